From an optimization exercise on the open Yosys and OpenROAD flow, aimed at small area, a short achievable clock period and few clock cycles per item; shortcuts taken in it are not production practice. At most, simulation tests tie the RTL to the original design; equivalence was not proved. Runs are listed by start time; runs that overlapped did not see each other's results, and the first one shown may already differ from the original design. Some runs may be left out. An edit can pass the tests and still lose a function that they never use. For runs 2 to 10, 17, 23, 24, 33 and 34, only the layout was checked, not whether the RTL still works. Power is estimated from default activity; no workload was simulated.

--- design/flow/run.sh ---
#!/bin/bash
# synth_recipe.tcl (not shown) runs the flow's synth.tcl, then flattens the netlist and writes it again
# the make line also repeats each setting of config.mk as NAME=value (left out here)
make -C /OpenROAD-flow-scripts/flow DESIGN_CONFIG=/design/flow/config.mk WORK_HOME=/design/flow/orfs CLKGATE_MAP_FILE= SYNTH_SCRIPT=/design/flow/synth_recipe.tcl finish
--- design/flow/config.mk ---
export PLATFORM = sky130hd
export DESIGN_NAME = fp
export DESIGN_NICKNAME = fp
export VERILOG_FILES = /design/flow/design.v
export SDC_FILE = /design/flow/constraint.sdc
export NUM_CORES = 4
export LEC_CHECK = 0
export CAP_MARGIN = 20
export CORE_MARGIN = 2
export CORE_UTILIZATION = 40
export SLEW_MARGIN = 20
--- design/flow/constraint.sdc ---
create_clock -name core_clock -period 8.0 [get_ports {clk}]
set_input_delay 1.6000 -clock core_clock [delete_from_list [all_inputs] [get_ports {clk}]]
set_output_delay 1.6000 -clock core_clock [all_outputs]
set_load 0.01 [all_outputs]
--- design/flow/design.v ---
module fp(out,done,a,b,start,clk,rst);
input wire [9:0]a,b;
input wire start;
input wire clk,rst;
output reg [9:0]out;
output reg done;
wire [3:0] ea = a[8:5];
wire [3:0] eb = b[8:5];
wire [5:0] ma0 = {1'b1,a[4:0]};
wire [5:0] mb0 = {1'b1,b[4:0]};
wire agb = ea > eb;
wire [3:0] dab = ea - eb;
wire [3:0] dba = eb - ea;
wire [5:0] ma = agb ? ma0 : (ma0 >> dba);
wire [5:0] mb = agb ? (mb0 >> dab) : mb0;
wire [3:0] e  = agb ? ea : eb;
wire [6:0] sum = ma + mb;
wire [5:0] diff_ab = ma - mb;
wire [5:0] diff_ba = mb - ma;
wire a_gt = ma > mb;
wire eq = ma == mb;
reg [5:0] m;
reg [3:0] en;
reg sg;
reg [9:0] res;
integer k;
always @* begin
  if (a[9] == b[9]) begin
    sg = a[9];
    if (sum[6]) begin m = sum[6:1]; en = e + 4'd1; end
    else begin m = sum[5:0]; en = e; end
    res = {sg, en, m[4:0]};
  end else if (eq) begin
    m = 6'd0; en = e; sg = 1'b0;
    res = 10'd0;
  end else begin
    sg = a_gt ? a[9] : b[9];
    m = a_gt ? diff_ab : diff_ba;
    en = e;
    for (k = 0; k < 5; k = k + 1)
      if (!m[5]) begin m = m << 1; en = en - 4'd1; end
    res = {sg, en, m[4:0]};
  end
end
always @(posedge clk) begin
  out <= res;
  if (rst) done <= 1'b0;
  else done <= start;
end
endmodule
==> run_results.csv, run 1 <==
group,metric,value,unit
sta,drv_slew,0,
clock_network,postCtsSetupBuffers,0,
global_routing,grt_pass1_wl,11600,um
min_path,min_path_cells,2,
route,drt_pass1_iterations,5,
global_routing,overflow,0,
synth,synthesis.nets,407,
power_and_ir_drop,ir_worst_vdd,0.000173,V
route,vias,2654,
synth,synth_cell_type_count,74,
floorplanning,start_util,41.3,%
setup_path,crit_type,"in2reg",
power_and_ir_drop,p_sw,0.498,mW
floorplanning,rows,29,
power_and_ir_drop,p_leak,1.30,nW
layout,fillers,641,
placement,pre_cts_slack,143,ps
sta,worst_pin_slew,1000,ps
clock_network,clkSlewWorstSetupHoldPaths,50,ps
job,cap_viol_max_count,0,
floorplanning,core-area,6350,sq um
placement,portBuffers,33,
setup_path,start_kind,"input port",
placement,place_area,3050,sq um
sta,setup_slack,466,ps
sta,fin_setup_tns,0,ps
layout,layout.nets,441,
route,wl_per_cell,14.7,um
setup_path,crit_fanout,13,
synth,synth_area,2620,sq um
synth,synth-edff-count,0,
clock_network,clkSinkCount,11,
sta,rsz0062_at_grt,"no",
placement,post-dp-hpwl,5610,um
min_path,min_path_type,"in2reg",
sta,min_period,7530,ps
route,detail_route.vias_per_cell,5.76,
clock_network,clockRootBuffer,"clkbuf_8",
sta,hold_violations,0,
clock_network,tritoncts,"yes",
layout,final_layout_size_suffix_gt1_share,11.5,%
route,drtAntennaViolNets,0,
min_path,hold_start,"rst",
route,dr.first_iter.drc_count,160,
floorplanning,dieArea,7220,sq um
layout,num_antenna_cells,0,
placement,dp_cells,457,
placement,globalplace.congestion,0.877,
global_routing,grt_max_degree,14,
setup_path,critPathMaxStageDelay,590,ps
global_routing,track_usage,19.2,%
clock_network,h-tree-depth,1,
layout,stdcell_count,461,
setup_path,critical-path-slowest-cell,"or4_4",
floorplanning,io_pins,34,
sta,max_freq,133,MHz
layout,final_area,3100,sq um
power_and_ir_drop,p_sw_share,49.5,%
clock_network,cts_buffer_depth,2,
setup_path,crit_path_end_kind,"flip-flop",
route,drt_wl_total,6770,um
synth,synthArstFlopShare,0,%
synth,seq_area_frac_synth,8.39,%
clock_network,numCtsBuffers,3,
setup_path,critical-path-top-delay-family,"simple AND/OR/NAND/NOR gates",
layout,areaGrowthSynthToFinish,18.2,%
synth,ys_dominant_reg_cell,"dfxtp_1",
setup_path,required,8090,ps
floorplanning,dieWidth,85.0,um
sta,slew-limit-headroom,33.0,%
setup_path,crit_buf_inv,2,
synth,syn_inst,351,
sta,fin_crit_sh,94.2,%
route,drc,0,
power_and_ir_drop,pwr-share-clk,5.7,%
setup_path,cp-startpoint,"a[7]",
synth,syn_area_per_cell,7.48,sq um
setup_path,arrival,7630,ps
power_and_ir_drop,p_int,0.508,mW
power_and_ir_drop,seq_power_share,8.7,%
global_routing,grt_antenna_before_repair,0,
setup_path,path_depth,25,
synth,yosys_warnings,1,
power_and_ir_drop,pwr_density_cell,325,nW/um^2
global_routing,first_global_vias,2495,
outcome,status,"timing/DRC/antenna clean",
power_and_ir_drop,power_frac_comb,85.5,%
floorplanning,die_h,85.0,um
sta,setup_viol,0,
synth,yosys_register_bits,11,
## timing repair
action	CTS	global route
hold buffers	0	0
setup endpoints to repair	0	1
resized for setup	0	2
## per-stage QoR
| step | util [%] | power, mW | hold WS [ps] |
|---|---|---|---|
| floorplan | - | 0.718 | 1670 |
| global placement | 48.1 | 0.934 | 2150 |
| detailed placement | 48.1 | 0.937 | 2160 |
| CTS | 48.8 | 1.00 | 1900 |
| global route | 48.8 | 1.11 | 1920 |
| finish | 48.8 | 1.01 | 1900 |
## path summary, 6_finish.rpt
path / endpoint / slack, ps
worst max-delay path: out[7]$_DFF_P_ / 470
worst min-delay path: done$_SDFF_PP0_ / 1900
## registers in the layout (all words and copies together), names as in the netlist
signal,count
out,10
done,1
## power groups by stage
stage / combinational, mW / sequential (mW) / clock (mW)
2_1_floorplan: 0.615 / 0.103 / 0
4_1_cts: 0.855 / 0.0885 / 0.0588
3_5_place_dp: 0.847 / 0.0898 / 0
6_report: 0.861 / 0.0880 / 0.0578
3_3_place_gp: 0.846 / 0.0881 / 0
5_1_grt: 0.954 / 0.0906 / 0.0625
## cell families (layout without fill, tap and decap cells)
group                    Yosys count  count (layout)  share of synthesized area [%]
flip-flops                        11              11                           8.39
AND/OR/NAND/NOR                  113             113                           23.6
XOR/XNOR                          19              19                           6.34
multiplexers                      13              13                           6.53
AO/OA/AOI/OAI                    109             109                           29.3
adder cells (fa/ha/maj)           33              33                           17.2
buffers and inverters             53              86                           8.68
## synth_stat cells (2+ instances only)
cell | count | share of area, %
and3_1 | 3 | 0.72
o21bai_1 | 3 | 0.86
nand4_1 | 3 | 0.72
nor3b_1 | 5 | 1.4
o22a_1 | 3 | 1.0
and2_1 | 2 | 0.48
clkbuf_1 | 9 | 1.3
nor4_2 | 2 | 0.95
a22o_1 | 2 | 0.67
a211o_1 | 2 | 0.67
o21ai_0 | 17 | 3.2
o21a_1 | 2 | 0.57
buf_6 | 3 | 1.3
a21oi_2 | 2 | 0.67
a211oi_1 | 3 | 0.86
nor3_1 | 7 | 1.3
ha_1 | 28 | 13
o22ai_1 | 4 | 0.95
dfxtp_1 | 11 | 8.4
or2_2 | 3 | 0.72
a21o_1 | 6 | 1.7
a21boi_0 | 3 | 0.86
o32ai_1 | 6 | 2.0
nand3_1 | 4 | 0.76
nor2_1 | 25 | 3.6
xnor2_1 | 14 | 4.7
o2111a_1 | 2 | 0.86
fa_1 | 5 | 3.8
mux2i_1 | 7 | 2.7
xor2_1 | 5 | 1.7
a21oi_1 | 20 | 3.8
o221ai_1 | 2 | 0.67
mux2_2 | 3 | 1.3
nand2_1 | 31 | 4.4
buf_2 | 2 | 0.38
nand2b_1 | 4 | 0.95
nor2b_1 | 9 | 2.1
o211ai_1 | 5 | 1.4
o31ai_1 | 5 | 1.4
inv_1 | 37 | 5.3
mux2i_4 | 2 | 1.7
or3_1 | 3 | 0.72
a31oi_1 | 6 | 1.4
## per-layer routing
layer  GRT usage, %  up-vias  part of all wire, %
li1               -     1332                    -
met1           25.6     1245                   47
met2           33.2       67                   48
met3           2.43       10                  4.2
met4           3.75        0                  1.2
met5              0        -                    0
## final cells by class
| type | count | area, sq um | area share [%] |
|---|---|---|---|
| inverters | 37 | 139 | 4.48 |
| repair buffers | 45 | 420 | 13.6 |
| multi-input cells | 287 | 2180 | 70.3 |
| well taps | 77 | 96.3 | 3.11 |
| flip-flops and latches | 11 | 220 | 7.10 |
| clock buffers | 4 | 45.0 | 1.45 |
## cells in the final DEF, fill, tap and decap left out, types with 4 or more instances in the layout
master | Yosys | layout
a21o_1 | 6 | 6
a21oi_1 | 20 | 20
a31oi_1 | 6 | 6
buf_4 | 1 | 12
clkdlybuf4s50_1 | 0 | 33
dfxtp_1 | 11 | 11
fa_1 | 5 | 5
ha_1 | 28 | 28
inv_1 | 37 | 37
mux2i_1 | 7 | 7
nand2_1 | 31 | 31
nand2b_1 | 4 | 4
nand3_1 | 4 | 4
nor2_1 | 25 | 25
nor2b_1 | 9 | 9
nor3_1 | 7 | 7
nor3b_1 | 5 | 5
o211ai_1 | 5 | 5
o21ai_0 | 17 | 16
o22ai_1 | 4 | 4
o31ai_1 | 5 | 4
o32ai_1 | 6 | 6
xnor2_1 | 14 | 14
xor2_1 | 5 | 5
Testbench counts, summed over its fixed seeds: cycles 24,000, items 24,000.
==> inputs of run 2 (changes only) <==
==> design/flow/design.v (replaced) <==
module fp(out,done,a,b,start,clk,rst);
input wire [9:0]a,b;
input wire start;
input wire clk,rst;
output wire [9:0]out;
output reg done;
wire a_lt_b = a[8:0] < b[8:0];
wire [9:0] x = a_lt_b ? b : a;
wire [9:0] y = a_lt_b ? a : b;
wire [3:0] dab = a[8:5] - b[8:5];
wire [3:0] dba = b[8:5] - a[8:5];
wire [3:0] d = a_lt_b ? dba : dab;
wire sub = a[9] ^ b[9];
wire [5:0] mx = {1'b1, x[4:0]};
wire [5:0] my = ({1'b1, y[4:0]} >> d) ^ {6{sub}};
reg [5:0] r_p, r_g;
reg [3:0] r_e;
reg r_s, r_sub, r_zero;
always @(posedge clk) begin
  r_p <= mx ^ my;
  r_g <= mx & my;
  r_e <= x[8:5];
  r_s <= x[9];
  r_sub <= sub;
  r_zero <= sub & (a[8:0] == b[8:0]);
  if (rst) done <= 1'b0;
  else done <= start;
end
wire [5:0] g = r_g, p = r_p;
wire cin = r_sub;
wire g10 = g[1] | (p[1] & g[0]);           wire p10 = p[1] & p[0];
wire g32 = g[3] | (p[3] & g[2]);           wire p32 = p[3] & p[2];
wire g54 = g[5] | (p[5] & g[4]);           wire p54 = p[5] & p[4];
wire g0c = g[0] | (p[0] & cin);
wire c0 = cin;
wire c1 = g0c;
wire c2 = g10 | (p10 & cin);
wire c3 = g[2] | (p[2] & c2);
wire g30 = g32 | (p32 & g10);              wire p30 = p32 & p10;
wire c4 = g30 | (p30 & cin);
wire c5 = g[4] | (p[4] & c4);
wire c6 = g54 | (p54 & c4);
wire [6:0] mag = {c6 & ~r_sub, p ^ {c5, c4, c3, c2, c1, c0}};
wire h6 = mag[6];
wire h5 = ~mag[6] & mag[5];
wire h4 = ~mag[6] & ~mag[5] & mag[4];
wire h3 = ~|mag[6:4] & mag[3];
wire h2 = ~|mag[6:3] & mag[2];
wire h1 = ~|mag[6:2] & mag[1];
wire h0 = ~|mag[6:1];
wire [3:0] ep1 = r_e + 4'd1;
wire [3:0] em1 = r_e - 4'd1;
wire [3:0] em2 = r_e - 4'd2;
wire [3:0] em3 = r_e - 4'd3;
wire [3:0] em4 = r_e - 4'd4;
wire [3:0] em5 = r_e - 4'd5;
wire [4:0] m = ({5{h6}} & mag[5:1])
             | ({5{h5}} & mag[4:0])
             | ({5{h4}} & {mag[3:0], 1'b0})
             | ({5{h3}} & {mag[2:0], 2'b0})
             | ({5{h2}} & {mag[1:0], 3'b0})
             | ({5{h1}} & {mag[0], 4'b0});
wire [3:0] e = ({4{h6}} & ep1) | ({4{h5}} & r_e) | ({4{h4}} & em1)
             | ({4{h3}} & em2) | ({4{h2}} & em3) | ({4{h1}} & em4)
             | ({4{h0}} & em5);
assign out = r_zero ? 10'd0 : {r_s, e, m};
endmodule
==> run_results.csv, run 2 <==
group,metric,value,unit
synth,synth_area,2030,sq um
power_and_ir_drop,ir_worst_vdd,0.000144,V
floorplanning,rows,25,
placement,globalplace.congestion,0.873,
synth,synth_cell_type_count,52,
floorplanning,die_h,75.2,um
placement,post-dp-hpwl,3820,um
route,drc,0,
min_path,min_path_type,"in2reg",
layout,layout_common_cells,"33 x clkdlybuf4s50_1, 27 x ha_1, 26 x nand2_1",
layout,fillers,501,
synth,yosysTopAreaCellShare,19.7,%
power_and_ir_drop,pwr-share-clk,12.9,%
synth,synthArstFlopShare,0,%
floorplanning,core-area,4820,sq um
sta,fin_setup_tns,0,ps
sta,hold_violations,0,
power_and_ir_drop,p_int,0.432,mW
sta,drv_slew,0,
route,wl_per_cell,13.4,um
synth,seq_area_frac_synth,19.7,%
global_routing,track_usage,18.2,%
clock_network,clkSinkCount,20,
clock_network,post_cts_resized,0,
synth,synth.most_common_cell,"ha_1",
power_and_ir_drop,power_frac_comb,68.3,%
power_and_ir_drop,pwr_density_cell,300,nW/um^2
clock_network,clockRootBuffer,"clkbuf_8",
sta,worst_pin_slew,951,ps
clock_network,tritoncts,"yes",
synth,yosys_warnings,1,
setup_path,crit_type,"in2reg",
layout,final_common_cell,"clkdlybuf4s50_1",
route,vias,1884,
synth,syn_inst,249,
setup_path,crit_path_end_kind,"flip-flop",
floorplanning,dieWidth,75.2,um
layout,final_layout_size_suffix_gt1_share,6.03,%
synth,synth-edff-count,0,
layout,stdcell_count,349,
synth,yosys_register_bits,20,
route,detail_route.vias_per_cell,5.40,
layout,layout.nets,335,
sta,rsz0062_at_grt,"no",
min_path,min_path_cells,2,
sta,setup_viol,0,
clock_network,h-tree-depth,1,
route,drt_pass1_iterations,4,
global_routing,overflow,0,
route,top_layer,"met4",
synth,ys_dominant_reg_cell,"dfxtp_1",
setup_path,crit_fanout,14,
placement,dp_cells,345,
sta,max_freq,199,MHz
layout,top_regs,"r_g: 6 flops, r_p: 6 flops, r_e: 4 flops",
global_routing,grt_max_degree,15,
min_path,hold_start,"rst",
route,dr.first_iter.drc_count,64,
clock_network,cts_buffer_depth,2,
route,drt_wl_total,4690,um
layout,areaGrowthSynthToFinish,23.3,%
floorplanning,start_util,42.1,%
layout,final_util,51.9,%
setup_path,arrival,5160,ps
layout,num_antenna_cells,0,
job,cap_viol_max_count,0,
global_routing,grt_antenna_before_repair,0,
sta,slew-limit-headroom,36.4,%
global_routing,grt_pass1_wl,8170,um
route,dr_wl_met2,2310,um
sta,min_period,5030,ps
route,wl_met3,109,um
setup_path,required,8140,ps
route,drtAntennaViolNets,0,
sta,fin_crit_sh,62.8,%
global_routing,first_global_vias,1788,
synth,synthTopCellsByArea,"dfxtp_1 20%, ha_1 17%, nand2_1 4.8%, mux4_2 4.4%, xnor2_1 4.3%",
power_and_ir_drop,p_sw,0.319,mW
route,m1WireLength,2240,um
outcome,status,"timing/DRC/antenna clean",
power_and_ir_drop,p_leak,1.05,nW
clock_network,holdBufCountCts,0,
placement,portBuffers,33,
synth,synthesis.nets,301,
clock_network,numCtsBuffers,3,
power_and_ir_drop,seq_power_share,18.8,%
floorplanning,io_pins,34,
setup_path,start_kind,"input port",
clock_network,postCtsSetupBuffers,0,
synth,synth_top_cell_by_area,"dfxtp_1",
synth,syn_area_per_cell,8.15,sq um
synth,synth_common_cells,"27 x ha_1, 26 x nand2_1, 20 x dfxtp_1",
floorplanning,dieArea,5660,sq um
min_path,worstHoldEndpoint,"done$_SDFF_PP0_",
power_and_ir_drop,p_sw_share,42.5,%
clock_network,clkSlewWorstSetupHoldPaths,70,ps
-- run 2: changes by cell type in the layout (fill, tap and decap cells not counted), sizes merged, moves of 7 or more --
cell	before	now
mux2i	9	2
inv	37	18
buf	12	1
dfxtp	11	20
a21oi	22	15
-- run 2: worst max path at each step --
stage,from,to,cells past startpoint
global placement,b[5],r_p[0]$_DFF_P_,12
detailed placement,b[5],r_p[0]$_DFF_P_,12
finish,b[5],r_p[0]$_DFF_P_,12
floorplan,b[5],r_p[0]$_DFF_P_,12
CTS,b[5],r_p[0]$_DFF_P_,12
global route,b[5],r_p[0]$_DFF_P_,12
-- run 2: power by group through the flow --
stage	clock network (mW)	logic, mW	registers, mW
after floorplan	0	0.336	0.139
after global placement	0	0.512	0.143
after detailed placement	0	0.512	0.144
after CTS	0.0999	0.515	0.141
after global routing	0.102	0.580	0.144
final	0.0970	0.513	0.141
-- run 2: layer usage --
metal	up-vias	track usage, %
met5	-	0
met4	0	5.26
met3	2	0.134
met2	41	33.2
met1	857	23.5
li1	984	-
-- run 2: final cells by class --
| class | count | area, sq um | area share (%) |
|---|---|---|---|
| Clock buffer | 3 | 41.3 | 1.65 |
| Clock inverter | 1 | 30.0 | 1.20 |
| Inverter | 19 | 71.3 | 2.85 |
| Multi-Input combinational cell | 205 | 1540 | 61.4 |
| Sequential cell | 20 | 400 | 16.0 |
| Tap cell | 67 | 83.8 | 3.35 |
| Timing Repair Buffer | 34 | 338 | 13.5 |
-- run 2: per-stage QoR --
step / instance area, sq um / hold slack, ps / setup slack, ps / total power, mW
6_report: 2500 / 1870 / 2970 / 0.752
5_1_grt: 2500 / 1890 / 2660 / 0.826
4_1_cts: 2500 / 1860 / 3000 / 0.756
3_5_place_dp: 2430 / 2130 / 2750 / 0.655
3_3_place_gp: 2430 / 2130 / 2850 / 0.655
2_1_floorplan: 2030 / 1670 / 3950 / 0.475
-- run 2: kinds of logic (layout without fill, tap and decap cells) --
kind of cell               after synthesis  in the layout  synth area share, %
AOI/OAI and AO/OA                       76             76                 25.8
adders and majority gates               29             29                 18.6
and+or+nand+nor                         81             81                 20.2
DFF                                     20             20                 19.7
muxes                                    7              7                 5.98
buffers and inverters                   24             57                 4.50
xor gates and xnor gates                12             12                 5.18
-- run 2: critical path, cell delays in order --
cell and delay, ps:
clkdlybuf4s50_1 500, inv_1 50, ha_1 210, fa_1 410, nand3_1 110, o211ai_1 170, nor2_1 760, mux4_2 590
mux2i_1 190, nor2_1 60, a211oi_1 230, ha_1 270
==> inputs of run 3 (changes only) <==
--- a/design/flow/config.mk
+++ b/design/flow/config.mk
@@ -8,4 +8,5 @@
 export CAP_MARGIN = 20
 export CORE_MARGIN = 2
 export CORE_UTILIZATION = 40
+export SETUP_SLACK_MARGIN = 4.4
 export SLEW_MARGIN = 20
==> run_results.csv, run 3 <==
group,metric,value,unit
sta,slew-limit-headroom,63.2,%
route,vias,2225,
synth,synth_common_cells,"27 x ha_1, 26 x nand2_1, 20 x dfxtp_1",
floorplanning,io_pins,34,
route,drt_wl_total,6380,um
clock_network,holdBufCountCts,0,
route,drc,0,
placement,globalplace.congestion,0.875,
setup_path,required,6400,ps
clock_network,tritoncts,"yes",
sta,hold_violations,0,
floorplanning,start_util,42.1,%
sta,max_freq,241,MHz
setup_path,path_depth,12,
route,drtAntennaViolNets,0,
placement,portBuffers,33,
setup_path,crit_path_end_kind,"output pin",
global_routing,first_global_vias,2151,
floorplanning,core-area,4820,sq um
setup_path,start_kind,"flip-flop",
floorplanning,die_h,75.2,um
job,cap_viol_max_count,0,
min_path,min_path_type,"in2reg",
setup_path,crit_fanout,4,
route,dr.first_iter.drc_count,89,
placement,post-dp-hpwl,4100,um
layout,areaGrowthSynthToFinish,70.8,%
setup_path,crit_buf_inv,3,
synth,yosys_warnings,1,
synth,synth.most_common_cell,"ha_1",
clock_network,clockRootBuffer,"clkbuf_8",
layout,register_area,404,sq um
outcome,status,"timing/DRC/antenna clean",
global_routing,grt_antenna_before_repair,0,
layout,final_layout_size_suffix_gt1_share,52.8,%
power_and_ir_drop,pwr_density_cell,303,nW/um^2
setup_path,arrival,2550,ps
setup_path,critPathMaxStageDelay,320,ps
setup_path,critical-path-slowest-cell,"dfxtp_2",
synth,synth-edff-count,0,
clock_network,h-tree-depth,1,
synth,yosys_register_bits,20,
floorplanning,dieArea,5660,sq um
clock_network,numCtsBuffers,3,
layout,final_common_cell,"buf_4",
route,wl_per_cell,15.9,um
power_and_ir_drop,ir_worst_vdd,0.000173,V
synth,synth_top_cell_by_area,"dfxtp_1",
sta,min_period,4150,ps
layout,multi_input_area,2090,sq um
route,detail_route.vias_per_cell,5.53,
floorplanning,rows,25,
setup_path,crit_path_frequent_cell,"a21o_1",
global_routing,grt_pass1_wl,10000,um
synth,synth_area,2030,sq um
setup_path,crit_end,"out[1]",
layout,fillers,381,
layout,layout.nets,388,
setup_path,critical-path-top-delay-family,"compound AO/OA/AOI/OAI gates",
synth,yosysTopAreaCellShare,19.7,%
sta,fin_setup_tns,0,ps
layout,num_antenna_cells,0,
synth,synthArstFlopShare,0,%
clock_network,clkSinkCount,20,
min_path,min_path_cells,3,
setup_path,cp_cell_sequence,"a21o_1 -> a21o_1 -> a31o_4 -> ha_4 -> nor2_4 -> xor2_4 -> buf_4 -> buf_6 -> nor2_1 -> a311oi_1 -> a211oi_1 -> buf_2",
global_routing,overflow,0,
sta,rsz0062_at_grt,"yes",
power_and_ir_drop,p_leak,1.42,nW
synth,synth_cell_type_count,52,
synth,seq_area_frac_synth,19.7,%
layout,top_regs,"r_g: 6 flops, r_p: 6 flops, r_e: 4 flops",
floorplanning,dieWidth,75.2,um
synth,ys_dominant_reg_cell,"dfxtp_1",
synth,synthTopCellsByArea,"dfxtp_1 20%, ha_1 17%, nand2_1 4.8%, mux4_2 4.4%, xnor2_1 4.3%",
setup_path,crit_type,"reg2out",
clock_network,clkSlewWorstSetupHoldPaths,70,ps
sta,setup_viol,0,
layout,layout_common_cells,"39 x buf_4, 22 x nand2_1, 20 x buf_6",
sta,fin_crit_sh,51.9,%
sta,hold_ws,1620,ps
clock_network,cts_buffer_depth,2,
route,drt_pass1_iterations,4,
synth,synthesis.nets,301,
synth,syn_area_per_cell,8.15,sq um
synth,syn_inst,249,
sta,worst_pin_slew,549,ps
sta,drv_slew,0,
global_routing,grt_max_degree,14,
global_routing,track_usage,22.9,%
setup_path,cp-startpoint,"r_p[0]$_DFF_P_",
==> run 3: changes by cell type in the layout (fill, tap and decap cells not counted), moves of 9 or more <==
cell / before / now
inv_2: 0 / 9
ha_4: 0 / 11
buf_6: 0 / 20
ha_1: 27 / 12
inv_1: 18 / 7
clkdlybuf4s50_1: 33 / 6
buf_4: 1 / 39
buf_2: 0 / 18
==> run 3: routing by layer <==
metal / wire length, um / share of wire (%) / track usage [%]
met1: 2730 / 43 / 28.6
met4: 172 / 2.7 / 9.55
met2: 3300 / 52 / 41.1
met3: 175 / 2.7 / 0.937
met5: 0 / 0 / 0
==> run 3: worst min path at each step <==
stage	from	to	slack, ps
final	b[7]	r_e[2]$_DFF_P_	1620
after global routing	b[7]	r_e[2]$_DFF_P_	1630
after CTS	b[7]	r_e[2]$_DFF_P_	1610
after detailed placement	rst	done$_SDFF_PP0_	2140
after global placement	rst	done$_SDFF_PP0_	2130
after floorplan	rst	done$_SDFF_PP0_	1670
==> run 3: power breakdown <==
group	internal, mW	total (mW)	switching [mW]
registers	0.124	0.152	0.0278
clock network	0.0667	0.0985	0.0318
logic	0.406	0.799	0.393
==> run 3: per-stage QoR <==
step                      total power [mW]  utilization [%]  worst slack (ps)  instance area (sq um)  cells
after floorplan                      0.534                -              4160                   2250    249
after global placement               0.715             54.9              3060                   2650    345
after detailed placement             0.716             54.9              2990                   2650    345
after CTS                            0.985             69.1              3840                   3330    392
after global routing                  1.12             72.0              3740                   3470    402
final                                 1.05             72.0              3850                   3470    402
==> run 3: repair_timing <==
action,4_1_cts,5_1_grt
buffers inserted,43,10
pin swaps,53,20
resized for setup,193,20
endpoints found under the setup margin,26,21
==> run 3: layout make-up <==
cell class / instances / share of cell area [%]
clock inverter: 1 / 0.866
sequential: 20 / 11.7
inverter: 19 / 2.35
timing repair buffer: 87 / 21.2
multi-input combinational: 205 / 60.3
clock buffer: 3 / 1.19
tap: 67 / 2.42
==> run 3: cells by family (layout without fill, tap and decap cells) <==
logic type | Yosys count | count (layout) | share of synthesized area, %
compound gates | 76 | 76 | 25.8
xor+xnor | 12 | 12 | 5.18
fa+ha+maj | 29 | 29 | 18.6
buf+inv | 24 | 110 | 4.50
flops | 20 | 20 | 19.7
mux | 7 | 7 | 5.98
simple gates | 81 | 81 | 20.2
==> run 3: tightest hold or removal path, cell delays in order <==
cell and delay [ps]:
buf_2 120, nand2_1 50, o21ai_0 60
==> inputs of run 4 (changes only) <==
--- a/design/flow/config.mk
+++ b/design/flow/config.mk
@@ -8,5 +8,5 @@
 export CAP_MARGIN = 20
 export CORE_MARGIN = 2
 export CORE_UTILIZATION = 40
-export SETUP_SLACK_MARGIN = 4.4
+export SETUP_SLACK_MARGIN = 3.2
 export SLEW_MARGIN = 20
==> run_results.csv, run 4 <==
group,metric,value,unit
setup_path,crit_type,"reg2out",
route,detail_route.vias_per_cell,5.52,
floorplanning,die_h,75.2,um
setup_path,critPathMaxStageDelay,580,ps
setup_path,arrival,3030,ps
global_routing,overflow,0,
setup_path,crit_path_end_kind,"output pin",
power_and_ir_drop,p_leak,1.11,nW
synth,synthesis.nets,301,
clock_network,h-tree-depth,1,
synth,syn_inst,249,
global_routing,met2_usage,33.1,%
global_routing,grt_use_met3,0.134,%
setup_path,crit_buf_inv,1,
synth,synth_area,2030,sq um
sta,fin_crit_sh,57.8,%
sta,min_period,4630,ps
route,drc,0,
floorplanning,dieWidth,75.2,um
floorplanning,core-area,4820,sq um
sta,max_freq,216,MHz
sta,rsz0062_at_grt,"no",
clock_network,clkSinkCount,20,
placement,globalplace.congestion,0.873,
route,vias,1949,
synth,syn_area_per_cell,8.15,sq um
clock_network,tritoncts,"yes",
synth,synthTopCellsByArea,"dfxtp_1 20%, ha_1 17%, nand2_1 4.8%, mux4_2 4.4%, xnor2_1 4.3%",
clock_network,cts_buffer_depth,2,
global_routing,grt.busiest_layer,"met2",
setup_path,start_kind,"flip-flop",
sta,fin_setup_tns,0,ps
synth,seq_area_frac_synth,19.7,%
synth,synth_top_cell_by_area,"dfxtp_1",
sta,drv_slew,0,
global_routing,use_met1,23.5,%
placement,dp_cells,345,
placement,portBuffers,33,
setup_path,critical-path-slowest-cell,"clkdlybuf4s50_1",
outcome,status,"timing/DRC/antenna clean",
sta,hold_violations,0,
synth,synth-edff-count,0,
global_routing,grt_antenna_before_repair,0,
setup_path,required,6400,ps
floorplanning,rows,25,
placement,pre_cts_slack,2750,ps
clock_network,numCtsBuffers,3,
route,dr.first_iter.drc_count,73,
power_and_ir_drop,ir_worst_vdd,0.000139,V
job,cap_viol_max_count,0,
layout,layout.nets,339,
route,drt_wl_total,4810,um
route,drt_pass1_iterations,5,
route,drtAntennaViolNets,0,
synth,synth.most_common_cell,"ha_1",
clock_network,clkSlewWorstSetupHoldPaths,70,ps
sta,setup_viol,0,
sta,hold_ws,1870,ps
layout,final_layout_size_suffix_gt1_share,10.5,%
global_routing,track_usage,18.2,%
layout,top_regs,"r_g: 6 flops, r_p: 6 flops, r_e: 4 flops",
power_and_ir_drop,pwr_density_cell,299,nW/um^2
clock_network,clockRootBuffer,"clkbuf_8",
synth,synth_common_cells,"27 x ha_1, 26 x nand2_1, 20 x dfxtp_1",
layout,layout_common_cells,"31 x clkdlybuf4s50_1, 27 x ha_1, 25 x nand2_1",
global_routing,first_global_vias,1797,
setup_path,critical-path-top-delay-family,"compound AO/OA/AOI/OAI gates",
synth,yosys_warnings,1,
setup_path,crit_fanout,10,
floorplanning,io_pins,34,
synth,synth_cell_type_count,52,
sta,slew-limit-headroom,39.9,%
setup_path,crit_path_frequent_cell,"a21o_1",
layout,final_util,53.7,%
synth,yosys_register_bits,20,
sta,setup_slack,3370,ps
global_routing,grt_max_degree,15,
route,wl_per_cell,13.6,um
floorplanning,start_util,42.1,%
min_path,min_path_type,"in2reg",
setup_path,cp_cell_sequence,"a21o_1 -> a21o_1 -> a31o_2 -> ha_1 -> nor2_2 -> xnor2_2 -> nor2_2 -> nand2_1 -> a21o_1 -> a221oi_1 -> clkdlybuf4s50_1",
layout,final_common_cell,"clkdlybuf4s50_1",
placement,post-dp-hpwl,3820,um
layout,stdcell_count,353,
synth,ys_dominant_reg_cell,"dfxtp_1",
synth,synthArstFlopShare,0,%
clock_network,holdBufCountCts,0,
floorplanning,dieArea,5660,sq um
synth,yosysTopAreaCellShare,19.7,%
global_routing,grt_pass1_wl,8160,um
sta,worst_pin_slew,895,ps
layout,num_antenna_cells,0,
layout,areaGrowthSynthToFinish,27.6,%
## run 4: cell counts after synthesis
No cell type changed its count.
## run 4: path summary, 6_finish.rpt
path,cells past startpoint,from,to
worst max-delay path,11,r_sub$_DFF_P_,out[4]
worst min-delay path,2,rst,done$_SDFF_PP0_
## run 4: where the power goes
part	switching [mW]	internal, mW	leakage [nW]
Sequential	0.0195	0.123	0.168
Combinational	0.279	0.254	0.902
Clock	0.0304	0.0667	0.0357
## run 4: metal layers
layer / part of all wire [%] / wire length (um) / vias up
li1: - / - / 992
met4: 1.1 / 53 / 0
met2: 49 / 2370 / 62
met1: 46 / 2200 / 889
met3: 3.7 / 176 / 6
met5: 0 / 0 / -
## run 4: cell type report
class,instances,area [sq um]
fill,493,2230
multi-input combinational,205,1590
sequential,20,400
timing repair buffer,38,373
tap,67,83.8
inverter,19,71.3
clock buffer,3,41.3
clock inverter,1,30.0
## run 4: through the flow
stage          total power, mW  area [sq um]
4_1_cts                  0.759          2520
3_3_place_gp             0.655          2430
3_5_place_dp             0.655          2430
2_1_floorplan            0.475          2030
5_1_grt                  0.845          2590
6_report                 0.774          2590
## run 4: cells by family (layout without fill, tap and decap cells)
logic type | Yosys count | in the layout | synth area share (%)
AOI/OAI and AO/OA | 76 | 76 | 25.8
xor gates and xnor gates | 12 | 12 | 5.18
adders and majority gates | 29 | 29 | 18.6
buffers and inverters | 24 | 61 | 4.50
DFF | 20 | 20 | 19.7
muxes | 7 | 7 | 5.98
and+or+nand+nor | 81 | 81 | 20.2
## run 4: timing repair
item,in CTS,in global routing
endpoints found under the setup margin,5,9
cloned,0,0
buffers inserted,0,4
pin swaps,0,2
resized for setup,3,10
==> inputs of run 5 (changes only) <==
--- a/design/flow/config.mk
+++ b/design/flow/config.mk
@@ -8,5 +8,5 @@
 export CAP_MARGIN = 20
 export CORE_MARGIN = 2
 export CORE_UTILIZATION = 40
-export SETUP_SLACK_MARGIN = 3.2
+export SETUP_SLACK_MARGIN = 2.5
 export SLEW_MARGIN = 20
==> run_results.csv, run 5 <==
group,metric,value,unit
layout,num_antenna_cells,0,
synth,yosysTopAreaCellShare,19.7,%
global_routing,grt_antenna_before_repair,0,
global_routing,grt_pass1_wl,8170,um
floorplanning,die_h,75.2,um
route,drt_wl_total,4690,um
clock_network,clkSlewWorstSetupHoldPaths,70,ps
placement,dp_cells,345,
sta,min_period,5030,ps
synth,synth.most_common_cell,"ha_1",
floorplanning,io_pins,34,
synth,synth_area,2030,sq um
layout,top_regs,"r_g: 6 flops, r_p: 6 flops, r_e: 4 flops",
global_routing,overflow,0,
layout,final_util,51.9,%
clock_network,cts_buffer_depth,2,
synth,synth-edff-count,0,
global_routing,track_usage,18.2,%
route,drc,0,
sta,fin_setup_tns,0,ps
synth,synth_cell_type_count,52,
layout,fillers,501,
layout,final_common_cell,"clkdlybuf4s50_1",
route,drt_pass1_iterations,4,
route,vias,1884,
layout,final_layout_size_suffix_gt1_share,6.03,%
synth,synth_top_cell_by_area,"dfxtp_1",
placement,globalplace.congestion,0.873,
sta,drv_slew,0,
floorplanning,rows,25,
synth,synth_common_cells,"27 x ha_1, 26 x nand2_1, 20 x dfxtp_1",
global_routing,first_global_vias,1788,
synth,synthArstFlopShare,0,%
route,detail_route.vias_per_cell,5.40,
synth,synth-xor-area-share,5.18,%
clock_network,tritoncts,"yes",
sta,fin_crit_sh,62.8,%
clock_network,clkSinkCount,20,
clock_network,h-tree-depth,1,
route,wl_per_cell,13.4,um
clock_network,numCtsBuffers,3,
floorplanning,start_util,42.1,%
clock_network,postCtsSetupBuffers,0,
floorplanning,core-area,4820,sq um
synth,syn_area_per_cell,8.15,sq um
power_and_ir_drop,pwr_density_cell,300,nW/um^2
synth,syn_inst,249,
sta,worst_pin_slew,951,ps
layout,layout.nets,335,
min_path,worstHoldEndpoint,"done$_SDFF_PP0_",
sta,hold_violations,0,
synth,synth-simple-area-share,20.2,%
placement,portBuffers,33,
min_path,min_path_type,"in2reg",
synth,synthTopCellsByArea,"dfxtp_1 20%, ha_1 17%, nand2_1 4.8%, mux4_2 4.4%, xnor2_1 4.3%",
synth,seq_area_frac_synth,19.7,%
clock_network,post_cts_resized,0,
synth,synth_top_family_by_area,"compound AO/OA/AOI/OAI gates",
min_path,hold_start,"rst",
synth,muxShareOfSynthArea,5.98,%
layout,areaGrowthSynthToFinish,23.3,%
setup_path,start_kind,"input port",
layout,layout_common_cells,"33 x clkdlybuf4s50_1, 27 x ha_1, 26 x nand2_1",
synth,synthAdderAreaFrac,18.6,%
sta,slew-limit-headroom,36.4,%
floorplanning,dieWidth,75.2,um
sta,max_freq,199,MHz
setup_path,crit_path_end_kind,"flip-flop",
layout,stdcell_count,349,
synth,yosys_register_bits,20,
setup_path,crit_type,"in2reg",
synth,synthesis.nets,301,
global_routing,grt_max_degree,15,
job,cap_viol_max_count,0,
placement,post-dp-hpwl,3820,um
setup_path,crit_fanout,14,
route,drtAntennaViolNets,0,
clock_network,holdBufCountCts,0,
setup_path,arrival,5160,ps
power_and_ir_drop,ir_worst_vdd,0.000144,V
min_path,min_path_cells,2,
floorplanning,dieArea,5660,sq um
outcome,status,"timing/DRC/antenna clean",
route,dr.first_iter.drc_count,64,
synth,yosys_warnings,1,
synth,ys_dominant_reg_cell,"dfxtp_1",
sta,rsz0062_at_grt,"no",
sta,setup_viol,0,
synth,synth_compound_area_share,25.8,%
power_and_ir_drop,p_leak,1.05,nW
clock_network,clockRootBuffer,"clkbuf_8",
setup_path,required,8140,ps
## run 5: cell counts after synthesis
Identical to the previous run, type by type.
## run 5: cell type report
type	count	area (sq um)	share of cell area (%)
clock buffer	3	41.3	1.65
tap	67	83.8	3.35
clock inverter	1	30.0	1.20
timing repair buffer	34	338	13.5
multi-input combinational	205	1540	61.4
inverter	19	71.3	2.85
sequential	20	400	16.0
## run 5: layer usage
| layer | vias up | global-route usage [%] | share of wire, % |
|---|---|---|---|
| met2 | 41 | 33.2 | 49 |
| li1 | 984 | - | - |
| met1 | 857 | 23.5 | 48 |
| met4 | 0 | 5.26 | 0.70 |
| met3 | 2 | 0.134 | 2.3 |
| met5 | - | 0 | 0 |
## run 5: worst max-delay path by stage
stage               startpoint              to  slack (ps)  depth (start not counted)
floorplan                 b[5]  r_p[0]$_DFF_P_        3950                         12
global placement          b[5]  r_p[0]$_DFF_P_        2850                         12
detailed placement        b[5]  r_p[0]$_DFF_P_        2750                         12
CTS                       b[5]  r_p[0]$_DFF_P_        3000                         12
global route              b[5]  r_p[0]$_DFF_P_        2660                         12
finish                    b[5]  r_p[0]$_DFF_P_        2970                         12
## run 5: critical path, stage by stage
cell and delay [ps]:
clkdlybuf4s50_1 500, inv_1 50, ha_1 210, fa_1 410, nand3_1 110, o211ai_1 170, nor2_1 760, mux4_2 590
mux2i_1 190, nor2_1 60, a211oi_1 230, ha_1 270
## run 5: logic make-up (layout without fill, tap and decap cells)
family,after synthesis,after routing
fa+ha+maj,29,29
mux,7,7
buf+inv,24,57
flops,20,20
compound gates,76,76
xor+xnor,12,12
simple gates,81,81
## run 5: report_power, final
group | switching [mW] | internal (mW)
logic | 0.271 | 0.242
clock network | 0.0304 | 0.0667
registers | 0.0177 | 0.123
## run 5: through the flow
stage / power [mW] / setup WS, ps / instance area, sq um / hold WS (ps)
finish: 0.752 / 2970 / 2500 / 1870
global route: 0.826 / 2660 / 2500 / 1890
detailed placement: 0.655 / 2750 / 2430 / 2130
floorplan: 0.475 / 3950 / 2030 / 1670
global placement: 0.655 / 2850 / 2430 / 2130
CTS: 0.756 / 3000 / 2500 / 1860
==> inputs of run 6 (changes only) <==
--- a/design/flow/config.mk
+++ b/design/flow/config.mk
@@ -8,5 +8,5 @@
 export CAP_MARGIN = 20
 export CORE_MARGIN = 2
 export CORE_UTILIZATION = 40
-export SETUP_SLACK_MARGIN = 2.5
+export SETUP_SLACK_MARGIN = 3.6
 export SLEW_MARGIN = 20
==> run_results.csv, run 6 <==
group,metric,value,unit
synth,synth_cell_type_count,52,
route,detail_route.vias_per_cell,5.44,
layout,layout.nets,348,
setup_path,start_kind,"input port",
clock_network,numCtsBuffers,3,
synth,synth-xor-area-share,5.18,%
setup_path,crit_type,"in2reg",
route,drc,0,
setup_path,critical-path-slowest-cell,"clkdlybuf4s50_1",
floorplanning,rows,25,
synth,yosysTopAreaCellShare,19.7,%
setup_path,critPathMaxStageDelay,450,ps
power_and_ir_drop,p_leak,1.17,nW
route,drt_pass1_iterations,4,
sta,hold_ws,1690,ps
layout,num_antenna_cells,0,
placement,post-dp-hpwl,3820,um
clock_network,h-tree-depth,1,
setup_path,required,8150,ps
setup_path,arrival,4480,ps
min_path,min_path_type,"in2reg",
setup_path,crit_path_end_kind,"flip-flop",
synth,ys_dominant_reg_cell,"dfxtp_1",
route,dr.first_iter.drc_count,69,
setup_path,cp_cell_sequence,"clkdlybuf4s50_1 -> inv_1 -> ha_2 -> nand4_4 -> o211ai_1 -> nor2_4 -> buf_4 -> mux4_2 -> mux2i_1 -> o221ai_1 -> a211oi_1 -> ha_1",
sta,hold_violations,0,
synth,synthArstFlopShare,0,%
route,wl_per_cell,14.1,um
sta,setup_viol,0,
global_routing,first_global_vias,1844,
sta,max_freq,231,MHz
clock_network,clockRootBuffer,"clkbuf_8",
global_routing,overflow,0,
synth,syn_area_per_cell,8.15,sq um
synth,synthAdderAreaFrac,18.6,%
layout,fillers,474,
power_and_ir_drop,power,0.809,mW
synth,synth_area,2030,sq um
placement,dp_cells,345,
route,drtAntennaViolNets,0,
synth,synth_compound_area_share,25.8,%
floorplanning,dieArea,5660,sq um
placement,globalplace.congestion,0.873,
layout,final_util,56.8,%
floorplanning,core-area,4820,sq um
route,drt_wl_total,5100,um
global_routing,grt_antenna_before_repair,0,
floorplanning,io_pins,34,
layout,final_layout_size_suffix_gt1_share,17.6,%
synth,seq_area_frac_synth,19.7,%
synth,synth.most_common_cell,"ha_1",
clock_network,cts_buffer_depth,2,
outcome,status,"timing/DRC/antenna clean",
sta,fin_setup_tns,0,ps
floorplanning,dieWidth,75.2,um
global_routing,grt_max_degree,14,
synth,synth_common_cells,"27 x ha_1, 26 x nand2_1, 20 x dfxtp_1",
sta,min_period,4340,ps
power_and_ir_drop,ir_worst_vdd,0.000123,V
layout,final_common_cell,"nand2_1",
sta,setup_slack,3660,ps
synth,synthTopCellsByArea,"dfxtp_1 20%, ha_1 17%, nand2_1 4.8%, mux4_2 4.4%, xnor2_1 4.3%",
synth,synth_top_family_by_area,"compound AO/OA/AOI/OAI gates",
sta,rsz0062_at_grt,"yes",
synth,synth-edff-count,0,
layout,stdcell_count,362,
synth,muxShareOfSynthArea,5.98,%
clock_network,clkSinkCount,20,
job,cap_viol_max_count,0,
synth,syn_inst,249,
clock_network,tritoncts,"yes",
layout,areaGrowthSynthToFinish,34.9,%
global_routing,track_usage,18.8,%
sta,fin_crit_sh,54.2,%
route,vias,1971,
clock_network,clkSlewWorstSetupHoldPaths,70,ps
placement,pre_cts_slack,2750,ps
setup_path,critical-path-top-delay-family,"compound AO/OA/AOI/OAI gates",
setup_path,crit_fanout,7,
sta,drv_slew,0,
power_and_ir_drop,pwr_density_cell,295,nW/um^2
layout,final_area,2740,sq um
synth,synth-simple-area-share,20.2,%
synth,yosys_register_bits,20,
sta,slew-limit-headroom,40.0,%
setup_path,crit_buf_inv,3,
placement,place_area,2430,sq um
synth,yosys_warnings,1,
floorplanning,die_h,75.2,um
layout,layout_common_cells,"25 x nand2_1, 23 x clkdlybuf4s50_1, 22 x ha_1",
global_routing,grt_pass1_wl,8390,um
synth,synthesis.nets,301,
placement,portBuffers,33,
floorplanning,start_util,42.1,%
sta,worst_pin_slew,893,ps
layout,top_regs,"r_g: 6 flops, r_p: 6 flops, r_e: 4 flops",
synth,synth_top_cell_by_area,"dfxtp_1",
## run 6: logic make-up (layout without fill, tap and decap cells)
kind of cell,Yosys count,in the layout
mux,7,7
simple gates,81,81
buf+inv,24,70
fa+ha+maj,29,29
compound gates,76,76
xor+xnor,12,12
flops,20,20
## run 6: layout make-up
cell class                 instances  area [sq um]  area share [%]
clock inverter                     1          30.0            1.10
tap                               67          83.8            3.06
clock buffer                       3          41.3            1.51
multi-input combinational        205          1680            61.5
inverter                          19          71.3            2.61
timing repair buffer              47           427            15.6
sequential                        20           402            14.7
## run 6: what timing repair did
action | in CTS | in global routing
pin swaps | 4 | 9
buffers inserted | 7 | 6
hold buffers | 0 | 0
endpoints found under the setup margin | 20 | 19
resized for setup | 21 | 26
## run 6: worst min-delay path: stages
cell and delay, ps:
dlymetal6s2s_1 170, nand2_1 60, o21ai_0 70
## run 6: path summary, 6_finish.rpt
kind	from	end	slack (ps)	cells after the start
setup / recovery	b[8]	r_p[1]$_DFF_P_	3660	12
hold / removal	b[5]	r_e[0]$_DFF_P_	1690	3
## run 6: routing by layer
layer	GRT usage [%]	wire, um	up-vias
met2	35.1	2570	51
li1	-	-	1008
met5	0	0	-
met3	0.268	136	8
met1	23.5	2330	904
met4	5.65	68	0
## run 6: power by group
| group | switching, mW | internal [mW] | total (mW) |
|---|---|---|---|
| logic | 0.301 | 0.267 | 0.568 |
| registers | 0.0207 | 0.124 | 0.144 |
| clock network | 0.0300 | 0.0667 | 0.0967 |
| total | 0.351 | 0.457 | 0.809 |
==> inputs of run 7 (changes only) <==
--- a/design/flow/design.v
+++ b/design/flow/design.v
@@ -4,15 +4,36 @@
 input wire clk,rst;
 output wire [9:0]out;
 output reg done;
-wire a_lt_b = a[8:0] < b[8:0];
+wire [8:0] lt_b = ~a[8:0] & b[8:0];
+wire [8:0] eq_b = ~(a[8:0] ^ b[8:0]);
+wire lt87 = lt_b[8] | (eq_b[8] & lt_b[7]);  wire eq87 = eq_b[8] & eq_b[7];
+wire lt65 = lt_b[6] | (eq_b[6] & lt_b[5]);  wire eq65 = eq_b[6] & eq_b[5];
+wire lt43 = lt_b[4] | (eq_b[4] & lt_b[3]);  wire eq43 = eq_b[4] & eq_b[3];
+wire lt21 = lt_b[2] | (eq_b[2] & lt_b[1]);  wire eq21 = eq_b[2] & eq_b[1];
+wire lt85 = lt87 | (eq87 & lt65);           wire eq85 = eq87 & eq65;
+wire lt41 = lt43 | (eq43 & lt21);           wire eq41 = eq43 & eq21;
+wire lt40 = lt41 | (eq41 & lt_b[0]);        wire eq40 = eq41 & eq_b[0];
+wire a_lt_b = lt85 | (eq85 & lt40);
+wire a_eq_b = eq85 & eq40;
+wire [3:0] ea = a[8:5], eb = b[8:5];
+wire [3:0] bo_ab, bo_ba;    
+assign bo_ab[0] = 1'b0;
+assign bo_ab[1] = ~ea[0] & eb[0];
+assign bo_ab[2] = (~ea[1] & eb[1]) | (eq_b[6] & bo_ab[1]);
+assign bo_ab[3] = (~ea[2] & eb[2]) | (eq_b[7] & (~ea[1] & eb[1])) | (eq_b[7] & eq_b[6] & bo_ab[1]);
+assign bo_ba[0] = 1'b0;
+assign bo_ba[1] = ~eb[0] & ea[0];
+assign bo_ba[2] = (~eb[1] & ea[1]) | (eq_b[6] & bo_ba[1]);
+assign bo_ba[3] = (~eb[2] & ea[2]) | (eq_b[7] & (~eb[1] & ea[1])) | (eq_b[7] & eq_b[6] & bo_ba[1]);
+wire [3:0] dab = ~eq_b[8:5] ^ bo_ab;
+wire [3:0] dba = ~eq_b[8:5] ^ bo_ba;
+wire [5:0] ma = {1'b1, a[4:0]};
+wire [5:0] mb = {1'b1, b[4:0]};
+wire sub = a[9] ^ b[9];
+wire [5:0] mx = a_lt_b ? mb : ma;
+wire [3:0] d = lt85 ? dba : dab;
+wire [5:0] my = ((a_lt_b ? ma : mb) >> d) ^ {6{sub}};
 wire [9:0] x = a_lt_b ? b : a;
-wire [9:0] y = a_lt_b ? a : b;
-wire [3:0] dab = a[8:5] - b[8:5];
-wire [3:0] dba = b[8:5] - a[8:5];
-wire [3:0] d = a_lt_b ? dba : dab;
-wire sub = a[9] ^ b[9];
-wire [5:0] mx = {1'b1, x[4:0]};
-wire [5:0] my = ({1'b1, y[4:0]} >> d) ^ {6{sub}};
 reg [5:0] r_p, r_g;
 reg [3:0] r_e;
 reg r_s, r_sub, r_zero;
@@ -22,7 +43,7 @@
   r_e <= x[8:5];
   r_s <= x[9];
   r_sub <= sub;
-  r_zero <= sub & (a[8:0] == b[8:0]);
+  r_zero <= sub & a_eq_b;
   if (rst) done <= 1'b0;
   else done <= start;
 end
==> design/flow/flow/run.sh (new file) <==
#!/bin/bash
# The standard layout (standard.sh: ORFS synthesis to finish,
# unchanged), with extra ORFS settings from flow/extra.mk appended to
# config.mk: the port buffers are made as a sized buffer cell instead of
# the cell buffer_ports picks by default, and repair may aim at a setup
# margin.  The tool output goes to standard.log.
cat flow/extra.mk >> config.mk
bash standard.sh > standard.log 2>&1
==> design/flow/flow/extra.mk (new file) <==
export BUFFER_PORTS_ARGS = -buffer_cell sky130_fd_sc_hd__buf_2
==> design/flow/standard.sh (new file) <==
#!/bin/bash
# synth_recipe.tcl (not shown) runs the flow's synth.tcl, then flattens the netlist and writes it again
# the make line also repeats each setting of config.mk as NAME=value (left out here)
make -C /OpenROAD-flow-scripts/flow DESIGN_CONFIG=/design/flow/config.mk WORK_HOME=/design/flow/orfs CLKGATE_MAP_FILE= SYNTH_SCRIPT=/design/flow/synth_recipe.tcl "${@:-finish}"
--- a/design/flow/config.mk
+++ b/design/flow/config.mk
@@ -8,5 +8,5 @@
 export CAP_MARGIN = 20
 export CORE_MARGIN = 2
 export CORE_UTILIZATION = 40
-export SETUP_SLACK_MARGIN = 3.6
 export SLEW_MARGIN = 20
+export BUFFER_PORTS_ARGS = -buffer_cell sky130_fd_sc_hd__buf_2
removed: design/flow/run.sh
==> run_results.csv, run 7 <==
group,metric,value,unit
clock_network,cts_buffer_depth,2,
clock_network,numCtsBuffers,3,
floorplanning,core-area,5110,sq um
setup_path,crit_path_end_kind,"output pin",
placement,pre_cts_slack,3240,ps
layout,top_regs,"r_g: 6 flops, r_p: 6 flops, r_e: 4 flops",
layout,layout.nets,329,
sta,hold_violations,0,
setup_path,crit_type,"reg2out",
layout,final_area,2360,sq um
setup_path,arrival,3090,ps
clock_network,clkSinkCount,20,
sta,fin_crit_sh,58.6,%
route,drt_wl_total,4480,um
sta,rsz0062_at_grt,"no",
synth,synth.most_common_cell,"nand2_1",
outcome,status,"timing/DRC/antenna clean",
power_and_ir_drop,ir_worst_vdd,0.000160,V
power_and_ir_drop,power,0.762,mW
global_routing,grt_pass1_wl,7750,um
layout,layout_common_cells,"33 x buf_2, 28 x nand2_1, 27 x ha_1",
power_and_ir_drop,p_int,0.416,mW
global_routing,met2_usage,27.6,%
synth,yosys_register_bits,20,
synth,syn_inst,253,
synth,seq_area_frac_synth,19.0,%
floorplanning,start_util,41.2,%
synth,synth-edff-count,0,
sta,setup_viol,0,
global_routing,use_met1,21.1,%
route,detail_route.vias_per_cell,5.30,
sta,setup_slack,3310,ps
floorplanning,die_h,76.5,um
floorplanning,io_pins,34,
route,wl_per_cell,12.9,um
route,vias,1845,
clock_network,post_cts_resized,0,
floorplanning,dieArea,5860,sq um
clock_network,holdBufCountCts,0,
global_routing,grt_antenna_before_repair,0,
layout,final_layout_size_suffix_gt1_share,20.9,%
clock_network,h-tree-depth,1,
synth,synthTopCellsByArea,"dfxtp_1 19%, ha_1 16%, a21oi_1 5.2%, nand2_1 5.0%, xnor2_1 5.0%",
global_routing,grt_max_degree,25,
layout,areaGrowthSynthToFinish,12.1,%
global_routing,track_usage,15.7,%
layout,num_antenna_cells,0,
min_path,min_path_type,"in2reg",
route,dr.first_iter.drc_count,74,
global_routing,grt.busiest_layer,"met2",
clock_network,tritoncts,"yes",
route,drt_pass1_iterations,4,
route,drc,0,
layout,fillers,526,
sta,max_freq,213,MHz
synth,synth_cell_type_count,62,
synth,yosysTopAreaCellShare,19.0,%
route,drtAntennaViolNets,0,
clock_network,clockRootBuffer,"clkbuf_8",
synth,yosys_warnings,1,
global_routing,grt_use_met3,0.711,%
power_and_ir_drop,pwr_density_cell,323,nW/um^2
setup_path,start_kind,"flip-flop",
floorplanning,dieWidth,76.5,um
layout,final_common_cell,"buf_2",
power_and_ir_drop,p_sw_share,45.5,%
job,cap_viol_max_count,0,
global_routing,overflow,0,
power_and_ir_drop,pwr-share-clk,12.7,%
synth,syn_area_per_cell,8.32,sq um
sta,fin_setup_tns,0,ps
power_and_ir_drop,p_leak,1.09,nW
synth,synth_common_cells,"28 x nand2_1, 27 x ha_1, 22 x a21oi_1",
power_and_ir_drop,p_sw,0.346,mW
floorplanning,rows,26,
synth,ys_dominant_reg_cell,"dfxtp_1",
power_and_ir_drop,power_frac_comb,67.6,%
sta,min_period,4690,ps
synth,synthesis.nets,303,
setup_path,required,6400,ps
clock_network,postCtsSetupBuffers,0,
placement,globalplace.congestion,0.863,
synth,synth_top_cell_by_area,"dfxtp_1",
global_routing,first_global_vias,1728,
clock_network,clkSlewWorstSetupHoldPaths,70,ps
sta,slew-limit-headroom,34.7,%
placement,portBuffers,33,
power_and_ir_drop,seq_power_share,19.7,%
synth,synth_area,2100,sq um
placement,post-dp-hpwl,3650,um
setup_path,crit_fanout,11,
synth,synthArstFlopShare,0,%
placement,place_area,2290,sq um
sta,drv_slew,0,
sta,worst_pin_slew,979,ps
-- run 7: changes by cell type after synthesis, sizes merged, moves of 4 or more --
cell   previous run  this run
buf               1         6
nor3              6         2
o21ai            17        11
a21oi            15        22
a21o              5         9
-- run 7: layer usage --
metal | routed length, um | vias up
li1 | - | 971
met1 | 2230 | 823
met2 | 2080 | 49
met3 | 132 | 2
met4 | 34 | 0
met5 | 0 | -
-- run 7: metrics by stage --
step | instances | hold slack (ps) | utilization (%)
final | 348 | 1490 | 46.2
after global routing | 348 | 1480 | 46.2
after CTS | 348 | 1490 | 46.2
after detailed placement | 344 | 1760 | 44.8
after global placement | 344 | 1750 | 44.8
after floorplan | 253 | 1670 | -
-- run 7: cell families after synthesis --
| group | Yosys count | share of synthesized area, % |
|---|---|---|
| simple gates | 77 | 19.8 |
| buf+inv | 31 | 6.72 |
| mux | 10 | 7.73 |
| flops | 20 | 19.0 |
| compound gates | 72 | 24.0 |
| fa+ha+maj | 27 | 16.1 |
| xor+xnor | 16 | 6.66 |
-- run 7: worst paths after layout --
path	cells after the start	to	from	slack (ps)
min	2	done$_SDFF_PP0_	rst	1490
max	10	out[6]	r_sub$_DFF_P_	3310
-- run 7: critical path: stages, from the launching register on --
cell and delay [ps]:
dfxtp_1 360, a21o_1 210, a21o_1 180, ha_1 170, nor2_1 110, xor2_1 620
nor4b_4 480, a21boi_1 150, mux2_2 280, a21oi_1 140, buf_2 150
-- run 7: power groups by stage --
| stage | registers [mW] | clock network [mW] | logic (mW) |
|---|---|---|---|
| detailed placement | 0.152 | 0 | 0.514 |
| floorplan | 0.143 | 0 | 0.397 |
| global placement | 0.152 | 0 | 0.514 |
| global route | 0.155 | 0.103 | 0.575 |
| CTS | 0.150 | 0.0989 | 0.517 |
| finish | 0.150 | 0.0971 | 0.515 |
-- run 7: cell type report --
class / count / area, sq um / area share (%)
multi-input combinational: 202 / 1560 / 66.3
sequential: 20 / 400 / 17.0
timing repair buffer: 33 / 165 / 7.00
tap: 70 / 87.6 / 3.71
inverter: 19 / 71.3 / 3.02
clock buffer: 3 / 41.3 / 1.75
clock inverter: 1 / 30.0 / 1.27
==> inputs of run 8 (changes only) <==
==> design/flow/design.v (replaced) <==
module fp(out,done,a,b,start,clk,rst);
input wire [9:0]a,b;
input wire start;
input wire clk,rst;
output wire [9:0]out;
output reg done;
wire a_lt_b = a[8:0] < b[8:0];
wire [9:0] x = a_lt_b ? b : a;
wire [9:0] y = a_lt_b ? a : b;
wire [3:0] dab = a[8:5] - b[8:5];
wire [3:0] dba = b[8:5] - a[8:5];
wire [3:0] d = a_lt_b ? dba : dab;
wire sub = a[9] ^ b[9];
wire [5:0] mx = {1'b1, x[4:0]};
wire [5:0] my = ({1'b1, y[4:0]} >> d) ^ {6{sub}};
reg [5:0] r_p, r_g;
reg [3:0] r_e;
reg r_s, r_sub, r_zero;
always @(posedge clk) begin
  r_p <= mx ^ my;
  r_g <= mx & my;
  r_e <= x[8:5];
  r_s <= x[9];
  r_sub <= sub;
  r_zero <= sub & (a[8:0] == b[8:0]);
  if (rst) done <= 1'b0;
  else done <= start;
end
wire [5:0] g = r_g, p = r_p;
wire cin = r_sub;
wire g10 = g[1] | (p[1] & g[0]);           wire p10 = p[1] & p[0];
wire g32 = g[3] | (p[3] & g[2]);           wire p32 = p[3] & p[2];
wire g54 = g[5] | (p[5] & g[4]);           wire p54 = p[5] & p[4];
wire g0c = g[0] | (p[0] & cin);
wire c0 = cin;
wire c1 = g0c;
wire c2 = g10 | (p10 & cin);
wire c3 = g[2] | (p[2] & c2);
wire g30 = g32 | (p32 & g10);              wire p30 = p32 & p10;
wire c4 = g30 | (p30 & cin);
wire c5 = g[4] | (p[4] & c4);
wire c6 = g54 | (p54 & c4);
wire [6:0] mag = {c6 & ~r_sub, p ^ {c5, c4, c3, c2, c1, c0}};
wire h6 = mag[6];
wire h5 = ~mag[6] & mag[5];
wire h4 = ~mag[6] & ~mag[5] & mag[4];
wire h3 = ~|mag[6:4] & mag[3];
wire h2 = ~|mag[6:3] & mag[2];
wire h1 = ~|mag[6:2] & mag[1];
wire h0 = ~|mag[6:1];
wire [3:0] ep1 = r_e + 4'd1;
wire [3:0] em1 = r_e - 4'd1;
wire [3:0] em2 = r_e - 4'd2;
wire [3:0] em3 = r_e - 4'd3;
wire [3:0] em4 = r_e - 4'd4;
wire [3:0] em5 = r_e - 4'd5;
wire [4:0] m = ({5{h6}} & mag[5:1])
             | ({5{h5}} & mag[4:0])
             | ({5{h4}} & {mag[3:0], 1'b0})
             | ({5{h3}} & {mag[2:0], 2'b0})
             | ({5{h2}} & {mag[1:0], 3'b0})
             | ({5{h1}} & {mag[0], 4'b0});
wire [3:0] e = ({4{h6}} & ep1) | ({4{h5}} & r_e) | ({4{h4}} & em1)
             | ({4{h3}} & em2) | ({4{h2}} & em3) | ({4{h1}} & em4)
             | ({4{h0}} & em5);
assign out = r_zero ? 10'd0 : {r_s, e, m};
endmodule
==> design/flow/flow/extra.mk (replaced) <==
export BUFFER_PORTS_ARGS = -buffer_cell sky130_fd_sc_hd__buf_2
export SETUP_SLACK_MARGIN = 3.7
--- a/design/flow/config.mk
+++ b/design/flow/config.mk
@@ -10,3 +10,4 @@
 export CORE_UTILIZATION = 40
 export SLEW_MARGIN = 20
 export BUFFER_PORTS_ARGS = -buffer_cell sky130_fd_sc_hd__buf_2
+export SETUP_SLACK_MARGIN = 3.7
==> run_results.csv, run 8 <==
group,metric,value,unit
outcome,status,"timing/DRC/antenna clean",
layout,final_layout_size_suffix_gt1_share,22.2,%
layout,fillers,485,
sta,fin_crit_sh,52.1,%
route,detail_route.vias_per_cell,5.46,
clock_network,tritoncts,"yes",
power_and_ir_drop,p_sw_share,46.4,%
floorplanning,die_h,75.2,um
global_routing,use_met1,23.2,%
layout,layout_common_cells,"33 x buf_2, 26 x ha_1, 25 x nand2_1",
synth,synth.most_common_cell,"ha_1",
synth,synth-edff-count,0,
clock_network,h-tree-depth,1,
route,vias,1918,
clock_network,clockRootBuffer,"clkbuf_8",
route,drc,0,
synth,synthesis.nets,301,
sta,setup_slack,3830,ps
layout,num_antenna_cells,0,
job,cap_viol_max_count,0,
sta,drv_slew,0,
floorplanning,dieArea,5660,sq um
clock_network,clkSlewWorstSetupHoldPaths,60,ps
placement,pre_cts_slack,3150,ps
global_routing,first_global_vias,1761,
setup_path,arrival,2570,ps
sta,rsz0062_at_grt,"yes",
layout,final_util,50.9,%
global_routing,grt_use_met3,0.134,%
clock_network,cts_buffer_depth,2,
sta,min_period,4170,ps
power_and_ir_drop,power,0.725,mW
global_routing,overflow,0,
min_path,hold_start,"rst",
route,wl_per_cell,13.4,um
power_and_ir_drop,p_leak,1.09,nW
power_and_ir_drop,power_frac_comb,69.8,%
synth,ys_dominant_reg_cell,"dfxtp_1",
setup_path,crit_fanout,8,
layout,layout.nets,337,
power_and_ir_drop,p_int,0.388,mW
synth,syn_area_per_cell,8.15,sq um
power_and_ir_drop,pwr-share-clk,9.7,%
floorplanning,start_util,42.1,%
floorplanning,core-area,4820,sq um
min_path,min_path_type,"in2reg",
layout,final_common_cell,"buf_2",
placement,post-dp-hpwl,3800,um
global_routing,grt_max_degree,15,
global_routing,met2_usage,31.9,%
power_and_ir_drop,pwr_density_cell,296,nW/um^2
layout,areaGrowthSynthToFinish,20.8,%
power_and_ir_drop,p_sw,0.336,mW
layout,multi_input_area,1650,sq um
route,dr.first_iter.drc_count,47,
global_routing,track_usage,17.5,%
sta,worst_pin_slew,867,ps
synth,yosys_register_bits,20,
clock_network,clkSinkCount,20,
sta,setup_viol,0,
setup_path,crit_type,"reg2out",
min_path,worstHoldEndpoint,"done$_SDFF_PP0_",
global_routing,grt.busiest_layer,"met2",
sta,fin_setup_tns,0,ps
synth,yosys_warnings,1,
synth,synthArstFlopShare,0,%
min_path,min_path_cells,2,
route,drt_wl_total,4710,um
sta,max_freq,240,MHz
layout,top_regs,"r_g: 6 flops, r_p: 6 flops, r_e: 4 flops",
route,drtAntennaViolNets,0,
synth,synth_common_cells,"27 x ha_1, 26 x nand2_1, 20 x dfxtp_1",
setup_path,crit_path_end_kind,"output pin",
synth,syn_inst,249,
floorplanning,dieWidth,75.2,um
floorplanning,io_pins,34,
clock_network,numCtsBuffers,3,
synth,seq_area_frac_synth,19.7,%
setup_path,start_kind,"flip-flop",
synth,synthTopCellsByArea,"dfxtp_1 20%, ha_1 17%, nand2_1 4.8%, mux4_2 4.4%, xnor2_1 4.3%",
synth,synth_cell_type_count,52,
power_and_ir_drop,seq_power_share,20.4,%
setup_path,required,6400,ps
floorplanning,rows,25,
synth,synth_area,2030,sq um
global_routing,grt_pass1_wl,7900,um
global_routing,grt_antenna_before_repair,0,
layout,register_area,400,sq um
sta,slew-limit-headroom,41.8,%
synth,yosysTopAreaCellShare,19.7,%
placement,portBuffers,33,
sta,hold_violations,0,
clock_network,holdBufCountCts,0,
placement,globalplace.congestion,0.845,
route,drt_pass1_iterations,4,
setup_path,cp-startpoint,"r_sub$_DFF_P_",
power_and_ir_drop,ir_worst_vdd,0.000132,V
synth,synth_top_cell_by_area,"dfxtp_1",
run 8: cell types whose count changed after synthesis, moves of 3 or more:
cell | before | now
o221ai_1 | 0 | 3
and4_1 | 3 | 0
nor2_1 | 16 | 19
buf_6 | 3 | 0
a21oi_1 | 22 | 15
o211ai_1 | 2 | 5
nor3_1 | 1 | 6
o21ai_0 | 11 | 17
run 8: power by group through the flow:
stage / logic, mW / registers (mW) / clock network (mW)
detailed placement: 0.451 / 0.143 / 0
floorplan: 0.336 / 0.139 / 0
global placement: 0.451 / 0.143 / 0
finish: 0.506 / 0.148 / 0.0705
global route: 0.563 / 0.152 / 0.0752
CTS: 0.459 / 0.142 / 0.0725
run 8: timing repair:
item / 4_1_cts / 5_1_grt
buffers inserted: 0 / 3
pin swaps: 0 / 1
resized for setup: 5 / 14
setup endpoints to repair: 11 / 13
run 8: metal layers:
layer,routed length (um),part of all wire (%),vias to the layer above
li1,-,-,989
met1,2220,47,887
met2,2310,49,36
met3,112,2.4,6
met4,60,1.3,0
met5,0,0,-
run 8: logic make-up after synthesis:
family | synth area share, %
compound gates | 25.8
xor+xnor | 5.18
fa+ha+maj | 18.6
buf+inv | 4.50
flops | 19.7
mux | 5.98
simple gates | 20.2
run 8: cell type report:
cell class	count	area share (%)
sequential	20	16.3
tap	67	3.42
multi-input combinational	205	67.4
clock buffer	4	2.24
inverter	19	2.91
timing repair buffer	36	7.65
run 8: worst max path at each step:
stage / endpoint / slack (ps) / depth (start not counted)
finish: out[7] / 3830 / 11
floorplan: r_p[0]$_DFF_P_ / 3950 / 12
global route: out[5] / 3670 / 10
CTS: r_p[0]$_DFF_P_ / 3670 / 12
global placement: r_p[0]$_DFF_P_ / 3290 / 12
detailed placement: r_p[0]$_DFF_P_ / 3150 / 12
run 8: stage by stage:
stage / cells / hold WS [ps] / cell area, sq um
2_1_floorplan: 249 / 1670 / 2030
3_3_place_gp: 344 / 1750 / 2260
3_5_place_dp: 344 / 1760 / 2260
4_1_cts: 348 / 1500 / 2340
5_1_grt: 351 / 1520 / 2450
6_report: 351 / 1500 / 2450
run 8: worst max-delay path, stage by stage (launching register included):
cell	delay, ps
dfxtp_1	320
a21o_1	170
a21o_1	190
a31o_2	260
ha_2	180
nor2_4	220
xor2_4	270
nand3_1	110
o21ai_0	80
a221oi_1	100
a221oi_1	250
buf_2	170
==> inputs of run 9 (changes only) <==
==> design/flow/flow/extra.mk (replaced) <==
export BUFFER_PORTS_ARGS = -buffer_cell sky130_fd_sc_hd__buf_2
--- a/design/flow/config.mk
+++ b/design/flow/config.mk
@@ -5,9 +5,9 @@
 export SDC_FILE = /design/flow/constraint.sdc
 export NUM_CORES = 4
 export LEC_CHECK = 0
+export ABC_AREA = 1
 export CAP_MARGIN = 20
 export CORE_MARGIN = 2
 export CORE_UTILIZATION = 40
 export SLEW_MARGIN = 20
 export BUFFER_PORTS_ARGS = -buffer_cell sky130_fd_sc_hd__buf_2
-export SETUP_SLACK_MARGIN = 3.7
==> run_results.csv, run 9 <==
group,metric,value,unit
floorplanning,dieWidth,79.3,um
synth,seq_area_frac_synth,17.6,%
route,drc,0,
sta,worst_pin_slew,478,ps
placement,dp_cells,448,
synth,synth_top_cell_by_area,"dfxtp_1",
layout,register_area,400,sq um
power_and_ir_drop,power_frac_comb,64.8,%
sta,fin_crit_sh,51.9,%
job,cap_viol_max_count,0,
route,drt_pass1_iterations,4,
synth,yosys_warnings,1,
layout,final_util,46.2,%
outcome,status,"timing/DRC/antenna clean",
sta,hold_violations,0,
min_path,min_path_type,"in2reg",
floorplanning,start_util,41.2,%
setup_path,crit_type,"reg2out",
synth,synth_cell_type_count,37,
layout,layout.nets,433,
route,vias,2183,
sta,setup_viol,0,
global_routing,use_met1,23.5,%
setup_path,arrival,2550,ps
synth,synthTopCellsByArea,"dfxtp_1 18%, nand2_1 15%, ha_1 15%, inv_1 7.9%, nand3_1 7.3%",
floorplanning,dieArea,6290,sq um
setup_path,crit_path_frequent_cell,"nand2_1",
clock_network,post_cts_resized,0,
layout,multi_input_area,1620,sq um
layout,areaGrowthSynthToFinish,12.1,%
synth,synth.most_common_cell,"nand2_1",
clock_network,tritoncts,"yes",
sta,min_period,4150,ps
clock_network,clkSinkCount,20,
layout,num_antenna_cells,0,
setup_path,critical-path-slowest-cell,"dfxtp_1",
route,wl_per_cell,11.1,um
clock_network,holdBufCountCts,0,
setup_path,critPathMaxStageDelay,350,ps
clock_network,clkSlewWorstSetupHoldPaths,70,ps
sta,rsz0062_at_grt,"no",
synth,syn_area_per_cell,6.47,sq um
power_and_ir_drop,p_sw_share,48.1,%
floorplanning,io_pins,34,
layout,layout_common_cells,"92 x nand2_1, 48 x inv_1, 33 x nand3_1, 33 x buf_2, 28 x nor2_1",
setup_path,crit_buf_inv,2,
setup_path,required,6400,ps
global_routing,grt_pass1_wl,8840,um
route,detail_route.vias_per_cell,4.83,
setup_path,crit_fanout,9,
power_and_ir_drop,p_leak,1.39,nW
global_routing,first_global_vias,1996,
floorplanning,rows,27,
setup_path,cp_cell_sequence,"nand2_1 -> nand2_1 -> o21bai_1 -> ha_1 -> nor2_1 -> xor2_1 -> inv_2 -> nor3_1 -> nand3_1 -> nand2_1 -> a21oi_1 -> a21oi_1 -> buf_2",
power_and_ir_drop,p_sw,0.324,mW
route,drt_wl_total,5030,um
layout,stdcell_count,452,
clock_network,postCtsSetupBuffers,0,
global_routing,grt_use_met3,1.02,%
power_and_ir_drop,p_int,0.349,mW
synth,yosys_register_bits,20,
sta,slew-limit-headroom,68.1,%
setup_path,start_kind,"flip-flop",
power_and_ir_drop,ir_worst_vdd,0.000113,V
layout,final_layout_size_suffix_gt1_share,15.5,%
synth,ys_dominant_reg_cell,"dfxtp_1",
synth,yosysTopAreaCellShare,17.6,%
layout,top_regs,"r_g: 6 flops, r_p: 6 flops, r_e: 4 flops",
sta,max_freq,241,MHz
synth,synth_area,2270,sq um
placement,post-dp-hpwl,4290,um
placement,portBuffers,33,
global_routing,grt_max_degree,29,
global_routing,grt_antenna_before_repair,0,
route,dr.first_iter.drc_count,89,
global_routing,overflow,0,
global_routing,met2_usage,29.1,%
sta,drv_slew,0,
floorplanning,core-area,5510,sq um
synth,synth-edff-count,0,
clock_network,cts_buffer_depth,2,
placement,globalplace.congestion,0.871,
power_and_ir_drop,pwr_density_cell,264,nW/um^2
clock_network,h-tree-depth,1,
synth,synthesis.nets,403,
power_and_ir_drop,seq_power_share,20.7,%
clock_network,numCtsBuffers,3,
clock_network,clockRootBuffer,"clkbuf_8",
sta,fin_setup_tns,0,ps
global_routing,track_usage,17.1,%
layout,final_common_cell,"nand2_1",
layout,fillers,588,
synth,synthArstFlopShare,0,%
route,drtAntennaViolNets,0,
synth,synth_common_cells,"92 x nand2_1, 48 x inv_1, 33 x nand3_1",
power_and_ir_drop,pwr-share-clk,14.4,%
setup_path,crit_path_end_kind,"output pin",
synth,syn_inst,351,
setup_path,critical-path-top-delay-family,"simple AND/OR/NAND/NOR gates",
floorplanning,die_h,79.3,um
global_routing,grt.busiest_layer,"met2",
## run 9: path summary, 6_finish.rpt
kind                          end  slack [ps]  cells after the start      startpoint
hold / removal    done$_SDFF_PP0_        1510                      2             rst
setup / recovery           out[6]        3850                     13  r_p[1]$_DFF_P_
## run 9: layout make-up
type                       instances  area share, %
multi-input combinational        271           63.7
sequential                        20           15.7
inverter                          52           7.67
timing repair buffer              33           6.49
tap                               72           3.54
clock buffer                       3           1.62
clock inverter                     1           1.18
## run 9: logic make-up (layout without fill, tap and decap cells)
kind of cell | Yosys count | count (layout) | synth area share (%)
simple gates | 188 | 188 | 38.5
buf+inv | 60 | 89 | 10.9
compound gates | 38 | 38 | 9.76
fa+ha+maj | 29 | 29 | 16.6
flops | 20 | 20 | 17.6
xor+xnor | 16 | 16 | 6.51
## run 9: through the flow
step / setup slack (ps) / power, mW / instance area, sq um / hold WS, ps
after CTS: 3800 / 0.676 / 2540 / 1510
after floorplan: 4410 / 0.463 / 2270 / 1670
final: 3850 / 0.673 / 2540 / 1510
after global routing: 3600 / 0.747 / 2540 / 1520
after global placement: 3910 / 0.576 / 2470 / 1760
after detailed placement: 3890 / 0.578 / 2470 / 1770
## run 9: power groups by stage
| stage | sequential (mW) | combinational, mW | clock [mW] |
|---|---|---|---|
| 2_1_floorplan | 0.135 | 0.328 | 0 |
| 3_3_place_gp | 0.142 | 0.434 | 0 |
| 3_5_place_dp | 0.142 | 0.436 | 0 |
| 4_1_cts | 0.140 | 0.438 | 0.0986 |
| 5_1_grt | 0.143 | 0.500 | 0.104 |
| 6_report | 0.139 | 0.436 | 0.0971 |
## run 9: per-layer routing
metal  routed length [um]  vias to the layer above  part of all wire, %
li1                     -                     1185                    -
met1                 2430                      944                   48
met2                 2360                       50                   47
met3                  186                        4                  3.7
met4                   44                        0                 0.88
met5                    0                        -                    0
==> inputs of run 10 (changes only) <==
--- a/design/flow/design.v
+++ b/design/flow/design.v
@@ -4,15 +4,36 @@
 input wire clk,rst;
 output wire [9:0]out;
 output reg done;
-wire a_lt_b = a[8:0] < b[8:0];
+wire [8:0] lt_b = ~a[8:0] & b[8:0];
+wire [8:0] eq_b = ~(a[8:0] ^ b[8:0]);
+wire lt87 = lt_b[8] | (eq_b[8] & lt_b[7]);  wire eq87 = eq_b[8] & eq_b[7];
+wire lt65 = lt_b[6] | (eq_b[6] & lt_b[5]);  wire eq65 = eq_b[6] & eq_b[5];
+wire lt43 = lt_b[4] | (eq_b[4] & lt_b[3]);  wire eq43 = eq_b[4] & eq_b[3];
+wire lt21 = lt_b[2] | (eq_b[2] & lt_b[1]);  wire eq21 = eq_b[2] & eq_b[1];
+wire lt85 = lt87 | (eq87 & lt65);           wire eq85 = eq87 & eq65;
+wire lt41 = lt43 | (eq43 & lt21);           wire eq41 = eq43 & eq21;
+wire lt40 = lt41 | (eq41 & lt_b[0]);        wire eq40 = eq41 & eq_b[0];
+wire a_lt_b = lt85 | (eq85 & lt40);
+wire a_eq_b = eq85 & eq40;
+wire [3:0] ea = a[8:5], eb = b[8:5];
+wire [3:0] bo_ab, bo_ba;    
+assign bo_ab[0] = 1'b0;
+assign bo_ab[1] = ~ea[0] & eb[0];
+assign bo_ab[2] = (~ea[1] & eb[1]) | (eq_b[6] & bo_ab[1]);
+assign bo_ab[3] = (~ea[2] & eb[2]) | (eq_b[7] & (~ea[1] & eb[1])) | (eq_b[7] & eq_b[6] & bo_ab[1]);
+assign bo_ba[0] = 1'b0;
+assign bo_ba[1] = ~eb[0] & ea[0];
+assign bo_ba[2] = (~eb[1] & ea[1]) | (eq_b[6] & bo_ba[1]);
+assign bo_ba[3] = (~eb[2] & ea[2]) | (eq_b[7] & (~eb[1] & ea[1])) | (eq_b[7] & eq_b[6] & bo_ba[1]);
+wire [3:0] dab = ~eq_b[8:5] ^ bo_ab;
+wire [3:0] dba = ~eq_b[8:5] ^ bo_ba;
+wire [5:0] ma = {1'b1, a[4:0]};
+wire [5:0] mb = {1'b1, b[4:0]};
+wire sub = a[9] ^ b[9];
+wire [5:0] mx = a_lt_b ? mb : ma;
+wire [3:0] d = lt85 ? dba : dab;
+wire [5:0] my = ((a_lt_b ? ma : mb) >> d) ^ {6{sub}};
 wire [9:0] x = a_lt_b ? b : a;
-wire [9:0] y = a_lt_b ? a : b;
-wire [3:0] dab = a[8:5] - b[8:5];
-wire [3:0] dba = b[8:5] - a[8:5];
-wire [3:0] d = a_lt_b ? dba : dab;
-wire sub = a[9] ^ b[9];
-wire [5:0] mx = {1'b1, x[4:0]};
-wire [5:0] my = ({1'b1, y[4:0]} >> d) ^ {6{sub}};
 reg [5:0] r_p, r_g;
 reg [3:0] r_e;
 reg r_s, r_sub, r_zero;
@@ -22,7 +43,7 @@
   r_e <= x[8:5];
   r_s <= x[9];
   r_sub <= sub;
-  r_zero <= sub & (a[8:0] == b[8:0]);
+  r_zero <= sub & a_eq_b;
   if (rst) done <= 1'b0;
   else done <= start;
 end
==> run_results.csv, run 10 <==
group,metric,value,unit
floorplanning,io_pins,34,
synth,ys_dominant_reg_cell,"dfxtp_1",
min_path,hold_start,"rst",
layout,final_layout_size_suffix_gt1_share,16.9,%
synth,yosys_register_bits,20,
sta,hold_ws,1500,ps
sta,slew-limit-headroom,60.0,%
route,drtAntennaViolNets,0,
synth,synth_common_cells,"90 x nand2_1, 50 x inv_1, 39 x nand3_1",
layout,num_antenna_cells,0,
power_and_ir_drop,pwr_density_cell,258,nW/um^2
route,vias,2137,
route,drt_wl_total,4790,um
synth,yosys_warnings,1,
global_routing,first_global_vias,1949,
global_routing,grt_max_degree,25,
layout,final_common_cell,"nand2_1",
layout,layout_common_cells,"90 x nand2_1, 50 x inv_1, 39 x nand3_1",
clock_network,cts_buffer_depth,2,
setup_path,cp-startpoint,"r_p[1]$_DFF_P_",
sta,rsz0062_at_grt,"no",
setup_path,crit_type,"reg2out",
floorplanning,rows,26,
synth,syn_inst,341,
setup_path,crit_path_end_kind,"output pin",
layout,layout.nets,423,
synth,syn_area_per_cell,6.40,sq um
synth,synth.most_common_cell,"nand2_1",
synth,synthTopCellsByArea,"dfxtp_1 18%, ha_1 15%, nand2_1 15%, nand3_1 8.9%, inv_1 8.6%",
setup_path,arrival,2410,ps
global_routing,overflow,0,
layout,areaGrowthSynthToFinish,13.1,%
setup_path,critical-path-slowest-cell,"dfxtp_1",
sta,min_period,4010,ps
placement,globalplace.congestion,0.868,
route,dr.first_iter.drc_count,89,
synth,synth_cell_type_count,36,
power_and_ir_drop,ir_worst_vdd,0.000101,V
floorplanning,start_util,42.2,%
synth,synth_top_cell_by_area,"dfxtp_1",
placement,portBuffers,33,
synth,synthArstFlopShare,0,%
setup_path,crit_fanout,7,
sta,max_freq,250,MHz
route,drc,0,
floorplanning,core-area,5170,sq um
clock_network,clkSinkCount,20,
global_routing,track_usage,16.8,%
sta,fin_crit_sh,50.1,%
floorplanning,dieWidth,77.9,um
route,wl_per_cell,10.8,um
sta,fin_setup_tns,0,ps
synth,synth_area,2180,sq um
floorplanning,die_h,77.9,um
global_routing,grt_antenna_before_repair,0,
route,detail_route.vias_per_cell,4.83,
sta,hold_violations,0,
placement,post-dp-hpwl,4060,um
clock_network,h-tree-depth,1,
synth,seq_area_frac_synth,18.3,%
min_path,min_path_type,"in2reg",
sta,setup_viol,0,
clock_network,post_cts_resized,0,
clock_network,tritoncts,"yes",
setup_path,cp_cell_sequence,"nand2_1 -> nand2_1 -> o21bai_1 -> ha_1 -> nor2_1 -> xor2_1 -> inv_1 -> nor2_1 -> nand3_1 -> a21oi_1 -> nor2_1 -> nand3_1 -> nand2_1 -> inv_1 -> buf_2",
setup_path,start_kind,"flip-flop",
setup_path,critPathMaxStageDelay,350,ps
route,drt_pass1_iterations,4,
clock_network,numCtsBuffers,3,
clock_network,holdBufCountCts,0,
job,cap_viol_max_count,0,
synth,yosysTopAreaCellShare,18.3,%
synth,synthesis.nets,391,
clock_network,clkSlewWorstSetupHoldPaths,70,ps
outcome,status,"timing/DRC/antenna clean",
global_routing,grt_pass1_wl,8380,um
sta,drv_slew,0,
clock_network,postCtsSetupBuffers,0,
synth,synth-edff-count,0,
layout,top_regs,"r_g: 6 flops, r_p: 6 flops, r_e: 4 flops",
sta,worst_pin_slew,596,ps
floorplanning,dieArea,6060,sq um
clock_network,clockRootBuffer,"clkbuf_8",
setup_path,required,6400,ps
power_and_ir_drop,p_leak,1.37,nW
-- run 10: changes by cell type in the layout (fill, tap and decap cells not counted), moves of 2 or more --
cell      before  now
nand3_2        0    4
o21ai_1        4    2
nand4_1       13    6
fa_1           2    0
nand3b_1       3    0
nand2_1       92   90
nand3_1       33   39
inv_1         48   50
-- run 10: logic make-up (layout without fill, tap and decap cells) --
family,count (synthesis),after routing,synth area share [%]
compound gates,35,35,9.17
flops,20,20,18.3
xor+xnor,13,13,5.22
mux,1,1,0.516
fa+ha+maj,27,27,15.5
simple gates,184,184,40.0
buf+inv,61,92,11.3
-- run 10: cell type report --
type,instances,area [sq um]
clock buffer,3,41.3
clock inverter,1,30.0
fill,566,2700
inverter,55,209
multi-input combinational,260,1540
sequential,20,400
tap,70,87.6
timing repair buffer,33,165
-- run 10: critical path: cells and delay by family, from the launching register on --
kind / cells / cell delay (ps)
buffers and inverters: 3 / 310
AO/OA/AOI/OAI: 2 / 330
adder cells (fa/ha/maj): 1 / 180
flip-flops: 1 / 350
AND/OR/NAND/NOR: 8 / 760
XOR/XNOR: 1 / 230
-- run 10: per-stage QoR --
stage	power (mW)	cell area [sq um]	setup WS (ps)	util (%)	std cells
5_1_grt	0.706	2470	3670	47.7	442
4_1_cts	0.644	2470	3980	47.7	442
3_5_place_dp	0.544	2400	4260	46.3	438
6_report	0.638	2470	3990	47.7	442
3_3_place_gp	0.544	2400	4260	46.3	438
2_1_floorplan	0.439	2180	4550	-	341
-- run 10: where the power goes --
group          switching (mW)  internal (mW)
combinational           0.253          0.149
sequential             0.0173          0.121
clock                  0.0303         0.0667
total                   0.301          0.337
-- run 10: path summary, 6_finish.rpt --
kind,slack (ps),endpoint,depth (start not counted)
max,3990,out[8],15
min,1500,done$_SDFF_PP0_,2
-- run 10: per-layer routing --
metal  track usage [%]  vias to the layer above  part of all wire, %
li1                  -                     1152                    -
met1              21.0                      922                   46
met2              29.7                       57                   49
met3             0.581                        6                  3.0
met4              7.14                        0                  1.6
met5                 0                        -                    0
==> inputs of run 11 (changes only) <==
--- a/design/flow/design.v
+++ b/design/flow/design.v
@@ -34,20 +34,21 @@
 wire [3:0] d = lt85 ? dba : dab;
 wire [5:0] my = ((a_lt_b ? ma : mb) >> d) ^ {6{sub}};
 wire [9:0] x = a_lt_b ? b : a;
-reg [5:0] r_p, r_g;
+reg [5:0] r_p;
+reg [4:0] r_g;    
 reg [3:0] r_e;
-reg r_s, r_sub, r_zero;
+reg r_s, r_sub;
 always @(posedge clk) begin
   r_p <= mx ^ my;
-  r_g <= mx & my;
+  r_g <= mx[4:0] & my[4:0];
   r_e <= x[8:5];
   r_s <= x[9];
   r_sub <= sub;
-  r_zero <= sub & a_eq_b;
   if (rst) done <= 1'b0;
   else done <= start;
 end
-wire [5:0] g = r_g, p = r_p;
+wire [5:0] p = r_p;
+wire [5:0] g = {~r_p[5], r_g};
 wire cin = r_sub;
 wire g10 = g[1] | (p[1] & g[0]);           wire p10 = p[1] & p[0];
 wire g32 = g[3] | (p[3] & g[2]);           wire p32 = p[3] & p[2];
@@ -84,5 +85,6 @@
 wire [3:0] e = ({4{h6}} & ep1) | ({4{h5}} & r_e) | ({4{h4}} & em1)
              | ({4{h3}} & em2) | ({4{h2}} & em3) | ({4{h1}} & em4)
              | ({4{h0}} & em5);
-assign out = r_zero ? 10'd0 : {r_s, e, m};
+wire zero = r_sub & (&r_p);
+assign out = zero ? 10'd0 : {r_s, e, m};
 endmodule
==> design/flow/flow/extra.mk (replaced) <==
export BUFFER_PORTS_ARGS = -buffer_cell sky130_fd_sc_hd__buf_2
export SETUP_SLACK_MARGIN = 4.0
--- a/design/flow/config.mk
+++ b/design/flow/config.mk
@@ -11,3 +11,4 @@
 export CORE_UTILIZATION = 40
 export SLEW_MARGIN = 20
 export BUFFER_PORTS_ARGS = -buffer_cell sky130_fd_sc_hd__buf_2
+export SETUP_SLACK_MARGIN = 4.0
==> run_results.csv, run 11 <==
group,metric,value,unit
synth,synthesis.nets,369,
global_routing,grt.busiest_layer,"met2",
sta,fin_crit_sh,49.0,%
clock_network,clockRootBuffer,"clkbuf_8",
floorplanning,die_h,76.1,um
sta,min_period,3920,ps
floorplanning,start_util,41.0,%
placement,pre_cts_slack,4120,ps
layout,stdcell_count,431,
route,dr.first_iter.drc_count,51,
power_and_ir_drop,pwr_density_cell,284,nW/um^2
sta,drv_slew,0,
placement,portBuffers,33,
sta,fin_setup_tns,0,ps
setup_path,cp_cell_sequence,"inv_2 -> nor2_4 -> or2_4 -> ha_4 -> nor2_4 -> xor2_4 -> inv_2 -> nor2_4 -> nand3_4 -> or2_1 -> nand3_1 -> nor2_1 -> nor2_1 -> buf_2",
floorplanning,dieWidth,76.1,um
global_routing,overflow,0,
floorplanning,io_pins,34,
global_routing,track_usage,16.1,%
layout,final_common_cell,"nand2_1",
setup_path,crit_buf_inv,3,
power_and_ir_drop,ir_worst_vdd,0.000152,V
layout,top_regs,"r_p: 6 flops, r_g: 5 flops, r_e: 4 flops",
synth,seq_area_frac_synth,17.3,%
floorplanning,dieArea,5800,sq um
setup_path,start_kind,"flip-flop",
setup_path,crit_path_end_kind,"output pin",
global_routing,first_global_vias,1814,
floorplanning,rows,26,
setup_path,crit_path_frequent_cell,"nor2_4",
sta,slew-limit-headroom,59.6,%
clock_network,tritoncts,"yes",
synth,syn_area_per_cell,6.50,sq um
clock_network,clkSinkCount,18,
placement,dp_cells,417,
clock_network,cts_buffer_depth,2,
clock_network,h-tree-depth,1,
sta,max_freq,255,MHz
synth,synth_top_cell_by_area,"dfxtp_1",
setup_path,crit_fanout,3,
synth,synth.most_common_cell,"nand2_1",
power_and_ir_drop,power,0.737,mW
layout,final_util,51.1,%
layout,areaGrowthSynthToFinish,24.7,%
layout,max_flop_register,"r_p",
route,drtAntennaViolNets,0,
layout,largest_reg_flops,6,
job,cap_viol_max_count,0,
outcome,status,"timing/DRC/antenna clean",
synth,syn_inst,320,
route,vias,2060,
clock_network,clkSlewWorstSetupHoldPaths,60,ps
setup_path,arrival,2320,ps
synth,synth_area,2080,sq um
placement,post-dp-hpwl,3740,um
route,detail_route.vias_per_cell,4.78,
synth,yosysTopAreaCellShare,17.3,%
synth,synthArstFlopShare,0,%
min_path,min_path_cells,2,
sta,setup_slack,4080,ps
sta,hold_violations,0,
global_routing,use_met1,20.6,%
synth,ys_dominant_reg_cell,"dfxtp_1",
synth,synth_common_cells,"74 x nand2_1, 41 x inv_1, 41 x nand3_1",
setup_path,required,6400,ps
layout,num_antenna_cells,0,
route,wl_per_cell,10.9,um
synth,synthTopCellsByArea,"dfxtp_1 17%, ha_1 16%, nand2_1 13%, nand3_1 9.9%, inv_1 7.4%",
global_routing,grt_use_met3,0.592,%
setup_path,critical-path-slowest-cell,"dfxtp_2",
route,drt_pass1_iterations,4,
synth,synth-edff-count,0,
placement,globalplace.congestion,0.868,
route,drt_wl_total,4680,um
min_path,min_path_type,"in2reg",
layout,final_layout_size_suffix_gt1_share,28.5,%
route,drc,0,
sta,worst_pin_slew,601,ps
global_routing,met2_usage,28.4,%
sta,setup_viol,0,
clock_network,numCtsBuffers,3,
global_routing,grt_antenna_before_repair,0,
setup_path,critical-path-top-delay-family,"simple AND/OR/NAND/NOR gates",
synth,synth_cell_type_count,35,
layout,layout.nets,411,
layout,layout_common_cells,"66 x nand2_1, 40 x inv_1, 39 x nand3_1",
synth,yosys_register_bits,18,
synth,yosys_warnings,1,
power_and_ir_drop,p_leak,1.34,nW
floorplanning,core-area,5070,sq um
sta,rsz0062_at_grt,"yes",
global_routing,grt_max_degree,25,
global_routing,grt_pass1_wl,7850,um
setup_path,critPathMaxStageDelay,320,ps
setup_path,path_depth,14,
clock_network,holdBufCountCts,0,
setup_path,crit_type,"reg2out",
## run 11: cell count changes after synthesis, moves of 3 or more
cell | before | now
inv_1 | 50 | 41
nand2_2 | 6 | 9
nand2_1 | 90 | 74
nand4_1 | 6 | 10
o21ai_0 | 12 | 9
o22ai_1 | 1 | 5
## run 11: cells by family after synthesis
logic type | Yosys count | synth area share (%)
adders and majority gates | 26 | 15.6
xor gates and xnor gates | 15 | 7.04
buffers and inverters | 52 | 10.1
muxes | 1 | 0.541
and+or+nand+nor | 180 | 41.1
AOI/OAI and AO/OA | 28 | 8.30
DFF | 18 | 17.3
## run 11: layer usage
layer  share of wire [%]  routed length [um]
met5                   0                   0
met4                 1.5                  71
met3                 2.8                 130
met2                  49                2310
met1                  46                2170
## run 11: layout make-up
cell class / instances / area (sq um)
multi-input cells: 250 / 1650
flip-flops and latches: 18 / 370
clock buffers: 4 / 55.1
inverters: 46 / 175
repair buffers: 43 / 253
well taps: 70 / 87.6
fillers: 548 / 2480
## run 11: power breakdown
group / total, mW / internal, mW / switching, mW
clock network: 0.0715 / 0.0437 / 0.0279
registers: 0.138 / 0.114 / 0.0246
logic: 0.527 / 0.223 / 0.304
## run 11: repair_timing
action | CTS | global route
setup buffers | 6 | 4
hold endpoints to repair | 0 | 0
pin swaps | 3 | 17
endpoints found under the setup margin | 5 | 7
gates resized for setup | 12 | 26
## run 11: through the flow
step / hold slack, ps / cell area, sq um
after floorplan: 1670 / 2080
after global placement: 1750 / 2300
after detailed placement: 1760 / 2300
after CTS: 1490 / 2450
after global routing: 1490 / 2590
final: 1500 / 2590
## run 11: path summary, 6_finish.rpt
check                startpoint         endpoint  slack [ps]
hold / removal              rst  done$_SDFF_PP0_        1500
setup / recovery  r_sub$_DFF_P_           out[7]        4080
Testbench counts for the RTL of run 11, summed over its fixed seeds: cycles 24,000, items 24,000.
==> inputs of run 12 (changes only) <==
==> design/flow/flow/extra.mk (replaced) <==
export BUFFER_PORTS_ARGS = -buffer_cell sky130_fd_sc_hd__buf_2
--- a/design/flow/config.mk
+++ b/design/flow/config.mk
@@ -11,4 +11,3 @@
 export CORE_UTILIZATION = 40
 export SLEW_MARGIN = 20
 export BUFFER_PORTS_ARGS = -buffer_cell sky130_fd_sc_hd__buf_2
-export SETUP_SLACK_MARGIN = 4.0
==> run_results.csv, run 12 <==
group,metric,value,unit
outcome,status,"timing/DRC/antenna clean",
sta,worst_pin_slew,600,ps
layout,max_flop_register,"r_p",
floorplanning,core-area,5070,sq um
setup_path,crit_fanout,4,
power_and_ir_drop,pwr_density_cell,260,nW/um^2
clock_network,clkSlewWorstSetupHoldPaths,60,ps
floorplanning,rows,26,
layout,multi_input_area,1510,sq um
placement,post-dp-hpwl,3740,um
floorplanning,io_pins,34,
synth,synthesis.nets,369,
setup_path,crit_path_end_kind,"output pin",
synth,synth_area,2080,sq um
layout,final_common_cell,"nand2_1",
route,detail_route.vias_per_cell,4.71,
synth,synth.most_common_cell,"nand2_1",
sta,rsz0062_at_grt,"no",
layout,final_layout_size_suffix_gt1_share,19.4,%
layout,register_area,360,sq um
floorplanning,start_util,41.0,%
floorplanning,dieWidth,76.1,um
sta,setup_viol,0,
setup_path,required,6400,ps
floorplanning,dieArea,5800,sq um
layout,fillers,576,
clock_network,h-tree-depth,1,
layout,areaGrowthSynthToFinish,13.1,%
power_and_ir_drop,ir_worst_vdd,0.000115,V
sta,max_freq,243,MHz
synth,yosys_warnings,1,
power_and_ir_drop,p_leak,1.27,nW
synth,syn_area_per_cell,6.50,sq um
layout,top_regs,"r_p: 6 flops, r_g: 5 flops, r_e: 4 flops",
clock_network,clockRootBuffer,"clkbuf_8",
setup_path,start_kind,"flip-flop",
clock_network,numCtsBuffers,3,
synth,synthArstFlopShare,0,%
setup_path,arrival,2520,ps
layout,stdcell_count,421,
sta,fin_crit_sh,51.5,%
layout,layout.nets,401,
synth,synth_cell_type_count,35,
global_routing,grt_antenna_before_repair,0,
placement,dp_cells,417,
setup_path,cp-startpoint,"r_p[1]$_DFF_P_",
sta,min_period,4120,ps
layout,layout_common_cells,"74 x nand2_1, 41 x inv_1, 41 x nand3_1",
clock_network,cts_buffer_depth,2,
synth,synthTopCellsByArea,"dfxtp_1 17%, ha_1 16%, nand2_1 13%, nand3_1 9.9%, inv_1 7.4%",
global_routing,grt_pass1_wl,7650,um
synth,ys_dominant_reg_cell,"dfxtp_1",
setup_path,crit_type,"reg2out",
clock_network,tritoncts,"yes",
min_path,min_path_type,"in2reg",
setup_path,crit_end,"out[7]",
clock_network,postCtsSetupBuffers,0,
synth,yosysTopAreaCellShare,17.3,%
synth,synth-edff-count,0,
global_routing,grt_max_degree,25,
setup_path,critical-path-slowest-cell,"dfxtp_1",
route,drc,0,
route,dr.first_iter.drc_count,47,
setup_path,crit_path_frequent_cell,"nor2_1",
global_routing,first_global_vias,1780,
layout,final_area,2350,sq um
synth,seq_area_frac_synth,17.3,%
placement,place_area,2300,sq um
layout,largest_reg_flops,6,
global_routing,overflow,0,
setup_path,critPathMaxStageDelay,330,ps
synth,syn_inst,320,
clock_network,post_cts_resized,0,
power_and_ir_drop,power,0.612,mW
sta,slew-limit-headroom,59.7,%
synth,yosys_register_bits,18,
synth,synth_top_cell_by_area,"dfxtp_1",
placement,portBuffers,33,
global_routing,track_usage,15.6,%
route,wl_per_cell,10.5,um
layout,num_antenna_cells,0,
sta,drv_slew,0,
job,cap_viol_max_count,0,
route,drt_pass1_iterations,6,
route,drt_wl_total,4430,um
placement,globalplace.congestion,0.868,
setup_path,cp_cell_sequence,"nand2_1 -> nand2_1 -> or2_2 -> ha_1 -> nor2_1 -> xor2_2 -> inv_2 -> nor2_4 -> nand3_1 -> or2_1 -> nand3_1 -> nor2_1 -> nor2_1 -> buf_2",
route,drtAntennaViolNets,0,
sta,fin_setup_tns,0,ps
clock_network,holdBufCountCts,0,
floorplanning,die_h,76.1,um
synth,synth_common_cells,"74 x nand2_1, 41 x inv_1, 41 x nand3_1",
sta,hold_violations,0,
clock_network,clkSinkCount,18,
route,vias,1985,
==> run 12: where the power goes <==
| group | internal (mW) | total [mW] | switching, mW |
|---|---|---|---|
| registers | 0.111 | 0.129 | 0.0185 |
| clock network | 0.0437 | 0.0713 | 0.0276 |
| logic | 0.153 | 0.412 | 0.258 |
==> run 12: area by class of cell <==
| type | count | area share, % |
|---|---|---|
| inverters | 46 | 7.44 |
| multi-input cells | 250 | 64.2 |
| flip-flops and latches | 18 | 15.3 |
| repair buffers | 33 | 7.02 |
| well taps | 70 | 3.72 |
| clock buffers | 4 | 2.34 |
==> run 12: kinds of logic after synthesis <==
kind of cell,count (synthesis),share of synthesized area (%)
xor gates and xnor gates,15,7.04
AOI/OAI and AO/OA,28,8.30
muxes,1,0.541
DFF,18,17.3
adders and majority gates,26,15.6
buffers and inverters,52,10.1
and+or+nand+nor,180,41.1
==> run 12: metrics by stage <==
step | util (%) | hold slack, ps | worst slack [ps]
6_report | 46.4 | 1500 | 3880
5_1_grt | 46.4 | 1490 | 3620
4_1_cts | 46.4 | 1490 | 3840
3_5_place_dp | 45.3 | 1760 | 4120
3_3_place_gp | 45.3 | 1750 | 4140
2_1_floorplan | - | 1670 | 4410
==> run 12: worst min path at each step <==
stage	start	endpoint	slack [ps]	cells after the start
5_1_grt	rst	done$_SDFF_PP0_	1490	2
2_1_floorplan	rst	done$_SDFF_PP0_	1670	1
3_3_place_gp	rst	done$_SDFF_PP0_	1750	2
4_1_cts	rst	done$_SDFF_PP0_	1490	2
3_5_place_dp	rst	done$_SDFF_PP0_	1760	2
6_report	rst	done$_SDFF_PP0_	1500	2
==> run 12: layer usage <==
metal  track usage, %  wire length, um
met4             6.55               83
met5                0                0
met2             27.5             2110
met3            0.592               98
met1             20.1             2140
==> run 12: worst max-delay path: cells and delay by family, from the launching register on <==
family / cells / cell delay (ps)
DFF: 1 / 330
xor gates and xnor gates: 1 / 240
adders and majority gates: 1 / 180
and+or+nand+nor: 10 / 1290
buffers and inverters: 2 / 230
==> inputs of run 13 (changes only) <==
--- a/design/flow/config.mk
+++ b/design/flow/config.mk
@@ -9,5 +9,7 @@
 export CAP_MARGIN = 20
 export CORE_MARGIN = 2
 export CORE_UTILIZATION = 40
+export CTS_BUF_LIST = sky130_fd_sc_hd__clkbuf_8
+export CTS_CLUSTER_SIZE = 30
 export SLEW_MARGIN = 20
 export BUFFER_PORTS_ARGS = -buffer_cell sky130_fd_sc_hd__buf_2
==> run_results.csv, run 13 <==
group,metric,value,unit
power_and_ir_drop,pwr_density_cell,260,nW/um^2
route,drt_wl_total,4430,um
global_routing,first_global_vias,1780,
clock_network,h-tree-depth,1,
sta,fin_setup_tns,0,ps
power_and_ir_drop,seq_power_share,21.1,%
layout,layout.nets,401,
sta,hold_violations,0,
synth,synth_top_cell_by_area,"dfxtp_1",
power_and_ir_drop,p_int,0.307,mW
sta,min_period,4120,ps
synth,synth_cell_type_count,35,
placement,place_area,2300,sq um
power_and_ir_drop,ir_worst_vdd,0.000115,V
min_path,min_path_type,"in2reg",
route,wl_per_cell,10.5,um
placement,post-dp-hpwl,3740,um
sta,fin_crit_sh,51.5,%
route,drt_pass1_iterations,6,
route,m1WireLength,2140,um
clock_network,cts_buffer_depth,2,
floorplanning,rows,26,
global_routing,track_usage,15.6,%
floorplanning,dieWidth,76.1,um
power_and_ir_drop,power,0.612,mW
sta,setup_viol,0,
route,detail_route.vias_per_cell,4.71,
synth,synthesis.nets,369,
sta,worst_pin_slew,600,ps
synth,synth-edff-count,0,
placement,pre_cts_slack,4120,ps
sta,drv_slew,0,
power_and_ir_drop,p_leak,1.27,nW
placement,portBuffers,33,
setup_path,start_kind,"flip-flop",
synth,seq_area_frac_synth,17.3,%
clock_network,clkSlewWorstSetupHoldPaths,60,ps
route,drtAntennaViolNets,0,
synth,ys_dominant_reg_cell,"dfxtp_1",
setup_path,crit_type,"reg2out",
min_path,hold_start,"rst",
min_path,min_path_cells,2,
clock_network,postCtsSetupBuffers,0,
min_path,worstHoldEndpoint,"done$_SDFF_PP0_",
power_and_ir_drop,pwr-share-clk,11.7,%
clock_network,clockRootBuffer,"clkbuf_8",
placement,globalplace.congestion,0.868,
floorplanning,start_util,41.0,%
synth,synth_common_cells,"74 x nand2_1, 41 x inv_1, 41 x nand3_1",
layout,final_area,2350,sq um
layout,areaGrowthSynthToFinish,13.1,%
synth,synth.most_common_cell,"nand2_1",
floorplanning,dieArea,5800,sq um
synth,synthArstFlopShare,0,%
route,dr.first_iter.drc_count,47,
job,cap_viol_max_count,0,
power_and_ir_drop,p_sw,0.304,mW
synth,yosys_register_bits,18,
setup_path,crit_path_end_kind,"output pin",
clock_network,holdBufCountCts,0,
route,dr_wl_met2,2110,um
setup_path,arrival,2520,ps
power_and_ir_drop,power_frac_comb,67.3,%
layout,layout_common_cells,"74 x nand2_1, 41 x inv_1, 41 x nand3_1",
route,wl_met3,98,um
global_routing,grt_pass1_wl,7650,um
setup_path,required,6400,ps
sta,rsz0062_at_grt,"no",
synth,yosys_warnings,1,
power_and_ir_drop,p_sw_share,49.7,%
layout,max_flop_register,"r_p",
floorplanning,die_h,76.1,um
layout,final_common_cell,"nand2_1",
sta,setup_slack,3880,ps
global_routing,grt_max_degree,25,
synth,syn_area_per_cell,6.50,sq um
route,vias,1985,
sta,max_freq,243,MHz
global_routing,overflow,0,
layout,final_layout_size_suffix_gt1_share,19.4,%
layout,largest_reg_flops,6,
clock_network,clkSinkCount,18,
layout,top_regs,"r_p: 6 flops, r_g: 5 flops, r_e: 4 flops",
floorplanning,io_pins,34,
route,drc,0,
global_routing,grt_antenna_before_repair,0,
synth,syn_inst,320,
synth,synthTopCellsByArea,"dfxtp_1 17%, ha_1 16%, nand2_1 13%, nand3_1 9.9%, inv_1 7.4%",
outcome,status,"timing/DRC/antenna clean",
setup_path,crit_fanout,4,
clock_network,numCtsBuffers,3,
sta,slew-limit-headroom,59.7,%
route,top_layer,"met4",
clock_network,post_cts_resized,0,
clock_network,tritoncts,"yes",
floorplanning,core-area,5070,sq um
layout,num_antenna_cells,0,
synth,yosysTopAreaCellShare,17.3,%
synth,synth_area,2080,sq um
[run 13: kinds of logic (layout without fill, tap and decap cells)]
group                    count (synthesis)  count (layout)  synth area share, %
AO/OA/AOI/OAI                           28              28                 8.30
XOR/XNOR                                15              15                 7.04
adder cells (fa/ha/maj)                 26              26                 15.6
buffers and inverters                   52              83                 10.1
flip-flops                              18              18                 17.3
multiplexers                             1               1                0.541
AND/OR/NAND/NOR                        180             180                 41.1
[run 13: critical path: stages, from the launching register on]
cell and delay (ps):
dfxtp_1 330, nand2_1 70, nand2_1 60, or2_2 290, ha_1 180, nor2_1 150
xor2_2 240, inv_2 100, nor2_4 110, nand3_1 170, or2_1 260, nand3_1 70
nor2_1 40, nor2_1 70, buf_2 130
[run 13: layer usage]
metal	global-route usage, %	vias up
li1	-	1100
met1	20.1	845
met2	27.5	33
met3	0.592	7
met4	6.55	0
met5	0	-
[run 13: stage by stage]
step / hold slack (ps) / utilization [%] / instances
3_3_place_gp: 1750 / 45.3 / 417
2_1_floorplan: 1670 / - / 320
4_1_cts: 1490 / 46.4 / 421
3_5_place_dp: 1760 / 45.3 / 417
5_1_grt: 1490 / 46.4 / 421
6_report: 1500 / 46.4 / 421
[run 13: power by group through the flow]
stage	sequential, mW	combinational, mW	clock (mW)
finish	0.129	0.412	0.0713
global route	0.132	0.470	0.0764
CTS	0.129	0.415	0.0738
detailed placement	0.131	0.413	0
global placement	0.131	0.411	0
floorplan	0.123	0.317	0
[run 13: how the worst max path moves through the flow]
stage	start	endpoint	slack (ps)	cells after the start
finish	r_p[1]$_DFF_P_	out[7]	3880	14
floorplan	r_p[1]$_DFF_P_	out[7]	4410	13
global route	r_p[1]$_DFF_P_	out[7]	3620	14
global placement	r_p[1]$_DFF_P_	out[7]	4140	14
CTS	r_p[1]$_DFF_P_	out[7]	3840	14
detailed placement	r_p[1]$_DFF_P_	out[7]	4120	14
[run 13: area by class of cell]
class	count	area (sq um)
flip-flops and latches	18	360
inverters	46	175
well taps	70	87.6
multi-input cells	250	1510
clock buffers	4	55.1
fillers	576	2720
repair buffers	33	165
==> inputs of run 14 (changes only) <==
==> design/flow/flow/run.sh (replaced) <==
#!/bin/bash
# The standard layout with two changes, each tool's output in its own log:
#  - synthesis is the standard flow's own script (synth_recipe.tcl) run without ORFS's
#    adder extraction (ADDER_MAP_FILE empty), so ABC maps the whole logic,
#    and, if flow/abc.script exists, with that ABC script in place of
#    ORFS's; registers, flattening and renaming are as in the standard run
#  - flow/extra.mk adds ORFS settings to config.mk (port buffer cell, ...)
# The rest is standard.sh, unchanged.
set -e
cat flow/extra.mk >> config.mk
{ head -1 synth_recipe.tcl; cat flow/abc_swap.tcl; tail -n +2 synth_recipe.tcl; } > my_synth.tcl
if [ -f flow/abc.script ]; then export FLOW_ABC_SCRIPT=$PWD/flow/abc.script; fi
bash standard.sh ADDER_MAP_FILE= SYNTH_SCRIPT=$PWD/my_synth.tcl synth > synth.log 2>&1
bash standard.sh > standard.log 2>&1
==> design/flow/flow/abc_swap.tcl (new file) <==
# Map the combinational logic with the ABC script named by FLOW_ABC_SCRIPT
# instead of ORFS's; every other step of the synthesis is unchanged.
if {[info exists ::env(FLOW_ABC_SCRIPT)] && $::env(FLOW_ABC_SCRIPT) ne ""} {
  proc abc {args} {
    set i [lsearch -exact $args -script]
    if {$i >= 0} { set args [lreplace $args [expr {$i + 1}] [expr {$i + 1}] $::env(FLOW_ABC_SCRIPT)] }
    yosys abc {*}$args
  }
}
--- a/design/flow/config.mk
+++ b/design/flow/config.mk
@@ -9,7 +9,5 @@
 export CAP_MARGIN = 20
 export CORE_MARGIN = 2
 export CORE_UTILIZATION = 40
-export CTS_BUF_LIST = sky130_fd_sc_hd__clkbuf_8
-export CTS_CLUSTER_SIZE = 30
 export SLEW_MARGIN = 20
 export BUFFER_PORTS_ARGS = -buffer_cell sky130_fd_sc_hd__buf_2
==> run_results.csv, run 14 <==
group,metric,value,unit
synth,syn_inst,342,
placement,place_area,2090,sq um
synth,muxShareOfSynthArea,0.598,%
synth,synth_top_cell_by_area,"nand2_1",
route,dr.first_iter.drc_count,125,
layout,final_area,2150,sq um
power_and_ir_drop,ir_worst_vdd,0.0000654,V
sta,fin_setup_tns,0,ps
floorplanning,dieWidth,72.6,um
setup_path,crit_path_frequent_cell,"nand2_1",
synth,synth-edff-count,0,
placement,globalplace.congestion,0.898,
sta,fin_crit_sh,50.4,%
route,drc,0,
setup_path,crit_fanout,7,
synth,ys_dominant_reg_cell,"dfxtp_1",
clock_network,h-tree-depth,1,
synth,yosys_warnings,1,
global_routing,grt_max_degree,23,
outcome,status,"timing/DRC/antenna clean",
clock_network,tritoncts,"yes",
synth,seq_area_frac_synth,19.1,%
setup_path,start_kind,"flip-flop",
layout,final_layout_size_suffix_gt1_share,15.2,%
global_routing,first_global_vias,1910,
synth,synth_cell_type_count,35,
layout,layout.nets,399,
sta,rsz0062_at_grt,"no",
setup_path,required,6400,ps
synth,synthesis.nets,365,
setup_path,crit_type,"reg2out",
floorplanning,die_h,72.6,um
sta,hold_violations,0,
synth,synthArstFlopShare,0,%
setup_path,path_depth,13,
clock_network,clockRootBuffer,"clkbuf_8",
sta,setup_slack,3970,ps
synth,synth_top_family_by_area,"simple AND/OR/NAND/NOR gates",
layout,max_flop_register,"r_p",
global_routing,track_usage,17.9,%
synth,synthAdderAreaFrac,0,%
power_and_ir_drop,p_leak,1.23,nW
setup_path,critical-path-slowest-cell,"nor3_2",
clock_network,post_cts_resized,0,
sta,max_freq,248,MHz
sta,slew-limit-headroom,45.9,%
synth,synthTopCellsByArea,"nand2_1 22%, dfxtp_1 19%, nand3_1 14%, inv_1 9.4%, nor2_1 7.0%",
sta,hold_ws,1500,ps
synth,yosysTopAreaCellShare,22.3,%
synth,syn_area_per_cell,5.50,sq um
layout,largest_reg_flops,6,
clock_network,clkSinkCount,18,
setup_path,crit_path_end_kind,"output pin",
synth,synth-xor-area-share,6.72,%
synth,synth_compound_area_share,13.2,%
synth,synth_common_cells,"112 x nand2_1, 51 x nand3_1, 47 x inv_1",
route,wl_per_cell,10.5,um
synth,synth.most_common_cell,"nand2_1",
setup_path,crit_buf_inv,1,
route,drt_pass1_iterations,4,
route,detail_route.vias_per_cell,4.98,
sta,min_period,4030,ps
floorplanning,io_pins,34,
synth,synth_area,1880,sq um
route,vias,2127,
layout,areaGrowthSynthToFinish,14.0,%
clock_network,numCtsBuffers,3,
clock_network,postCtsSetupBuffers,0,
setup_path,cp_cell_sequence,"nand2_1 -> nand2_1 -> a21oi_2 -> o21ai_0 -> nand2_1 -> nand3_1 -> nand3_1 -> nor3_2 -> o21ai_0 -> nand2_1 -> nor2_1 -> nor2_1 -> buf_2",
setup_path,cp-startpoint,"r_sub$_DFF_P_",
floorplanning,rows,24,
setup_path,critical-path-top-delay-family,"simple AND/OR/NAND/NOR gates",
floorplanning,start_util,42.3,%
route,drt_wl_total,4460,um
global_routing,grt_pass1_wl,7730,um
placement,post-dp-hpwl,3800,um
floorplanning,core-area,4440,sq um
placement,portBuffers,33,
synth,yosys_register_bits,18,
global_routing,grt_antenna_before_repair,0,
sta,setup_viol,0,
layout,final_util,48.3,%
global_routing,overflow,0,
layout,fillers,481,
clock_network,cts_buffer_depth,2,
setup_path,arrival,2430,ps
layout,num_antenna_cells,0,
floorplanning,dieArea,5270,sq um
job,cap_viol_max_count,0,
layout,layout_common_cells,"112 x nand2_1, 51 x nand3_1, 47 x inv_1",
layout,top_regs,"r_p: 6 flops, r_g: 5 flops, r_e: 4 flops",
clock_network,clkSlewWorstSetupHoldPaths,60,ps
min_path,min_path_type,"in2reg",
power_and_ir_drop,pwr_density_cell,217,nW/um^2
clock_network,holdBufCountCts,0,
route,drtAntennaViolNets,0,
setup_path,critPathMaxStageDelay,390,ps
sta,worst_pin_slew,805,ps
layout,final_common_cell,"nand2_1",
synth,synth-simple-area-share,48.9,%
placement,pre_cts_slack,4240,ps
setup_path,crit_end,"out[8]",
sta,drv_slew,0,
run 14: cell types whose count changed after synthesis, sizes merged, moves of 2 or more:
cell | before | now
o21ai | 9 | 18
nor2 | 32 | 38
xor2 | 11 | 9
nand2 | 86 | 116
nand4 | 10 | 3
ha | 26 | 0
inv | 46 | 51
clkbuf | 3 | 1
o21bai | 2 | 0
xnor2 | 4 | 2
o2111ai | 0 | 2
nand3 | 44 | 51
run 14: per-stage QoR:
stage	power, mW	instances
floorplan	0.325	342
global placement	0.399	423
detailed placement	0.397	423
CTS	0.470	427
global route	0.513	427
finish	0.465	427
run 14: kinds of logic (layout without fill, tap and decap cells):
| kind of cell | Yosys count | count (layout) |
|---|---|---|
| AOI/OAI and AO/OA | 40 | 40 |
| DFF | 18 | 18 |
| and+or+nand+nor | 215 | 215 |
| xor gates and xnor gates | 12 | 12 |
| muxes | 1 | 1 |
| buffers and inverters | 56 | 89 |
run 14: layout make-up:
type                            instances  area, sq um  share of cell area, %
Tap cell                               52         65.1                   3.03
Timing Repair Buffer                   33          165                   7.70
Clock buffer                            4         55.1                   2.57
Multi-Input combinational cell        268         1310                   60.8
Inverter                               52          195                   9.10
Sequential cell                        18          360                   16.8
run 14: worst min path at each step:
stage	slack, ps	end	from	cells past startpoint
after floorplan	1670	done$_SDFF_PP0_	rst	1
after global placement	1760	done$_SDFF_PP0_	rst	2
after detailed placement	1760	done$_SDFF_PP0_	rst	2
after CTS	1490	done$_SDFF_PP0_	rst	2
after global routing	1490	done$_SDFF_PP0_	rst	2
final	1500	done$_SDFF_PP0_	rst	2
run 14: power breakdown:
group	switching [mW]	internal (mW)
Sequential	0.0119	0.107
Combinational	0.178	0.0991
Clock	0.0260	0.0436
run 14: per-layer routing:
| metal | GRT usage, % | vias to the layer above | wire [um] |
|---|---|---|---|
| met1 | 22.2 | 909 | 2030 |
| li1 | - | 1157 | - |
| met3 | 1.10 | 8 | 148 |
| met5 | 0 | - | 0 |
| met2 | 31.3 | 53 | 2190 |
| met4 | 9.05 | 0 | 96 |
==> inputs of run 15 (changes only) <==
==> design/flow/flow/abc.script (new file) <==
strash
dch
map -B 0.9
topo
stime -c
buffer -c
upsize -c
dnsize -c
strash
dch
map -B 0.9
topo
stime -c
buffer -c
upsize -c
dnsize -c
==> run_results.csv, run 15 <==
group,metric,value,unit
sta,hold_violations,0,
min_path,min_path_type,"in2reg",
synth,synthArstFlopShare,0,%
clock_network,tritoncts,"yes",
floorplanning,dieWidth,73.4,um
route,vias,1997,
power_and_ir_drop,pwr_density_cell,234,nW/um^2
min_path,worstHoldEndpoint,"done$_SDFF_PP0_",
route,drt_wl_total,4300,um
synth,synthTopCellsByArea,"dfxtp_1 19%, nand2_1 17%, nand3_1 13%, inv_1 9.9%, nor2_1 8.2%",
route,drtAntennaViolNets,0,
global_routing,track_usage,17.1,%
sta,setup_viol,0,
sta,fin_crit_sh,48.4,%
route,wl_per_cell,10.1,um
synth,synth_cell_type_count,33,
clock_network,post_cts_resized,0,
clock_network,cts_buffer_depth,2,
job,cap_viol_max_count,0,
setup_path,critical-path-top-delay-family,"simple AND/OR/NAND/NOR gates",
synth,synth.most_common_cell,"nand2_1",
floorplanning,dieArea,5390,sq um
synth,syn_inst,337,
sta,worst_pin_slew,775,ps
route,dr.first_iter.drc_count,84,
clock_network,numCtsBuffers,3,
setup_path,crit_buf_inv,1,
layout,multi_input_area,1320,sq um
layout,layout_common_cells,"85 x nand2_1, 51 x inv_1, 49 x nand3_1",
placement,portBuffers,33,
synth,synth-edff-count,0,
clock_network,clockRootBuffer,"clkbuf_8",
synth,synth-xor-area-share,6.10,%
layout,areaGrowthSynthToFinish,13.9,%
outcome,status,"timing/DRC/antenna clean",
setup_path,start_kind,"flip-flop",
global_routing,first_global_vias,1806,
setup_path,crit_type,"reg2out",
clock_network,clkSlewWorstSetupHoldPaths,60,ps
clock_network,holdBufCountCts,0,
synth,yosysTopAreaCellShare,18.7,%
synth,synth_area,1930,sq um
layout,layout.nets,395,
setup_path,crit_path_end_kind,"output pin",
synth,synthesis.nets,360,
sta,fin_setup_tns,0,ps
global_routing,grt_max_degree,23,
synth,synth_common_cells,"85 x nand2_1, 51 x inv_1, 49 x nand3_1",
setup_path,crit_path_frequent_cell,"nand2_1",
clock_network,postCtsSetupBuffers,0,
clock_network,clkSinkCount,18,
synth,synth_top_family_by_area,"simple AND/OR/NAND/NOR gates",
setup_path,critPathMaxStageDelay,340,ps
global_routing,grt_pass1_wl,7530,um
setup_path,critical-path-slowest-cell,"dfxtp_1",
sta,setup_slack,4130,ps
route,detail_route.vias_per_cell,4.70,
min_path,hold_start,"rst",
synth,synth_compound_area_share,12.0,%
clock_network,h-tree-depth,1,
layout,fillers,527,
power_and_ir_drop,p_leak,1.24,nW
placement,post-dp-hpwl,3680,um
route,drc,0,
floorplanning,rows,25,
placement,place_area,2140,sq um
layout,final_layout_size_suffix_gt1_share,21.3,%
synth,syn_area_per_cell,5.72,sq um
layout,top_regs,"r_p: 6 flops, r_g: 5 flops, r_e: 4 flops",
synth,synth-simple-area-share,49.9,%
setup_path,crit_fanout,10,
min_path,min_path_cells,2,
layout,num_antenna_cells,0,
placement,pre_cts_slack,4410,ps
route,drt_pass1_iterations,4,
synth,synthAdderAreaFrac,0,%
setup_path,required,6400,ps
synth,muxShareOfSynthArea,0.584,%
layout,largest_reg_flops,6,
sta,rsz0062_at_grt,"no",
global_routing,grt_antenna_before_repair,0,
layout,final_util,46.8,%
power_and_ir_drop,ir_worst_vdd,0.0000719,V
synth,synth_top_cell_by_area,"dfxtp_1",
sta,max_freq,258,MHz
floorplanning,start_util,41.1,%
synth,ys_dominant_reg_cell,"dfxtp_1",
layout,max_flop_register,"r_p",
floorplanning,die_h,73.4,um
setup_path,cp_cell_sequence,"nand2_1 -> nand2_1 -> nand2_1 -> nand2_1 -> nand2_1 -> nand2_1 -> o21ai_2 -> nand3_1 -> nand2_2 -> nand2_1 -> o21ai_0 -> a21oi_1 -> o21ai_0 -> buf_2",
synth,seq_area_frac_synth,18.7,%
synth,yosys_warnings,1,
placement,globalplace.congestion,0.869,
floorplanning,core-area,4690,sq um
synth,yosys_register_bits,18,
layout,final_area,2190,sq um
sta,slew-limit-headroom,48.0,%
layout,final_common_cell,"nand2_1",
sta,drv_slew,0,
sta,min_period,3870,ps
setup_path,arrival,2270,ps
global_routing,overflow,0,
layout,register_area,360,sq um
floorplanning,io_pins,34,
run 15: cell types whose count changed after synthesis, moves of 4 or more:
cell / change
nor2_1: +7
inv_2: +4
nand3_2: +6
inv_1: +4
nand2_1: -27
nor2_2: +4
run 15: worst max-delay path by stage:
stage / startpoint / to / slack [ps] / cells after the start
3_5_place_dp: r_sub$_DFF_P_ / out[2] / 4410 / 14
6_report: r_sub$_DFF_P_ / out[2] / 4130 / 14
5_1_grt: r_sub$_DFF_P_ / out[8] / 3860 / 17
2_1_floorplan: r_sub$_DFF_P_ / out[8] / 4710 / 17
4_1_cts: r_sub$_DFF_P_ / out[2] / 4140 / 14
3_3_place_gp: r_sub$_DFF_P_ / out[2] / 4480 / 14
run 15: kinds of logic (layout without fill, tap and decap cells):
logic type             Yosys count  in the layout
AO/OA/AOI/OAI                   38             38
XOR/XNOR                        11             11
buffers and inverters           63             97
flip-flops                      18             18
multiplexers                     1              1
AND/OR/NAND/NOR                206            206
run 15: metrics by stage:
step                cells  hold WS, ps  total power, mW
floorplan             337         1670            0.363
global placement      421         1760            0.445
detailed placement    421         1760            0.445
CTS                   425         1490            0.517
global route          425         1500            0.568
finish                425         1490            0.514
run 15: area by class of cell:
| cell class | count | share of cell area [%] |
|---|---|---|
| Timing Repair Buffer | 33 | 7.53 |
| Sequential cell | 18 | 16.4 |
| Multi-Input combinational cell | 256 | 60.2 |
| Clock buffer | 4 | 2.51 |
| Tap cell | 54 | 3.08 |
| Inverter | 60 | 10.3 |
run 15: power breakdown:
| group | internal [mW] | total, mW | switching, mW |
|---|---|---|---|
| Clock | 0.0436 | 0.0709 | 0.0272 |
| Combinational | 0.114 | 0.320 | 0.206 |
| Sequential | 0.109 | 0.123 | 0.0134 |
run 15: layer usage:
layer,track usage (%),vias to the layer above,share of wire (%)
li1,-,1132,-
met1,21.3,836,48
met2,31.9,25,49
met3,0.823,4,1.7
met4,4.24,0,0.95
met5,0,-,0
==> inputs of run 16 (changes only) <==
--- a/design/flow/design.v
+++ b/design/flow/design.v
@@ -70,21 +70,15 @@
 wire h2 = ~|mag[6:3] & mag[2];
 wire h1 = ~|mag[6:2] & mag[1];
 wire h0 = ~|mag[6:1];
-wire [3:0] ep1 = r_e + 4'd1;
-wire [3:0] em1 = r_e - 4'd1;
-wire [3:0] em2 = r_e - 4'd2;
-wire [3:0] em3 = r_e - 4'd3;
-wire [3:0] em4 = r_e - 4'd4;
-wire [3:0] em5 = r_e - 4'd5;
 wire [4:0] m = ({5{h6}} & mag[5:1])
              | ({5{h5}} & mag[4:0])
              | ({5{h4}} & {mag[3:0], 1'b0})
              | ({5{h3}} & {mag[2:0], 2'b0})
              | ({5{h2}} & {mag[1:0], 3'b0})
              | ({5{h1}} & {mag[0], 4'b0});
-wire [3:0] e = ({4{h6}} & ep1) | ({4{h5}} & r_e) | ({4{h4}} & em1)
-             | ({4{h3}} & em2) | ({4{h2}} & em3) | ({4{h1}} & em4)
-             | ({4{h0}} & em5);
+wire [3:0] adj = ({4{h6}} & 4'd1) | ({4{h4}} & 4'hf) | ({4{h3}} & 4'he)
+               | ({4{h2}} & 4'hd) | ({4{h1}} & 4'hc) | ({4{h0}} & 4'hb);
+wire [3:0] e = r_e + adj;
 wire zero = r_sub & (&r_p);
 assign out = zero ? 10'd0 : {r_s, e, m};
 endmodule
==> run_results.csv, run 16 <==
group,metric,value,unit
layout,final_common_cell,"nand2_1",
layout,top_regs,"r_p: 6 flops, r_g: 5 flops, r_e: 4 flops",
synth,synth-edff-count,0,
placement,post-dp-hpwl,3350,um
route,vias,1937,
synth,yosysTopAreaCellShare,19.5,%
sta,min_period,3890,ps
placement,dp_cells,411,
setup_path,crit_fanout,5,
setup_path,arrival,2290,ps
setup_path,start_kind,"flip-flop",
synth,syn_inst,328,
min_path,min_path_cells,2,
layout,layout.nets,387,
global_routing,grt_max_degree,23,
route,wl_per_cell,9.35,um
clock_network,h-tree-depth,1,
global_routing,grt_antenna_before_repair,0,
global_routing,grt_pass1_wl,6790,um
power_and_ir_drop,ir_worst_vdd,0.0000786,V
sta,max_freq,257,MHz
synth,seq_area_frac_synth,19.1,%
layout,stdcell_count,414,
synth,ys_dominant_reg_cell,"dfxtp_1",
clock_network,post_cts_resized,0,
floorplanning,dieWidth,72.7,um
clock_network,cts_buffer_depth,2,
clock_network,numCtsBuffers,3,
floorplanning,core-area,4440,sq um
global_routing,track_usage,15.6,%
sta,slew-limit-headroom,55.8,%
synth,synth_area,1890,sq um
synth,yosys_register_bits,18,
layout,largest_reg_flops,6,
synth,synth.most_common_cell,"nand2_1",
synth,yosys_warnings,1,
outcome,status,"timing/DRC/antenna clean",
sta,drv_slew,0,
route,drt_wl_total,3870,um
power_and_ir_drop,pwr_density_cell,229,nW/um^2
global_routing,overflow,0,
layout,areaGrowthSynthToFinish,13.5,%
clock_network,clkSlewWorstSetupHoldPaths,60,ps
route,detail_route.vias_per_cell,4.68,
job,cap_viol_max_count,0,
placement,portBuffers,33,
layout,final_area,2140,sq um
clock_network,clockRootBuffer,"clkbuf_8",
layout,layout_common_cells,"98 x nand2_1, 51 x inv_1, 36 x nand3_1",
synth,synth_cell_type_count,34,
route,drtAntennaViolNets,0,
synth,synth_top_cell_by_area,"nand2_1",
sta,worst_pin_slew,658,ps
layout,max_flop_register,"r_p",
sta,hold_violations,0,
clock_network,postCtsSetupBuffers,0,
sta,fin_crit_sh,48.7,%
floorplanning,rows,24,
global_routing,first_global_vias,1740,
clock_network,tritoncts,"yes",
floorplanning,io_pins,34,
clock_network,clkSinkCount,18,
route,drt_pass1_iterations,4,
layout,fillers,480,
sta,fin_setup_tns,0,ps
synth,synthArstFlopShare,0,%
setup_path,crit_type,"reg2out",
synth,synthTopCellsByArea,"nand2_1 19%, dfxtp_1 19%, inv_1 10%, nand3_1 9.5%, nor2_1 6.0%",
synth,synthesis.nets,351,
placement,globalplace.congestion,0.829,
layout,num_antenna_cells,0,
route,drc,0,
floorplanning,die_h,72.7,um
clock_network,holdBufCountCts,0,
route,dr.first_iter.drc_count,57,
placement,place_area,2100,sq um
power_and_ir_drop,p_leak,1.23,nW
min_path,min_path_type,"in2reg",
layout,final_layout_size_suffix_gt1_share,22.1,%
setup_path,required,6400,ps
synth,synth_common_cells,"98 x nand2_1, 51 x inv_1, 36 x nand3_1",
sta,rsz0062_at_grt,"no",
sta,setup_viol,0,
setup_path,crit_path_end_kind,"output pin",
synth,syn_area_per_cell,5.75,sq um
floorplanning,dieArea,5280,sq um
floorplanning,start_util,42.5,%
## run 16: kinds of logic (layout without fill, tap and decap cells)
logic type	after synthesis	after routing	synth area share [%]
AOI/OAI and AO/OA	40	40	12.3
xor gates and xnor gates	7	7	4.64
buffers and inverters	59	93	12.2
DFF	18	18	19.1
muxes	1	1	0.597
and+or+nand+nor	203	203	51.2
## run 16: layout make-up
| cell class | instances | area, sq um | share of cell area [%] |
|---|---|---|---|
| flip-flops and latches | 18 | 360 | 16.8 |
| well taps | 52 | 65.1 | 3.04 |
| repair buffers | 33 | 165 | 7.71 |
| inverters | 57 | 214 | 9.99 |
| multi-input cells | 251 | 1300 | 60.5 |
| clock buffers | 3 | 41.3 | 1.93 |
## run 16: worst max-delay path, stage by stage (launching register included)
cell	delay, ps
dfxtp_1	320
nand2_1	80
inv_1	60
nor2_2	140
nand3_2	130
nand2_2	90
nand2_1	60
nand2_1	120
nand4_1	200
nand2_1	110
inv_1	60
a21oi_2	210
nand3_1	120
nand3_1	90
nand2_1	50
nor2_1	70
buf_2	130
## run 16: through the flow
stage	worst slack [ps]	utilization [%]	hold WS [ps]	power, mW
3_5_place_dp	4350	47.3	1760	0.435
4_1_cts	4080	48.2	1500	0.494
6_report	4110	48.2	1500	0.490
5_1_grt	3810	48.2	1510	0.544
2_1_floorplan	4690	-	1670	0.361
3_3_place_gp	4330	47.3	1750	0.436
## run 16: worst paths after layout
kind	to	start
worst min-delay path	done$_SDFF_PP0_	rst
worst max-delay path	out[8]	r_p[3]$_DFF_P_
## run 16: per-layer routing
layer	part of all wire, %	track usage, %	wire (um)
met1	47	20.0	1830
met2	49	27.7	1900
met3	2.6	0.552	101
met4	1.1	6.17	44
met5	0	0	0
## run 16: report_power, final
part           switching [mW]  leakage [nW]  internal (mW)  total (mW)
Sequential             0.0135         0.151          0.108       0.122
Combinational           0.198          1.06          0.114       0.311
Clock                  0.0242        0.0216         0.0333      0.0575
Total                   0.235          1.23          0.255       0.490
Testbench counts for the RTL of run 16, summed over its fixed seeds: cycles 24,000, items 24,000.
==> inputs of run 17 (changes only) <==
==> design/flow/design.v (replaced) <==
module fp(out,done,a,b,start,clk,rst);
input wire [9:0]a,b;
input wire start;
input wire clk,rst;
output wire [9:0]out;
output reg done;
wire a_lt_b = a[8:0] < b[8:0];
wire [9:0] x = a_lt_b ? b : a;
wire [9:0] y = a_lt_b ? a : b;
wire [3:0] dab = a[8:5] - b[8:5];
wire [3:0] dba = b[8:5] - a[8:5];
wire [3:0] d = a_lt_b ? dba : dab;
wire sub = a[9] ^ b[9];
wire [5:0] mx = {1'b1, x[4:0]};
wire [5:0] my = ({1'b1, y[4:0]} >> d) ^ {6{sub}};
reg [5:0] r_p;
reg [4:0] r_g;    
reg [3:0] r_e;
reg r_s, r_sub;
always @(posedge clk) begin
  r_p <= mx ^ my;
  r_g <= mx[4:0] & my[4:0];
  r_e <= x[8:5];
  r_s <= x[9];
  r_sub <= sub;
  if (rst) done <= 1'b0;
  else done <= start;
end
wire [5:0] p = r_p;
wire [5:0] g = {~r_p[5], r_g};
wire cin = r_sub;
wire g10 = g[1] | (p[1] & g[0]);           wire p10 = p[1] & p[0];
wire g32 = g[3] | (p[3] & g[2]);           wire p32 = p[3] & p[2];
wire g54 = g[5] | (p[5] & g[4]);           wire p54 = p[5] & p[4];
wire g0c = g[0] | (p[0] & cin);
wire c0 = cin;
wire c1 = g0c;
wire c2 = g10 | (p10 & cin);
wire c3 = g[2] | (p[2] & c2);
wire g30 = g32 | (p32 & g10);              wire p30 = p32 & p10;
wire c4 = g30 | (p30 & cin);
wire c5 = g[4] | (p[4] & c4);
wire c6 = g54 | (p54 & c4);
wire [6:0] mag = {c6 & ~r_sub, p ^ {c5, c4, c3, c2, c1, c0}};
wire h6 = mag[6];
wire h5 = ~mag[6] & mag[5];
wire h4 = ~mag[6] & ~mag[5] & mag[4];
wire h3 = ~|mag[6:4] & mag[3];
wire h2 = ~|mag[6:3] & mag[2];
wire h1 = ~|mag[6:2] & mag[1];
wire h0 = ~|mag[6:1];
wire [3:0] ep1 = r_e + 4'd1;
wire [3:0] em1 = r_e - 4'd1;
wire [3:0] em2 = r_e - 4'd2;
wire [3:0] em3 = r_e - 4'd3;
wire [3:0] em4 = r_e - 4'd4;
wire [3:0] em5 = r_e - 4'd5;
wire [4:0] m = ({5{h6}} & mag[5:1])
             | ({5{h5}} & mag[4:0])
             | ({5{h4}} & {mag[3:0], 1'b0})
             | ({5{h3}} & {mag[2:0], 2'b0})
             | ({5{h2}} & {mag[1:0], 3'b0})
             | ({5{h1}} & {mag[0], 4'b0});
wire [3:0] e = ({4{h6}} & ep1) | ({4{h5}} & r_e) | ({4{h4}} & em1)
             | ({4{h3}} & em2) | ({4{h2}} & em3) | ({4{h1}} & em4)
             | ({4{h0}} & em5);
wire zero = r_sub & (&r_p);
assign out = zero ? 10'd0 : {r_s, e, m};
endmodule
==> run_results.csv, run 17 <==
group,metric,value,unit
outcome,status,"timing/DRC/antenna clean",
placement,portBuffers,33,
global_routing,overflow,0,
route,drc,0,
layout,layout_common_cells,"101 x nand2_1, 46 x nand3_1, 44 x inv_1",
route,drtAntennaViolNets,0,
route,vias,2078,
power_and_ir_drop,p_leak,1.24,nW
setup_path,critical-path-top-delay-family,"simple AND/OR/NAND/NOR gates",
min_path,hold_start,"rst",
synth,synthTopCellsByArea,"nand2_1 19%, dfxtp_1 18%, nand3_1 12%, inv_1 8.4%, nor2_1 6.1%",
floorplanning,rows,25,
route,detail_route.vias_per_cell,4.78,
min_path,worstHoldEndpoint,"done$_SDFF_PP0_",
synth,synth-xor-area-share,9.03,%
floorplanning,start_util,41.6,%
clock_network,clkSlewWorstSetupHoldPaths,60,ps
power_and_ir_drop,pwr-share-clk,14.0,%
route,drt_pass1_iterations,4,
route,drt_wl_total,4320,um
setup_path,critPathMaxStageDelay,330,ps
synth,synth-edff-count,0,
global_routing,grt_pass1_wl,7620,um
sta,worst_pin_slew,736,ps
placement,globalplace.congestion,0.947,
power_and_ir_drop,power,0.502,mW
clock_network,numCtsBuffers,3,
placement,post-dp-hpwl,3710,um
layout,fillers,508,
synth,synth_top_family_by_area,"simple AND/OR/NAND/NOR gates",
layout,max_flop_register,"r_p",
sta,fin_setup_tns,0,ps
clock_network,clockRootBuffer,"clkbuf_8",
synth,ys_dominant_reg_cell,"dfxtp_1",
clock_network,tritoncts,"yes",
power_and_ir_drop,p_sw_share,47.2,%
sta,fin_crit_sh,49.4,%
synth,synth_compound_area_share,13.1,%
global_routing,grt_max_degree,28,
floorplanning,dieWidth,74.1,um
clock_network,h-tree-depth,1,
power_and_ir_drop,pwr_density_cell,222,nW/um^2
layout,stdcell_count,435,
setup_path,required,6400,ps
power_and_ir_drop,power_frac_comb,62.0,%
power_and_ir_drop,p_sw,0.237,mW
setup_path,crit_path_end_kind,"output pin",
layout,final_common_cell,"nand2_1",
synth,yosys_register_bits,18,
route,wl_per_cell,9.92,um
layout,layout.nets,392,
clock_network,clkSinkCount,18,
setup_path,crit_fanout,8,
min_path,min_path_cells,2,
setup_path,critical-path-slowest-cell,"dfxtp_1",
sta,drv_slew,0,
synth,yosysTopAreaCellShare,19.3,%
sta,min_period,3950,ps
synth,synthArstFlopShare,0,%
sta,setup_viol,0,
synth,syn_area_per_cell,5.92,sq um
global_routing,grt_antenna_before_repair,0,
synth,synthesis.nets,355,
synth,synthAdderAreaFrac,0,%
clock_network,post_cts_resized,0,
floorplanning,dieArea,5490,sq um
sta,rsz0062_at_grt,"no",
floorplanning,die_h,74.1,um
power_and_ir_drop,seq_power_share,23.9,%
setup_path,crit_path_frequent_cell,"nand2_1",
synth,synth.most_common_cell,"nand2_1",
synth,synth_common_cells,"101 x nand2_1, 46 x nand3_1, 44 x inv_1",
global_routing,track_usage,17.2,%
global_routing,first_global_vias,1855,
setup_path,start_kind,"flip-flop",
sta,hold_violations,0,
power_and_ir_drop,p_int,0.265,mW
clock_network,postCtsSetupBuffers,0,
setup_path,crit_type,"reg2out",
setup_path,crit_buf_inv,1,
synth,syn_inst,332,
layout,num_antenna_cells,0,
clock_network,holdBufCountCts,0,
synth,muxShareOfSynthArea,0.573,%
setup_path,arrival,2350,ps
setup_path,cp_cell_sequence,"nand2_1 -> nor2_1 -> or2_1 -> nand2_1 -> nand2_1 -> nand3_1 -> nand2_1 -> nor2_2 -> nand2_1 -> nand2_1 -> nor3_1 -> nor3_1 -> buf_2",
layout,areaGrowthSynthToFinish,14.7,%
floorplanning,io_pins,34,
min_path,min_path_type,"in2reg",
synth,synth_top_cell_by_area,"nand2_1",
layout,largest_reg_flops,6,
sta,max_freq,253,MHz
layout,top_regs,"r_p: 6 flops, r_g: 5 flops, r_e: 4 flops",
sta,slew-limit-headroom,50.6,%
synth,yosys_warnings,1,
clock_network,cts_buffer_depth,2,
synth,synth_area,1970,sq um
route,dr.first_iter.drc_count,56,
job,cap_viol_max_count,0,
placement,dp_cells,431,
layout,final_layout_size_suffix_gt1_share,19.8,%
floorplanning,core-area,4720,sq um
synth,synth_cell_type_count,36,
setup_path,path_depth,13,
power_and_ir_drop,ir_worst_vdd,0.0000835,V
synth,synth-simple-area-share,48.1,%
synth,seq_area_frac_synth,18.3,%
## run 17: changes by cell type after synthesis, sizes merged, moves of 2 or more
cell and change:
o21ai +3, nand2 -2, nand3 +10, nor3 +2, inv -8, o2111ai +2
xor2 +5, clkinv +2, nand3b -2, nor2 -2, a21oi -9, nand4 -3
xnor2 +4
## run 17: power by group through the flow
stage | Sequential [mW] | Clock, mW | Combinational [mW]
3_5_place_dp | 0.122 | 0 | 0.310
3_3_place_gp | 0.122 | 0 | 0.311
2_1_floorplan | 0.119 | 0 | 0.234
5_1_grt | 0.122 | 0.0779 | 0.351
6_report | 0.120 | 0.0704 | 0.311
4_1_cts | 0.120 | 0.0732 | 0.311
## run 17: logic make-up (layout without fill, tap and decap cells)
kind of cell    Yosys count  in the layout
xor+xnor                 17             17
flops                    18             18
buf+inv                  53             89
mux                       1              1
simple gates            205            205
compound gates           38             38
## run 17: final cells by class
class | count | area, sq um | share of cell area (%)
inverter | 51 | 191 | 8.49
timing repair buffer | 34 | 173 | 7.65
sequential | 18 | 360 | 16.0
multi-input combinational | 261 | 1390 | 61.7
clock buffer | 4 | 55.1 | 2.44
tap | 67 | 83.8 | 3.72
## run 17: worst max path at each step
stage                        end  slack (ps)          start
after floorplan           out[5]        4630  r_sub$_DFF_P_
after global placement    out[5]        4270  r_sub$_DFF_P_
after detailed placement  out[5]        4330  r_sub$_DFF_P_
after CTS                 out[5]        4050  r_sub$_DFF_P_
after global routing      out[5]        3850  r_sub$_DFF_P_
final                     out[5]        4050  r_sub$_DFF_P_
## run 17: per-layer routing
metal  wire [um]  track usage [%]  vias to the layer above
li1            -                -                     1129
met1        1990             21.8                      887
met2        2100             30.4                       52
met3         133            0.813                       10
met4          83             7.07                        0
met5           0                0                        -
## run 17: per-stage QoR
step | util, % | setup slack, ps | hold WS (ps) | area (sq um)
after CTS | 47.8 | 4050 | 1500 | 2260
final | 47.8 | 4050 | 1500 | 2260
after global placement | 46.6 | 4270 | 1750 | 2200
after global routing | 47.8 | 3850 | 1500 | 2260
after detailed placement | 46.6 | 4330 | 1760 | 2200
after floorplan | - | 4630 | 1670 | 1970
==> inputs of run 18 (changes only) <==
==> design/flow/design.v: back to that of run 16 <==
==> design/flow/flow/abc.script (replaced) <==
strash
&get -n
&dch -f
&nf -R 1000
&put
topo
stime -c
buffer -c
upsize -c
dnsize -c
==> run_results.csv, run 18 <==
group,metric,value,unit
outcome,status,"timing/DRC/antenna clean",
sta,slew-limit-headroom,59.4,%
route,detail_route.vias_per_cell,4.98,
layout,layout_common_cells,"33 x buf_2, 19 x nor2_1, 18 x dfxtp_1",
clock_network,clkSlewWorstSetupHoldPaths,60,ps
route,drc,0,
synth,syn_area_per_cell,8.40,sq um
synth,seq_area_frac_synth,23.8,%
sta,min_period,4730,ps
synth,synth_cell_type_count,38,
layout,num_antenna_cells,0,
sta,fin_crit_sh,59.1,%
route,wl_per_cell,10.7,um
placement,portBuffers,33,
route,drtAntennaViolNets,0,
global_routing,grt_max_degree,15,
power_and_ir_drop,pwr_density_cell,317,nW/um^2
min_path,min_path_cells,2,
setup_path,cp_cell_sequence,"a21oi_1 -> nand2_1 -> nand3_1 -> nand2_1 -> a21oi_2 -> xor2_2 -> and2_1 -> nand3_1 -> o211a_1 -> nor2_4 -> nand2_1 -> a21o_1 -> o21ai_1 -> xnor2_1 -> nor2_1 -> buf_2",
floorplanning,core-area,3660,sq um
min_path,hold_start,"rst",
min_path,worstHoldEndpoint,"done$_SDFF_PP0_",
placement,pre_cts_slack,3500,ps
synth,synth_top_cell_by_area,"dfxtp_1",
layout,final_area,1770,sq um
setup_path,critPathMaxStageDelay,330,ps
layout,top_regs,"r_p: 6 flops, r_g: 5 flops, r_e: 4 flops",
synth,synth_area,1510,sq um
setup_path,start_kind,"flip-flop",
sta,setup_slack,3270,ps
synth,ys_dominant_reg_cell,"dfxtp_1",
layout,largest_reg_flops,6,
synth,synth_common_cells,"19 x nor2_1, 18 x dfxtp_1, 16 x mux2i_1",
clock_network,cts_buffer_depth,2,
global_routing,first_global_vias,1237,
sta,hold_violations,0,
placement,globalplace.congestion,0.800,
sta,rsz0062_at_grt,"no",
synth,yosys_warnings,1,
synth,synth-edff-count,0,
floorplanning,dieArea,4290,sq um
synth,syn_inst,180,
power_and_ir_drop,ir_worst_vdd,0.0000844,V
placement,place_area,1720,sq um
layout,max_flop_register,"r_p",
sta,drv_slew,0,
power_and_ir_drop,p_leak,0.800,nW
clock_network,numCtsBuffers,3,
floorplanning,die_h,65.5,um
setup_path,arrival,3130,ps
global_routing,overflow,0,
placement,post-dp-hpwl,2380,um
synth,synthArstFlopShare,0,%
floorplanning,start_util,41.3,%
setup_path,crit_type,"reg2out",
floorplanning,io_pins,34,
sta,max_freq,212,MHz
route,drt_pass1_iterations,5,
clock_network,clockRootBuffer,"clkbuf_8",
layout,final_layout_size_suffix_gt1_share,25.1,%
clock_network,tritoncts,"yes",
global_routing,grt_antenna_before_repair,0,
clock_network,post_cts_resized,0,
setup_path,crit_path_end_kind,"output pin",
sta,setup_viol,0,
synth,synth.most_common_cell,"nor2_1",
synth,yosys_register_bits,18,
layout,final_common_cell,"buf_2",
setup_path,crit_fanout,8,
clock_network,clkSinkCount,18,
sta,worst_pin_slew,608,ps
layout,layout.nets,239,
route,drt_wl_total,2800,um
floorplanning,rows,22,
clock_network,h-tree-depth,1,
job,cap_viol_max_count,0,
synth,synthTopCellsByArea,"dfxtp_1 24%, mux2i_1 11%, xnor2_1 7.5%, xor2_1 5.2%, nor2_1 4.7%",
min_path,min_path_type,"in2reg",
route,dr.first_iter.drc_count,25,
setup_path,required,6400,ps
setup_path,critical-path-slowest-cell,"dfxtp_1",
route,vias,1311,
power_and_ir_drop,power,0.561,mW
clock_network,holdBufCountCts,0,
synth,yosysTopAreaCellShare,23.8,%
clock_network,postCtsSetupBuffers,0,
global_routing,track_usage,14.8,%
setup_path,crit_path_frequent_cell,"nand2_1",
global_routing,grt_pass1_wl,5210,um
floorplanning,dieWidth,65.5,um
layout,areaGrowthSynthToFinish,17.0,%
synth,synthesis.nets,203,
sta,fin_setup_tns,0,ps
-- run 18: changes by cell type in the layout (fill, tap and decap cells not counted), moves of 13 or more --
cell	before	now
mux2i_1	0	16
nor2_1	32	19
nand2_1	101	11
inv_1	44	9
nand3_1	46	5
-- run 18: metal layers --
| metal | part of all wire [%] | up-vias | track usage (%) |
|---|---|---|---|
| met2 | 47 | 37 | 25.9 |
| li1 | - | 706 | - |
| met1 | 49 | 566 | 19.6 |
| met3 | 3.7 | 2 | 0.514 |
| met5 | 0 | - | 0 |
| met4 | 0.50 | 0 | 4.69 |
-- run 18: logic make-up (layout without fill, tap and decap cells) --
family	count (synthesis)	after routing	synth area share, %
AOI/OAI and AO/OA	44	44	19.9
xor gates and xnor gates	26	26	17.0
adders and majority gates	2	2	1.49
buffers and inverters	11	46	3.72
DFF	18	18	23.8
muxes	21	21	15.1
and+or+nand+nor	58	58	18.9
-- run 18: final cells by class --
class,instances,area [sq um]
Fill cell,357,1890
Sequential cell,18,360
Timing Repair Buffer,33,165
Tap cell,48,60.1
Inverter,9,33.8
Clock buffer,4,55.1
Multi-Input combinational cell,151,1100
-- run 18: worst max-delay path by stage --
stage,start,to,slack (ps)
final,r_p[1]$_DFF_P_,out[8],3270
after detailed placement,r_sub$_DFF_P_,out[8],3500
after CTS,r_sub$_DFF_P_,out[8],3230
after floorplan,r_p[1]$_DFF_P_,out[8],3920
after global placement,r_sub$_DFF_P_,out[8],3500
after global routing,r_p[1]$_DFF_P_,out[8],2890
-- run 18: critical path, delay by kind of cell (launching register included) --
kind / cells / cell delay, ps
compound gates: 5 / 990
flops: 1 / 330
xor+xnor: 2 / 360
simple gates: 8 / 1050
buf+inv: 1 / 140
-- run 18: where the power goes --
group | total (mW) | switching (mW) | internal (mW) | leakage, nW
clock network | 0.0699 | 0.0263 | 0.0436 | 0.0288
registers | 0.132 | 0.0192 | 0.113 | 0.151
logic | 0.359 | 0.205 | 0.154 | 0.620
-- run 18: through the flow --
step	hold slack, ps	instances	util, %
5_1_grt	1510	263	48.4
2_1_floorplan	1670	180	-
3_5_place_dp	1760	259	46.9
4_1_cts	1500	263	48.4
3_3_place_gp	1750	259	46.9
6_report	1500	263	48.4
Testbench counts for the RTL of run 18, summed over its fixed seeds: cycles 24,000, items 24,000.
==> inputs of run 19 (changes only) <==
==> design/flow/flow/abc.script (replaced) <==
strash
balance
rewrite
refactor
balance
rewrite
rewrite -z
balance
refactor -z
rewrite -z
balance
dch -f
map -B 0.9
topo
stime -c
buffer -c
upsize -c
dnsize -c
==> design/flow/flow/extra.mk (replaced) <==
export BUFFER_PORTS_ARGS = -buffer_cell sky130_fd_sc_hd__buf_2
export SETUP_SLACK_MARGIN = 4.2
--- a/design/flow/config.mk
+++ b/design/flow/config.mk
@@ -11,3 +11,4 @@
 export CORE_UTILIZATION = 40
 export SLEW_MARGIN = 20
 export BUFFER_PORTS_ARGS = -buffer_cell sky130_fd_sc_hd__buf_2
+export SETUP_SLACK_MARGIN = 4.2
==> run_results.csv, run 19 <==
group,metric,value,unit
power_and_ir_drop,ir_worst_vdd,0.0000719,V
synth,seq_area_frac_synth,20.4,%
synth,ys_dominant_reg_cell,"dfxtp_1",
placement,post-dp-hpwl,3130,um
layout,top_regs,"r_p: 6 flops, r_g: 5 flops, r_e: 4 flops",
sta,max_freq,264,MHz
placement,globalplace.congestion,0.924,
sta,hold_violations,0,
layout,fillers,468,
min_path,min_path_type,"in2reg",
sta,min_period,3780,ps
setup_path,crit_path_frequent_cell,"nand2_4",
global_routing,grt_antenna_before_repair,0,
sta,drv_slew,0,
synth,synthesis.nets,312,
synth,synth_cell_type_count,37,
floorplanning,core-area,4290,sq um
setup_path,required,6400,ps
setup_path,crit_path_end_kind,"output pin",
clock_network,cts_buffer_depth,2,
floorplanning,die_h,70.4,um
synth,synth_common_cells,"84 x nand2_1, 45 x inv_1, 30 x nand3_1",
power_and_ir_drop,p_leak,1.23,nW
route,wl_per_cell,10.2,um
synth,synth.most_common_cell,"nand2_1",
sta,worst_pin_slew,633,ps
layout,layout.nets,357,
setup_path,crit_fanout,4,
synth,yosys_register_bits,18,
clock_network,numCtsBuffers,3,
sta,setup_viol,0,
synth,synth-edff-count,0,
floorplanning,rows,24,
route,vias,1841,
layout,areaGrowthSynthToFinish,26.4,%
clock_network,h-tree-depth,1,
synth,synthTopCellsByArea,"dfxtp_1 20%, nand2_1 18%, inv_1 9.6%, nand3_1 8.5%, nor2_1 4.5%",
synth,yosys_warnings,1,
outcome,status,"timing/DRC/antenna clean",
setup_path,crit_type,"reg2out",
layout,num_antenna_cells,0,
floorplanning,io_pins,34,
setup_path,critPathMaxStageDelay,360,ps
floorplanning,dieArea,4960,sq um
route,detail_route.vias_per_cell,4.78,
layout,final_common_cell,"nand2_1",
layout,largest_reg_flops,6,
floorplanning,dieWidth,70.4,um
sta,fin_crit_sh,47.3,%
clock_network,tritoncts,"yes",
clock_network,clockRootBuffer,"clkbuf_8",
global_routing,overflow,0,
setup_path,cp-startpoint,"r_sub$_DFF_P_",
synth,syn_inst,289,
route,dr.first_iter.drc_count,60,
floorplanning,start_util,41.1,%
synth,synth_top_cell_by_area,"dfxtp_1",
global_routing,first_global_vias,1595,
job,cap_viol_max_count,0,
setup_path,cp_cell_sequence,"nand3_4 -> nand3_4 -> nand2_4 -> nand2_4 -> nand2_4 -> nand2_2 -> nand2_2 -> nand2_4 -> nor2_4 -> nand2_2 -> nand2_2 -> nand2_4 -> and2_1 -> o21ai_2 -> nand3_1 -> nand2_1 -> nor2_1 -> buf_2",
synth,yosysTopAreaCellShare,20.4,%
synth,synthArstFlopShare,0,%
clock_network,clkSlewWorstSetupHoldPaths,60,ps
setup_path,crit_end,"out[8]",
layout,final_layout_size_suffix_gt1_share,33.6,%
setup_path,start_kind,"flip-flop",
route,drt_wl_total,3930,um
layout,max_flop_register,"r_p",
synth,syn_area_per_cell,6.11,sq um
route,drtAntennaViolNets,0,
global_routing,grt_max_degree,23,
power_and_ir_drop,power,0.570,mW
sta,slew-limit-headroom,57.6,%
setup_path,crit_buf_inv,1,
clock_network,holdBufCountCts,0,
placement,portBuffers,33,
clock_network,clkSinkCount,18,
route,drc,0,
setup_path,critical-path-top-delay-family,"simple AND/OR/NAND/NOR gates",
route,drt_pass1_iterations,4,
global_routing,grt_pass1_wl,6690,um
sta,fin_setup_tns,0,ps
setup_path,path_depth,18,
setup_path,critical-path-slowest-cell,"dfxtp_4",
synth,synth_area,1770,sq um
setup_path,arrival,2180,ps
global_routing,track_usage,16.0,%
layout,layout_common_cells,"71 x nand2_1, 44 x inv_1, 33 x buf_2",
power_and_ir_drop,pwr_density_cell,255,nW/um^2
sta,rsz0062_at_grt,"yes",
[run 19: per-stage QoR]
| step | setup WS, ps | cell area (sq um) | utilization (%) | hold WS (ps) | std cells |
|---|---|---|---|---|---|
| floorplan | 4660 | 1770 | - | 1670 | 289 |
| global placement | 4360 | 1980 | 46.0 | 1750 | 372 |
| detailed placement | 4360 | 1980 | 46.0 | 1760 | 372 |
| CTS | 4200 | 2140 | 49.9 | 1490 | 382 |
| global route | 4020 | 2230 | 52.0 | 1510 | 385 |
| finish | 4220 | 2230 | 52.0 | 1500 | 385 |
[run 19: worst min-delay path by stage]
stage | start | to | depth (start not counted)
finish | rst | done$_SDFF_PP0_ | 2
CTS | rst | done$_SDFF_PP0_ | 2
global route | rst | done$_SDFF_PP0_ | 2
floorplan | rst | done$_SDFF_PP0_ | 1
detailed placement | rst | done$_SDFF_PP0_ | 2
global placement | rst | done$_SDFF_PP0_ | 2
[run 19: logic make-up after synthesis]
logic type / synth area share [%]
XOR/XNOR: 6.09
flip-flops: 20.4
AO/OA/AOI/OAI: 14.3
multiplexers: 0.638
buffers and inverters: 11.8
AND/OR/NAND/NOR: 46.8
[run 19: layout make-up]
| class | instances | area (sq um) | share of cell area, % |
|---|---|---|---|
| Clock buffer | 4 | 55.1 | 2.47 |
| Inverter | 50 | 188 | 8.41 |
| Multi-Input combinational cell | 219 | 1320 | 59.1 |
| Sequential cell | 18 | 373 | 16.7 |
| Tap cell | 52 | 65.1 | 2.92 |
| Timing Repair Buffer | 42 | 233 | 10.4 |
[run 19: power by group]
group / internal, mW / leakage, nW / switching, mW / total [mW]
combinational: 0.153 / 1.05 / 0.220 / 0.373
clock: 0.0436 / 0.0288 / 0.0260 / 0.0695
sequential: 0.110 / 0.152 / 0.0172 / 0.127
total: 0.306 / 1.23 / 0.263 / 0.570
[run 19: metal layers]
layer	wire length, um	GRT usage, %	part of all wire, %	up-vias
met4	45	4.91	1.1	0
met3	93	1.01	2.4	4
li1	-	-	-	1011
met2	2030	28.7	52	35
met5	0	0	0	-
met1	1760	20.3	45	791
[run 19: timing repair]
item,in CTS,in global routing
gates resized for setup,18,21
buffers inserted,6,3
pin swaps,3,11
endpoints found under the hold margin,0,0
endpoints found under the setup margin,3,6
==> inputs of run 20 (changes only) <==
==> design/flow/flow/abc.script (replaced) <==
strash
&get -n
&dch -f
&nf -R 1000
&put
topo
stime -c
buffer -c
upsize -c
dnsize -c
==> design/flow/flow/extra.mk (replaced) <==
export BUFFER_PORTS_ARGS = -buffer_cell sky130_fd_sc_hd__buf_2
export SETUP_SLACK_MARGIN = 3.9
--- a/design/flow/config.mk
+++ b/design/flow/config.mk
@@ -11,4 +11,4 @@
 export CORE_UTILIZATION = 40
 export SLEW_MARGIN = 20
 export BUFFER_PORTS_ARGS = -buffer_cell sky130_fd_sc_hd__buf_2
-export SETUP_SLACK_MARGIN = 4.2
+export SETUP_SLACK_MARGIN = 3.9
==> run_results.csv, run 20 <==
group,metric,value,unit
power_and_ir_drop,power_frac_comb,69.1,%
clock_network,h-tree-depth,1,
setup_path,critPathMaxStageDelay,330,ps
min_path,hold_start,"rst",
floorplanning,io_pins,34,
synth,synth_common_cells,"19 x nor2_1, 18 x dfxtp_1, 16 x mux2i_1",
setup_path,required,6400,ps
clock_network,clkSinkCount,18,
sta,setup_viol,0,
synth,synthTopCellsByArea,"dfxtp_1 24%, mux2i_1 11%, xnor2_1 7.5%, xor2_1 5.2%, nor2_1 4.7%",
setup_path,cp_cell_sequence,"a21oi_2 -> nand2_2 -> nand3_2 -> nand2_4 -> a21oi_4 -> xor2_2 -> and2_4 -> buf_4 -> o21ai_1 -> xnor2_1 -> nand2_2 -> a21o_1 -> o21ai_1 -> xnor2_1 -> nor2_1 -> buf_2",
layout,layout_common_cells,"33 x buf_2, 20 x buf_4, 19 x nor2_1",
floorplanning,dieWidth,65.5,um
route,drt_pass1_iterations,5,
global_routing,first_global_vias,1353,
min_path,worstHoldEndpoint,"done$_SDFF_PP0_",
placement,place_area,1720,sq um
synth,yosys_register_bits,18,
placement,portBuffers,33,
setup_path,crit_fanout,6,
sta,rsz0062_at_grt,"yes",
outcome,status,"timing/DRC/antenna clean",
power_and_ir_drop,pwr_density_cell,340,nW/um^2
layout,max_flop_register,"r_p",
job,cap_viol_max_count,0,
synth,synth-edff-count,0,
route,drc,0,
setup_path,critical-path-top-delay-family,"compound AO/OA/AOI/OAI gates",
route,dr.first_iter.drc_count,29,
power_and_ir_drop,pwr-share-clk,10.2,%
placement,pre_cts_slack,3500,ps
sta,drv_slew,0,
synth,syn_inst,180,
layout,stdcell_count,284,
sta,min_period,4230,ps
placement,post-dp-hpwl,2380,um
synth,synth_top_cell_by_area,"dfxtp_1",
sta,fin_crit_sh,52.9,%
sta,fin_setup_tns,0,ps
min_path,min_path_cells,2,
layout,final_common_cell,"buf_2",
clock_network,clkSlewWorstSetupHoldPaths,60,ps
floorplanning,start_util,41.3,%
layout,largest_reg_flops,6,
synth,synth_cell_type_count,38,
route,detail_route.vias_per_cell,4.94,
power_and_ir_drop,seq_power_share,20.7,%
layout,top_regs,"r_p: 6 flops, r_g: 5 flops, r_e: 4 flops",
power_and_ir_drop,p_sw,0.296,mW
synth,syn_area_per_cell,8.40,sq um
setup_path,crit_type,"reg2out",
synth,ys_dominant_reg_cell,"dfxtp_1",
route,wl_per_cell,11.3,um
floorplanning,dieArea,4290,sq um
synth,yosysTopAreaCellShare,23.8,%
sta,slew-limit-headroom,63.2,%
layout,areaGrowthSynthToFinish,33.1,%
global_routing,grt_max_degree,15,
sta,max_freq,236,MHz
floorplanning,core-area,3660,sq um
placement,dp_cells,259,
layout,num_antenna_cells,0,
synth,synthesis.nets,203,
floorplanning,rows,22,
clock_network,tritoncts,"yes",
synth,seq_area_frac_synth,23.8,%
min_path,min_path_type,"in2reg",
placement,globalplace.congestion,0.800,
global_routing,overflow,0,
setup_path,start_kind,"flip-flop",
power_and_ir_drop,p_int,0.387,mW
layout,final_layout_size_suffix_gt1_share,39.0,%
global_routing,track_usage,15.9,%
global_routing,grt_pass1_wl,5590,um
power_and_ir_drop,p_sw_share,43.4,%
floorplanning,die_h,65.5,um
route,drt_wl_total,3220,um
power_and_ir_drop,ir_worst_vdd,0.000101,V
sta,hold_violations,0,
clock_network,clockRootBuffer,"clkbuf_8",
setup_path,critical-path-slowest-cell,"dfxtp_1",
setup_path,crit_path_end_kind,"output pin",
sta,setup_slack,3770,ps
layout,final_area,2010,sq um
sta,worst_pin_slew,550,ps
clock_network,cts_buffer_depth,2,
route,vias,1402,
clock_network,numCtsBuffers,3,
setup_path,arrival,2630,ps
layout,layout.nets,260,
route,drtAntennaViolNets,0,
setup_path,crit_buf_inv,2,
synth,synthArstFlopShare,0,%
synth,synth.most_common_cell,"nor2_1",
power_and_ir_drop,p_leak,0.919,nW
synth,yosys_warnings,1,
global_routing,grt_antenna_before_repair,0,
synth,synth_area,1510,sq um
run 20: changes by cell type in the layout (fill, tap and decap cells not counted), moves of 6 or more:
| cell | delta |
|---|---|
| nand2_2 | -16 |
| nor2_2 | -6 |
| inv_2 | -6 |
| mux2i_1 | +16 |
| nand2b_1 | +9 |
| nand2_1 | -64 |
| nand3_1 | -28 |
| nand2_4 | -8 |
| xnor2_1 | +11 |
| buf_4 | +11 |
| a21oi_1 | +7 |
| inv_1 | -35 |
run 20: power groups by stage:
stage               clock [mW]  combinational [mW]  sequential, mW
finish                  0.0699               0.472           0.141
CTS                     0.0719               0.421           0.139
detailed placement           0               0.360           0.134
global route            0.0765               0.517           0.146
floorplan                    0               0.279           0.130
global placement             0               0.360           0.134
run 20: metal layers:
metal,share of wire (%),track usage [%]
met5,0,0
met4,0.50,5.47
met1,46,19.8
met2,51,29.2
met3,2.6,0.514
run 20: worst max-delay path by stage:
stage,start,endpoint,slack (ps),depth (start not counted)
3_3_place_gp,r_sub$_DFF_P_,out[8],3500,16
4_1_cts,r_p[1]$_DFF_P_,out[8],3810,16
2_1_floorplan,r_p[1]$_DFF_P_,out[8],3920,16
6_report,r_g[0]$_DFF_P_,out[8],3770,16
5_1_grt,r_g[0]$_DFF_P_,out[8],3610,16
3_5_place_dp,r_sub$_DFF_P_,out[8],3500,16
run 20: final cells by class:
| cell class | count | area (sq um) |
|---|---|---|
| timing repair buffer | 54 | 327 |
| clock buffer | 4 | 55.1 |
| multi-input combinational | 151 | 1170 |
| tap | 48 | 60.1 |
| sequential | 18 | 367 |
| inverter | 9 | 33.8 |
| fill | 342 | 1650 |
run 20: metrics by stage:
step           total power [mW]  utilization [%]  hold WS [ps]
3_5_place_dp              0.494             46.9          1760
5_1_grt                   0.739             55.0          1510
4_1_cts                   0.632             52.3          1500
3_3_place_gp              0.495             46.9          1750
6_report                  0.684             55.0          1500
2_1_floorplan             0.409                -          1670
run 20: what timing repair did:
action	in CTS	in global routing
pin swaps	10	2
hold buffers	0	0
buffers inserted	10	11
gates resized for setup	18	4
endpoints found under the setup margin	5	11
run 20: kinds of logic after synthesis:
group	count (synthesis)	share of synthesized area, %
mux	21	15.1
compound gates	44	19.9
xor+xnor	26	17.0
buf+inv	11	3.72
simple gates	58	18.9
fa+ha+maj	2	1.49
flops	18	23.8
==> inputs of run 21 (changes only) <==
==> design/flow/flow/abc.script (replaced) <==
strash
balance
rewrite
refactor
balance
rewrite
rewrite -z
balance
refactor -z
rewrite -z
balance
dch -f
map -B 0.9
topo
stime -c
buffer -c
upsize -c
dnsize -c
==> design/flow/flow/extra.mk (replaced) <==
export BUFFER_PORTS_ARGS = -buffer_cell sky130_fd_sc_hd__buf_2
--- a/design/flow/config.mk
+++ b/design/flow/config.mk
@@ -11,4 +11,3 @@
 export CORE_UTILIZATION = 40
 export SLEW_MARGIN = 20
 export BUFFER_PORTS_ARGS = -buffer_cell sky130_fd_sc_hd__buf_2
-export SETUP_SLACK_MARGIN = 3.9
==> run_results.csv, run 21 <==
group,metric,value,unit
synth,synthArstFlopShare,0,%
route,drt_pass1_iterations,4,
clock_network,numCtsBuffers,3,
layout,multi_input_area,1200,sq um
clock_network,clkSinkCount,18,
placement,portBuffers,33,
global_routing,grt_antenna_before_repair,0,
synth,syn_area_per_cell,6.11,sq um
placement,dp_cells,372,
synth,synth.most_common_cell,"nand2_1",
power_and_ir_drop,pwr_density_cell,242,nW/um^2
setup_path,start_kind,"flip-flop",
global_routing,track_usage,15.2,%
clock_network,cts_buffer_depth,2,
sta,hold_violations,0,
layout,fillers,481,
placement,post-dp-hpwl,3130,um
route,drc,0,
power_and_ir_drop,p_leak,1.15,nW
synth,yosys_register_bits,18,
sta,fin_setup_tns,0,ps
power_and_ir_drop,ir_worst_vdd,0.0000606,V
route,dr.first_iter.drc_count,27,
layout,areaGrowthSynthToFinish,15.0,%
layout,top_regs,"r_p: 6 flops, r_g: 5 flops, r_e: 4 flops",
layout,final_util,47.3,%
clock_network,clkSlewWorstSetupHoldPaths,60,ps
clock_network,postCtsSetupBuffers,0,
floorplanning,dieArea,4960,sq um
layout,final_common_cell,"nand2_1",
layout,final_area,2030,sq um
layout,final_layout_size_suffix_gt1_share,24.1,%
setup_path,required,6400,ps
min_path,min_path_type,"in2reg",
job,cap_viol_max_count,0,
synth,seq_area_frac_synth,20.4,%
floorplanning,die_h,70.4,um
route,detail_route.vias_per_cell,4.74,
synth,synthesis.nets,312,
sta,fin_crit_sh,48.6,%
placement,place_area,1980,sq um
sta,rsz0062_at_grt,"no",
synth,synth_top_cell_by_area,"dfxtp_1",
setup_path,crit_fanout,5,
power_and_ir_drop,power,0.491,mW
global_routing,grt_pass1_wl,6370,um
layout,register_area,360,sq um
setup_path,crit_path_end_kind,"output pin",
synth,synth_area,1770,sq um
sta,drv_slew,0,
global_routing,grt_max_degree,23,
floorplanning,core-area,4290,sq um
layout,stdcell_count,376,
layout,num_antenna_cells,0,
setup_path,arrival,2290,ps
layout,layout_common_cells,"84 x nand2_1, 45 x inv_1, 33 x buf_2",
clock_network,holdBufCountCts,0,
floorplanning,io_pins,34,
floorplanning,rows,24,
synth,synthTopCellsByArea,"dfxtp_1 20%, nand2_1 18%, inv_1 9.6%, nand3_1 8.5%, nor2_1 4.5%",
floorplanning,start_util,41.1,%
synth,ys_dominant_reg_cell,"dfxtp_1",
synth,synth-edff-count,0,
clock_network,clockRootBuffer,"clkbuf_8",
synth,yosysTopAreaCellShare,20.4,%
global_routing,first_global_vias,1525,
route,wl_per_cell,9.57,um
outcome,status,"timing/DRC/antenna clean",
layout,max_flop_register,"r_p",
route,drt_wl_total,3600,um
floorplanning,dieWidth,70.4,um
global_routing,overflow,0,
layout,largest_reg_flops,6,
sta,setup_viol,0,
route,drtAntennaViolNets,0,
sta,slew-limit-headroom,57.4,%
clock_network,post_cts_resized,0,
clock_network,h-tree-depth,1,
layout,layout.nets,348,
sta,worst_pin_slew,636,ps
synth,synth_common_cells,"84 x nand2_1, 45 x inv_1, 30 x nand3_1",
setup_path,crit_type,"reg2out",
placement,globalplace.congestion,0.924,
sta,min_period,3890,ps
sta,max_freq,257,MHz
route,vias,1781,
synth,synth_cell_type_count,37,
synth,syn_inst,289,
clock_network,tritoncts,"yes",
synth,yosys_warnings,1,
[run 21: changes by cell type after synthesis, moves of 7 or more]
cell	before	now
nand2_1	11	84
nand3_1	5	30
mux2i_1	16	0
xnor2_1	13	1
nand2_2	0	12
inv_1	9	45
a21oi_1	13	6
nand2b_1	9	0
[run 21: worst max-delay path, stage by stage (launching register included)]
cell and delay, ps:
dfxtp_1 420, nand2_1 80, inv_1 80, nor2_1 50, xor2_1 310, nand2_1 130, o21ai_0 180, nand2_1 120
nand3_2 100, nand2_1 110, o21ai_1 190, nand2_1 70, nand2_1 60, nor2_1 40, buf_2 130
[run 21: final timing paths]
kind	from	endpoint	slack [ps]	cells after the start
max	r_p[0]$_DFF_P_	out[7]	4110	14
min	rst	done$_SDFF_PP0_	1500	2
[run 21: routing by layer]
metal  vias up  track usage, %  wire [um]  share of wire, %
met1       756            19.8       1720                48
met3         2            1.01         94               2.6
li1        994               -          -                 -
met4         0            4.06         21              0.58
met5         -               0          0                 0
met2        29            26.9       1770                49
[run 21: kinds of logic after synthesis]
| group | count (synthesis) | synth area share (%) |
|---|---|---|
| flip-flops | 18 | 20.4 |
| AO/OA/AOI/OAI | 38 | 14.3 |
| AND/OR/NAND/NOR | 171 | 46.8 |
| multiplexers | 1 | 0.638 |
| XOR/XNOR | 9 | 6.09 |
| buffers and inverters | 52 | 11.8 |
[run 21: metrics by stage]
stage | hold WS, ps | setup slack, ps
floorplan | 1670 | 4660
global placement | 1750 | 4360
detailed placement | 1760 | 4360
CTS | 1490 | 4090
global route | 1510 | 3760
finish | 1500 | 4110
[run 21: final cells by class]
cell class / instances / share of cell area, %
clock buffers: 4 / 2.71
inverters: 50 / 9.24
multi-input cells: 219 / 59.0
flip-flops and latches: 18 / 17.7
well taps: 52 / 3.20
repair buffers: 33 / 8.13
[run 21: power by group]
part           switching (mW)  internal [mW]
registers              0.0125          0.107
clock network          0.0260         0.0436
logic                   0.186          0.115
==> inputs of run 22 (changes only) <==
==> design/flow/flow/extra.mk (replaced) <==
export BUFFER_PORTS_ARGS = -buffer_cell sky130_fd_sc_hd__buf_2
export CTS_ARGS = -repair_clock_nets -buf_list sky130_fd_sc_hd__clkbuf_16 -root_buf sky130_fd_sc_hd__clkbuf_16
--- a/design/flow/config.mk
+++ b/design/flow/config.mk
@@ -11,3 +11,4 @@
 export CORE_UTILIZATION = 40
 export SLEW_MARGIN = 20
 export BUFFER_PORTS_ARGS = -buffer_cell sky130_fd_sc_hd__buf_2
+export CTS_ARGS = -repair_clock_nets -buf_list sky130_fd_sc_hd__clkbuf_16 -root_buf sky130_fd_sc_hd__clkbuf_16
==> run_results.csv, run 22 <==
group,metric,value,unit
clock_network,clockRootBuffer,"clkbuf_16",
layout,final_layout_size_suffix_gt1_share,23.8,%
power_and_ir_drop,p_leak,1.16,nW
route,dr.first_iter.drc_count,35,
layout,fillers,481,
layout,num_antenna_cells,0,
setup_path,crit_fanout,5,
synth,syn_area_per_cell,6.11,sq um
route,detail_route.vias_per_cell,4.76,
setup_path,start_kind,"flip-flop",
global_routing,first_global_vias,1532,
route,drtAntennaViolNets,0,
placement,place_area,1980,sq um
layout,final_common_cell,"nand2_1",
power_and_ir_drop,pwr_density_cell,252,nW/um^2
sta,rsz0062_at_grt,"no",
sta,setup_viol,0,
setup_path,critical-path-slowest-cell,"dfxtp_1",
placement,globalplace.congestion,0.924,
clock_network,h-tree-depth,1,
synth,synth_common_cells,"84 x nand2_1, 45 x inv_1, 30 x nand3_1",
clock_network,numCtsBuffers,3,
sta,fin_setup_tns,0,ps
synth,synth_cell_type_count,37,
sta,max_freq,257,MHz
route,dr_wl_met2,1750,um
route,wl_met3,100,um
global_routing,grt_pass1_wl,6440,um
setup_path,critical-path-top-delay-family,"simple AND/OR/NAND/NOR gates",
layout,max_flop_register,"r_p",
sta,worst_pin_slew,633,ps
global_routing,overflow,0,
sta,drv_slew,0,
floorplanning,dieArea,4960,sq um
job,cap_viol_max_count,0,
synth,synthTopCellsByArea,"dfxtp_1 20%, nand2_1 18%, inv_1 9.6%, nand3_1 8.5%, nor2_1 4.5%",
placement,pre_cts_slack,4360,ps
synth,synth_top_cell_by_area,"dfxtp_1",
route,m1WireLength,1730,um
setup_path,crit_path_end_kind,"output pin",
power_and_ir_drop,ir_worst_vdd,0.0000836,V
floorplanning,die_h,70.4,um
floorplanning,core-area,4290,sq um
clock_network,cts_buffer_depth,2,
clock_network,holdBufCountCts,0,
clock_network,clkSlewWorstSetupHoldPaths,50,ps
floorplanning,rows,24,
sta,setup_slack,4110,ps
setup_path,cp_cell_sequence,"nand2_1 -> inv_1 -> nor2_1 -> xor2_1 -> nand2_1 -> o21ai_0 -> nand2_1 -> nand3_2 -> nand2_1 -> o21ai_1 -> nand2_1 -> nand2_1 -> nor2_1 -> buf_2",
sta,slew-limit-headroom,57.7,%
layout,layout_common_cells,"84 x nand2_1, 45 x inv_1, 33 x buf_2",
setup_path,critPathMaxStageDelay,410,ps
synth,synthesis.nets,312,
synth,yosys_register_bits,18,
synth,synth.most_common_cell,"nand2_1",
layout,final_util,47.8,%
synth,synth_area,1770,sq um
synth,synth-edff-count,0,
route,drt_wl_total,3640,um
min_path,min_path_type,"in2reg",
clock_network,postCtsSetupBuffers,0,
route,vias,1790,
route,drc,0,
floorplanning,start_util,41.1,%
setup_path,arrival,2290,ps
setup_path,crit_type,"reg2out",
route,wl_per_cell,9.68,um
sta,min_period,3890,ps
global_routing,track_usage,15.6,%
synth,syn_inst,289,
sta,fin_crit_sh,48.6,%
layout,areaGrowthSynthToFinish,16.4,%
setup_path,crit_path_frequent_cell,"nand2_1",
power_and_ir_drop,power,0.518,mW
synth,ys_dominant_reg_cell,"dfxtp_1",
setup_path,crit_buf_inv,2,
synth,yosysTopAreaCellShare,20.4,%
outcome,status,"timing/DRC/antenna clean",
route,top_layer,"met4",
global_routing,grt_antenna_before_repair,0,
placement,portBuffers,33,
layout,register_area,360,sq um
placement,post-dp-hpwl,3130,um
floorplanning,dieWidth,70.4,um
global_routing,grt_max_degree,23,
clock_network,tritoncts,"yes",
route,drt_pass1_iterations,4,
layout,largest_reg_flops,6,
layout,layout.nets,348,
floorplanning,io_pins,34,
layout,top_regs,"r_p: 6 flops, r_g: 5 flops, r_e: 4 flops",
layout,multi_input_area,1200,sq um
synth,yosys_warnings,1,
clock_network,clkSinkCount,18,
synth,seq_area_frac_synth,20.4,%
layout,final_area,2050,sq um
sta,hold_violations,0,
setup_path,required,6400,ps
clock_network,post_cts_resized,0,
synth,synthArstFlopShare,0,%
run 22: cell counts after synthesis:
No cell type changed its count.
run 22: power by group:
part / internal (mW) / switching [mW] / leakage (nW)
sequential: 0.108 / 0.0125 / 0.151
combinational: 0.115 / 0.186 / 0.973
clock: 0.0663 / 0.0304 / 0.0385
run 22: final cells by class:
type,instances,share of cell area (%)
multi-input cells,219,58.3
flip-flops and latches,18,17.5
inverters,50,9.14
repair buffers,33,8.04
clock inverters,1,0.183
clock buffers,3,3.65
well taps,52,3.17
run 22: per-layer routing:
| layer | global-route usage, % | vias to the layer above |
|---|---|---|
| met5 | 0 | - |
| met4 | 5.98 | 0 |
| met3 | 1.01 | 4 |
| met2 | 27.0 | 29 |
| met1 | 20.0 | 763 |
| li1 | - | 994 |
run 22: path summary, 6_finish.rpt:
| kind | from | to | slack (ps) | depth (start not counted) |
|---|---|---|---|---|
| hold / removal | rst | done$_SDFF_PP0_ | 1500 | 2 |
| setup / recovery | r_p[0]$_DFF_P_ | out[7] | 4110 | 14 |
run 22: kinds of logic after synthesis:
| logic type | synth area share (%) |
|---|---|
| flops | 20.4 |
| mux | 0.638 |
| simple gates | 46.8 |
| compound gates | 14.3 |
| buf+inv | 11.8 |
| xor+xnor | 6.09 |
run 22: metrics by stage:
| step | std cells | hold slack, ps |
|---|---|---|
| 2_1_floorplan | 289 | 1670 |
| 3_3_place_gp | 372 | 1750 |
| 3_5_place_dp | 372 | 1760 |
| 5_1_grt | 376 | 1510 |
| 6_report | 376 | 1500 |
| 4_1_cts | 376 | 1500 |
==> inputs of run 23 (changes only) <==
--- a/design/flow/design.v
+++ b/design/flow/design.v
@@ -34,22 +34,9 @@
 wire [3:0] d = lt85 ? dba : dab;
 wire [5:0] my = ((a_lt_b ? ma : mb) >> d) ^ {6{sub}};
 wire [9:0] x = a_lt_b ? b : a;
-reg [5:0] r_p;
-reg [4:0] r_g;    
-reg [3:0] r_e;
-reg r_s, r_sub;
-always @(posedge clk) begin
-  r_p <= mx ^ my;
-  r_g <= mx[4:0] & my[4:0];
-  r_e <= x[8:5];
-  r_s <= x[9];
-  r_sub <= sub;
-  if (rst) done <= 1'b0;
-  else done <= start;
-end
-wire [5:0] p = r_p;
-wire [5:0] g = {~r_p[5], r_g};
-wire cin = r_sub;
+wire [5:0] p = mx ^ my;
+wire [5:0] g = mx & my;
+wire cin = sub;
 wire g10 = g[1] | (p[1] & g[0]);           wire p10 = p[1] & p[0];
 wire g32 = g[3] | (p[3] & g[2]);           wire p32 = p[3] & p[2];
 wire g54 = g[5] | (p[5] & g[4]);           wire p54 = p[5] & p[4];
@@ -62,7 +49,16 @@
 wire c4 = g30 | (p30 & cin);
 wire c5 = g[4] | (p[4] & c4);
 wire c6 = g54 | (p54 & c4);
-wire [6:0] mag = {c6 & ~r_sub, p ^ {c5, c4, c3, c2, c1, c0}};
+reg [6:0] mag;
+reg [3:0] r_e;
+reg r_s;
+always @(posedge clk) begin
+  mag <= {c6 & ~sub, p ^ {c5, c4, c3, c2, c1, c0}};
+  r_e <= x[8:5];
+  r_s <= x[9];
+  if (rst) done <= 1'b0;
+  else done <= start;
+end
 wire h6 = mag[6];
 wire h5 = ~mag[6] & mag[5];
 wire h4 = ~mag[6] & ~mag[5] & mag[4];
@@ -79,6 +75,6 @@
 wire [3:0] adj = ({4{h6}} & 4'd1) | ({4{h4}} & 4'hf) | ({4{h3}} & 4'he)
                | ({4{h2}} & 4'hd) | ({4{h1}} & 4'hc) | ({4{h0}} & 4'hb);
 wire [3:0] e = r_e + adj;
-wire zero = r_sub & (&r_p);
+wire zero = ~|mag;
 assign out = zero ? 10'd0 : {r_s, e, m};
 endmodule
--- a/design/flow/flow/abc.script
+++ b/design/flow/flow/abc.script
@@ -1,3 +1,16 @@
+strash
+balance
+rewrite
+refactor
+balance
+rewrite
+rewrite -z
+balance
+refactor -z
+rewrite -z
+balance
+dch -f
+map -B 0.9
 strash
 balance
 rewrite
==> design/flow/flow/extra.mk (replaced) <==
export BUFFER_PORTS_ARGS = -buffer_cell sky130_fd_sc_hd__buf_2
--- a/design/flow/config.mk
+++ b/design/flow/config.mk
@@ -11,4 +11,3 @@
 export CORE_UTILIZATION = 40
 export SLEW_MARGIN = 20
 export BUFFER_PORTS_ARGS = -buffer_cell sky130_fd_sc_hd__buf_2
-export CTS_ARGS = -repair_clock_nets -buf_list sky130_fd_sc_hd__clkbuf_16 -root_buf sky130_fd_sc_hd__clkbuf_16
==> run_results.csv, run 23 <==
group,metric,value,unit
floorplanning,die_h,66.8,um
setup_path,required,6400,ps
setup_path,crit_type,"reg2out",
synth,synth_common_cells,"91 x nand2_1, 42 x inv_1, 34 x nand3_1",
sta,slew-limit-headroom,52.4,%
floorplanning,core-area,3720,sq um
sta,worst_pin_slew,709,ps
floorplanning,dieWidth,66.8,um
layout,layout_common_cells,"91 x nand2_1, 42 x inv_1, 34 x nand3_1",
synth,synthTopCellsByArea,"nand2_1 22%, dfxtp_1 17%, nand3_1 11%, inv_1 10%, nand3_2 5.1%",
power_and_ir_drop,p_leak,1.06,nW
clock_network,holdBufCountCts,0,
layout,areaGrowthSynthToFinish,16.1,%
layout,largest_reg_flops,7,
layout,num_antenna_cells,0,
setup_path,arrival,2430,ps
job,cap_viol_max_count,0,
power_and_ir_drop,pwr_density_cell,234,nW/um^2
sta,fin_crit_sh,50.4,%
synth,synth-edff-count,0,
layout,layout.nets,338,
clock_network,postCtsSetupBuffers,0,
power_and_ir_drop,p_int,0.226,mW
synth,muxShareOfSynthArea,0.714,%
clock_network,h-tree-depth,1,
route,vias,1694,
floorplanning,dieArea,4460,sq um
global_routing,grt_pass1_wl,6330,um
floorplanning,rows,22,
synth,syn_area_per_cell,5.65,sq um
global_routing,first_global_vias,1539,
synth,synthArstFlopShare,0,%
layout,final_area,1830,sq um
setup_path,crit_path_end_kind,"output pin",
synth,ys_dominant_reg_cell,"dfxtp_1",
global_routing,overflow,0,
clock_network,clkSlewWorstSetupHoldPaths,50,ps
synth,yosys_register_bits,13,
sta,drv_slew,0,
layout,final_common_cell,"nand2_1",
synth,syn_inst,279,
power_and_ir_drop,power_frac_comb,63.1,%
synth,synthesis.nets,302,
layout,register_area,260,sq um
synth,yosysTopAreaCellShare,21.7,%
placement,post-dp-hpwl,3000,um
global_routing,track_usage,18.0,%
clock_network,tritoncts,"yes",
power_and_ir_drop,ir_worst_vdd,0.0000762,V
route,drt_pass1_iterations,4,
layout,stdcell_count,362,
outcome,status,"timing/DRC/antenna clean",
synth,synth-xor-area-share,5.00,%
global_routing,grt_antenna_before_repair,0,
sta,hold_violations,0,
placement,dp_cells,358,
setup_path,start_kind,"flip-flop",
route,wl_per_cell,9.64,um
route,drtAntennaViolNets,0,
layout,max_flop_register,"mag",
synth,synth_top_cell_by_area,"nand2_1",
layout,multi_input_area,1130,sq um
synth,synth_compound_area_share,10.4,%
synth,synth_cell_type_count,34,
synth,seq_area_frac_synth,16.5,%
sta,rsz0062_at_grt,"no",
sta,fin_setup_tns,0,ps
power_and_ir_drop,seq_power_share,24.2,%
synth,synthAdderAreaFrac,0,%
placement,place_area,1790,sq um
setup_path,crit_fanout,8,
power_and_ir_drop,pwr-share-clk,12.7,%
placement,globalplace.congestion,0.880,
route,detail_route.vias_per_cell,4.68,
placement,portBuffers,33,
layout,fillers,440,
layout,top_regs,"mag: 7 flops, r_e: 4 flops",
power_and_ir_drop,p_sw,0.204,mW
clock_network,cts_buffer_depth,2,
route,drt_wl_total,3490,um
synth,synth-simple-area-share,55.4,%
sta,setup_viol,0,
clock_network,numCtsBuffers,3,
power_and_ir_drop,p_sw_share,47.4,%
clock_network,post_cts_resized,0,
min_path,min_path_type,"in2reg",
route,drc,0,
clock_network,clkSinkCount,13,
sta,max_freq,248,MHz
floorplanning,io_pins,34,
synth,synth_top_family_by_area,"simple AND/OR/NAND/NOR gates",
layout,final_layout_size_suffix_gt1_share,21.7,%
synth,yosys_warnings,1,
clock_network,clockRootBuffer,"clkbuf_8",
power_and_ir_drop,power,0.429,mW
sta,min_period,4030,ps
floorplanning,start_util,42.4,%
synth,synth_area,1580,sq um
synth,synth.most_common_cell,"nand2_1",
route,dr.first_iter.drc_count,44,
global_routing,grt_max_degree,23,
==> run 23: changes by cell type in the layout (fill, tap and decap cells not counted), sizes merged, moves of 2 or more <==
cell and delta:
a21oi -3, dfxtp -5, inv -5, nand2 +6, nand3 +8, nand3b -2, nor2 -6, nor3b +2
o21ai -2, o21bai -2, o22ai -3
==> run 23: routing by layer <==
layer  GRT usage [%]  routed length, um  vias to the layer above
met4            5.87                 31                        0
met5               0                  0                        -
li1                -                  -                      957
met1            21.7               1700                      711
met2            33.4               1670                       24
met3            1.52                 85                        2
==> run 23: layout make-up <==
cell class | instances | share of cell area [%]
sequential | 13 | 14.2
multi-input combinational | 218 | 61.6
timing repair buffer | 33 | 9.02
clock buffer | 4 | 2.46
inverter | 46 | 9.43
tap | 48 | 3.28
==> run 23: final timing paths <==
kind                       start              end  slack (ps)  depth (start not counted)
hold / removal               rst  done$_SDFF_PP0_        1520                          2
setup / recovery  mag[6]$_DFF_P_           out[8]        3970                         10
==> run 23: power groups by stage <==
stage                     Clock (mW)  Combinational [mW]  Sequential, mW
after global routing          0.0606               0.311           0.108
after floorplan                    0               0.205          0.0993
after detailed placement           0               0.272           0.104
final                         0.0545               0.271           0.104
after global placement             0               0.272           0.105
after CTS                     0.0566               0.272           0.103
==> run 23: cell families (layout without fill, tap and decap cells) <==
logic type,count (synthesis),count (layout)
xor gates and xnor gates,9,9
AOI/OAI and AO/OA,28,28
buffers and inverters,48,83
muxes,1,1
and+or+nand+nor,180,180
DFF,13,13
==> run 23: worst max-delay path: stages, from the launching register on <==
cell and delay, ps:
dfxtp_1 350, nor2_1 440, nand3_1 220, nand3_1 180, nand2_1 90, nor2_1 140, nor2_1 60, or2_2 290
and3_1 150, nor3_1 120, buf_2 150
==> run 23: through the flow <==
step / worst slack (ps) / hold WS (ps) / util (%)
after floorplan: 4530 / 1670 / -
final: 3970 / 1520 / 49.3
after global routing: 3700 / 1510 / 49.3
after detailed placement: 4120 / 1760 / 48.0
after CTS: 3990 / 1510 / 49.3
after global placement: 4130 / 1760 / 48.0
==> inputs of run 24 (changes only) <==
==> design/flow/flow/abc.script (replaced) <==
strash
dch
map -B 0.9
topo
stime -c
buffer -c
upsize -c
dnsize -c
strash
dch
map -B 0.9
topo
stime -c
buffer -c
upsize -c
dnsize -c
==> run_results.csv, run 24 <==
group,metric,value,unit
sta,slew-limit-headroom,44.4,%
synth,synthArstFlopShare,0,%
power_and_ir_drop,seq_power_share,22.0,%
setup_path,crit_fanout,4,
clock_network,h-tree-depth,1,
job,cap_viol_max_count,0,
floorplanning,core-area,3970,sq um
power_and_ir_drop,p_sw,0.222,mW
floorplanning,dieWidth,68.2,um
layout,max_flop_register,"mag",
global_routing,first_global_vias,1674,
global_routing,use_met1,21.8,%
route,drc,0,
setup_path,start_kind,"flip-flop",
setup_path,crit_type,"reg2out",
setup_path,required,6400,ps
sta,fin_setup_tns,0,ps
route,drt_pass1_iterations,4,
sta,fin_crit_sh,49.7,%
power_and_ir_drop,pwr-share-clk,12.1,%
sta,drv_slew,0,
layout,largest_reg_flops,7,
route,detail_route.vias_per_cell,4.72,
floorplanning,rows,23,
sta,hold_violations,0,
layout,layout_common_cells,"86 x nand2_1, 41 x inv_1, 36 x nand3_1",
floorplanning,die_h,68.2,um
layout,top_regs,"mag: 7 flops, r_e: 4 flops",
clock_network,cts_buffer_depth,2,
global_routing,grt_antenna_before_repair,0,
route,drtAntennaViolNets,0,
synth,syn_inst,295,
power_and_ir_drop,p_sw_share,48.5,%
min_path,min_path_type,"in2reg",
placement,portBuffers,33,
placement,place_area,1860,sq um
sta,min_period,3970,ps
synth,yosys_register_bits,13,
sta,rsz0062_at_grt,"no",
global_routing,grt_max_degree,23,
placement,globalplace.congestion,0.905,
floorplanning,start_util,41.5,%
route,dr.first_iter.drc_count,54,
layout,final_layout_size_suffix_gt1_share,21.5,%
power_and_ir_drop,p_leak,1.08,nW
layout,final_common_cell,"nand2_1",
floorplanning,dieArea,4650,sq um
synth,synth.most_common_cell,"nand2_1",
clock_network,postCtsSetupBuffers,0,
route,drt_wl_total,3720,um
setup_path,crit_path_end_kind,"output pin",
clock_network,clockRootBuffer,"clkbuf_8",
synth,synthTopCellsByArea,"nand2_1 20%, dfxtp_1 16%, nand3_1 11%, inv_1 9.3%, nor2_1 7.3%",
synth,seq_area_frac_synth,15.8,%
clock_network,clkSlewWorstSetupHoldPaths,50,ps
global_routing,track_usage,18.3,%
clock_network,post_cts_resized,0,
clock_network,tritoncts,"yes",
placement,post-dp-hpwl,3190,um
setup_path,arrival,2370,ps
route,wl_per_cell,9.80,um
floorplanning,io_pins,34,
synth,synth_top_cell_by_area,"nand2_1",
global_routing,overflow,0,
power_and_ir_drop,ir_worst_vdd,0.0000693,V
outcome,status,"timing/DRC/antenna clean",
synth,ys_dominant_reg_cell,"dfxtp_1",
clock_network,numCtsBuffers,3,
min_path,hold_start,"rst",
synth,yosys_warnings,1,
clock_network,holdBufCountCts,0,
global_routing,grt.busiest_layer,"met2",
synth,synth-edff-count,0,
layout,layout.nets,354,
global_routing,met2_usage,34.2,%
clock_network,clkSinkCount,13,
global_routing,grt_pass1_wl,6640,um
min_path,worstHoldEndpoint,"done$_SDFF_PP0_",
route,vias,1792,
sta,setup_slack,4030,ps
layout,num_antenna_cells,0,
layout,areaGrowthSynthToFinish,15.6,%
synth,yosysTopAreaCellShare,19.6,%
synth,synth_common_cells,"86 x nand2_1, 41 x inv_1, 36 x nand3_1",
sta,max_freq,252,MHz
sta,setup_viol,0,
synth,synthesis.nets,318,
power_and_ir_drop,pwr_density_cell,241,nW/um^2
placement,dp_cells,376,
min_path,min_path_cells,2,
layout,final_util,48.0,%
placement,pre_cts_slack,4030,ps
power_and_ir_drop,p_int,0.236,mW
synth,synth_area,1650,sq um
global_routing,grt_use_met3,0.822,%
layout,stdcell_count,380,
sta,worst_pin_slew,828,ps
synth,synth_cell_type_count,30,
synth,syn_area_per_cell,5.59,sq um
power_and_ir_drop,power_frac_comb,65.9,%
layout,final_area,1910,sq um
-- run 24: cell types whose count changed after synthesis, sizes merged, moves of 2 or more --
cell,delta
nand2,-8
a21oi,+5
o22ai,+4
inv,+2
nor2,+18
xor2,+2
nand3b,-3
o21bai,+2
-- run 24: layout make-up --
cell class / count / area (sq um)
Fill cell: 423 / 2070
Multi-Input combinational cell: 233 / 1200
Sequential cell: 13 / 260
Inverter: 47 / 176
Timing Repair Buffer: 33 / 165
Tap cell: 50 / 62.6
Clock buffer: 4 / 45.0
-- run 24: worst max path at each step --
stage,start,to,slack (ps),depth (start not counted)
finish,mag[5]$_DFF_P_,out[8],4030,14
detailed placement,b[7],mag[4]$_DFF_P_,4030,22
CTS,mag[5]$_DFF_P_,out[8],4010,14
floorplan,b[7],mag[4]$_DFF_P_,4520,22
global route,mag[5]$_DFF_P_,out[8],3680,14
global placement,b[7],mag[4]$_DFF_P_,4060,22
-- run 24: power groups by stage --
stage	logic (mW)	registers [mW]	clock network [mW]
after floorplan	0.229	0.0980	0
after global placement	0.303	0.102	0
after detailed placement	0.303	0.102	0
after CTS	0.304	0.101	0.0577
after global routing	0.349	0.103	0.0617
final	0.302	0.101	0.0556
-- run 24: critical path, stage by stage, from the launching register on --
cell	delay [ps]
dfxtp_1	330
nor2_1	190
inv_1	80
nor2_1	130
inv_1	70
nor2_1	130
inv_1	100
o2111ai_1	250
nand2_1	140
o21ai_0	220
nand2_1	90
nand2_1	80
xor2_1	140
nor2_1	50
buf_2	140
-- run 24: cells by family (layout without fill, tap and decap cells) --
kind of cell              count (synthesis)  after routing  share of synthesized area [%]
buffers and inverters                    49             84                           11.7
and+or+nand+nor                         184            184                           53.0
xor gates and xnor gates                 10             10                           5.31
AOI/OAI and AO/OA                        38             38                           13.6
muxes                                     1              1                          0.683
DFF                                      13             13                           15.8
-- run 24: per-layer routing --
| layer | vias up | part of all wire (%) |
|---|---|---|
| li1 | 1005 | - |
| met1 | 741 | 46 |
| met5 | - | 0 |
| met3 | 2 | 4.8 |
| met4 | 0 | 0.78 |
| met2 | 44 | 49 |
-- run 24: per-stage QoR --
step / power [mW] / hold slack (ps)
2_1_floorplan: 0.327 / 1670
3_3_place_gp: 0.406 / 1750
3_5_place_dp: 0.406 / 1760
4_1_cts: 0.463 / 1500
5_1_grt: 0.514 / 1510
6_report: 0.459 / 1510
==> inputs of run 25 (changes only) <==
--- a/design/flow/design.v
+++ b/design/flow/design.v
@@ -72,9 +72,15 @@
              | ({5{h3}} & {mag[2:0], 2'b0})
              | ({5{h2}} & {mag[1:0], 3'b0})
              | ({5{h1}} & {mag[0], 4'b0});
-wire [3:0] adj = ({4{h6}} & 4'd1) | ({4{h4}} & 4'hf) | ({4{h3}} & 4'he)
-               | ({4{h2}} & 4'hd) | ({4{h1}} & 4'hc) | ({4{h0}} & 4'hb);
-wire [3:0] e = r_e + adj;
+wire [3:0] ep1 = r_e + 4'd1;
+wire [3:0] em1 = r_e - 4'd1;
+wire [3:0] em2 = r_e - 4'd2;
+wire [3:0] em3 = r_e - 4'd3;
+wire [3:0] em4 = r_e - 4'd4;
+wire [3:0] em5 = r_e - 4'd5;
+wire [3:0] e = ({4{h6}} & ep1) | ({4{h5}} & r_e) | ({4{h4}} & em1)
+             | ({4{h3}} & em2) | ({4{h2}} & em3) | ({4{h1}} & em4)
+             | ({4{h0}} & em5);
 wire zero = ~|mag;
 assign out = zero ? 10'd0 : {r_s, e, m};
 endmodule
==> run_results.csv, run 25 <==
group,metric,value,unit
floorplanning,dieWidth,68.7,um
global_routing,overflow,0,
setup_path,crit_path_end_kind,"flip-flop",
power_and_ir_drop,pwr_density_cell,222,nW/um^2
placement,portBuffers,33,
layout,multi_input_area,1190,sq um
clock_network,postCtsSetupBuffers,0,
setup_path,arrival,3860,ps
synth,synth-edff-count,0,
floorplanning,core-area,4030,sq um
route,drt_pass1_iterations,5,
floorplanning,start_util,41.6,%
layout,areaGrowthSynthToFinish,15.1,%
layout,top_regs,"mag: 7 flops, r_e: 4 flops",
clock_network,tritoncts,"yes",
sta,fin_crit_sh,46.8,%
clock_network,post_cts_resized,0,
clock_network,cts_buffer_depth,2,
synth,synth_top_cell_by_area,"nand2_1",
synth,yosys_warnings,1,
placement,globalplace.congestion,0.870,
clock_network,numCtsBuffers,3,
global_routing,first_global_vias,1665,
sta,drv_slew,0,
synth,syn_area_per_cell,5.42,sq um
clock_network,clockRootBuffer,"clkbuf_8",
sta,min_period,3750,ps
synth,ys_dominant_reg_cell,"dfxtp_1",
layout,fillers,468,
floorplanning,io_pins,34,
route,drt_wl_total,4100,um
sta,slew-limit-headroom,52.3,%
layout,num_antenna_cells,0,
global_routing,grt_pass1_wl,7000,um
global_routing,grt_max_degree,23,
floorplanning,rows,23,
sta,fin_setup_tns,0,ps
synth,seq_area_frac_synth,15.5,%
route,detail_route.vias_per_cell,4.91,
clock_network,clkSlewWorstSetupHoldPaths,50,ps
sta,rsz0062_at_grt,"no",
layout,register_area,260,sq um
setup_path,crit_fanout,22,
synth,yosysTopAreaCellShare,20.8,%
synth,synth_area,1680,sq um
clock_network,h-tree-depth,1,
setup_path,required,8110,ps
route,drc,0,
placement,post-dp-hpwl,3450,um
synth,synthesis.nets,332,
route,wl_per_cell,10.4,um
layout,stdcell_count,394,
route,wl_met3,201,um
sta,worst_pin_slew,710,ps
sta,hold_violations,0,
synth,synthArstFlopShare,0,%
clock_network,clkSinkCount,13,
synth,synth.most_common_cell,"nand2_1",
route,drtAntennaViolNets,0,
global_routing,grt_antenna_before_repair,0,
synth,synth_cell_type_count,32,
route,dr.first_iter.drc_count,125,
synth,synthTopCellsByArea,"nand2_1 21%, dfxtp_1 16%, nand3_1 10%, inv_1 10%, o21ai_0 6.0%",
layout,final_common_cell,"nand2_1",
route,top_layer,"met4",
synth,syn_inst,309,
route,m1WireLength,1870,um
floorplanning,die_h,68.7,um
layout,final_layout_size_suffix_gt1_share,20.1,%
layout,layout.nets,368,
route,vias,1935,
global_routing,track_usage,18.9,%
sta,max_freq,267,MHz
synth,yosys_register_bits,13,
synth,synth_common_cells,"93 x nand2_1, 46 x inv_1, 35 x nand3_1",
min_path,min_path_type,"in2reg",
floorplanning,dieArea,4720,sq um
clock_network,holdBufCountCts,0,
outcome,status,"timing/DRC/antenna clean",
job,cap_viol_max_count,0,
setup_path,crit_type,"in2reg",
placement,dp_cells,390,
layout,layout_common_cells,"93 x nand2_1, 46 x inv_1, 35 x nand3_1",
power_and_ir_drop,ir_worst_vdd,0.0000651,V
layout,largest_reg_flops,7,
layout,max_flop_register,"mag",
power_and_ir_drop,p_leak,1.10,nW
route,dr_wl_met2,1990,um
setup_path,start_kind,"input port",
sta,setup_viol,0,
## run 25: critical path, cell delays in order
cell     delay (ps)
buf_2           120
nand2_2          90
inv_1            70
nor2_4          180
nand2_2         110
nor2_4          160
nand2_4          90
nand2_4         180
nand2_1         120
nand3_1         110
nand3_1         100
nand2_1         110
nand2_2          60
nand2_1          80
nand2_1          60
nand2_1          80
nand2_1          60
nor2_2          110
nand2_2          80
nand2_2          80
nand2_1          60
xor2_1          130
## run 25: per-layer routing
layer | vias to the layer above | global-route usage (%)
met1 | 815 | 24.3
met4 | 0 | 4.41
met2 | 55 | 34.1
li1 | 1063 | -
met3 | 2 | 1.46
met5 | - | 0
## run 25: layout make-up
cell class	count	share of cell area (%)
clock buffer	4	2.34
timing repair buffer	33	8.57
multi-input combinational	240	61.8
inverter	54	10.5
sequential	13	13.5
tap	50	3.24
## run 25: stage by stage
| step | worst slack, ps | area, sq um | hold slack, ps | total power, mW | util [%] |
|---|---|---|---|---|---|
| final | 4250 | 1930 | 1520 | 0.428 | 47.9 |
| after global routing | 3900 | 1930 | 1520 | 0.474 | 47.9 |
| after CTS | 4290 | 1930 | 1510 | 0.429 | 47.9 |
| after detailed placement | 4040 | 1880 | 1760 | 0.373 | 46.7 |
| after global placement | 4060 | 1880 | 1760 | 0.374 | 46.7 |
| after floorplan | 4500 | 1680 | 1670 | 0.302 | - |
## run 25: path summary, 6_finish.rpt
path | startpoint | to | slack, ps | cells after the start
setup / recovery | b[5] | mag[4]$_DFF_P_ | 4250 | 22
hold / removal | rst | done$_SDFF_PP0_ | 1520 | 2
## run 25: cell families (layout without fill, tap and decap cells)
logic type      after synthesis  count (layout)  share of synthesized area (%)
simple gates                182             182                           49.0
buf+inv                      56              91                           13.3
compound gates               50              50                           17.9
flops                        13              13                           15.5
xor+xnor                      7               7                           3.66
mux                           1               1                          0.672
## run 25: power by group
part	internal, mW	total [mW]	switching (mW)
combinational	0.101	0.273	0.172
sequential	0.0842	0.100	0.0162
clock	0.0349	0.0546	0.0197
Testbench counts for the RTL of run 25, summed over its fixed seeds: cycles 24,000, items 24,000.
==> inputs of run 26 (changes only) <==
==> design/flow/flow/abc.script (replaced) <==
strash
balance
rewrite
refactor
balance
rewrite
rewrite -z
balance
refactor -z
rewrite -z
balance
balance
rewrite
refactor
balance
rewrite
rewrite -z
balance
refactor -z
rewrite -z
balance
dch -f
map -B 0.9
topo
stime -c
buffer -c
upsize -c
dnsize -c
==> run_results.csv, run 26 <==
group,metric,value,unit
outcome,status,"timing/DRC/antenna clean",
floorplanning,dieArea,4850,sq um
layout,layout.nets,362,
synth,muxShareOfSynthArea,0.654,%
clock_network,clkSlewWorstSetupHoldPaths,50,ps
floorplanning,die_h,69.6,um
layout,layout_common_cells,"89 x nand2_1, 50 x inv_1, 33 x buf_2",
synth,synth_area,1720,sq um
synth,synth-simple-area-share,51.3,%
route,detail_route.vias_per_cell,4.90,
floorplanning,start_util,42.2,%
route,wl_per_cell,10.5,um
floorplanning,rows,23,
synth,synth_top_family_by_area,"simple AND/OR/NAND/NOR gates",
sta,fin_setup_tns,0,ps
min_path,min_path_type,"in2reg",
layout,final_layout_size_suffix_gt1_share,22.5,%
synth,synthesis.nets,326,
clock_network,h-tree-depth,1,
sta,max_freq,275,MHz
sta,min_period,3630,ps
setup_path,crit_path_end_kind,"output pin",
synth,synth_common_cells,"89 x nand2_1, 50 x inv_1, 31 x nand3_1",
synth,synth_top_cell_by_area,"nand2_1",
global_routing,track_usage,17.6,%
layout,top_regs,"mag: 7 flops, r_e: 4 flops",
synth,syn_area_per_cell,5.69,sq um
setup_path,required,6400,ps
setup_path,crit_fanout,7,
layout,num_antenna_cells,0,
min_path,hold_start,"rst",
global_routing,first_global_vias,1796,
synth,synthArstFlopShare,0,%
synth,synth-xor-area-share,5.08,%
layout,areaGrowthSynthToFinish,14.7,%
clock_network,cts_buffer_depth,2,
global_routing,overflow,0,
synth,yosysTopAreaCellShare,19.4,%
placement,globalplace.congestion,0.866,
min_path,min_path_cells,2,
route,dr.first_iter.drc_count,45,
power_and_ir_drop,pwr_density_cell,218,nW/um^2
synth,yosys_warnings,1,
sta,slew-limit-headroom,60.2,%
clock_network,post_cts_resized,0,
sta,rsz0062_at_grt,"no",
clock_network,clockRootBuffer,"clkbuf_8",
synth,synthAdderAreaFrac,0,%
clock_network,holdBufCountCts,0,
floorplanning,dieWidth,69.6,um
clock_network,clkSinkCount,13,
floorplanning,core-area,4090,sq um
route,drt_wl_total,4080,um
layout,final_common_cell,"nand2_1",
route,drtAntennaViolNets,0,
layout,max_flop_register,"mag",
synth,synth.most_common_cell,"nand2_1",
sta,worst_pin_slew,593,ps
global_routing,grt_antenna_before_repair,0,
floorplanning,io_pins,34,
global_routing,grt_pass1_wl,7330,um
synth,yosys_register_bits,13,
synth,synth_cell_type_count,35,
synth,synth-edff-count,0,
setup_path,arrival,2030,ps
clock_network,tritoncts,"yes",
route,drt_pass1_iterations,4,
route,drc,0,
global_routing,grt_max_degree,23,
sta,drv_slew,0,
power_and_ir_drop,p_leak,1.10,nW
synth,seq_area_frac_synth,15.1,%
layout,fillers,491,
clock_network,numCtsBuffers,3,
clock_network,postCtsSetupBuffers,0,
route,vias,1900,
synth,ys_dominant_reg_cell,"dfxtp_1",
setup_path,start_kind,"flip-flop",
setup_path,cp-startpoint,"mag[6]$_DFF_P_",
placement,post-dp-hpwl,3490,um
sta,hold_violations,0,
synth,syn_inst,303,
placement,portBuffers,33,
sta,setup_viol,0,
layout,largest_reg_flops,7,
sta,hold_ws,1520,ps
sta,fin_crit_sh,45.4,%
synth,synth_compound_area_share,14.7,%
setup_path,crit_type,"reg2out",
job,cap_viol_max_count,0,
synth,synthTopCellsByArea,"nand2_1 19%, dfxtp_1 15%, inv_1 11%, nand3_1 9.0%, o21ai_0 6.1%",
power_and_ir_drop,ir_worst_vdd,0.0000615,V
==> run 26: cell count changes after synthesis, sizes merged, moves of 4 or more <==
cell / change
nor2: -7
a21oi: -5
nor3: -4
nand3: +4
==> run 26: cell type report <==
class / count / area (sq um) / area share, %
Multi-Input combinational cell: 233 / 1240 / 62.6
Sequential cell: 13 / 260 / 13.2
Inverter: 55 / 206 / 10.4
Timing Repair Buffer: 33 / 165 / 8.35
Tap cell: 50 / 62.6 / 3.16
Clock buffer: 4 / 45.0 / 2.28
==> run 26: report_power, final <==
part / switching, mW / leakage [nW] / internal (mW) / total (mW)
registers: 0.0180 / 0.109 / 0.0847 / 0.103
logic: 0.171 / 0.970 / 0.103 / 0.274
clock network: 0.0199 / 0.0228 / 0.0349 / 0.0548
total: 0.209 / 1.10 / 0.223 / 0.431
==> run 26: through the flow <==
stage	power (mW)	setup slack, ps	util [%]	cells	area, sq um
after floorplan	0.305	4640	-	303	1720
after global placement	0.376	4200	47.3	384	1930
after detailed placement	0.378	4140	47.3	384	1930
after CTS	0.434	4380	48.4	388	1980
after global routing	0.480	4080	48.4	388	1980
final	0.431	4370	48.4	388	1980
==> run 26: critical path, cell delays in order, from the launching register on <==
cell and delay [ps]:
dfxtp_1 360, nor2_1 120, inv_1 60, nor4_1 360, inv_1 190, o21ai_0 110, a21oi_1 60, o21ai_0 160
o31ai_1 90, a21oi_1 150, buf_2 150
==> run 26: layer usage <==
metal	global-route usage [%]	wire [um]	vias up
met3	0.727	95	2
met4	5.77	27	0
met1	21.9	1880	824
met2	32.3	2070	33
met5	0	0	-
li1	-	-	1041
==> run 26: path summary, 6_finish.rpt <==
kind                     endpoint  slack [ps]
setup / recovery           out[8]        4370
hold / removal    done$_SDFF_PP0_        1520
==> run 26: kinds of logic (layout without fill, tap and decap cells) <==
family,after synthesis,count (layout)
and+or+nand+nor,178,178
AOI/OAI and AO/OA,44,44
buffers and inverters,57,92
DFF,13,13
xor gates and xnor gates,10,10
muxes,1,1
==> inputs of run 27 (changes only) <==
--- a/design/flow/config.mk
+++ b/design/flow/config.mk
@@ -9,5 +9,6 @@
 export CAP_MARGIN = 20
 export CORE_MARGIN = 2
 export CORE_UTILIZATION = 40
+export CTS_BUF_LIST = sky130_fd_sc_hd__clkbuf_2
 export SLEW_MARGIN = 20
 export BUFFER_PORTS_ARGS = -buffer_cell sky130_fd_sc_hd__buf_2
==> run_results.csv, run 27 <==
group,metric,value,unit
floorplanning,dieArea,4850,sq um
synth,synth_top_cell_by_area,"nand2_1",
synth,yosysTopAreaCellShare,19.4,%
floorplanning,start_util,42.2,%
outcome,status,"timing/DRC/antenna clean",
floorplanning,rows,23,
power_and_ir_drop,pwr_density_cell,209,nW/um^2
layout,layout.nets,362,
synth,synth_common_cells,"89 x nand2_1, 50 x inv_1, 31 x nand3_1",
synth,synthesis.nets,326,
synth,ys_dominant_reg_cell,"dfxtp_1",
floorplanning,die_h,69.6,um
layout,final_common_cell,"nand2_1",
clock_network,holdBufCountCts,0,
global_routing,track_usage,17.3,%
clock_network,post_cts_resized,0,
route,wl_per_cell,10.4,um
setup_path,required,6400,ps
layout,top_regs,"mag: 7 flops, r_e: 4 flops",
clock_network,clockRootBuffer,"clkbuf_2",
sta,slew-limit-headroom,60.8,%
clock_network,cts_buffer_depth,2,
clock_network,numCtsBuffers,3,
min_path,min_path_cells,2,
setup_path,arrival,2070,ps
global_routing,grt_pass1_wl,7240,um
sta,worst_pin_slew,583,ps
synth,synth_area,1720,sq um
sta,max_freq,272,MHz
synth,syn_inst,303,
setup_path,crit_type,"reg2out",
clock_network,tritoncts,"yes",
route,drtAntennaViolNets,0,
layout,final_util,47.8,%
power_and_ir_drop,ir_worst_vdd,0.0000623,V
sta,fin_crit_sh,45.9,%
layout,fillers,485,
sta,drv_slew,0,
synth,synthArstFlopShare,0,%
setup_path,start_kind,"flip-flop",
floorplanning,io_pins,34,
synth,synthTopCellsByArea,"nand2_1 19%, dfxtp_1 15%, inv_1 11%, nand3_1 9.0%, o21ai_0 6.1%",
placement,globalplace.congestion,0.866,
global_routing,grt_max_degree,23,
floorplanning,core-area,4090,sq um
setup_path,cp_cell_sequence,"nor2_1 -> inv_1 -> nor4_1 -> inv_1 -> o21ai_0 -> a21oi_1 -> o21ai_0 -> o31ai_1 -> a21oi_1 -> buf_2",
clock_network,clkSlewWorstSetupHoldPaths,100,ps
route,detail_route.vias_per_cell,4.90,
route,vias,1900,
clock_network,clkSinkCount,13,
min_path,min_path_type,"in2reg",
layout,final_layout_size_suffix_gt1_share,22.8,%
synth,synth-edff-count,0,
synth,syn_area_per_cell,5.69,sq um
global_routing,first_global_vias,1781,
placement,portBuffers,33,
clock_network,h-tree-depth,1,
global_routing,overflow,0,
job,cap_viol_max_count,0,
sta,setup_viol,0,
synth,seq_area_frac_synth,15.1,%
layout,multi_input_area,1240,sq um
sta,fin_setup_tns,0,ps
synth,yosys_warnings,1,
sta,rsz0062_at_grt,"no",
route,drc,0,
layout,largest_reg_flops,7,
route,drt_pass1_iterations,4,
placement,post-dp-hpwl,3490,um
sta,min_period,3670,ps
setup_path,crit_path_end_kind,"output pin",
setup_path,crit_fanout,7,
setup_path,critPathMaxStageDelay,380,ps
sta,hold_violations,0,
clock_network,postCtsSetupBuffers,0,
floorplanning,dieWidth,69.6,um
synth,synth_cell_type_count,35,
setup_path,critical-path-slowest-cell,"dfxtp_1",
layout,areaGrowthSynthToFinish,13.3,%
route,dr.first_iter.drc_count,48,
layout,layout_common_cells,"89 x nand2_1, 50 x inv_1, 33 x buf_2",
synth,synth.most_common_cell,"nand2_1",
layout,register_area,260,sq um
global_routing,grt_antenna_before_repair,0,
synth,yosys_register_bits,13,
layout,num_antenna_cells,0,
power_and_ir_drop,p_leak,1.10,nW
layout,max_flop_register,"mag",
route,drt_wl_total,4050,um
[run 27: cell count changes in the layout (fill, tap and decap cells not counted)]
cell and delta:
clkbuf_8 -3, clkbuf_1 -1, clkbuf_2 +4
[run 27: cell families after synthesis]
kind of cell           after synthesis  synth area share [%]
multiplexers                         1                 0.654
AO/OA/AOI/OAI                       44                  14.7
XOR/XNOR                            10                  5.08
flip-flops                          13                  15.1
buffers and inverters               57                  13.1
AND/OR/NAND/NOR                    178                  51.3
[run 27: final timing paths]
check	slack, ps	endpoint	from
max	4330	out[8]	mag[6]$_DFF_P_
min	1490	done$_SDFF_PP0_	rst
[run 27: worst max-delay path: cells and delay by family (launching register included)]
kind                   cells  cell delay (ps)
AO/OA/AOI/OAI              5              570
AND/OR/NAND/NOR            2              480
buffers and inverters      3              400
flip-flops                 1              380
[run 27: per-stage QoR]
stage	std cells	setup WS [ps]	power, mW	cell area [sq um]	hold slack [ps]
after floorplan	303	4640	0.305	1720	1670
after global placement	384	4200	0.376	1930	1750
after detailed placement	384	4140	0.378	1930	1760
after CTS	388	4360	0.409	1950	1480
after global routing	388	4120	0.454	1950	1470
final	388	4330	0.407	1950	1490
[run 27: power by group]
part | switching (mW) | internal (mW)
sequential | 0.0180 | 0.0844
combinational | 0.171 | 0.103
clock | 0.0177 | 0.0133
[run 27: routing by layer]
layer | GRT usage (%) | up-vias | routed length, um | part of all wire, %
li1 | - | 1039 | - | -
met1 | 21.5 | 822 | 1870 | 46
met2 | 31.9 | 37 | 2050 | 51
met3 | 0.727 | 2 | 105 | 2.6
met4 | 5.77 | 0 | 27 | 0.67
met5 | 0 | - | 0 | 0
[run 27: area by class of cell]
cell class	count	share of cell area [%]
Multi-Input combinational cell	233	63.4
Sequential cell	13	13.3
Inverter	55	10.6
Timing Repair Buffer	33	8.46
Tap cell	50	3.21
Clock buffer	4	1.03
==> inputs of run 28 (changes only) <==
==> design/flow/flow/extra.mk (replaced) <==
export BUFFER_PORTS_ARGS = -buffer_cell sky130_fd_sc_hd__buf_1
==> design/flow/config.mk (replaced) <==
export PLATFORM = sky130hd
export DESIGN_NAME = fp
export DESIGN_NICKNAME = fp
export VERILOG_FILES = /design/flow/design.v
export SDC_FILE = /design/flow/constraint.sdc
export NUM_CORES = 4
export LEC_CHECK = 0
export ABC_AREA = 1
export CAP_MARGIN = 20
export CORE_MARGIN = 2
export CORE_UTILIZATION = 70
export PLACE_DENSITY = 0.8
export SLEW_MARGIN = 20
export BUFFER_PORTS_ARGS = -buffer_cell sky130_fd_sc_hd__buf_1
==> run_results.csv, run 28 <==
group,metric,value,unit
layout,final_common_cell,"nand2_1",
power_and_ir_drop,ir_worst_vdd,0.000197,V
min_path,worstHoldEndpoint,"done$_SDFF_PP0_",
layout,areaGrowthSynthToFinish,9.66,%
route,drc,0,
sta,fin_setup_tns,0,ps
sta,setup_slack,4300,ps
setup_path,crit_path_end_kind,"output pin",
global_routing,track_usage,30.1,%
synth,synth_common_cells,"89 x nand2_1, 50 x inv_1, 31 x nand3_1",
min_path,hold_start,"rst",
sta,slew-limit-headroom,57.8,%
layout,layout_common_cells,"89 x nand2_1, 50 x inv_1, 33 x buf_1",
layout,largest_reg_flops,7,
layout,top_regs,"mag: 7 flops, r_e: 4 flops",
setup_path,required,6400,ps
route,dr.first_iter.drc_count,78,
route,detail_route.vias_per_cell,5.37,
synth,seq_area_frac_synth,15.1,%
floorplanning,io_pins,34,
route,vias,1964,
floorplanning,dieArea,2870,sq um
job,cap_viol_max_count,0,
synth,syn_inst,303,
synth,synth_area,1720,sq um
sta,hold_violations,0,
global_routing,grt_antenna_before_repair,0,
floorplanning,die_h,53.6,um
synth,synth.most_common_cell,"nand2_1",
setup_path,crit_fanout,7,
floorplanning,core-area,2280,sq um
outcome,status,"timing/DRC/antenna clean",
floorplanning,start_util,75.7,%
setup_path,start_kind,"flip-flop",
clock_network,tritoncts,"yes",
clock_network,cts_buffer_depth,2,
synth,synthTopCellsByArea,"nand2_1 19%, dfxtp_1 15%, inv_1 11%, nand3_1 9.0%, o21ai_0 6.1%",
floorplanning,rows,17,
synth,yosysTopAreaCellShare,19.4,%
synth,synthesis.nets,326,
sta,fin_crit_sh,46.2,%
layout,max_flop_register,"mag",
setup_path,arrival,2100,ps
synth,synth-edff-count,0,
clock_network,clkSlewWorstSetupHoldPaths,70,ps
synth,ys_dominant_reg_cell,"dfxtp_1",
clock_network,post_cts_resized,0,
power_and_ir_drop,p_leak,1.00,nW
layout,layout.nets,362,
sta,worst_pin_slew,629,ps
sta,max_freq,270,MHz
sta,min_period,3700,ps
global_routing,grt_pass1_wl,6460,um
placement,post-dp-hpwl,3330,um
route,drt_pass1_iterations,5,
placement,pre_cts_slack,4120,ps
global_routing,overflow,0,
route,wl_per_cell,11.0,um
synth,synth_cell_type_count,35,
route,drt_wl_total,4030,um
global_routing,grt_max_degree,23,
synth,syn_area_per_cell,5.69,sq um
power_and_ir_drop,pwr_density_cell,218,nW/um^2
min_path,min_path_cells,2,
synth,synthArstFlopShare,0,%
sta,drv_slew,0,
clock_network,clockRootBuffer,"clkbuf_4",
synth,yosys_register_bits,13,
min_path,min_path_type,"in2reg",
clock_network,holdBufCountCts,0,
clock_network,h-tree-depth,1,
synth,synth_top_cell_by_area,"nand2_1",
layout,final_layout_size_suffix_gt1_share,12.7,%
sta,setup_viol,0,
clock_network,numCtsBuffers,3,
clock_network,clkSinkCount,13,
layout,num_antenna_cells,0,
floorplanning,dieWidth,53.6,um
placement,globalplace.congestion,0.930,
route,drtAntennaViolNets,0,
global_routing,first_global_vias,1669,
placement,portBuffers,33,
synth,yosys_warnings,1,
clock_network,postCtsSetupBuffers,0,
sta,rsz0062_at_grt,"no",
setup_path,crit_type,"reg2out",
==> run 28: cell counts after synthesis <==
No cell type changed its count.
==> run 28: where the power goes <==
part | leakage [nW] | switching (mW) | internal [mW]
Combinational | 0.877 | 0.176 | 0.0936
Sequential | 0.109 | 0.0185 | 0.0845
Clock | 0.0150 | 0.0195 | 0.0193
Total | 1.00 | 0.213 | 0.197
==> run 28: area by class of cell <==
class                           count  area (sq um)
Multi-Input combinational cell    233          1240
Fill cell                         171           387
Sequential cell                    13           260
Inverter                           55           206
Timing Repair Buffer               33           124
Tap cell                           28          35.0
Clock buffer                        4          26.3
==> run 28: layer usage <==
| layer | track usage [%] | wire length (um) | part of all wire, % | vias up |
|---|---|---|---|---|
| met1 | 31.6 | 1700 | 42 | 846 |
| li1 | - | - | - | 1045 |
| met4 | 12.4 | 75 | 1.9 | 0 |
| met3 | 2.78 | 177 | 4.4 | 8 |
| met2 | 60.1 | 2070 | 51 | 65 |
| met5 | 0 | 0 | 0 | - |
==> run 28: critical path: stages, from the launching register on <==
cell,delay [ps]
dfxtp_1,380
nor2_1,120
inv_1,60
nor4_1,340
inv_1,180
o21ai_0,120
a21oi_1,60
o21ai_0,160
o31ai_1,90
a21oi_1,150
buf_1,170
==> run 28: logic make-up after synthesis <==
logic type	count (synthesis)	synth area share, %
AOI/OAI and AO/OA	44	14.7
xor gates and xnor gates	10	5.08
buffers and inverters	57	13.1
DFF	13	15.1
muxes	1	0.654
and+or+nand+nor	178	51.3
==> run 28: worst max path at each step <==
stage                         startpoint  depth (start not counted)  slack [ps]              to
after CTS                 mag[6]$_DFF_P_                         10        4330          out[8]
after global placement              b[5]                         22        4220  mag[6]$_DFF_P_
after detailed placement            b[5]                         22        4120  mag[6]$_DFF_P_
final                     mag[6]$_DFF_P_                         10        4300          out[8]
after global routing                b[5]                         20        4060  mag[6]$_DFF_P_
after floorplan                     a[6]                         18        4640  mag[6]$_DFF_P_
==> run 28: through the flow <==
stage | cell area [sq um] | utilization (%) | cells | hold slack, ps | total power [mW]
after CTS | 1890 | 83.0 | 366 | 1470 | 0.409
after floorplan | 1720 | - | 303 | 1670 | 0.305
after global routing | 1890 | 83.0 | 366 | 1510 | 0.452
after global placement | 1860 | 81.9 | 362 | 1750 | 0.361
final | 1890 | 83.0 | 366 | 1470 | 0.411
after detailed placement | 1860 | 81.9 | 362 | 1760 | 0.369
==> inputs of run 29 (changes only) <==
==> design/flow/flow/extra.mk (replaced) <==
export BUFFER_PORTS_ARGS = -buffer_cell sky130_fd_sc_hd__buf_1
export SETUP_SLACK_MARGIN = 4.5
export SETUP_MOVE_SEQUENCE = sizeup,swap
--- a/design/flow/config.mk
+++ b/design/flow/config.mk
@@ -8,7 +8,8 @@
 export ABC_AREA = 1
 export CAP_MARGIN = 20
 export CORE_MARGIN = 2
-export CORE_UTILIZATION = 70
-export PLACE_DENSITY = 0.8
+export CORE_UTILIZATION = 40
 export SLEW_MARGIN = 20
 export BUFFER_PORTS_ARGS = -buffer_cell sky130_fd_sc_hd__buf_1
+export SETUP_SLACK_MARGIN = 4.5
+export SETUP_MOVE_SEQUENCE = sizeup,swap
==> run_results.csv, run 29 <==
group,metric,value,unit
outcome,status,"timing/DRC/antenna clean",
synth,synthesis.nets,326,
sta,min_period,3560,ps
sta,drv_slew,0,
synth,yosys_register_bits,13,
route,vias,1949,
placement,dp_cells,384,
layout,layout.nets,362,
placement,portBuffers,33,
placement,globalplace.congestion,0.898,
route,drt_wl_total,4420,um
synth,synthArstFlopShare,0,%
route,drc,0,
floorplanning,core-area,4090,sq um
sta,setup_viol,0,
layout,layout_common_cells,"77 x nand2_1, 43 x inv_1, 24 x buf_1",
power_and_ir_drop,ir_worst_vdd,0.0000708,V
clock_network,tritoncts,"yes",
route,wl_per_cell,11.4,um
global_routing,grt_max_degree,23,
sta,slew-limit-headroom,46.6,%
clock_network,clkSlewWorstSetupHoldPaths,50,ps
setup_path,arrival,3690,ps
route,drt_pass1_iterations,4,
placement,post-dp-hpwl,3370,um
layout,final_common_cell,"nand2_1",
clock_network,postCtsSetupBuffers,0,
sta,worst_pin_slew,795,ps
floorplanning,rows,23,
power_and_ir_drop,p_leak,1.11,nW
synth,syn_inst,303,
setup_path,start_kind,"input port",
layout,areaGrowthSynthToFinish,29.0,%
layout,largest_reg_flops,7,
clock_network,clockRootBuffer,"clkbuf_8",
setup_path,required,8140,ps
setup_path,crit_type,"in2reg",
floorplanning,dieWidth,69.6,um
global_routing,grt_antenna_before_repair,0,
floorplanning,start_util,42.2,%
clock_network,numCtsBuffers,3,
clock_network,cts_buffer_depth,2,
clock_network,h-tree-depth,1,
layout,stdcell_count,388,
layout,num_antenna_cells,0,
route,detail_route.vias_per_cell,5.02,
min_path,min_path_type,"in2reg",
synth,seq_area_frac_synth,15.1,%
global_routing,overflow,0,
synth,ys_dominant_reg_cell,"dfxtp_1",
layout,max_flop_register,"mag",
floorplanning,io_pins,34,
layout,final_area,2220,sq um
floorplanning,dieArea,4850,sq um
sta,fin_setup_tns,0,ps
route,dr.first_iter.drc_count,57,
synth,synth.most_common_cell,"nand2_1",
synth,synth_area,1720,sq um
power_and_ir_drop,pwr_density_cell,210,nW/um^2
global_routing,first_global_vias,1726,
power_and_ir_drop,power,0.468,mW
route,drtAntennaViolNets,0,
sta,rsz0062_at_grt,"yes",
synth,synth-edff-count,0,
floorplanning,die_h,69.6,um
layout,final_layout_size_suffix_gt1_share,27.2,%
global_routing,track_usage,17.5,%
clock_network,clkSinkCount,13,
job,cap_viol_max_count,0,
layout,top_regs,"mag: 7 flops, r_e: 4 flops",
synth,synth_cell_type_count,35,
synth,syn_area_per_cell,5.69,sq um
global_routing,grt_pass1_wl,7270,um
synth,synth_top_cell_by_area,"nand2_1",
sta,hold_violations,0,
synth,yosysTopAreaCellShare,19.4,%
synth,synthTopCellsByArea,"nand2_1 19%, dfxtp_1 15%, inv_1 11%, nand3_1 9.0%, o21ai_0 6.1%",
setup_path,crit_path_end_kind,"flip-flop",
placement,place_area,1890,sq um
sta,max_freq,281,MHz
sta,fin_crit_sh,44.5,%
synth,yosys_warnings,1,
synth,synth_common_cells,"89 x nand2_1, 50 x inv_1, 31 x nand3_1",
setup_path,crit_fanout,10,
## run 29: timing repair
| action | CTS | global route |
|---|---|---|
| endpoints found under the setup margin | 4 | 11 |
| pin swaps | 8 | 23 |
| cloned | 0 | 0 |
| gates resized for setup | 20 | 63 |
| hold buffers | 0 | 0 |
## run 29: final timing paths
check / from / to / depth (start not counted)
worst min-delay path: rst / done$_SDFF_PP0_ / 2
worst max-delay path: a[6] / mag[6]$_DFF_P_ / 20
## run 29: logic make-up after synthesis
logic type / after synthesis / synth area share (%)
AO/OA/AOI/OAI: 44 / 14.7
AND/OR/NAND/NOR: 178 / 51.3
buffers and inverters: 57 / 13.1
multiplexers: 1 / 0.654
XOR/XNOR: 10 / 5.08
flip-flops: 13 / 15.1
## run 29: power by group
group / total [mW] / internal [mW] / switching, mW
clock: 0.0549 / 0.0349 / 0.0200
sequential: 0.108 / 0.0848 / 0.0232
combinational: 0.305 / 0.110 / 0.195
total: 0.468 / 0.229 / 0.239
## run 29: area by class of cell
class | instances | area, sq um
Clock buffer | 4 | 45.0
Fill cell | 445 | 1860
Inverter | 55 | 229
Multi-Input combinational cell | 233 | 1470
Sequential cell | 13 | 260
Tap cell | 50 | 62.6
Timing Repair Buffer | 33 | 160
## run 29: critical path: stages
cell      delay, ps
buf_1            90
inv_1            70
nand2_2          80
nand2_2         100
nand3_2         100
nand2_4         120
nand2_8          90
o211ai_1        360
and2_4          220
nand3_2          90
nand2_2          80
nand2_1          60
nand2_2         110
nand2_2          80
nand3_4          90
nand2_2          60
nand3_2          80
nand3_2          80
nand2_2          70
inv_2            30
## run 29: metrics by stage
| stage | setup slack (ps) | hold slack (ps) | util [%] |
|---|---|---|---|
| 2_1_floorplan | 4640 | 1670 | - |
| 3_3_place_gp | 4120 | 1750 | 46.3 |
| 3_5_place_dp | 4150 | 1760 | 46.3 |
| 4_1_cts | 4500 | 1510 | 48.9 |
| 5_1_grt | 4270 | 1560 | 54.4 |
| 6_report | 4440 | 1510 | 54.4 |
## run 29: metal layers
metal  wire length (um)  track usage (%)  share of wire, %  up-vias
li1                   -                -                 -     1038
met4                 99             6.20               2.2        0
met2               2300             32.3                52       37
met5                  0                0                 0        -
met1               1900             21.7                43      865
met3                117            0.581               2.6        9
==> inputs of run 30 (changes only) <==
==> design/flow/flow/extra.mk (replaced) <==
export BUFFER_PORTS_ARGS = -buffer_cell sky130_fd_sc_hd__buf_1
--- a/design/flow/config.mk
+++ b/design/flow/config.mk
@@ -11,5 +11,3 @@
 export CORE_UTILIZATION = 40
 export SLEW_MARGIN = 20
 export BUFFER_PORTS_ARGS = -buffer_cell sky130_fd_sc_hd__buf_1
-export SETUP_SLACK_MARGIN = 4.5
-export SETUP_MOVE_SEQUENCE = sizeup,swap
==> run_results.csv, run 30 <==
group,metric,value,unit
outcome,status,"timing/DRC/antenna clean",
placement,dp_cells,384,
sta,max_freq,275,MHz
clock_network,h-tree-depth,1,
layout,stdcell_count,388,
sta,worst_pin_slew,615,ps
setup_path,arrival,2030,ps
global_routing,overflow,0,
synth,synth_area,1720,sq um
clock_network,tritoncts,"yes",
min_path,min_path_type,"in2reg",
route,vias,1888,
clock_network,holdBufCountCts,0,
min_path,worstHoldEndpoint,"done$_SDFF_PP0_",
layout,max_flop_register,"mag",
synth,synth_common_cells,"89 x nand2_1, 50 x inv_1, 31 x nand3_1",
floorplanning,io_pins,34,
synth,synthArstFlopShare,0,%
layout,final_layout_size_suffix_gt1_share,12.7,%
placement,globalplace.congestion,0.898,
synth,yosys_register_bits,13,
setup_path,required,6400,ps
power_and_ir_drop,p_leak,1.01,nW
global_routing,grt_antenna_before_repair,0,
synth,ys_dominant_reg_cell,"dfxtp_1",
synth,seq_area_frac_synth,15.1,%
min_path,min_path_cells,2,
route,drt_pass1_iterations,4,
power_and_ir_drop,power,0.422,mW
route,wl_per_cell,10.2,um
layout,num_antenna_cells,0,
global_routing,grt_pass1_wl,7120,um
setup_path,start_kind,"flip-flop",
sta,setup_slack,4370,ps
placement,post-dp-hpwl,3370,um
synth,synthTopCellsByArea,"nand2_1 19%, dfxtp_1 15%, inv_1 11%, nand3_1 9.0%, o21ai_0 6.1%",
route,drtAntennaViolNets,0,
layout,top_regs,"mag: 7 flops, r_e: 4 flops",
power_and_ir_drop,ir_worst_vdd,0.0000663,V
setup_path,cp-startpoint,"mag[6]$_DFF_P_",
layout,fillers,461,
synth,synth_top_family_by_area,"simple AND/OR/NAND/NOR gates",
sta,setup_viol,0,
sta,fin_crit_sh,45.4,%
synth,synthesis.nets,326,
synth,synth_top_cell_by_area,"nand2_1",
setup_path,crit_fanout,7,
global_routing,first_global_vias,1707,
floorplanning,start_util,42.2,%
layout,largest_reg_flops,7,
placement,pre_cts_slack,4150,ps
synth,yosysTopAreaCellShare,19.4,%
floorplanning,dieArea,4850,sq um
clock_network,clockRootBuffer,"clkbuf_8",
layout,final_util,47.4,%
job,cap_viol_max_count,0,
route,drc,0,
clock_network,numCtsBuffers,3,
sta,fin_setup_tns,0,ps
clock_network,clkSlewWorstSetupHoldPaths,50,ps
synth,synth_compound_area_share,14.7,%
synth,synth_cell_type_count,35,
sta,min_period,3630,ps
sta,drv_slew,0,
sta,slew-limit-headroom,58.7,%
synth,synth-edff-count,0,
synth,yosys_warnings,1,
floorplanning,die_h,69.6,um
route,detail_route.vias_per_cell,4.87,
sta,hold_violations,0,
setup_path,crit_path_end_kind,"output pin",
synth,syn_inst,303,
clock_network,post_cts_resized,0,
min_path,hold_start,"rst",
global_routing,track_usage,17.2,%
synth,synth-simple-area-share,51.3,%
synth,muxShareOfSynthArea,0.654,%
floorplanning,core-area,4090,sq um
clock_network,postCtsSetupBuffers,0,
synth,synthAdderAreaFrac,0,%
floorplanning,rows,23,
sta,rsz0062_at_grt,"no",
setup_path,crit_type,"reg2out",
layout,layout_common_cells,"89 x nand2_1, 50 x inv_1, 33 x buf_1",
layout,areaGrowthSynthToFinish,12.3,%
route,drt_wl_total,3980,um
synth,synth-xor-area-share,5.08,%
layout,layout.nets,362,
synth,synth.most_common_cell,"nand2_1",
synth,syn_area_per_cell,5.69,sq um
clock_network,cts_buffer_depth,2,
power_and_ir_drop,pwr_density_cell,218,nW/um^2
placement,portBuffers,33,
layout,final_common_cell,"nand2_1",
route,dr.first_iter.drc_count,40,
global_routing,grt_max_degree,23,
clock_network,clkSinkCount,13,
floorplanning,dieWidth,69.6,um
## run 30: layout make-up
class                   instances  area [sq um]  area share [%]
clock buffers                   4          45.0            2.33
flip-flops and latches         13           260            13.4
inverters                      55           206            10.7
multi-input cells             233          1240            63.9
repair buffers                 33           124            6.40
well taps                      50          62.6            3.23
## run 30: report_power, final
group	total (mW)	internal [mW]	switching, mW
sequential	0.104	0.0848	0.0189
combinational	0.263	0.0936	0.170
clock	0.0546	0.0349	0.0197
## run 30: worst max-delay path by stage
| stage | to | slack [ps] |
|---|---|---|
| floorplan | mag[6]$_DFF_P_ | 4640 |
| global placement | mag[6]$_DFF_P_ | 4120 |
| detailed placement | mag[6]$_DFF_P_ | 4150 |
| CTS | mag[6]$_DFF_P_ | 4390 |
| global route | mag[6]$_DFF_P_ | 4070 |
| finish | out[8] | 4370 |
## run 30: metal layers
metal | up-vias | part of all wire, % | GRT usage, %
met5 | - | 0 | 0
met4 | 0 | 1.3 | 5.98
met3 | 4 | 3.2 | 0.436
met2 | 41 | 49 | 31.8
met1 | 806 | 46 | 21.2
li1 | 1037 | - | -
## run 30: logic make-up after synthesis
logic type,Yosys count
AND/OR/NAND/NOR,178
XOR/XNOR,10
AO/OA/AOI/OAI,44
flip-flops,13
multiplexers,1
buffers and inverters,57
## run 30: critical path, stage by stage (launching register included)
cell and delay [ps]:
dfxtp_1 370, nor2_1 120, inv_1 60, nor4_1 340, inv_1 180, o21ai_0 110
a21oi_1 60, o21ai_0 150, o31ai_1 90, a21oi_1 150, buf_1 170
## run 30: through the flow
step / hold WS (ps) / area [sq um]
6_report: 1510 / 1940
2_1_floorplan: 1670 / 1720
3_5_place_dp: 1760 / 1890
3_3_place_gp: 1750 / 1890
5_1_grt: 1560 / 1940
4_1_cts: 1510 / 1940
==> inputs of run 31 (changes only) <==
--- a/design/flow/config.mk
+++ b/design/flow/config.mk
@@ -9,5 +9,8 @@
 export CAP_MARGIN = 20
 export CORE_MARGIN = 2
 export CORE_UTILIZATION = 40
+export CTS_BUF_LIST = sky130_fd_sc_hd__clkbuf_4
+export CTS_CLUSTER_DIAMETER = 300
+export CTS_CLUSTER_SIZE = 30
 export SLEW_MARGIN = 20
 export BUFFER_PORTS_ARGS = -buffer_cell sky130_fd_sc_hd__buf_1
==> run_results.csv, run 31 <==
group,metric,value,unit
outcome,status,"timing/DRC/antenna clean",
sta,hold_ws,1480,ps
layout,areaGrowthSynthToFinish,11.5,%
floorplanning,rows,23,
synth,synth.most_common_cell,"nand2_1",
synth,synth_common_cells,"89 x nand2_1, 50 x inv_1, 31 x nand3_1",
global_routing,grt_max_degree,23,
layout,final_common_cell,"nand2_1",
synth,yosysTopAreaCellShare,19.4,%
route,drt_wl_total,3940,um
synth,synth_area,1720,sq um
global_routing,first_global_vias,1704,
sta,setup_viol,0,
layout,top_regs,"mag: 7 flops, r_e: 4 flops",
floorplanning,io_pins,34,
layout,multi_input_area,1240,sq um
synth,yosys_warnings,1,
floorplanning,die_h,69.6,um
layout,num_antenna_cells,0,
sta,fin_setup_tns,0,ps
layout,final_layout_size_suffix_gt1_share,13.0,%
power_and_ir_drop,ir_worst_vdd,0.0000658,V
synth,seq_area_frac_synth,15.1,%
setup_path,cp_cell_sequence,"nor2_1 -> inv_1 -> nor4_1 -> inv_1 -> o21ai_0 -> a21oi_1 -> o21ai_0 -> o31ai_1 -> a21oi_1 -> buf_1",
clock_network,post_cts_resized,0,
sta,hold_violations,0,
route,drt_pass1_iterations,4,
sta,min_period,3650,ps
synth,synth_top_cell_by_area,"nand2_1",
synth,ys_dominant_reg_cell,"dfxtp_1",
synth,synthesis.nets,326,
synth,synth_cell_type_count,35,
setup_path,arrival,2050,ps
setup_path,start_kind,"flip-flop",
synth,synthArstFlopShare,0,%
layout,max_flop_register,"mag",
layout,largest_reg_flops,7,
setup_path,crit_fanout,7,
route,wl_per_cell,10.1,um
global_routing,track_usage,17.2,%
setup_path,crit_type,"reg2out",
floorplanning,dieWidth,69.6,um
sta,slew-limit-headroom,58.9,%
layout,layout.nets,362,
synth,syn_area_per_cell,5.69,sq um
clock_network,numCtsBuffers,3,
clock_network,clkSlewWorstSetupHoldPaths,70,ps
global_routing,overflow,0,
setup_path,critical-path-slowest-cell,"dfxtp_1",
clock_network,postCtsSetupBuffers,0,
sta,worst_pin_slew,613,ps
placement,portBuffers,33,
setup_path,critical-path-top-delay-family,"compound AO/OA/AOI/OAI gates",
layout,fillers,464,
synth,synthTopCellsByArea,"nand2_1 19%, dfxtp_1 15%, inv_1 11%, nand3_1 9.0%, o21ai_0 6.1%",
route,drc,0,
setup_path,required,6400,ps
sta,rsz0062_at_grt,"no",
power_and_ir_drop,p_leak,1.01,nW
route,detail_route.vias_per_cell,4.88,
global_routing,grt_pass1_wl,7120,um
clock_network,holdBufCountCts,0,
min_path,min_path_cells,2,
clock_network,clkSinkCount,13,
clock_network,tritoncts,"yes",
floorplanning,dieArea,4850,sq um
sta,fin_crit_sh,45.6,%
setup_path,critPathMaxStageDelay,380,ps
sta,drv_slew,0,
floorplanning,core-area,4090,sq um
job,cap_viol_max_count,0,
route,vias,1893,
synth,synth-edff-count,0,
floorplanning,start_util,42.2,%
route,dr.first_iter.drc_count,36,
min_path,hold_start,"rst",
setup_path,crit_buf_inv,3,
clock_network,h-tree-depth,1,
placement,post-dp-hpwl,3370,um
min_path,worstHoldEndpoint,"done$_SDFF_PP0_",
clock_network,clockRootBuffer,"clkbuf_4",
placement,globalplace.congestion,0.898,
global_routing,grt_antenna_before_repair,0,
power_and_ir_drop,pwr_density_cell,212,nW/um^2
synth,yosys_register_bits,13,
layout,register_area,260,sq um
layout,layout_common_cells,"89 x nand2_1, 50 x inv_1, 33 x buf_1",
route,drtAntennaViolNets,0,
min_path,min_path_type,"in2reg",
setup_path,crit_path_end_kind,"output pin",
clock_network,cts_buffer_depth,2,
sta,max_freq,274,MHz
synth,syn_inst,303,
-- run 31: cell count changes in the layout (fill, tap and decap cells not counted) --
cell,before,now
clkbuf_4,0,4
clkbuf_8,3,0
clkbuf_1,1,0
-- run 31: how the worst max path moves through the flow --
| stage | from | endpoint | slack [ps] | cells after the start |
|---|---|---|---|---|
| 3_5_place_dp | b[5] | mag[6]$_DFF_P_ | 4150 | 22 |
| 2_1_floorplan | a[6] | mag[6]$_DFF_P_ | 4640 | 18 |
| 4_1_cts | mag[6]$_DFF_P_ | out[8] | 4380 | 10 |
| 6_report | mag[6]$_DFF_P_ | out[8] | 4350 | 10 |
| 3_3_place_gp | b[5] | mag[6]$_DFF_P_ | 4120 | 22 |
| 5_1_grt | b[5] | mag[6]$_DFF_P_ | 4110 | 22 |
-- run 31: logic make-up (layout without fill, tap and decap cells) --
| logic type | Yosys count | count (layout) | synth area share, % |
|---|---|---|---|
| and+or+nand+nor | 178 | 178 | 51.3 |
| AOI/OAI and AO/OA | 44 | 44 | 14.7 |
| xor gates and xnor gates | 10 | 10 | 5.08 |
| DFF | 13 | 13 | 15.1 |
| muxes | 1 | 1 | 0.654 |
| buffers and inverters | 57 | 92 | 13.1 |
-- run 31: routing by layer --
metal | GRT usage, % | share of wire (%) | vias up
li1 | - | - | 1038
met1 | 21.2 | 46 | 813
met2 | 31.8 | 49 | 36
met3 | 0.436 | 2.8 | 6
met4 | 5.98 | 1.8 | 0
met5 | 0 | 0 | -
-- run 31: per-stage QoR --
stage	power, mW	instance area (sq um)	std cells	utilization, %	setup slack (ps)
CTS	0.409	1920	388	47.0	4380
global placement	0.368	1890	384	46.3	4120
finish	0.407	1920	388	47.0	4350
global route	0.453	1920	388	47.0	4110
floorplan	0.305	1720	303	-	4640
detailed placement	0.368	1890	384	46.3	4150
-- run 31: report_power, final --
group | total (mW) | internal [mW] | switching (mW)
Sequential | 0.103 | 0.0845 | 0.0187
Clock | 0.0401 | 0.0227 | 0.0175
Combinational | 0.263 | 0.0936 | 0.170
Total | 0.407 | 0.201 | 0.206
-- run 31: area by class of cell --
cell class / count / area share, %
multi-input cells: 233 / 64.4
flip-flops and latches: 13 / 13.6
inverters: 55 / 10.7
repair buffers: 33 / 6.45
well taps: 50 / 3.26
clock buffers: 4 / 1.56
==> inputs of run 32 (changes only) <==
--- a/design/flow/design.v
+++ b/design/flow/design.v
@@ -2,7 +2,7 @@
 input wire [9:0]a,b;
 input wire start;
 input wire clk,rst;
-output wire [9:0]out;
+output reg [9:0]out;
 output reg done;
 wire [8:0] lt_b = ~a[8:0] & b[8:0];
 wire [8:0] eq_b = ~(a[8:0] ^ b[8:0]);
@@ -49,16 +49,9 @@
 wire c4 = g30 | (p30 & cin);
 wire c5 = g[4] | (p[4] & c4);
 wire c6 = g54 | (p54 & c4);
-reg [6:0] mag;
-reg [3:0] r_e;
-reg r_s;
-always @(posedge clk) begin
-  mag <= {c6 & ~sub, p ^ {c5, c4, c3, c2, c1, c0}};
-  r_e <= x[8:5];
-  r_s <= x[9];
-  if (rst) done <= 1'b0;
-  else done <= start;
-end
+wire [6:0] mag = {c6 & ~sub, p ^ {c5, c4, c3, c2, c1, c0}};
+wire [3:0] r_e = x[8:5];
+wire r_s = x[9];
 wire h6 = mag[6];
 wire h5 = ~mag[6] & mag[5];
 wire h4 = ~mag[6] & ~mag[5] & mag[4];
@@ -82,5 +75,9 @@
              | ({4{h3}} & em2) | ({4{h2}} & em3) | ({4{h1}} & em4)
              | ({4{h0}} & em5);
 wire zero = ~|mag;
-assign out = zero ? 10'd0 : {r_s, e, m};
+always @(posedge clk) begin
+  out <= zero ? 10'd0 : {r_s, e, m};
+  if (rst) done <= 1'b0;
+  else done <= start;
+end
 endmodule
--- a/design/flow/config.mk
+++ b/design/flow/config.mk
@@ -9,8 +9,5 @@
 export CAP_MARGIN = 20
 export CORE_MARGIN = 2
 export CORE_UTILIZATION = 40
-export CTS_BUF_LIST = sky130_fd_sc_hd__clkbuf_4
-export CTS_CLUSTER_DIAMETER = 300
-export CTS_CLUSTER_SIZE = 30
 export SLEW_MARGIN = 20
 export BUFFER_PORTS_ARGS = -buffer_cell sky130_fd_sc_hd__buf_1
==> run_results.csv, run 32 <==
group,metric,value,unit
sta,setup_viol,0,
route,drc,0,
synth,ys_dominant_reg_cell,"dfxtp_1",
layout,top_regs,"out: 10 flops, done: 1 flops",
power_and_ir_drop,power,0.469,mW
sta,worst_pin_slew,569,ps
setup_path,crit_type,"in2reg",
setup_path,crit_fanout,22,
global_routing,grt_antenna_before_repair,0,
layout,fillers,492,
clock_network,postCtsSetupBuffers,0,
clock_network,h-tree-depth,1,
route,dr.first_iter.drc_count,96,
route,drt_pass1_iterations,4,
placement,globalplace.congestion,0.874,
global_routing,grt_max_degree,23,
placement,place_area,2040,sq um
synth,synth_area,1870,sq um
synth,syn_area_per_cell,5.41,sq um
layout,max_flop_register,"out",
route,drt_wl_total,4490,um
layout,multi_input_area,1390,sq um
synth,yosysTopAreaCellShare,22.0,%
min_path,min_path_cells,2,
synth,synth_common_cells,"110 x nand2_1, 56 x inv_1, 55 x nand3_1",
setup_path,crit_path_end_kind,"flip-flop",
route,wl_per_cell,10.4,um
synth,synth-edff-count,0,
placement,post-dp-hpwl,3860,um
min_path,hold_start,"rst",
clock_network,clockRootBuffer,"clkbuf_8",
sta,fin_crit_sh,55.8,%
layout,register_area,220,sq um
sta,drv_slew,0,
floorplanning,dieArea,5250,sq um
layout,final_util,47.0,%
synth,yosys_warnings,1,
power_and_ir_drop,ir_worst_vdd,0.0000851,V
sta,hold_ws,1510,ps
sta,slew-limit-headroom,62.1,%
clock_network,post_cts_resized,0,
sta,fin_setup_tns,0,ps
global_routing,grt_pass1_wl,7850,um
layout,final_common_cell,"nand2_1",
layout,layout_common_cells,"110 x nand2_1, 56 x inv_1, 55 x nand3_1",
clock_network,holdBufCountCts,0,
synth,synthTopCellsByArea,"nand2_1 22%, nand3_1 15%, dfxtp_1 12%, inv_1 11%, nand2_2 5.3%",
global_routing,overflow,0,
job,cap_viol_max_count,0,
global_routing,first_global_vias,1833,
synth,synth_top_cell_by_area,"nand2_1",
layout,layout.nets,404,
placement,pre_cts_slack,3300,ps
min_path,worstHoldEndpoint,"done$_SDFF_PP0_",
outcome,status,"timing/DRC/antenna clean",
floorplanning,core-area,4440,sq um
floorplanning,die_h,72.4,um
min_path,min_path_type,"in2reg",
sta,hold_violations,0,
clock_network,clkSlewWorstSetupHoldPaths,50,ps
setup_path,required,8170,ps
setup_path,arrival,4630,ps
clock_network,clkSinkCount,11,
sta,setup_slack,3540,ps
synth,seq_area_frac_synth,11.8,%
layout,num_antenna_cells,0,
synth,yosys_register_bits,11,
sta,min_period,4460,ps
synth,synth_cell_type_count,28,
synth,synthArstFlopShare,0,%
layout,areaGrowthSynthToFinish,11.5,%
placement,dp_cells,428,
clock_network,cts_buffer_depth,2,
clock_network,numCtsBuffers,3,
route,drtAntennaViolNets,0,
synth,synthesis.nets,369,
placement,portBuffers,33,
power_and_ir_drop,p_leak,1.17,nW
floorplanning,rows,24,
clock_network,tritoncts,"yes",
global_routing,track_usage,18.6,%
route,vias,2114,
setup_path,start_kind,"input port",
layout,largest_reg_flops,10,
layout,final_layout_size_suffix_gt1_share,13.4,%
layout,stdcell_count,432,
power_and_ir_drop,pwr_density_cell,224,nW/um^2
synth,syn_inst,346,
synth,synth.most_common_cell,"nand2_1",
floorplanning,dieWidth,72.4,um
route,detail_route.vias_per_cell,4.89,
floorplanning,io_pins,34,
sta,rsz0062_at_grt,"no",
floorplanning,start_util,42.1,%
layout,final_area,2090,sq um
sta,max_freq,224,MHz
-- run 32: cell types whose count changed in the layout (fill, tap and decap cells not counted), moves of 4 or more --
cell	before	now
nand3_1	31	55
nand2_1	89	110
o21ai_0	21	11
inv_1	50	56
clkbuf_4	4	0
-- run 32: report_power, final --
part	leakage, nW	total [mW]	internal (mW)	switching, mW
clock network	0.0228	0.0543	0.0349	0.0195
registers	0.0925	0.0853	0.0801	0.00515
logic	1.06	0.329	0.107	0.222
-- run 32: worst max path at each step --
stage	to	start	slack (ps)	cells after the start
after floorplan	out[5]$_SDFF_PN0_	a[5]	4000	28
after global placement	out[7]$_SDFF_PN0_	b[5]	3380	27
after detailed placement	out[7]$_SDFF_PN0_	b[5]	3300	27
after CTS	out[7]$_SDFF_PN0_	b[5]	3540	27
after global routing	out[6]$_SDFF_PN0_	b[5]	3050	29
final	out[7]$_SDFF_PN0_	b[5]	3540	27
-- run 32: cells by family (layout without fill, tap and decap cells) --
logic type | after synthesis | count (layout) | synth area share [%]
xor+xnor | 10 | 10 | 4.68
simple gates | 230 | 230 | 61.0
flops | 11 | 11 | 11.8
buf+inv | 66 | 100 | 13.8
compound gates | 29 | 29 | 8.75
-- run 32: area by class of cell --
| cell class | instances | share of cell area, % |
|---|---|---|
| multi-input combinational | 269 | 66.7 |
| inverter | 62 | 11.1 |
| sequential | 11 | 10.5 |
| timing repair buffer | 34 | 6.29 |
| tap | 52 | 3.12 |
| clock buffer | 4 | 2.16 |
-- run 32: worst max-delay path: stages --
cell and delay, ps:
buf_1 140, inv_2 50, nand2_2 80, inv_2 50, nor2_4 160, nand2_2 100
nor2_2 120, nand2_2 130, nand2_4 210, nand2_1 100, nand3_1 110, nand2_1 70
nand2_1 100, nand3_1 90, nand3_1 120, nand2_1 90, nor2_1 150, nand3_1 130
nand3_2 110, nand2_4 70, nand2_4 110, nand3_2 120, nor2_2 270, nand2_1 100
nand2_1 80, nor2_1 40, a21oi_1 110
-- run 32: routing by layer --
layer	up-vias	global-route usage, %	wire length (um)
met1	898	25.9	2270
met2	49	29.7	1980
li1	1159	-	-
met4	0	5.35	83
met5	-	0	0
met3	8	2.92	161
Testbench counts for the RTL of run 32, summed over its fixed seeds: cycles 24,000, items 24,000.
==> inputs of run 33 (changes only) <==
--- a/design/flow/design.v
+++ b/design/flow/design.v
@@ -2,7 +2,7 @@
 input wire [9:0]a,b;
 input wire start;
 input wire clk,rst;
-output reg [9:0]out;
+output wire [9:0]out;
 output reg done;
 wire [8:0] lt_b = ~a[8:0] & b[8:0];
 wire [8:0] eq_b = ~(a[8:0] ^ b[8:0]);
@@ -31,7 +31,7 @@
 wire [5:0] mb = {1'b1, b[4:0]};
 wire sub = a[9] ^ b[9];
 wire [5:0] mx = a_lt_b ? mb : ma;
-wire [3:0] d = lt85 ? dba : dab;
+wire [3:0] d = (lt85 ? eb : ea) - (lt85 ? ea : eb);
 wire [5:0] my = ((a_lt_b ? ma : mb) >> d) ^ {6{sub}};
 wire [9:0] x = a_lt_b ? b : a;
 wire [5:0] p = mx ^ my;
@@ -49,9 +49,16 @@
 wire c4 = g30 | (p30 & cin);
 wire c5 = g[4] | (p[4] & c4);
 wire c6 = g54 | (p54 & c4);
-wire [6:0] mag = {c6 & ~sub, p ^ {c5, c4, c3, c2, c1, c0}};
-wire [3:0] r_e = x[8:5];
-wire r_s = x[9];
+reg [6:0] mag;
+reg [3:0] r_e;
+reg r_s;
+always @(posedge clk) begin
+  mag <= {c6 & ~sub, p ^ {c5, c4, c3, c2, c1, c0}};
+  r_e <= x[8:5];
+  r_s <= x[9];
+  if (rst) done <= 1'b0;
+  else done <= start;
+end
 wire h6 = mag[6];
 wire h5 = ~mag[6] & mag[5];
 wire h4 = ~mag[6] & ~mag[5] & mag[4];
@@ -75,9 +82,5 @@
              | ({4{h3}} & em2) | ({4{h2}} & em3) | ({4{h1}} & em4)
              | ({4{h0}} & em5);
 wire zero = ~|mag;
-always @(posedge clk) begin
-  out <= zero ? 10'd0 : {r_s, e, m};
-  if (rst) done <= 1'b0;
-  else done <= start;
-end
+assign out = zero ? 10'd0 : {r_s, e, m};
 endmodule
==> run_results.csv, run 33 <==
group,metric,value,unit
setup_path,critical-path-slowest-cell,"or2_1",
synth,syn_area_per_cell,5.66,sq um
synth,yosys_warnings,1,
route,drt_pass1_iterations,4,
synth,synth_cell_type_count,34,
floorplanning,dieWidth,69.0,um
route,wl_per_cell,9.63,um
clock_network,holdBufCountCts,0,
synth,synth-edff-count,0,
synth,synthArstFlopShare,0,%
clock_network,postCtsSetupBuffers,0,
setup_path,critical-path-top-delay-family,"simple AND/OR/NAND/NOR gates",
placement,post-dp-hpwl,3220,um
sta,min_period,3690,ps
setup_path,path_depth,18,
layout,areaGrowthSynthToFinish,12.4,%
setup_path,crit_path_frequent_cell,"nand2_1",
clock_network,cts_buffer_depth,2,
synth,seq_area_frac_synth,15.4,%
floorplanning,core-area,4030,sq um
floorplanning,io_pins,34,
sta,setup_viol,0,
floorplanning,start_util,41.9,%
route,detail_route.vias_per_cell,4.68,
outcome,status,"timing/DRC/antenna clean",
sta,hold_violations,0,
synth,syn_inst,298,
sta,drv_slew,0,
setup_path,critPathMaxStageDelay,280,ps
synth,yosysTopAreaCellShare,17.6,%
clock_network,numCtsBuffers,3,
placement,portBuffers,33,
setup_path,arrival,3820,ps
setup_path,crit_path_end_kind,"flip-flop",
global_routing,grt_max_degree,25,
synth,synth_common_cells,"79 x nand2_1, 50 x inv_1, 30 x nand3_1",
synth,synth.most_common_cell,"nand2_1",
power_and_ir_drop,p_leak,1.03,nW
layout,fillers,445,
synth,synthesis.nets,321,
layout,layout_common_cells,"79 x nand2_1, 50 x inv_1, 33 x buf_1",
synth,synth_top_cell_by_area,"nand2_1",
layout,layout.nets,357,
global_routing,overflow,0,
setup_path,cp_cell_sequence,"buf_1 -> nor2_2 -> nor2_4 -> nand2_2 -> nor3_4 -> nand2_4 -> nand2_4 -> nand2_1 -> nand3_1 -> nand3_1 -> o21ai_1 -> nand2_1 -> xor2_1 -> or2_1 -> nand3_2 -> nand3_2 -> nand2_1 -> inv_1",
route,dr.first_iter.drc_count,90,
global_routing,grt_pass1_wl,6440,um
sta,max_freq,271,MHz
layout,multi_input_area,1170,sq um
sta,fin_setup_tns,0,ps
sta,rsz0062_at_grt,"no",
job,cap_viol_max_count,0,
route,vias,1792,
layout,top_regs,"mag: 7 flops, r_e: 4 flops",
route,drtAntennaViolNets,0,
layout,num_antenna_cells,0,
layout,max_flop_register,"mag",
layout,final_common_cell,"nand2_1",
clock_network,clkSinkCount,13,
global_routing,track_usage,17.4,%
placement,pre_cts_slack,4090,ps
power_and_ir_drop,pwr_density_cell,216,nW/um^2
setup_path,crit_fanout,24,
sta,hold_ws,1510,ps
min_path,min_path_type,"in2reg",
layout,register_area,260,sq um
floorplanning,rows,23,
synth,synthTopCellsByArea,"nand2_1 18%, dfxtp_1 15%, inv_1 11%, nand3_1 8.9%, nand2_2 6.3%",
clock_network,clkSlewWorstSetupHoldPaths,50,ps
sta,worst_pin_slew,713,ps
setup_path,crit_end,"mag[6]$_DFF_P_",
synth,synth_area,1690,sq um
global_routing,grt_antenna_before_repair,0,
clock_network,tritoncts,"yes",
setup_path,start_kind,"input port",
setup_path,required,8130,ps
global_routing,first_global_vias,1602,
sta,slew-limit-headroom,52.1,%
synth,ys_dominant_reg_cell,"dfxtp_1",
sta,fin_crit_sh,46.2,%
setup_path,cp-startpoint,"b[5]",
route,drt_wl_total,3690,um
clock_network,clockRootBuffer,"clkbuf_8",
floorplanning,die_h,69.0,um
placement,globalplace.congestion,0.877,
floorplanning,dieArea,4760,sq um
route,drc,0,
layout,final_layout_size_suffix_gt1_share,14.4,%
setup_path,crit_type,"in2reg",
clock_network,h-tree-depth,1,
layout,largest_reg_flops,7,
sta,setup_slack,4310,ps
clock_network,post_cts_resized,0,
setup_path,crit_buf_inv,2,
power_and_ir_drop,ir_worst_vdd,0.0000606,V
synth,yosys_register_bits,13,
[run 33: cell types whose count changed after synthesis, sizes merged, moves of 2 or more]
cell and delta:
nor3 +2, nand3 -27, nand3b -2, o21ai +8
nand2 -35, o41ai +2, o22ai +2, buf -2
nand4 -2, dfxtp +2, o211ai -2
[run 33: stage by stage]
step           cell area, sq um  power [mW]  utilization, %  cells
2_1_floorplan              1690       0.296               -    298
3_3_place_gp               1850       0.357            46.0    379
3_5_place_dp               1850       0.357            46.0    379
4_1_cts                    1900       0.413            47.1    383
5_1_grt                    1900       0.459            47.1    383
6_report                   1900       0.410            47.1    383
[run 33: worst min path at each step]
stage               startpoint         endpoint  cells past startpoint
floorplan                  rst  done$_SDFF_PP0_                      1
global placement           rst  done$_SDFF_PP0_                      2
detailed placement         rst  done$_SDFF_PP0_                      2
CTS                        rst  done$_SDFF_PP0_                      2
global route               rst  done$_SDFF_PP0_                      2
finish                     rst  done$_SDFF_PP0_                      2
[run 33: final cells by class]
cell class,count,area share [%]
inverter,62,12.3
clock buffer,4,2.37
multi-input combinational,221,61.8
tap,50,3.30
timing repair buffer,33,6.53
sequential,13,13.7
[run 33: power breakdown]
group | internal, mW | leakage, nW | switching [mW]
clock | 0.0350 | 0.0228 | 0.0205
combinational | 0.0911 | 0.894 | 0.161
sequential | 0.0846 | 0.110 | 0.0176
total | 0.211 | 1.03 | 0.199
[run 33: kinds of logic after synthesis]
| family | Yosys count | synth area share, % |
|---|---|---|
| flops | 13 | 15.4 |
| xor+xnor | 10 | 6.08 |
| compound gates | 44 | 15.5 |
| mux | 1 | 0.667 |
| simple gates | 166 | 47.2 |
| buf+inv | 64 | 15.1 |
[run 33: layer usage]
metal | GRT usage, % | share of wire [%] | vias up
li1 | - | - | 1005
met1 | 21.5 | 50 | 747
met2 | 31.4 | 47 | 36
met3 | 0.649 | 2.7 | 4
met4 | 7.35 | 1.1 | 0
met5 | 0 | 0 | -
==> inputs of run 34 (changes only) <==
--- a/design/flow/design.v
+++ b/design/flow/design.v
@@ -31,29 +31,15 @@
 wire [5:0] mb = {1'b1, b[4:0]};
 wire sub = a[9] ^ b[9];
 wire [5:0] mx = a_lt_b ? mb : ma;
-wire [3:0] d = (lt85 ? eb : ea) - (lt85 ? ea : eb);
+wire [3:0] d = lt85 ? dba : dab;
 wire [5:0] my = ((a_lt_b ? ma : mb) >> d) ^ {6{sub}};
 wire [9:0] x = a_lt_b ? b : a;
-wire [5:0] p = mx ^ my;
-wire [5:0] g = mx & my;
-wire cin = sub;
-wire g10 = g[1] | (p[1] & g[0]);           wire p10 = p[1] & p[0];
-wire g32 = g[3] | (p[3] & g[2]);           wire p32 = p[3] & p[2];
-wire g54 = g[5] | (p[5] & g[4]);           wire p54 = p[5] & p[4];
-wire g0c = g[0] | (p[0] & cin);
-wire c0 = cin;
-wire c1 = g0c;
-wire c2 = g10 | (p10 & cin);
-wire c3 = g[2] | (p[2] & c2);
-wire g30 = g32 | (p32 & g10);              wire p30 = p32 & p10;
-wire c4 = g30 | (p30 & cin);
-wire c5 = g[4] | (p[4] & c4);
-wire c6 = g54 | (p54 & c4);
+wire [6:0] sum = {1'b0, mx} + {1'b0, my} + {6'd0, sub};
 reg [6:0] mag;
 reg [3:0] r_e;
 reg r_s;
 always @(posedge clk) begin
-  mag <= {c6 & ~sub, p ^ {c5, c4, c3, c2, c1, c0}};
+  mag <= {sum[6] & ~sub, sum[5:0]};
   r_e <= x[8:5];
   r_s <= x[9];
   if (rst) done <= 1'b0;
==> run_results.csv, run 34 <==
group,metric,value,unit
outcome,status,"timing/DRC/antenna clean",
global_routing,overflow,0,
placement,post-dp-hpwl,3570,um
clock_network,postCtsSetupBuffers,0,
sta,hold_violations,0,
synth,synth_area,1740,sq um
clock_network,cts_buffer_depth,2,
setup_path,crit_path_end_kind,"flip-flop",
route,m1WireLength,1870,um
floorplanning,core-area,4090,sq um
setup_path,required,8130,ps
synth,synth_common_cells,"99 x nand2_1, 51 x inv_1, 38 x nand3_1",
synth,synthesis.nets,347,
route,drt_wl_total,4120,um
synth,ys_dominant_reg_cell,"dfxtp_1",
route,detail_route.vias_per_cell,4.92,
placement,dp_cells,405,
route,vias,2011,
clock_network,numCtsBuffers,3,
sta,hold_ws,1520,ps
power_and_ir_drop,ir_worst_vdd,0.0000766,V
route,drt_pass1_iterations,4,
layout,stdcell_count,409,
global_routing,track_usage,17.7,%
route,wl_per_cell,10.1,um
synth,yosys_warnings,1,
power_and_ir_drop,p_leak,1.05,nW
floorplanning,die_h,69.9,um
setup_path,crit_type,"in2reg",
min_path,min_path_type,"in2reg",
synth,synth_top_cell_by_area,"nand2_1",
sta,fin_crit_sh,45.6,%
placement,place_area,1910,sq um
route,dr.first_iter.drc_count,59,
floorplanning,dieWidth,69.9,um
placement,portBuffers,33,
floorplanning,start_util,42.6,%
synth,synth_cell_type_count,31,
global_routing,grt_pass1_wl,7400,um
setup_path,arrival,3780,ps
layout,largest_reg_flops,7,
route,drtAntennaViolNets,0,
global_routing,first_global_vias,1867,
clock_network,h-tree-depth,1,
layout,fillers,473,
sta,setup_viol,0,
sta,rsz0062_at_grt,"no",
floorplanning,dieArea,4890,sq um
synth,synth.most_common_cell,"nand2_1",
placement,globalplace.congestion,0.929,
sta,fin_setup_tns,0,ps
global_routing,grt_max_degree,23,
synth,seq_area_frac_synth,15.0,%
route,dr_wl_met2,2050,um
layout,final_layout_size_suffix_gt1_share,10.6,%
layout,areaGrowthSynthToFinish,12.4,%
clock_network,post_cts_resized,0,
floorplanning,io_pins,34,
route,wl_met3,166,um
power_and_ir_drop,pwr_density_cell,232,nW/um^2
global_routing,grt_antenna_before_repair,0,
synth,yosys_register_bits,13,
layout,layout_common_cells,"99 x nand2_1, 51 x inv_1, 38 x nand3_1",
synth,syn_area_per_cell,5.37,sq um
layout,final_area,1950,sq um
synth,synthArstFlopShare,0,%
layout,final_common_cell,"nand2_1",
route,drc,0,
synth,synthTopCellsByArea,"nand2_1 21%, dfxtp_1 15%, inv_1 11%, nand3_1 11%, nor2_1 6.0%",
clock_network,clkSinkCount,13,
clock_network,tritoncts,"yes",
clock_network,clockRootBuffer,"clkbuf_8",
sta,worst_pin_slew,760,ps
clock_network,holdBufCountCts,0,
synth,yosysTopAreaCellShare,21.4,%
synth,synth-edff-count,0,
layout,top_regs,"mag: 7 flops, r_e: 4 flops",
job,cap_viol_max_count,0,
sta,min_period,3640,ps
layout,num_antenna_cells,0,
route,top_layer,"met4",
floorplanning,rows,23,
clock_network,clkSlewWorstSetupHoldPaths,50,ps
sta,slew-limit-headroom,49.0,%
sta,max_freq,274,MHz
setup_path,crit_fanout,22,
setup_path,start_kind,"input port",
layout,layout.nets,383,
sta,drv_slew,0,
placement,pre_cts_slack,4120,ps
layout,max_flop_register,"mag",
sta,setup_slack,4360,ps
synth,syn_inst,324,
[run 34: changes by cell type after synthesis, moves of 2 or more]
cell,delta
a21oi_1,+3
a31oi_1,+2
inv_2,-3
nand2_1,+20
nand2_2,-8
nand3_1,+8
nand3_2,+4
nand4_1,+3
nor2_1,+6
nor3_1,-2
o21ai_1,+2
xor2_1,-2
xor2_2,-2
[run 34: worst max-delay path, stage by stage]
cell and delay [ps]:
buf_1 140, inv_2 60, nand2_2 70, inv_2 50, nor2_4 180, nand2_2 110
nor2_4 130, nand2_4 90, nand2_4 190, nand2_1 110, nand3_1 110, nand2_1 60
nand2_1 80, nand3_1 80, nand2_1 120, nand2_1 120, nand2_1 120, nand3_1 110
nand3b_1 120, inv_2 30, nand2_1 50, nand2_1 40
[run 34: worst paths after layout]
check	slack (ps)	cells after the start	startpoint	endpoint
max	4360	22	b[5]	mag[5]$_DFF_P_
min	1520	2	rst	done$_SDFF_PP0_
[run 34: area by class of cell]
class                      count  area [sq um]  share of cell area, %
clock buffer                   4          45.0                   2.30
inverter                      61           230                   11.8
sequential                    13           260                   13.3
multi-input combinational    248          1230                   63.1
timing repair buffer          33           124                   6.34
tap                           50          62.6                   3.20
[run 34: cell families after synthesis]
group / share of synthesized area [%]
flip-flops: 15.0
buffers and inverters: 14.2
AND/OR/NAND/NOR: 52.7
AO/OA/AOI/OAI: 14.5
multiplexers: 0.647
XOR/XNOR: 3.02
[run 34: where the power goes]
part	switching (mW)	total (mW)	internal [mW]	leakage [nW]
sequential	0.0156	0.100	0.0849	0.109
combinational	0.196	0.298	0.103	0.921
clock	0.0205	0.0555	0.0350	0.0228
total	0.232	0.454	0.223	1.05
[run 34: stage by stage]
stage                     util (%)  power, mW
after floorplan                  -      0.328
final                         47.8      0.454
after detailed placement      46.7      0.400
after global placement        46.7      0.401
after global routing          47.8      0.509
after CTS                     47.8      0.457
[run 34: per-layer routing]
layer,up-vias,global-route usage (%)
met5,-,0
met4,0,7.05
met3,4,0.866
met2,42,32.4
met1,867,21.4
li1,1098,-
==> inputs of run 35 (changes only) <==
--- a/design/flow/design.v
+++ b/design/flow/design.v
@@ -34,12 +34,26 @@
 wire [3:0] d = lt85 ? dba : dab;
 wire [5:0] my = ((a_lt_b ? ma : mb) >> d) ^ {6{sub}};
 wire [9:0] x = a_lt_b ? b : a;
-wire [6:0] sum = {1'b0, mx} + {1'b0, my} + {6'd0, sub};
+wire [5:0] p = mx ^ my;
+wire [5:0] g = mx & my;
+wire cin = sub;
+wire g10 = g[1] | (p[1] & g[0]);           wire p10 = p[1] & p[0];
+wire g32 = g[3] | (p[3] & g[2]);           wire p32 = p[3] & p[2];
+wire g54 = g[5] | (p[5] & g[4]);           wire p54 = p[5] & p[4];
+wire g0c = g[0] | (p[0] & cin);
+wire c0 = cin;
+wire c1 = g0c;
+wire c2 = g10 | (p10 & cin);
+wire c3 = g[2] | (p[2] & c2);
+wire g30 = g32 | (p32 & g10);              wire p30 = p32 & p10;
+wire c4 = g30 | (p30 & cin);
+wire c5 = g[4] | (p[4] & c4);
+wire c6 = g54 | (p54 & c4);
 reg [6:0] mag;
 reg [3:0] r_e;
 reg r_s;
 always @(posedge clk) begin
-  mag <= {sum[6] & ~sub, sum[5:0]};
+  mag <= {c6 & ~sub, p ^ {c5, c4, c3, c2, c1, c0}};
   r_e <= x[8:5];
   r_s <= x[9];
   if (rst) done <= 1'b0;
--- a/design/flow/flow/abc.script
+++ b/design/flow/flow/abc.script
@@ -1,4 +1,14 @@
 strash
+balance
+rewrite
+refactor
+balance
+rewrite
+rewrite -z
+balance
+refactor -z
+rewrite -z
+balance
 balance
 rewrite
 refactor
==> run_results.csv, run 35 <==
group,metric,value,unit
layout,max_flop_register,"mag",
route,wl_per_cell,10.3,um
min_path,min_path_type,"in2reg",
layout,num_antenna_cells,0,
outcome,status,"timing/DRC/antenna clean",
synth,synthAdderAreaFrac,0,%
layout,layout_common_cells,"85 x nand2_1, 49 x inv_1, 33 x nand3_1, 33 x buf_1, 21 x nor2_1",
global_routing,track_usage,17.6,%
synth,seq_area_frac_synth,14.7,%
synth,synth_top_cell_by_area,"nand2_1",
synth,synth_area,1770,sq um
clock_network,clkSlewWorstSetupHoldPaths,50,ps
setup_path,cp_cell_sequence,"buf_1 -> inv_2 -> nand2_1 -> nand2_2 -> nor2_2 -> nand2_2 -> nor2_4 -> nand2_4 -> nand2_4 -> nand2_1 -> nand3_1 -> nand2_1 -> nand2_1 -> nand2_1 -> nand2_1 -> nand3_1 -> nand2_1 -> inv_2 -> nand3_4 -> nand2_4 -> nand3_4 -> nand3_2 -> nand2_1 -> inv_1",
route,m1WireLength,1850,um
clock_network,cts_buffer_depth,2,
route,vias,1884,
clock_network,h-tree-depth,1,
floorplanning,core-area,4320,sq um
setup_path,critical-path-top-delay-family,"simple AND/OR/NAND/NOR gates",
layout,top_regs,"mag: 7 flops, r_e: 4 flops",
placement,globalplace.congestion,0.904,
setup_path,arrival,3800,ps
sta,max_freq,273,MHz
setup_path,required,8130,ps
synth,synthArstFlopShare,0,%
synth,yosys_register_bits,13,
synth,synthesis.nets,327,
layout,final_layout_size_suffix_gt1_share,14.2,%
route,drc,0,
sta,fin_setup_tns,0,ps
synth,synth.most_common_cell,"nand2_1",
global_routing,grt_antenna_before_repair,0,
route,top_layer,"met4",
layout,final_common_cell,"nand2_1",
sta,slew-limit-headroom,68.7,%
floorplanning,dieArea,4980,sq um
floorplanning,io_pins,34,
global_routing,overflow,0,
sta,hold_ws,1520,ps
setup_path,crit_type,"in2reg",
synth,muxShareOfSynthArea,0.635,%
sta,hold_violations,0,
clock_network,numCtsBuffers,3,
setup_path,crit_path_frequent_cell,"nand2_1",
route,drt_wl_total,4040,um
route,drtAntennaViolNets,0,
route,detail_route.vias_per_cell,4.82,
setup_path,start_kind,"input port",
floorplanning,dieWidth,70.6,um
power_and_ir_drop,p_leak,1.03,nW
synth,synth-edff-count,0,
sta,worst_pin_slew,468,ps
synth,synthTopCellsByArea,"nand2_1 18%, dfxtp_1 15%, inv_1 10%, nand3_1 9.3%, o21ai_0 5.6%",
clock_network,post_cts_resized,0,
min_path,min_path_cells,2,
synth,syn_area_per_cell,5.83,sq um
sta,setup_viol,0,
synth,syn_inst,304,
sta,fin_crit_sh,45.8,%
synth,synth_top_family_by_area,"simple AND/OR/NAND/NOR gates",
clock_network,postCtsSetupBuffers,0,
placement,post-dp-hpwl,3520,um
power_and_ir_drop,ir_worst_vdd,0.0000647,V
setup_path,crit_buf_inv,4,
clock_network,clkSinkCount,13,
route,drt_pass1_iterations,4,
route,dr_wl_met2,1980,um
setup_path,critPathMaxStageDelay,210,ps
synth,synth-xor-area-share,4.45,%
sta,rsz0062_at_grt,"no",
setup_path,crit_fanout,22,
floorplanning,start_util,41.0,%
setup_path,path_depth,24,
clock_network,clockRootBuffer,"clkbuf_8",
synth,synth_common_cells,"85 x nand2_1, 49 x inv_1, 33 x nand3_1",
job,cap_viol_max_count,0,
global_routing,grt_max_degree,23,
setup_path,critical-path-slowest-cell,"nand2_4",
setup_path,crit_path_end_kind,"flip-flop",
clock_network,tritoncts,"yes",
layout,areaGrowthSynthToFinish,11.4,%
global_routing,grt_pass1_wl,7370,um
global_routing,first_global_vias,1698,
synth,yosysTopAreaCellShare,18.0,%
layout,layout.nets,363,
synth,synth-simple-area-share,52.4,%
layout,largest_reg_flops,7,
power_and_ir_drop,pwr_density_cell,219,nW/um^2
placement,portBuffers,33,
synth,ys_dominant_reg_cell,"dfxtp_1",
floorplanning,die_h,70.6,um
synth,yosys_warnings,1,
route,wl_met3,127,um
clock_network,holdBufCountCts,0,
sta,drv_slew,0,
route,dr.first_iter.drc_count,56,
sta,min_period,3670,ps
floorplanning,rows,24,
synth,synth_cell_type_count,33,
synth,synth_compound_area_share,14.0,%
## run 35: changes by cell type after synthesis, sizes merged, moves of 3 or more
cell,change
o211ai,+3
xor2,+3
inv,-4
nand3,-3
nand2,-6
a31oi,-3
a21oi,-7
nor2,-5
nand4,-3
## run 35: cell type report
cell class / instances / area (sq um)
Tap cell: 52 / 65.1
Timing Repair Buffer: 33 / 124
Fill cell: 491 / 2350
Clock buffer: 4 / 45.0
Sequential cell: 13 / 260
Inverter: 57 / 214
Multi-Input combinational cell: 232 / 1270
## run 35: path summary, 6_finish.rpt
check / startpoint / end / slack [ps]
max: a[7] / mag[6]$_DFF_P_ / 4330
min: rst / done$_SDFF_PP0_ / 1520
## run 35: where the power goes
| group | internal, mW | switching (mW) |
|---|---|---|
| Clock | 0.0349 | 0.0200 |
| Combinational | 0.0980 | 0.177 |
| Sequential | 0.0847 | 0.0185 |
## run 35: cell families after synthesis
kind of cell	after synthesis
AOI/OAI and AO/OA	41
xor gates and xnor gates	9
buffers and inverters	59
DFF	13
muxes	1
and+or+nand+nor	181
## run 35: metrics by stage
step | instances | total power [mW] | setup slack, ps | util [%] | area, sq um
finish | 391 | 0.433 | 4330 | 45.7 | 1980
global route | 391 | 0.481 | 3990 | 45.7 | 1980
CTS | 391 | 0.437 | 4310 | 45.7 | 1980
detailed placement | 387 | 0.381 | 4070 | 44.6 | 1930
global placement | 387 | 0.379 | 4090 | 44.6 | 1930
floorplan | 304 | 0.317 | 4620 | - | 1770
## run 35: per-layer routing
| layer | global-route usage, % | vias up |
|---|---|---|
| li1 | - | 1043 |
| met1 | 23.8 | 798 |
| met5 | 0 | - |
| met2 | 29.8 | 37 |
| met3 | 1.14 | 6 |
| met4 | 6.50 | 0 |
Testbench counts for the RTL of run 35, summed over its fixed seeds: cycles 24,000, items 24,000.
==> inputs of run 36 (changes only) <==
==> design/flow/flow/abc.script (replaced) <==
strash
balance
rewrite
refactor
balance
rewrite
rewrite -z
balance
refactor -z
rewrite -z
balance
dch -f
map -B 0.9
strash
balance
rewrite
refactor
balance
rewrite
rewrite -z
balance
refactor -z
rewrite -z
balance
dch -f
map -B 0.9
topo
stime -c
buffer -c
upsize -c
dnsize -c
==> run_results.csv, run 36 <==
group,metric,value,unit
layout,num_antenna_cells,0,
setup_path,cp-startpoint,"a[6]",
layout,layout_common_cells,"88 x nand2_1, 54 x inv_1, 33 x buf_1",
power_and_ir_drop,ir_worst_vdd,0.0000669,V
placement,post-dp-hpwl,3620,um
clock_network,h-tree-depth,1,
floorplanning,die_h,70.6,um
sta,setup_viol,0,
setup_path,crit_type,"in2reg",
setup_path,cp_cell_sequence,"buf_1 -> inv_1 -> nand2_1 -> and2_2 -> nand2_4 -> nor2_4 -> nand2_4 -> nand2_4 -> nand2_2 -> nand3_2 -> nand2_1 -> a21oi_1 -> nand2_1 -> nand2_1 -> nand2_1 -> nand2_1 -> nand2_1 -> o21ai_1 -> xnor2_1",
layout,max_flop_register,"mag",
route,drc,0,
synth,yosys_register_bits,13,
layout,stdcell_count,396,
synth,synthArstFlopShare,0,%
layout,largest_reg_flops,7,
global_routing,overflow,0,
setup_path,start_kind,"input port",
setup_path,arrival,3770,ps
sta,rsz0062_at_grt,"no",
sta,drv_slew,0,
global_routing,grt_pass1_wl,7650,um
synth,synth_common_cells,"88 x nand2_1, 54 x inv_1, 32 x nand3_1",
route,drtAntennaViolNets,0,
floorplanning,dieWidth,70.6,um
setup_path,crit_path_end_kind,"flip-flop",
layout,register_area,260,sq um
sta,worst_pin_slew,685,ps
global_routing,grt_max_degree,23,
synth,synthTopCellsByArea,"nand2_1 19%, dfxtp_1 15%, inv_1 11%, nand3_1 9.0%, nand2_2 4.9%",
sta,fin_setup_tns,0,ps
route,vias,1931,
placement,dp_cells,392,
sta,hold_violations,0,
synth,syn_inst,309,
synth,synth.most_common_cell,"nand2_1",
synth,synthesis.nets,332,
clock_network,clockRootBuffer,"clkbuf_8",
sta,hold_ws,1520,ps
route,detail_route.vias_per_cell,4.88,
setup_path,critical-path-slowest-cell,"and2_2",
layout,multi_input_area,1270,sq um
setup_path,required,8160,ps
min_path,min_path_type,"in2reg",
outcome,status,"timing/DRC/antenna clean",
route,dr.first_iter.drc_count,79,
clock_network,numCtsBuffers,3,
sta,slew-limit-headroom,54.0,%
layout,areaGrowthSynthToFinish,12.3,%
floorplanning,io_pins,34,
synth,yosysTopAreaCellShare,18.6,%
clock_network,cts_buffer_depth,2,
sta,fin_crit_sh,45.2,%
floorplanning,start_util,41.0,%
layout,layout.nets,368,
synth,synth_top_cell_by_area,"nand2_1",
clock_network,clkSlewWorstSetupHoldPaths,50,ps
route,drt_pass1_iterations,4,
layout,fillers,503,
setup_path,crit_fanout,22,
global_routing,track_usage,18.3,%
floorplanning,dieArea,4980,sq um
setup_path,crit_end,"mag[3]$_DFF_P_",
placement,portBuffers,33,
power_and_ir_drop,power,0.437,mW
synth,ys_dominant_reg_cell,"dfxtp_1",
setup_path,critPathMaxStageDelay,230,ps
synth,seq_area_frac_synth,14.7,%
synth,synth_cell_type_count,35,
sta,setup_slack,4380,ps
layout,final_layout_size_suffix_gt1_share,12.8,%
route,wl_per_cell,10.6,um
clock_network,tritoncts,"yes",
route,drt_wl_total,4210,um
global_routing,first_global_vias,1792,
floorplanning,rows,24,
clock_network,postCtsSetupBuffers,0,
placement,pre_cts_slack,4130,ps
synth,synth-edff-count,0,
job,cap_viol_max_count,0,
floorplanning,core-area,4320,sq um
clock_network,clkSinkCount,13,
sta,max_freq,276,MHz
power_and_ir_drop,p_leak,1.04,nW
setup_path,crit_path_frequent_cell,"nand2_1",
synth,synth_area,1770,sq um
layout,top_regs,"mag: 7 flops, r_e: 4 flops",
power_and_ir_drop,pwr_density_cell,220,nW/um^2
synth,syn_area_per_cell,5.74,sq um
clock_network,holdBufCountCts,0,
synth,yosys_warnings,1,
layout,final_common_cell,"nand2_1",
clock_network,post_cts_resized,0,
global_routing,grt_antenna_before_repair,0,
placement,globalplace.congestion,0.946,
sta,min_period,3620,ps
run 36: changes by cell type after synthesis, moves of 3 or more:
| cell | before | now |
|---|---|---|
| a21oi_1 | 4 | 7 |
| inv_1 | 49 | 54 |
| inv_2 | 7 | 4 |
| nand2_1 | 85 | 88 |
| nor2_2 | 4 | 1 |
| nor3_1 | 3 | 6 |
| o211ai_1 | 4 | 0 |
| o21ai_0 | 20 | 15 |
run 36: per-layer routing:
metal / GRT usage (%) / routed length [um] / vias to the layer above
li1: - / - / 1052
met1: 23.8 / 1890 / 828
met2: 31.6 / 2100 / 47
met3: 1.14 / 186 / 4
met4: 7.97 / 40 / 0
met5: 0 / 0 / -
run 36: final cells by class:
class                           instances  area share [%]
Clock buffer                            4            2.26
Sequential cell                        13            13.1
Inverter                               60            11.3
Multi-Input combinational cell        234            63.9
Timing Repair Buffer                   33            6.22
Tap cell                               52            3.27
run 36: how the worst min path moves through the flow:
stage	startpoint	end	slack, ps	cells past startpoint
finish	rst	done$_SDFF_PP0_	1520	2
global route	rst	done$_SDFF_PP0_	1510	2
CTS	rst	done$_SDFF_PP0_	1510	2
detailed placement	rst	done$_SDFF_PP0_	1760	2
global placement	rst	done$_SDFF_PP0_	1750	2
floorplan	rst	done$_SDFF_PP0_	1670	1
run 36: report_power, final:
| part | internal [mW] | leakage, nW | switching [mW] |
|---|---|---|---|
| Sequential | 0.0846 | 0.109 | 0.0200 |
| Clock | 0.0350 | 0.0228 | 0.0205 |
| Combinational | 0.0986 | 0.907 | 0.179 |
run 36: metrics by stage:
stage / instance area, sq um / utilization (%)
finish: 1990 / 46.1
global route: 1990 / 46.1
CTS: 1990 / 46.1
detailed placement: 1950 / 45.0
global placement: 1950 / 45.0
floorplan: 1770 / -
run 36: kinds of logic (layout without fill, tap and decap cells):
| family | after synthesis | count (layout) | share of synthesized area [%] |
|---|---|---|---|
| DFF | 13 | 13 | 14.7 |
| AOI/OAI and AO/OA | 40 | 40 | 13.7 |
| muxes | 1 | 1 | 0.635 |
| buffers and inverters | 62 | 97 | 13.6 |
| and+or+nand+nor | 185 | 185 | 53.5 |
| xor gates and xnor gates | 8 | 8 | 3.95 |
run 36: critical path, delay by kind of cell:
family | cells | cell delay, ps
and+or+nand+nor | 14 | 1520
AOI/OAI and AO/OA | 2 | 320
buffers and inverters | 2 | 170
xor gates and xnor gates | 1 | 140
==> inputs of run 37 (changes only) <==
--- a/design/flow/flow/abc.script
+++ b/design/flow/flow/abc.script
@@ -9,9 +9,6 @@
 refactor -z
 rewrite -z
 balance
-dch -f
-map -B 0.9
-strash
 balance
 rewrite
 refactor
==> design/flow/flow/extra.mk (replaced) <==
export BUFFER_PORTS_ARGS = -buffer_cell sky130_fd_sc_hd__buf_1
export SETUP_SLACK_MARGIN = 4.6
export SETUP_MOVE_SEQUENCE = swap
--- a/design/flow/config.mk
+++ b/design/flow/config.mk
@@ -11,3 +11,5 @@
 export CORE_UTILIZATION = 40
 export SLEW_MARGIN = 20
 export BUFFER_PORTS_ARGS = -buffer_cell sky130_fd_sc_hd__buf_1
+export SETUP_SLACK_MARGIN = 4.6
+export SETUP_MOVE_SEQUENCE = swap
==> run_results.csv, run 37 <==
group,metric,value,unit
outcome,status,"timing/DRC/antenna clean",
route,detail_route.vias_per_cell,4.84,
synth,synthesis.nets,326,
clock_network,h-tree-depth,1,
sta,fin_crit_sh,45.1,%
synth,synth_common_cells,"89 x nand2_1, 50 x inv_1, 31 x nand3_1",
synth,synth_cell_type_count,35,
setup_path,crit_end,"mag[6]$_DFF_P_",
layout,top_regs,"mag: 7 flops, r_e: 4 flops",
layout,final_area,1940,sq um
global_routing,grt_pass1_wl,7090,um
synth,synth-edff-count,0,
global_routing,overflow,0,
synth,syn_area_per_cell,5.69,sq um
layout,areaGrowthSynthToFinish,12.3,%
setup_path,critPathMaxStageDelay,200,ps
floorplanning,io_pins,34,
power_and_ir_drop,ir_worst_vdd,0.0000664,V
layout,final_layout_size_suffix_gt1_share,12.7,%
synth,seq_area_frac_synth,15.1,%
global_routing,grt_max_degree,23,
floorplanning,rows,23,
layout,layout.nets,362,
sta,setup_viol,0,
clock_network,clkSlewWorstSetupHoldPaths,50,ps
synth,yosysTopAreaCellShare,19.4,%
sta,slew-limit-headroom,58.7,%
synth,yosys_register_bits,13,
clock_network,postCtsSetupBuffers,0,
synth,synth_top_cell_by_area,"nand2_1",
setup_path,critical-path-top-delay-family,"simple AND/OR/NAND/NOR gates",
sta,worst_pin_slew,614,ps
power_and_ir_drop,pwr_density_cell,218,nW/um^2
global_routing,grt_antenna_before_repair,0,
sta,fin_setup_tns,0,ps
clock_network,holdBufCountCts,0,
setup_path,arrival,3790,ps
min_path,min_path_cells,2,
setup_path,cp-startpoint,"b[6]",
floorplanning,dieArea,4850,sq um
job,cap_viol_max_count,0,
global_routing,first_global_vias,1720,
setup_path,crit_fanout,22,
placement,post-dp-hpwl,3370,um
route,vias,1877,
floorplanning,dieWidth,69.6,um
power_and_ir_drop,power,0.422,mW
layout,final_common_cell,"nand2_1",
floorplanning,die_h,69.6,um
layout,max_flop_register,"mag",
setup_path,critical-path-slowest-cell,"nand2_4",
placement,globalplace.congestion,0.898,
clock_network,numCtsBuffers,3,
route,dr.first_iter.drc_count,38,
synth,yosys_warnings,1,
layout,fillers,461,
route,wl_per_cell,10.2,um
route,drtAntennaViolNets,0,
synth,synthArstFlopShare,0,%
setup_path,cp_cell_sequence,"buf_1 -> inv_1 -> nand2_1 -> and2_1 -> nand2_1 -> nor2_4 -> nand2_4 -> nand2_4 -> nand2_1 -> nand3_1 -> nand3_1 -> nand3_2 -> nand2_1 -> nand2_1 -> nand3_1 -> nand2_2 -> nand3_2 -> nand2_2 -> nand3_2 -> nand3_2 -> nand2_1 -> inv_1",
sta,rsz0062_at_grt,"yes",
placement,place_area,1890,sq um
synth,ys_dominant_reg_cell,"dfxtp_1",
layout,largest_reg_flops,7,
clock_network,clkSinkCount,13,
setup_path,crit_path_end_kind,"flip-flop",
power_and_ir_drop,p_leak,1.01,nW
setup_path,crit_path_frequent_cell,"nand2_1",
setup_path,crit_type,"in2reg",
setup_path,path_depth,22,
synth,synthTopCellsByArea,"nand2_1 19%, dfxtp_1 15%, inv_1 11%, nand3_1 9.0%, o21ai_0 6.1%",
min_path,min_path_type,"in2reg",
layout,num_antenna_cells,0,
route,drt_wl_total,3940,um
floorplanning,core-area,4090,sq um
setup_path,start_kind,"input port",
clock_network,clockRootBuffer,"clkbuf_8",
route,drc,0,
sta,min_period,3610,ps
clock_network,cts_buffer_depth,2,
route,drt_pass1_iterations,4,
layout,layout_common_cells,"89 x nand2_1, 50 x inv_1, 33 x buf_1",
synth,synth_area,1720,sq um
setup_path,crit_buf_inv,3,
sta,drv_slew,0,
sta,max_freq,277,MHz
setup_path,required,8180,ps
global_routing,track_usage,17.1,%
placement,portBuffers,33,
sta,hold_violations,0,
floorplanning,start_util,42.2,%
synth,syn_inst,303,
clock_network,tritoncts,"yes",
synth,synth.most_common_cell,"nand2_1",
layout,final_util,47.4,%
run 37: cell types whose count changed in the layout (fill, tap and decap cells not counted), moves of 2 or more:
cell / before / now
o21ai_0: 15 / 21
nor3_1: 6 / 1
inv_1: 54 / 50
nand3_2: 6 / 10
nor2_1: 21 / 18
o21ai_1: 4 / 1
o221ai_1: 4 / 1
and2_1: 0 / 2
nand3b_1: 3 / 1
o211ai_1: 0 / 2
o22ai_1: 2 / 4
xor2_1: 5 / 7
run 37: report_power, final:
part           internal (mW)  total [mW]  switching [mW]
clock network         0.0349      0.0547          0.0198
registers             0.0848       0.103          0.0186
logic                 0.0939       0.264           0.170
run 37: repair_timing:
| item | 4_1_cts | 5_1_grt |
|---|---|---|
| setup endpoints to repair | 10 | 12 |
| pin swaps | 3 | 2 |
| cloned | 0 | 0 |
| resized for setup | 0 | 0 |
run 37: per-stage QoR:
| step | setup WS (ps) | std cells | hold slack [ps] |
|---|---|---|---|
| after global placement | 4120 | 384 | 1750 |
| after global routing | 4070 | 388 | 1560 |
| after detailed placement | 4150 | 384 | 1760 |
| final | 4390 | 388 | 1510 |
| after floorplan | 4640 | 303 | 1670 |
| after CTS | 4390 | 388 | 1510 |
run 37: routing by layer:
layer  global-route usage (%)  routed length [um]  vias up
met5                        0                   0        -
met4                     5.98                  64        0
met3                    0.436                  92        6
met2                     31.8                1940       28
met1                     21.1                1840      805
li1                         -                   -     1038
run 37: cell families (layout without fill, tap and decap cells):
| logic type | Yosys count | after routing | synth area share (%) |
|---|---|---|---|
| AOI/OAI and AO/OA | 44 | 44 | 14.7 |
| xor gates and xnor gates | 10 | 10 | 5.08 |
| buffers and inverters | 57 | 92 | 13.1 |
| DFF | 13 | 13 | 15.1 |
| muxes | 1 | 1 | 0.654 |
| and+or+nand+nor | 178 | 178 | 51.3 |
run 37: worst min path at each step:
stage,from,end,slack [ps]
6_report,rst,done$_SDFF_PP0_,1510
5_1_grt,rst,done$_SDFF_PP0_,1560
4_1_cts,rst,done$_SDFF_PP0_,1510
3_5_place_dp,rst,done$_SDFF_PP0_,1760
3_3_place_gp,rst,done$_SDFF_PP0_,1750
2_1_floorplan,rst,done$_SDFF_PP0_,1670
run 37: final cells by class:
cell class                 count  area [sq um]  share of cell area, %
clock buffer                   4          45.0                   2.33
inverter                      55           206                   10.7
multi-input combinational    233          1240                   63.9
sequential                    13           260                   13.4
tap                           50          62.6                   3.23
timing repair buffer          33           124                   6.40
==> inputs of run 38 (changes only) <==
--- a/design/flow/design.v
+++ b/design/flow/design.v
@@ -2,7 +2,7 @@
 input wire [9:0]a,b;
 input wire start;
 input wire clk,rst;
-output wire [9:0]out;
+output reg [9:0]out;
 output reg done;
 wire [8:0] lt_b = ~a[8:0] & b[8:0];
 wire [8:0] eq_b = ~(a[8:0] ^ b[8:0]);
@@ -49,16 +49,9 @@
 wire c4 = g30 | (p30 & cin);
 wire c5 = g[4] | (p[4] & c4);
 wire c6 = g54 | (p54 & c4);
-reg [6:0] mag;
-reg [3:0] r_e;
-reg r_s;
-always @(posedge clk) begin
-  mag <= {c6 & ~sub, p ^ {c5, c4, c3, c2, c1, c0}};
-  r_e <= x[8:5];
-  r_s <= x[9];
-  if (rst) done <= 1'b0;
-  else done <= start;
-end
+wire [6:0] mag = {c6 & ~sub, p ^ {c5, c4, c3, c2, c1, c0}};
+wire [3:0] r_e = x[8:5];
+wire r_s = x[9];
 wire h6 = mag[6];
 wire h5 = ~mag[6] & mag[5];
 wire h4 = ~mag[6] & ~mag[5] & mag[4];
@@ -82,5 +75,9 @@
              | ({4{h3}} & em2) | ({4{h2}} & em3) | ({4{h1}} & em4)
              | ({4{h0}} & em5);
 wire zero = ~|mag;
-assign out = zero ? 10'd0 : {r_s, e, m};
+always @(posedge clk) begin
+  out <= zero ? 10'd0 : {r_s, e, m};
+  if (rst) done <= 1'b0;
+  else done <= start;
+end
 endmodule
--- a/design/flow/flow/abc.script
+++ b/design/flow/flow/abc.script
@@ -26,3 +26,21 @@
 buffer -c
 upsize -c
 dnsize -c
+strash
+balance
+rewrite
+refactor
+balance
+rewrite
+rewrite -z
+balance
+refactor -z
+rewrite -z
+balance
+dch -f
+map -B 0.9
+topo
+stime -c
+buffer -c
+upsize -c
+dnsize -c
==> design/flow/flow/extra.mk (replaced) <==
export BUFFER_PORTS_ARGS = -buffer_cell sky130_fd_sc_hd__buf_1
--- a/design/flow/config.mk
+++ b/design/flow/config.mk
@@ -11,5 +11,3 @@
 export CORE_UTILIZATION = 40
 export SLEW_MARGIN = 20
 export BUFFER_PORTS_ARGS = -buffer_cell sky130_fd_sc_hd__buf_1
-export SETUP_SLACK_MARGIN = 4.6
-export SETUP_MOVE_SEQUENCE = swap
==> run_results.csv, run 38 <==
group,metric,value,unit
route,drtAntennaViolNets,0,
synth,synth_area,1830,sq um
synth,ys_dominant_reg_cell,"dfxtp_1",
synth,seq_area_frac_synth,12.0,%
global_routing,track_usage,17.5,%
sta,min_period,4520,ps
sta,slew-limit-headroom,40.3,%
floorplanning,die_h,71.6,um
power_and_ir_drop,p_sw_share,52.1,%
power_and_ir_drop,p_int,0.217,mW
power_and_ir_drop,power_frac_comb,69.8,%
power_and_ir_drop,pwr_density_cell,222,nW/um^2
sta,fin_setup_tns,0,ps
synth,yosys_warnings,1,
floorplanning,rows,24,
setup_path,required,8170,ps
clock_network,cts_buffer_depth,2,
layout,largest_reg_flops,10,
setup_path,arrival,4690,ps
clock_network,postCtsSetupBuffers,0,
sta,drv_slew,0,
min_path,hold_start,"rst",
floorplanning,start_util,41.7,%
layout,layout_common_cells,"107 x nand2_1, 62 x inv_1, 51 x nand3_1",
synth,synth.most_common_cell,"nand2_1",
synth,synth-edff-count,0,
global_routing,overflow,0,
synth,synthArstFlopShare,0,%
clock_network,clkSlewWorstSetupHoldPaths,50,ps
synth,synth_top_cell_by_area,"nand2_1",
clock_network,tritoncts,"yes",
route,drc,0,
global_routing,first_global_vias,1807,
synth,yosysTopAreaCellShare,22.0,%
layout,layout.nets,402,
setup_path,crit_type,"in2reg",
layout,register_area,220,sq um
synth,synth_common_cells,"107 x nand2_1, 62 x inv_1, 51 x nand3_1",
setup_path,crit_fanout,23,
placement,portBuffers,33,
floorplanning,dieArea,5130,sq um
setup_path,crit_path_end_kind,"flip-flop",
global_routing,grt_antenna_before_repair,0,
clock_network,post_cts_resized,0,
clock_network,clockRootBuffer,"clkbuf_8",
sta,rsz0062_at_grt,"no",
sta,fin_crit_sh,56.5,%
clock_network,h-tree-depth,1,
power_and_ir_drop,ir_worst_vdd,0.0000879,V
global_routing,grt_pass1_wl,7590,um
synth,synth_cell_type_count,28,
synth,syn_area_per_cell,5.31,sq um
route,drt_pass1_iterations,4,
layout,fillers,510,
placement,globalplace.congestion,0.842,
min_path,worstHoldEndpoint,"done$_SDFF_PP0_",
power_and_ir_drop,p_sw,0.236,mW
sta,hold_violations,0,
layout,max_flop_register,"out",
placement,place_area,1990,sq um
global_routing,grt_max_degree,24,
layout,final_common_cell,"nand2_1",
power_and_ir_drop,power,0.453,mW
synth,yosys_register_bits,11,
layout,num_antenna_cells,0,
layout,top_regs,"out: 10 flops, done: 1 flops",
floorplanning,core-area,4380,sq um
synth,synthTopCellsByArea,"nand2_1 22%, nand3_1 14%, inv_1 13%, dfxtp_1 12%, nor2_1 5.1%",
layout,areaGrowthSynthToFinish,11.5,%
clock_network,clkSinkCount,11,
layout,final_layout_size_suffix_gt1_share,10.3,%
layout,multi_input_area,1340,sq um
synth,syn_inst,344,
floorplanning,io_pins,34,
sta,setup_viol,0,
outcome,status,"timing/DRC/antenna clean",
synth,synthesis.nets,367,
sta,worst_pin_slew,892,ps
route,dr.first_iter.drc_count,123,
power_and_ir_drop,seq_power_share,18.6,%
setup_path,cp-startpoint,"b[6]",
min_path,min_path_type,"in2reg",
power_and_ir_drop,p_leak,1.16,nW
setup_path,start_kind,"input port",
placement,post-dp-hpwl,3720,um
route,wl_per_cell,10.0,um
floorplanning,dieWidth,71.6,um
sta,max_freq,221,MHz
job,cap_viol_max_count,0,
layout,final_util,46.5,%
layout,final_area,2040,sq um
min_path,min_path_cells,2,
clock_network,numCtsBuffers,3,
clock_network,holdBufCountCts,0,
route,vias,2094,
sta,hold_ws,1520,ps
power_and_ir_drop,pwr-share-clk,11.6,%
route,detail_route.vias_per_cell,4.87,
route,drt_wl_total,4310,um
[run 38: cell types whose count changed after synthesis, sizes merged, moves of 3 or more]
cell   previous run  this run
xnor2             3         0
nand4             1         6
o21ai            23        18
nand2           106       124
a21oi             8        11
nor2             24        29
inv              54        64
nand3            41        59
[run 38: worst max-delay path, cell delays in order]
cell and delay (ps):
buf_1 110, inv_1 50, nand2_1 130, nand4_1 220, nor2_2 210, nand2_4 110, nand2_4 210, nand2_1 110
nand3_1 100, nand3_1 100, nand3_2 100, nand2_1 70, nand2_1 70, nand3_1 130, nand2_1 130, inv_1 50
nand2_1 80, nand3_2 80, nand2_2 90, nand2_1 70, nand2_2 100, nand3_1 170, nor2_1 290, nand2_1 80
nand2_1 60, nor2_1 50, a21oi_2 100
[run 38: per-layer routing]
layer  vias up  wire length [um]  global-route usage [%]
li1       1159                 -                       -
met1       872              2150                    24.7
met2        57              1880                    28.2
met3         6               218                    3.09
met4         0                63                    3.35
met5         -                 0                       0
[run 38: kinds of logic after synthesis]
group / share of synthesized area [%]
AOI/OAI and AO/OA: 11.4
xor gates and xnor gates: 4.31
buffers and inverters: 14.4
DFF: 12.0
and+or+nand+nor: 57.8
[run 38: layout make-up]
class	count	share of cell area, %
Sequential cell	11	10.8
Tap cell	52	3.19
Clock buffer	4	2.21
Inverter	64	11.8
Timing Repair Buffer	33	6.08
Multi-Input combinational cell	266	65.9
[run 38: worst max-delay path by stage]
stage / depth (start not counted) / endpoint / slack, ps
floorplan: 30 / out[7]$_SDFF_PN0_ / 4050
global placement: 26 / out[8]$_SDFF_PN0_ / 3210
detailed placement: 27 / out[8]$_SDFF_PN0_ / 3280
CTS: 26 / out[8]$_SDFF_PN0_ / 3500
global route: 29 / out[8]$_SDFF_PN0_ / 3000
finish: 27 / out[8]$_SDFF_PN0_ / 3480
[run 38: power groups by stage]
| stage | registers (mW) | logic (mW) | clock network [mW] |
|---|---|---|---|
| after global placement | 0.0857 | 0.318 | 0 |
| after detailed placement | 0.0856 | 0.316 | 0 |
| after floorplan | 0.100 | 0.236 | 0 |
| final | 0.0844 | 0.316 | 0.0523 |
| after global routing | 0.0868 | 0.362 | 0.0568 |
| after CTS | 0.0845 | 0.317 | 0.0541 |
[run 38: stage by stage]
step | std cells | setup WS, ps
global placement | 426 | 3210
floorplan | 344 | 4050
global route | 430 | 3000
finish | 430 | 3480
CTS | 430 | 3500
detailed placement | 426 | 3280
Testbench counts for the RTL of run 38, summed over its fixed seeds: cycles 24,000, items 24,000.
==> inputs of run 39 (changes only) <==
--- a/design/flow/design.v
+++ b/design/flow/design.v
@@ -2,7 +2,7 @@
 input wire [9:0]a,b;
 input wire start;
 input wire clk,rst;
-output reg [9:0]out;
+output wire [9:0]out;
 output reg done;
 wire [8:0] lt_b = ~a[8:0] & b[8:0];
 wire [8:0] eq_b = ~(a[8:0] ^ b[8:0]);
@@ -49,9 +49,16 @@
 wire c4 = g30 | (p30 & cin);
 wire c5 = g[4] | (p[4] & c4);
 wire c6 = g54 | (p54 & c4);
-wire [6:0] mag = {c6 & ~sub, p ^ {c5, c4, c3, c2, c1, c0}};
-wire [3:0] r_e = x[8:5];
-wire r_s = x[9];
+reg [6:0] mag;
+reg [3:0] r_e;
+reg r_s;
+always @(posedge clk) begin
+  mag <= {c6 & ~sub, p ^ {c5, c4, c3, c2, c1, c0}};
+  r_e <= x[8:5];
+  r_s <= x[9];
+  if (rst) done <= 1'b0;
+  else done <= start;
+end
 wire h6 = mag[6];
 wire h5 = ~mag[6] & mag[5];
 wire h4 = ~mag[6] & ~mag[5] & mag[4];
@@ -75,9 +82,5 @@
              | ({4{h3}} & em2) | ({4{h2}} & em3) | ({4{h1}} & em4)
              | ({4{h0}} & em5);
 wire zero = ~|mag;
-always @(posedge clk) begin
-  out <= zero ? 10'd0 : {r_s, e, m};
-  if (rst) done <= 1'b0;
-  else done <= start;
-end
+assign out = zero ? 10'd0 : {r_s, e, m};
 endmodule
==> design/flow/flow/abc.script (replaced) <==
strash
balance
rewrite
refactor
balance
rewrite
rewrite -z
balance
refactor -z
rewrite -z
balance
balance
rewrite
refactor
balance
rewrite
rewrite -z
balance
refactor -z
rewrite -z
balance
dch -f
map -B 0.9
topo
stime -c
buffer -c
upsize -c -D 2000
dnsize -c -D 2000
==> design/flow/flow/extra.mk (replaced) <==
export BUFFER_PORTS_ARGS = -buffer_cell sky130_fd_sc_hd__buf_1
export SETUP_SLACK_MARGIN = 4.6
export SETUP_MOVE_SEQUENCE = swap
--- a/design/flow/config.mk
+++ b/design/flow/config.mk
@@ -11,3 +11,5 @@
 export CORE_UTILIZATION = 40
 export SLEW_MARGIN = 20
 export BUFFER_PORTS_ARGS = -buffer_cell sky130_fd_sc_hd__buf_1
+export SETUP_SLACK_MARGIN = 4.6
+export SETUP_MOVE_SEQUENCE = swap
==> run_results.csv, run 39 <==
group,metric,value,unit
floorplanning,die_h,67.1,um
floorplanning,start_util,42.6,%
clock_network,tritoncts,"yes",
power_and_ir_drop,ir_worst_vdd,0.0000730,V
sta,slew-limit-headroom,56.7,%
synth,synth_cell_type_count,30,
setup_path,start_kind,"input port",
route,dr.first_iter.drc_count,115,
synth,synth.most_common_cell,"nand2_1",
sta,worst_pin_slew,645,ps
setup_path,crit_type,"in2reg",
global_routing,grt_max_degree,23,
synth,seq_area_frac_synth,16.3,%
power_and_ir_drop,pwr_density_cell,220,nW/um^2
layout,layout_common_cells,"92 x nand2_1, 49 x inv_1, 34 x nand3_1",
route,drc,0,
sta,hold_ws,1520,ps
layout,fillers,429,
layout,areaGrowthSynthToFinish,17.6,%
sta,fin_crit_sh,47.7,%
sta,setup_viol,0,
route,wl_per_cell,10.0,um
global_routing,grt_pass1_wl,6960,um
sta,drv_slew,0,
job,cap_viol_max_count,0,
placement,portBuffers,33,
route,vias,1863,
sta,hold_violations,0,
layout,max_flop_register,"mag",
global_routing,grt_antenna_before_repair,0,
layout,stdcell_count,386,
synth,syn_inst,303,
clock_network,clkSlewWorstSetupHoldPaths,50,ps
setup_path,crit_path_end_kind,"flip-flop",
synth,yosys_register_bits,13,
route,drt_pass1_iterations,4,
floorplanning,dieArea,4510,sq um
floorplanning,rows,22,
sta,rsz0062_at_grt,"yes",
clock_network,numCtsBuffers,3,
clock_network,holdBufCountCts,0,
synth,syn_area_per_cell,5.26,sq um
route,drt_wl_total,3870,um
floorplanning,dieWidth,67.1,um
setup_path,arrival,3950,ps
clock_network,clkSinkCount,13,
placement,dp_cells,382,
synth,ys_dominant_reg_cell,"dfxtp_1",
clock_network,post_cts_resized,0,
synth,synth_top_cell_by_area,"nand2_1",
layout,final_layout_size_suffix_gt1_share,10.4,%
floorplanning,io_pins,34,
floorplanning,core-area,3740,sq um
synth,yosys_warnings,1,
clock_network,h-tree-depth,1,
synth,synth_area,1590,sq um
layout,final_common_cell,"nand2_1",
placement,pre_cts_slack,3890,ps
layout,layout.nets,362,
sta,setup_slack,4180,ps
clock_network,clockRootBuffer,"clkbuf_8",
placement,post-dp-hpwl,3330,um
sta,max_freq,262,MHz
global_routing,track_usage,19.4,%
outcome,status,"timing/DRC/antenna clean",
route,drtAntennaViolNets,0,
layout,largest_reg_flops,7,
synth,synthTopCellsByArea,"nand2_1 24%, dfxtp_1 16%, inv_1 13%, nand3_1 12%, o21ai_0 7.2%",
setup_path,required,8130,ps
clock_network,cts_buffer_depth,2,
synth,synth-edff-count,0,
min_path,min_path_type,"in2reg",
global_routing,overflow,0,
layout,final_util,50.1,%
sta,min_period,3820,ps
sta,fin_setup_tns,0,ps
synth,yosysTopAreaCellShare,24.3,%
power_and_ir_drop,p_leak,0.988,nW
synth,synth_common_cells,"103 x nand2_1, 54 x inv_1, 39 x nand3_1",
synth,synthArstFlopShare,0,%
synth,synthesis.nets,326,
placement,globalplace.congestion,0.929,
setup_path,crit_fanout,22,
route,detail_route.vias_per_cell,4.83,
layout,top_regs,"mag: 7 flops, r_e: 4 flops",
global_routing,first_global_vias,1713,
layout,num_antenna_cells,0,
[run 39: changes by cell type in the layout (fill, tap and decap cells not counted), moves of 3 or more]
| cell | previous run | this run |
|---|---|---|
| inv_1 | 62 | 49 |
| nor2_1 | 25 | 21 |
| nand4_1 | 6 | 1 |
| o21ai_0 | 14 | 22 |
| nand2_4 | 5 | 1 |
| xnor2_1 | 0 | 3 |
| nand3_1 | 51 | 34 |
| nand2_1 | 107 | 92 |
[run 39: kinds of logic (layout without fill, tap and decap cells)]
family                    Yosys count  in the layout  synth area share [%]
xor gates and xnor gates           10             10                  5.49
and+or+nand+nor                   178            178                  47.8
buffers and inverters              57             92                  14.0
DFF                                13             13                  16.3
AOI/OAI and AO/OA                  44             44                  15.7
muxes                               1              1                 0.706
[run 39: worst paths after layout]
check,start,to,depth (start not counted)
worst min-delay path,rst,done$_SDFF_PP0_,2
worst max-delay path,b[5],mag[6]$_DFF_P_,22
[run 39: area by class of cell]
class	count	area, sq um	area share (%)
clock buffers	4	45.0	2.40
multi-input cells	233	1170	62.6
repair buffers	33	124	6.61
inverters	55	211	11.3
well taps	48	60.1	3.20
flip-flops and latches	13	260	13.9
[run 39: power breakdown]
group | switching [mW] | internal, mW | leakage, nW
clock network | 0.0196 | 0.0349 | 0.0228
logic | 0.164 | 0.0904 | 0.856
registers | 0.0186 | 0.0848 | 0.109
total | 0.203 | 0.210 | 0.988
[run 39: layer usage]
metal / wire length (um) / part of all wire [%] / GRT usage, % / up-vias
met4: 42 / 1.1 / 6.89 / 0
met3: 125 / 3.2 / 1.18 / 4
met1: 1850 / 48 / 25.0 / 777
met2: 1860 / 48 / 33.9 / 42
met5: 0 / 0 / 0 / -
li1: - / - / - / 1040
[run 39: timing repair]
action	4_1_cts	5_1_grt
setup endpoints to repair	11	13
gates cloned	0	0
pin swaps	16	8
buffers inserted	0	0
[run 39: metrics by stage]
stage,cell area (sq um),power (mW)
final,1870,0.413
after global routing,1870,0.463
after CTS,1870,0.416
after detailed placement,1830,0.359
after global placement,1830,0.361
after floorplan,1660,0.296
[run 39: worst max-delay path, cell delays in order]
cell and delay, ps:
buf_1 170, nor2_2 90, nor2_4 200, o21ai_1 100, nor2_1 130, nand2_2 120
nand2_2 310, nand2_2 110, nand3_2 90, nor2_1 50, nor2_1 170, nand2_1 100
nand2_1 80, nand3_2 80, nand2_1 90, inv_1 50, nand3_2 70, nand2_2 70
nand3_2 80, nand3_2 70, nand2_1 60, inv_1 40
Testbench counts for the RTL of run 39, summed over its fixed seeds: cycles 24,000, items 24,000.
==> inputs of run 40 (changes only) <==
--- a/design/flow/flow/abc.script
+++ b/design/flow/flow/abc.script
@@ -24,5 +24,5 @@
 topo
 stime -c
 buffer -c
-upsize -c -D 2000
-dnsize -c -D 2000
+upsize -c -D 1900
+dnsize -c -D 1900
==> run_results.csv, run 40 <==
group,metric,value,unit
outcome,status,"timing/DRC/antenna clean",
synth,synthArstFlopShare,0,%
setup_path,start_kind,"input port",
layout,top_regs,"mag: 7 flops, r_e: 4 flops",
synth,synth_area,1660,sq um
route,top_layer,"met4",
power_and_ir_drop,p_sw,0.206,mW
synth,syn_inst,303,
clock_network,cts_buffer_depth,2,
min_path,min_path_type,"in2reg",
sta,fin_crit_sh,46.5,%
power_and_ir_drop,ir_worst_vdd,0.0000713,V
synth,yosys_register_bits,13,
floorplanning,start_util,41.5,%
power_and_ir_drop,pwr_density_cell,223,nW/um^2
route,vias,1884,
route,dr_wl_met2,1900,um
sta,max_freq,269,MHz
sta,fin_setup_tns,0,ps
route,wl_met3,103,um
clock_network,post_cts_resized,0,
route,drt_pass1_iterations,4,
synth,yosys_warnings,1,
layout,num_antenna_cells,0,
setup_path,required,8130,ps
route,wl_per_cell,10.3,um
clock_network,clkSlewWorstSetupHoldPaths,50,ps
min_path,hold_start,"rst",
setup_path,critical-path-slowest-cell,"nand2_4",
global_routing,overflow,0,
power_and_ir_drop,pwr-share-clk,13.3,%
min_path,worstHoldEndpoint,"done$_SDFF_PP0_",
layout,final_util,46.8,%
sta,hold_ws,1510,ps
layout,final_common_cell,"nand2_1",
global_routing,grt_antenna_before_repair,0,
floorplanning,die_h,68.4,um
synth,synthAdderAreaFrac,0,%
sta,slew-limit-headroom,56.7,%
clock_network,numCtsBuffers,3,
floorplanning,core-area,4000,sq um
clock_network,postCtsSetupBuffers,0,
placement,place_area,1830,sq um
min_path,min_path_cells,2,
route,drt_wl_total,3990,um
setup_path,arrival,3860,ps
power_and_ir_drop,power_frac_comb,61.7,%
route,detail_route.vias_per_cell,4.86,
synth,synth_compound_area_share,15.1,%
synth,synthesis.nets,326,
clock_network,tritoncts,"yes",
power_and_ir_drop,p_sw_share,49.4,%
clock_network,h-tree-depth,1,
placement,globalplace.congestion,0.861,
layout,areaGrowthSynthToFinish,12.8,%
placement,pre_cts_slack,4030,ps
sta,setup_slack,4280,ps
floorplanning,dieWidth,68.4,um
job,cap_viol_max_count,0,
synth,muxShareOfSynthArea,0.679,%
route,drtAntennaViolNets,0,
floorplanning,rows,23,
power_and_ir_drop,seq_power_share,25.0,%
setup_path,crit_path_end_kind,"flip-flop",
synth,synthTopCellsByArea,"nand2_1 21%, dfxtp_1 16%, inv_1 12%, nand3_1 10%, o21ai_0 6.6%",
route,m1WireLength,1870,um
sta,drv_slew,0,
placement,portBuffers,33,
synth,synth-simple-area-share,49.7,%
route,drc,0,
layout,final_layout_size_suffix_gt1_share,8.28,%
layout,stdcell_count,388,
route,dr.first_iter.drc_count,96,
synth,ys_dominant_reg_cell,"dfxtp_1",
synth,synth.most_common_cell,"nand2_1",
placement,dp_cells,384,
layout,layout.nets,362,
layout,fillers,443,
setup_path,crit_type,"in2reg",
clock_network,clockRootBuffer,"clkbuf_8",
sta,hold_violations,0,
synth,yosysTopAreaCellShare,21.3,%
setup_path,critPathMaxStageDelay,210,ps
power_and_ir_drop,p_leak,0.993,nW
synth,synth_common_cells,"94 x nand2_1, 54 x inv_1, 34 x nand3_1",
setup_path,cp_cell_sequence,"buf_1 -> inv_1 -> nor2_1 -> nor2_4 -> o21ai_1 -> nor2_1 -> nand2_2 -> nand2_4 -> nand2_1 -> nand3_2 -> nor2_1 -> nor2_2 -> nand2_1 -> nand2_1 -> nand3_2 -> nand2_1 -> inv_1 -> nand3_2 -> nand2_2 -> nand3_2 -> nand3_2 -> nand2_1 -> inv_1",
power_and_ir_drop,power,0.417,mW
synth,seq_area_frac_synth,15.7,%
layout,max_flop_register,"mag",
layout,largest_reg_flops,7,
synth,synth_cell_type_count,33,
synth,syn_area_per_cell,5.48,sq um
sta,rsz0062_at_grt,"yes",
clock_network,clkSinkCount,13,
sta,min_period,3720,ps
floorplanning,io_pins,34,
synth,synth-xor-area-share,5.28,%
global_routing,grt_max_degree,23,
power_and_ir_drop,p_int,0.211,mW
global_routing,first_global_vias,1744,
global_routing,track_usage,19.2,%
synth,synth_top_family_by_area,"simple AND/OR/NAND/NOR gates",
synth,synth-edff-count,0,
synth,synth_top_cell_by_area,"nand2_1",
global_routing,grt_pass1_wl,7000,um
layout,final_area,1870,sq um
sta,setup_viol,0,
floorplanning,dieArea,4680,sq um
layout,layout_common_cells,"94 x nand2_1, 54 x inv_1, 34 x nand3_1",
setup_path,crit_fanout,22,
sta,worst_pin_slew,645,ps
placement,post-dp-hpwl,3330,um
-- run 40: worst max path at each step --
stage | end | from | slack [ps]
after global placement | mag[6]$_DFF_P_ | b[5] | 4080
after floorplan | mag[6]$_DFF_P_ | a[6] | 4620
after detailed placement | mag[6]$_DFF_P_ | a[5] | 4030
after global routing | mag[6]$_DFF_P_ | b[7] | 3980
final | mag[6]$_DFF_P_ | a[5] | 4280
after CTS | mag[6]$_DFF_P_ | a[5] | 4280
-- run 40: worst max-delay path, delay by kind of cell --
family,cells,cell delay (ps)
simple gates,18,1860
buf+inv,4,270
compound gates,1,100
-- run 40: timing repair --
item,4_1_cts,5_1_grt
setup endpoints to repair,10,11
hold buffers,0,0
pin swaps,5,5
-- run 40: area by class of cell --
cell class	count	area, sq um	share of cell area (%)
multi-input combinational	233	1170	62.7
tap	50	62.6	3.34
sequential	13	260	13.9
inverter	55	206	11.0
timing repair buffer	33	124	6.62
clock buffer	4	45.0	2.41
-- run 40: cells by family (layout without fill, tap and decap cells) --
logic type	Yosys count	in the layout
simple gates	178	178
buf+inv	57	92
compound gates	44	44
flops	13	13
xor+xnor	10	10
mux	1	1
-- run 40: power groups by stage --
stage | combinational, mW | clock (mW) | sequential [mW]
detailed placement | 0.257 | 0 | 0.105
CTS | 0.258 | 0.0578 | 0.103
global route | 0.297 | 0.0610 | 0.108
global placement | 0.257 | 0 | 0.105
floorplan | 0.199 | 0 | 0.0996
finish | 0.257 | 0.0555 | 0.104
-- run 40: layer usage --
layer	global-route usage, %	up-vias
met3	1.15	12
li1	-	1036
met1	22.5	793
met4	9.50	0
met2	34.7	43
met5	0	-

-- port drivers added, routing unchanged --
No port has a modelled driver above. Below, the same layouts with a new extraction and two added sets of constraints. Step 1 sets driving cells, clkbuf_16 on the clock port and buf_2 on the other inputs (assumed; they add their load-dependent delay and slew). Step 2, shift: input delay + t, output delay - t, t = (earliest + latest rising clock arrival at the registers) / 2. This alone moves slack from input paths to output paths. a / b / c = no drivers / after step 1 / after step 2; a / b = the first two.
run	t, ns	setup slack, ns	worst setup path at the end
run 1	0.269	0.466 / 0.467 / 0.199	input to register
run 2	0.273	2.974 / 2.976 / 2.703	input to register
run 3	0.277	3.846 / 3.821 / 3.693	input to register
run 4	0.273	3.373 / 3.350 / 3.199	input to register
run 5	0.273	2.974 / 2.976 / 2.703	input to register
run 6	0.272	3.664 / 3.661 / 3.390	input to register
run 7	0.272	3.310 / 3.286 / 3.254	input to register
run 8	0.265	3.834 / 3.813 / 3.605	input to register
run 9	0.276	3.850 / 3.822 / 3.870	input to register
run 10	0.275	3.992 / 3.967 / 4.242	register to output
run 11	0.273	4.078 / 4.053 / 4.255	input to register
run 12	0.273	3.877 / 3.852 / 4.125	register to output
run 13	0.273	3.877 / 3.852 / 4.125	register to output
run 14	0.266	3.970 / 3.948 / 4.213	register to output
run 15	0.268	4.131 / 4.110 / 4.377	register to output
run 16	0.263	4.106 / 4.082 / 4.345	register to output
run 17	0.268	4.045 / 4.022 / 4.290	register to output
run 18	0.262	3.274 / 3.256 / 3.518	register to output
run 19	0.264	4.217 / 4.196 / 4.460	register to output
run 20	0.262	3.771 / 3.753 / 3.818	input to register
run 21	0.264	4.110 / 4.089 / 4.353	register to output
run 22	0.271	4.111 / 4.084 / 4.355	register to output
run 23	0.257	3.965 / 3.940 / 4.110	input to register
run 24	0.257	4.025 / 4.003 / 4.034	input to register
run 25	0.256	4.252 / 4.258 / 4.003	input to register
run 26	0.254	4.369 / 4.348 / 4.127	input to register
run 27	0.267	4.329 / 4.310 / 4.140	input to register
run 28	0.291	4.303 / 4.281 / 4.091	input to register
run 29	0.259	4.444 / 4.435 / 4.176	input to register
run 30	0.257	4.370 / 4.346 / 4.133	input to register
run 31	0.281	4.352 / 4.331 / 4.147	input to register
run 32	0.261	3.538 / 3.540 / 3.280	input to register
run 33	0.256	4.307 / 4.307 / 4.051	input to register
run 34	0.255	4.355 / 4.352 / 4.097	input to register
run 35	0.255	4.332 / 4.331 / 4.076	input to register
run 36	0.257	4.382 / 4.382 / 4.125	input to register
run 37	0.257	4.394 / 4.396 / 4.139	input to register
run 38	0.245	3.480 / 3.477 / 3.232	input to register
run 39	0.254	4.181 / 4.182 / 3.929	input to register
run 40	0.258	4.279 / 4.283 / 4.025	input to register
After both steps every run listed still meets setup and hold. For run 6, which loses most, drivers alone change the setup slack by -0.003 ns; drivers and shift together by -0.274 ns.
